This is an optimization exercise on Yosys and OpenROAD, whose aim is small area, a short achievable clock period and few clock cycles per item, not a production implementation. Only simulation tests tie the RTL to the original design; equivalence was not proved. The runs stand in the order in which they began. Some may have run side by side, so a run need not build on the results above it, and the first need not be the original design. Not every run is shown, and edits may drop behaviour that the tests do not exercise.

$ cat flow/constraint.sdc
create_clock -name core_clock -period 8.0 [get_ports {clk}]
set_input_delay 1.6000 -clock core_clock [delete_from_list [all_inputs] [get_ports {clk}]]
set_output_delay 1.6000 -clock core_clock [all_outputs]
set_load 0.01 [all_outputs]
$ cat flow/config.mk
export PLATFORM = sky130hd
export DESIGN_NAME = net_4_8_12_16_16_1_10
export DESIGN_NICKNAME = net_4_8_12_16_16_1_10
export VERILOG_FILES = /design/flow/design.v
export SDC_FILE = /design/flow/constraint.sdc
export NUM_CORES = 4
export LEC_CHECK = 0
export CAP_MARGIN = 20
export CORE_MARGIN = 2
export CORE_UTILIZATION = 40
export SLEW_MARGIN = 20
$ cat flow/design.v
module net_4_8_12_16_16_1_10(clk, reset, input_valid, input_ready, input_data, output_valid, output_ready, output_data);
   localparam N = 4;
   localparam M1 = 8;
   localparam M2 = 12;
   localparam M3 = 16;
   localparam T = 16;
   localparam R = 1;
   localparam B = 10;
   input                    clk, reset, input_valid, output_ready;
   input  signed [T-1:0]    input_data;
   output                   output_valid, input_ready;
   output signed [T-1:0]    output_data;
   logic                    output_valid_l1;
   logic  signed [T-1:0]    output_data_l1;
   logic                    input_ready_l2, output_valid_l2, output_ready_l2;
   logic  signed [T-1:0]    output_data_l2;
   logic                    input_ready_l3;
   l1_fc_8_4_16_1_2 l1(.clk(clk), .reset(reset), .input_valid(input_valid), .input_ready(input_ready), .input_data(input_data),
                       .output_valid(output_valid_l1), .output_ready(input_ready_l2), .output_data(output_data_l1));
   l2_fc_12_8_16_1_4 l2(.clk(clk), .reset(reset), .input_valid(output_valid_l1), .input_ready(input_ready_l2), .input_data(output_data_l1),
                       .output_valid(output_valid_l2), .output_ready(input_ready_l3), .output_data(output_data_l2));
   l3_fc_16_12_16_1_4 l3(.clk(clk), .reset(reset), .input_valid(output_valid_l2), .input_ready(input_ready_l3), .input_data(output_data_l2),
                      .output_valid(output_valid), .output_ready(output_ready), .output_data(output_data));
endmodule
module l1_fc_8_4_16_1_2(clk, reset, input_valid, input_ready, input_data, output_valid, output_ready, output_data);
    localparam              WIDTH = 16;
    localparam              W_M = 8;
    localparam              W_N = 4;
    localparam              P = 2;
    localparam              R = 1;
    localparam              LOGSIZE_X = $clog2(W_N);
    localparam              LOGSIZE_W = $clog2(W_M/P * W_N);
    localparam              NUM_OUTPUT = $clog2(P);
    input                           clk, reset, input_valid, output_ready;
    input  signed [WIDTH-1:0]       input_data;
    output signed [WIDTH-1:0]       output_data;
    output                          output_valid, input_ready;
    logic                           clk, reset, wr_en_x, clear_acc, en_acc;
    logic [LOGSIZE_X-1:0]           addr_x;
    logic [LOGSIZE_W-1:0]           addr_w;
    logic [NUM_OUTPUT:0]            out_addr;
    logic [1:0]                     delay_ctrl;
    l1_fc_8_4_16_1_2_datapath #(WIDTH, W_M, W_N, P, R) dp( 
                            .in_data(input_data), .clk(clk), .reset(reset), .clear_acc(clear_acc), .en_acc(en_acc), 
                            .addr_x(addr_x), .wr_en_x(wr_en_x), .addr_w(addr_w),
                            .out_addr(out_addr), .delay_ctrl(delay_ctrl),
                            .out_data(output_data));
    l1_fc_8_4_16_1_2_control #(WIDTH, W_M, W_N, P) ctrl(
                            .clk(clk), .reset(reset), .in_valid(input_valid), .out_ready(output_ready),
                            .addr_x(addr_x), .wr_en_x(wr_en_x), .addr_w(addr_w),
                            .clear_acc(clear_acc), .en_acc(en_acc), .in_ready(input_ready),
                            .out_valid(output_valid), .out_addr(out_addr),
                            .delay_ctrl(delay_ctrl));
endmodule
module l1_fc_8_4_16_1_2_datapath(in_data, clk, reset, 
                addr_x, wr_en_x, addr_w,
                clear_acc, en_acc, out_data, out_addr, delay_ctrl);
    parameter                           WIDTH = 20, W_M = 5, W_N = 4, P = 1, R = 1;
    localparam                          X_SIZE = W_N;
    localparam                          LOGSIZE_X=$clog2(W_N);
    localparam                          LOGSIZE_W=$clog2(W_M/P * W_N);
    localparam                          NUM_PER_ROM = W_M/P * W_N;
    localparam                          NUM_OUTPUT = $clog2(P);
    input                               clk, reset, clear_acc, en_acc;
    input signed    [WIDTH-1:0]         in_data;
    input                               wr_en_x;
    input           [LOGSIZE_X-1:0]     addr_x;
    input           [LOGSIZE_W-1:0]     addr_w;
    input           [NUM_OUTPUT:0]      out_addr;
    input           [1:0]               delay_ctrl;
    output signed   [WIDTH-1:0]         out_data;
    logic                               acc_clr;
    logic signed    [WIDTH-1:0]         w_in0;
    logic signed    [WIDTH-1:0]         w_in1;
    logic signed    [WIDTH-1:0]         x_in;
    logic signed    [WIDTH-1:0]         mac_out0;
    logic signed    [WIDTH-1:0]         mac_out1;
    logic                               mac_out_valid0;
    logic                               mac_out_valid1;
    logic signed    [P:0][WIDTH-1:0]     out_v;
    logic signed    [WIDTH-1:0]          out;
    memory #(WIDTH, X_SIZE) l1_fc_8_4_16_1_2_vector(.clk(clk), .data_in(in_data), .addr(addr_x), .wr_en(wr_en_x), .data_out(x_in));
    l1_fc_8_4_16_1_2_W_rom0 l1_fc_8_4_16_1_2_w0(.clk(clk), .addr(addr_w), .z(w_in0));
    l1_fc_8_4_16_1_2_W_rom1 l1_fc_8_4_16_1_2_w1(.clk(clk), .addr(addr_w), .z(w_in1));
    mac #(WIDTH) l1_fc_8_4_16_1_2_mc0(.clk(clk), .reset(acc_clr), .a(w_in0), .b(x_in), .valid_in(en_acc), .f(mac_out0), .valid_out(mac_out_valid0));
    mac #(WIDTH) l1_fc_8_4_16_1_2_mc1(.clk(clk), .reset(acc_clr), .a(w_in1), .b(x_in), .valid_in(en_acc), .f(mac_out1), .valid_out(mac_out_valid1));
    always_comb begin
        acc_clr = reset || clear_acc;
    end
    always_ff @(posedge clk) begin
        if(delay_ctrl == 2)begin
            if (R==0)begin
                out_v[0] <= mac_out0;
                out_v[1] <= mac_out1;
            end
            else begin
                if (mac_out0 > 0)
                    out_v[0] <= mac_out0;
                else
                    out_v[0] <= 0;
                if (mac_out1 > 0)
                    out_v[1] <= mac_out1;
                else
                    out_v[1] <= 0;
            end
        end
        else
            out_v <= out_v;
        end
        always_comb begin
            case(out_addr)
                0: out = out_v[0];
                1: out = out_v[1];
                default: out = 0;
            endcase
        end
        assign out_data = out;
endmodule
module l1_fc_8_4_16_1_2_control(clk, reset, in_valid, out_ready,
               addr_x, wr_en_x, addr_w, 
               clear_acc, en_acc, in_ready, out_valid, out_addr, delay_ctrl);
    parameter                     WIDTH = 20, W_M = 5, W_N = 4, P = 1;
    localparam                    X_SIZE = W_N;
    localparam                    LOGSIZE_X=$clog2(W_N);
    localparam                    LOGSIZE_W=$clog2(W_M/P * W_N);
    localparam                    NUM_ACC=W_N;
    localparam                    LOG_NUM_ACC = $clog2(W_N);
    localparam                    NUM_OUTPUT = W_M;
    localparam                    LOG_NUM_OUTPUT = $clog2(W_M);
    localparam                    NUM_ITER = P;
    localparam                    LOG_NUM_ITER = $clog2(P);
    input                                   clk, reset, in_valid, out_ready;
    output                                  wr_en_x;
    output                                  clear_acc;
    output logic                            en_acc;
    output logic [LOGSIZE_X-1:0]            addr_x;
    output logic [LOGSIZE_W-1:0]            addr_w;
    output                                  in_ready, out_valid;
    output       [LOG_NUM_ITER:0]           out_addr;
    output logic [1:0]                      delay_ctrl;
    logic        [2:0]                      state, next_state;
    logic        [LOG_NUM_ACC:0]            acc_count;
    logic        [LOG_NUM_OUTPUT:0]         output_count;
    logic        [LOGSIZE_W+1:0]            addr_count_w; 
    logic        [LOGSIZE_X+1:0]            addr_count_x;
    logic                                   last_valid;
    logic        [LOG_NUM_ITER+1:0]         iter_count;
    always_ff @(posedge clk) begin
        if(reset)
            state <= 0;
        else
            state <= next_state;
    end
    always_comb begin
        next_state = state;
        if(state == 0) begin
            if(in_valid == 1)begin
                next_state = 2;
            end 
            else
                next_state = 0;
        end
        else if(state == 2) begin
            if (addr_count_x < X_SIZE)
                next_state = 2;
            else if (delay_ctrl == 2 && output_count < W_M)
                next_state = 2;
            else
                next_state = 3;
        end
        else if (state == 3) begin
            if(last_valid == 0) 
                next_state = 3;
            else if (output_count < W_M-P)
                next_state = 4;
            else
                next_state = 0;
        end
        else if (state == 4) begin
            if(delay_ctrl == 2 && iter_count < P)
               next_state = 4;
            else
               next_state = 3;
        end
    end
    assign clear_acc = ((state == 2 && output_count >= W_M) ||(state == 4 && iter_count >= P) || reset == 1)? 1 : 0;
    assign in_ready = (state == 2 && addr_count_x < X_SIZE)? 1 : 0; 
    assign wr_en_x = (state == 2) && (in_valid == 1) && (addr_count_x < X_SIZE)? 1 : 0;
    assign out_valid = ( last_valid == 1 && (((state == 2 || state == 0) && output_count < W_M) || (state == 4 && iter_count < P)))? 1 : 0;
    assign out_addr = iter_count;
    always_ff @(posedge clk)begin
        if(state == 0) begin
            addr_x <= 0;
            addr_count_x <= 0;
        end 
        else if (state == 2 && addr_count_x >= X_SIZE && output_count >= W_M)begin
                addr_x <= 0;
                addr_count_x <= 0;
        end
        else if (state == 2 && delay_ctrl < 2 && addr_count_x >= X_SIZE)begin
                addr_x <= 0;
                addr_count_x <= 0;
        end
        else if (state == 4 && iter_count >= P)begin
                addr_x <= 0;
                addr_count_x <= 0;
        end
        else if ((state == 2 && in_valid == 1 && addr_count_x < X_SIZE)|| (state == 3 && acc_count < NUM_ACC)) begin
            addr_x <= addr_x + 1;
            addr_count_x <= addr_count_x + 1;
        end else begin
            addr_x <= addr_x;
            addr_count_x <= addr_count_x;
        end
    end
    always_ff @(posedge clk)begin
        if(state == 0 || state == 2) begin
            addr_w <= 0;
            addr_count_w <= 0;
        end 
        else if (state == 3 && acc_count < NUM_ACC) begin
            addr_w <= addr_w + 1;
            addr_count_w <= addr_count_w + 1;
        end
        else begin
            addr_w <= addr_w;
            addr_count_w <= addr_count_w;
        end
    end
    always_ff @(posedge clk)begin
        if(state == 0 | state == 4)
            acc_count <= 0;
        else if(state == 3 && acc_count < NUM_ACC)
            acc_count <= acc_count + 1;
        else
            acc_count <= acc_count;
    end
    always_ff @(posedge clk)begin
        if(reset == 1 || (state == 2 && addr_count_x >= X_SIZE && output_count >= W_M))
            output_count <= 0;
        else if(out_ready == 1 && out_valid == 1 && (((state == 2 || state == 0) && output_count < W_M) || (state == 4 && iter_count < P)))
            output_count <= output_count + 1;
        else
            output_count <= output_count;
    end
    always_ff @(posedge clk) begin
        if(state == 3 && acc_count < NUM_ACC )
            en_acc <= 1;
        else
            en_acc <= 0;
    end
    always_ff @(posedge clk)begin
       if(reset == 1 | state == 3)
         iter_count <= 0;
       else if ((state == 4 || state == 2 || state == 0) && out_ready == 1 && out_valid == 1 && iter_count < P)
         iter_count <= iter_count + 1;
       else
         iter_count <= iter_count;
    end
    always_ff @(posedge clk) begin
        if(reset == 1 || en_acc == 1 || ((state == 4 || state ==3) && iter_count >= P))
            delay_ctrl <= 0;
        else if (state == 3 && delay_ctrl < 2)
            delay_ctrl <= delay_ctrl + 1;
        else
            delay_ctrl <= delay_ctrl;
    end
    always_ff @(posedge clk) begin
        if(delay_ctrl == 2 && (((state == 4||state == 3) && iter_count < P) || ((state == 2 || state == 0) && output_count < W_M))) 
            last_valid <= 1;
        else
            last_valid <= 0;
    end
endmodule
module l1_fc_8_4_16_1_2_W_rom0(clk, addr, z);
   input clk;
   input [3:0] addr;
   output logic signed [15:0] z;
   always_ff @(posedge clk) begin
      case(addr)
        0: z <= 16'd7;
        1: z <= 16'd1;
        2: z <= -16'd4;
        3: z <= -16'd5;
        4: z <= 16'd0;
        5: z <= -16'd3;
        6: z <= 16'd2;
        7: z <= 16'd2;
        8: z <= -16'd1;
        9: z <= 16'd1;
        10: z <= -16'd7;
        11: z <= 16'd5;
        12: z <= 16'd7;
        13: z <= -16'd4;
        14: z <= 16'd2;
        15: z <= 16'd3;
      endcase
   end
endmodule
module l1_fc_8_4_16_1_2_W_rom1(clk, addr, z);
   input clk;
   input [3:0] addr;
   output logic signed [15:0] z;
   always_ff @(posedge clk) begin
      case(addr)
        0: z <= 16'd1;
        1: z <= 16'd7;
        2: z <= 16'd2;
        3: z <= -16'd1;
        4: z <= -16'd6;
        5: z <= 16'd6;
        6: z <= -16'd6;
        7: z <= -16'd2;
        8: z <= -16'd1;
        9: z <= -16'd2;
        10: z <= 16'd0;
        11: z <= -16'd4;
        12: z <= -16'd2;
        13: z <= -16'd4;
        14: z <= 16'd7;
        15: z <= -16'd3;
      endcase
   end
endmodule
module l2_fc_12_8_16_1_4(clk, reset, input_valid, input_ready, input_data, output_valid, output_ready, output_data);
    localparam              WIDTH = 16;
    localparam              W_M = 12;
    localparam              W_N = 8;
    localparam              P = 4;
    localparam              R = 1;
    localparam              LOGSIZE_X = $clog2(W_N);
    localparam              LOGSIZE_W = $clog2(W_M/P * W_N);
    localparam              NUM_OUTPUT = $clog2(P);
    input                           clk, reset, input_valid, output_ready;
    input  signed [WIDTH-1:0]       input_data;
    output signed [WIDTH-1:0]       output_data;
    output                          output_valid, input_ready;
    logic                           clk, reset, wr_en_x, clear_acc, en_acc;
    logic [LOGSIZE_X-1:0]           addr_x;
    logic [LOGSIZE_W-1:0]           addr_w;
    logic [NUM_OUTPUT:0]            out_addr;
    logic [1:0]                     delay_ctrl;
    l2_fc_12_8_16_1_4_datapath #(WIDTH, W_M, W_N, P, R) dp( 
                            .in_data(input_data), .clk(clk), .reset(reset), .clear_acc(clear_acc), .en_acc(en_acc), 
                            .addr_x(addr_x), .wr_en_x(wr_en_x), .addr_w(addr_w),
                            .out_addr(out_addr), .delay_ctrl(delay_ctrl),
                            .out_data(output_data));
    l2_fc_12_8_16_1_4_control #(WIDTH, W_M, W_N, P) ctrl(
                            .clk(clk), .reset(reset), .in_valid(input_valid), .out_ready(output_ready),
                            .addr_x(addr_x), .wr_en_x(wr_en_x), .addr_w(addr_w),
                            .clear_acc(clear_acc), .en_acc(en_acc), .in_ready(input_ready),
                            .out_valid(output_valid), .out_addr(out_addr),
                            .delay_ctrl(delay_ctrl));
endmodule
module l2_fc_12_8_16_1_4_datapath(in_data, clk, reset, 
                addr_x, wr_en_x, addr_w,
                clear_acc, en_acc, out_data, out_addr, delay_ctrl);
    parameter                           WIDTH = 20, W_M = 5, W_N = 4, P = 1, R = 1;
    localparam                          X_SIZE = W_N;
    localparam                          LOGSIZE_X=$clog2(W_N);
    localparam                          LOGSIZE_W=$clog2(W_M/P * W_N);
    localparam                          NUM_PER_ROM = W_M/P * W_N;
    localparam                          NUM_OUTPUT = $clog2(P);
    input                               clk, reset, clear_acc, en_acc;
    input signed    [WIDTH-1:0]         in_data;
    input                               wr_en_x;
    input           [LOGSIZE_X-1:0]     addr_x;
    input           [LOGSIZE_W-1:0]     addr_w;
    input           [NUM_OUTPUT:0]      out_addr;
    input           [1:0]               delay_ctrl;
    output signed   [WIDTH-1:0]         out_data;
    logic                               acc_clr;
    logic signed    [WIDTH-1:0]         w_in0;
    logic signed    [WIDTH-1:0]         w_in1;
    logic signed    [WIDTH-1:0]         w_in2;
    logic signed    [WIDTH-1:0]         w_in3;
    logic signed    [WIDTH-1:0]         x_in;
    logic signed    [WIDTH-1:0]         mac_out0;
    logic signed    [WIDTH-1:0]         mac_out1;
    logic signed    [WIDTH-1:0]         mac_out2;
    logic signed    [WIDTH-1:0]         mac_out3;
    logic                               mac_out_valid0;
    logic                               mac_out_valid1;
    logic                               mac_out_valid2;
    logic                               mac_out_valid3;
    logic signed    [P:0][WIDTH-1:0]     out_v;
    logic signed    [WIDTH-1:0]          out;
    memory #(WIDTH, X_SIZE) l2_fc_12_8_16_1_4_vector(.clk(clk), .data_in(in_data), .addr(addr_x), .wr_en(wr_en_x), .data_out(x_in));
    l2_fc_12_8_16_1_4_W_rom0 l2_fc_12_8_16_1_4_w0(.clk(clk), .addr(addr_w), .z(w_in0));
    l2_fc_12_8_16_1_4_W_rom1 l2_fc_12_8_16_1_4_w1(.clk(clk), .addr(addr_w), .z(w_in1));
    l2_fc_12_8_16_1_4_W_rom2 l2_fc_12_8_16_1_4_w2(.clk(clk), .addr(addr_w), .z(w_in2));
    l2_fc_12_8_16_1_4_W_rom3 l2_fc_12_8_16_1_4_w3(.clk(clk), .addr(addr_w), .z(w_in3));
    mac #(WIDTH) l2_fc_12_8_16_1_4_mc0(.clk(clk), .reset(acc_clr), .a(w_in0), .b(x_in), .valid_in(en_acc), .f(mac_out0), .valid_out(mac_out_valid0));
    mac #(WIDTH) l2_fc_12_8_16_1_4_mc1(.clk(clk), .reset(acc_clr), .a(w_in1), .b(x_in), .valid_in(en_acc), .f(mac_out1), .valid_out(mac_out_valid1));
    mac #(WIDTH) l2_fc_12_8_16_1_4_mc2(.clk(clk), .reset(acc_clr), .a(w_in2), .b(x_in), .valid_in(en_acc), .f(mac_out2), .valid_out(mac_out_valid2));
    mac #(WIDTH) l2_fc_12_8_16_1_4_mc3(.clk(clk), .reset(acc_clr), .a(w_in3), .b(x_in), .valid_in(en_acc), .f(mac_out3), .valid_out(mac_out_valid3));
    always_comb begin
        acc_clr = reset || clear_acc;
    end
    always_ff @(posedge clk) begin
        if(delay_ctrl == 2)begin
            if (R==0)begin
                out_v[0] <= mac_out0;
                out_v[1] <= mac_out1;
                out_v[2] <= mac_out2;
                out_v[3] <= mac_out3;
            end
            else begin
                if (mac_out0 > 0)
                    out_v[0] <= mac_out0;
                else
                    out_v[0] <= 0;
                if (mac_out1 > 0)
                    out_v[1] <= mac_out1;
                else
                    out_v[1] <= 0;
                if (mac_out2 > 0)
                    out_v[2] <= mac_out2;
                else
                    out_v[2] <= 0;
                if (mac_out3 > 0)
                    out_v[3] <= mac_out3;
                else
                    out_v[3] <= 0;
            end
        end
        else
            out_v <= out_v;
        end
        always_comb begin
            case(out_addr)
                0: out = out_v[0];
                1: out = out_v[1];
                2: out = out_v[2];
                3: out = out_v[3];
                default: out = 0;
            endcase
        end
        assign out_data = out;
endmodule
module l2_fc_12_8_16_1_4_control(clk, reset, in_valid, out_ready,
               addr_x, wr_en_x, addr_w, 
               clear_acc, en_acc, in_ready, out_valid, out_addr, delay_ctrl);
    parameter                     WIDTH = 20, W_M = 5, W_N = 4, P = 1;
    localparam                    X_SIZE = W_N;
    localparam                    LOGSIZE_X=$clog2(W_N);
    localparam                    LOGSIZE_W=$clog2(W_M/P * W_N);
    localparam                    NUM_ACC=W_N;
    localparam                    LOG_NUM_ACC = $clog2(W_N);
    localparam                    NUM_OUTPUT = W_M;
    localparam                    LOG_NUM_OUTPUT = $clog2(W_M);
    localparam                    NUM_ITER = P;
    localparam                    LOG_NUM_ITER = $clog2(P);
    input                                   clk, reset, in_valid, out_ready;
    output                                  wr_en_x;
    output                                  clear_acc;
    output logic                            en_acc;
    output logic [LOGSIZE_X-1:0]            addr_x;
    output logic [LOGSIZE_W-1:0]            addr_w;
    output                                  in_ready, out_valid;
    output       [LOG_NUM_ITER:0]           out_addr;
    output logic [1:0]                      delay_ctrl;
    logic        [2:0]                      state, next_state;
    logic        [LOG_NUM_ACC:0]            acc_count;
    logic        [LOG_NUM_OUTPUT:0]         output_count;
    logic        [LOGSIZE_W+1:0]            addr_count_w; 
    logic        [LOGSIZE_X+1:0]            addr_count_x;
    logic                                   last_valid;
    logic        [LOG_NUM_ITER+1:0]         iter_count;
    always_ff @(posedge clk) begin
        if(reset)
            state <= 0;
        else
            state <= next_state;
    end
    always_comb begin
        next_state = state;
        if(state == 0) begin
            if(in_valid == 1)begin
                next_state = 2;
            end 
            else
                next_state = 0;
        end
        else if(state == 2) begin
            if (addr_count_x < X_SIZE)
                next_state = 2;
            else if (delay_ctrl == 2 && output_count < W_M)
                next_state = 2;
            else
                next_state = 3;
        end
        else if (state == 3) begin
            if(last_valid == 0) 
                next_state = 3;
            else if (output_count < W_M-P)
                next_state = 4;
            else
                next_state = 0;
        end
        else if (state == 4) begin
            if(delay_ctrl == 2 && iter_count < P)
               next_state = 4;
            else
               next_state = 3;
        end
    end
    assign clear_acc = ((state == 2 && output_count >= W_M) ||(state == 4 && iter_count >= P) || reset == 1)? 1 : 0;
    assign in_ready = (state == 2 && addr_count_x < X_SIZE)? 1 : 0; 
    assign wr_en_x = (state == 2) && (in_valid == 1) && (addr_count_x < X_SIZE)? 1 : 0;
    assign out_valid = ( last_valid == 1 && (((state == 2 || state == 0) && output_count < W_M) || (state == 4 && iter_count < P)))? 1 : 0;
    assign out_addr = iter_count;
    always_ff @(posedge clk)begin
        if(state == 0) begin
            addr_x <= 0;
            addr_count_x <= 0;
        end 
        else if (state == 2 && addr_count_x >= X_SIZE && output_count >= W_M)begin
                addr_x <= 0;
                addr_count_x <= 0;
        end
        else if (state == 2 && delay_ctrl < 2 && addr_count_x >= X_SIZE)begin
                addr_x <= 0;
                addr_count_x <= 0;
        end
        else if (state == 4 && iter_count >= P)begin
                addr_x <= 0;
                addr_count_x <= 0;
        end
        else if ((state == 2 && in_valid == 1 && addr_count_x < X_SIZE)|| (state == 3 && acc_count < NUM_ACC)) begin
            addr_x <= addr_x + 1;
            addr_count_x <= addr_count_x + 1;
        end else begin
            addr_x <= addr_x;
            addr_count_x <= addr_count_x;
        end
    end
    always_ff @(posedge clk)begin
        if(state == 0 || state == 2) begin
            addr_w <= 0;
            addr_count_w <= 0;
        end 
        else if (state == 3 && acc_count < NUM_ACC) begin
            addr_w <= addr_w + 1;
            addr_count_w <= addr_count_w + 1;
        end
        else begin
            addr_w <= addr_w;
            addr_count_w <= addr_count_w;
        end
    end
    always_ff @(posedge clk)begin
        if(state == 0 | state == 4)
            acc_count <= 0;
        else if(state == 3 && acc_count < NUM_ACC)
            acc_count <= acc_count + 1;
        else
            acc_count <= acc_count;
    end
    always_ff @(posedge clk)begin
        if(reset == 1 || (state == 2 && addr_count_x >= X_SIZE && output_count >= W_M))
            output_count <= 0;
        else if(out_ready == 1 && out_valid == 1 && (((state == 2 || state == 0) && output_count < W_M) || (state == 4 && iter_count < P)))
            output_count <= output_count + 1;
        else
            output_count <= output_count;
    end
    always_ff @(posedge clk) begin
        if(state == 3 && acc_count < NUM_ACC )
            en_acc <= 1;
        else
            en_acc <= 0;
    end
    always_ff @(posedge clk)begin
       if(reset == 1 | state == 3)
         iter_count <= 0;
       else if ((state == 4 || state == 2 || state == 0) && out_ready == 1 && out_valid == 1 && iter_count < P)
         iter_count <= iter_count + 1;
       else
         iter_count <= iter_count;
    end
    always_ff @(posedge clk) begin
        if(reset == 1 || en_acc == 1 || ((state == 4 || state ==3) && iter_count >= P))
            delay_ctrl <= 0;
        else if (state == 3 && delay_ctrl < 2)
            delay_ctrl <= delay_ctrl + 1;
        else
            delay_ctrl <= delay_ctrl;
    end
    always_ff @(posedge clk) begin
        if(delay_ctrl == 2 && (((state == 4||state == 3) && iter_count < P) || ((state == 2 || state == 0) && output_count < W_M))) 
            last_valid <= 1;
        else
            last_valid <= 0;
    end
endmodule
module l2_fc_12_8_16_1_4_W_rom0(clk, addr, z);
   input clk;
   input [4:0] addr;
   output logic signed [15:0] z;
   always_ff @(posedge clk) begin
      case(addr)
        0: z <= 16'd5;
        1: z <= -16'd5;
        2: z <= 16'd0;
        3: z <= -16'd1;
        4: z <= -16'd5;
        5: z <= -16'd6;
        6: z <= 16'd6;
        7: z <= 16'd3;
        8: z <= -16'd3;
        9: z <= 16'd4;
        10: z <= 16'd6;
        11: z <= 16'd0;
        12: z <= 16'd6;
        13: z <= 16'd5;
        14: z <= -16'd4;
        15: z <= -16'd2;
        16: z <= 16'd7;
        17: z <= 16'd2;
        18: z <= -16'd2;
        19: z <= 16'd6;
        20: z <= -16'd1;
        21: z <= 16'd2;
        22: z <= -16'd4;
        23: z <= 16'd5;
      endcase
   end
endmodule
module l2_fc_12_8_16_1_4_W_rom1(clk, addr, z);
   input clk;
   input [4:0] addr;
   output logic signed [15:0] z;
   always_ff @(posedge clk) begin
      case(addr)
        0: z <= 16'd0;
        1: z <= 16'd1;
        2: z <= -16'd3;
        3: z <= 16'd2;
        4: z <= -16'd1;
        5: z <= -16'd1;
        6: z <= -16'd7;
        7: z <= 16'd6;
        8: z <= -16'd2;
        9: z <= 16'd1;
        10: z <= -16'd7;
        11: z <= 16'd5;
        12: z <= -16'd7;
        13: z <= -16'd6;
        14: z <= 16'd3;
        15: z <= -16'd7;
        16: z <= -16'd4;
        17: z <= -16'd3;
        18: z <= 16'd2;
        19: z <= -16'd3;
        20: z <= -16'd1;
        21: z <= -16'd2;
        22: z <= -16'd2;
        23: z <= 16'd3;
      endcase
   end
endmodule
module l2_fc_12_8_16_1_4_W_rom2(clk, addr, z);
   input clk;
   input [4:0] addr;
   output logic signed [15:0] z;
   always_ff @(posedge clk) begin
      case(addr)
        0: z <= -16'd8;
        1: z <= -16'd6;
        2: z <= 16'd3;
        3: z <= -16'd1;
        4: z <= 16'd0;
        5: z <= -16'd5;
        6: z <= 16'd3;
        7: z <= -16'd1;
        8: z <= -16'd4;
        9: z <= -16'd1;
        10: z <= 16'd1;
        11: z <= 16'd4;
        12: z <= 16'd2;
        13: z <= -16'd4;
        14: z <= -16'd4;
        15: z <= -16'd6;
        16: z <= 16'd5;
        17: z <= 16'd7;
        18: z <= 16'd0;
        19: z <= -16'd1;
        20: z <= -16'd4;
        21: z <= 16'd4;
        22: z <= 16'd1;
        23: z <= 16'd6;
      endcase
   end
endmodule
module l2_fc_12_8_16_1_4_W_rom3(clk, addr, z);
   input clk;
   input [4:0] addr;
   output logic signed [15:0] z;
   always_ff @(posedge clk) begin
      case(addr)
        0: z <= -16'd1;
        1: z <= -16'd2;
        2: z <= -16'd6;
        3: z <= 16'd6;
        4: z <= 16'd2;
        5: z <= -16'd6;
        6: z <= -16'd5;
        7: z <= -16'd1;
        8: z <= 16'd2;
        9: z <= -16'd2;
        10: z <= -16'd8;
        11: z <= -16'd4;
        12: z <= 16'd0;
        13: z <= -16'd5;
        14: z <= 16'd4;
        15: z <= 16'd6;
        16: z <= -16'd6;
        17: z <= 16'd1;
        18: z <= -16'd5;
        19: z <= 16'd3;
        20: z <= 16'd5;
        21: z <= 16'd7;
        22: z <= 16'd1;
        23: z <= 16'd4;
      endcase
   end
endmodule
module l3_fc_16_12_16_1_4(clk, reset, input_valid, input_ready, input_data, output_valid, output_ready, output_data);
    localparam              WIDTH = 16;
    localparam              W_M = 16;
    localparam              W_N = 12;
    localparam              P = 4;
    localparam              R = 1;
    localparam              LOGSIZE_X = $clog2(W_N);
    localparam              LOGSIZE_W = $clog2(W_M/P * W_N);
    localparam              NUM_OUTPUT = $clog2(P);
    input                           clk, reset, input_valid, output_ready;
    input  signed [WIDTH-1:0]       input_data;
    output signed [WIDTH-1:0]       output_data;
    output                          output_valid, input_ready;
    logic                           clk, reset, wr_en_x, clear_acc, en_acc;
    logic [LOGSIZE_X-1:0]           addr_x;
    logic [LOGSIZE_W-1:0]           addr_w;
    logic [NUM_OUTPUT:0]            out_addr;
    logic [1:0]                     delay_ctrl;
    l3_fc_16_12_16_1_4_datapath #(WIDTH, W_M, W_N, P, R) dp( 
                            .in_data(input_data), .clk(clk), .reset(reset), .clear_acc(clear_acc), .en_acc(en_acc), 
                            .addr_x(addr_x), .wr_en_x(wr_en_x), .addr_w(addr_w),
                            .out_addr(out_addr), .delay_ctrl(delay_ctrl),
                            .out_data(output_data));
    l3_fc_16_12_16_1_4_control #(WIDTH, W_M, W_N, P) ctrl(
                            .clk(clk), .reset(reset), .in_valid(input_valid), .out_ready(output_ready),
                            .addr_x(addr_x), .wr_en_x(wr_en_x), .addr_w(addr_w),
                            .clear_acc(clear_acc), .en_acc(en_acc), .in_ready(input_ready),
                            .out_valid(output_valid), .out_addr(out_addr),
                            .delay_ctrl(delay_ctrl));
endmodule
module l3_fc_16_12_16_1_4_datapath(in_data, clk, reset, 
                addr_x, wr_en_x, addr_w,
                clear_acc, en_acc, out_data, out_addr, delay_ctrl);
    parameter                           WIDTH = 20, W_M = 5, W_N = 4, P = 1, R = 1;
    localparam                          X_SIZE = W_N;
    localparam                          LOGSIZE_X=$clog2(W_N);
    localparam                          LOGSIZE_W=$clog2(W_M/P * W_N);
    localparam                          NUM_PER_ROM = W_M/P * W_N;
    localparam                          NUM_OUTPUT = $clog2(P);
    input                               clk, reset, clear_acc, en_acc;
    input signed    [WIDTH-1:0]         in_data;
    input                               wr_en_x;
    input           [LOGSIZE_X-1:0]     addr_x;
    input           [LOGSIZE_W-1:0]     addr_w;
    input           [NUM_OUTPUT:0]      out_addr;
    input           [1:0]               delay_ctrl;
    output signed   [WIDTH-1:0]         out_data;
    logic                               acc_clr;
    logic signed    [WIDTH-1:0]         w_in0;
    logic signed    [WIDTH-1:0]         w_in1;
    logic signed    [WIDTH-1:0]         w_in2;
    logic signed    [WIDTH-1:0]         w_in3;
    logic signed    [WIDTH-1:0]         x_in;
    logic signed    [WIDTH-1:0]         mac_out0;
    logic signed    [WIDTH-1:0]         mac_out1;
    logic signed    [WIDTH-1:0]         mac_out2;
    logic signed    [WIDTH-1:0]         mac_out3;
    logic                               mac_out_valid0;
    logic                               mac_out_valid1;
    logic                               mac_out_valid2;
    logic                               mac_out_valid3;
    logic signed    [P:0][WIDTH-1:0]     out_v;
    logic signed    [WIDTH-1:0]          out;
    memory #(WIDTH, X_SIZE) l3_fc_16_12_16_1_4_vector(.clk(clk), .data_in(in_data), .addr(addr_x), .wr_en(wr_en_x), .data_out(x_in));
    l3_fc_16_12_16_1_4_W_rom0 l3_fc_16_12_16_1_4_w0(.clk(clk), .addr(addr_w), .z(w_in0));
    l3_fc_16_12_16_1_4_W_rom1 l3_fc_16_12_16_1_4_w1(.clk(clk), .addr(addr_w), .z(w_in1));
    l3_fc_16_12_16_1_4_W_rom2 l3_fc_16_12_16_1_4_w2(.clk(clk), .addr(addr_w), .z(w_in2));
    l3_fc_16_12_16_1_4_W_rom3 l3_fc_16_12_16_1_4_w3(.clk(clk), .addr(addr_w), .z(w_in3));
    mac #(WIDTH) l3_fc_16_12_16_1_4_mc0(.clk(clk), .reset(acc_clr), .a(w_in0), .b(x_in), .valid_in(en_acc), .f(mac_out0), .valid_out(mac_out_valid0));
    mac #(WIDTH) l3_fc_16_12_16_1_4_mc1(.clk(clk), .reset(acc_clr), .a(w_in1), .b(x_in), .valid_in(en_acc), .f(mac_out1), .valid_out(mac_out_valid1));
    mac #(WIDTH) l3_fc_16_12_16_1_4_mc2(.clk(clk), .reset(acc_clr), .a(w_in2), .b(x_in), .valid_in(en_acc), .f(mac_out2), .valid_out(mac_out_valid2));
    mac #(WIDTH) l3_fc_16_12_16_1_4_mc3(.clk(clk), .reset(acc_clr), .a(w_in3), .b(x_in), .valid_in(en_acc), .f(mac_out3), .valid_out(mac_out_valid3));
    always_comb begin
        acc_clr = reset || clear_acc;
    end
    always_ff @(posedge clk) begin
        if(delay_ctrl == 2)begin
            if (R==0)begin
                out_v[0] <= mac_out0;
                out_v[1] <= mac_out1;
                out_v[2] <= mac_out2;
                out_v[3] <= mac_out3;
            end
            else begin
                if (mac_out0 > 0)
                    out_v[0] <= mac_out0;
                else
                    out_v[0] <= 0;
                if (mac_out1 > 0)
                    out_v[1] <= mac_out1;
                else
                    out_v[1] <= 0;
                if (mac_out2 > 0)
                    out_v[2] <= mac_out2;
                else
                    out_v[2] <= 0;
                if (mac_out3 > 0)
                    out_v[3] <= mac_out3;
                else
                    out_v[3] <= 0;
            end
        end
        else
            out_v <= out_v;
        end
        always_comb begin
            case(out_addr)
                0: out = out_v[0];
                1: out = out_v[1];
                2: out = out_v[2];
                3: out = out_v[3];
                default: out = 0;
            endcase
        end
        assign out_data = out;
endmodule
module l3_fc_16_12_16_1_4_control(clk, reset, in_valid, out_ready,
               addr_x, wr_en_x, addr_w, 
               clear_acc, en_acc, in_ready, out_valid, out_addr, delay_ctrl);
    parameter                     WIDTH = 20, W_M = 5, W_N = 4, P = 1;
    localparam                    X_SIZE = W_N;
    localparam                    LOGSIZE_X=$clog2(W_N);
    localparam                    LOGSIZE_W=$clog2(W_M/P * W_N);
    localparam                    NUM_ACC=W_N;
    localparam                    LOG_NUM_ACC = $clog2(W_N);
    localparam                    NUM_OUTPUT = W_M;
    localparam                    LOG_NUM_OUTPUT = $clog2(W_M);
    localparam                    NUM_ITER = P;
    localparam                    LOG_NUM_ITER = $clog2(P);
    input                                   clk, reset, in_valid, out_ready;
    output                                  wr_en_x;
    output                                  clear_acc;
    output logic                            en_acc;
    output logic [LOGSIZE_X-1:0]            addr_x;
    output logic [LOGSIZE_W-1:0]            addr_w;
    output                                  in_ready, out_valid;
    output       [LOG_NUM_ITER:0]           out_addr;
    output logic [1:0]                      delay_ctrl;
    logic        [2:0]                      state, next_state;
    logic        [LOG_NUM_ACC:0]            acc_count;
    logic        [LOG_NUM_OUTPUT:0]         output_count;
    logic        [LOGSIZE_W+1:0]            addr_count_w; 
    logic        [LOGSIZE_X+1:0]            addr_count_x;
    logic                                   last_valid;
    logic        [LOG_NUM_ITER+1:0]         iter_count;
    always_ff @(posedge clk) begin
        if(reset)
            state <= 0;
        else
            state <= next_state;
    end
    always_comb begin
        next_state = state;
        if(state == 0) begin
            if(in_valid == 1)begin
                next_state = 2;
            end 
            else
                next_state = 0;
        end
        else if(state == 2) begin
            if (addr_count_x < X_SIZE)
                next_state = 2;
            else if (delay_ctrl == 2 && output_count < W_M)
                next_state = 2;
            else
                next_state = 3;
        end
        else if (state == 3) begin
            if(last_valid == 0) 
                next_state = 3;
            else if (output_count < W_M-P)
                next_state = 4;
            else
                next_state = 0;
        end
        else if (state == 4) begin
            if(delay_ctrl == 2 && iter_count < P)
               next_state = 4;
            else
               next_state = 3;
        end
    end
    assign clear_acc = ((state == 2 && output_count >= W_M) ||(state == 4 && iter_count >= P) || reset == 1)? 1 : 0;
    assign in_ready = (state == 2 && addr_count_x < X_SIZE)? 1 : 0; 
    assign wr_en_x = (state == 2) && (in_valid == 1) && (addr_count_x < X_SIZE)? 1 : 0;
    assign out_valid = ( last_valid == 1 && (((state == 2 || state == 0) && output_count < W_M) || (state == 4 && iter_count < P)))? 1 : 0;
    assign out_addr = iter_count;
    always_ff @(posedge clk)begin
        if(state == 0) begin
            addr_x <= 0;
            addr_count_x <= 0;
        end 
        else if (state == 2 && addr_count_x >= X_SIZE && output_count >= W_M)begin
                addr_x <= 0;
                addr_count_x <= 0;
        end
        else if (state == 2 && delay_ctrl < 2 && addr_count_x >= X_SIZE)begin
                addr_x <= 0;
                addr_count_x <= 0;
        end
        else if (state == 4 && iter_count >= P)begin
                addr_x <= 0;
                addr_count_x <= 0;
        end
        else if ((state == 2 && in_valid == 1 && addr_count_x < X_SIZE)|| (state == 3 && acc_count < NUM_ACC)) begin
            addr_x <= addr_x + 1;
            addr_count_x <= addr_count_x + 1;
        end else begin
            addr_x <= addr_x;
            addr_count_x <= addr_count_x;
        end
    end
    always_ff @(posedge clk)begin
        if(state == 0 || state == 2) begin
            addr_w <= 0;
            addr_count_w <= 0;
        end 
        else if (state == 3 && acc_count < NUM_ACC) begin
            addr_w <= addr_w + 1;
            addr_count_w <= addr_count_w + 1;
        end
        else begin
            addr_w <= addr_w;
            addr_count_w <= addr_count_w;
        end
    end
    always_ff @(posedge clk)begin
        if(state == 0 | state == 4)
            acc_count <= 0;
        else if(state == 3 && acc_count < NUM_ACC)
            acc_count <= acc_count + 1;
        else
            acc_count <= acc_count;
    end
    always_ff @(posedge clk)begin
        if(reset == 1 || (state == 2 && addr_count_x >= X_SIZE && output_count >= W_M))
            output_count <= 0;
        else if(out_ready == 1 && out_valid == 1 && (((state == 2 || state == 0) && output_count < W_M) || (state == 4 && iter_count < P)))
            output_count <= output_count + 1;
        else
            output_count <= output_count;
    end
    always_ff @(posedge clk) begin
        if(state == 3 && acc_count < NUM_ACC )
            en_acc <= 1;
        else
            en_acc <= 0;
    end
    always_ff @(posedge clk)begin
       if(reset == 1 | state == 3)
         iter_count <= 0;
       else if ((state == 4 || state == 2 || state == 0) && out_ready == 1 && out_valid == 1 && iter_count < P)
         iter_count <= iter_count + 1;
       else
         iter_count <= iter_count;
    end
    always_ff @(posedge clk) begin
        if(reset == 1 || en_acc == 1 || ((state == 4 || state ==3) && iter_count >= P))
            delay_ctrl <= 0;
        else if (state == 3 && delay_ctrl < 2)
            delay_ctrl <= delay_ctrl + 1;
        else
            delay_ctrl <= delay_ctrl;
    end
    always_ff @(posedge clk) begin
        if(delay_ctrl == 2 && (((state == 4||state == 3) && iter_count < P) || ((state == 2 || state == 0) && output_count < W_M))) 
            last_valid <= 1;
        else
            last_valid <= 0;
    end
endmodule
module l3_fc_16_12_16_1_4_W_rom0(clk, addr, z);
   input clk;
   input [5:0] addr;
   output logic signed [15:0] z;
   always_ff @(posedge clk) begin
      case(addr)
        0: z <= 16'd1;
        1: z <= 16'd7;
        2: z <= 16'd2;
        3: z <= -16'd7;
        4: z <= 16'd2;
        5: z <= 16'd7;
        6: z <= 16'd6;
        7: z <= 16'd6;
        8: z <= -16'd4;
        9: z <= 16'd1;
        10: z <= -16'd5;
        11: z <= 16'd4;
        12: z <= -16'd7;
        13: z <= 16'd6;
        14: z <= 16'd4;
        15: z <= 16'd4;
        16: z <= 16'd3;
        17: z <= -16'd1;
        18: z <= 16'd2;
        19: z <= -16'd7;
        20: z <= -16'd2;
        21: z <= -16'd5;
        22: z <= -16'd3;
        23: z <= -16'd5;
        24: z <= -16'd1;
        25: z <= 16'd5;
        26: z <= 16'd6;
        27: z <= -16'd8;
        28: z <= 16'd1;
        29: z <= -16'd3;
        30: z <= 16'd1;
        31: z <= -16'd7;
        32: z <= -16'd2;
        33: z <= -16'd8;
        34: z <= -16'd8;
        35: z <= 16'd1;
        36: z <= -16'd8;
        37: z <= 16'd5;
        38: z <= -16'd1;
        39: z <= -16'd1;
        40: z <= -16'd3;
        41: z <= -16'd2;
        42: z <= 16'd4;
        43: z <= 16'd5;
        44: z <= 16'd7;
        45: z <= -16'd3;
        46: z <= 16'd4;
        47: z <= 16'd6;
      endcase
   end
endmodule
module l3_fc_16_12_16_1_4_W_rom1(clk, addr, z);
   input clk;
   input [5:0] addr;
   output logic signed [15:0] z;
   always_ff @(posedge clk) begin
      case(addr)
        0: z <= 16'd7;
        1: z <= 16'd1;
        2: z <= -16'd1;
        3: z <= 16'd4;
        4: z <= 16'd1;
        5: z <= 16'd7;
        6: z <= -16'd5;
        7: z <= 16'd5;
        8: z <= 16'd3;
        9: z <= 16'd5;
        10: z <= 16'd3;
        11: z <= 16'd6;
        12: z <= -16'd3;
        13: z <= -16'd3;
        14: z <= 16'd2;
        15: z <= -16'd1;
        16: z <= 16'd7;
        17: z <= -16'd6;
        18: z <= -16'd6;
        19: z <= 16'd1;
        20: z <= 16'd1;
        21: z <= 16'd4;
        22: z <= -16'd1;
        23: z <= 16'd0;
        24: z <= -16'd7;
        25: z <= 16'd5;
        26: z <= 16'd4;
        27: z <= -16'd7;
        28: z <= -16'd1;
        29: z <= 16'd4;
        30: z <= 16'd3;
        31: z <= 16'd0;
        32: z <= -16'd1;
        33: z <= -16'd1;
        34: z <= 16'd7;
        35: z <= -16'd3;
        36: z <= 16'd0;
        37: z <= -16'd8;
        38: z <= -16'd4;
        39: z <= 16'd0;
        40: z <= -16'd6;
        41: z <= 16'd2;
        42: z <= -16'd7;
        43: z <= 16'd2;
        44: z <= 16'd2;
        45: z <= 16'd3;
        46: z <= 16'd1;
        47: z <= 16'd1;
      endcase
   end
endmodule
module l3_fc_16_12_16_1_4_W_rom2(clk, addr, z);
   input clk;
   input [5:0] addr;
   output logic signed [15:0] z;
   always_ff @(posedge clk) begin
      case(addr)
        0: z <= -16'd2;
        1: z <= 16'd6;
        2: z <= 16'd1;
        3: z <= -16'd5;
        4: z <= 16'd5;
        5: z <= -16'd6;
        6: z <= -16'd8;
        7: z <= -16'd1;
        8: z <= -16'd7;
        9: z <= 16'd2;
        10: z <= 16'd0;
        11: z <= 16'd3;
        12: z <= 16'd0;
        13: z <= -16'd7;
        14: z <= -16'd1;
        15: z <= 16'd6;
        16: z <= -16'd6;
        17: z <= -16'd7;
        18: z <= 16'd5;
        19: z <= -16'd5;
        20: z <= 16'd7;
        21: z <= 16'd1;
        22: z <= -16'd8;
        23: z <= 16'd2;
        24: z <= 16'd0;
        25: z <= 16'd1;
        26: z <= 16'd0;
        27: z <= 16'd6;
        28: z <= 16'd6;
        29: z <= -16'd5;
        30: z <= -16'd4;
        31: z <= -16'd2;
        32: z <= -16'd8;
        33: z <= -16'd6;
        34: z <= -16'd2;
        35: z <= 16'd1;
        36: z <= -16'd2;
        37: z <= -16'd8;
        38: z <= 16'd2;
        39: z <= 16'd6;
        40: z <= -16'd4;
        41: z <= 16'd4;
        42: z <= 16'd5;
        43: z <= -16'd3;
        44: z <= 16'd2;
        45: z <= -16'd4;
        46: z <= 16'd4;
        47: z <= 16'd7;
      endcase
   end
endmodule
module l3_fc_16_12_16_1_4_W_rom3(clk, addr, z);
   input clk;
   input [5:0] addr;
   output logic signed [15:0] z;
   always_ff @(posedge clk) begin
      case(addr)
        0: z <= 16'd1;
        1: z <= -16'd2;
        2: z <= 16'd1;
        3: z <= 16'd6;
        4: z <= 16'd7;
        5: z <= 16'd4;
        6: z <= 16'd2;
        7: z <= 16'd6;
        8: z <= -16'd2;
        9: z <= -16'd7;
        10: z <= 16'd2;
        11: z <= 16'd7;
        12: z <= -16'd7;
        13: z <= 16'd2;
        14: z <= 16'd4;
        15: z <= -16'd1;
        16: z <= 16'd6;
        17: z <= -16'd7;
        18: z <= 16'd2;
        19: z <= -16'd5;
        20: z <= -16'd2;
        21: z <= -16'd3;
        22: z <= 16'd2;
        23: z <= -16'd3;
        24: z <= 16'd0;
        25: z <= 16'd7;
        26: z <= 16'd2;
        27: z <= 16'd6;
        28: z <= 16'd7;
        29: z <= 16'd2;
        30: z <= -16'd1;
        31: z <= -16'd7;
        32: z <= 16'd0;
        33: z <= -16'd4;
        34: z <= -16'd6;
        35: z <= 16'd7;
        36: z <= 16'd2;
        37: z <= 16'd1;
        38: z <= 16'd4;
        39: z <= 16'd1;
        40: z <= 16'd6;
        41: z <= 16'd0;
        42: z <= -16'd1;
        43: z <= -16'd2;
        44: z <= 16'd0;
        45: z <= 16'd3;
        46: z <= 16'd6;
        47: z <= 16'd3;
      endcase
   end
endmodule
module memory(clk, data_in, data_out, addr, wr_en);
    parameter                   WIDTH=16, SIZE=64;
    localparam                  LOGSIZE=$clog2(SIZE);
    input [WIDTH-1:0]           data_in;
    output logic [WIDTH-1:0]    data_out;
    input [LOGSIZE-1:0]         addr;
    input                       clk, wr_en;
    logic [SIZE-1:0][WIDTH-1:0] mem;
    always_ff @(posedge clk) begin
        data_out <= mem[addr];
        if (wr_en)
            mem[addr] <= data_in;
    end
endmodule
module mac(clk, reset, a, b, valid_in, f, valid_out);
    parameter                           WIDTH = 16;
    localparam                          MAX = 32767;
    localparam                          MIN = -32768;
    input                               clk, reset, valid_in;
    input signed [WIDTH - 1:0]          a, b;
    output logic signed [WIDTH - 1:0]   f;
    output                              valid_out;
    logic signed [WIDTH - 1:0]          a_r, b_r;
    logic signed [WIDTH*2 - 1:0]        product;
    logic signed [WIDTH-1:0]            acc;
    logic [2:0]                         shift_delay;
    logic signed [WIDTH-1:0]            product_sat;
    always_ff @(posedge clk) begin
          if(reset)
            shift_delay <= 0;
          else
            shift_delay <= {shift_delay[2:0], valid_in};
    end
    assign valid_out = shift_delay[2];
    always_comb begin
        if(shift_delay[1]==1)
            acc = f + product_sat;
        else
            acc = 0;
    end
    always_comb begin
        product = a_r*b_r;
    end
    always_ff @(posedge clk) begin
        if (product > MAX)
            product_sat <= MAX;
        else if (product < MIN)
            product_sat <= MIN;
        else
            product_sat <= product[WIDTH-1:0];
    end
    always_ff @(posedge clk)begin
        if(reset) begin
            a_r <= 0;
            b_r <= 0;
        end
        else if(valid_in)begin
            a_r <= a;
            b_r <= b;
        end
        else begin
            a_r <= a_r;
            b_r <= b_r;
        end
    end
    always_ff @ (posedge clk) begin
        if(reset)
            f <= 0;
		else if(shift_delay[1]==1)begin
		      if(f[WIDTH-1]==0 & product_sat[WIDTH-1]==0 & acc[WIDTH-1]==1)    
	              f <= MAX;
		      else if (f[WIDTH-1]==1 & product_sat[WIDTH-1]==1 & acc[WIDTH-1]==0)  
			      f <= MIN;
		      else
		   	      f <= acc;
        end
        else
            f <= f;
    end
endmodule
$ cat flow/run.sh
#!/bin/bash
# synth_recipe.tcl (not shown) runs the flow's synth.tcl, then flattens the netlist and writes it again
# the make line also repeats each setting of config.mk as NAME=value (left out here)
make -C /OpenROAD-flow-scripts/flow DESIGN_CONFIG=/design/flow/config.mk WORK_HOME=/design/flow/orfs CLKGATE_MAP_FILE= SYNTH_SCRIPT=/design/flow/synth_recipe.tcl finish
==> results of run 1 <==
cell usage after synthesis, types with 57 or more instances:
master    instances  area [µm²]
a21oi_1         568        2840
fa_1           1080       21600
o21bai_1         85         638
xor2_1          138        1210
nor3_1          108         541
clkbuf_1        382        1430
a22oi_1          57         428
nand2b_1         84         526
xnor2_1         219        1920
edfxtp_1        576       17300
nand3_1         101         505
dfxtp_1         567       11400
nor2_1          662        2480
ha_1            898       11200
and2_1          430        2690
mux4_2           96        2160
nor2b_1         162        1010
a21o_1          180        1350
inv_1          1906        7150
o21ai_0         563        2820
a22o_1          153        1340
mux2i_1         135        1350
nand2_1         810        3040
final timing paths:
kind | endpoint | slack, ns | cells past startpoint
worst max-delay path | l3.dp.l3_fc_16_12_16_1_4_mc2.product_sat[5]$_SDFF_PN1_ | 0.43 | 22
worst min-delay path | l1.dp.l1_fc_8_4_16_1_2_mc0.shift_delay[1]$_SDFF_PP0_ | 0.42 | 1
worst max register to register | l3.dp.l3_fc_16_12_16_1_4_mc2.product_sat[5]$_SDFF_PN1_ | 0.43 | 22
worst min register to register | l1.dp.l1_fc_8_4_16_1_2_mc0.shift_delay[1]$_SDFF_PP0_ | 0.42 | 1
metrics by stage:
step / util / hold slack, ns / std cells
after global placement: 0.419 / 0.410 / 14000
final: 0.438 / 0.416 / 14200
after CTS: 0.437 / 0.421 / 14200
after global routing: 0.438 / 0.448 / 14200
after detailed placement: 0.419 / 0.416 / 14000
after floorplan: - / 0.406 / 10800
critical path, cell delays in order (launching register included):
cell      delay [ns]
dfxtp_1         0.41
nand2_1         0.16
fa_1            0.63
fa_1            0.62
inv_1           0.18
fa_1            0.65
inv_1           0.12
fa_1            0.61
fa_1            0.48
fa_1            0.51
inv_1           0.04
ha_1            0.33
and4_1          0.19
and2_1          0.19
a31o_2          0.25
a21oi_1         0.17
a21boi_0        0.43
mux2i_1         0.23
nand4_1         0.10
or4b_1          0.57
o31ai_4         0.29
buf_12          0.18
a31o_2          0.16
cell type report:
cell class              instances  area share
multi-input cells            7329       0.588
flip-flops and latches       1143       0.255
diodes                          2   0.0000445
repair buffers                203      0.0151
clock buffers                 182      0.0324
inverters                    1909      0.0639
clock inverters                66     0.00818
well taps                    3384      0.0377
repair_timing:
item                                    CTS  global route
endpoints found under the setup margin    0            88
gates resized for setup                   0            13
hold endpoints to repair                  0             0
buffers inserted                          0            14
registers in the layout, summed over array words and instances (netlist names), 32 cells and up:
name                                 flops
l1.dp.l1_fc_8_4_16_1_2_vector.mem       64
l3.dp.l3_fc_16_12_16_1_4_vector.mem    192
l1.dp.out_v                             32
l3.dp.out_v                             64
l2.dp.out_v                             64
l2.dp.l2_fc_12_8_16_1_4_vector.mem     128
kinds of logic (layout without fill, tap and decap cells):
kind of cell,Yosys count,in the layout,share of synthesized area
compound gates,2122,2122,0.132
xor+xnor,357,357,0.0302
fa+ha+maj,1978,1978,0.318
buf+inv,2334,2360,0.0851
flops,1143,1143,0.277
mux,243,243,0.0353
other cells,1,12,0.0000363
simple gates,2619,2619,0.122
layer usage:
metal  track usage  part of all wire
met2         0.334              0.50
met1         0.241              0.44
met5             0                 0
met4        0.0550             0.028
met3        0.0214             0.036
layout by cell type (no fill, tap or decap), drive strengths merged, types with 31 or more instances in the layout:
cell,count
nand4,41
inv,1910
or3,31
nor2,662
clkbuf,182
fa,1080
clkinv,43
o22ai,44
and2,431
a21o,182
o211ai,31
dfxtp,567
nand2,810
o21ai,581
a31oi,40
xnor2,219
mux4,96
a21oi,571
nor3,108
ha,898
o21a,55
xor2,138
edfxtp,576
a22oi,57
a22o,153
nand2b,84
nand3,102
clkdlybuf4s50,36
o21bai,85
nor4,52
nor2b,162
buf,167
and3,36
mux2i,135
o31ai,39
a211oi,43
==> results.sh, run 1 <==
export IMPL_placed_area_um2=108000
export IMPL_maxSlewHeadroom=0.235
export IMPL_rr_startpoint="l3.dp.l3_fc_16_12_16_1_4_mc2.a_r[14]$_SDFFE_PP0P_"
export IMPL_grt_pass1_wl_um=407000
export IMPL_tightest_slew_ns=1.15
export IMPL_skew_ns=0.0467
export IMPL_fin_area_um2=112000
export IMPL_wl_per_cell_um=17.3
export IMPL_pre_cts_slack_ns=0.257
export IMPL_status="timing/DRC/antenna clean"
export IMPL_worstHoldStart="l1.dp.l1_fc_8_4_16_1_2_mc0.shift_delay[0]$_SDFF_PP0_"
export IMPL_netlist_instances=10800
export IMPL_synth_flop_cell="edfxtp_1"
export IMPL_clock_sinks=1143
export IMPL_finalMaxSlewViolations=0
export IMPL_worstSetupPathType="flop to flop"
export IMPL_multi_input_area_um2=66100
export IMPL_yosysWarnings=20
export IMPL_die_area_um2=263000
export IMPL_critical_path_arrival_ns=8.29
export IMPL_rsz0062_at_grt="no"
export IMPL_worst_slack_ns=0.430
export IMPL_rows=186
export IMPL_tritoncts="built"
export IMPL_async_reset_ff_frac=0
export IMPL_hold_viol_final=0
export IMPL_syn_to_final_growth_pct=8.77
export IMPL_final_nets=12700
export IMPL_grt_max_degree=83
export IMPL_die_x_um=512
export IMPL_fin_tns_setup_ns=0
export IMPL_crit_fanout=15
export IMPL_crit_path_end_kind="flop"
export IMPL_ys_types=105
export IMPL_drt_pass1_iterations=5
export IMPL_startpoint="l3.dp.l3_fc_16_12_16_1_4_mc2.a_r[14]$_SDFFE_PP0P_"
export IMPL_grt_pass1_vias=76800
export IMPL_dp_hpwl_um=191000
export IMPL_dr_total_vias=73600
export IMPL_regArea_um2=28700
export IMPL_cts_buffers=133
export IMPL_wl_um=246000
export IMPL_initial_core_util=0.402
export IMPL_critPathLaunchType="flop"
export IMPL_port_buffers=37
export IMPL_yosysSeqAreaShare=0.277
export IMPL_via_per_inst=5.18
export IMPL_clk_path_buf_depth=3
export IMPL_core_area_um2=257000
export IMPL_cts_root_buf="clkbuf_16"
export IMPL_track_usage=0.189
export IMPL_fmax_ghz=0.132
export IMPL_io_pins=38
export IMPL_overflow=0
export IMPL_worstPathRequired_ns=8.72
export IMPL_fillerInstances=24600
export IMPL_cts_hold_buf=0
export IMPL_syn_area_um2=103000
export IMPL_drive_gt1_frac=0.0570
export IMPL_final_antenna_net_count=0
export IMPL_path_clk_slew_ns=0.06
export IMPL_antenna_found_initial=1
export IMPL_hp_class="flop to flop"
export IMPL_drt_iter0_drc=4441
export IMPL_synth_edf_count=576
export IMPL_die_h_um=512
export IMPL_globalplace_congestion=0.887
export IMPL_insertion_delay_ns=0.81
export IMPL_setup_viol=0
export IMPL_synth_seq_cells=1143
export IMPL_min_period_over_period=0.946
export IMPL_synth_avg_cell_area_um2=9.57
export IMPL_drc=0
export IMPL_min_period_ns=7.57
export IMPL_drv_cap=0
export IMPL_h_tree_depth=4
Testbench counts, summed over its fixed seeds: cycles 120,576, items 960.
Power of run 1 is not shown: the default activity estimate is doubtful for this run.
==> inputs of run 2 (changes only) <==
==> flow/design.v (replaced) <==
module net_4_8_12_16_16_1_10(clk, reset, input_valid, input_ready, input_data, output_valid, output_ready, output_data);
    input                    clk, reset, input_valid, output_ready;
    input  signed [15:0]     input_data;
    output                   output_valid, input_ready;
    output signed [15:0]     output_data;
    function automatic logic signed [15:0] mac(input logic signed [15:0] f, input logic signed [3:0] w, input logic signed [16:0] x);
        logic signed [20:0] pr;
        logic signed [15:0] ps;
        logic signed [16:0] s;
        pr = w * x;
        if (pr > 21'sd32767) ps = 16'sd32767;
        else if (pr < -21'sd32768) ps = -16'sd32768;
        else ps = pr[15:0];
        s = f + ps;
        if (s > 17'sd32767) mac = 16'sd32767;
        else if (s < -17'sd32768) mac = -16'sd32768;
        else mac = s[15:0];
    endfunction
    logic [3:0]  ph;           
    logic [2:0]  fvs;          
    logic [2:0]  wcnt;         
    logic        in_v;         
    logic signed [15:0] in_r;
    logic        v0, v1;       
    logic [14:0] o0, o1;       
    wire         en = ~v1;
    wire         wr = in_v && (wcnt < 3'd4) && (!fvs[0] || ph >= {1'b0, wcnt} + 4'd8);
    wire         launch = en && (ph == 4'd15);
    assign input_ready = ~in_v;
    always_ff @(posedge clk) begin
        if (reset) begin
            ph <= 4'd6;
            fvs <= 3'd0;
            wcnt <= 3'd0;
            in_v <= 1'b0;
        end else begin
            if (en) ph <= ph + 4'd1;
            if (launch) fvs <= {fvs[1:0], wcnt == 3'd4};
            if (launch && wcnt == 3'd4) wcnt <= 3'd0;
            else if (wr) wcnt <= wcnt + 3'd1;
            if (in_v) in_v <= ~wr;
            else in_v <= input_valid;
        end
    end
    always_ff @(posedge clk)
        if (!in_v) in_r <= input_data;
    logic signed [15:0] x1_0;
    logic signed [3:0] w1_0;
    logic signed [15:0] f1_0;
    logic signed [15:0] x1_1;
    logic signed [3:0] w1_1;
    logic signed [15:0] f1_1;
    logic signed [15:0] x1_2;
    logic signed [3:0] w1_2;
    logic signed [15:0] f1_2;
    logic signed [15:0] x1_3;
    logic signed [3:0] w1_3;
    logic signed [15:0] f1_3;
    logic [14:0] x2_0;
    logic signed [3:0] w2_0;
    logic signed [15:0] f2_0;
    logic [14:0] x2_1;
    logic signed [3:0] w2_1;
    logic signed [15:0] f2_1;
    logic [14:0] x2_2;
    logic signed [3:0] w2_2;
    logic signed [15:0] f2_2;
    logic [14:0] x2_3;
    logic signed [3:0] w2_3;
    logic signed [15:0] f2_3;
    logic [14:0] x2_4;
    logic signed [3:0] w2_4;
    logic signed [15:0] f2_4;
    logic [14:0] x2_5;
    logic signed [3:0] w2_5;
    logic signed [15:0] f2_5;
    logic [14:0] x2_6;
    logic signed [3:0] w2_6;
    logic signed [15:0] f2_6;
    logic [14:0] x2_7;
    logic signed [3:0] w2_7;
    logic signed [15:0] f2_7;
    logic [14:0] x3_0;
    logic signed [3:0] w3_0;
    logic signed [15:0] f3_0;
    logic [14:0] x3_1;
    logic signed [3:0] w3_1;
    logic signed [15:0] f3_1;
    logic [14:0] x3_2;
    logic signed [3:0] w3_2;
    logic signed [15:0] f3_2;
    logic [14:0] x3_3;
    logic signed [3:0] w3_3;
    logic signed [15:0] f3_3;
    logic [14:0] x3_4;
    logic signed [3:0] w3_4;
    logic signed [15:0] f3_4;
    logic [14:0] x3_5;
    logic signed [3:0] w3_5;
    logic signed [15:0] f3_5;
    logic [14:0] x3_6;
    logic signed [3:0] w3_6;
    logic signed [15:0] f3_6;
    logic [14:0] x3_7;
    logic signed [3:0] w3_7;
    logic signed [15:0] f3_7;
    logic [14:0] x3_8;
    logic signed [3:0] w3_8;
    logic signed [15:0] f3_8;
    logic [14:0] x3_9;
    logic signed [3:0] w3_9;
    logic signed [15:0] f3_9;
    logic [14:0] x3_10;
    logic signed [3:0] w3_10;
    logic signed [15:0] f3_10;
    logic [14:0] x3_11;
    logic signed [3:0] w3_11;
    always_comb begin
        case (ph)
            4'd0: w1_0 = 4'sd7;
            4'd1: w1_0 = 4'sd1;
            4'd2: w1_0 = 4'sd0;
            4'd3: w1_0 = -4'sd6;
            4'd4: w1_0 = -4'sd1;
            4'd5: w1_0 = -4'sd1;
            4'd6: w1_0 = 4'sd7;
            4'd7: w1_0 = -4'sd2;
            4'd8: w1_0 = 4'sd0;
            4'd9: w1_0 = 4'sd0;
            4'd10: w1_0 = 4'sd0;
            4'd11: w1_0 = 4'sd0;
            4'd12: w1_0 = 4'sd0;
            4'd13: w1_0 = 4'sd0;
            4'd14: w1_0 = 4'sd0;
            4'd15: w1_0 = 4'sd0;
            default: w1_0 = 4'sd0;
        endcase
    end
    always_comb begin
        case (ph)
            4'd0: w1_1 = 4'sd0;
            4'd1: w1_1 = 4'sd1;
            4'd2: w1_1 = 4'sd7;
            4'd3: w1_1 = -4'sd3;
            4'd4: w1_1 = 4'sd6;
            4'd5: w1_1 = 4'sd1;
            4'd6: w1_1 = -4'sd2;
            4'd7: w1_1 = -4'sd4;
            4'd8: w1_1 = -4'sd4;
            4'd9: w1_1 = 4'sd0;
            4'd10: w1_1 = 4'sd0;
            4'd11: w1_1 = 4'sd0;
            4'd12: w1_1 = 4'sd0;
            4'd13: w1_1 = 4'sd0;
            4'd14: w1_1 = 4'sd0;
            4'd15: w1_1 = 4'sd0;
            default: w1_1 = 4'sd0;
        endcase
    end
    always_comb begin
        case (ph)
            4'd0: w1_2 = 4'sd0;
            4'd1: w1_2 = 4'sd0;
            4'd2: w1_2 = -4'sd4;
            4'd3: w1_2 = 4'sd2;
            4'd4: w1_2 = 4'sd2;
            4'd5: w1_2 = -4'sd6;
            4'd6: w1_2 = -4'sd7;
            4'd7: w1_2 = 4'sd0;
            4'd8: w1_2 = 4'sd2;
            4'd9: w1_2 = 4'sd7;
            4'd10: w1_2 = 4'sd0;
            4'd11: w1_2 = 4'sd0;
            4'd12: w1_2 = 4'sd0;
            4'd13: w1_2 = 4'sd0;
            4'd14: w1_2 = 4'sd0;
            4'd15: w1_2 = 4'sd0;
            default: w1_2 = 4'sd0;
        endcase
    end
    always_comb begin
        case (ph)
            4'd0: w1_3 = 4'sd0;
            4'd1: w1_3 = 4'sd0;
            4'd2: w1_3 = 4'sd0;
            4'd3: w1_3 = -4'sd5;
            4'd4: w1_3 = -4'sd1;
            4'd5: w1_3 = 4'sd2;
            4'd6: w1_3 = -4'sd2;
            4'd7: w1_3 = 4'sd5;
            4'd8: w1_3 = -4'sd4;
            4'd9: w1_3 = 4'sd3;
            4'd10: w1_3 = -4'sd3;
            4'd11: w1_3 = 4'sd0;
            4'd12: w1_3 = 4'sd0;
            4'd13: w1_3 = 4'sd0;
            4'd14: w1_3 = 4'sd0;
            4'd15: w1_3 = 4'sd0;
            default: w1_3 = 4'sd0;
        endcase
    end
    always_comb begin
        case (ph)
            4'd0: w2_0 = -4'sd6;
            4'd1: w2_0 = 4'sd0;
            4'd2: w2_0 = 4'sd0;
            4'd3: w2_0 = 4'sd0;
            4'd4: w2_0 = 4'sd0;
            4'd5: w2_0 = 4'sd5;
            4'd6: w2_0 = 4'sd0;
            4'd7: w2_0 = -4'sd8;
            4'd8: w2_0 = -4'sd1;
            4'd9: w2_0 = -4'sd3;
            4'd10: w2_0 = -4'sd2;
            4'd11: w2_0 = -4'sd4;
            4'd12: w2_0 = 4'sd2;
            4'd13: w2_0 = 4'sd7;
            4'd14: w2_0 = -4'sd4;
            4'd15: w2_0 = 4'sd5;
            default: w2_0 = 4'sd0;
        endcase
    end
    always_comb begin
        case (ph)
            4'd0: w2_1 = 4'sd7;
            4'd1: w2_1 = 4'sd1;
            4'd2: w2_1 = 4'sd0;
            4'd3: w2_1 = 4'sd0;
            4'd4: w2_1 = 4'sd0;
            4'd5: w2_1 = 4'sd0;
            4'd6: w2_1 = -4'sd5;
            4'd7: w2_1 = 4'sd1;
            4'd8: w2_1 = -4'sd6;
            4'd9: w2_1 = -4'sd2;
            4'd10: w2_1 = 4'sd4;
            4'd11: w2_1 = 4'sd1;
            4'd12: w2_1 = -4'sd1;
            4'd13: w2_1 = -4'sd2;
            4'd14: w2_1 = 4'sd2;
            4'd15: w2_1 = -4'sd3;
            default: w2_1 = 4'sd0;
        endcase
    end
    always_comb begin
        case (ph)
            4'd0: w2_2 = 4'sd2;
            4'd1: w2_2 = 4'sd0;
            4'd2: w2_2 = -4'sd5;
            4'd3: w2_2 = 4'sd0;
            4'd4: w2_2 = 4'sd0;
            4'd5: w2_2 = 4'sd0;
            4'd6: w2_2 = 4'sd0;
            4'd7: w2_2 = 4'sd0;
            4'd8: w2_2 = -4'sd3;
            4'd9: w2_2 = 4'sd3;
            4'd10: w2_2 = -4'sd6;
            4'd11: w2_2 = 4'sd6;
            4'd12: w2_2 = -4'sd7;
            4'd13: w2_2 = 4'sd1;
            4'd14: w2_2 = -4'sd8;
            4'd15: w2_2 = -4'sd2;
            default: w2_2 = 4'sd0;
        endcase
    end
    always_comb begin
        case (ph)
            4'd0: w2_3 = 4'sd6;
            4'd1: w2_3 = -4'sd3;
            4'd2: w2_3 = -4'sd1;
            4'd3: w2_3 = 4'sd3;
            4'd4: w2_3 = 4'sd0;
            4'd5: w2_3 = 4'sd0;
            4'd6: w2_3 = 4'sd0;
            4'd7: w2_3 = 4'sd0;
            4'd8: w2_3 = -4'sd1;
            4'd9: w2_3 = 4'sd2;
            4'd10: w2_3 = -4'sd1;
            4'd11: w2_3 = 4'sd6;
            4'd12: w2_3 = 4'sd0;
            4'd13: w2_3 = 4'sd5;
            4'd14: w2_3 = 4'sd4;
            4'd15: w2_3 = -4'sd4;
            default: w2_3 = 4'sd0;
        endcase
    end
    always_comb begin
        case (ph)
            4'd0: w2_4 = 4'sd0;
            4'd1: w2_4 = -4'sd1;
            4'd2: w2_4 = -4'sd1;
            4'd3: w2_4 = -4'sd4;
            4'd4: w2_4 = 4'sd5;
            4'd5: w2_4 = 4'sd0;
            4'd6: w2_4 = 4'sd0;
            4'd7: w2_4 = 4'sd0;
            4'd8: w2_4 = 4'sd0;
            4'd9: w2_4 = -4'sd5;
            4'd10: w2_4 = -4'sd1;
            4'd11: w2_4 = 4'sd0;
            4'd12: w2_4 = 4'sd2;
            4'd13: w2_4 = 4'sd6;
            4'd14: w2_4 = -4'sd7;
            4'd15: w2_4 = 4'sd2;
            default: w2_4 = 4'sd0;
        endcase
    end
    always_comb begin
        case (ph)
            4'd0: w2_5 = -4'sd4;
            4'd1: w2_5 = -4'sd5;
            4'd2: w2_5 = 4'sd2;
            4'd3: w2_5 = -4'sd2;
            4'd4: w2_5 = 4'sd4;
            4'd5: w2_5 = 4'sd7;
            4'd6: w2_5 = 4'sd0;
            4'd7: w2_5 = 4'sd0;
            4'd8: w2_5 = 4'sd0;
            4'd9: w2_5 = 4'sd0;
            4'd10: w2_5 = -4'sd6;
            4'd11: w2_5 = -4'sd1;
            4'd12: w2_5 = -4'sd5;
            4'd13: w2_5 = -4'sd6;
            4'd14: w2_5 = 4'sd5;
            4'd15: w2_5 = -4'sd6;
            default: w2_5 = 4'sd0;
        endcase
    end
    always_comb begin
        case (ph)
            4'd0: w2_6 = 4'sd3;
            4'd1: w2_6 = -4'sd4;
            4'd2: w2_6 = 4'sd4;
            4'd3: w2_6 = -4'sd4;
            4'd4: w2_6 = -4'sd2;
            4'd5: w2_6 = 4'sd1;
            4'd6: w2_6 = 4'sd1;
            4'd7: w2_6 = 4'sd0;
            4'd8: w2_6 = 4'sd0;
            4'd9: w2_6 = 4'sd0;
            4'd10: w2_6 = 4'sd0;
            4'd11: w2_6 = 4'sd6;
            4'd12: w2_6 = -4'sd7;
            4'd13: w2_6 = 4'sd3;
            4'd14: w2_6 = -4'sd5;
            4'd15: w2_6 = -4'sd4;
            default: w2_6 = 4'sd0;
        endcase
    end
    always_comb begin
        case (ph)
            4'd0: w2_7 = -4'sd2;
            4'd1: w2_7 = -4'sd7;
            4'd2: w2_7 = -4'sd6;
            4'd3: w2_7 = 4'sd6;
            4'd4: w2_7 = 4'sd5;
            4'd5: w2_7 = 4'sd3;
            4'd6: w2_7 = 4'sd6;
            4'd7: w2_7 = 4'sd4;
            4'd8: w2_7 = 4'sd0;
            4'd9: w2_7 = 4'sd0;
            4'd10: w2_7 = 4'sd0;
            4'd11: w2_7 = 4'sd0;
            4'd12: w2_7 = 4'sd3;
            4'd13: w2_7 = 4'sd6;
            4'd14: w2_7 = -4'sd1;
            4'd15: w2_7 = -4'sd1;
            default: w2_7 = 4'sd0;
        endcase
    end
    always_comb begin
        case (ph)
            4'd0: w3_0 = -4'sd2;
            4'd1: w3_0 = 4'sd1;
            4'd2: w3_0 = -4'sd7;
            4'd3: w3_0 = -4'sd3;
            4'd4: w3_0 = 4'sd0;
            4'd5: w3_0 = -4'sd7;
            4'd6: w3_0 = -4'sd1;
            4'd7: w3_0 = -4'sd7;
            4'd8: w3_0 = 4'sd0;
            4'd9: w3_0 = 4'sd0;
            4'd10: w3_0 = -4'sd8;
            4'd11: w3_0 = 4'sd0;
            4'd12: w3_0 = -4'sd2;
            4'd13: w3_0 = 4'sd2;
            4'd14: w3_0 = 4'sd1;
            4'd15: w3_0 = 4'sd7;
            default: w3_0 = 4'sd0;
        endcase
    end
    always_comb begin
        case (ph)
            4'd0: w3_1 = 4'sd1;
            4'd1: w3_1 = 4'sd6;
            4'd2: w3_1 = -4'sd2;
            4'd3: w3_1 = 4'sd6;
            4'd4: w3_1 = -4'sd3;
            4'd5: w3_1 = -4'sd7;
            4'd6: w3_1 = 4'sd2;
            4'd7: w3_1 = 4'sd5;
            4'd8: w3_1 = 4'sd5;
            4'd9: w3_1 = 4'sd1;
            4'd10: w3_1 = 4'sd7;
            4'd11: w3_1 = 4'sd5;
            4'd12: w3_1 = -4'sd8;
            4'd13: w3_1 = -4'sd8;
            4'd14: w3_1 = 4'sd1;
            4'd15: w3_1 = 4'sd7;
            default: w3_1 = 4'sd0;
        endcase
    end
    always_comb begin
        case (ph)
            4'd0: w3_2 = 4'sd2;
            4'd1: w3_2 = -4'sd1;
            4'd2: w3_2 = 4'sd1;
            4'd3: w3_2 = 4'sd1;
            4'd4: w3_2 = 4'sd4;
            4'd5: w3_2 = 4'sd2;
            4'd6: w3_2 = -4'sd1;
            4'd7: w3_2 = 4'sd4;
            4'd8: w3_2 = 4'sd6;
            4'd9: w3_2 = 4'sd4;
            4'd10: w3_2 = 4'sd0;
            4'd11: w3_2 = 4'sd2;
            4'd12: w3_2 = -4'sd1;
            4'd13: w3_2 = -4'sd4;
            4'd14: w3_2 = 4'sd2;
            4'd15: w3_2 = 4'sd4;
            default: w3_2 = 4'sd0;
        endcase
    end
    always_comb begin
        case (ph)
            4'd0: w3_3 = 4'sd1;
            4'd1: w3_3 = -4'sd7;
            4'd2: w3_3 = 4'sd4;
            4'd3: w3_3 = -4'sd5;
            4'd4: w3_3 = 4'sd6;
            4'd5: w3_3 = 4'sd4;
            4'd6: w3_3 = -4'sd1;
            4'd7: w3_3 = 4'sd6;
            4'd8: w3_3 = -4'sd1;
            4'd9: w3_3 = -4'sd8;
            4'd10: w3_3 = -4'sd7;
            4'd11: w3_3 = 4'sd6;
            4'd12: w3_3 = 4'sd6;
            4'd13: w3_3 = -4'sd1;
            4'd14: w3_3 = 4'sd0;
            4'd15: w3_3 = 4'sd6;
            default: w3_3 = 4'sd0;
        endcase
    end
    always_comb begin
        case (ph)
            4'd0: w3_4 = -4'sd4;
            4'd1: w3_4 = 4'sd6;
            4'd2: w3_4 = 4'sd2;
            4'd3: w3_4 = 4'sd1;
            4'd4: w3_4 = 4'sd5;
            4'd5: w3_4 = 4'sd7;
            4'd6: w3_4 = 4'sd3;
            4'd7: w3_4 = 4'sd7;
            4'd8: w3_4 = -4'sd6;
            4'd9: w3_4 = 4'sd6;
            4'd10: w3_4 = 4'sd1;
            4'd11: w3_4 = -4'sd1;
            4'd12: w3_4 = 4'sd6;
            4'd13: w3_4 = 4'sd7;
            4'd14: w3_4 = -4'sd3;
            4'd15: w3_4 = -4'sd6;
            default: w3_4 = 4'sd0;
        endcase
    end
    always_comb begin
        case (ph)
            4'd0: w3_5 = 4'sd2;
            4'd1: w3_5 = 4'sd4;
            4'd2: w3_5 = 4'sd0;
            4'd3: w3_5 = 4'sd7;
            4'd4: w3_5 = 4'sd7;
            4'd5: w3_5 = -4'sd6;
            4'd6: w3_5 = 4'sd4;
            4'd7: w3_5 = -4'sd1;
            4'd8: w3_5 = -4'sd6;
            4'd9: w3_5 = -4'sd7;
            4'd10: w3_5 = -4'sd7;
            4'd11: w3_5 = -4'sd3;
            4'd12: w3_5 = 4'sd4;
            4'd13: w3_5 = -4'sd5;
            4'd14: w3_5 = 4'sd2;
            4'd15: w3_5 = -4'sd2;
            default: w3_5 = 4'sd0;
        endcase
    end
    always_comb begin
        case (ph)
            4'd0: w3_6 = 4'sd4;
            4'd1: w3_6 = -4'sd7;
            4'd2: w3_6 = 4'sd5;
            4'd3: w3_6 = -4'sd1;
            4'd4: w3_6 = 4'sd6;
            4'd5: w3_6 = -4'sd5;
            4'd6: w3_6 = -4'sd8;
            4'd7: w3_6 = 4'sd2;
            4'd8: w3_6 = 4'sd2;
            4'd9: w3_6 = -4'sd6;
            4'd10: w3_6 = 4'sd5;
            4'd11: w3_6 = 4'sd2;
            4'd12: w3_6 = 4'sd1;
            4'd13: w3_6 = 4'sd3;
            4'd14: w3_6 = -4'sd4;
            4'd15: w3_6 = -4'sd1;
            default: w3_6 = 4'sd0;
        endcase
    end
    always_comb begin
        case (ph)
            4'd0: w3_7 = -4'sd7;
            4'd1: w3_7 = 4'sd5;
            4'd2: w3_7 = 4'sd2;
            4'd3: w3_7 = -4'sd3;
            4'd4: w3_7 = -4'sd2;
            4'd5: w3_7 = 4'sd6;
            4'd6: w3_7 = 4'sd5;
            4'd7: w3_7 = -4'sd1;
            4'd8: w3_7 = 4'sd6;
            4'd9: w3_7 = -4'sd7;
            4'd10: w3_7 = 4'sd1;
            4'd11: w3_7 = -4'sd5;
            4'd12: w3_7 = -4'sd5;
            4'd13: w3_7 = -4'sd7;
            4'd14: w3_7 = 4'sd0;
            4'd15: w3_7 = -4'sd2;
            default: w3_7 = 4'sd0;
        endcase
    end
    always_comb begin
        case (ph)
            4'd0: w3_8 = -4'sd8;
            4'd1: w3_8 = 4'sd0;
            4'd2: w3_8 = 4'sd7;
            4'd3: w3_8 = 4'sd2;
            4'd4: w3_8 = 4'sd2;
            4'd5: w3_8 = 4'sd0;
            4'd6: w3_8 = -4'sd4;
            4'd7: w3_8 = 4'sd3;
            4'd8: w3_8 = -4'sd7;
            4'd9: w3_8 = -4'sd2;
            4'd10: w3_8 = -4'sd2;
            4'd11: w3_8 = 4'sd1;
            4'd12: w3_8 = 4'sd7;
            4'd13: w3_8 = -4'sd2;
            4'd14: w3_8 = -4'sd2;
            4'd15: w3_8 = -4'sd1;
            default: w3_8 = 4'sd0;
        endcase
    end
    always_comb begin
        case (ph)
            4'd0: w3_9 = -4'sd1;
            4'd1: w3_9 = -4'sd6;
            4'd2: w3_9 = -4'sd4;
            4'd3: w3_9 = -4'sd3;
            4'd4: w3_9 = 4'sd3;
            4'd5: w3_9 = -4'sd4;
            4'd6: w3_9 = 4'sd3;
            4'd7: w3_9 = 4'sd1;
            4'd8: w3_9 = 4'sd5;
            4'd9: w3_9 = 4'sd2;
            4'd10: w3_9 = -4'sd7;
            4'd11: w3_9 = -4'sd5;
            4'd12: w3_9 = 4'sd4;
            4'd13: w3_9 = 4'sd1;
            4'd14: w3_9 = -4'sd3;
            4'd15: w3_9 = -4'sd8;
            default: w3_9 = 4'sd0;
        endcase
    end
    always_comb begin
        case (ph)
            4'd0: w3_10 = -4'sd8;
            4'd1: w3_10 = 4'sd7;
            4'd2: w3_10 = -4'sd2;
            4'd3: w3_10 = -4'sd6;
            4'd4: w3_10 = 4'sd4;
            4'd5: w3_10 = 4'sd1;
            4'd6: w3_10 = 4'sd4;
            4'd7: w3_10 = 4'sd6;
            4'd8: w3_10 = -4'sd5;
            4'd9: w3_10 = 4'sd3;
            4'd10: w3_10 = 4'sd0;
            4'd11: w3_10 = 4'sd2;
            4'd12: w3_10 = -4'sd3;
            4'd13: w3_10 = -4'sd1;
            4'd14: w3_10 = -4'sd8;
            4'd15: w3_10 = 4'sd2;
            default: w3_10 = 4'sd0;
        endcase
    end
    always_comb begin
        case (ph)
            4'd0: w3_11 = -4'sd3;
            4'd1: w3_11 = 4'sd1;
            4'd2: w3_11 = -4'sd3;
            4'd3: w3_11 = 4'sd1;
            4'd4: w3_11 = 4'sd7;
            4'd5: w3_11 = 4'sd6;
            4'd6: w3_11 = 4'sd1;
            4'd7: w3_11 = 4'sd7;
            4'd8: w3_11 = 4'sd3;
            4'd9: w3_11 = 4'sd4;
            4'd10: w3_11 = 4'sd6;
            4'd11: w3_11 = 4'sd3;
            4'd12: w3_11 = 4'sd7;
            4'd13: w3_11 = -4'sd5;
            4'd14: w3_11 = 4'sd0;
            4'd15: w3_11 = 4'sd2;
            default: w3_11 = 4'sd0;
        endcase
    end
    always_ff @(posedge clk) if (wr && wcnt == 3'd0) x1_0 <= in_r;
    always_ff @(posedge clk) if (wr && wcnt == 3'd1) x1_1 <= in_r;
    always_ff @(posedge clk) if (wr && wcnt == 3'd2) x1_2 <= in_r;
    always_ff @(posedge clk) if (wr && wcnt == 3'd3) x1_3 <= in_r;
    always_ff @(posedge clk) if (en && ph == 4'd4) x2_0 <= f1_3[15] ? 15'd0 : f1_3[14:0];
    always_ff @(posedge clk) if (en && ph == 4'd5) x2_1 <= f1_3[15] ? 15'd0 : f1_3[14:0];
    always_ff @(posedge clk) if (en && ph == 4'd6) x2_2 <= f1_3[15] ? 15'd0 : f1_3[14:0];
    always_ff @(posedge clk) if (en && ph == 4'd7) x2_3 <= f1_3[15] ? 15'd0 : f1_3[14:0];
    always_ff @(posedge clk) if (en && ph == 4'd8) x2_4 <= f1_3[15] ? 15'd0 : f1_3[14:0];
    always_ff @(posedge clk) if (en && ph == 4'd9) x2_5 <= f1_3[15] ? 15'd0 : f1_3[14:0];
    always_ff @(posedge clk) if (en && ph == 4'd10) x2_6 <= f1_3[15] ? 15'd0 : f1_3[14:0];
    always_ff @(posedge clk) if (en && ph == 4'd11) x2_7 <= f1_3[15] ? 15'd0 : f1_3[14:0];
    always_ff @(posedge clk) if (en && ph == 4'd13) x3_0 <= f2_7[15] ? 15'd0 : f2_7[14:0];
    always_ff @(posedge clk) if (en && ph == 4'd14) x3_1 <= f2_7[15] ? 15'd0 : f2_7[14:0];
    always_ff @(posedge clk) if (en && ph == 4'd15) x3_2 <= f2_7[15] ? 15'd0 : f2_7[14:0];
    always_ff @(posedge clk) if (en && ph == 4'd0) x3_3 <= f2_7[15] ? 15'd0 : f2_7[14:0];
    always_ff @(posedge clk) if (en && ph == 4'd1) x3_4 <= f2_7[15] ? 15'd0 : f2_7[14:0];
    always_ff @(posedge clk) if (en && ph == 4'd2) x3_5 <= f2_7[15] ? 15'd0 : f2_7[14:0];
    always_ff @(posedge clk) if (en && ph == 4'd3) x3_6 <= f2_7[15] ? 15'd0 : f2_7[14:0];
    always_ff @(posedge clk) if (en && ph == 4'd4) x3_7 <= f2_7[15] ? 15'd0 : f2_7[14:0];
    always_ff @(posedge clk) if (en && ph == 4'd5) x3_8 <= f2_7[15] ? 15'd0 : f2_7[14:0];
    always_ff @(posedge clk) if (en && ph == 4'd6) x3_9 <= f2_7[15] ? 15'd0 : f2_7[14:0];
    always_ff @(posedge clk) if (en && ph == 4'd7) x3_10 <= f2_7[15] ? 15'd0 : f2_7[14:0];
    always_ff @(posedge clk) if (en && ph == 4'd8) x3_11 <= f2_7[15] ? 15'd0 : f2_7[14:0];
    always_ff @(posedge clk) if (en) f1_0 <= mac(16'sd0, w1_0, {x1_0[15], x1_0});
    always_ff @(posedge clk) if (en) f1_1 <= mac(f1_0, w1_1, {x1_1[15], x1_1});
    always_ff @(posedge clk) if (en) f1_2 <= mac(f1_1, w1_2, {x1_2[15], x1_2});
    always_ff @(posedge clk) if (en) f1_3 <= mac(f1_2, w1_3, {x1_3[15], x1_3});
    always_ff @(posedge clk) if (en) f2_0 <= mac(16'sd0, w2_0, {2'b00, x2_0});
    always_ff @(posedge clk) if (en) f2_1 <= mac(f2_0, w2_1, {2'b00, x2_1});
    always_ff @(posedge clk) if (en) f2_2 <= mac(f2_1, w2_2, {2'b00, x2_2});
    always_ff @(posedge clk) if (en) f2_3 <= mac(f2_2, w2_3, {2'b00, x2_3});
    always_ff @(posedge clk) if (en) f2_4 <= mac(f2_3, w2_4, {2'b00, x2_4});
    always_ff @(posedge clk) if (en) f2_5 <= mac(f2_4, w2_5, {2'b00, x2_5});
    always_ff @(posedge clk) if (en) f2_6 <= mac(f2_5, w2_6, {2'b00, x2_6});
    always_ff @(posedge clk) if (en) f2_7 <= mac(f2_6, w2_7, {2'b00, x2_7});
    always_ff @(posedge clk) if (en) f3_0 <= mac(16'sd0, w3_0, {2'b00, x3_0});
    always_ff @(posedge clk) if (en) f3_1 <= mac(f3_0, w3_1, {2'b00, x3_1});
    always_ff @(posedge clk) if (en) f3_2 <= mac(f3_1, w3_2, {2'b00, x3_2});
    always_ff @(posedge clk) if (en) f3_3 <= mac(f3_2, w3_3, {2'b00, x3_3});
    always_ff @(posedge clk) if (en) f3_4 <= mac(f3_3, w3_4, {2'b00, x3_4});
    always_ff @(posedge clk) if (en) f3_5 <= mac(f3_4, w3_5, {2'b00, x3_5});
    always_ff @(posedge clk) if (en) f3_6 <= mac(f3_5, w3_6, {2'b00, x3_6});
    always_ff @(posedge clk) if (en) f3_7 <= mac(f3_6, w3_7, {2'b00, x3_7});
    always_ff @(posedge clk) if (en) f3_8 <= mac(f3_7, w3_8, {2'b00, x3_8});
    always_ff @(posedge clk) if (en) f3_9 <= mac(f3_8, w3_9, {2'b00, x3_9});
    always_ff @(posedge clk) if (en) f3_10 <= mac(f3_9, w3_10, {2'b00, x3_10});
    wire signed [15:0] y = mac(f3_10, w3_11, {2'b00, x3_11});
    wire [14:0] yr = y[15] ? 15'd0 : y[14:0];
    wire push = en && (ph >= 4'd9 ? fvs[1] : fvs[2]);
    wire pop = v0 && output_ready;
    always_ff @(posedge clk) begin
        if (reset) begin
            v0 <= 1'b0;
            v1 <= 1'b0;
        end else begin
            if (!v0) v0 <= push;
            else if (!v1) begin
                if (pop && !push) v0 <= 1'b0;
                if (!pop && push) v1 <= 1'b1;
            end else if (pop) v1 <= 1'b0;
        end
    end
    always_ff @(posedge clk) begin
        if (!v0 || (!v1 && pop)) begin
            if (push) o0 <= yr;
        end else if (v1 && pop) o0 <= o1;
        if (v0 && !v1 && !pop && push) o1 <= yr;
    end
    assign output_valid = v0;
    assign output_data = {1'b0, o0};
endmodule
==> run 2 against run 1 <==
Against the previous run: global-route usage grew 0.97 points; final area shrank 6.8%; routed wire length shrank 2.7%; maximum frequency shrank 1.5%; highest routed layer is now met5.
==> results.sh, run 2 <==
export IMPL_io_pins=38
export IMPL_tritoncts="built"
export IMPL_gr_usage_met2=0.345
export IMPL_min_period_ns=7.68
export IMPL_min_period_over_period=0.960
export IMPL_drc=0
export IMPL_synth_area_leaders="edfxtp_1 (25%), ha_1 (17%), fa_1 (15%)"
export IMPL_synthXorXnorAreaFrac=0.0572
export IMPL_final_util=0.446
export IMPL_worst_slack_ns=0.316
export IMPL_grt_pass1_vias=70100
export IMPL_post_synth_top_area_cell="edfxtp_1"
export IMPL_final_nets=11700
export IMPL_grt_busiest_layer="met2"
export IMPL_r2r_end="f2_4[0]$_SDFFCE_PN1N_"
export IMPL_overflow=0
export IMPL_tightest_slew_ns=1.21
export IMPL_hp_class="flop to flop"
export IMPL_rows=178
export IMPL_worstSetupPathType="flop to flop"
export IMPL_muxShareOfSynthArea=0.00122
export IMPL_initial_core_util=0.402
export IMPL_netlist_instances=9544
export IMPL_layout_commonest_cell="ha_1"
export IMPL_synth_top_family_by_area="adder cells"
export IMPL_hold_slack_ns=0.464
export IMPL_crit_fanout=8
export IMPL_reg2reg_depth=30
export IMPL_track_usage=0.198
export IMPL_h_tree_depth=3
export IMPL_synth_avg_cell_area_um2=9.88
export IMPL_maxSlewHeadroom=0.189
export IMPL_drt_pass1_iterations=6
export IMPL_crit_path_end_kind="flop"
export IMPL_core_area_um2=235000
export IMPL_die_area_um2=240000
export IMPL_async_reset_ff_frac=0
export IMPL_syn_area_um2=94300
export IMPL_critPathLaunchType="flop"
export IMPL_fmax_ghz=0.130
export IMPL_grt_pass1_wl_um=381000
export IMPL_ys_types=104
export IMPL_globalRouteMet3Util=0.0221
export IMPL_die_x_um=490
export IMPL_worstHoldStart="fvs[1]$_SDFFE_PP0P_"
export IMPL_setup_viol=0
export IMPL_syn_to_final_growth_pct=11.1
export IMPL_port_buffers=36
export IMPL_synth_flop_cell="edfxtp_1"
export IMPL_synth_compound_area_share=0.154
export IMPL_drive_gt1_frac=0.0792
export IMPL_globalRouteMet1Util=0.259
export IMPL_synth_most_common_cell="ha_1"
export IMPL_final_antenna_net_count=0
export IMPL_status="timing/DRC/antenna clean"
export IMPL_startpoint="x2_4[0]$_DFFE_PP_"
export IMPL_worstSetupEndpoint="f2_4[0]$_SDFFCE_PN1N_"
export IMPL_synth_seq_cells=887
export IMPL_clock_sinks=887
export IMPL_final_cell_mix="ha_1 (1284), and2_1 (848), edfxtp_1 (778)"
export IMPL_worstPathRequired_ns=8.47
export IMPL_synth_commonest_cells="ha_1 (1285), and2_1 (850), edfxtp_1 (778), fa_1 (693), inv_1 (692)"
export IMPL_via_per_inst=5.35
export IMPL_rr_startpoint="x2_4[0]$_DFFE_PP_"
export IMPL_synth_fa_ha_area_frac=0.323
export IMPL_yosysTopAreaCellShare=0.248
export IMPL_grt_max_degree=119
export IMPL_wl_per_cell_um=18.5
export IMPL_antenna_found_initial=13
export IMPL_critical_path_arrival_ns=8.16
export IMPL_cts_buffers=103
export IMPL_skew_ns=0.0461
export IMPL_cts_hold_buf=0
export IMPL_path_clk_slew_ns=0.07
export IMPL_hold_viol_final=0
export IMPL_dp_hpwl_um=188000
export IMPL_die_h_um=490
export IMPL_yosysWarnings=1
export IMPL_fillerInstances=22300
export IMPL_synth_simple_area_share=0.155
export IMPL_clk_path_buf_depth=3
export IMPL_dr_total_vias=69300
export IMPL_drv_cap=0
export IMPL_critPathMaxStageDelay_ns=0.55
export IMPL_globalplace_congestion=0.902
export IMPL_synth_edf_count=778
export IMPL_drt_iter0_drc=4360
export IMPL_ff2ff_setup_slack_ns=0.32
export IMPL_cpMaxStageDelayCell="fa_1"
export IMPL_yosysSeqAreaShare=0.271
export IMPL_cts_root_buf="clkbuf_16"
export IMPL_wl_um=240000
export IMPL_insertion_delay_ns=0.79
export IMPL_finalMaxSlewViolations=0
export IMPL_pre_cts_slack_ns=-0.227
==> run 2: cell count changes after synthesis, moves of 128 or more <==
cell and change:
mux2i_1 -128, fa_1 -387, xnor2_1 +164, ha_1 +387, a22o_1 -149, inv_1 -1214, and2_1 +420, clkbuf_1 -164
nor2b_1 +169, dfxtp_1 -458, nand2_1 -249, edfxtp_1 +202, nor2_1 -246, a21o_1 +193
==> run 2: metrics by stage <==
step,cell area [µm²],std cells,TNS [ns]
5_1_grt,105000,12900,-0.860
3_3_place_gp,99400,12700,-2.63
6_report,105000,13000,0
2_1_floorplan,94300,9544,0
4_1_cts,103000,12900,0
3_5_place_dp,99400,12700,-4.23
==> run 2: worst min path at each step <==
stage | end | slack (ns) | depth (start not counted)
finish | fvs[2]$_SDFFE_PP0P_ | 0.46 | 2
global route | fvs[2]$_SDFFE_PP0P_ | 0.48 | 2
CTS | fvs[2]$_SDFFE_PP0P_ | 0.47 | 2
detailed placement | fvs[2]$_SDFFE_PP0P_ | 0.46 | 2
global placement | fvs[2]$_SDFFE_PP0P_ | 0.46 | 2
floorplan | fvs[2]$_SDFFE_PP0P_ | 0.44 | 2
==> run 2: layer usage <==
| layer | vias up | wire length (µm) |
|---|---|---|
| met3 | 352 | 8890 |
| met5 | - | 41 |
| met2 | 1286 | 117000 |
| met1 | 33800 | 107000 |
| met4 | 6 | 7420 |
| li1 | 33800 | - |
==> run 2: cells by family (layout without fill, tap and decap cells) <==
family          count (synthesis)  after routing
compound gates               2312           2312
xor+xnor                      614            615
fa+ha+maj                    2030           2030
buf+inv                       944           1194
flops                         887            887
mux                            11             11
other cells                     1              7
simple gates                 2745           2748
==> run 2: worst max-delay path: cells and delay by family, from the launching register on <==
| kind | cells | cell delay [ns] |
|---|---|---|
| XOR/XNOR | 1 | 0.12 |
| flip-flops | 1 | 0.38 |
| adder cells (fa/ha/maj) | 7 | 2.75 |
| AO/OA/AOI/OAI | 14 | 2.81 |
| buffers and inverters | 3 | 0.41 |
| AND/OR/NAND/NOR | 5 | 0.92 |
==> run 2: what timing repair did <==
item	in CTS	in global routing
gates resized for setup	20	254
pin swaps	4	68
endpoints found under the setup margin	76	344
setup buffers	4	59
cloned	1	4
==> run 2: final cells by class <==
| type | count | area (µm²) | area share |
|---|---|---|---|
| Sequential cell | 887 | 25600 | 0.244 |
| Timing Repair Buffer | 305 | 2450 | 0.0234 |
| Clock buffer | 128 | 2860 | 0.0273 |
| Multi-Input combinational cell | 7717 | 66500 | 0.635 |
| Inverter | 693 | 2620 | 0.0250 |
| Clock inverter | 68 | 812 | 0.00775 |
| Tap cell | 3150 | 3940 | 0.0376 |
| Antenna cell | 6 | 15.0 | 0.000143 |
Testbench counts for the RTL of run 2, summed over its fixed seeds: cycles 15,640, items 960.
Power of run 2 is not shown: default switching activity piles up to over one toggle a cycle in this logic, so the estimate is an artifact.
==> inputs of run 3 (changes only) <==
==> flow/design.v (replaced) <==
module net_4_8_12_16_16_1_10(clk, reset, input_valid, input_ready, input_data, output_valid, output_ready, output_data);
    input                    clk, reset, input_valid, output_ready;
    input  signed [15:0]     input_data;
    output                   output_valid, input_ready;
    output signed [15:0]     output_data;
    logic [3:0]  ph;           
    logic [2:0]  fvs;          
    logic [2:0]  wcnt;         
    logic        in_v;         
    logic signed [15:0] in_r;
    logic        v0, v1;       
    logic [14:0] o0, o1;       
    wire         en = ~v1;
    wire         wr = in_v && (wcnt < 3'd4) && (!fvs[0] || ph >= {1'b0, wcnt} + 4'd8);
    wire         launch = en && (ph == 4'd15);
    assign input_ready = ~in_v;
    always_ff @(posedge clk) begin
        if (reset) begin
            ph <= 4'd6;
            fvs <= 3'd0;
            wcnt <= 3'd0;
            in_v <= 1'b0;
        end else begin
            if (en) ph <= ph + 4'd1;
            if (launch) fvs <= {fvs[1:0], wcnt == 3'd4};
            if (launch && wcnt == 3'd4) wcnt <= 3'd0;
            else if (wr) wcnt <= wcnt + 3'd1;
            if (in_v) in_v <= ~wr;
            else in_v <= input_valid;
        end
    end
    always_ff @(posedge clk)
        if (!in_v) in_r <= input_data;
    logic signed [15:0] x1_0;
    logic [5:0] c1_0;
    logic signed [15:0] f1_0, g1_0;
    logic signed [15:0] x1_1;
    logic [5:0] c1_1;
    logic signed [15:0] f1_1, g1_1;
    logic signed [15:0] x1_2;
    logic [5:0] c1_2;
    logic signed [15:0] f1_2, g1_2;
    logic signed [15:0] x1_3;
    logic [5:0] c1_3;
    logic signed [15:0] f1_3, g1_3;
    logic [14:0] x2_0;
    logic [5:0] c2_0;
    logic signed [15:0] f2_0, g2_0;
    logic [14:0] x2_1;
    logic [5:0] c2_1;
    logic signed [15:0] f2_1, g2_1;
    logic [14:0] x2_2;
    logic [5:0] c2_2;
    logic signed [15:0] f2_2, g2_2;
    logic [14:0] x2_3;
    logic [5:0] c2_3;
    logic signed [15:0] f2_3, g2_3;
    logic [14:0] x2_4;
    logic [5:0] c2_4;
    logic signed [15:0] f2_4, g2_4;
    logic [14:0] x2_5;
    logic [5:0] c2_5;
    logic signed [15:0] f2_5, g2_5;
    logic [14:0] x2_6;
    logic [5:0] c2_6;
    logic signed [15:0] f2_6, g2_6;
    logic [14:0] x2_7;
    logic [5:0] c2_7;
    logic signed [15:0] f2_7, g2_7;
    logic [14:0] x3_0;
    logic [5:0] c3_0;
    logic signed [15:0] f3_0, g3_0;
    logic [14:0] x3_1;
    logic [5:0] c3_1;
    logic signed [15:0] f3_1, g3_1;
    logic [14:0] x3_2;
    logic [5:0] c3_2;
    logic signed [15:0] f3_2, g3_2;
    logic [14:0] x3_3;
    logic [5:0] c3_3;
    logic signed [15:0] f3_3, g3_3;
    logic [14:0] x3_4;
    logic [5:0] c3_4;
    logic signed [15:0] f3_4, g3_4;
    logic [14:0] x3_5;
    logic [5:0] c3_5;
    logic signed [15:0] f3_5, g3_5;
    logic [14:0] x3_6;
    logic [5:0] c3_6;
    logic signed [15:0] f3_6, g3_6;
    logic [14:0] x3_7;
    logic [5:0] c3_7;
    logic signed [15:0] f3_7, g3_7;
    logic [14:0] x3_8;
    logic [5:0] c3_8;
    logic signed [15:0] f3_8, g3_8;
    logic [14:0] x3_9;
    logic [5:0] c3_9;
    logic signed [15:0] f3_9, g3_9;
    logic [14:0] x3_10;
    logic [5:0] c3_10;
    logic signed [15:0] f3_10, g3_10;
    logic [14:0] x3_11;
    logic [5:0] c3_11;
    logic signed [15:0] f3_11, g3_11;
    always_comb begin
        case (ph)
            4'd0: c1_0 = 6'b010101;
            4'd1: c1_0 = 6'b000001;
            4'd2: c1_0 = 6'b000000;
            4'd3: c1_0 = 6'b101110;
            4'd4: c1_0 = 6'b000101;
            4'd5: c1_0 = 6'b000101;
            4'd6: c1_0 = 6'b010101;
            4'd7: c1_0 = 6'b000110;
            4'd8: c1_0 = 6'b000000;
            4'd9: c1_0 = 6'b000000;
            4'd10: c1_0 = 6'b000000;
            4'd11: c1_0 = 6'b000000;
            4'd12: c1_0 = 6'b000000;
            4'd13: c1_0 = 6'b000000;
            4'd14: c1_0 = 6'b000000;
            4'd15: c1_0 = 6'b000000;
            default: c1_0 = 6'b000000;
        endcase
    end
    always_comb begin
        case (ph)
            4'd0: c1_1 = 6'b000000;
            4'd1: c1_1 = 6'b000001;
            4'd2: c1_1 = 6'b010101;
            4'd3: c1_1 = 6'b101001;
            4'd4: c1_1 = 6'b010110;
            4'd5: c1_1 = 6'b000001;
            4'd6: c1_1 = 6'b000110;
            4'd7: c1_1 = 6'b101000;
            4'd8: c1_1 = 6'b101000;
            4'd9: c1_1 = 6'b000000;
            4'd10: c1_1 = 6'b000000;
            4'd11: c1_1 = 6'b000000;
            4'd12: c1_1 = 6'b000000;
            4'd13: c1_1 = 6'b000000;
            4'd14: c1_1 = 6'b000000;
            4'd15: c1_1 = 6'b000000;
            default: c1_1 = 6'b000000;
        endcase
    end
    always_comb begin
        case (ph)
            4'd0: c1_2 = 6'b000000;
            4'd1: c1_2 = 6'b000000;
            4'd2: c1_2 = 6'b101000;
            4'd3: c1_2 = 6'b001110;
            4'd4: c1_2 = 6'b001110;
            4'd5: c1_2 = 6'b101110;
            4'd6: c1_2 = 6'b110001;
            4'd7: c1_2 = 6'b000000;
            4'd8: c1_2 = 6'b001110;
            4'd9: c1_2 = 6'b010101;
            4'd10: c1_2 = 6'b000000;
            4'd11: c1_2 = 6'b000000;
            4'd12: c1_2 = 6'b000000;
            4'd13: c1_2 = 6'b000000;
            4'd14: c1_2 = 6'b000000;
            4'd15: c1_2 = 6'b000000;
            default: c1_2 = 6'b000000;
        endcase
    end
    always_comb begin
        case (ph)
            4'd0: c1_3 = 6'b000000;
            4'd1: c1_3 = 6'b000000;
            4'd2: c1_3 = 6'b000000;
            4'd3: c1_3 = 6'b101101;
            4'd4: c1_3 = 6'b000101;
            4'd5: c1_3 = 6'b001110;
            4'd6: c1_3 = 6'b000110;
            4'd7: c1_3 = 6'b001001;
            4'd8: c1_3 = 6'b101000;
            4'd9: c1_3 = 6'b001101;
            4'd10: c1_3 = 6'b101001;
            4'd11: c1_3 = 6'b000000;
            4'd12: c1_3 = 6'b000000;
            4'd13: c1_3 = 6'b000000;
            4'd14: c1_3 = 6'b000000;
            4'd15: c1_3 = 6'b000000;
            default: c1_3 = 6'b000000;
        endcase
    end
    always_comb begin
        case (ph)
            4'd0: c2_0 = 6'b110110;
            4'd1: c2_0 = 6'b000000;
            4'd2: c2_0 = 6'b000000;
            4'd3: c2_0 = 6'b000000;
            4'd4: c2_0 = 6'b000000;
            4'd5: c2_0 = 6'b001001;
            4'd6: c2_0 = 6'b000000;
            4'd7: c2_0 = 6'b110000;
            4'd8: c2_0 = 6'b100001;
            4'd9: c2_0 = 6'b101101;
            4'd10: c2_0 = 6'b101110;
            4'd11: c2_0 = 6'b101000;
            4'd12: c2_0 = 6'b001110;
            4'd13: c2_0 = 6'b010101;
            4'd14: c2_0 = 6'b101000;
            4'd15: c2_0 = 6'b001001;
            default: c2_0 = 6'b000000;
        endcase
    end
    always_comb begin
        case (ph)
            4'd0: c2_1 = 6'b010101;
            4'd1: c2_1 = 6'b000001;
            4'd2: c2_1 = 6'b000000;
            4'd3: c2_1 = 6'b000000;
            4'd4: c2_1 = 6'b000000;
            4'd5: c2_1 = 6'b000000;
            4'd6: c2_1 = 6'b101001;
            4'd7: c2_1 = 6'b000001;
            4'd8: c2_1 = 6'b110110;
            4'd9: c2_1 = 6'b101110;
            4'd10: c2_1 = 6'b001000;
            4'd11: c2_1 = 6'b000001;
            4'd12: c2_1 = 6'b100001;
            4'd13: c2_1 = 6'b101110;
            4'd14: c2_1 = 6'b001110;
            4'd15: c2_1 = 6'b101101;
            default: c2_1 = 6'b000000;
        endcase
    end
    always_comb begin
        case (ph)
            4'd0: c2_2 = 6'b001110;
            4'd1: c2_2 = 6'b000000;
            4'd2: c2_2 = 6'b101001;
            4'd3: c2_2 = 6'b000000;
            4'd4: c2_2 = 6'b000000;
            4'd5: c2_2 = 6'b000000;
            4'd6: c2_2 = 6'b000000;
            4'd7: c2_2 = 6'b000000;
            4'd8: c2_2 = 6'b101101;
            4'd9: c2_2 = 6'b001101;
            4'd10: c2_2 = 6'b110110;
            4'd11: c2_2 = 6'b010110;
            4'd12: c2_2 = 6'b110101;
            4'd13: c2_2 = 6'b000001;
            4'd14: c2_2 = 6'b110000;
            4'd15: c2_2 = 6'b101110;
            default: c2_2 = 6'b000000;
        endcase
    end
    always_comb begin
        case (ph)
            4'd0: c2_3 = 6'b010110;
            4'd1: c2_3 = 6'b101101;
            4'd2: c2_3 = 6'b100001;
            4'd3: c2_3 = 6'b001101;
            4'd4: c2_3 = 6'b000000;
            4'd5: c2_3 = 6'b000000;
            4'd6: c2_3 = 6'b000000;
            4'd7: c2_3 = 6'b000000;
            4'd8: c2_3 = 6'b100001;
            4'd9: c2_3 = 6'b001110;
            4'd10: c2_3 = 6'b100001;
            4'd11: c2_3 = 6'b010110;
            4'd12: c2_3 = 6'b000000;
            4'd13: c2_3 = 6'b001001;
            4'd14: c2_3 = 6'b001000;
            4'd15: c2_3 = 6'b101000;
            default: c2_3 = 6'b000000;
        endcase
    end
    always_comb begin
        case (ph)
            4'd0: c2_4 = 6'b000000;
            4'd1: c2_4 = 6'b100001;
            4'd2: c2_4 = 6'b100001;
            4'd3: c2_4 = 6'b101000;
            4'd4: c2_4 = 6'b001001;
            4'd5: c2_4 = 6'b000000;
            4'd6: c2_4 = 6'b000000;
            4'd7: c2_4 = 6'b000000;
            4'd8: c2_4 = 6'b000000;
            4'd9: c2_4 = 6'b101001;
            4'd10: c2_4 = 6'b100001;
            4'd11: c2_4 = 6'b000000;
            4'd12: c2_4 = 6'b001110;
            4'd13: c2_4 = 6'b010110;
            4'd14: c2_4 = 6'b110101;
            4'd15: c2_4 = 6'b001110;
            default: c2_4 = 6'b000000;
        endcase
    end
    always_comb begin
        case (ph)
            4'd0: c2_5 = 6'b101000;
            4'd1: c2_5 = 6'b101001;
            4'd2: c2_5 = 6'b001110;
            4'd3: c2_5 = 6'b101110;
            4'd4: c2_5 = 6'b001000;
            4'd5: c2_5 = 6'b010101;
            4'd6: c2_5 = 6'b000000;
            4'd7: c2_5 = 6'b000000;
            4'd8: c2_5 = 6'b000000;
            4'd9: c2_5 = 6'b000000;
            4'd10: c2_5 = 6'b110110;
            4'd11: c2_5 = 6'b100001;
            4'd12: c2_5 = 6'b101001;
            4'd13: c2_5 = 6'b110110;
            4'd14: c2_5 = 6'b001001;
            4'd15: c2_5 = 6'b110110;
            default: c2_5 = 6'b000000;
        endcase
    end
    always_comb begin
        case (ph)
            4'd0: c2_6 = 6'b001101;
            4'd1: c2_6 = 6'b101000;
            4'd2: c2_6 = 6'b001000;
            4'd3: c2_6 = 6'b101000;
            4'd4: c2_6 = 6'b101110;
            4'd5: c2_6 = 6'b000001;
            4'd6: c2_6 = 6'b000001;
            4'd7: c2_6 = 6'b000000;
            4'd8: c2_6 = 6'b000000;
            4'd9: c2_6 = 6'b000000;
            4'd10: c2_6 = 6'b000000;
            4'd11: c2_6 = 6'b010110;
            4'd12: c2_6 = 6'b110101;
            4'd13: c2_6 = 6'b001101;
            4'd14: c2_6 = 6'b101001;
            4'd15: c2_6 = 6'b101000;
            default: c2_6 = 6'b000000;
        endcase
    end
    always_comb begin
        case (ph)
            4'd0: c2_7 = 6'b101110;
            4'd1: c2_7 = 6'b110101;
            4'd2: c2_7 = 6'b110110;
            4'd3: c2_7 = 6'b010110;
            4'd4: c2_7 = 6'b001001;
            4'd5: c2_7 = 6'b001101;
            4'd6: c2_7 = 6'b010110;
            4'd7: c2_7 = 6'b001000;
            4'd8: c2_7 = 6'b000000;
            4'd9: c2_7 = 6'b000000;
            4'd10: c2_7 = 6'b000000;
            4'd11: c2_7 = 6'b000000;
            4'd12: c2_7 = 6'b001101;
            4'd13: c2_7 = 6'b010110;
            4'd14: c2_7 = 6'b100001;
            4'd15: c2_7 = 6'b100001;
            default: c2_7 = 6'b000000;
        endcase
    end
    always_comb begin
        case (ph)
            4'd0: c3_0 = 6'b101110;
            4'd1: c3_0 = 6'b000001;
            4'd2: c3_0 = 6'b110101;
            4'd3: c3_0 = 6'b101101;
            4'd4: c3_0 = 6'b000000;
            4'd5: c3_0 = 6'b110101;
            4'd6: c3_0 = 6'b100001;
            4'd7: c3_0 = 6'b110101;
            4'd8: c3_0 = 6'b000000;
            4'd9: c3_0 = 6'b000000;
            4'd10: c3_0 = 6'b110000;
            4'd11: c3_0 = 6'b000000;
            4'd12: c3_0 = 6'b101110;
            4'd13: c3_0 = 6'b001110;
            4'd14: c3_0 = 6'b000001;
            4'd15: c3_0 = 6'b010101;
            default: c3_0 = 6'b000000;
        endcase
    end
    always_comb begin
        case (ph)
            4'd0: c3_1 = 6'b000001;
            4'd1: c3_1 = 6'b010110;
            4'd2: c3_1 = 6'b101110;
            4'd3: c3_1 = 6'b010110;
            4'd4: c3_1 = 6'b101101;
            4'd5: c3_1 = 6'b110101;
            4'd6: c3_1 = 6'b001110;
            4'd7: c3_1 = 6'b001001;
            4'd8: c3_1 = 6'b001001;
            4'd9: c3_1 = 6'b000001;
            4'd10: c3_1 = 6'b010101;
            4'd11: c3_1 = 6'b001001;
            4'd12: c3_1 = 6'b110000;
            4'd13: c3_1 = 6'b110000;
            4'd14: c3_1 = 6'b000001;
            4'd15: c3_1 = 6'b010101;
            default: c3_1 = 6'b000000;
        endcase
    end
    always_comb begin
        case (ph)
            4'd0: c3_2 = 6'b001110;
            4'd1: c3_2 = 6'b100001;
            4'd2: c3_2 = 6'b000001;
            4'd3: c3_2 = 6'b000001;
            4'd4: c3_2 = 6'b001000;
            4'd5: c3_2 = 6'b001110;
            4'd6: c3_2 = 6'b100001;
            4'd7: c3_2 = 6'b001000;
            4'd8: c3_2 = 6'b010110;
            4'd9: c3_2 = 6'b001000;
            4'd10: c3_2 = 6'b000000;
            4'd11: c3_2 = 6'b001110;
            4'd12: c3_2 = 6'b100001;
            4'd13: c3_2 = 6'b101000;
            4'd14: c3_2 = 6'b001110;
            4'd15: c3_2 = 6'b001000;
            default: c3_2 = 6'b000000;
        endcase
    end
    always_comb begin
        case (ph)
            4'd0: c3_3 = 6'b000001;
            4'd1: c3_3 = 6'b110101;
            4'd2: c3_3 = 6'b001000;
            4'd3: c3_3 = 6'b101001;
            4'd4: c3_3 = 6'b010110;
            4'd5: c3_3 = 6'b001000;
            4'd6: c3_3 = 6'b100001;
            4'd7: c3_3 = 6'b010110;
            4'd8: c3_3 = 6'b100001;
            4'd9: c3_3 = 6'b110000;
            4'd10: c3_3 = 6'b110101;
            4'd11: c3_3 = 6'b010110;
            4'd12: c3_3 = 6'b010110;
            4'd13: c3_3 = 6'b100001;
            4'd14: c3_3 = 6'b000000;
            4'd15: c3_3 = 6'b010110;
            default: c3_3 = 6'b000000;
        endcase
    end
    always_comb begin
        case (ph)
            4'd0: c3_4 = 6'b101000;
            4'd1: c3_4 = 6'b010110;
            4'd2: c3_4 = 6'b001110;
            4'd3: c3_4 = 6'b000001;
            4'd4: c3_4 = 6'b001001;
            4'd5: c3_4 = 6'b010101;
            4'd6: c3_4 = 6'b001101;
            4'd7: c3_4 = 6'b010101;
            4'd8: c3_4 = 6'b110110;
            4'd9: c3_4 = 6'b010110;
            4'd10: c3_4 = 6'b000001;
            4'd11: c3_4 = 6'b100001;
            4'd12: c3_4 = 6'b010110;
            4'd13: c3_4 = 6'b010101;
            4'd14: c3_4 = 6'b101101;
            4'd15: c3_4 = 6'b110110;
            default: c3_4 = 6'b000000;
        endcase
    end
    always_comb begin
        case (ph)
            4'd0: c3_5 = 6'b001110;
            4'd1: c3_5 = 6'b001000;
            4'd2: c3_5 = 6'b000000;
            4'd3: c3_5 = 6'b010101;
            4'd4: c3_5 = 6'b010101;
            4'd5: c3_5 = 6'b110110;
            4'd6: c3_5 = 6'b001000;
            4'd7: c3_5 = 6'b100001;
            4'd8: c3_5 = 6'b110110;
            4'd9: c3_5 = 6'b110101;
            4'd10: c3_5 = 6'b110101;
            4'd11: c3_5 = 6'b101101;
            4'd12: c3_5 = 6'b001000;
            4'd13: c3_5 = 6'b101001;
            4'd14: c3_5 = 6'b001110;
            4'd15: c3_5 = 6'b101110;
            default: c3_5 = 6'b000000;
        endcase
    end
    always_comb begin
        case (ph)
            4'd0: c3_6 = 6'b001000;
            4'd1: c3_6 = 6'b110101;
            4'd2: c3_6 = 6'b001001;
            4'd3: c3_6 = 6'b100001;
            4'd4: c3_6 = 6'b010110;
            4'd5: c3_6 = 6'b101001;
            4'd6: c3_6 = 6'b110000;
            4'd7: c3_6 = 6'b001110;
            4'd8: c3_6 = 6'b001110;
            4'd9: c3_6 = 6'b110110;
            4'd10: c3_6 = 6'b001001;
            4'd11: c3_6 = 6'b001110;
            4'd12: c3_6 = 6'b000001;
            4'd13: c3_6 = 6'b001101;
            4'd14: c3_6 = 6'b101000;
            4'd15: c3_6 = 6'b100001;
            default: c3_6 = 6'b000000;
        endcase
    end
    always_comb begin
        case (ph)
            4'd0: c3_7 = 6'b110101;
            4'd1: c3_7 = 6'b001001;
            4'd2: c3_7 = 6'b001110;
            4'd3: c3_7 = 6'b101101;
            4'd4: c3_7 = 6'b101110;
            4'd5: c3_7 = 6'b010110;
            4'd6: c3_7 = 6'b001001;
            4'd7: c3_7 = 6'b100001;
            4'd8: c3_7 = 6'b010110;
            4'd9: c3_7 = 6'b110101;
            4'd10: c3_7 = 6'b000001;
            4'd11: c3_7 = 6'b101001;
            4'd12: c3_7 = 6'b101001;
            4'd13: c3_7 = 6'b110101;
            4'd14: c3_7 = 6'b000000;
            4'd15: c3_7 = 6'b101110;
            default: c3_7 = 6'b000000;
        endcase
    end
    always_comb begin
        case (ph)
            4'd0: c3_8 = 6'b110000;
            4'd1: c3_8 = 6'b000000;
            4'd2: c3_8 = 6'b010101;
            4'd3: c3_8 = 6'b001110;
            4'd4: c3_8 = 6'b001110;
            4'd5: c3_8 = 6'b000000;
            4'd6: c3_8 = 6'b101000;
            4'd7: c3_8 = 6'b001101;
            4'd8: c3_8 = 6'b110101;
            4'd9: c3_8 = 6'b101110;
            4'd10: c3_8 = 6'b101110;
            4'd11: c3_8 = 6'b000001;
            4'd12: c3_8 = 6'b010101;
            4'd13: c3_8 = 6'b101110;
            4'd14: c3_8 = 6'b101110;
            4'd15: c3_8 = 6'b100001;
            default: c3_8 = 6'b000000;
        endcase
    end
    always_comb begin
        case (ph)
            4'd0: c3_9 = 6'b100001;
            4'd1: c3_9 = 6'b110110;
            4'd2: c3_9 = 6'b101000;
            4'd3: c3_9 = 6'b101101;
            4'd4: c3_9 = 6'b001101;
            4'd5: c3_9 = 6'b101000;
            4'd6: c3_9 = 6'b001101;
            4'd7: c3_9 = 6'b000001;
            4'd8: c3_9 = 6'b001001;
            4'd9: c3_9 = 6'b001110;
            4'd10: c3_9 = 6'b110101;
            4'd11: c3_9 = 6'b101001;
            4'd12: c3_9 = 6'b001000;
            4'd13: c3_9 = 6'b000001;
            4'd14: c3_9 = 6'b101101;
            4'd15: c3_9 = 6'b110000;
            default: c3_9 = 6'b000000;
        endcase
    end
    always_comb begin
        case (ph)
            4'd0: c3_10 = 6'b110000;
            4'd1: c3_10 = 6'b010101;
            4'd2: c3_10 = 6'b101110;
            4'd3: c3_10 = 6'b110110;
            4'd4: c3_10 = 6'b001000;
            4'd5: c3_10 = 6'b000001;
            4'd6: c3_10 = 6'b001000;
            4'd7: c3_10 = 6'b010110;
            4'd8: c3_10 = 6'b101001;
            4'd9: c3_10 = 6'b001101;
            4'd10: c3_10 = 6'b000000;
            4'd11: c3_10 = 6'b001110;
            4'd12: c3_10 = 6'b101101;
            4'd13: c3_10 = 6'b100001;
            4'd14: c3_10 = 6'b110000;
            4'd15: c3_10 = 6'b001110;
            default: c3_10 = 6'b000000;
        endcase
    end
    always_comb begin
        case (ph)
            4'd0: c3_11 = 6'b101101;
            4'd1: c3_11 = 6'b000001;
            4'd2: c3_11 = 6'b101101;
            4'd3: c3_11 = 6'b000001;
            4'd4: c3_11 = 6'b010101;
            4'd5: c3_11 = 6'b010110;
            4'd6: c3_11 = 6'b000001;
            4'd7: c3_11 = 6'b010101;
            4'd8: c3_11 = 6'b001101;
            4'd9: c3_11 = 6'b001000;
            4'd10: c3_11 = 6'b010110;
            4'd11: c3_11 = 6'b001101;
            4'd12: c3_11 = 6'b010101;
            4'd13: c3_11 = 6'b101001;
            4'd14: c3_11 = 6'b000000;
            4'd15: c3_11 = 6'b001110;
            default: c3_11 = 6'b000000;
        endcase
    end
    always_ff @(posedge clk) if (wr && wcnt == 3'd0) x1_0 <= in_r;
    always_ff @(posedge clk) if (wr && wcnt == 3'd1) x1_1 <= in_r;
    always_ff @(posedge clk) if (wr && wcnt == 3'd2) x1_2 <= in_r;
    always_ff @(posedge clk) if (wr && wcnt == 3'd3) x1_3 <= in_r;
    always_ff @(posedge clk) if (en && ph == 4'd4) x2_0 <= f1_3[15] ? 15'd0 : f1_3[14:0];
    always_ff @(posedge clk) if (en && ph == 4'd5) x2_1 <= f1_3[15] ? 15'd0 : f1_3[14:0];
    always_ff @(posedge clk) if (en && ph == 4'd6) x2_2 <= f1_3[15] ? 15'd0 : f1_3[14:0];
    always_ff @(posedge clk) if (en && ph == 4'd7) x2_3 <= f1_3[15] ? 15'd0 : f1_3[14:0];
    always_ff @(posedge clk) if (en && ph == 4'd8) x2_4 <= f1_3[15] ? 15'd0 : f1_3[14:0];
    always_ff @(posedge clk) if (en && ph == 4'd9) x2_5 <= f1_3[15] ? 15'd0 : f1_3[14:0];
    always_ff @(posedge clk) if (en && ph == 4'd10) x2_6 <= f1_3[15] ? 15'd0 : f1_3[14:0];
    always_ff @(posedge clk) if (en && ph == 4'd11) x2_7 <= f1_3[15] ? 15'd0 : f1_3[14:0];
    always_ff @(posedge clk) if (en && ph == 4'd13) x3_0 <= f2_7[15] ? 15'd0 : f2_7[14:0];
    always_ff @(posedge clk) if (en && ph == 4'd14) x3_1 <= f2_7[15] ? 15'd0 : f2_7[14:0];
    always_ff @(posedge clk) if (en && ph == 4'd15) x3_2 <= f2_7[15] ? 15'd0 : f2_7[14:0];
    always_ff @(posedge clk) if (en && ph == 4'd0) x3_3 <= f2_7[15] ? 15'd0 : f2_7[14:0];
    always_ff @(posedge clk) if (en && ph == 4'd1) x3_4 <= f2_7[15] ? 15'd0 : f2_7[14:0];
    always_ff @(posedge clk) if (en && ph == 4'd2) x3_5 <= f2_7[15] ? 15'd0 : f2_7[14:0];
    always_ff @(posedge clk) if (en && ph == 4'd3) x3_6 <= f2_7[15] ? 15'd0 : f2_7[14:0];
    always_ff @(posedge clk) if (en && ph == 4'd4) x3_7 <= f2_7[15] ? 15'd0 : f2_7[14:0];
    always_ff @(posedge clk) if (en && ph == 4'd5) x3_8 <= f2_7[15] ? 15'd0 : f2_7[14:0];
    always_ff @(posedge clk) if (en && ph == 4'd6) x3_9 <= f2_7[15] ? 15'd0 : f2_7[14:0];
    always_ff @(posedge clk) if (en && ph == 4'd7) x3_10 <= f2_7[15] ? 15'd0 : f2_7[14:0];
    always_ff @(posedge clk) if (en && ph == 4'd8) x3_11 <= f2_7[15] ? 15'd0 : f2_7[14:0];
    mac_s m1_0(.f(16'sd0), .x(x1_0), .c(c1_0), .g(g1_0));
    always_ff @(posedge clk) if (en) f1_0 <= g1_0;
    mac_s m1_1(.f(f1_0), .x(x1_1), .c(c1_1), .g(g1_1));
    always_ff @(posedge clk) if (en) f1_1 <= g1_1;
    mac_s m1_2(.f(f1_1), .x(x1_2), .c(c1_2), .g(g1_2));
    always_ff @(posedge clk) if (en) f1_2 <= g1_2;
    mac_s m1_3(.f(f1_2), .x(x1_3), .c(c1_3), .g(g1_3));
    always_ff @(posedge clk) if (en) f1_3 <= g1_3;
    mac_u m2_0(.f(16'sd0), .x(x2_0), .c(c2_0), .g(g2_0));
    always_ff @(posedge clk) if (en) f2_0 <= g2_0;
    mac_u m2_1(.f(f2_0), .x(x2_1), .c(c2_1), .g(g2_1));
    always_ff @(posedge clk) if (en) f2_1 <= g2_1;
    mac_u m2_2(.f(f2_1), .x(x2_2), .c(c2_2), .g(g2_2));
    always_ff @(posedge clk) if (en) f2_2 <= g2_2;
    mac_u m2_3(.f(f2_2), .x(x2_3), .c(c2_3), .g(g2_3));
    always_ff @(posedge clk) if (en) f2_3 <= g2_3;
    mac_u m2_4(.f(f2_3), .x(x2_4), .c(c2_4), .g(g2_4));
    always_ff @(posedge clk) if (en) f2_4 <= g2_4;
    mac_u m2_5(.f(f2_4), .x(x2_5), .c(c2_5), .g(g2_5));
    always_ff @(posedge clk) if (en) f2_5 <= g2_5;
    mac_u m2_6(.f(f2_5), .x(x2_6), .c(c2_6), .g(g2_6));
    always_ff @(posedge clk) if (en) f2_6 <= g2_6;
    mac_u m2_7(.f(f2_6), .x(x2_7), .c(c2_7), .g(g2_7));
    always_ff @(posedge clk) if (en) f2_7 <= g2_7;
    mac_u m3_0(.f(16'sd0), .x(x3_0), .c(c3_0), .g(g3_0));
    always_ff @(posedge clk) if (en) f3_0 <= g3_0;
    mac_u m3_1(.f(f3_0), .x(x3_1), .c(c3_1), .g(g3_1));
    always_ff @(posedge clk) if (en) f3_1 <= g3_1;
    mac_u m3_2(.f(f3_1), .x(x3_2), .c(c3_2), .g(g3_2));
    always_ff @(posedge clk) if (en) f3_2 <= g3_2;
    mac_u m3_3(.f(f3_2), .x(x3_3), .c(c3_3), .g(g3_3));
    always_ff @(posedge clk) if (en) f3_3 <= g3_3;
    mac_u m3_4(.f(f3_3), .x(x3_4), .c(c3_4), .g(g3_4));
    always_ff @(posedge clk) if (en) f3_4 <= g3_4;
    mac_u m3_5(.f(f3_4), .x(x3_5), .c(c3_5), .g(g3_5));
    always_ff @(posedge clk) if (en) f3_5 <= g3_5;
    mac_u m3_6(.f(f3_5), .x(x3_6), .c(c3_6), .g(g3_6));
    always_ff @(posedge clk) if (en) f3_6 <= g3_6;
    mac_u m3_7(.f(f3_6), .x(x3_7), .c(c3_7), .g(g3_7));
    always_ff @(posedge clk) if (en) f3_7 <= g3_7;
    mac_u m3_8(.f(f3_7), .x(x3_8), .c(c3_8), .g(g3_8));
    always_ff @(posedge clk) if (en) f3_8 <= g3_8;
    mac_u m3_9(.f(f3_8), .x(x3_9), .c(c3_9), .g(g3_9));
    always_ff @(posedge clk) if (en) f3_9 <= g3_9;
    mac_u m3_10(.f(f3_9), .x(x3_10), .c(c3_10), .g(g3_10));
    always_ff @(posedge clk) if (en) f3_10 <= g3_10;
    mac_u m3_11(.f(f3_10), .x(x3_11), .c(c3_11), .g(g3_11));
    wire [14:0] yr = g3_11[15] ? 15'd0 : g3_11[14:0];
    wire push = en && (ph >= 4'd9 ? fvs[1] : fvs[2]);
    wire pop = v0 && output_ready;
    always_ff @(posedge clk) begin
        if (reset) begin
            v0 <= 1'b0;
            v1 <= 1'b0;
        end else begin
            if (!v0) v0 <= push;
            else if (!v1) begin
                if (pop && !push) v0 <= 1'b0;
                if (!pop && push) v1 <= 1'b1;
            end else if (pop) v1 <= 1'b0;
        end
    end
    always_ff @(posedge clk) begin
        if (!v0 || (!v1 && pop)) begin
            if (push) o0 <= yr;
        end else if (v1 && pop) o0 <= o1;
        if (v0 && !v1 && !pop && push) o1 <= yr;
    end
    assign output_valid = v0;
    assign output_data = {1'b0, o0};
endmodule
module mac_u(f, x, c, g);
    input  signed [15:0] f;
    input         [14:0] x;
    input         [5:0]  c;
    output signed [15:0] g;
    wire         s = c[5];
    wire  [17:0] t1 = c[4] ? {x, 3'b000} : c[3] ? {1'b0, x, 2'b00} : 18'd0;
    wire  [17:0] t0 = c[1] ? {2'b00, x, 1'b0} : c[0] ? {3'b000, x} : 18'd0;
    wire  [17:0] m = t1 + (t0 ^ {18{c[2]}}) + {17'd0, c[2]};    
    wire         ovf = |m[17:15];
    wire  [15:0] a = ovf ? {s, {15{~s}}} : {s, m[14:0] ^ {15{s}}};
    wire  [16:0] sum = {f[15], f} + {a[15], a} + {16'd0, s & ~ovf};
    assign g = (sum[16] != sum[15]) ? {sum[16], {15{~sum[16]}}} : sum[15:0];
endmodule
module mac_s(f, x, c, g);
    input  signed [15:0] f;
    input  signed [15:0] x;
    input         [5:0]  c;
    output signed [15:0] g;
    wire  [17:0] xe = {{2{x[15]}}, x};
    wire  [17:0] s1 = c[4] ? {xe[16:0], 1'b0} : c[3] ? xe : 18'd0;
    wire  [17:0] s0 = c[1] ? {xe[16:0], 1'b0} : c[0] ? xe : 18'd0;
    wire  [19:0] pr = {s1 ^ {18{c[5]}}, 2'b00} + {{2{s0[17] ^ c[2]}}, s0 ^ {18{c[2]}}} + {17'd0, c[5], 1'b0, c[2]};
    wire  [15:0] ps = (pr[19:15] == 5'b00000 || pr[19:15] == 5'b11111) ? pr[15:0] : {pr[19], {15{~pr[19]}}};
    wire  [16:0] sum = {f[15], f} + {ps[15], ps};
    assign g = (sum[16] != sum[15]) ? {sum[16], {15{~sum[16]}}} : sum[15:0];
endmodule
==> run 3 against run 2 <==
Against the previous run: critical endpoint is now f1_1[4]$_DFFE_PN_; register-to-register slack better by 0.10 ns; synthesized area decreased by 13%; clock skew is 0.022 ns lower; still clean on timing, DRC and antenna; maximum frequency is 1.3% higher; highest routed layer unchanged; sequential share of layout area increased by 5.0 points; critical path type unchanged.
==> results.sh, run 3 <==
export IMPL_status="timing/DRC/antenna clean"
export IMPL_synth_avg_cell_area_um2=9.10
export IMPL_grt_pass1_vias=63300
export IMPL_worstSetupPathType="flop to flop"
export IMPL_tightest_slew_ns=1.14
export IMPL_path_clk_slew_ns=0.06
export IMPL_fillerInstances=19600
export IMPL_synth_commonest_cells="xnor2_1 (939), ha_1 (829), nand2_1 (789), edfxtp_1 (778), a21oi_1 (683)"
export IMPL_setup_viol=0
export IMPL_h_tree_depth=3
export IMPL_crit_path_end_kind="flop"
export IMPL_pre_cts_slack_ns=-0.0167
export IMPL_fin_area_um2=89800
export IMPL_final_util=0.441
export IMPL_die_x_um=456
export IMPL_finalMaxSlewViolations=0
export IMPL_track_usage=0.211
export IMPL_drt_pass1_iterations=7
export IMPL_netlist_instances=8995
export IMPL_synth_seq_cells=930
export IMPL_yosysWarnings=1
export IMPL_die_h_um=456
export IMPL_globalplace_congestion=0.958
export IMPL_cts_root_buf="clkbuf_16"
export IMPL_dr_total_vias=66400
export IMPL_drc=0
export IMPL_min_period_ns=7.58
export IMPL_final_cell_mix="xnor2_1 (936), ha_1 (829), nand2_1 (783)"
export IMPL_synth_most_common_cell="xnor2_1"
export IMPL_final_nets=9829
export IMPL_syn_to_final_growth_pct=9.74
export IMPL_ys_types=102
export IMPL_crit_fanout=15
export IMPL_synth_flop_cell="edfxtp_1"
export IMPL_hold_slack_ns=0.460
export IMPL_antenna_found_initial=28
export IMPL_cpMaxStageDelayCell="or3b_2"
export IMPL_placed_area_um2=85800
export IMPL_synth_area_leaders="edfxtp_1 (29%), ha_1 (13%), xnor2_1 (10%)"
export IMPL_via_per_inst=5.66
export IMPL_cts_hold_buf=0
export IMPL_ff2ff_setup_slack_ns=0.42
export IMPL_r2r_end="f1_1[4]$_DFFE_PN_"
export IMPL_worstHoldStart="fvs[2]$_SDFFE_PP0P_"
export IMPL_maxSlewHeadroom=0.234
export IMPL_worst_slack_ns=0.416
export IMPL_wl_um=227000
export IMPL_critPathLaunchType="flop"
export IMPL_drt_iter0_drc=5657
export IMPL_hold_viol_final=0
export IMPL_hp_class="flop to flop"
export IMPL_yosysTopAreaCellShare=0.285
export IMPL_rr_startpoint="m1_1.c[0]$_SDFF_PP0_"
export IMPL_skew_ns=0.0241
export IMPL_synth_edf_count=778
export IMPL_syn_area_um2=81900
export IMPL_cpMostUsedCell="a21o_1"
export IMPL_async_reset_ff_frac=0
export IMPL_clk_path_buf_depth=3
export IMPL_drive_gt1_frac=0.0704
export IMPL_whs_path_depth=2
export IMPL_insertion_delay_ns=0.77
export IMPL_fmax_ghz=0.132
export IMPL_dp_hpwl_um=173000
export IMPL_critPathMaxStageDelay_ns=0.50
export IMPL_io_pins=38
export IMPL_drv_cap=0
export IMPL_rows=166
export IMPL_core_area_um2=204000
export IMPL_grt_pass1_wl_um=355000
export IMPL_initial_core_util=0.401
export IMPL_final_antenna_net_count=0
export IMPL_min_period_over_period=0.948
export IMPL_reg2reg_depth=32
export IMPL_tritoncts="built"
export IMPL_critical_path_arrival_ns=8.08
export IMPL_yosysSeqAreaShare=0.323
export IMPL_post_synth_top_area_cell="edfxtp_1"
export IMPL_port_buffers=36
export IMPL_cts_buffers=103
export IMPL_worstPathRequired_ns=8.50
export IMPL_clock_sinks=930
export IMPL_layout_commonest_cell="xnor2_1"
export IMPL_die_area_um2=208000
export IMPL_wl_per_cell_um=19.4
export IMPL_holdPathEnd="fvs[2]$_SDFFE_PP0P_"
export IMPL_overflow=0
export IMPL_grt_max_degree=70
==> run 3: worst max-delay path by stage <==
stage / from / slack, ns / end / cells past startpoint
final: m1_1.c[0]$_SDFF_PP0_ / 0.42 / f1_1[4]$_DFFE_PN_ / 32
after global routing: m3_10.c[0]$_DFF_P_ / -0.06 / f3_10[8]$_DFFE_PN_ / 30
after CTS: m2_1.c[1]$_SDFF_PN0_ / 0.03 / f2_1[2]$_DFFE_PN_ / 30
after detailed placement: m2_1.c[1]$_SDFF_PN0_ / -0.02 / f2_1[10]$_DFFE_PN_ / 30
after global placement: m2_1.c[1]$_SDFF_PN0_ / 0.20 / f2_1[0]$_DFFE_PN_ / 30
after floorplan: m3_10.c[1]$_DFF_P_ / 0.06 / f3_10[10]$_DFFE_PN_ / 34
==> run 3: metal layers <==
metal  vias up  global-route usage  wire length (µm)
met1     31500               0.290            106000
met5         -                   0                69
met4        10              0.0670              7210
li1      32900                   -                 -
met2      1653               0.345            103000
met3       340              0.0263             11000
==> run 3: cell type report <==
cell class              count  area [µm²]  share of cell area
inverters                 247         931              0.0104
well taps                2688        3360              0.0374
flip-flops and latches    930       26400               0.294
clock inverters            65         701             0.00780
clock buffers             130        2900              0.0323
multi-input cells        7418       53600               0.596
diodes                     11        27.5            0.000306
repair buffers            241        1920              0.0213
==> run 3: worst max-delay path, delay by kind of cell, from the launching register on <==
| family | cells | cell delay [ns] |
|---|---|---|
| XOR/XNOR | 1 | 0.14 |
| adder cells (fa/ha/maj) | 4 | 1.29 |
| AND/OR/NAND/NOR | 5 | 1.08 |
| multiplexers | 2 | 0.51 |
| flip-flops | 1 | 0.36 |
| AO/OA/AOI/OAI | 19 | 3.73 |
| buffers and inverters | 1 | 0.18 |
==> run 3: through the flow <==
step / setup TNS, ns / instances
final: 0 / 11700
after global routing: -0.754 / 11700
after CTS: 0 / 11700
after detailed placement: -0.112 / 11500
after global placement: 0 / 11500
after floorplan: 0 / 8995
==> run 3: what timing repair did <==
| item | in CTS | in global routing |
|---|---|---|
| gates cloned | 0 | 1 |
| resized for setup | 2 | 108 |
| pin swaps | 0 | 6 |
| endpoints found under the setup margin | 19 | 313 |
| setup buffers | 0 | 4 |
| hold endpoints to repair | 0 | 0 |
==> run 3: cells by family after synthesis <==
group / after synthesis / synth area share
AOI/OAI and AO/OA: 2835 / 0.228
and+or+nand+nor: 2378 / 0.138
xor gates and xnor gates: 1256 / 0.135
DFF: 930 / 0.323
adders and majority gates: 869 / 0.136
buffers and inverters: 648 / 0.0301
muxes: 78 / 0.0101
other: 1 / 0.0000458
Testbench counts for the RTL of run 3, summed over its fixed seeds: cycles 15,640, items 960.
Power of run 3 is not shown: the default activity estimate is doubtful for this run.
==> inputs of run 4 (changes only) <==
==> flow/design.v (replaced) <==
module net_4_8_12_16_16_1_10(clk, reset, input_valid, input_ready, input_data, output_valid, output_ready, output_data);
    input                    clk, reset, input_valid, output_ready;
    input  signed [15:0]     input_data;
    output                   output_valid, input_ready;
    output signed [15:0]     output_data;
    logic [3:0]  ph;           
    logic [2:0]  fvs;          
    logic [2:0]  wcnt;         
    logic        in_v;         
    logic signed [15:0] in_r;
    logic        v0, v1;       
    logic [14:0] o0, o1;       
    wire         en = ~v1;
    wire         wr = in_v && (wcnt < 3'd4) && (!fvs[0] || ph >= {1'b0, wcnt} + 4'd8);
    wire         launch = en && (ph == 4'd15);
    assign input_ready = ~in_v;
    always_ff @(posedge clk) begin
        if (reset) begin
            ph <= 4'd6;
            fvs <= 3'd0;
            wcnt <= 3'd0;
            in_v <= 1'b0;
        end else begin
            if (en) ph <= ph + 4'd1;
            if (launch) fvs <= {fvs[1:0], wcnt == 3'd4};
            if (launch && wcnt == 3'd4) wcnt <= 3'd0;
            else if (wr) wcnt <= wcnt + 3'd1;
            if (in_v) in_v <= ~wr;
            else in_v <= input_valid;
        end
    end
    always_ff @(posedge clk)
        if (!in_v) in_r <= input_data;
    logic signed [15:0] x1_0;
    logic [5:0] c1_0;
    logic signed [15:0] f1_0, g1_0;
    logic signed [15:0] x1_1;
    logic [5:0] c1_1;
    logic signed [15:0] f1_1, g1_1;
    logic signed [15:0] x1_2;
    logic [5:0] c1_2;
    logic signed [15:0] f1_2, g1_2;
    logic signed [15:0] x1_3;
    logic [5:0] c1_3;
    logic signed [15:0] f1_3, g1_3;
    logic [14:0] x2_0;
    logic [5:0] c2_0;
    logic signed [15:0] f2_0, g2_0;
    logic [14:0] x2_1;
    logic [5:0] c2_1;
    logic signed [15:0] f2_1, g2_1;
    logic [14:0] x2_2;
    logic [5:0] c2_2;
    logic signed [15:0] f2_2, g2_2;
    logic [14:0] x2_3;
    logic [5:0] c2_3;
    logic signed [15:0] f2_3, g2_3;
    logic [14:0] x2_4;
    logic [5:0] c2_4;
    logic signed [15:0] f2_4, g2_4;
    logic [14:0] x2_5;
    logic [5:0] c2_5;
    logic signed [15:0] f2_5, g2_5;
    logic [14:0] x2_6;
    logic [5:0] c2_6;
    logic signed [15:0] f2_6, g2_6;
    logic [14:0] x2_7;
    logic [5:0] c2_7;
    logic signed [15:0] f2_7, g2_7;
    logic [14:0] x3_0;
    logic [5:0] c3_0;
    logic signed [15:0] f3_0, g3_0;
    logic [14:0] x3_1;
    logic [5:0] c3_1;
    logic signed [15:0] f3_1, g3_1;
    logic [14:0] x3_2;
    logic [5:0] c3_2;
    logic signed [15:0] f3_2, g3_2;
    logic [14:0] x3_3;
    logic [5:0] c3_3;
    logic signed [15:0] f3_3, g3_3;
    logic [14:0] x3_4;
    logic [5:0] c3_4;
    logic signed [15:0] f3_4, g3_4;
    logic [14:0] x3_5;
    logic [5:0] c3_5;
    logic signed [15:0] f3_5, g3_5;
    logic [14:0] x3_6;
    logic [5:0] c3_6;
    logic signed [15:0] f3_6, g3_6;
    logic [14:0] x3_7;
    logic [5:0] c3_7;
    logic signed [15:0] f3_7, g3_7;
    logic [14:0] x3_8;
    logic [5:0] c3_8;
    logic signed [15:0] f3_8, g3_8;
    logic [14:0] x3_9;
    logic [5:0] c3_9;
    logic signed [15:0] f3_9, g3_9;
    logic [14:0] x3_10;
    logic [5:0] c3_10;
    logic signed [15:0] f3_10, g3_10;
    logic [14:0] x3_11;
    logic [5:0] c3_11;
    logic signed [15:0] f3_11, g3_11;
    always_comb begin
        case (ph)
            4'd0: c1_0 = 6'b010101;
            4'd1: c1_0 = 6'b000001;
            4'd2: c1_0 = 6'b000000;
            4'd3: c1_0 = 6'b101110;
            4'd4: c1_0 = 6'b000101;
            4'd5: c1_0 = 6'b000101;
            4'd6: c1_0 = 6'b010101;
            4'd7: c1_0 = 6'b000110;
            4'd8: c1_0 = 6'b000000;
            4'd9: c1_0 = 6'b000000;
            4'd10: c1_0 = 6'b000000;
            4'd11: c1_0 = 6'b000000;
            4'd12: c1_0 = 6'b000000;
            4'd13: c1_0 = 6'b000000;
            4'd14: c1_0 = 6'b000000;
            4'd15: c1_0 = 6'b000000;
            default: c1_0 = 6'b000000;
        endcase
    end
    always_comb begin
        case (ph)
            4'd0: c1_1 = 6'b000000;
            4'd1: c1_1 = 6'b000001;
            4'd2: c1_1 = 6'b010101;
            4'd3: c1_1 = 6'b101001;
            4'd4: c1_1 = 6'b010110;
            4'd5: c1_1 = 6'b000001;
            4'd6: c1_1 = 6'b000110;
            4'd7: c1_1 = 6'b101000;
            4'd8: c1_1 = 6'b101000;
            4'd9: c1_1 = 6'b000000;
            4'd10: c1_1 = 6'b000000;
            4'd11: c1_1 = 6'b000000;
            4'd12: c1_1 = 6'b000000;
            4'd13: c1_1 = 6'b000000;
            4'd14: c1_1 = 6'b000000;
            4'd15: c1_1 = 6'b000000;
            default: c1_1 = 6'b000000;
        endcase
    end
    always_comb begin
        case (ph)
            4'd0: c1_2 = 6'b000000;
            4'd1: c1_2 = 6'b000000;
            4'd2: c1_2 = 6'b101000;
            4'd3: c1_2 = 6'b001110;
            4'd4: c1_2 = 6'b001110;
            4'd5: c1_2 = 6'b101110;
            4'd6: c1_2 = 6'b110001;
            4'd7: c1_2 = 6'b000000;
            4'd8: c1_2 = 6'b001110;
            4'd9: c1_2 = 6'b010101;
            4'd10: c1_2 = 6'b000000;
            4'd11: c1_2 = 6'b000000;
            4'd12: c1_2 = 6'b000000;
            4'd13: c1_2 = 6'b000000;
            4'd14: c1_2 = 6'b000000;
            4'd15: c1_2 = 6'b000000;
            default: c1_2 = 6'b000000;
        endcase
    end
    always_comb begin
        case (ph)
            4'd0: c1_3 = 6'b000000;
            4'd1: c1_3 = 6'b000000;
            4'd2: c1_3 = 6'b000000;
            4'd3: c1_3 = 6'b101101;
            4'd4: c1_3 = 6'b000101;
            4'd5: c1_3 = 6'b001110;
            4'd6: c1_3 = 6'b000110;
            4'd7: c1_3 = 6'b001001;
            4'd8: c1_3 = 6'b101000;
            4'd9: c1_3 = 6'b001101;
            4'd10: c1_3 = 6'b101001;
            4'd11: c1_3 = 6'b000000;
            4'd12: c1_3 = 6'b000000;
            4'd13: c1_3 = 6'b000000;
            4'd14: c1_3 = 6'b000000;
            4'd15: c1_3 = 6'b000000;
            default: c1_3 = 6'b000000;
        endcase
    end
    always_comb begin
        case (ph)
            4'd0: c2_0 = 6'b001001;
            4'd1: c2_0 = 6'b110110;
            4'd2: c2_0 = 6'b000000;
            4'd3: c2_0 = 6'b000000;
            4'd4: c2_0 = 6'b000000;
            4'd5: c2_0 = 6'b000000;
            4'd6: c2_0 = 6'b001001;
            4'd7: c2_0 = 6'b000000;
            4'd8: c2_0 = 6'b110000;
            4'd9: c2_0 = 6'b100001;
            4'd10: c2_0 = 6'b101101;
            4'd11: c2_0 = 6'b101110;
            4'd12: c2_0 = 6'b101000;
            4'd13: c2_0 = 6'b001110;
            4'd14: c2_0 = 6'b010101;
            4'd15: c2_0 = 6'b101000;
            default: c2_0 = 6'b000000;
        endcase
    end
    always_comb begin
        case (ph)
            4'd0: c2_1 = 6'b101101;
            4'd1: c2_1 = 6'b010101;
            4'd2: c2_1 = 6'b000001;
            4'd3: c2_1 = 6'b000000;
            4'd4: c2_1 = 6'b000000;
            4'd5: c2_1 = 6'b000000;
            4'd6: c2_1 = 6'b000000;
            4'd7: c2_1 = 6'b101001;
            4'd8: c2_1 = 6'b000001;
            4'd9: c2_1 = 6'b110110;
            4'd10: c2_1 = 6'b101110;
            4'd11: c2_1 = 6'b001000;
            4'd12: c2_1 = 6'b000001;
            4'd13: c2_1 = 6'b100001;
            4'd14: c2_1 = 6'b101110;
            4'd15: c2_1 = 6'b001110;
            default: c2_1 = 6'b000000;
        endcase
    end
    always_comb begin
        case (ph)
            4'd0: c2_2 = 6'b101110;
            4'd1: c2_2 = 6'b001110;
            4'd2: c2_2 = 6'b000000;
            4'd3: c2_2 = 6'b101001;
            4'd4: c2_2 = 6'b000000;
            4'd5: c2_2 = 6'b000000;
            4'd6: c2_2 = 6'b000000;
            4'd7: c2_2 = 6'b000000;
            4'd8: c2_2 = 6'b000000;
            4'd9: c2_2 = 6'b101101;
            4'd10: c2_2 = 6'b001101;
            4'd11: c2_2 = 6'b110110;
            4'd12: c2_2 = 6'b010110;
            4'd13: c2_2 = 6'b110101;
            4'd14: c2_2 = 6'b000001;
            4'd15: c2_2 = 6'b110000;
            default: c2_2 = 6'b000000;
        endcase
    end
    always_comb begin
        case (ph)
            4'd0: c2_3 = 6'b101000;
            4'd1: c2_3 = 6'b010110;
            4'd2: c2_3 = 6'b101101;
            4'd3: c2_3 = 6'b100001;
            4'd4: c2_3 = 6'b001101;
            4'd5: c2_3 = 6'b000000;
            4'd6: c2_3 = 6'b000000;
            4'd7: c2_3 = 6'b000000;
            4'd8: c2_3 = 6'b000000;
            4'd9: c2_3 = 6'b100001;
            4'd10: c2_3 = 6'b001110;
            4'd11: c2_3 = 6'b100001;
            4'd12: c2_3 = 6'b010110;
            4'd13: c2_3 = 6'b000000;
            4'd14: c2_3 = 6'b001001;
            4'd15: c2_3 = 6'b001000;
            default: c2_3 = 6'b000000;
        endcase
    end
    always_comb begin
        case (ph)
            4'd0: c2_4 = 6'b001110;
            4'd1: c2_4 = 6'b000000;
            4'd2: c2_4 = 6'b100001;
            4'd3: c2_4 = 6'b100001;
            4'd4: c2_4 = 6'b101000;
            4'd5: c2_4 = 6'b001001;
            4'd6: c2_4 = 6'b000000;
            4'd7: c2_4 = 6'b000000;
            4'd8: c2_4 = 6'b000000;
            4'd9: c2_4 = 6'b000000;
            4'd10: c2_4 = 6'b101001;
            4'd11: c2_4 = 6'b100001;
            4'd12: c2_4 = 6'b000000;
            4'd13: c2_4 = 6'b001110;
            4'd14: c2_4 = 6'b010110;
            4'd15: c2_4 = 6'b110101;
            default: c2_4 = 6'b000000;
        endcase
    end
    always_comb begin
        case (ph)
            4'd0: c2_5 = 6'b110110;
            4'd1: c2_5 = 6'b101000;
            4'd2: c2_5 = 6'b101001;
            4'd3: c2_5 = 6'b001110;
            4'd4: c2_5 = 6'b101110;
            4'd5: c2_5 = 6'b001000;
            4'd6: c2_5 = 6'b010101;
            4'd7: c2_5 = 6'b000000;
            4'd8: c2_5 = 6'b000000;
            4'd9: c2_5 = 6'b000000;
            4'd10: c2_5 = 6'b000000;
            4'd11: c2_5 = 6'b110110;
            4'd12: c2_5 = 6'b100001;
            4'd13: c2_5 = 6'b101001;
            4'd14: c2_5 = 6'b110110;
            4'd15: c2_5 = 6'b001001;
            default: c2_5 = 6'b000000;
        endcase
    end
    always_comb begin
        case (ph)
            4'd0: c2_6 = 6'b101000;
            4'd1: c2_6 = 6'b001101;
            4'd2: c2_6 = 6'b101000;
            4'd3: c2_6 = 6'b001000;
            4'd4: c2_6 = 6'b101000;
            4'd5: c2_6 = 6'b101110;
            4'd6: c2_6 = 6'b000001;
            4'd7: c2_6 = 6'b000001;
            4'd8: c2_6 = 6'b000000;
            4'd9: c2_6 = 6'b000000;
            4'd10: c2_6 = 6'b000000;
            4'd11: c2_6 = 6'b000000;
            4'd12: c2_6 = 6'b010110;
            4'd13: c2_6 = 6'b110101;
            4'd14: c2_6 = 6'b001101;
            4'd15: c2_6 = 6'b101001;
            default: c2_6 = 6'b000000;
        endcase
    end
    always_comb begin
        case (ph)
            4'd0: c2_7 = 6'b100001;
            4'd1: c2_7 = 6'b101110;
            4'd2: c2_7 = 6'b110101;
            4'd3: c2_7 = 6'b110110;
            4'd4: c2_7 = 6'b010110;
            4'd5: c2_7 = 6'b001001;
            4'd6: c2_7 = 6'b001101;
            4'd7: c2_7 = 6'b010110;
            4'd8: c2_7 = 6'b001000;
            4'd9: c2_7 = 6'b000000;
            4'd10: c2_7 = 6'b000000;
            4'd11: c2_7 = 6'b000000;
            4'd12: c2_7 = 6'b000000;
            4'd13: c2_7 = 6'b001101;
            4'd14: c2_7 = 6'b010110;
            4'd15: c2_7 = 6'b100001;
            default: c2_7 = 6'b000000;
        endcase
    end
    always_comb begin
        case (ph)
            4'd0: c3_0 = 6'b000001;
            4'd1: c3_0 = 6'b010101;
            4'd2: c3_0 = 6'b101110;
            4'd3: c3_0 = 6'b000001;
            4'd4: c3_0 = 6'b110101;
            4'd5: c3_0 = 6'b101101;
            4'd6: c3_0 = 6'b000000;
            4'd7: c3_0 = 6'b110101;
            4'd8: c3_0 = 6'b100001;
            4'd9: c3_0 = 6'b110101;
            4'd10: c3_0 = 6'b000000;
            4'd11: c3_0 = 6'b000000;
            4'd12: c3_0 = 6'b110000;
            4'd13: c3_0 = 6'b000000;
            4'd14: c3_0 = 6'b101110;
            4'd15: c3_0 = 6'b001110;
            default: c3_0 = 6'b000000;
        endcase
    end
    always_comb begin
        case (ph)
            4'd0: c3_1 = 6'b000001;
            4'd1: c3_1 = 6'b010101;
            4'd2: c3_1 = 6'b000001;
            4'd3: c3_1 = 6'b010110;
            4'd4: c3_1 = 6'b101110;
            4'd5: c3_1 = 6'b010110;
            4'd6: c3_1 = 6'b101101;
            4'd7: c3_1 = 6'b110101;
            4'd8: c3_1 = 6'b001110;
            4'd9: c3_1 = 6'b001001;
            4'd10: c3_1 = 6'b001001;
            4'd11: c3_1 = 6'b000001;
            4'd12: c3_1 = 6'b010101;
            4'd13: c3_1 = 6'b001001;
            4'd14: c3_1 = 6'b110000;
            4'd15: c3_1 = 6'b110000;
            default: c3_1 = 6'b000000;
        endcase
    end
    always_comb begin
        case (ph)
            4'd0: c3_2 = 6'b001110;
            4'd1: c3_2 = 6'b001000;
            4'd2: c3_2 = 6'b001110;
            4'd3: c3_2 = 6'b100001;
            4'd4: c3_2 = 6'b000001;
            4'd5: c3_2 = 6'b000001;
            4'd6: c3_2 = 6'b001000;
            4'd7: c3_2 = 6'b001110;
            4'd8: c3_2 = 6'b100001;
            4'd9: c3_2 = 6'b001000;
            4'd10: c3_2 = 6'b010110;
            4'd11: c3_2 = 6'b001000;
            4'd12: c3_2 = 6'b000000;
            4'd13: c3_2 = 6'b001110;
            4'd14: c3_2 = 6'b100001;
            4'd15: c3_2 = 6'b101000;
            default: c3_2 = 6'b000000;
        endcase
    end
    always_comb begin
        case (ph)
            4'd0: c3_3 = 6'b000000;
            4'd1: c3_3 = 6'b010110;
            4'd2: c3_3 = 6'b000001;
            4'd3: c3_3 = 6'b110101;
            4'd4: c3_3 = 6'b001000;
            4'd5: c3_3 = 6'b101001;
            4'd6: c3_3 = 6'b010110;
            4'd7: c3_3 = 6'b001000;
            4'd8: c3_3 = 6'b100001;
            4'd9: c3_3 = 6'b010110;
            4'd10: c3_3 = 6'b100001;
            4'd11: c3_3 = 6'b110000;
            4'd12: c3_3 = 6'b110101;
            4'd13: c3_3 = 6'b010110;
            4'd14: c3_3 = 6'b010110;
            4'd15: c3_3 = 6'b100001;
            default: c3_3 = 6'b000000;
        endcase
    end
    always_comb begin
        case (ph)
            4'd0: c3_4 = 6'b101101;
            4'd1: c3_4 = 6'b110110;
            4'd2: c3_4 = 6'b101000;
            4'd3: c3_4 = 6'b010110;
            4'd4: c3_4 = 6'b001110;
            4'd5: c3_4 = 6'b000001;
            4'd6: c3_4 = 6'b001001;
            4'd7: c3_4 = 6'b010101;
            4'd8: c3_4 = 6'b001101;
            4'd9: c3_4 = 6'b010101;
            4'd10: c3_4 = 6'b110110;
            4'd11: c3_4 = 6'b010110;
            4'd12: c3_4 = 6'b000001;
            4'd13: c3_4 = 6'b100001;
            4'd14: c3_4 = 6'b010110;
            4'd15: c3_4 = 6'b010101;
            default: c3_4 = 6'b000000;
        endcase
    end
    always_comb begin
        case (ph)
            4'd0: c3_5 = 6'b001110;
            4'd1: c3_5 = 6'b101110;
            4'd2: c3_5 = 6'b001110;
            4'd3: c3_5 = 6'b001000;
            4'd4: c3_5 = 6'b000000;
            4'd5: c3_5 = 6'b010101;
            4'd6: c3_5 = 6'b010101;
            4'd7: c3_5 = 6'b110110;
            4'd8: c3_5 = 6'b001000;
            4'd9: c3_5 = 6'b100001;
            4'd10: c3_5 = 6'b110110;
            4'd11: c3_5 = 6'b110101;
            4'd12: c3_5 = 6'b110101;
            4'd13: c3_5 = 6'b101101;
            4'd14: c3_5 = 6'b001000;
            4'd15: c3_5 = 6'b101001;
            default: c3_5 = 6'b000000;
        endcase
    end
    always_comb begin
        case (ph)
            4'd0: c3_6 = 6'b101000;
            4'd1: c3_6 = 6'b100001;
            4'd2: c3_6 = 6'b001000;
            4'd3: c3_6 = 6'b110101;
            4'd4: c3_6 = 6'b001001;
            4'd5: c3_6 = 6'b100001;
            4'd6: c3_6 = 6'b010110;
            4'd7: c3_6 = 6'b101001;
            4'd8: c3_6 = 6'b110000;
            4'd9: c3_6 = 6'b001110;
            4'd10: c3_6 = 6'b001110;
            4'd11: c3_6 = 6'b110110;
            4'd12: c3_6 = 6'b001001;
            4'd13: c3_6 = 6'b001110;
            4'd14: c3_6 = 6'b000001;
            4'd15: c3_6 = 6'b001101;
            default: c3_6 = 6'b000000;
        endcase
    end
    always_comb begin
        case (ph)
            4'd0: c3_7 = 6'b000000;
            4'd1: c3_7 = 6'b101110;
            4'd2: c3_7 = 6'b110101;
            4'd3: c3_7 = 6'b001001;
            4'd4: c3_7 = 6'b001110;
            4'd5: c3_7 = 6'b101101;
            4'd6: c3_7 = 6'b101110;
            4'd7: c3_7 = 6'b010110;
            4'd8: c3_7 = 6'b001001;
            4'd9: c3_7 = 6'b100001;
            4'd10: c3_7 = 6'b010110;
            4'd11: c3_7 = 6'b110101;
            4'd12: c3_7 = 6'b000001;
            4'd13: c3_7 = 6'b101001;
            4'd14: c3_7 = 6'b101001;
            4'd15: c3_7 = 6'b110101;
            default: c3_7 = 6'b000000;
        endcase
    end
    always_comb begin
        case (ph)
            4'd0: c3_8 = 6'b101110;
            4'd1: c3_8 = 6'b100001;
            4'd2: c3_8 = 6'b110000;
            4'd3: c3_8 = 6'b000000;
            4'd4: c3_8 = 6'b010101;
            4'd5: c3_8 = 6'b001110;
            4'd6: c3_8 = 6'b001110;
            4'd7: c3_8 = 6'b000000;
            4'd8: c3_8 = 6'b101000;
            4'd9: c3_8 = 6'b001101;
            4'd10: c3_8 = 6'b110101;
            4'd11: c3_8 = 6'b101110;
            4'd12: c3_8 = 6'b101110;
            4'd13: c3_8 = 6'b000001;
            4'd14: c3_8 = 6'b010101;
            4'd15: c3_8 = 6'b101110;
            default: c3_8 = 6'b000000;
        endcase
    end
    always_comb begin
        case (ph)
            4'd0: c3_9 = 6'b101101;
            4'd1: c3_9 = 6'b110000;
            4'd2: c3_9 = 6'b100001;
            4'd3: c3_9 = 6'b110110;
            4'd4: c3_9 = 6'b101000;
            4'd5: c3_9 = 6'b101101;
            4'd6: c3_9 = 6'b001101;
            4'd7: c3_9 = 6'b101000;
            4'd8: c3_9 = 6'b001101;
            4'd9: c3_9 = 6'b000001;
            4'd10: c3_9 = 6'b001001;
            4'd11: c3_9 = 6'b001110;
            4'd12: c3_9 = 6'b110101;
            4'd13: c3_9 = 6'b101001;
            4'd14: c3_9 = 6'b001000;
            4'd15: c3_9 = 6'b000001;
            default: c3_9 = 6'b000000;
        endcase
    end
    always_comb begin
        case (ph)
            4'd0: c3_10 = 6'b110000;
            4'd1: c3_10 = 6'b001110;
            4'd2: c3_10 = 6'b110000;
            4'd3: c3_10 = 6'b010101;
            4'd4: c3_10 = 6'b101110;
            4'd5: c3_10 = 6'b110110;
            4'd6: c3_10 = 6'b001000;
            4'd7: c3_10 = 6'b000001;
            4'd8: c3_10 = 6'b001000;
            4'd9: c3_10 = 6'b010110;
            4'd10: c3_10 = 6'b101001;
            4'd11: c3_10 = 6'b001101;
            4'd12: c3_10 = 6'b000000;
            4'd13: c3_10 = 6'b001110;
            4'd14: c3_10 = 6'b101101;
            4'd15: c3_10 = 6'b100001;
            default: c3_10 = 6'b000000;
        endcase
    end
    always_comb begin
        case (ph)
            4'd0: c3_11 = 6'b000000;
            4'd1: c3_11 = 6'b001110;
            4'd2: c3_11 = 6'b101101;
            4'd3: c3_11 = 6'b000001;
            4'd4: c3_11 = 6'b101101;
            4'd5: c3_11 = 6'b000001;
            4'd6: c3_11 = 6'b010101;
            4'd7: c3_11 = 6'b010110;
            4'd8: c3_11 = 6'b000001;
            4'd9: c3_11 = 6'b010101;
            4'd10: c3_11 = 6'b001101;
            4'd11: c3_11 = 6'b001000;
            4'd12: c3_11 = 6'b010110;
            4'd13: c3_11 = 6'b001101;
            4'd14: c3_11 = 6'b010101;
            4'd15: c3_11 = 6'b101001;
            default: c3_11 = 6'b000000;
        endcase
    end
    always_ff @(posedge clk) if (wr && wcnt == 3'd0) x1_0 <= in_r;
    always_ff @(posedge clk) if (wr && wcnt == 3'd1) x1_1 <= in_r;
    always_ff @(posedge clk) if (wr && wcnt == 3'd2) x1_2 <= in_r;
    always_ff @(posedge clk) if (wr && wcnt == 3'd3) x1_3 <= in_r;
    always_ff @(posedge clk) if (en && ph == 4'd5) x2_0 <= f1_3[15] ? 15'd0 : f1_3[14:0];
    always_ff @(posedge clk) if (en && ph == 4'd6) x2_1 <= f1_3[15] ? 15'd0 : f1_3[14:0];
    always_ff @(posedge clk) if (en && ph == 4'd7) x2_2 <= f1_3[15] ? 15'd0 : f1_3[14:0];
    always_ff @(posedge clk) if (en && ph == 4'd8) x2_3 <= f1_3[15] ? 15'd0 : f1_3[14:0];
    always_ff @(posedge clk) if (en && ph == 4'd9) x2_4 <= f1_3[15] ? 15'd0 : f1_3[14:0];
    always_ff @(posedge clk) if (en && ph == 4'd10) x2_5 <= f1_3[15] ? 15'd0 : f1_3[14:0];
    always_ff @(posedge clk) if (en && ph == 4'd11) x2_6 <= f1_3[15] ? 15'd0 : f1_3[14:0];
    always_ff @(posedge clk) if (en && ph == 4'd12) x2_7 <= f1_3[15] ? 15'd0 : f1_3[14:0];
    always_ff @(posedge clk) if (en && ph == 4'd15) x3_0 <= f2_7[15] ? 15'd0 : f2_7[14:0];
    always_ff @(posedge clk) if (en && ph == 4'd0) x3_1 <= f2_7[15] ? 15'd0 : f2_7[14:0];
    always_ff @(posedge clk) if (en && ph == 4'd1) x3_2 <= f2_7[15] ? 15'd0 : f2_7[14:0];
    always_ff @(posedge clk) if (en && ph == 4'd2) x3_3 <= f2_7[15] ? 15'd0 : f2_7[14:0];
    always_ff @(posedge clk) if (en && ph == 4'd3) x3_4 <= f2_7[15] ? 15'd0 : f2_7[14:0];
    always_ff @(posedge clk) if (en && ph == 4'd4) x3_5 <= f2_7[15] ? 15'd0 : f2_7[14:0];
    always_ff @(posedge clk) if (en && ph == 4'd5) x3_6 <= f2_7[15] ? 15'd0 : f2_7[14:0];
    always_ff @(posedge clk) if (en && ph == 4'd6) x3_7 <= f2_7[15] ? 15'd0 : f2_7[14:0];
    always_ff @(posedge clk) if (en && ph == 4'd7) x3_8 <= f2_7[15] ? 15'd0 : f2_7[14:0];
    always_ff @(posedge clk) if (en && ph == 4'd8) x3_9 <= f2_7[15] ? 15'd0 : f2_7[14:0];
    always_ff @(posedge clk) if (en && ph == 4'd9) x3_10 <= f2_7[15] ? 15'd0 : f2_7[14:0];
    always_ff @(posedge clk) if (en && ph == 4'd10) x3_11 <= f2_7[15] ? 15'd0 : f2_7[14:0];
    wire signed [15:0] pn1_0;
    logic signed [15:0] pr1_0;
    mul_s u1_0(.x(x1_0), .c(c1_0), .p(pn1_0));
    always_ff @(posedge clk) if (en) pr1_0 <= pn1_0;
    acc a1_0(.f(16'sd0), .a(pr1_0), .ci(1'b0), .g(g1_0));
    always_ff @(posedge clk) if (en) f1_0 <= g1_0;
    wire signed [15:0] pn1_1;
    logic signed [15:0] pr1_1;
    mul_s u1_1(.x(x1_1), .c(c1_1), .p(pn1_1));
    always_ff @(posedge clk) if (en) pr1_1 <= pn1_1;
    acc a1_1(.f(f1_0), .a(pr1_1), .ci(1'b0), .g(g1_1));
    always_ff @(posedge clk) if (en) f1_1 <= g1_1;
    wire signed [15:0] pn1_2;
    logic signed [15:0] pr1_2;
    mul_s u1_2(.x(x1_2), .c(c1_2), .p(pn1_2));
    always_ff @(posedge clk) if (en) pr1_2 <= pn1_2;
    acc a1_2(.f(f1_1), .a(pr1_2), .ci(1'b0), .g(g1_2));
    always_ff @(posedge clk) if (en) f1_2 <= g1_2;
    wire signed [15:0] pn1_3;
    logic signed [15:0] pr1_3;
    mul_s u1_3(.x(x1_3), .c(c1_3), .p(pn1_3));
    always_ff @(posedge clk) if (en) pr1_3 <= pn1_3;
    acc a1_3(.f(f1_2), .a(pr1_3), .ci(1'b0), .g(g1_3));
    always_ff @(posedge clk) if (en) f1_3 <= g1_3;
    wire [16:0] pn2_0;
    logic [16:0] pr2_0;
    mul_u u2_0(.x(x2_0), .c(c2_0), .p(pn2_0));
    always_ff @(posedge clk) if (en) pr2_0 <= pn2_0;
    acc a2_0(.f(16'sd0), .a(pr2_0[15:0]), .ci(pr2_0[16]), .g(g2_0));
    always_ff @(posedge clk) if (en) f2_0 <= g2_0;
    wire [16:0] pn2_1;
    logic [16:0] pr2_1;
    mul_u u2_1(.x(x2_1), .c(c2_1), .p(pn2_1));
    always_ff @(posedge clk) if (en) pr2_1 <= pn2_1;
    acc a2_1(.f(f2_0), .a(pr2_1[15:0]), .ci(pr2_1[16]), .g(g2_1));
    always_ff @(posedge clk) if (en) f2_1 <= g2_1;
    wire [16:0] pn2_2;
    logic [16:0] pr2_2;
    mul_u u2_2(.x(x2_2), .c(c2_2), .p(pn2_2));
    always_ff @(posedge clk) if (en) pr2_2 <= pn2_2;
    acc a2_2(.f(f2_1), .a(pr2_2[15:0]), .ci(pr2_2[16]), .g(g2_2));
    always_ff @(posedge clk) if (en) f2_2 <= g2_2;
    wire [16:0] pn2_3;
    logic [16:0] pr2_3;
    mul_u u2_3(.x(x2_3), .c(c2_3), .p(pn2_3));
    always_ff @(posedge clk) if (en) pr2_3 <= pn2_3;
    acc a2_3(.f(f2_2), .a(pr2_3[15:0]), .ci(pr2_3[16]), .g(g2_3));
    always_ff @(posedge clk) if (en) f2_3 <= g2_3;
    wire [16:0] pn2_4;
    logic [16:0] pr2_4;
    mul_u u2_4(.x(x2_4), .c(c2_4), .p(pn2_4));
    always_ff @(posedge clk) if (en) pr2_4 <= pn2_4;
    acc a2_4(.f(f2_3), .a(pr2_4[15:0]), .ci(pr2_4[16]), .g(g2_4));
    always_ff @(posedge clk) if (en) f2_4 <= g2_4;
    wire [16:0] pn2_5;
    logic [16:0] pr2_5;
    mul_u u2_5(.x(x2_5), .c(c2_5), .p(pn2_5));
    always_ff @(posedge clk) if (en) pr2_5 <= pn2_5;
    acc a2_5(.f(f2_4), .a(pr2_5[15:0]), .ci(pr2_5[16]), .g(g2_5));
    always_ff @(posedge clk) if (en) f2_5 <= g2_5;
    wire [16:0] pn2_6;
    logic [16:0] pr2_6;
    mul_u u2_6(.x(x2_6), .c(c2_6), .p(pn2_6));
    always_ff @(posedge clk) if (en) pr2_6 <= pn2_6;
    acc a2_6(.f(f2_5), .a(pr2_6[15:0]), .ci(pr2_6[16]), .g(g2_6));
    always_ff @(posedge clk) if (en) f2_6 <= g2_6;
    wire [16:0] pn2_7;
    logic [16:0] pr2_7;
    mul_u u2_7(.x(x2_7), .c(c2_7), .p(pn2_7));
    always_ff @(posedge clk) if (en) pr2_7 <= pn2_7;
    acc a2_7(.f(f2_6), .a(pr2_7[15:0]), .ci(pr2_7[16]), .g(g2_7));
    always_ff @(posedge clk) if (en) f2_7 <= g2_7;
    wire [16:0] pn3_0;
    logic [16:0] pr3_0;
    mul_u u3_0(.x(x3_0), .c(c3_0), .p(pn3_0));
    always_ff @(posedge clk) if (en) pr3_0 <= pn3_0;
    acc a3_0(.f(16'sd0), .a(pr3_0[15:0]), .ci(pr3_0[16]), .g(g3_0));
    always_ff @(posedge clk) if (en) f3_0 <= g3_0;
    wire [16:0] pn3_1;
    logic [16:0] pr3_1;
    mul_u u3_1(.x(x3_1), .c(c3_1), .p(pn3_1));
    always_ff @(posedge clk) if (en) pr3_1 <= pn3_1;
    acc a3_1(.f(f3_0), .a(pr3_1[15:0]), .ci(pr3_1[16]), .g(g3_1));
    always_ff @(posedge clk) if (en) f3_1 <= g3_1;
    wire [16:0] pn3_2;
    logic [16:0] pr3_2;
    mul_u u3_2(.x(x3_2), .c(c3_2), .p(pn3_2));
    always_ff @(posedge clk) if (en) pr3_2 <= pn3_2;
    acc a3_2(.f(f3_1), .a(pr3_2[15:0]), .ci(pr3_2[16]), .g(g3_2));
    always_ff @(posedge clk) if (en) f3_2 <= g3_2;
    wire [16:0] pn3_3;
    logic [16:0] pr3_3;
    mul_u u3_3(.x(x3_3), .c(c3_3), .p(pn3_3));
    always_ff @(posedge clk) if (en) pr3_3 <= pn3_3;
    acc a3_3(.f(f3_2), .a(pr3_3[15:0]), .ci(pr3_3[16]), .g(g3_3));
    always_ff @(posedge clk) if (en) f3_3 <= g3_3;
    wire [16:0] pn3_4;
    logic [16:0] pr3_4;
    mul_u u3_4(.x(x3_4), .c(c3_4), .p(pn3_4));
    always_ff @(posedge clk) if (en) pr3_4 <= pn3_4;
    acc a3_4(.f(f3_3), .a(pr3_4[15:0]), .ci(pr3_4[16]), .g(g3_4));
    always_ff @(posedge clk) if (en) f3_4 <= g3_4;
    wire [16:0] pn3_5;
    logic [16:0] pr3_5;
    mul_u u3_5(.x(x3_5), .c(c3_5), .p(pn3_5));
    always_ff @(posedge clk) if (en) pr3_5 <= pn3_5;
    acc a3_5(.f(f3_4), .a(pr3_5[15:0]), .ci(pr3_5[16]), .g(g3_5));
    always_ff @(posedge clk) if (en) f3_5 <= g3_5;
    wire [16:0] pn3_6;
    logic [16:0] pr3_6;
    mul_u u3_6(.x(x3_6), .c(c3_6), .p(pn3_6));
    always_ff @(posedge clk) if (en) pr3_6 <= pn3_6;
    acc a3_6(.f(f3_5), .a(pr3_6[15:0]), .ci(pr3_6[16]), .g(g3_6));
    always_ff @(posedge clk) if (en) f3_6 <= g3_6;
    wire [16:0] pn3_7;
    logic [16:0] pr3_7;
    mul_u u3_7(.x(x3_7), .c(c3_7), .p(pn3_7));
    always_ff @(posedge clk) if (en) pr3_7 <= pn3_7;
    acc a3_7(.f(f3_6), .a(pr3_7[15:0]), .ci(pr3_7[16]), .g(g3_7));
    always_ff @(posedge clk) if (en) f3_7 <= g3_7;
    wire [16:0] pn3_8;
    logic [16:0] pr3_8;
    mul_u u3_8(.x(x3_8), .c(c3_8), .p(pn3_8));
    always_ff @(posedge clk) if (en) pr3_8 <= pn3_8;
    acc a3_8(.f(f3_7), .a(pr3_8[15:0]), .ci(pr3_8[16]), .g(g3_8));
    always_ff @(posedge clk) if (en) f3_8 <= g3_8;
    wire [16:0] pn3_9;
    logic [16:0] pr3_9;
    mul_u u3_9(.x(x3_9), .c(c3_9), .p(pn3_9));
    always_ff @(posedge clk) if (en) pr3_9 <= pn3_9;
    acc a3_9(.f(f3_8), .a(pr3_9[15:0]), .ci(pr3_9[16]), .g(g3_9));
    always_ff @(posedge clk) if (en) f3_9 <= g3_9;
    wire [16:0] pn3_10;
    logic [16:0] pr3_10;
    mul_u u3_10(.x(x3_10), .c(c3_10), .p(pn3_10));
    always_ff @(posedge clk) if (en) pr3_10 <= pn3_10;
    acc a3_10(.f(f3_9), .a(pr3_10[15:0]), .ci(pr3_10[16]), .g(g3_10));
    always_ff @(posedge clk) if (en) f3_10 <= g3_10;
    wire [16:0] pn3_11;
    logic [16:0] pr3_11;
    mul_u u3_11(.x(x3_11), .c(c3_11), .p(pn3_11));
    always_ff @(posedge clk) if (en) pr3_11 <= pn3_11;
    acc a3_11(.f(f3_10), .a(pr3_11[15:0]), .ci(pr3_11[16]), .g(g3_11));
    wire [14:0] yr = g3_11[15] ? 15'd0 : g3_11[14:0];
    wire push = en && (ph >= 4'd12 ? fvs[1] : fvs[2]);
    wire pop = v0 && output_ready;
    always_ff @(posedge clk) begin
        if (reset) begin
            v0 <= 1'b0;
            v1 <= 1'b0;
        end else begin
            if (!v0) v0 <= push;
            else if (!v1) begin
                if (pop && !push) v0 <= 1'b0;
                if (!pop && push) v1 <= 1'b1;
            end else if (pop) v1 <= 1'b0;
        end
    end
    always_ff @(posedge clk) begin
        if (!v0 || (!v1 && pop)) begin
            if (push) o0 <= yr;
        end else if (v1 && pop) o0 <= o1;
        if (v0 && !v1 && !pop && push) o1 <= yr;
    end
    assign output_valid = v0;
    assign output_data = {1'b0, o0};
endmodule
module mul_u(x, c, p);
    input         [14:0] x;
    input         [5:0]  c;
    output        [16:0] p;
    wire         s = c[5];
    wire  [17:0] t1 = c[4] ? {x, 3'b000} : c[3] ? {1'b0, x, 2'b00} : 18'd0;
    wire  [17:0] t0 = c[1] ? {2'b00, x, 1'b0} : c[0] ? {3'b000, x} : 18'd0;
    wire  [17:0] m = t1 + (t0 ^ {18{c[2]}}) + {17'd0, c[2]};    
    wire         ovf = |m[17:15];
    assign p = ovf ? {1'b0, s, {15{~s}}} : {s, s, m[14:0] ^ {15{s}}};
endmodule
module mul_s(x, c, p);
    input  signed [15:0] x;
    input         [5:0]  c;
    output signed [15:0] p;
    wire  [17:0] xe = {{2{x[15]}}, x};
    wire  [17:0] s1 = c[4] ? {xe[16:0], 1'b0} : c[3] ? xe : 18'd0;
    wire  [17:0] s0 = c[1] ? {xe[16:0], 1'b0} : c[0] ? xe : 18'd0;
    wire  [19:0] pr = {s1 ^ {18{c[5]}}, 2'b00} + {{2{s0[17] ^ c[2]}}, s0 ^ {18{c[2]}}} + {17'd0, c[5], 1'b0, c[2]};
    assign p = (pr[19:15] == 5'b00000 || pr[19:15] == 5'b11111) ? pr[15:0] : {pr[19], {15{~pr[19]}}};
endmodule
module acc(f, a, ci, g);
    input  signed [15:0] f;
    input  signed [15:0] a;
    input                ci;
    output signed [15:0] g;
    wire  [16:0] sum = {f[15], f} + {a[15], a} + {16'd0, ci};
    assign g = (sum[16] != sum[15]) ? {sum[16], {15{~sum[16]}}} : sum[15:0];
endmodule
--- a/flow/config.mk
+++ b/flow/config.mk
@@ -8,4 +8,5 @@
 export CAP_MARGIN = 20
 export CORE_MARGIN = 2
 export CORE_UTILIZATION = 40
+export SETUP_SLACK_MARGIN = 5
 export SLEW_MARGIN = 20
==> run 4 against run 3 <==
Against the previous run: non-clock buffer count is 881 higher; worst setup slack better by 3.4 ns; cell count is 18% higher; clock skew is 0.014 ns higher; sequential share of layout area is 2.0 points higher; synthesized cell count is 7.1% higher; utilization is 8.5 points higher; via count is 17% higher; final area is 38% higher; synthesized area is 16% higher.
==> results.sh, run 4 <==
export IMPL_drt_iter0_drc=5660
export IMPL_yosysTopAreaCellShare=0.374
export IMPL_hold_viol_final=0
export IMPL_wl_um=280000
export IMPL_fillerInstances=20200
export IMPL_critical_path_arrival_ns=4.74
export IMPL_fmax_ghz=0.239
export IMPL_yosysSeqAreaShare=0.406
export IMPL_grt_pass1_wl_um=424000
export IMPL_track_usage=0.219
export IMPL_io_pins=38
export IMPL_grt_max_degree=86
export IMPL_cts_buffers=157
export IMPL_port_buffers=36
export IMPL_cpMaxStageDelayCell="a2111o_1"
export IMPL_post_synth_top_area_cell="edfxtp_1"
export IMPL_regArea_um2=38800
export IMPL_synth_avg_cell_area_um2=9.85
export IMPL_grt_pass1_vias=75700
export IMPL_fin_cells=13800
export IMPL_finalMaxSlewViolations=0
export IMPL_drv_cap=0
export IMPL_syn_area_um2=94900
export IMPL_worstSetupPathType="flop to flop"
export IMPL_synth_area_leaders="edfxtp_1 (37%), ha_1 (11%), xnor2_1 (8.7%)"
export IMPL_final_antenna_net_count=0
export IMPL_final_nets=11400
export IMPL_setup_viol=0
export IMPL_clk_path_buf_depth=3
export IMPL_cpMostUsedCell="nor2b_4"
export IMPL_min_period_over_period=0.524
export IMPL_critPathLaunchType="flop"
export IMPL_worstPathRequired_ns=8.55
export IMPL_min_period_ns=4.19
export IMPL_path_cells="nor2b_4, buf_6, a21boi_2, xnor2_1, ha_1, ha_4, a2111o_1, or3_1, a31o_1, a311o_1, a41oi_2, nor2b_4, xnor2_2, o41ai_4, buf_4, o21ai_0"
export IMPL_path_clk_slew_ns=0.06
export IMPL_die_h_um=491
export IMPL_insertion_delay_ns=0.83
export IMPL_drt_pass1_iterations=6
export IMPL_dr_total_vias=77900
export IMPL_h_tree_depth=4
export IMPL_netlist_instances=9635
export IMPL_tightest_slew_ns=1.29
export IMPL_die_x_um=491
export IMPL_synth_commonest_cells="edfxtp_1 (1182), xnor2_1 (942), ha_1 (825), nand2_1 (778), nor2_1 (732)"
export IMPL_core_area_um2=236000
export IMPL_tritoncts="built"
export IMPL_maxSlewHeadroom=0.141
export IMPL_clock_sinks=1333
export IMPL_wl_per_cell_um=20.2
export IMPL_synth_most_common_cell="edfxtp_1"
export IMPL_critPathMaxStageDelay_ns=0.38
export IMPL_overflow=0
export IMPL_synth_seq_cells=1333
export IMPL_globalplace_congestion=0.910
export IMPL_rows=178
export IMPL_cts_hold_buf=0
export IMPL_synth_edf_count=1182
export IMPL_cts_root_buf="clkbuf_16"
export IMPL_dp_cells=12500
export IMPL_via_per_inst=5.63
export IMPL_async_reset_ff_frac=0
export IMPL_crit_path_end_kind="flop"
export IMPL_layout_commonest_cell="edfxtp_1"
export IMPL_dp_hpwl_um=182000
export IMPL_skew_ns=0.0381
export IMPL_die_area_um2=241000
export IMPL_syn_to_final_growth_pct=30.5
export IMPL_synth_flop_cell="edfxtp_1"
export IMPL_final_cell_mix="edfxtp_1 (1182), xnor2_1 (847), buf_4 (825)"
export IMPL_drc=0
export IMPL_rsz0062_at_grt="yes"
export IMPL_yosysWarnings=1
export IMPL_antenna_found_initial=17
export IMPL_hp_class="flop to flop"
export IMPL_initial_core_util=0.403
export IMPL_crit_fanout=6
export IMPL_multi_input_area_um2=64000
export IMPL_status="timing/DRC/antenna clean"
export IMPL_ys_types=95
export IMPL_drive_gt1_frac=0.294
==> run 4: logic make-up after synthesis <==
kind of cell             Yosys count  synth area share
other                              1         0.0000395
XOR/XNOR                        1293             0.119
AO/OA/AOI/OAI                   2791             0.194
flip-flops                      1333             0.406
buffers and inverters            731            0.0294
AND/OR/NAND/NOR                 2554             0.127
adder cells (fa/ha/maj)          875             0.118
multiplexers                      57           0.00631
==> run 4: worst paths after layout <==
| kind | from | end | slack, ns | depth (start not counted) |
|---|---|---|---|---|
| setup reg to reg | u1_2.c[3]$_DFF_P_ | pr1_2[0]$_DFFE_PN_ | 3.81 | 16 |
| hold / removal | pr1_0[7]$_DFFE_PN_ | f1_0[7]$_DFFE_PN_ | 0.41 | 0 |
| setup / recovery | u1_2.c[3]$_DFF_P_ | pr1_2[0]$_DFFE_PN_ | 3.81 | 16 |
| hold reg to reg | pr1_0[7]$_DFFE_PN_ | f1_0[7]$_DFFE_PN_ | 0.41 | 0 |
==> run 4: timing repair <==
action / 4_1_cts / 5_1_grt
hold endpoints to repair: 0 / 0
cloned: 66 / 11
setup endpoints to repair: 1883 / 1336
setup buffers: 741 / 222
pin swaps: 799 / 578
gates resized for setup: 2127 / 760
==> run 4: final cells by class <==
class | count | area share
inverter | 335 | 0.0104
antenna | 2 | 0.0000404
timing repair buffer | 1122 | 0.0841
timing repair inverter | 3 | 0.000141
multi-input combinational | 7609 | 0.517
clock inverter | 100 | 0.00969
clock buffer | 189 | 0.0333
sequential | 1333 | 0.314
tap | 3150 | 0.0318
==> run 4: worst max-delay path: cells and delay by family, from the launching register on <==
family                   cells  cell delay, ns
adder cells (fa/ha/maj)      2            0.56
XOR/XNOR                     2            0.24
AO/OA/AOI/OAI                7            1.65
flip-flops                   1            0.34
AND/OR/NAND/NOR              3            0.78
buffers and inverters        2            0.34
==> run 4: through the flow <==
stage               worst slack (ns)  TNS [ns]   util  hold WS [ns]  instance area, µm²
global placement                2.34         0  0.418         0.402               98500
CTS                             3.92         0  0.503         0.411              119000
finish                          3.81         0  0.526         0.413              124000
detailed placement              2.33         0  0.418         0.405               98500
global route                    3.66         0  0.526         0.417              124000
floorplan                      -5.11  -5447.24      -         0.400               95100
==> run 4: metal layers <==
layer	up-vias	GRT usage	wire (µm)
li1	37300	-	-
met1	38000	0.287	121000
met2	2094	0.371	134000
met3	511	0.0267	13900
met4	2	0.0750	10400
met5	-	0	13
Testbench counts for the RTL of run 4, summed over its fixed seeds: cycles 15,664, items 960.
Power of run 4 is not shown: the default activity estimate is doubtful for this run.
==> inputs of run 5 (changes only) <==
--- a/flow/design.v
+++ b/flow/design.v
@@ -108,11 +108,11 @@
             4'd0: c1_0 = 6'b010101;
             4'd1: c1_0 = 6'b000001;
             4'd2: c1_0 = 6'b000000;
-            4'd3: c1_0 = 6'b101110;
-            4'd4: c1_0 = 6'b000101;
-            4'd5: c1_0 = 6'b000101;
+            4'd3: c1_0 = 6'b110110;
+            4'd4: c1_0 = 6'b100001;
+            4'd5: c1_0 = 6'b100001;
             4'd6: c1_0 = 6'b010101;
-            4'd7: c1_0 = 6'b000110;
+            4'd7: c1_0 = 6'b101110;
             4'd8: c1_0 = 6'b000000;
             4'd9: c1_0 = 6'b000000;
             4'd10: c1_0 = 6'b000000;
@@ -124,15 +124,16 @@
             default: c1_0 = 6'b000000;
         endcase
     end
+    wire c1_0_v = (c1_0 == 6'b110110 && ((~x1_0[15] & (x1_0[14] | (x1_0[13] | (x1_0[12] & (x1_0[11] | (x1_0[10] & (x1_0[9] | (x1_0[8] & (x1_0[7] | (x1_0[6] & (x1_0[5] | (x1_0[4] & (x1_0[3] | (x1_0[2] & x1_0[1])))))))))))))) || (x1_0[15] & (~x1_0[14] | (~x1_0[13] | (~x1_0[12] & (~x1_0[11] | (~x1_0[10] & (~x1_0[9] | (~x1_0[8] & (~x1_0[7] | (~x1_0[6] & (~x1_0[5] | (~x1_0[4] & (~x1_0[3] | (~x1_0[2] & (~x1_0[1] | ~x1_0[0]))))))))))))))))) || (c1_0 == 6'b101110 && ((~x1_0[15] & x1_0[14]) || (x1_0[15] & (~x1_0[14] | (~x1_0[13] & (~x1_0[12] & (~x1_0[11] & (~x1_0[10] & (~x1_0[9] & (~x1_0[8] & (~x1_0[7] & (~x1_0[6] & (~x1_0[5] & (~x1_0[4] & (~x1_0[3] & (~x1_0[2] & (~x1_0[1] & ~x1_0[0]))))))))))))))))) || (c1_0 == 6'b100001 && ((x1_0[15] & (~x1_0[14] & (~x1_0[13] & (~x1_0[12] & (~x1_0[11] & (~x1_0[10] & (~x1_0[9] & (~x1_0[8] & (~x1_0[7] & (~x1_0[6] & (~x1_0[5] & (~x1_0[4] & (~x1_0[3] & (~x1_0[2] & (~x1_0[1] & ~x1_0[0]))))))))))))))))) || (c1_0 == 6'b000001 && ((x1_0[15] & (~x1_0[14] & (~x1_0[13] & (~x1_0[12] & (~x1_0[11] & (~x1_0[10] & (~x1_0[9] & (~x1_0[8] & (~x1_0[7] & (~x1_0[6] & (~x1_0[5] & (~x1_0[4] & (~x1_0[3] & (~x1_0[2] & (~x1_0[1] & ~x1_0[0]))))))))))))))))) || (c1_0 == 6'b010101 && ((~x1_0[15] & (x1_0[14] | (x1_0[13] | (x1_0[12] & (x1_0[11] | (x1_0[10] | (x1_0[9] & (x1_0[8] | (x1_0[7] | (x1_0[6] & (x1_0[5] | (x1_0[4] | (x1_0[3] & (x1_0[2] | x1_0[1])))))))))))))) || (x1_0[15] & (~x1_0[14] | (~x1_0[13] | (~x1_0[12] & (~x1_0[11] | (~x1_0[10] | (~x1_0[9] & (~x1_0[8] | (~x1_0[7] | (~x1_0[6] & (~x1_0[5] | (~x1_0[4] | (~x1_0[3] & (~x1_0[2] | (~x1_0[1] | ~x1_0[0])))))))))))))))));
     always_comb begin
         case (ph)
             4'd0: c1_1 = 6'b000000;
             4'd1: c1_1 = 6'b000001;
             4'd2: c1_1 = 6'b010101;
-            4'd3: c1_1 = 6'b101001;
+            4'd3: c1_1 = 6'b101101;
             4'd4: c1_1 = 6'b010110;
             4'd5: c1_1 = 6'b000001;
-            4'd6: c1_1 = 6'b000110;
+            4'd6: c1_1 = 6'b101110;
             4'd7: c1_1 = 6'b101000;
             4'd8: c1_1 = 6'b101000;
             4'd9: c1_1 = 6'b000000;
@@ -145,6 +146,7 @@
             default: c1_1 = 6'b000000;
         endcase
     end
+    wire c1_1_v = (c1_1 == 6'b101000 && ((~x1_1[15] & (x1_1[14] | x1_1[13])) || (x1_1[15] & (~x1_1[14] | (~x1_1[13] | (~x1_1[12] & (~x1_1[11] & (~x1_1[10] & (~x1_1[9] & (~x1_1[8] & (~x1_1[7] & (~x1_1[6] & (~x1_1[5] & (~x1_1[4] & (~x1_1[3] & (~x1_1[2] & (~x1_1[1] & ~x1_1[0]))))))))))))))))) || (c1_1 == 6'b101101 && ((~x1_1[15] & (x1_1[14] | (x1_1[13] & (x1_1[12] | (x1_1[11] & (x1_1[10] | (x1_1[9] & (x1_1[8] | (x1_1[7] & (x1_1[6] | (x1_1[5] & (x1_1[4] | (x1_1[3] & (x1_1[2] | (x1_1[1] & x1_1[0]))))))))))))))) || (x1_1[15] & (~x1_1[14] | (~x1_1[13] & (~x1_1[12] | (~x1_1[11] & (~x1_1[10] | (~x1_1[9] & (~x1_1[8] | (~x1_1[7] & (~x1_1[6] | (~x1_1[5] & (~x1_1[4] | (~x1_1[3] & (~x1_1[2] | ~x1_1[1])))))))))))))))) || (c1_1 == 6'b101110 && ((~x1_1[15] & x1_1[14]) || (x1_1[15] & (~x1_1[14] | (~x1_1[13] & (~x1_1[12] & (~x1_1[11] & (~x1_1[10] & (~x1_1[9] & (~x1_1[8] & (~x1_1[7] & (~x1_1[6] & (~x1_1[5] & (~x1_1[4] & (~x1_1[3] & (~x1_1[2] & (~x1_1[1] & ~x1_1[0]))))))))))))))))) || (c1_1 == 6'b000001 && ((x1_1[15] & (~x1_1[14] & (~x1_1[13] & (~x1_1[12] & (~x1_1[11] & (~x1_1[10] & (~x1_1[9] & (~x1_1[8] & (~x1_1[7] & (~x1_1[6] & (~x1_1[5] & (~x1_1[4] & (~x1_1[3] & (~x1_1[2] & (~x1_1[1] & ~x1_1[0]))))))))))))))))) || (c1_1 == 6'b010110 && ((~x1_1[15] & (x1_1[14] | (x1_1[13] | (x1_1[12] & (x1_1[11] | (x1_1[10] & (x1_1[9] | (x1_1[8] & (x1_1[7] | (x1_1[6] & (x1_1[5] | (x1_1[4] & (x1_1[3] | (x1_1[2] & x1_1[1])))))))))))))) || (x1_1[15] & (~x1_1[14] | (~x1_1[13] | (~x1_1[12] & (~x1_1[11] | (~x1_1[10] & (~x1_1[9] | (~x1_1[8] & (~x1_1[7] | (~x1_1[6] & (~x1_1[5] | (~x1_1[4] & (~x1_1[3] | (~x1_1[2] & (~x1_1[1] | ~x1_1[0]))))))))))))))))) || (c1_1 == 6'b010101 && ((~x1_1[15] & (x1_1[14] | (x1_1[13] | (x1_1[12] & (x1_1[11] | (x1_1[10] | (x1_1[9] & (x1_1[8] | (x1_1[7] | (x1_1[6] & (x1_1[5] | (x1_1[4] | (x1_1[3] & (x1_1[2] | x1_1[1])))))))))))))) || (x1_1[15] & (~x1_1[14] | (~x1_1[13] | (~x1_1[12] & (~x1_1[11] | (~x1_1[10] | (~x1_1[9] & (~x1_1[8] | (~x1_1[7] | (~x1_1[6] & (~x1_1[5] | (~x1_1[4] | (~x1_1[3] & (~x1_1[2] | (~x1_1[1] | ~x1_1[0])))))))))))))))));
     always_comb begin
         case (ph)
             4'd0: c1_2 = 6'b000000;
@@ -152,8 +154,8 @@
             4'd2: c1_2 = 6'b101000;
             4'd3: c1_2 = 6'b001110;
             4'd4: c1_2 = 6'b001110;
-            4'd5: c1_2 = 6'b101110;
-            4'd6: c1_2 = 6'b110001;
+            4'd5: c1_2 = 6'b110110;
+            4'd6: c1_2 = 6'b110101;
             4'd7: c1_2 = 6'b000000;
             4'd8: c1_2 = 6'b001110;
             4'd9: c1_2 = 6'b010101;
@@ -166,19 +168,20 @@
             default: c1_2 = 6'b000000;
         endcase
     end
+    wire c1_2_v = (c1_2 == 6'b110101 && ((~x1_2[15] & (x1_2[14] | (x1_2[13] | (x1_2[12] & (x1_2[11] | (x1_2[10] | (x1_2[9] & (x1_2[8] | (x1_2[7] | (x1_2[6] & (x1_2[5] | (x1_2[4] | (x1_2[3] & (x1_2[2] | x1_2[1])))))))))))))) || (x1_2[15] & (~x1_2[14] | (~x1_2[13] | (~x1_2[12] & (~x1_2[11] | (~x1_2[10] | (~x1_2[9] & (~x1_2[8] | (~x1_2[7] | (~x1_2[6] & (~x1_2[5] | (~x1_2[4] | (~x1_2[3] & (~x1_2[2] | (~x1_2[1] | ~x1_2[0]))))))))))))))))) || (c1_2 == 6'b110110 && ((~x1_2[15] & (x1_2[14] | (x1_2[13] | (x1_2[12] & (x1_2[11] | (x1_2[10] & (x1_2[9] | (x1_2[8] & (x1_2[7] | (x1_2[6] & (x1_2[5] | (x1_2[4] & (x1_2[3] | (x1_2[2] & x1_2[1])))))))))))))) || (x1_2[15] & (~x1_2[14] | (~x1_2[13] | (~x1_2[12] & (~x1_2[11] | (~x1_2[10] & (~x1_2[9] | (~x1_2[8] & (~x1_2[7] | (~x1_2[6] & (~x1_2[5] | (~x1_2[4] & (~x1_2[3] | (~x1_2[2] & (~x1_2[1] | ~x1_2[0]))))))))))))))))) || (c1_2 == 6'b101000 && ((~x1_2[15] & (x1_2[14] | x1_2[13])) || (x1_2[15] & (~x1_2[14] | (~x1_2[13] | (~x1_2[12] & (~x1_2[11] & (~x1_2[10] & (~x1_2[9] & (~x1_2[8] & (~x1_2[7] & (~x1_2[6] & (~x1_2[5] & (~x1_2[4] & (~x1_2[3] & (~x1_2[2] & (~x1_2[1] & ~x1_2[0]))))))))))))))))) || (c1_2 == 6'b001110 && ((~x1_2[15] & x1_2[14]) || (x1_2[15] & (~x1_2[14] | (~x1_2[13] & (~x1_2[12] & (~x1_2[11] & (~x1_2[10] & (~x1_2[9] & (~x1_2[8] & (~x1_2[7] & (~x1_2[6] & (~x1_2[5] & (~x1_2[4] & (~x1_2[3] & (~x1_2[2] & (~x1_2[1] & ~x1_2[0]))))))))))))))))) || (c1_2 == 6'b010101 && ((~x1_2[15] & (x1_2[14] | (x1_2[13] | (x1_2[12] & (x1_2[11] | (x1_2[10] | (x1_2[9] & (x1_2[8] | (x1_2[7] | (x1_2[6] & (x1_2[5] | (x1_2[4] | (x1_2[3] & (x1_2[2] | x1_2[1])))))))))))))) || (x1_2[15] & (~x1_2[14] | (~x1_2[13] | (~x1_2[12] & (~x1_2[11] | (~x1_2[10] | (~x1_2[9] & (~x1_2[8] | (~x1_2[7] | (~x1_2[6] & (~x1_2[5] | (~x1_2[4] | (~x1_2[3] & (~x1_2[2] | (~x1_2[1] | ~x1_2[0])))))))))))))))));
     always_comb begin
         case (ph)
             4'd0: c1_3 = 6'b000000;
             4'd1: c1_3 = 6'b000000;
             4'd2: c1_3 = 6'b000000;
-            4'd3: c1_3 = 6'b101101;
-            4'd4: c1_3 = 6'b000101;
+            4'd3: c1_3 = 6'b101001;
+            4'd4: c1_3 = 6'b100001;
             4'd5: c1_3 = 6'b001110;
-            4'd6: c1_3 = 6'b000110;
+            4'd6: c1_3 = 6'b101110;
             4'd7: c1_3 = 6'b001001;
             4'd8: c1_3 = 6'b101000;
             4'd9: c1_3 = 6'b001101;
-            4'd10: c1_3 = 6'b101001;
+            4'd10: c1_3 = 6'b101101;
             4'd11: c1_3 = 6'b000000;
             4'd12: c1_3 = 6'b000000;
             4'd13: c1_3 = 6'b000000;
@@ -187,6 +190,7 @@
             default: c1_3 = 6'b000000;
         endcase
     end
+    wire c1_3_v = (c1_3 == 6'b101001 && ((~x1_3[15] & (x1_3[14] | (x1_3[13] | (x1_3[12] & (x1_3[11] & (x1_3[10] | (x1_3[9] | (x1_3[8] & (x1_3[7] & (x1_3[6] | (x1_3[5] | (x1_3[4] & (x1_3[3] & (x1_3[2] | x1_3[1])))))))))))))) || (x1_3[15] & (~x1_3[14] | (~x1_3[13] | (~x1_3[12] & (~x1_3[11] & (~x1_3[10] | (~x1_3[9] | (~x1_3[8] & (~x1_3[7] & (~x1_3[6] | (~x1_3[5] | (~x1_3[4] & (~x1_3[3] & (~x1_3[2] | (~x1_3[1] | ~x1_3[0]))))))))))))))))) || (c1_3 == 6'b101000 && ((~x1_3[15] & (x1_3[14] | x1_3[13])) || (x1_3[15] & (~x1_3[14] | (~x1_3[13] | (~x1_3[12] & (~x1_3[11] & (~x1_3[10] & (~x1_3[9] & (~x1_3[8] & (~x1_3[7] & (~x1_3[6] & (~x1_3[5] & (~x1_3[4] & (~x1_3[3] & (~x1_3[2] & (~x1_3[1] & ~x1_3[0]))))))))))))))))) || (c1_3 == 6'b101101 && ((~x1_3[15] & (x1_3[14] | (x1_3[13] & (x1_3[12] | (x1_3[11] & (x1_3[10] | (x1_3[9] & (x1_3[8] | (x1_3[7] & (x1_3[6] | (x1_3[5] & (x1_3[4] | (x1_3[3] & (x1_3[2] | (x1_3[1] & x1_3[0]))))))))))))))) || (x1_3[15] & (~x1_3[14] | (~x1_3[13] & (~x1_3[12] | (~x1_3[11] & (~x1_3[10] | (~x1_3[9] & (~x1_3[8] | (~x1_3[7] & (~x1_3[6] | (~x1_3[5] & (~x1_3[4] | (~x1_3[3] & (~x1_3[2] | ~x1_3[1])))))))))))))))) || (c1_3 == 6'b101110 && ((~x1_3[15] & x1_3[14]) || (x1_3[15] & (~x1_3[14] | (~x1_3[13] & (~x1_3[12] & (~x1_3[11] & (~x1_3[10] & (~x1_3[9] & (~x1_3[8] & (~x1_3[7] & (~x1_3[6] & (~x1_3[5] & (~x1_3[4] & (~x1_3[3] & (~x1_3[2] & (~x1_3[1] & ~x1_3[0]))))))))))))))))) || (c1_3 == 6'b100001 && ((x1_3[15] & (~x1_3[14] & (~x1_3[13] & (~x1_3[12] & (~x1_3[11] & (~x1_3[10] & (~x1_3[9] & (~x1_3[8] & (~x1_3[7] & (~x1_3[6] & (~x1_3[5] & (~x1_3[4] & (~x1_3[3] & (~x1_3[2] & (~x1_3[1] & ~x1_3[0]))))))))))))))))) || (c1_3 == 6'b001110 && ((~x1_3[15] & x1_3[14]) || (x1_3[15] & (~x1_3[14] | (~x1_3[13] & (~x1_3[12] & (~x1_3[11] & (~x1_3[10] & (~x1_3[9] & (~x1_3[8] & (~x1_3[7] & (~x1_3[6] & (~x1_3[5] & (~x1_3[4] & (~x1_3[3] & (~x1_3[2] & (~x1_3[1] & ~x1_3[0]))))))))))))))))) || (c1_3 == 6'b001101 && ((~x1_3[15] & (x1_3[14] | (x1_3[13] & (x1_3[12] | (x1_3[11] & (x1_3[10] | (x1_3[9] & (x1_3[8] | (x1_3[7] & (x1_3[6] | (x1_3[5] & (x1_3[4] | (x1_3[3] & (x1_3[2] | (x1_3[1] & x1_3[0]))))))))))))))) || (x1_3[15] & (~x1_3[14] | (~x1_3[13] & (~x1_3[12] | (~x1_3[11] & (~x1_3[10] | (~x1_3[9] & (~x1_3[8] | (~x1_3[7] & (~x1_3[6] | (~x1_3[5] & (~x1_3[4] | (~x1_3[3] & (~x1_3[2] | ~x1_3[1])))))))))))))))) || (c1_3 == 6'b001001 && ((~x1_3[15] & (x1_3[14] | (x1_3[13] | (x1_3[12] & (x1_3[11] & (x1_3[10] | (x1_3[9] | (x1_3[8] & (x1_3[7] & (x1_3[6] | (x1_3[5] | (x1_3[4] & (x1_3[3] & (x1_3[2] | x1_3[1])))))))))))))) || (x1_3[15] & (~x1_3[14] | (~x1_3[13] | (~x1_3[12] & (~x1_3[11] & (~x1_3[10] | (~x1_3[9] | (~x1_3[8] & (~x1_3[7] & (~x1_3[6] | (~x1_3[5] | (~x1_3[4] & (~x1_3[3] & (~x1_3[2] | (~x1_3[1] | ~x1_3[0])))))))))))))))));
     always_comb begin
         case (ph)
             4'd0: c2_0 = 6'b001001;
@@ -208,6 +212,7 @@
             default: c2_0 = 6'b000000;
         endcase
     end
+    wire c2_0_v = (c2_0 == 6'b110000 && ((x2_0[14] | (x2_0[13] | x2_0[12])))) || (c2_0 == 6'b110110 && ((x2_0[14] | (x2_0[13] | (x2_0[12] & (x2_0[11] | (x2_0[10] & (x2_0[9] | (x2_0[8] & (x2_0[7] | (x2_0[6] & (x2_0[5] | (x2_0[4] & (x2_0[3] | (x2_0[2] & x2_0[1]))))))))))))))) || (c2_0 == 6'b101000 && ((x2_0[14] | x2_0[13]))) || (c2_0 == 6'b101101 && ((x2_0[14] | (x2_0[13] & (x2_0[12] | (x2_0[11] & (x2_0[10] | (x2_0[9] & (x2_0[8] | (x2_0[7] & (x2_0[6] | (x2_0[5] & (x2_0[4] | (x2_0[3] & (x2_0[2] | (x2_0[1] & x2_0[0])))))))))))))))) || (c2_0 == 6'b101110 && (x2_0[14])) || (c2_0 == 6'b001110 && (x2_0[14])) || (c2_0 == 6'b001001 && ((x2_0[14] | (x2_0[13] | (x2_0[12] & (x2_0[11] & (x2_0[10] | (x2_0[9] | (x2_0[8] & (x2_0[7] & (x2_0[6] | (x2_0[5] | (x2_0[4] & (x2_0[3] & (x2_0[2] | x2_0[1]))))))))))))))) || (c2_0 == 6'b010101 && ((x2_0[14] | (x2_0[13] | (x2_0[12] & (x2_0[11] | (x2_0[10] | (x2_0[9] & (x2_0[8] | (x2_0[7] | (x2_0[6] & (x2_0[5] | (x2_0[4] | (x2_0[3] & (x2_0[2] | x2_0[1])))))))))))))));
     always_comb begin
         case (ph)
             4'd0: c2_1 = 6'b101101;
@@ -229,6 +234,7 @@
             default: c2_1 = 6'b000000;
         endcase
     end
+    wire c2_1_v = (c2_1 == 6'b110110 && ((x2_1[14] | (x2_1[13] | (x2_1[12] & (x2_1[11] | (x2_1[10] & (x2_1[9] | (x2_1[8] & (x2_1[7] | (x2_1[6] & (x2_1[5] | (x2_1[4] & (x2_1[3] | (x2_1[2] & x2_1[1]))))))))))))))) || (c2_1 == 6'b101001 && ((x2_1[14] | (x2_1[13] | (x2_1[12] & (x2_1[11] & (x2_1[10] | (x2_1[9] | (x2_1[8] & (x2_1[7] & (x2_1[6] | (x2_1[5] | (x2_1[4] & (x2_1[3] & (x2_1[2] | x2_1[1]))))))))))))))) || (c2_1 == 6'b101101 && ((x2_1[14] | (x2_1[13] & (x2_1[12] | (x2_1[11] & (x2_1[10] | (x2_1[9] & (x2_1[8] | (x2_1[7] & (x2_1[6] | (x2_1[5] & (x2_1[4] | (x2_1[3] & (x2_1[2] | (x2_1[1] & x2_1[0])))))))))))))))) || (c2_1 == 6'b101110 && (x2_1[14])) || (c2_1 == 6'b001110 && (x2_1[14])) || (c2_1 == 6'b001000 && ((x2_1[14] | x2_1[13]))) || (c2_1 == 6'b010101 && ((x2_1[14] | (x2_1[13] | (x2_1[12] & (x2_1[11] | (x2_1[10] | (x2_1[9] & (x2_1[8] | (x2_1[7] | (x2_1[6] & (x2_1[5] | (x2_1[4] | (x2_1[3] & (x2_1[2] | x2_1[1])))))))))))))));
     always_comb begin
         case (ph)
             4'd0: c2_2 = 6'b101110;
@@ -250,6 +256,7 @@
             default: c2_2 = 6'b000000;
         endcase
     end
+    wire c2_2_v = (c2_2 == 6'b110000 && ((x2_2[14] | (x2_2[13] | x2_2[12])))) || (c2_2 == 6'b110101 && ((x2_2[14] | (x2_2[13] | (x2_2[12] & (x2_2[11] | (x2_2[10] | (x2_2[9] & (x2_2[8] | (x2_2[7] | (x2_2[6] & (x2_2[5] | (x2_2[4] | (x2_2[3] & (x2_2[2] | x2_2[1]))))))))))))))) || (c2_2 == 6'b110110 && ((x2_2[14] | (x2_2[13] | (x2_2[12] & (x2_2[11] | (x2_2[10] & (x2_2[9] | (x2_2[8] & (x2_2[7] | (x2_2[6] & (x2_2[5] | (x2_2[4] & (x2_2[3] | (x2_2[2] & x2_2[1]))))))))))))))) || (c2_2 == 6'b101001 && ((x2_2[14] | (x2_2[13] | (x2_2[12] & (x2_2[11] & (x2_2[10] | (x2_2[9] | (x2_2[8] & (x2_2[7] & (x2_2[6] | (x2_2[5] | (x2_2[4] & (x2_2[3] & (x2_2[2] | x2_2[1]))))))))))))))) || (c2_2 == 6'b101101 && ((x2_2[14] | (x2_2[13] & (x2_2[12] | (x2_2[11] & (x2_2[10] | (x2_2[9] & (x2_2[8] | (x2_2[7] & (x2_2[6] | (x2_2[5] & (x2_2[4] | (x2_2[3] & (x2_2[2] | (x2_2[1] & x2_2[0])))))))))))))))) || (c2_2 == 6'b101110 && (x2_2[14])) || (c2_2 == 6'b001110 && (x2_2[14])) || (c2_2 == 6'b001101 && ((x2_2[14] | (x2_2[13] & (x2_2[12] | (x2_2[11] & (x2_2[10] | (x2_2[9] & (x2_2[8] | (x2_2[7] & (x2_2[6] | (x2_2[5] & (x2_2[4] | (x2_2[3] & (x2_2[2] | (x2_2[1] & x2_2[0])))))))))))))))) || (c2_2 == 6'b010110 && ((x2_2[14] | (x2_2[13] | (x2_2[12] & (x2_2[11] | (x2_2[10] & (x2_2[9] | (x2_2[8] & (x2_2[7] | (x2_2[6] & (x2_2[5] | (x2_2[4] & (x2_2[3] | (x2_2[2] & x2_2[1])))))))))))))));
     always_comb begin
         case (ph)
             4'd0: c2_3 = 6'b101000;
@@ -271,6 +278,7 @@
             default: c2_3 = 6'b000000;
         endcase
     end
+    wire c2_3_v = (c2_3 == 6'b101000 && ((x2_3[14] | x2_3[13]))) || (c2_3 == 6'b101101 && ((x2_3[14] | (x2_3[13] & (x2_3[12] | (x2_3[11] & (x2_3[10] | (x2_3[9] & (x2_3[8] | (x2_3[7] & (x2_3[6] | (x2_3[5] & (x2_3[4] | (x2_3[3] & (x2_3[2] | (x2_3[1] & x2_3[0])))))))))))))))) || (c2_3 == 6'b001110 && (x2_3[14])) || (c2_3 == 6'b001101 && ((x2_3[14] | (x2_3[13] & (x2_3[12] | (x2_3[11] & (x2_3[10] | (x2_3[9] & (x2_3[8] | (x2_3[7] & (x2_3[6] | (x2_3[5] & (x2_3[4] | (x2_3[3] & (x2_3[2] | (x2_3[1] & x2_3[0])))))))))))))))) || (c2_3 == 6'b001000 && ((x2_3[14] | x2_3[13]))) || (c2_3 == 6'b001001 && ((x2_3[14] | (x2_3[13] | (x2_3[12] & (x2_3[11] & (x2_3[10] | (x2_3[9] | (x2_3[8] & (x2_3[7] & (x2_3[6] | (x2_3[5] | (x2_3[4] & (x2_3[3] & (x2_3[2] | x2_3[1]))))))))))))))) || (c2_3 == 6'b010110 && ((x2_3[14] | (x2_3[13] | (x2_3[12] & (x2_3[11] | (x2_3[10] & (x2_3[9] | (x2_3[8] & (x2_3[7] | (x2_3[6] & (x2_3[5] | (x2_3[4] & (x2_3[3] | (x2_3[2] & x2_3[1])))))))))))))));
     always_comb begin
         case (ph)
             4'd0: c2_4 = 6'b001110;
@@ -292,6 +300,7 @@
             default: c2_4 = 6'b000000;
         endcase
     end
+    wire c2_4_v = (c2_4 == 6'b110101 && ((x2_4[14] | (x2_4[13] | (x2_4[12] & (x2_4[11] | (x2_4[10] | (x2_4[9] & (x2_4[8] | (x2_4[7] | (x2_4[6] & (x2_4[5] | (x2_4[4] | (x2_4[3] & (x2_4[2] | x2_4[1]))))))))))))))) || (c2_4 == 6'b101001 && ((x2_4[14] | (x2_4[13] | (x2_4[12] & (x2_4[11] & (x2_4[10] | (x2_4[9] | (x2_4[8] & (x2_4[7] & (x2_4[6] | (x2_4[5] | (x2_4[4] & (x2_4[3] & (x2_4[2] | x2_4[1]))))))))))))))) || (c2_4 == 6'b101000 && ((x2_4[14] | x2_4[13]))) || (c2_4 == 6'b001110 && (x2_4[14])) || (c2_4 == 6'b001001 && ((x2_4[14] | (x2_4[13] | (x2_4[12] & (x2_4[11] & (x2_4[10] | (x2_4[9] | (x2_4[8] & (x2_4[7] & (x2_4[6] | (x2_4[5] | (x2_4[4] & (x2_4[3] & (x2_4[2] | x2_4[1]))))))))))))))) || (c2_4 == 6'b010110 && ((x2_4[14] | (x2_4[13] | (x2_4[12] & (x2_4[11] | (x2_4[10] & (x2_4[9] | (x2_4[8] & (x2_4[7] | (x2_4[6] & (x2_4[5] | (x2_4[4] & (x2_4[3] | (x2_4[2] & x2_4[1])))))))))))))));
     always_comb begin
         case (ph)
             4'd0: c2_5 = 6'b110110;
@@ -313,6 +322,7 @@
             default: c2_5 = 6'b000000;
         endcase
     end
+    wire c2_5_v = (c2_5 == 6'b110110 && ((x2_5[14] | (x2_5[13] | (x2_5[12] & (x2_5[11] | (x2_5[10] & (x2_5[9] | (x2_5[8] & (x2_5[7] | (x2_5[6] & (x2_5[5] | (x2_5[4] & (x2_5[3] | (x2_5[2] & x2_5[1]))))))))))))))) || (c2_5 == 6'b101001 && ((x2_5[14] | (x2_5[13] | (x2_5[12] & (x2_5[11] & (x2_5[10] | (x2_5[9] | (x2_5[8] & (x2_5[7] & (x2_5[6] | (x2_5[5] | (x2_5[4] & (x2_5[3] & (x2_5[2] | x2_5[1]))))))))))))))) || (c2_5 == 6'b101000 && ((x2_5[14] | x2_5[13]))) || (c2_5 == 6'b101110 && (x2_5[14])) || (c2_5 == 6'b001110 && (x2_5[14])) || (c2_5 == 6'b001000 && ((x2_5[14] | x2_5[13]))) || (c2_5 == 6'b001001 && ((x2_5[14] | (x2_5[13] | (x2_5[12] & (x2_5[11] & (x2_5[10] | (x2_5[9] | (x2_5[8] & (x2_5[7] & (x2_5[6] | (x2_5[5] | (x2_5[4] & (x2_5[3] & (x2_5[2] | x2_5[1]))))))))))))))) || (c2_5 == 6'b010101 && ((x2_5[14] | (x2_5[13] | (x2_5[12] & (x2_5[11] | (x2_5[10] | (x2_5[9] & (x2_5[8] | (x2_5[7] | (x2_5[6] & (x2_5[5] | (x2_5[4] | (x2_5[3] & (x2_5[2] | x2_5[1])))))))))))))));
     always_comb begin
         case (ph)
             4'd0: c2_6 = 6'b101000;
@@ -334,6 +344,7 @@
             default: c2_6 = 6'b000000;
         endcase
     end
+    wire c2_6_v = (c2_6 == 6'b110101 && ((x2_6[14] | (x2_6[13] | (x2_6[12] & (x2_6[11] | (x2_6[10] | (x2_6[9] & (x2_6[8] | (x2_6[7] | (x2_6[6] & (x2_6[5] | (x2_6[4] | (x2_6[3] & (x2_6[2] | x2_6[1]))))))))))))))) || (c2_6 == 6'b101001 && ((x2_6[14] | (x2_6[13] | (x2_6[12] & (x2_6[11] & (x2_6[10] | (x2_6[9] | (x2_6[8] & (x2_6[7] & (x2_6[6] | (x2_6[5] | (x2_6[4] & (x2_6[3] & (x2_6[2] | x2_6[1]))))))))))))))) || (c2_6 == 6'b101000 && ((x2_6[14] | x2_6[13]))) || (c2_6 == 6'b101110 && (x2_6[14])) || (c2_6 == 6'b001101 && ((x2_6[14] | (x2_6[13] & (x2_6[12] | (x2_6[11] & (x2_6[10] | (x2_6[9] & (x2_6[8] | (x2_6[7] & (x2_6[6] | (x2_6[5] & (x2_6[4] | (x2_6[3] & (x2_6[2] | (x2_6[1] & x2_6[0])))))))))))))))) || (c2_6 == 6'b001000 && ((x2_6[14] | x2_6[13]))) || (c2_6 == 6'b010110 && ((x2_6[14] | (x2_6[13] | (x2_6[12] & (x2_6[11] | (x2_6[10] & (x2_6[9] | (x2_6[8] & (x2_6[7] | (x2_6[6] & (x2_6[5] | (x2_6[4] & (x2_6[3] | (x2_6[2] & x2_6[1])))))))))))))));
     always_comb begin
         case (ph)
             4'd0: c2_7 = 6'b100001;
@@ -355,6 +366,7 @@
             default: c2_7 = 6'b000000;
         endcase
     end
+    wire c2_7_v = (c2_7 == 6'b110101 && ((x2_7[14] | (x2_7[13] | (x2_7[12] & (x2_7[11] | (x2_7[10] | (x2_7[9] & (x2_7[8] | (x2_7[7] | (x2_7[6] & (x2_7[5] | (x2_7[4] | (x2_7[3] & (x2_7[2] | x2_7[1]))))))))))))))) || (c2_7 == 6'b110110 && ((x2_7[14] | (x2_7[13] | (x2_7[12] & (x2_7[11] | (x2_7[10] & (x2_7[9] | (x2_7[8] & (x2_7[7] | (x2_7[6] & (x2_7[5] | (x2_7[4] & (x2_7[3] | (x2_7[2] & x2_7[1]))))))))))))))) || (c2_7 == 6'b101110 && (x2_7[14])) || (c2_7 == 6'b001101 && ((x2_7[14] | (x2_7[13] & (x2_7[12] | (x2_7[11] & (x2_7[10] | (x2_7[9] & (x2_7[8] | (x2_7[7] & (x2_7[6] | (x2_7[5] & (x2_7[4] | (x2_7[3] & (x2_7[2] | (x2_7[1] & x2_7[0])))))))))))))))) || (c2_7 == 6'b001000 && ((x2_7[14] | x2_7[13]))) || (c2_7 == 6'b001001 && ((x2_7[14] | (x2_7[13] | (x2_7[12] & (x2_7[11] & (x2_7[10] | (x2_7[9] | (x2_7[8] & (x2_7[7] & (x2_7[6] | (x2_7[5] | (x2_7[4] & (x2_7[3] & (x2_7[2] | x2_7[1]))))))))))))))) || (c2_7 == 6'b010110 && ((x2_7[14] | (x2_7[13] | (x2_7[12] & (x2_7[11] | (x2_7[10] & (x2_7[9] | (x2_7[8] & (x2_7[7] | (x2_7[6] & (x2_7[5] | (x2_7[4] & (x2_7[3] | (x2_7[2] & x2_7[1])))))))))))))));
     always_comb begin
         case (ph)
             4'd0: c3_0 = 6'b000001;
@@ -376,6 +388,7 @@
             default: c3_0 = 6'b000000;
         endcase
     end
+    wire c3_0_v = (c3_0 == 6'b110000 && ((x3_0[14] | (x3_0[13] | x3_0[12])))) || (c3_0 == 6'b110101 && ((x3_0[14] | (x3_0[13] | (x3_0[12] & (x3_0[11] | (x3_0[10] | (x3_0[9] & (x3_0[8] | (x3_0[7] | (x3_0[6] & (x3_0[5] | (x3_0[4] | (x3_0[3] & (x3_0[2] | x3_0[1]))))))))))))))) || (c3_0 == 6'b101101 && ((x3_0[14] | (x3_0[13] & (x3_0[12] | (x3_0[11] & (x3_0[10] | (x3_0[9] & (x3_0[8] | (x3_0[7] & (x3_0[6] | (x3_0[5] & (x3_0[4] | (x3_0[3] & (x3_0[2] | (x3_0[1] & x3_0[0])))))))))))))))) || (c3_0 == 6'b101110 && (x3_0[14])) || (c3_0 == 6'b001110 && (x3_0[14])) || (c3_0 == 6'b010101 && ((x3_0[14] | (x3_0[13] | (x3_0[12] & (x3_0[11] | (x3_0[10] | (x3_0[9] & (x3_0[8] | (x3_0[7] | (x3_0[6] & (x3_0[5] | (x3_0[4] | (x3_0[3] & (x3_0[2] | x3_0[1])))))))))))))));
     always_comb begin
         case (ph)
             4'd0: c3_1 = 6'b000001;
@@ -397,6 +410,7 @@
             default: c3_1 = 6'b000000;
         endcase
     end
+    wire c3_1_v = (c3_1 == 6'b110000 && ((x3_1[14] | (x3_1[13] | x3_1[12])))) || (c3_1 == 6'b110101 && ((x3_1[14] | (x3_1[13] | (x3_1[12] & (x3_1[11] | (x3_1[10] | (x3_1[9] & (x3_1[8] | (x3_1[7] | (x3_1[6] & (x3_1[5] | (x3_1[4] | (x3_1[3] & (x3_1[2] | x3_1[1]))))))))))))))) || (c3_1 == 6'b101101 && ((x3_1[14] | (x3_1[13] & (x3_1[12] | (x3_1[11] & (x3_1[10] | (x3_1[9] & (x3_1[8] | (x3_1[7] & (x3_1[6] | (x3_1[5] & (x3_1[4] | (x3_1[3] & (x3_1[2] | (x3_1[1] & x3_1[0])))))))))))))))) || (c3_1 == 6'b101110 && (x3_1[14])) || (c3_1 == 6'b001110 && (x3_1[14])) || (c3_1 == 6'b001001 && ((x3_1[14] | (x3_1[13] | (x3_1[12] & (x3_1[11] & (x3_1[10] | (x3_1[9] | (x3_1[8] & (x3_1[7] & (x3_1[6] | (x3_1[5] | (x3_1[4] & (x3_1[3] & (x3_1[2] | x3_1[1]))))))))))))))) || (c3_1 == 6'b010110 && ((x3_1[14] | (x3_1[13] | (x3_1[12] & (x3_1[11] | (x3_1[10] & (x3_1[9] | (x3_1[8] & (x3_1[7] | (x3_1[6] & (x3_1[5] | (x3_1[4] & (x3_1[3] | (x3_1[2] & x3_1[1]))))))))))))))) || (c3_1 == 6'b010101 && ((x3_1[14] | (x3_1[13] | (x3_1[12] & (x3_1[11] | (x3_1[10] | (x3_1[9] & (x3_1[8] | (x3_1[7] | (x3_1[6] & (x3_1[5] | (x3_1[4] | (x3_1[3] & (x3_1[2] | x3_1[1])))))))))))))));
     always_comb begin
         case (ph)
             4'd0: c3_2 = 6'b001110;
@@ -418,6 +432,7 @@
             default: c3_2 = 6'b000000;
         endcase
     end
+    wire c3_2_v = (c3_2 == 6'b101000 && ((x3_2[14] | x3_2[13]))) || (c3_2 == 6'b001110 && (x3_2[14])) || (c3_2 == 6'b001000 && ((x3_2[14] | x3_2[13]))) || (c3_2 == 6'b010110 && ((x3_2[14] | (x3_2[13] | (x3_2[12] & (x3_2[11] | (x3_2[10] & (x3_2[9] | (x3_2[8] & (x3_2[7] | (x3_2[6] & (x3_2[5] | (x3_2[4] & (x3_2[3] | (x3_2[2] & x3_2[1])))))))))))))));
     always_comb begin
         case (ph)
             4'd0: c3_3 = 6'b000000;
@@ -439,6 +454,7 @@
             default: c3_3 = 6'b000000;
         endcase
     end
+    wire c3_3_v = (c3_3 == 6'b110000 && ((x3_3[14] | (x3_3[13] | x3_3[12])))) || (c3_3 == 6'b110101 && ((x3_3[14] | (x3_3[13] | (x3_3[12] & (x3_3[11] | (x3_3[10] | (x3_3[9] & (x3_3[8] | (x3_3[7] | (x3_3[6] & (x3_3[5] | (x3_3[4] | (x3_3[3] & (x3_3[2] | x3_3[1]))))))))))))))) || (c3_3 == 6'b101001 && ((x3_3[14] | (x3_3[13] | (x3_3[12] & (x3_3[11] & (x3_3[10] | (x3_3[9] | (x3_3[8] & (x3_3[7] & (x3_3[6] | (x3_3[5] | (x3_3[4] & (x3_3[3] & (x3_3[2] | x3_3[1]))))))))))))))) || (c3_3 == 6'b001000 && ((x3_3[14] | x3_3[13]))) || (c3_3 == 6'b010110 && ((x3_3[14] | (x3_3[13] | (x3_3[12] & (x3_3[11] | (x3_3[10] & (x3_3[9] | (x3_3[8] & (x3_3[7] | (x3_3[6] & (x3_3[5] | (x3_3[4] & (x3_3[3] | (x3_3[2] & x3_3[1])))))))))))))));
     always_comb begin
         case (ph)
             4'd0: c3_4 = 6'b101101;
@@ -460,6 +476,7 @@
             default: c3_4 = 6'b000000;
         endcase
     end
+    wire c3_4_v = (c3_4 == 6'b110110 && ((x3_4[14] | (x3_4[13] | (x3_4[12] & (x3_4[11] | (x3_4[10] & (x3_4[9] | (x3_4[8] & (x3_4[7] | (x3_4[6] & (x3_4[5] | (x3_4[4] & (x3_4[3] | (x3_4[2] & x3_4[1]))))))))))))))) || (c3_4 == 6'b101000 && ((x3_4[14] | x3_4[13]))) || (c3_4 == 6'b101101 && ((x3_4[14] | (x3_4[13] & (x3_4[12] | (x3_4[11] & (x3_4[10] | (x3_4[9] & (x3_4[8] | (x3_4[7] & (x3_4[6] | (x3_4[5] & (x3_4[4] | (x3_4[3] & (x3_4[2] | (x3_4[1] & x3_4[0])))))))))))))))) || (c3_4 == 6'b001110 && (x3_4[14])) || (c3_4 == 6'b001101 && ((x3_4[14] | (x3_4[13] & (x3_4[12] | (x3_4[11] & (x3_4[10] | (x3_4[9] & (x3_4[8] | (x3_4[7] & (x3_4[6] | (x3_4[5] & (x3_4[4] | (x3_4[3] & (x3_4[2] | (x3_4[1] & x3_4[0])))))))))))))))) || (c3_4 == 6'b001001 && ((x3_4[14] | (x3_4[13] | (x3_4[12] & (x3_4[11] & (x3_4[10] | (x3_4[9] | (x3_4[8] & (x3_4[7] & (x3_4[6] | (x3_4[5] | (x3_4[4] & (x3_4[3] & (x3_4[2] | x3_4[1]))))))))))))))) || (c3_4 == 6'b010110 && ((x3_4[14] | (x3_4[13] | (x3_4[12] & (x3_4[11] | (x3_4[10] & (x3_4[9] | (x3_4[8] & (x3_4[7] | (x3_4[6] & (x3_4[5] | (x3_4[4] & (x3_4[3] | (x3_4[2] & x3_4[1]))))))))))))))) || (c3_4 == 6'b010101 && ((x3_4[14] | (x3_4[13] | (x3_4[12] & (x3_4[11] | (x3_4[10] | (x3_4[9] & (x3_4[8] | (x3_4[7] | (x3_4[6] & (x3_4[5] | (x3_4[4] | (x3_4[3] & (x3_4[2] | x3_4[1])))))))))))))));
     always_comb begin
         case (ph)
             4'd0: c3_5 = 6'b001110;
@@ -481,6 +498,7 @@
             default: c3_5 = 6'b000000;
         endcase
     end
+    wire c3_5_v = (c3_5 == 6'b110101 && ((x3_5[14] | (x3_5[13] | (x3_5[12] & (x3_5[11] | (x3_5[10] | (x3_5[9] & (x3_5[8] | (x3_5[7] | (x3_5[6] & (x3_5[5] | (x3_5[4] | (x3_5[3] & (x3_5[2] | x3_5[1]))))))))))))))) || (c3_5 == 6'b110110 && ((x3_5[14] | (x3_5[13] | (x3_5[12] & (x3_5[11] | (x3_5[10] & (x3_5[9] | (x3_5[8] & (x3_5[7] | (x3_5[6] & (x3_5[5] | (x3_5[4] & (x3_5[3] | (x3_5[2] & x3_5[1]))))))))))))))) || (c3_5 == 6'b101001 && ((x3_5[14] | (x3_5[13] | (x3_5[12] & (x3_5[11] & (x3_5[10] | (x3_5[9] | (x3_5[8] & (x3_5[7] & (x3_5[6] | (x3_5[5] | (x3_5[4] & (x3_5[3] & (x3_5[2] | x3_5[1]))))))))))))))) || (c3_5 == 6'b101101 && ((x3_5[14] | (x3_5[13] & (x3_5[12] | (x3_5[11] & (x3_5[10] | (x3_5[9] & (x3_5[8] | (x3_5[7] & (x3_5[6] | (x3_5[5] & (x3_5[4] | (x3_5[3] & (x3_5[2] | (x3_5[1] & x3_5[0])))))))))))))))) || (c3_5 == 6'b101110 && (x3_5[14])) || (c3_5 == 6'b001110 && (x3_5[14])) || (c3_5 == 6'b001000 && ((x3_5[14] | x3_5[13]))) || (c3_5 == 6'b010101 && ((x3_5[14] | (x3_5[13] | (x3_5[12] & (x3_5[11] | (x3_5[10] | (x3_5[9] & (x3_5[8] | (x3_5[7] | (x3_5[6] & (x3_5[5] | (x3_5[4] | (x3_5[3] & (x3_5[2] | x3_5[1])))))))))))))));
     always_comb begin
         case (ph)
             4'd0: c3_6 = 6'b101000;
@@ -502,6 +520,7 @@
             default: c3_6 = 6'b000000;
         endcase
     end
+    wire c3_6_v = (c3_6 == 6'b110000 && ((x3_6[14] | (x3_6[13] | x3_6[12])))) || (c3_6 == 6'b110101 && ((x3_6[14] | (x3_6[13] | (x3_6[12] & (x3_6[11] | (x3_6[10] | (x3_6[9] & (x3_6[8] | (x3_6[7] | (x3_6[6] & (x3_6[5] | (x3_6[4] | (x3_6[3] & (x3_6[2] | x3_6[1]))))))))))))))) || (c3_6 == 6'b110110 && ((x3_6[14] | (x3_6[13] | (x3_6[12] & (x3_6[11] | (x3_6[10] & (x3_6[9] | (x3_6[8] & (x3_6[7] | (x3_6[6] & (x3_6[5] | (x3_6[4] & (x3_6[3] | (x3_6[2] & x3_6[1]))))))))))))))) || (c3_6 == 6'b101001 && ((x3_6[14] | (x3_6[13] | (x3_6[12] & (x3_6[11] & (x3_6[10] | (x3_6[9] | (x3_6[8] & (x3_6[7] & (x3_6[6] | (x3_6[5] | (x3_6[4] & (x3_6[3] & (x3_6[2] | x3_6[1]))))))))))))))) || (c3_6 == 6'b101000 && ((x3_6[14] | x3_6[13]))) || (c3_6 == 6'b001110 && (x3_6[14])) || (c3_6 == 6'b001101 && ((x3_6[14] | (x3_6[13] & (x3_6[12] | (x3_6[11] & (x3_6[10] | (x3_6[9] & (x3_6[8] | (x3_6[7] & (x3_6[6] | (x3_6[5] & (x3_6[4] | (x3_6[3] & (x3_6[2] | (x3_6[1] & x3_6[0])))))))))))))))) || (c3_6 == 6'b001000 && ((x3_6[14] | x3_6[13]))) || (c3_6 == 6'b001001 && ((x3_6[14] | (x3_6[13] | (x3_6[12] & (x3_6[11] & (x3_6[10] | (x3_6[9] | (x3_6[8] & (x3_6[7] & (x3_6[6] | (x3_6[5] | (x3_6[4] & (x3_6[3] & (x3_6[2] | x3_6[1]))))))))))))))) || (c3_6 == 6'b010110 && ((x3_6[14] | (x3_6[13] | (x3_6[12] & (x3_6[11] | (x3_6[10] & (x3_6[9] | (x3_6[8] & (x3_6[7] | (x3_6[6] & (x3_6[5] | (x3_6[4] & (x3_6[3] | (x3_6[2] & x3_6[1])))))))))))))));
     always_comb begin
         case (ph)
             4'd0: c3_7 = 6'b000000;
@@ -523,6 +542,7 @@
             default: c3_7 = 6'b000000;
         endcase
     end
+    wire c3_7_v = (c3_7 == 6'b110101 && ((x3_7[14] | (x3_7[13] | (x3_7[12] & (x3_7[11] | (x3_7[10] | (x3_7[9] & (x3_7[8] | (x3_7[7] | (x3_7[6] & (x3_7[5] | (x3_7[4] | (x3_7[3] & (x3_7[2] | x3_7[1]))))))))))))))) || (c3_7 == 6'b101001 && ((x3_7[14] | (x3_7[13] | (x3_7[12] & (x3_7[11] & (x3_7[10] | (x3_7[9] | (x3_7[8] & (x3_7[7] & (x3_7[6] | (x3_7[5] | (x3_7[4] & (x3_7[3] & (x3_7[2] | x3_7[1]))))))))))))))) || (c3_7 == 6'b101101 && ((x3_7[14] | (x3_7[13] & (x3_7[12] | (x3_7[11] & (x3_7[10] | (x3_7[9] & (x3_7[8] | (x3_7[7] & (x3_7[6] | (x3_7[5] & (x3_7[4] | (x3_7[3] & (x3_7[2] | (x3_7[1] & x3_7[0])))))))))))))))) || (c3_7 == 6'b101110 && (x3_7[14])) || (c3_7 == 6'b001110 && (x3_7[14])) || (c3_7 == 6'b001001 && ((x3_7[14] | (x3_7[13] | (x3_7[12] & (x3_7[11] & (x3_7[10] | (x3_7[9] | (x3_7[8] & (x3_7[7] & (x3_7[6] | (x3_7[5] | (x3_7[4] & (x3_7[3] & (x3_7[2] | x3_7[1]))))))))))))))) || (c3_7 == 6'b010110 && ((x3_7[14] | (x3_7[13] | (x3_7[12] & (x3_7[11] | (x3_7[10] & (x3_7[9] | (x3_7[8] & (x3_7[7] | (x3_7[6] & (x3_7[5] | (x3_7[4] & (x3_7[3] | (x3_7[2] & x3_7[1])))))))))))))));
     always_comb begin
         case (ph)
             4'd0: c3_8 = 6'b101110;
@@ -544,6 +564,7 @@
             default: c3_8 = 6'b000000;
         endcase
     end
+    wire c3_8_v = (c3_8 == 6'b110000 && ((x3_8[14] | (x3_8[13] | x3_8[12])))) || (c3_8 == 6'b110101 && ((x3_8[14] | (x3_8[13] | (x3_8[12] & (x3_8[11] | (x3_8[10] | (x3_8[9] & (x3_8[8] | (x3_8[7] | (x3_8[6] & (x3_8[5] | (x3_8[4] | (x3_8[3] & (x3_8[2] | x3_8[1]))))))))))))))) || (c3_8 == 6'b101000 && ((x3_8[14] | x3_8[13]))) || (c3_8 == 6'b101110 && (x3_8[14])) || (c3_8 == 6'b001110 && (x3_8[14])) || (c3_8 == 6'b001101 && ((x3_8[14] | (x3_8[13] & (x3_8[12] | (x3_8[11] & (x3_8[10] | (x3_8[9] & (x3_8[8] | (x3_8[7] & (x3_8[6] | (x3_8[5] & (x3_8[4] | (x3_8[3] & (x3_8[2] | (x3_8[1] & x3_8[0])))))))))))))))) || (c3_8 == 6'b010101 && ((x3_8[14] | (x3_8[13] | (x3_8[12] & (x3_8[11] | (x3_8[10] | (x3_8[9] & (x3_8[8] | (x3_8[7] | (x3_8[6] & (x3_8[5] | (x3_8[4] | (x3_8[3] & (x3_8[2] | x3_8[1])))))))))))))));
     always_comb begin
         case (ph)
             4'd0: c3_9 = 6'b101101;
@@ -565,6 +586,7 @@
             default: c3_9 = 6'b000000;
         endcase
     end
+    wire c3_9_v = (c3_9 == 6'b110000 && ((x3_9[14] | (x3_9[13] | x3_9[12])))) || (c3_9 == 6'b110101 && ((x3_9[14] | (x3_9[13] | (x3_9[12] & (x3_9[11] | (x3_9[10] | (x3_9[9] & (x3_9[8] | (x3_9[7] | (x3_9[6] & (x3_9[5] | (x3_9[4] | (x3_9[3] & (x3_9[2] | x3_9[1]))))))))))))))) || (c3_9 == 6'b110110 && ((x3_9[14] | (x3_9[13] | (x3_9[12] & (x3_9[11] | (x3_9[10] & (x3_9[9] | (x3_9[8] & (x3_9[7] | (x3_9[6] & (x3_9[5] | (x3_9[4] & (x3_9[3] | (x3_9[2] & x3_9[1]))))))))))))))) || (c3_9 == 6'b101001 && ((x3_9[14] | (x3_9[13] | (x3_9[12] & (x3_9[11] & (x3_9[10] | (x3_9[9] | (x3_9[8] & (x3_9[7] & (x3_9[6] | (x3_9[5] | (x3_9[4] & (x3_9[3] & (x3_9[2] | x3_9[1]))))))))))))))) || (c3_9 == 6'b101000 && ((x3_9[14] | x3_9[13]))) || (c3_9 == 6'b101101 && ((x3_9[14] | (x3_9[13] & (x3_9[12] | (x3_9[11] & (x3_9[10] | (x3_9[9] & (x3_9[8] | (x3_9[7] & (x3_9[6] | (x3_9[5] & (x3_9[4] | (x3_9[3] & (x3_9[2] | (x3_9[1] & x3_9[0])))))))))))))))) || (c3_9 == 6'b001110 && (x3_9[14])) || (c3_9 == 6'b001101 && ((x3_9[14] | (x3_9[13] & (x3_9[12] | (x3_9[11] & (x3_9[10] | (x3_9[9] & (x3_9[8] | (x3_9[7] & (x3_9[6] | (x3_9[5] & (x3_9[4] | (x3_9[3] & (x3_9[2] | (x3_9[1] & x3_9[0])))))))))))))))) || (c3_9 == 6'b001000 && ((x3_9[14] | x3_9[13]))) || (c3_9 == 6'b001001 && ((x3_9[14] | (x3_9[13] | (x3_9[12] & (x3_9[11] & (x3_9[10] | (x3_9[9] | (x3_9[8] & (x3_9[7] & (x3_9[6] | (x3_9[5] | (x3_9[4] & (x3_9[3] & (x3_9[2] | x3_9[1])))))))))))))));
     always_comb begin
         case (ph)
             4'd0: c3_10 = 6'b110000;
@@ -586,6 +608,7 @@
             default: c3_10 = 6'b000000;
         endcase
     end
+    wire c3_10_v = (c3_10 == 6'b110000 && ((x3_10[14] | (x3_10[13] | x3_10[12])))) || (c3_10 == 6'b110110 && ((x3_10[14] | (x3_10[13] | (x3_10[12] & (x3_10[11] | (x3_10[10] & (x3_10[9] | (x3_10[8] & (x3_10[7] | (x3_10[6] & (x3_10[5] | (x3_10[4] & (x3_10[3] | (x3_10[2] & x3_10[1]))))))))))))))) || (c3_10 == 6'b101001 && ((x3_10[14] | (x3_10[13] | (x3_10[12] & (x3_10[11] & (x3_10[10] | (x3_10[9] | (x3_10[8] & (x3_10[7] & (x3_10[6] | (x3_10[5] | (x3_10[4] & (x3_10[3] & (x3_10[2] | x3_10[1]))))))))))))))) || (c3_10 == 6'b101101 && ((x3_10[14] | (x3_10[13] & (x3_10[12] | (x3_10[11] & (x3_10[10] | (x3_10[9] & (x3_10[8] | (x3_10[7] & (x3_10[6] | (x3_10[5] & (x3_10[4] | (x3_10[3] & (x3_10[2] | (x3_10[1] & x3_10[0])))))))))))))))) || (c3_10 == 6'b101110 && (x3_10[14])) || (c3_10 == 6'b001110 && (x3_10[14])) || (c3_10 == 6'b001101 && ((x3_10[14] | (x3_10[13] & (x3_10[12] | (x3_10[11] & (x3_10[10] | (x3_10[9] & (x3_10[8] | (x3_10[7] & (x3_10[6] | (x3_10[5] & (x3_10[4] | (x3_10[3] & (x3_10[2] | (x3_10[1] & x3_10[0])))))))))))))))) || (c3_10 == 6'b001000 && ((x3_10[14] | x3_10[13]))) || (c3_10 == 6'b010110 && ((x3_10[14] | (x3_10[13] | (x3_10[12] & (x3_10[11] | (x3_10[10] & (x3_10[9] | (x3_10[8] & (x3_10[7] | (x3_10[6] & (x3_10[5] | (x3_10[4] & (x3_10[3] | (x3_10[2] & x3_10[1]))))))))))))))) || (c3_10 == 6'b010101 && ((x3_10[14] | (x3_10[13] | (x3_10[12] & (x3_10[11] | (x3_10[10] | (x3_10[9] & (x3_10[8] | (x3_10[7] | (x3_10[6] & (x3_10[5] | (x3_10[4] | (x3_10[3] & (x3_10[2] | x3_10[1])))))))))))))));
     always_comb begin
         case (ph)
             4'd0: c3_11 = 6'b000000;
@@ -607,6 +630,7 @@
             default: c3_11 = 6'b000000;
         endcase
     end
+    wire c3_11_v = (c3_11 == 6'b101001 && ((x3_11[14] | (x3_11[13] | (x3_11[12] & (x3_11[11] & (x3_11[10] | (x3_11[9] | (x3_11[8] & (x3_11[7] & (x3_11[6] | (x3_11[5] | (x3_11[4] & (x3_11[3] & (x3_11[2] | x3_11[1]))))))))))))))) || (c3_11 == 6'b101101 && ((x3_11[14] | (x3_11[13] & (x3_11[12] | (x3_11[11] & (x3_11[10] | (x3_11[9] & (x3_11[8] | (x3_11[7] & (x3_11[6] | (x3_11[5] & (x3_11[4] | (x3_11[3] & (x3_11[2] | (x3_11[1] & x3_11[0])))))))))))))))) || (c3_11 == 6'b001110 && (x3_11[14])) || (c3_11 == 6'b001101 && ((x3_11[14] | (x3_11[13] & (x3_11[12] | (x3_11[11] & (x3_11[10] | (x3_11[9] & (x3_11[8] | (x3_11[7] & (x3_11[6] | (x3_11[5] & (x3_11[4] | (x3_11[3] & (x3_11[2] | (x3_11[1] & x3_11[0])))))))))))))))) || (c3_11 == 6'b001000 && ((x3_11[14] | x3_11[13]))) || (c3_11 == 6'b010110 && ((x3_11[14] | (x3_11[13] | (x3_11[12] & (x3_11[11] | (x3_11[10] & (x3_11[9] | (x3_11[8] & (x3_11[7] | (x3_11[6] & (x3_11[5] | (x3_11[4] & (x3_11[3] | (x3_11[2] & x3_11[1]))))))))))))))) || (c3_11 == 6'b010101 && ((x3_11[14] | (x3_11[13] | (x3_11[12] & (x3_11[11] | (x3_11[10] | (x3_11[9] & (x3_11[8] | (x3_11[7] | (x3_11[6] & (x3_11[5] | (x3_11[4] | (x3_11[3] & (x3_11[2] | x3_11[1])))))))))))))));
     always_ff @(posedge clk) if (wr && wcnt == 3'd0) x1_0 <= in_r;
     always_ff @(posedge clk) if (wr && wcnt == 3'd1) x1_1 <= in_r;
     always_ff @(posedge clk) if (wr && wcnt == 3'd2) x1_2 <= in_r;
@@ -631,147 +655,147 @@
     always_ff @(posedge clk) if (en && ph == 4'd8) x3_9 <= f2_7[15] ? 15'd0 : f2_7[14:0];
     always_ff @(posedge clk) if (en && ph == 4'd9) x3_10 <= f2_7[15] ? 15'd0 : f2_7[14:0];
     always_ff @(posedge clk) if (en && ph == 4'd10) x3_11 <= f2_7[15] ? 15'd0 : f2_7[14:0];
-    wire signed [15:0] pn1_0;
-    logic signed [15:0] pr1_0;
-    mul_s u1_0(.x(x1_0), .c(c1_0), .p(pn1_0));
+    wire [16:0] pn1_0;
+    logic [16:0] pr1_0;
+    mulp u1_0(.xe({{2{x1_0[15]}}, x1_0}), .c(c1_0), .ovf(c1_0_v), .ps(c1_0[5] ^ x1_0[15]), .p(pn1_0));
     always_ff @(posedge clk) if (en) pr1_0 <= pn1_0;
-    acc a1_0(.f(16'sd0), .a(pr1_0), .ci(1'b0), .g(g1_0));
+    acc a1_0(.f(16'sd0), .a(pr1_0[15:0]), .ci(pr1_0[16]), .g(g1_0));
     always_ff @(posedge clk) if (en) f1_0 <= g1_0;
-    wire signed [15:0] pn1_1;
-    logic signed [15:0] pr1_1;
-    mul_s u1_1(.x(x1_1), .c(c1_1), .p(pn1_1));
+    wire [16:0] pn1_1;
+    logic [16:0] pr1_1;
+    mulp u1_1(.xe({{2{x1_1[15]}}, x1_1}), .c(c1_1), .ovf(c1_1_v), .ps(c1_1[5] ^ x1_1[15]), .p(pn1_1));
     always_ff @(posedge clk) if (en) pr1_1 <= pn1_1;
-    acc a1_1(.f(f1_0), .a(pr1_1), .ci(1'b0), .g(g1_1));
+    acc a1_1(.f(f1_0), .a(pr1_1[15:0]), .ci(pr1_1[16]), .g(g1_1));
     always_ff @(posedge clk) if (en) f1_1 <= g1_1;
-    wire signed [15:0] pn1_2;
-    logic signed [15:0] pr1_2;
-    mul_s u1_2(.x(x1_2), .c(c1_2), .p(pn1_2));
+    wire [16:0] pn1_2;
+    logic [16:0] pr1_2;
+    mulp u1_2(.xe({{2{x1_2[15]}}, x1_2}), .c(c1_2), .ovf(c1_2_v), .ps(c1_2[5] ^ x1_2[15]), .p(pn1_2));
     always_ff @(posedge clk) if (en) pr1_2 <= pn1_2;
-    acc a1_2(.f(f1_1), .a(pr1_2), .ci(1'b0), .g(g1_2));
+    acc a1_2(.f(f1_1), .a(pr1_2[15:0]), .ci(pr1_2[16]), .g(g1_2));
     always_ff @(posedge clk) if (en) f1_2 <= g1_2;
-    wire signed [15:0] pn1_3;
-    logic signed [15:0] pr1_3;
-    mul_s u1_3(.x(x1_3), .c(c1_3), .p(pn1_3));
+    wire [16:0] pn1_3;
+    logic [16:0] pr1_3;
+    mulp u1_3(.xe({{2{x1_3[15]}}, x1_3}), .c(c1_3), .ovf(c1_3_v), .ps(c1_3[5] ^ x1_3[15]), .p(pn1_3));
     always_ff @(posedge clk) if (en) pr1_3 <= pn1_3;
-    acc a1_3(.f(f1_2), .a(pr1_3), .ci(1'b0), .g(g1_3));
+    acc a1_3(.f(f1_2), .a(pr1_3[15:0]), .ci(pr1_3[16]), .g(g1_3));
     always_ff @(posedge clk) if (en) f1_3 <= g1_3;
     wire [16:0] pn2_0;
     logic [16:0] pr2_0;
-    mul_u u2_0(.x(x2_0), .c(c2_0), .p(pn2_0));
+    mulp u2_0(.xe({3'b000, x2_0}), .c(c2_0), .ovf(c2_0_v), .ps(c2_0[5]), .p(pn2_0));
     always_ff @(posedge clk) if (en) pr2_0 <= pn2_0;
     acc a2_0(.f(16'sd0), .a(pr2_0[15:0]), .ci(pr2_0[16]), .g(g2_0));
     always_ff @(posedge clk) if (en) f2_0 <= g2_0;
     wire [16:0] pn2_1;
     logic [16:0] pr2_1;
-    mul_u u2_1(.x(x2_1), .c(c2_1), .p(pn2_1));
+    mulp u2_1(.xe({3'b000, x2_1}), .c(c2_1), .ovf(c2_1_v), .ps(c2_1[5]), .p(pn2_1));
     always_ff @(posedge clk) if (en) pr2_1 <= pn2_1;
     acc a2_1(.f(f2_0), .a(pr2_1[15:0]), .ci(pr2_1[16]), .g(g2_1));
     always_ff @(posedge clk) if (en) f2_1 <= g2_1;
     wire [16:0] pn2_2;
     logic [16:0] pr2_2;
-    mul_u u2_2(.x(x2_2), .c(c2_2), .p(pn2_2));
+    mulp u2_2(.xe({3'b000, x2_2}), .c(c2_2), .ovf(c2_2_v), .ps(c2_2[5]), .p(pn2_2));
     always_ff @(posedge clk) if (en) pr2_2 <= pn2_2;
     acc a2_2(.f(f2_1), .a(pr2_2[15:0]), .ci(pr2_2[16]), .g(g2_2));
     always_ff @(posedge clk) if (en) f2_2 <= g2_2;
     wire [16:0] pn2_3;
     logic [16:0] pr2_3;
-    mul_u u2_3(.x(x2_3), .c(c2_3), .p(pn2_3));
+    mulp u2_3(.xe({3'b000, x2_3}), .c(c2_3), .ovf(c2_3_v), .ps(c2_3[5]), .p(pn2_3));
     always_ff @(posedge clk) if (en) pr2_3 <= pn2_3;
     acc a2_3(.f(f2_2), .a(pr2_3[15:0]), .ci(pr2_3[16]), .g(g2_3));
     always_ff @(posedge clk) if (en) f2_3 <= g2_3;
     wire [16:0] pn2_4;
     logic [16:0] pr2_4;
-    mul_u u2_4(.x(x2_4), .c(c2_4), .p(pn2_4));
+    mulp u2_4(.xe({3'b000, x2_4}), .c(c2_4), .ovf(c2_4_v), .ps(c2_4[5]), .p(pn2_4));
     always_ff @(posedge clk) if (en) pr2_4 <= pn2_4;
     acc a2_4(.f(f2_3), .a(pr2_4[15:0]), .ci(pr2_4[16]), .g(g2_4));
     always_ff @(posedge clk) if (en) f2_4 <= g2_4;
     wire [16:0] pn2_5;
     logic [16:0] pr2_5;
-    mul_u u2_5(.x(x2_5), .c(c2_5), .p(pn2_5));
+    mulp u2_5(.xe({3'b000, x2_5}), .c(c2_5), .ovf(c2_5_v), .ps(c2_5[5]), .p(pn2_5));
     always_ff @(posedge clk) if (en) pr2_5 <= pn2_5;
     acc a2_5(.f(f2_4), .a(pr2_5[15:0]), .ci(pr2_5[16]), .g(g2_5));
     always_ff @(posedge clk) if (en) f2_5 <= g2_5;
     wire [16:0] pn2_6;
     logic [16:0] pr2_6;
-    mul_u u2_6(.x(x2_6), .c(c2_6), .p(pn2_6));
+    mulp u2_6(.xe({3'b000, x2_6}), .c(c2_6), .ovf(c2_6_v), .ps(c2_6[5]), .p(pn2_6));
     always_ff @(posedge clk) if (en) pr2_6 <= pn2_6;
     acc a2_6(.f(f2_5), .a(pr2_6[15:0]), .ci(pr2_6[16]), .g(g2_6));
     always_ff @(posedge clk) if (en) f2_6 <= g2_6;
     wire [16:0] pn2_7;
     logic [16:0] pr2_7;
-    mul_u u2_7(.x(x2_7), .c(c2_7), .p(pn2_7));
+    mulp u2_7(.xe({3'b000, x2_7}), .c(c2_7), .ovf(c2_7_v), .ps(c2_7[5]), .p(pn2_7));
     always_ff @(posedge clk) if (en) pr2_7 <= pn2_7;
     acc a2_7(.f(f2_6), .a(pr2_7[15:0]), .ci(pr2_7[16]), .g(g2_7));
     always_ff @(posedge clk) if (en) f2_7 <= g2_7;
     wire [16:0] pn3_0;
     logic [16:0] pr3_0;
-    mul_u u3_0(.x(x3_0), .c(c3_0), .p(pn3_0));
+    mulp u3_0(.xe({3'b000, x3_0}), .c(c3_0), .ovf(c3_0_v), .ps(c3_0[5]), .p(pn3_0));
     always_ff @(posedge clk) if (en) pr3_0 <= pn3_0;
     acc a3_0(.f(16'sd0), .a(pr3_0[15:0]), .ci(pr3_0[16]), .g(g3_0));
     always_ff @(posedge clk) if (en) f3_0 <= g3_0;
     wire [16:0] pn3_1;
     logic [16:0] pr3_1;
-    mul_u u3_1(.x(x3_1), .c(c3_1), .p(pn3_1));
+    mulp u3_1(.xe({3'b000, x3_1}), .c(c3_1), .ovf(c3_1_v), .ps(c3_1[5]), .p(pn3_1));
     always_ff @(posedge clk) if (en) pr3_1 <= pn3_1;
     acc a3_1(.f(f3_0), .a(pr3_1[15:0]), .ci(pr3_1[16]), .g(g3_1));
     always_ff @(posedge clk) if (en) f3_1 <= g3_1;
     wire [16:0] pn3_2;
     logic [16:0] pr3_2;
-    mul_u u3_2(.x(x3_2), .c(c3_2), .p(pn3_2));
+    mulp u3_2(.xe({3'b000, x3_2}), .c(c3_2), .ovf(c3_2_v), .ps(c3_2[5]), .p(pn3_2));
     always_ff @(posedge clk) if (en) pr3_2 <= pn3_2;
     acc a3_2(.f(f3_1), .a(pr3_2[15:0]), .ci(pr3_2[16]), .g(g3_2));
     always_ff @(posedge clk) if (en) f3_2 <= g3_2;
     wire [16:0] pn3_3;
     logic [16:0] pr3_3;
-    mul_u u3_3(.x(x3_3), .c(c3_3), .p(pn3_3));
+    mulp u3_3(.xe({3'b000, x3_3}), .c(c3_3), .ovf(c3_3_v), .ps(c3_3[5]), .p(pn3_3));
     always_ff @(posedge clk) if (en) pr3_3 <= pn3_3;
     acc a3_3(.f(f3_2), .a(pr3_3[15:0]), .ci(pr3_3[16]), .g(g3_3));
     always_ff @(posedge clk) if (en) f3_3 <= g3_3;
     wire [16:0] pn3_4;
     logic [16:0] pr3_4;
-    mul_u u3_4(.x(x3_4), .c(c3_4), .p(pn3_4));
+    mulp u3_4(.xe({3'b000, x3_4}), .c(c3_4), .ovf(c3_4_v), .ps(c3_4[5]), .p(pn3_4));
     always_ff @(posedge clk) if (en) pr3_4 <= pn3_4;
     acc a3_4(.f(f3_3), .a(pr3_4[15:0]), .ci(pr3_4[16]), .g(g3_4));
     always_ff @(posedge clk) if (en) f3_4 <= g3_4;
     wire [16:0] pn3_5;
     logic [16:0] pr3_5;
-    mul_u u3_5(.x(x3_5), .c(c3_5), .p(pn3_5));
+    mulp u3_5(.xe({3'b000, x3_5}), .c(c3_5), .ovf(c3_5_v), .ps(c3_5[5]), .p(pn3_5));
     always_ff @(posedge clk) if (en) pr3_5 <= pn3_5;
     acc a3_5(.f(f3_4), .a(pr3_5[15:0]), .ci(pr3_5[16]), .g(g3_5));
     always_ff @(posedge clk) if (en) f3_5 <= g3_5;
     wire [16:0] pn3_6;
     logic [16:0] pr3_6;
-    mul_u u3_6(.x(x3_6), .c(c3_6), .p(pn3_6));
+    mulp u3_6(.xe({3'b000, x3_6}), .c(c3_6), .ovf(c3_6_v), .ps(c3_6[5]), .p(pn3_6));
     always_ff @(posedge clk) if (en) pr3_6 <= pn3_6;
     acc a3_6(.f(f3_5), .a(pr3_6[15:0]), .ci(pr3_6[16]), .g(g3_6));
     always_ff @(posedge clk) if (en) f3_6 <= g3_6;
     wire [16:0] pn3_7;
     logic [16:0] pr3_7;
-    mul_u u3_7(.x(x3_7), .c(c3_7), .p(pn3_7));
+    mulp u3_7(.xe({3'b000, x3_7}), .c(c3_7), .ovf(c3_7_v), .ps(c3_7[5]), .p(pn3_7));
     always_ff @(posedge clk) if (en) pr3_7 <= pn3_7;
     acc a3_7(.f(f3_6), .a(pr3_7[15:0]), .ci(pr3_7[16]), .g(g3_7));
     always_ff @(posedge clk) if (en) f3_7 <= g3_7;
     wire [16:0] pn3_8;
     logic [16:0] pr3_8;
-    mul_u u3_8(.x(x3_8), .c(c3_8), .p(pn3_8));
+    mulp u3_8(.xe({3'b000, x3_8}), .c(c3_8), .ovf(c3_8_v), .ps(c3_8[5]), .p(pn3_8));
     always_ff @(posedge clk) if (en) pr3_8 <= pn3_8;
     acc a3_8(.f(f3_7), .a(pr3_8[15:0]), .ci(pr3_8[16]), .g(g3_8));
     always_ff @(posedge clk) if (en) f3_8 <= g3_8;
     wire [16:0] pn3_9;
     logic [16:0] pr3_9;
-    mul_u u3_9(.x(x3_9), .c(c3_9), .p(pn3_9));
+    mulp u3_9(.xe({3'b000, x3_9}), .c(c3_9), .ovf(c3_9_v), .ps(c3_9[5]), .p(pn3_9));
     always_ff @(posedge clk) if (en) pr3_9 <= pn3_9;
     acc a3_9(.f(f3_8), .a(pr3_9[15:0]), .ci(pr3_9[16]), .g(g3_9));
     always_ff @(posedge clk) if (en) f3_9 <= g3_9;
     wire [16:0] pn3_10;
     logic [16:0] pr3_10;
-    mul_u u3_10(.x(x3_10), .c(c3_10), .p(pn3_10));
+    mulp u3_10(.xe({3'b000, x3_10}), .c(c3_10), .ovf(c3_10_v), .ps(c3_10[5]), .p(pn3_10));
     always_ff @(posedge clk) if (en) pr3_10 <= pn3_10;
     acc a3_10(.f(f3_9), .a(pr3_10[15:0]), .ci(pr3_10[16]), .g(g3_10));
     always_ff @(posedge clk) if (en) f3_10 <= g3_10;
     wire [16:0] pn3_11;
     logic [16:0] pr3_11;
-    mul_u u3_11(.x(x3_11), .c(c3_11), .p(pn3_11));
+    mulp u3_11(.xe({3'b000, x3_11}), .c(c3_11), .ovf(c3_11_v), .ps(c3_11[5]), .p(pn3_11));
     always_ff @(posedge clk) if (en) pr3_11 <= pn3_11;
     acc a3_11(.f(f3_10), .a(pr3_11[15:0]), .ci(pr3_11[16]), .g(g3_11));
     wire [14:0] yr = g3_11[15] ? 15'd0 : g3_11[14:0];
@@ -798,32 +822,205 @@
     assign output_valid = v0;
     assign output_data = {1'b0, o0};
 endmodule
-module mul_u(x, c, p);
-    input         [14:0] x;
+module mulp(xe, c, ovf, ps, p);
+    input         [17:0] xe;      
     input         [5:0]  c;
+    input                ovf;
+    input                ps;
     output        [16:0] p;
-    wire         s = c[5];
-    wire  [17:0] t1 = c[4] ? {x, 3'b000} : c[3] ? {1'b0, x, 2'b00} : 18'd0;
-    wire  [17:0] t0 = c[1] ? {2'b00, x, 1'b0} : c[0] ? {3'b000, x} : 18'd0;
-    wire  [17:0] m = t1 + (t0 ^ {18{c[2]}}) + {17'd0, c[2]};    
-    wire         ovf = |m[17:15];
-    assign p = ovf ? {1'b0, s, {15{~s}}} : {s, s, m[14:0] ^ {15{s}}};
-endmodule
-module mul_s(x, c, p);
-    input  signed [15:0] x;
-    input         [5:0]  c;
-    output signed [15:0] p;
-    wire  [17:0] xe = {{2{x[15]}}, x};
-    wire  [17:0] s1 = c[4] ? {xe[16:0], 1'b0} : c[3] ? xe : 18'd0;
-    wire  [17:0] s0 = c[1] ? {xe[16:0], 1'b0} : c[0] ? xe : 18'd0;
-    wire  [19:0] pr = {s1 ^ {18{c[5]}}, 2'b00} + {{2{s0[17] ^ c[2]}}, s0 ^ {18{c[2]}}} + {17'd0, c[5], 1'b0, c[2]};
-    assign p = (pr[19:15] == 5'b00000 || pr[19:15] == 5'b11111) ? pr[15:0] : {pr[19], {15{~pr[19]}}};
+    wire        s = c[5];
+    wire        n0 = c[5] ^ c[2];
+    wire [15:0] t1 = c[4] ? {xe[12:0], 3'b000} : c[3] ? {xe[13:0], 2'b00} : 16'd0;
+    wire [15:0] t0 = c[1] ? {xe[14:0], 1'b0} : c[0] ? xe[15:0] : 16'd0;
+    wire [15:0] m;
+    padd16 ad(.a(t1 ^ {16{s}}), .b(t0 ^ {16{n0}}), .ci(s), .s(m));
+    assign p = ovf ? {1'b0, ps, {15{~ps}}} : {n0, m};
 endmodule
 module acc(f, a, ci, g);
     input  signed [15:0] f;
     input  signed [15:0] a;
     input                ci;
     output signed [15:0] g;
-    wire  [16:0] sum = {f[15], f} + {a[15], a} + {16'd0, ci};
-    assign g = (sum[16] != sum[15]) ? {sum[16], {15{~sum[16]}}} : sum[15:0];
+    wire   [15:0] sum;
+    wire   [1:0]  cy;
+    padd16c ad(.a(f), .b(a), .ci(ci), .s(sum), .c(cy));
+    assign g = (cy[1] ^ cy[0]) ? {f[15], {15{~f[15]}}} : sum;
+endmodule
+module padd16(a, b, ci, s);
+    input  [15:0] a, b;
+    input            ci;
+    output [15:0] s;
+    wire   [15:0] p = a ^ b;
+    wire   [15:0] g0 = a & b;
+    wire gc0 = g0[0] | (p[0] & ci);
+    wire g_1 = g0[1] | (p[1] & gc0);
+    wire p_1 = p[1] & p[0];
+    wire g_2 = g0[3] | (p[3] & g0[2]);
+    wire p_2 = p[3] & p[2];
+    wire g_3 = g0[5] | (p[5] & g0[4]);
+    wire p_3 = p[5] & p[4];
+    wire g_4 = g0[7] | (p[7] & g0[6]);
+    wire p_4 = p[7] & p[6];
+    wire g_5 = g0[9] | (p[9] & g0[8]);
+    wire p_5 = p[9] & p[8];
+    wire g_6 = g0[11] | (p[11] & g0[10]);
+    wire p_6 = p[11] & p[10];
+    wire g_7 = g0[13] | (p[13] & g0[12]);
+    wire p_7 = p[13] & p[12];
+    wire g_8 = g0[15] | (p[15] & g0[14]);
+    wire p_8 = p[15] & p[14];
+    wire g_9 = g0[2] | (p[2] & g_1);
+    wire p_9 = p[2] & p_1;
+    wire g_10 = g_2 | (p_2 & g_1);
+    wire p_10 = p_2 & p_1;
+    wire g_11 = g0[6] | (p[6] & g_3);
+    wire p_11 = p[6] & p_3;
+    wire g_12 = g_4 | (p_4 & g_3);
+    wire p_12 = p_4 & p_3;
+    wire g_13 = g0[10] | (p[10] & g_5);
+    wire p_13 = p[10] & p_5;
+    wire g_14 = g_6 | (p_6 & g_5);
+    wire p_14 = p_6 & p_5;
+    wire g_15 = g0[14] | (p[14] & g_7);
+    wire p_15 = p[14] & p_7;
+    wire g_16 = g_8 | (p_8 & g_7);
+    wire p_16 = p_8 & p_7;
+    wire g_17 = g0[4] | (p[4] & g_10);
+    wire p_17 = p[4] & p_10;
+    wire g_18 = g_3 | (p_3 & g_10);
+    wire p_18 = p_3 & p_10;
+    wire g_19 = g_11 | (p_11 & g_10);
+    wire p_19 = p_11 & p_10;
+    wire g_20 = g_12 | (p_12 & g_10);
+    wire p_20 = p_12 & p_10;
+    wire g_21 = g0[12] | (p[12] & g_14);
+    wire p_21 = p[12] & p_14;
+    wire g_22 = g_7 | (p_7 & g_14);
+    wire p_22 = p_7 & p_14;
+    wire g_23 = g_15 | (p_15 & g_14);
+    wire p_23 = p_15 & p_14;
+    wire g_24 = g_16 | (p_16 & g_14);
+    wire p_24 = p_16 & p_14;
+    wire g_25 = g0[8] | (p[8] & g_20);
+    wire p_25 = p[8] & p_20;
+    wire g_26 = g_5 | (p_5 & g_20);
+    wire p_26 = p_5 & p_20;
+    wire g_27 = g_13 | (p_13 & g_20);
+    wire p_27 = p_13 & p_20;
+    wire g_28 = g_14 | (p_14 & g_20);
+    wire p_28 = p_14 & p_20;
+    wire g_29 = g_21 | (p_21 & g_20);
+    wire p_29 = p_21 & p_20;
+    wire g_30 = g_22 | (p_22 & g_20);
+    wire p_30 = p_22 & p_20;
+    wire g_31 = g_23 | (p_23 & g_20);
+    wire p_31 = p_23 & p_20;
+    wire g_32 = g_24 | (p_24 & g_20);
+    wire p_32 = p_24 & p_20;
+    assign s[0] = p[0] ^ ci;
+    assign s[1] = p[1] ^ gc0;
+    assign s[2] = p[2] ^ g_1;
+    assign s[3] = p[3] ^ g_9;
+    assign s[4] = p[4] ^ g_10;
+    assign s[5] = p[5] ^ g_17;
+    assign s[6] = p[6] ^ g_18;
+    assign s[7] = p[7] ^ g_19;
+    assign s[8] = p[8] ^ g_20;
+    assign s[9] = p[9] ^ g_25;
+    assign s[10] = p[10] ^ g_26;
+    assign s[11] = p[11] ^ g_27;
+    assign s[12] = p[12] ^ g_28;
+    assign s[13] = p[13] ^ g_29;
+    assign s[14] = p[14] ^ g_30;
+    assign s[15] = p[15] ^ g_31;
+endmodule
+module padd16c(a, b, ci, s, c);
+    input  [15:0] a, b;
+    input            ci;
+    output [15:0] s;
+    output [1:0]     c;
+    wire   [15:0] p = a ^ b;
+    wire   [15:0] g0 = a & b;
+    wire gc0 = g0[0] | (p[0] & ci);
+    wire g_1 = g0[1] | (p[1] & gc0);
+    wire p_1 = p[1] & p[0];
+    wire g_2 = g0[3] | (p[3] & g0[2]);
+    wire p_2 = p[3] & p[2];
+    wire g_3 = g0[5] | (p[5] & g0[4]);
+    wire p_3 = p[5] & p[4];
+    wire g_4 = g0[7] | (p[7] & g0[6]);
+    wire p_4 = p[7] & p[6];
+    wire g_5 = g0[9] | (p[9] & g0[8]);
+    wire p_5 = p[9] & p[8];
+    wire g_6 = g0[11] | (p[11] & g0[10]);
+    wire p_6 = p[11] & p[10];
+    wire g_7 = g0[13] | (p[13] & g0[12]);
+    wire p_7 = p[13] & p[12];
+    wire g_8 = g0[15] | (p[15] & g0[14]);
+    wire p_8 = p[15] & p[14];
+    wire g_9 = g0[2] | (p[2] & g_1);
+    wire p_9 = p[2] & p_1;
+    wire g_10 = g_2 | (p_2 & g_1);
+    wire p_10 = p_2 & p_1;
+    wire g_11 = g0[6] | (p[6] & g_3);
+    wire p_11 = p[6] & p_3;
+    wire g_12 = g_4 | (p_4 & g_3);
+    wire p_12 = p_4 & p_3;
+    wire g_13 = g0[10] | (p[10] & g_5);
+    wire p_13 = p[10] & p_5;
+    wire g_14 = g_6 | (p_6 & g_5);
+    wire p_14 = p_6 & p_5;
+    wire g_15 = g0[14] | (p[14] & g_7);
+    wire p_15 = p[14] & p_7;
+    wire g_16 = g_8 | (p_8 & g_7);
+    wire p_16 = p_8 & p_7;
+    wire g_17 = g0[4] | (p[4] & g_10);
+    wire p_17 = p[4] & p_10;
+    wire g_18 = g_3 | (p_3 & g_10);
+    wire p_18 = p_3 & p_10;
+    wire g_19 = g_11 | (p_11 & g_10);
+    wire p_19 = p_11 & p_10;
+    wire g_20 = g_12 | (p_12 & g_10);
+    wire p_20 = p_12 & p_10;
+    wire g_21 = g0[12] | (p[12] & g_14);
+    wire p_21 = p[12] & p_14;
+    wire g_22 = g_7 | (p_7 & g_14);
+    wire p_22 = p_7 & p_14;
+    wire g_23 = g_15 | (p_15 & g_14);
+    wire p_23 = p_15 & p_14;
+    wire g_24 = g_16 | (p_16 & g_14);
+    wire p_24 = p_16 & p_14;
+    wire g_25 = g0[8] | (p[8] & g_20);
+    wire p_25 = p[8] & p_20;
+    wire g_26 = g_5 | (p_5 & g_20);
+    wire p_26 = p_5 & p_20;
+    wire g_27 = g_13 | (p_13 & g_20);
+    wire p_27 = p_13 & p_20;
+    wire g_28 = g_14 | (p_14 & g_20);
+    wire p_28 = p_14 & p_20;
+    wire g_29 = g_21 | (p_21 & g_20);
+    wire p_29 = p_21 & p_20;
+    wire g_30 = g_22 | (p_22 & g_20);
+    wire p_30 = p_22 & p_20;
+    wire g_31 = g_23 | (p_23 & g_20);
+    wire p_31 = p_23 & p_20;
+    wire g_32 = g_24 | (p_24 & g_20);
+    wire p_32 = p_24 & p_20;
+    assign s[0] = p[0] ^ ci;
+    assign s[1] = p[1] ^ gc0;
+    assign s[2] = p[2] ^ g_1;
+    assign s[3] = p[3] ^ g_9;
+    assign s[4] = p[4] ^ g_10;
+    assign s[5] = p[5] ^ g_17;
+    assign s[6] = p[6] ^ g_18;
+    assign s[7] = p[7] ^ g_19;
+    assign s[8] = p[8] ^ g_20;
+    assign s[9] = p[9] ^ g_25;
+    assign s[10] = p[10] ^ g_26;
+    assign s[11] = p[11] ^ g_27;
+    assign s[12] = p[12] ^ g_28;
+    assign s[13] = p[13] ^ g_29;
+    assign s[14] = p[14] ^ g_30;
+    assign s[15] = p[15] ^ g_31;
+    assign c = {g_32, g_31};
 endmodule
==> run 5 against run 4 <==
Against the previous run: maximum frequency up 22%; synthesized area down 1.1%; register-to-register slack gained 0.76 ns.
==> results.sh, run 5 <==
export IMPL_status="timing/DRC/antenna clean"
export IMPL_min_period_over_period=0.428
export IMPL_syn_area_um2=93900
export IMPL_ys_types=112
export IMPL_die_area_um2=239000
export IMPL_yosysTopAreaCellShare=0.379
export IMPL_crit_path_end_kind="flop"
export IMPL_cts_buffers=161
export IMPL_reg2reg_depth=15
export IMPL_maxSlewHeadroom=0.260
export IMPL_wl_per_cell_um=21.4
export IMPL_worstHoldStart="fvs[0]$_SDFFE_PP0P_"
export IMPL_synth_edf_count=1186
export IMPL_drive_gt1_frac=0.289
export IMPL_final_cell_mix="edfxtp_1 (1186), buf_4 (837), xnor2_1 (739)"
export IMPL_globalplace_congestion=0.896
export IMPL_synth_seq_cells=1339
export IMPL_holdPathEnd="fvs[1]$_SDFFE_PP0P_"
export IMPL_whs_path_depth=2
export IMPL_drv_cap=0
export IMPL_hold_viol_final=0
export IMPL_synth_flop_cell="edfxtp_1"
export IMPL_setup_viol=0
export IMPL_insertion_delay_ns=0.83
export IMPL_yosysWarnings=1
export IMPL_die_x_um=488
export IMPL_clock_sinks=1339
export IMPL_io_pins=38
export IMPL_grt_max_degree=165
export IMPL_wl_um=280000
export IMPL_post_synth_top_area_cell="edfxtp_1"
export IMPL_fin_tns_setup_ns=0
export IMPL_skew_ns=0.0313
export IMPL_layout_commonest_cell="edfxtp_1"
export IMPL_overflow=0
export IMPL_final_nets=10600
export IMPL_clk_path_buf_depth=3
export IMPL_synth_commonest_cells="edfxtp_1 (1186), xnor2_1 (860), ha_1 (651), a22oi_1 (612), nand2_1 (503)"
export IMPL_synth_most_common_cell="edfxtp_1"
export IMPL_path_clk_slew_ns=0.06
export IMPL_cts_root_buf="clkbuf_16"
export IMPL_hold_slack_ns=0.482
export IMPL_synth_avg_cell_area_um2=10.5
export IMPL_critical_path_arrival_ns=3.96
export IMPL_fillerInstances=19900
export IMPL_die_h_um=488
export IMPL_grt_pass1_wl_um=419000
export IMPL_yosysSeqAreaShare=0.412
export IMPL_dr_total_vias=74700
export IMPL_h_tree_depth=4
export IMPL_rows=177
export IMPL_via_per_inst=5.71
export IMPL_min_period_ns=3.43
export IMPL_tightest_slew_ns=1.11
export IMPL_finalMaxSlewViolations=0
export IMPL_netlist_instances=8979
export IMPL_final_antenna_net_count=0
export IMPL_tritoncts="built"
export IMPL_critPathLaunchType="flop"
export IMPL_initial_core_util=0.403
export IMPL_async_reset_ff_frac=0
export IMPL_drt_iter0_drc=6607
export IMPL_port_buffers=36
export IMPL_drc=0
export IMPL_fmax_ghz=0.292
export IMPL_rsz0062_at_grt="yes"
export IMPL_startpoint="f3_1[0]$_DFFE_PN_"
export IMPL_drt_pass1_iterations=6
export IMPL_syn_to_final_growth_pct=29.0
export IMPL_track_usage=0.223
export IMPL_worstSetupPathType="flop to flop"
export IMPL_worstPathRequired_ns=8.53
export IMPL_hp_class="flop to flop"
export IMPL_r2r_end="f3_2[11]$_DFFE_PN_"
export IMPL_synth_area_leaders="edfxtp_1 (38%), ha_1 (8.7%), xnor2_1 (8.0%)"
export IMPL_ff2ff_setup_slack_ns=4.57
export IMPL_dp_hpwl_um=178000
export IMPL_antenna_found_initial=25
export IMPL_grt_pass1_vias=72700
export IMPL_crit_fanout=5
export IMPL_cts_hold_buf=0
export IMPL_rr_startpoint="f3_1[0]$_DFFE_PN_"
export IMPL_core_area_um2=233000
[run 5: changes by cell type after synthesis, sizes merged, moves of 139 or more]
cell	previous run	this run
a21oi	644	446
a22o	223	14
a22oi	256	612
clkbuf	318	457
ha	825	651
mux2i	34	227
nand2	778	503
nor2	732	414
[run 5: layout make-up]
class / instances / area [µm²] / share of cell area
inverters: 324 / 1280 / 0.0106
multi-input cells: 6740 / 59000 / 0.487
diodes: 6 / 15.0 / 0.000124
clock buffers: 194 / 4370 / 0.0361
repair buffers: 1243 / 12200 / 0.101
clock inverters: 107 / 1170 / 0.00970
repair inverters: 1 / 16.3 / 0.000134
flip-flops and latches: 1339 / 39100 / 0.323
well taps: 3132 / 3920 / 0.0324
[run 5: kinds of logic (layout without fill, tap and decap cells)]
kind of cell | count (synthesis) | in the layout | share of synthesized area
adders and majority gates | 810 | 810 | 0.120
xor gates and xnor gates | 1215 | 1215 | 0.114
buffers and inverters | 913 | 1869 | 0.0379
DFF | 1339 | 1339 | 0.412
AOI/OAI and AO/OA | 2668 | 2676 | 0.195
and+or+nand+nor | 1779 | 1784 | 0.0930
other | 1 | 7 | 0.0000400
muxes | 254 | 254 | 0.0280
[run 5: timing repair]
item	in CTS	in global routing
endpoints found under the hold margin	0	0
cloned	46	12
pin swaps	605	459
gates resized for setup	1459	710
setup buffers	773	246
endpoints found under the setup margin	918	783
[run 5: worst max-delay path by stage]
stage                                    end
after floorplan              c3_5[2]$_DFF_P_
after global placement       c3_7[3]$_DFF_P_
after detailed placement    c3_11[1]$_DFF_P_
after CTS                 f3_2[15]$_DFFE_PN_
after global routing      f3_2[11]$_DFFE_PN_
final                     f3_2[11]$_DFFE_PN_
[run 5: routing by layer]
| metal | track usage | routed length, µm |
|---|---|---|
| met3 | 0.0330 | 17000 |
| met2 | 0.372 | 134000 |
| met4 | 0.0977 | 12900 |
| met5 | 0 | 26 |
| met1 | 0.288 | 116000 |
[run 5: worst max-delay path: stages, from the launching register on]
cell and delay [ns]:
edfxtp_1 0.42, inv_2 0.08, fa_2 0.18, inv_2 0.04
fa_2 0.36, a211oi_4 0.26, o21ai_2 0.10, a31o_1 0.27
a41o_1 0.24, o41ai_4 0.29, buf_4 0.19, o21a_1 0.15
a211oi_4 0.10, clkbuf_16 0.18, buf_6 0.12, mux2i_2 0.14
[run 5: stage by stage]
step / util / instance area, µm² / cells / worst slack (ns)
detailed placement: 0.418 / 97300 / 11700 / 2.37
floorplan: - / 94200 / 8979 / 4.33
finish: 0.520 / 121000 / 13100 / 4.57
CTS: 0.496 / 116000 / 12800 / 4.43
global route: 0.520 / 121000 / 13100 / 4.37
global placement: 0.417 / 97200 / 11700 / 2.49
Testbench counts for the RTL of run 5, summed over its fixed seeds: cycles 15,664, items 960.
Power of run 5 is not shown: the default activity estimate is doubtful for this run.
==> inputs of run 6 (changes only) <==
--- a/flow/config.mk
+++ b/flow/config.mk
@@ -8,5 +8,5 @@
 export CAP_MARGIN = 20
 export CORE_MARGIN = 2
 export CORE_UTILIZATION = 40
-export SETUP_SLACK_MARGIN = 5
+export SETUP_SLACK_MARGIN = 4.0
 export SLEW_MARGIN = 20
==> run 6 against run 5 <==
Against the previous run: register-to-register slack worse by 0.47 ns; worst hold slack worse by 0.016 ns; non-clock buffer count down 985; sequential share of layout area up 5.0 points; via count down 8.5%; largest cell class unchanged; routed wire length down 12%; synthesized cell count unchanged; still clean; critical endpoint is now pr2_3[13]$_DFFE_PN_.
==> results.sh, run 6 <==
export IMPL_globalRouteMet1Util=0.279
export IMPL_fin_tns_setup_ns=0
export IMPL_maxSlewHeadroom=0.248
export IMPL_skew_ns=0.0309
export IMPL_multi_input_area_um2=52300
export IMPL_grt_max_degree=202
export IMPL_layout_commonest_cell="edfxtp_1"
export IMPL_globalplace_congestion=0.906
export IMPL_min_period_ns=3.89
export IMPL_min_period_over_period=0.487
export IMPL_fillerInstances=21800
export IMPL_netlist_instances=8979
export IMPL_post_synth_top_area_cell="edfxtp_1"
export IMPL_clock_sinks=1339
export IMPL_rsz0062_at_grt="yes"
export IMPL_worstHoldStart="fvs[1]$_SDFFE_PP0P_"
export IMPL_tightest_slew_ns=1.13
export IMPL_startpoint="c2_3[3]$_DFF_P_"
export IMPL_die_x_um=488
export IMPL_status="timing/DRC/antenna clean"
export IMPL_critical_path_arrival_ns=4.42
export IMPL_tritoncts="built"
export IMPL_r2r_end="pr2_3[13]$_DFFE_PN_"
export IMPL_wl_per_cell_um=20.5
export IMPL_synth_avg_cell_area_um2=10.5
export IMPL_h_tree_depth=4
export IMPL_worstSetupPathType="flop to flop"
export IMPL_gr_usage_met2=0.333
export IMPL_critPathLaunchType="flop"
export IMPL_antenna_found_initial=18
export IMPL_hold_slack_ns=0.467
export IMPL_synth_seq_cells=1339
export IMPL_syn_area_um2=93900
export IMPL_grt_pass1_vias=65900
export IMPL_wl_um=247000
export IMPL_yosysTopAreaCellShare=0.379
export IMPL_hp_class="flop to flop"
export IMPL_dr_total_vias=68300
export IMPL_cts_hold_buf=0
export IMPL_drv_cap=0
export IMPL_yosysWarnings=1
export IMPL_synth_edf_count=1186
export IMPL_setup_viol=0
export IMPL_syn_to_final_growth_pct=10.6
export IMPL_cts_root_buf="clkbuf_16"
export IMPL_port_buffers=36
export IMPL_synth_area_leaders="edfxtp_1 (38%), ha_1 (8.7%), xnor2_1 (8.0%)"
export IMPL_drt_pass1_iterations=6
export IMPL_via_per_inst=5.66
export IMPL_die_h_um=488
export IMPL_ys_types=112
export IMPL_worstPathRequired_ns=8.53
export IMPL_insertion_delay_ns=0.82
export IMPL_rows=177
export IMPL_core_area_um2=233000
export IMPL_synth_most_common_cell="edfxtp_1"
export IMPL_grt_busiest_layer="met2"
export IMPL_async_reset_ff_frac=0
export IMPL_yosysSeqAreaShare=0.412
export IMPL_rr_startpoint="c2_3[3]$_DFF_P_"
export IMPL_hold_viol_final=0
export IMPL_synth_commonest_cells="edfxtp_1 (1186), xnor2_1 (860), ha_1 (651), a22oi_1 (612), nand2_1 (503)"
export IMPL_finalMaxSlewViolations=0
export IMPL_die_area_um2=239000
export IMPL_path_clk_slew_ns=0.06
export IMPL_ff2ff_setup_slack_ns=4.11
export IMPL_grt_pass1_wl_um=381000
export IMPL_regArea_um2=38800
export IMPL_holdPathEnd="fvs[2]$_SDFFE_PP0P_"
export IMPL_drt_iter0_drc=5879
export IMPL_initial_core_util=0.403
export IMPL_crit_path_end_kind="flop"
export IMPL_drc=0
export IMPL_whs_path_depth=2
export IMPL_final_cell_mix="edfxtp_1 (1186), xnor2_1 (849), ha_1 (649)"
export IMPL_io_pins=38
export IMPL_overflow=0
export IMPL_final_nets=9630
export IMPL_clk_path_buf_depth=3
export IMPL_globalRouteMet3Util=0.0233
export IMPL_reg2reg_depth=13
export IMPL_drive_gt1_frac=0.0818
export IMPL_dp_hpwl_um=180000
export IMPL_track_usage=0.202
export IMPL_cts_buffers=154
export IMPL_final_antenna_net_count=0
export IMPL_fmax_ghz=0.257
export IMPL_crit_fanout=17
export IMPL_synth_flop_cell="edfxtp_1"
==> run 6: cell counts after synthesis <==
No cell type changed its count.
==> run 6: metrics by stage <==
stage / instances / worst slack (ns) / util / area (µm²)
floorplan: 8979 / 3.91 / - / 93900
global placement: 11700 / 2.69 / 0.417 / 97100
detailed placement: 11700 / 2.58 / 0.417 / 97200
CTS: 12000 / 3.90 / 0.441 / 103000
global route: 12100 / 3.97 / 0.446 / 104000
finish: 12100 / 4.11 / 0.446 / 104000
==> run 6: kinds of logic after synthesis <==
group                      count (synthesis)  synth area share
muxes                                    254            0.0280
adders and majority gates                810             0.120
DFF                                     1339             0.412
xor gates and xnor gates                1215             0.114
and+or+nand+nor                         1779            0.0930
AOI/OAI and AO/OA                       2668             0.195
buffers and inverters                    913            0.0379
other                                      1         0.0000400
==> run 6: area by class of cell <==
type | instances | share of cell area
Timing Repair Buffer | 258 | 0.0226
Timing Repair inverter | 2 | 0.000157
Sequential cell | 1339 | 0.373
Inverter | 324 | 0.0121
Clock buffer | 198 | 0.0407
Antenna cell | 4 | 0.0000964
Clock inverter | 88 | 0.00964
Multi-Input combinational cell | 6727 | 0.504
Tap cell | 3132 | 0.0377
==> run 6: worst max-delay path by stage <==
| stage | end | slack (ns) | cells past startpoint |
|---|---|---|---|
| floorplan | pr1_1[14]$_DFFE_PN_ | 3.91 | 15 |
| global placement | c3_11[1]$_DFF_P_ | 2.69 | 9 |
| detailed placement | c3_11[1]$_DFF_P_ | 2.58 | 9 |
| CTS | pr2_7[15]$_DFFE_PN_ | 3.90 | 11 |
| global route | pr2_7[15]$_DFFE_PN_ | 3.97 | 12 |
| finish | pr2_3[13]$_DFFE_PN_ | 4.11 | 13 |
==> run 6: timing repair <==
action,CTS,global route
pin swaps,4,8
setup endpoints to repair,203,220
gates cloned,0,2
resized for setup,62,94
buffers inserted,16,55
==> run 6: per-layer routing <==
| layer | routed length, µm | part of all wire | vias up |
|---|---|---|---|
| li1 | - | - | 32900 |
| met5 | 27 | 0.00011 | - |
| met2 | 115000 | 0.46 | 1885 |
| met3 | 13300 | 0.054 | 348 |
| met4 | 7310 | 0.030 | 4 |
| met1 | 112000 | 0.45 | 33300 |
==> run 6: worst max-delay path, stage by stage, from the launching register on <==
cell,delay (ns)
dfxtp_1,0.49
nor2b_1,0.19
buf_4,0.23
nand2_1,0.16
xnor2_1,0.16
ha_1,0.29
a21o_1,0.17
a21o_1,0.22
a2111o_1,0.46
a21o_1,0.21
o41a_1,0.40
a21oi_1,0.21
xor2_1,0.30
o21ai_1,0.12
Power of run 6 is not shown: the default activity estimate is doubtful for this run.
==> inputs of run 7 (changes only) <==
--- a/flow/config.mk
+++ b/flow/config.mk
@@ -8,5 +8,5 @@
 export CAP_MARGIN = 20
 export CORE_MARGIN = 2
 export CORE_UTILIZATION = 40
-export SETUP_SLACK_MARGIN = 4.0
+export SETUP_SLACK_MARGIN = 4.5
 export SLEW_MARGIN = 20
==> run 7 against run 6 <==
Against the previous run: final area grew 4.9%; non-clock buffer count grew 310; worst hold slack gained 0.0096 ns; cell count grew 2.7%; utilization grew 2.2 points; routed wire length grew 3.7%; critical endpoint is now c3_9[0]$_DFF_P_.
==> results.sh, run 7 <==
export IMPL_drive_gt1_frac=0.149
export IMPL_skew_ns=0.0386
export IMPL_synth_flop_cell="edfxtp_1"
export IMPL_grt_pass1_vias=67500
export IMPL_finalMaxSlewViolations=0
export IMPL_drv_cap=0
export IMPL_cts_root_buf="clkbuf_16"
export IMPL_synth_avg_cell_area_um2=10.5
export IMPL_h_tree_depth=4
export IMPL_synth_commonest_cells="edfxtp_1 (1186), xnor2_1 (860), ha_1 (651), a22oi_1 (612), nand2_1 (503)"
export IMPL_hp_class="flop to flop"
export IMPL_yosysSeqAreaShare=0.412
export IMPL_synth_seq_cells=1339
export IMPL_worstHoldStart="fvs[1]$_SDFFE_PP0P_"
export IMPL_die_h_um=488
export IMPL_dp_hpwl_um=177000
export IMPL_hold_slack_ns=0.476
export IMPL_yosysWarnings=1
export IMPL_clock_sinks=1339
export IMPL_rows=177
export IMPL_layout_commonest_cell="edfxtp_1"
export IMPL_ys_types=112
export IMPL_holdPathEnd="fvs[2]$_SDFFE_PP0P_"
export IMPL_grt_max_degree=105
export IMPL_synth_most_common_cell="edfxtp_1"
export IMPL_via_per_inst=5.66
export IMPL_fin_tns_setup_ns=0
export IMPL_wl_per_cell_um=20.7
export IMPL_port_buffers=36
export IMPL_track_usage=0.206
export IMPL_crit_path_end_kind="flop"
export IMPL_tritoncts="built"
export IMPL_syn_area_um2=93900
export IMPL_rr_startpoint="c2_3[3]$_DFF_P_"
export IMPL_globalplace_congestion=0.896
export IMPL_async_reset_ff_frac=0
export IMPL_crit_fanout=50
export IMPL_yosysTopAreaCellShare=0.379
export IMPL_overflow=0
export IMPL_netlist_instances=8979
export IMPL_die_area_um2=239000
export IMPL_final_antenna_net_count=0
export IMPL_r2r_end="pr2_3[15]$_DFFE_PN_"
export IMPL_final_cell_mix="edfxtp_1 (1186), xnor2_1 (826), ha_1 (636)"
export IMPL_fmax_ghz=0.280
export IMPL_reg2reg_depth=13
export IMPL_syn_to_final_growth_pct=16.0
export IMPL_maxSlewHeadroom=0.258
export IMPL_grt_pass1_wl_um=388000
export IMPL_insertion_delay_ns=0.83
export IMPL_cts_buffers=156
export IMPL_hold_viol_final=0
export IMPL_path_clk_slew_ns=0.06
export IMPL_synth_area_leaders="edfxtp_1 (38%), ha_1 (8.7%), xnor2_1 (8.0%)"
export IMPL_worstPathRequired_ns=8.57
export IMPL_final_nets=9947
export IMPL_min_period_ns=3.57
export IMPL_critPathLaunchType="primary input"
export IMPL_tightest_slew_ns=1.11
export IMPL_setup_viol=0
export IMPL_core_area_um2=233000
export IMPL_antenna_found_initial=17
export IMPL_io_pins=38
export IMPL_whs_path_depth=2
export IMPL_synth_edf_count=1186
export IMPL_die_x_um=488
export IMPL_post_synth_top_area_cell="edfxtp_1"
export IMPL_clk_path_buf_depth=3
export IMPL_dr_total_vias=70200
export IMPL_startpoint="reset"
export IMPL_critical_path_arrival_ns=4.14
export IMPL_ff2ff_setup_slack_ns=4.46
export IMPL_status="timing/DRC/antenna clean"
export IMPL_drt_pass1_iterations=6
export IMPL_rsz0062_at_grt="yes"
export IMPL_drt_iter0_drc=6125
export IMPL_wl_um=256000
export IMPL_drc=0
export IMPL_worstSetupPathType="primary input to flop"
export IMPL_initial_core_util=0.403
export IMPL_min_period_over_period=0.446
[run 7: cell counts after synthesis]
No cell type changed its count.
[run 7: cell type report]
class / count / area (µm²)
clock buffer: 184 / 4090
tap: 3132 / 3920
inverter: 324 / 1260
fill: 21200 / 124000
clock inverter: 108 / 1300
timing repair inverter: 2 / 27.5
sequential: 1339 / 39000
multi-input combinational: 6732 / 53900
timing repair buffer: 568 / 5420
antenna: 4 / 10.0
[run 7: cell families after synthesis]
family                   after synthesis  share of synthesized area
AND/OR/NAND/NOR                     1779                     0.0930
XOR/XNOR                            1215                      0.114
multiplexers                         254                     0.0280
flip-flops                          1339                      0.412
AO/OA/AOI/OAI                       2668                      0.195
buffers and inverters                913                     0.0379
adder cells (fa/ha/maj)              810                      0.120
other                                  1                  0.0000400
[run 7: worst max path at each step]
stage / to / slack [ns] / depth (start not counted)
after floorplan: pr3_5[9]$_DFFE_PN_ / 4.24 / 12
after global placement: c3_11[1]$_DFF_P_ / 3.23 / 10
after detailed placement: c3_11[1]$_DFF_P_ / 3.14 / 10
after CTS: f1_1[8]$_DFFE_PN_ / 4.41 / 14
after global routing: pr2_2[15]$_DFFE_PN_ / 4.38 / 13
final: c3_9[0]$_DFF_P_ / 4.43 / 8
[run 7: critical path: stages]
cell and delay [ns]:
buf_2 0.17, buf_8 0.33, inv_1 0.10, nand2_1 0.07, buf_4 0.31, ha_1 0.68
or3_1 0.46, nand3_1 0.37
[run 7: metal layers]
layer | part of all wire | up-vias | global-route usage
met2 | 0.47 | 2098 | 0.338
met3 | 0.060 | 440 | 0.0267
met1 | 0.44 | 34100 | 0.279
li1 | - | 33500 | -
met4 | 0.036 | 2 | 0.0684
met5 | 0.000027 | - | 0
[run 7: through the flow]
step / worst slack [ns] / util / instance area, µm² / cells
floorplan: 4.24 / - / 94100 / 8979
global placement: 3.23 / 0.417 / 97100 / 11700
detailed placement: 3.14 / 0.417 / 97200 / 11700
CTS: 4.41 / 0.453 / 106000 / 12200
global route: 4.38 / 0.467 / 109000 / 12400
finish: 4.43 / 0.467 / 109000 / 12400
[run 7: repair_timing]
item | in CTS | in global routing
setup buffers | 173 | 207
cloned | 9 | 16
pin swaps | 70 | 146
resized for setup | 368 | 310
hold buffers | 0 | 0
endpoints found under the setup margin | 814 | 473
Power of run 7 is not shown: the default activity estimate is doubtful for this run.
==> inputs of run 8 (changes only) <==
--- a/flow/config.mk
+++ b/flow/config.mk
@@ -7,6 +7,7 @@
 export LEC_CHECK = 0
 export CAP_MARGIN = 20
 export CORE_MARGIN = 2
-export CORE_UTILIZATION = 40
+export CORE_UTILIZATION = 65
+export PLACE_DENSITY = 0.75
 export SETUP_SLACK_MARGIN = 4.5
 export SLEW_MARGIN = 20
==> run 8 against run 7 <==
Against the previous run: worst hold slack improved by 0.019 ns; clock-buffer cell count fell by 5; still clean on timing, DRC and antenna; maximum frequency barely moved; highest routed layer unchanged; first-iteration DRC count rose by 20%; sequential share of layout area rose by 0.53 points; cell count fell by 9.8%; synthesized cell count did not move; routed wire length fell by 1.7%; die area fell by 38%; synthesized area did not move; critical path type is now flop to flop; flip-flop and latch count did not move.
==> results.sh, run 8 <==
export IMPL_tightest_slew_ns=1.09
export IMPL_dp_hpwl_um=169000
export IMPL_dr_total_vias=71900
export IMPL_synth_avg_cell_area_um2=10.5
export IMPL_port_buffers=36
export IMPL_grt_pass1_wl_um=380000
export IMPL_final_nets=9965
export IMPL_synth_edf_count=1186
export IMPL_hp_class="flop to flop"
export IMPL_ff2ff_setup_slack_ns=4.43
export IMPL_synth_seq_cells=1339
export IMPL_io_pins=38
export IMPL_synth_most_common_cell="edfxtp_1"
export IMPL_critPathLaunchType="flop"
export IMPL_grt_max_degree=145
export IMPL_worstSetupPathType="flop to flop"
export IMPL_core_area_um2=143000
export IMPL_syn_area_um2=93900
export IMPL_synth_commonest_cells="edfxtp_1 (1186), xnor2_1 (860), ha_1 (651), a22oi_1 (612), nand2_1 (503)"
export IMPL_critical_path_arrival_ns=4.10
export IMPL_min_period_over_period=0.446
export IMPL_track_usage=0.327
export IMPL_crit_path_end_kind="flop"
export IMPL_cts_buffers=149
export IMPL_netlist_instances=8979
export IMPL_min_period_ns=3.57
export IMPL_worstPathRequired_ns=8.53
export IMPL_ys_types=112
export IMPL_worst_slack_ns=4.43
export IMPL_path_clk_slew_ns=0.06
export IMPL_rows=139
export IMPL_yosysWarnings=1
export IMPL_insertion_delay_ns=0.81
export IMPL_crit_fanout=6
export IMPL_syn_to_final_growth_pct=14.2
export IMPL_final_util=0.747
export IMPL_fin_cells=11200
export IMPL_drt_pass1_iterations=8
export IMPL_fmax_ghz=0.280
export IMPL_overflow=0
export IMPL_dp_cells=10500
export IMPL_drv_cap=0
export IMPL_status="timing/DRC/antenna clean"
export IMPL_clock_sinks=1339
export IMPL_final_antenna_net_count=0
export IMPL_wl_um=252000
export IMPL_maxSlewHeadroom=0.270
export IMPL_yosysSeqAreaShare=0.412
export IMPL_rsz0062_at_grt="yes"
export IMPL_setup_viol=0
export IMPL_hold_viol_final=0
export IMPL_die_h_um=384
export IMPL_fillerInstances=9655
export IMPL_via_per_inst=6.43
export IMPL_yosysTopAreaCellShare=0.379
export IMPL_drive_gt1_frac=0.150
export IMPL_globalplace_congestion=0.917
export IMPL_skew_ns=0.0235
export IMPL_clk_path_buf_depth=3
export IMPL_finalMaxSlewViolations=0
export IMPL_die_area_um2=147000
export IMPL_whs_path_depth=2
export IMPL_initial_core_util=0.654
export IMPL_async_reset_ff_frac=0
export IMPL_die_x_um=384
export IMPL_cts_root_buf="clkbuf_16"
export IMPL_synth_area_leaders="edfxtp_1 (38%), ha_1 (8.7%), xnor2_1 (8.0%)"
export IMPL_post_synth_top_area_cell="edfxtp_1"
export IMPL_pre_cts_slack_ns=3.42
export IMPL_final_cell_mix="edfxtp_1 (1186), xnor2_1 (839), ha_1 (640)"
export IMPL_fin_tns_setup_ns=0
export IMPL_wl_per_cell_um=22.5
export IMPL_drc=0
export IMPL_grt_pass1_vias=67500
export IMPL_layout_commonest_cell="edfxtp_1"
export IMPL_synth_flop_cell="edfxtp_1"
export IMPL_reg2reg_depth=13
export IMPL_tritoncts="built"
export IMPL_h_tree_depth=4
export IMPL_drt_iter0_drc=7380
export IMPL_antenna_found_initial=15
## run 8: cell count changes in the layout (fill, tap and decap cells not counted), moves of 9 or more
cell	change
mux2i_1	+9
dfxtp_1	+9
a21oi_1	-14
nor2b_1	-11
a21oi_2	+11
mux2i_2	-9
buf_4	+14
clkbuf_16	-11
xnor2_1	+13
## run 8: what timing repair did
item	in CTS	in global routing
buffers inserted	158	239
hold buffers	0	0
setup endpoints to repair	628	457
cloned	10	18
resized for setup	340	323
endpoints found under the hold margin	0	0
pin swaps	56	168
## run 8: cell families after synthesis
| kind of cell | count (synthesis) | synth area share |
|---|---|---|
| simple gates | 1779 | 0.0930 |
| compound gates | 2668 | 0.195 |
| fa+ha+maj | 810 | 0.120 |
| mux | 254 | 0.0280 |
| buf+inv | 913 | 0.0379 |
| other cells | 1 | 0.0000400 |
| flops | 1339 | 0.412 |
| xor+xnor | 1215 | 0.114 |
## run 8: layout make-up
type                    count  area (µm²)  share of cell area
diodes                      7        17.5            0.000163
clock buffers             179        3950              0.0369
clock inverters           100        1220              0.0114
inverters                 324        1250              0.0117
multi-input cells        6730       53800               0.502
flip-flops and latches   1339       39000               0.363
well taps                1903        2380              0.0222
repair buffers            594        5620              0.0524
repair inverters            3        40.0            0.000373
## run 8: worst max-delay path, stage by stage (launching register included)
cell	delay [ns]
edfxtp_1	0.38
inv_2	0.08
fa_2	0.19
inv_2	0.04
fa_2	0.40
a211o_1	0.36
a2111oi_4	0.44
o21ai_2	0.13
a2111oi_4	0.44
o31ai_4	0.13
mux2i_4	0.24
buf_6	0.16
nor2b_4	0.24
a21oi_2	0.07
## run 8: path summary, 6_finish.rpt
kind,start,endpoint
worst max-delay path,f3_9[0]$_DFFE_PN_,f3_10[3]$_DFFE_PN_
worst max register to register,f3_9[0]$_DFFE_PN_,f3_10[3]$_DFFE_PN_
worst min-delay path,fvs[0]$_SDFFE_PP0P_,fvs[1]$_SDFFE_PP0P_
worst min register to register,fvs[0]$_SDFFE_PP0P_,fvs[1]$_SDFFE_PP0P_
## run 8: routing by layer
layer / GRT usage / up-vias / part of all wire
met4: 0.113 / 2 / 0.039
met1: 0.459 / 35100 / 0.42
li1: - / 33600 / -
met2: 0.515 / 2803 / 0.46
met3: 0.0564 / 487 / 0.082
met5: 0 / - / 0.000052
## run 8: metrics by stage
step                      hold WS [ns]  instance area, µm²
after CTS                        0.482              104000
after detailed placement         0.474               95700
after global placement           0.461               95600
final                            0.495              107000
after floorplan                  0.438               94100
after global routing             0.515              107000
Power of run 8 is not shown: the default activity estimate is doubtful for this run.
==> inputs of run 9 (changes only) <==
--- a/flow/design.v
+++ b/flow/design.v
@@ -33,76 +33,100 @@
         if (!in_v) in_r <= input_data;
     logic signed [15:0] x1_0;
     logic [5:0] c1_0;
-    logic signed [15:0] f1_0, g1_0;
+    logic signed [15:0] f1_0, g1_0;   
+    logic fo1_0, go1_0;   
     logic signed [15:0] x1_1;
     logic [5:0] c1_1;
-    logic signed [15:0] f1_1, g1_1;
+    logic signed [15:0] f1_1, g1_1;   
+    logic fo1_1, go1_1;   
     logic signed [15:0] x1_2;
     logic [5:0] c1_2;
-    logic signed [15:0] f1_2, g1_2;
+    logic signed [15:0] f1_2, g1_2;   
+    logic fo1_2, go1_2;   
     logic signed [15:0] x1_3;
     logic [5:0] c1_3;
-    logic signed [15:0] f1_3, g1_3;
+    logic signed [15:0] f1_3, g1_3;   
+    logic fo1_3, go1_3;   
     logic [14:0] x2_0;
     logic [5:0] c2_0;
-    logic signed [15:0] f2_0, g2_0;
+    logic signed [15:0] f2_0, g2_0;   
+    logic fo2_0, go2_0;   
     logic [14:0] x2_1;
     logic [5:0] c2_1;
-    logic signed [15:0] f2_1, g2_1;
+    logic signed [15:0] f2_1, g2_1;   
+    logic fo2_1, go2_1;   
     logic [14:0] x2_2;
     logic [5:0] c2_2;
-    logic signed [15:0] f2_2, g2_2;
+    logic signed [15:0] f2_2, g2_2;   
+    logic fo2_2, go2_2;   
     logic [14:0] x2_3;
     logic [5:0] c2_3;
-    logic signed [15:0] f2_3, g2_3;
+    logic signed [15:0] f2_3, g2_3;   
+    logic fo2_3, go2_3;   
     logic [14:0] x2_4;
     logic [5:0] c2_4;
-    logic signed [15:0] f2_4, g2_4;
+    logic signed [15:0] f2_4, g2_4;   
+    logic fo2_4, go2_4;   
     logic [14:0] x2_5;
     logic [5:0] c2_5;
-    logic signed [15:0] f2_5, g2_5;
+    logic signed [15:0] f2_5, g2_5;   
+    logic fo2_5, go2_5;   
     logic [14:0] x2_6;
     logic [5:0] c2_6;
-    logic signed [15:0] f2_6, g2_6;
+    logic signed [15:0] f2_6, g2_6;   
+    logic fo2_6, go2_6;   
     logic [14:0] x2_7;
     logic [5:0] c2_7;
-    logic signed [15:0] f2_7, g2_7;
+    logic signed [15:0] f2_7, g2_7;   
+    logic fo2_7, go2_7;   
     logic [14:0] x3_0;
     logic [5:0] c3_0;
-    logic signed [15:0] f3_0, g3_0;
+    logic signed [15:0] f3_0, g3_0;   
+    logic fo3_0, go3_0;   
     logic [14:0] x3_1;
     logic [5:0] c3_1;
-    logic signed [15:0] f3_1, g3_1;
+    logic signed [15:0] f3_1, g3_1;   
+    logic fo3_1, go3_1;   
     logic [14:0] x3_2;
     logic [5:0] c3_2;
-    logic signed [15:0] f3_2, g3_2;
+    logic signed [15:0] f3_2, g3_2;   
+    logic fo3_2, go3_2;   
     logic [14:0] x3_3;
     logic [5:0] c3_3;
-    logic signed [15:0] f3_3, g3_3;
+    logic signed [15:0] f3_3, g3_3;   
+    logic fo3_3, go3_3;   
     logic [14:0] x3_4;
     logic [5:0] c3_4;
-    logic signed [15:0] f3_4, g3_4;
+    logic signed [15:0] f3_4, g3_4;   
+    logic fo3_4, go3_4;   
     logic [14:0] x3_5;
     logic [5:0] c3_5;
-    logic signed [15:0] f3_5, g3_5;
+    logic signed [15:0] f3_5, g3_5;   
+    logic fo3_5, go3_5;   
     logic [14:0] x3_6;
     logic [5:0] c3_6;
-    logic signed [15:0] f3_6, g3_6;
+    logic signed [15:0] f3_6, g3_6;   
+    logic fo3_6, go3_6;   
     logic [14:0] x3_7;
     logic [5:0] c3_7;
-    logic signed [15:0] f3_7, g3_7;
+    logic signed [15:0] f3_7, g3_7;   
+    logic fo3_7, go3_7;   
     logic [14:0] x3_8;
     logic [5:0] c3_8;
-    logic signed [15:0] f3_8, g3_8;
+    logic signed [15:0] f3_8, g3_8;   
+    logic fo3_8, go3_8;   
     logic [14:0] x3_9;
     logic [5:0] c3_9;
-    logic signed [15:0] f3_9, g3_9;
+    logic signed [15:0] f3_9, g3_9;   
+    logic fo3_9, go3_9;   
     logic [14:0] x3_10;
     logic [5:0] c3_10;
-    logic signed [15:0] f3_10, g3_10;
+    logic signed [15:0] f3_10, g3_10;   
+    logic fo3_10, go3_10;   
     logic [14:0] x3_11;
     logic [5:0] c3_11;
-    logic signed [15:0] f3_11, g3_11;
+    logic signed [15:0] f3_11, g3_11;   
+    logic fo3_11, go3_11;   
     always_comb begin
         case (ph)
             4'd0: c1_0 = 6'b010101;
@@ -635,171 +659,172 @@
     always_ff @(posedge clk) if (wr && wcnt == 3'd1) x1_1 <= in_r;
     always_ff @(posedge clk) if (wr && wcnt == 3'd2) x1_2 <= in_r;
     always_ff @(posedge clk) if (wr && wcnt == 3'd3) x1_3 <= in_r;
-    always_ff @(posedge clk) if (en && ph == 4'd5) x2_0 <= f1_3[15] ? 15'd0 : f1_3[14:0];
-    always_ff @(posedge clk) if (en && ph == 4'd6) x2_1 <= f1_3[15] ? 15'd0 : f1_3[14:0];
-    always_ff @(posedge clk) if (en && ph == 4'd7) x2_2 <= f1_3[15] ? 15'd0 : f1_3[14:0];
-    always_ff @(posedge clk) if (en && ph == 4'd8) x2_3 <= f1_3[15] ? 15'd0 : f1_3[14:0];
-    always_ff @(posedge clk) if (en && ph == 4'd9) x2_4 <= f1_3[15] ? 15'd0 : f1_3[14:0];
-    always_ff @(posedge clk) if (en && ph == 4'd10) x2_5 <= f1_3[15] ? 15'd0 : f1_3[14:0];
-    always_ff @(posedge clk) if (en && ph == 4'd11) x2_6 <= f1_3[15] ? 15'd0 : f1_3[14:0];
-    always_ff @(posedge clk) if (en && ph == 4'd12) x2_7 <= f1_3[15] ? 15'd0 : f1_3[14:0];
-    always_ff @(posedge clk) if (en && ph == 4'd15) x3_0 <= f2_7[15] ? 15'd0 : f2_7[14:0];
-    always_ff @(posedge clk) if (en && ph == 4'd0) x3_1 <= f2_7[15] ? 15'd0 : f2_7[14:0];
-    always_ff @(posedge clk) if (en && ph == 4'd1) x3_2 <= f2_7[15] ? 15'd0 : f2_7[14:0];
-    always_ff @(posedge clk) if (en && ph == 4'd2) x3_3 <= f2_7[15] ? 15'd0 : f2_7[14:0];
-    always_ff @(posedge clk) if (en && ph == 4'd3) x3_4 <= f2_7[15] ? 15'd0 : f2_7[14:0];
-    always_ff @(posedge clk) if (en && ph == 4'd4) x3_5 <= f2_7[15] ? 15'd0 : f2_7[14:0];
-    always_ff @(posedge clk) if (en && ph == 4'd5) x3_6 <= f2_7[15] ? 15'd0 : f2_7[14:0];
-    always_ff @(posedge clk) if (en && ph == 4'd6) x3_7 <= f2_7[15] ? 15'd0 : f2_7[14:0];
-    always_ff @(posedge clk) if (en && ph == 4'd7) x3_8 <= f2_7[15] ? 15'd0 : f2_7[14:0];
-    always_ff @(posedge clk) if (en && ph == 4'd8) x3_9 <= f2_7[15] ? 15'd0 : f2_7[14:0];
-    always_ff @(posedge clk) if (en && ph == 4'd9) x3_10 <= f2_7[15] ? 15'd0 : f2_7[14:0];
-    always_ff @(posedge clk) if (en && ph == 4'd10) x3_11 <= f2_7[15] ? 15'd0 : f2_7[14:0];
+    always_ff @(posedge clk) if (en && ph == 4'd5) x2_0 <= f1_3[15] ? {15{fo1_3}} : (f1_3[14:0] & {15{~fo1_3}});
+    always_ff @(posedge clk) if (en && ph == 4'd6) x2_1 <= f1_3[15] ? {15{fo1_3}} : (f1_3[14:0] & {15{~fo1_3}});
+    always_ff @(posedge clk) if (en && ph == 4'd7) x2_2 <= f1_3[15] ? {15{fo1_3}} : (f1_3[14:0] & {15{~fo1_3}});
+    always_ff @(posedge clk) if (en && ph == 4'd8) x2_3 <= f1_3[15] ? {15{fo1_3}} : (f1_3[14:0] & {15{~fo1_3}});
+    always_ff @(posedge clk) if (en && ph == 4'd9) x2_4 <= f1_3[15] ? {15{fo1_3}} : (f1_3[14:0] & {15{~fo1_3}});
+    always_ff @(posedge clk) if (en && ph == 4'd10) x2_5 <= f1_3[15] ? {15{fo1_3}} : (f1_3[14:0] & {15{~fo1_3}});
+    always_ff @(posedge clk) if (en && ph == 4'd11) x2_6 <= f1_3[15] ? {15{fo1_3}} : (f1_3[14:0] & {15{~fo1_3}});
+    always_ff @(posedge clk) if (en && ph == 4'd12) x2_7 <= f1_3[15] ? {15{fo1_3}} : (f1_3[14:0] & {15{~fo1_3}});
+    always_ff @(posedge clk) if (en && ph == 4'd15) x3_0 <= f2_7[15] ? {15{fo2_7}} : (f2_7[14:0] & {15{~fo2_7}});
+    always_ff @(posedge clk) if (en && ph == 4'd0) x3_1 <= f2_7[15] ? {15{fo2_7}} : (f2_7[14:0] & {15{~fo2_7}});
+    always_ff @(posedge clk) if (en && ph == 4'd1) x3_2 <= f2_7[15] ? {15{fo2_7}} : (f2_7[14:0] & {15{~fo2_7}});
+    always_ff @(posedge clk) if (en && ph == 4'd2) x3_3 <= f2_7[15] ? {15{fo2_7}} : (f2_7[14:0] & {15{~fo2_7}});
+    always_ff @(posedge clk) if (en && ph == 4'd3) x3_4 <= f2_7[15] ? {15{fo2_7}} : (f2_7[14:0] & {15{~fo2_7}});
+    always_ff @(posedge clk) if (en && ph == 4'd4) x3_5 <= f2_7[15] ? {15{fo2_7}} : (f2_7[14:0] & {15{~fo2_7}});
+    always_ff @(posedge clk) if (en && ph == 4'd5) x3_6 <= f2_7[15] ? {15{fo2_7}} : (f2_7[14:0] & {15{~fo2_7}});
+    always_ff @(posedge clk) if (en && ph == 4'd6) x3_7 <= f2_7[15] ? {15{fo2_7}} : (f2_7[14:0] & {15{~fo2_7}});
+    always_ff @(posedge clk) if (en && ph == 4'd7) x3_8 <= f2_7[15] ? {15{fo2_7}} : (f2_7[14:0] & {15{~fo2_7}});
+    always_ff @(posedge clk) if (en && ph == 4'd8) x3_9 <= f2_7[15] ? {15{fo2_7}} : (f2_7[14:0] & {15{~fo2_7}});
+    always_ff @(posedge clk) if (en && ph == 4'd9) x3_10 <= f2_7[15] ? {15{fo2_7}} : (f2_7[14:0] & {15{~fo2_7}});
+    always_ff @(posedge clk) if (en && ph == 4'd10) x3_11 <= f2_7[15] ? {15{fo2_7}} : (f2_7[14:0] & {15{~fo2_7}});
     wire [16:0] pn1_0;
     logic [16:0] pr1_0;
     mulp u1_0(.xe({{2{x1_0[15]}}, x1_0}), .c(c1_0), .ovf(c1_0_v), .ps(c1_0[5] ^ x1_0[15]), .p(pn1_0));
     always_ff @(posedge clk) if (en) pr1_0 <= pn1_0;
-    acc a1_0(.f(16'sd0), .a(pr1_0[15:0]), .ci(pr1_0[16]), .g(g1_0));
-    always_ff @(posedge clk) if (en) f1_0 <= g1_0;
+    acc a1_0(.f(16'sd0), .fo(1'b0), .a(pr1_0[15:0]), .ci(pr1_0[16]), .g(g1_0), .go(go1_0));
+    always_ff @(posedge clk) if (en) begin f1_0 <= g1_0; fo1_0 <= go1_0; end
     wire [16:0] pn1_1;
     logic [16:0] pr1_1;
     mulp u1_1(.xe({{2{x1_1[15]}}, x1_1}), .c(c1_1), .ovf(c1_1_v), .ps(c1_1[5] ^ x1_1[15]), .p(pn1_1));
     always_ff @(posedge clk) if (en) pr1_1 <= pn1_1;
-    acc a1_1(.f(f1_0), .a(pr1_1[15:0]), .ci(pr1_1[16]), .g(g1_1));
-    always_ff @(posedge clk) if (en) f1_1 <= g1_1;
+    acc a1_1(.f(f1_0), .fo(fo1_0), .a(pr1_1[15:0]), .ci(pr1_1[16]), .g(g1_1), .go(go1_1));
+    always_ff @(posedge clk) if (en) begin f1_1 <= g1_1; fo1_1 <= go1_1; end
     wire [16:0] pn1_2;
     logic [16:0] pr1_2;
     mulp u1_2(.xe({{2{x1_2[15]}}, x1_2}), .c(c1_2), .ovf(c1_2_v), .ps(c1_2[5] ^ x1_2[15]), .p(pn1_2));
     always_ff @(posedge clk) if (en) pr1_2 <= pn1_2;
-    acc a1_2(.f(f1_1), .a(pr1_2[15:0]), .ci(pr1_2[16]), .g(g1_2));
-    always_ff @(posedge clk) if (en) f1_2 <= g1_2;
+    acc a1_2(.f(f1_1), .fo(fo1_1), .a(pr1_2[15:0]), .ci(pr1_2[16]), .g(g1_2), .go(go1_2));
+    always_ff @(posedge clk) if (en) begin f1_2 <= g1_2; fo1_2 <= go1_2; end
     wire [16:0] pn1_3;
     logic [16:0] pr1_3;
     mulp u1_3(.xe({{2{x1_3[15]}}, x1_3}), .c(c1_3), .ovf(c1_3_v), .ps(c1_3[5] ^ x1_3[15]), .p(pn1_3));
     always_ff @(posedge clk) if (en) pr1_3 <= pn1_3;
-    acc a1_3(.f(f1_2), .a(pr1_3[15:0]), .ci(pr1_3[16]), .g(g1_3));
-    always_ff @(posedge clk) if (en) f1_3 <= g1_3;
+    acc a1_3(.f(f1_2), .fo(fo1_2), .a(pr1_3[15:0]), .ci(pr1_3[16]), .g(g1_3), .go(go1_3));
+    always_ff @(posedge clk) if (en) begin f1_3 <= g1_3; fo1_3 <= go1_3; end
     wire [16:0] pn2_0;
     logic [16:0] pr2_0;
     mulp u2_0(.xe({3'b000, x2_0}), .c(c2_0), .ovf(c2_0_v), .ps(c2_0[5]), .p(pn2_0));
     always_ff @(posedge clk) if (en) pr2_0 <= pn2_0;
-    acc a2_0(.f(16'sd0), .a(pr2_0[15:0]), .ci(pr2_0[16]), .g(g2_0));
-    always_ff @(posedge clk) if (en) f2_0 <= g2_0;
+    acc a2_0(.f(16'sd0), .fo(1'b0), .a(pr2_0[15:0]), .ci(pr2_0[16]), .g(g2_0), .go(go2_0));
+    always_ff @(posedge clk) if (en) begin f2_0 <= g2_0; fo2_0 <= go2_0; end
     wire [16:0] pn2_1;
     logic [16:0] pr2_1;
     mulp u2_1(.xe({3'b000, x2_1}), .c(c2_1), .ovf(c2_1_v), .ps(c2_1[5]), .p(pn2_1));
     always_ff @(posedge clk) if (en) pr2_1 <= pn2_1;
-    acc a2_1(.f(f2_0), .a(pr2_1[15:0]), .ci(pr2_1[16]), .g(g2_1));
-    always_ff @(posedge clk) if (en) f2_1 <= g2_1;
+    acc a2_1(.f(f2_0), .fo(fo2_0), .a(pr2_1[15:0]), .ci(pr2_1[16]), .g(g2_1), .go(go2_1));
+    always_ff @(posedge clk) if (en) begin f2_1 <= g2_1; fo2_1 <= go2_1; end
     wire [16:0] pn2_2;
     logic [16:0] pr2_2;
     mulp u2_2(.xe({3'b000, x2_2}), .c(c2_2), .ovf(c2_2_v), .ps(c2_2[5]), .p(pn2_2));
     always_ff @(posedge clk) if (en) pr2_2 <= pn2_2;
-    acc a2_2(.f(f2_1), .a(pr2_2[15:0]), .ci(pr2_2[16]), .g(g2_2));
-    always_ff @(posedge clk) if (en) f2_2 <= g2_2;
+    acc a2_2(.f(f2_1), .fo(fo2_1), .a(pr2_2[15:0]), .ci(pr2_2[16]), .g(g2_2), .go(go2_2));
+    always_ff @(posedge clk) if (en) begin f2_2 <= g2_2; fo2_2 <= go2_2; end
     wire [16:0] pn2_3;
     logic [16:0] pr2_3;
     mulp u2_3(.xe({3'b000, x2_3}), .c(c2_3), .ovf(c2_3_v), .ps(c2_3[5]), .p(pn2_3));
     always_ff @(posedge clk) if (en) pr2_3 <= pn2_3;
-    acc a2_3(.f(f2_2), .a(pr2_3[15:0]), .ci(pr2_3[16]), .g(g2_3));
-    always_ff @(posedge clk) if (en) f2_3 <= g2_3;
+    acc a2_3(.f(f2_2), .fo(fo2_2), .a(pr2_3[15:0]), .ci(pr2_3[16]), .g(g2_3), .go(go2_3));
+    always_ff @(posedge clk) if (en) begin f2_3 <= g2_3; fo2_3 <= go2_3; end
     wire [16:0] pn2_4;
     logic [16:0] pr2_4;
     mulp u2_4(.xe({3'b000, x2_4}), .c(c2_4), .ovf(c2_4_v), .ps(c2_4[5]), .p(pn2_4));
     always_ff @(posedge clk) if (en) pr2_4 <= pn2_4;
-    acc a2_4(.f(f2_3), .a(pr2_4[15:0]), .ci(pr2_4[16]), .g(g2_4));
-    always_ff @(posedge clk) if (en) f2_4 <= g2_4;
+    acc a2_4(.f(f2_3), .fo(fo2_3), .a(pr2_4[15:0]), .ci(pr2_4[16]), .g(g2_4), .go(go2_4));
+    always_ff @(posedge clk) if (en) begin f2_4 <= g2_4; fo2_4 <= go2_4; end
     wire [16:0] pn2_5;
     logic [16:0] pr2_5;
     mulp u2_5(.xe({3'b000, x2_5}), .c(c2_5), .ovf(c2_5_v), .ps(c2_5[5]), .p(pn2_5));
     always_ff @(posedge clk) if (en) pr2_5 <= pn2_5;
-    acc a2_5(.f(f2_4), .a(pr2_5[15:0]), .ci(pr2_5[16]), .g(g2_5));
-    always_ff @(posedge clk) if (en) f2_5 <= g2_5;
+    acc a2_5(.f(f2_4), .fo(fo2_4), .a(pr2_5[15:0]), .ci(pr2_5[16]), .g(g2_5), .go(go2_5));
+    always_ff @(posedge clk) if (en) begin f2_5 <= g2_5; fo2_5 <= go2_5; end
     wire [16:0] pn2_6;
     logic [16:0] pr2_6;
     mulp u2_6(.xe({3'b000, x2_6}), .c(c2_6), .ovf(c2_6_v), .ps(c2_6[5]), .p(pn2_6));
     always_ff @(posedge clk) if (en) pr2_6 <= pn2_6;
-    acc a2_6(.f(f2_5), .a(pr2_6[15:0]), .ci(pr2_6[16]), .g(g2_6));
-    always_ff @(posedge clk) if (en) f2_6 <= g2_6;
+    acc a2_6(.f(f2_5), .fo(fo2_5), .a(pr2_6[15:0]), .ci(pr2_6[16]), .g(g2_6), .go(go2_6));
+    always_ff @(posedge clk) if (en) begin f2_6 <= g2_6; fo2_6 <= go2_6; end
     wire [16:0] pn2_7;
     logic [16:0] pr2_7;
     mulp u2_7(.xe({3'b000, x2_7}), .c(c2_7), .ovf(c2_7_v), .ps(c2_7[5]), .p(pn2_7));
     always_ff @(posedge clk) if (en) pr2_7 <= pn2_7;
-    acc a2_7(.f(f2_6), .a(pr2_7[15:0]), .ci(pr2_7[16]), .g(g2_7));
-    always_ff @(posedge clk) if (en) f2_7 <= g2_7;
+    acc a2_7(.f(f2_6), .fo(fo2_6), .a(pr2_7[15:0]), .ci(pr2_7[16]), .g(g2_7), .go(go2_7));
+    always_ff @(posedge clk) if (en) begin f2_7 <= g2_7; fo2_7 <= go2_7; end
     wire [16:0] pn3_0;
     logic [16:0] pr3_0;
     mulp u3_0(.xe({3'b000, x3_0}), .c(c3_0), .ovf(c3_0_v), .ps(c3_0[5]), .p(pn3_0));
     always_ff @(posedge clk) if (en) pr3_0 <= pn3_0;
-    acc a3_0(.f(16'sd0), .a(pr3_0[15:0]), .ci(pr3_0[16]), .g(g3_0));
-    always_ff @(posedge clk) if (en) f3_0 <= g3_0;
+    acc a3_0(.f(16'sd0), .fo(1'b0), .a(pr3_0[15:0]), .ci(pr3_0[16]), .g(g3_0), .go(go3_0));
+    always_ff @(posedge clk) if (en) begin f3_0 <= g3_0; fo3_0 <= go3_0; end
     wire [16:0] pn3_1;
     logic [16:0] pr3_1;
     mulp u3_1(.xe({3'b000, x3_1}), .c(c3_1), .ovf(c3_1_v), .ps(c3_1[5]), .p(pn3_1));
     always_ff @(posedge clk) if (en) pr3_1 <= pn3_1;
-    acc a3_1(.f(f3_0), .a(pr3_1[15:0]), .ci(pr3_1[16]), .g(g3_1));
-    always_ff @(posedge clk) if (en) f3_1 <= g3_1;
+    acc a3_1(.f(f3_0), .fo(fo3_0), .a(pr3_1[15:0]), .ci(pr3_1[16]), .g(g3_1), .go(go3_1));
+    always_ff @(posedge clk) if (en) begin f3_1 <= g3_1; fo3_1 <= go3_1; end
     wire [16:0] pn3_2;
     logic [16:0] pr3_2;
     mulp u3_2(.xe({3'b000, x3_2}), .c(c3_2), .ovf(c3_2_v), .ps(c3_2[5]), .p(pn3_2));
     always_ff @(posedge clk) if (en) pr3_2 <= pn3_2;
-    acc a3_2(.f(f3_1), .a(pr3_2[15:0]), .ci(pr3_2[16]), .g(g3_2));
-    always_ff @(posedge clk) if (en) f3_2 <= g3_2;
+    acc a3_2(.f(f3_1), .fo(fo3_1), .a(pr3_2[15:0]), .ci(pr3_2[16]), .g(g3_2), .go(go3_2));
+    always_ff @(posedge clk) if (en) begin f3_2 <= g3_2; fo3_2 <= go3_2; end
     wire [16:0] pn3_3;
     logic [16:0] pr3_3;
     mulp u3_3(.xe({3'b000, x3_3}), .c(c3_3), .ovf(c3_3_v), .ps(c3_3[5]), .p(pn3_3));
     always_ff @(posedge clk) if (en) pr3_3 <= pn3_3;
-    acc a3_3(.f(f3_2), .a(pr3_3[15:0]), .ci(pr3_3[16]), .g(g3_3));
-    always_ff @(posedge clk) if (en) f3_3 <= g3_3;
+    acc a3_3(.f(f3_2), .fo(fo3_2), .a(pr3_3[15:0]), .ci(pr3_3[16]), .g(g3_3), .go(go3_3));
+    always_ff @(posedge clk) if (en) begin f3_3 <= g3_3; fo3_3 <= go3_3; end
     wire [16:0] pn3_4;
     logic [16:0] pr3_4;
     mulp u3_4(.xe({3'b000, x3_4}), .c(c3_4), .ovf(c3_4_v), .ps(c3_4[5]), .p(pn3_4));
     always_ff @(posedge clk) if (en) pr3_4 <= pn3_4;
-    acc a3_4(.f(f3_3), .a(pr3_4[15:0]), .ci(pr3_4[16]), .g(g3_4));
-    always_ff @(posedge clk) if (en) f3_4 <= g3_4;
+    acc a3_4(.f(f3_3), .fo(fo3_3), .a(pr3_4[15:0]), .ci(pr3_4[16]), .g(g3_4), .go(go3_4));
+    always_ff @(posedge clk) if (en) begin f3_4 <= g3_4; fo3_4 <= go3_4; end
     wire [16:0] pn3_5;
     logic [16:0] pr3_5;
     mulp u3_5(.xe({3'b000, x3_5}), .c(c3_5), .ovf(c3_5_v), .ps(c3_5[5]), .p(pn3_5));
     always_ff @(posedge clk) if (en) pr3_5 <= pn3_5;
-    acc a3_5(.f(f3_4), .a(pr3_5[15:0]), .ci(pr3_5[16]), .g(g3_5));
-    always_ff @(posedge clk) if (en) f3_5 <= g3_5;
+    acc a3_5(.f(f3_4), .fo(fo3_4), .a(pr3_5[15:0]), .ci(pr3_5[16]), .g(g3_5), .go(go3_5));
+    always_ff @(posedge clk) if (en) begin f3_5 <= g3_5; fo3_5 <= go3_5; end
     wire [16:0] pn3_6;
     logic [16:0] pr3_6;
     mulp u3_6(.xe({3'b000, x3_6}), .c(c3_6), .ovf(c3_6_v), .ps(c3_6[5]), .p(pn3_6));
     always_ff @(posedge clk) if (en) pr3_6 <= pn3_6;
-    acc a3_6(.f(f3_5), .a(pr3_6[15:0]), .ci(pr3_6[16]), .g(g3_6));
-    always_ff @(posedge clk) if (en) f3_6 <= g3_6;
+    acc a3_6(.f(f3_5), .fo(fo3_5), .a(pr3_6[15:0]), .ci(pr3_6[16]), .g(g3_6), .go(go3_6));
+    always_ff @(posedge clk) if (en) begin f3_6 <= g3_6; fo3_6 <= go3_6; end
     wire [16:0] pn3_7;
     logic [16:0] pr3_7;
     mulp u3_7(.xe({3'b000, x3_7}), .c(c3_7), .ovf(c3_7_v), .ps(c3_7[5]), .p(pn3_7));
     always_ff @(posedge clk) if (en) pr3_7 <= pn3_7;
-    acc a3_7(.f(f3_6), .a(pr3_7[15:0]), .ci(pr3_7[16]), .g(g3_7));
-    always_ff @(posedge clk) if (en) f3_7 <= g3_7;
+    acc a3_7(.f(f3_6), .fo(fo3_6), .a(pr3_7[15:0]), .ci(pr3_7[16]), .g(g3_7), .go(go3_7));
+    always_ff @(posedge clk) if (en) begin f3_7 <= g3_7; fo3_7 <= go3_7; end
     wire [16:0] pn3_8;
     logic [16:0] pr3_8;
     mulp u3_8(.xe({3'b000, x3_8}), .c(c3_8), .ovf(c3_8_v), .ps(c3_8[5]), .p(pn3_8));
     always_ff @(posedge clk) if (en) pr3_8 <= pn3_8;
-    acc a3_8(.f(f3_7), .a(pr3_8[15:0]), .ci(pr3_8[16]), .g(g3_8));
-    always_ff @(posedge clk) if (en) f3_8 <= g3_8;
+    acc a3_8(.f(f3_7), .fo(fo3_7), .a(pr3_8[15:0]), .ci(pr3_8[16]), .g(g3_8), .go(go3_8));
+    always_ff @(posedge clk) if (en) begin f3_8 <= g3_8; fo3_8 <= go3_8; end
     wire [16:0] pn3_9;
     logic [16:0] pr3_9;
     mulp u3_9(.xe({3'b000, x3_9}), .c(c3_9), .ovf(c3_9_v), .ps(c3_9[5]), .p(pn3_9));
     always_ff @(posedge clk) if (en) pr3_9 <= pn3_9;
-    acc a3_9(.f(f3_8), .a(pr3_9[15:0]), .ci(pr3_9[16]), .g(g3_9));
-    always_ff @(posedge clk) if (en) f3_9 <= g3_9;
+    acc a3_9(.f(f3_8), .fo(fo3_8), .a(pr3_9[15:0]), .ci(pr3_9[16]), .g(g3_9), .go(go3_9));
+    always_ff @(posedge clk) if (en) begin f3_9 <= g3_9; fo3_9 <= go3_9; end
     wire [16:0] pn3_10;
     logic [16:0] pr3_10;
     mulp u3_10(.xe({3'b000, x3_10}), .c(c3_10), .ovf(c3_10_v), .ps(c3_10[5]), .p(pn3_10));
     always_ff @(posedge clk) if (en) pr3_10 <= pn3_10;
-    acc a3_10(.f(f3_9), .a(pr3_10[15:0]), .ci(pr3_10[16]), .g(g3_10));
-    always_ff @(posedge clk) if (en) f3_10 <= g3_10;
+    acc a3_10(.f(f3_9), .fo(fo3_9), .a(pr3_10[15:0]), .ci(pr3_10[16]), .g(g3_10), .go(go3_10));
+    always_ff @(posedge clk) if (en) begin f3_10 <= g3_10; fo3_10 <= go3_10; end
     wire [16:0] pn3_11;
     logic [16:0] pr3_11;
     mulp u3_11(.xe({3'b000, x3_11}), .c(c3_11), .ovf(c3_11_v), .ps(c3_11[5]), .p(pn3_11));
     always_ff @(posedge clk) if (en) pr3_11 <= pn3_11;
-    acc a3_11(.f(f3_10), .a(pr3_11[15:0]), .ci(pr3_11[16]), .g(g3_11));
-    wire [14:0] yr = g3_11[15] ? 15'd0 : g3_11[14:0];
-    wire push = en && (ph >= 4'd12 ? fvs[1] : fvs[2]);
+    acc a3_11(.f(f3_10), .fo(fo3_10), .a(pr3_11[15:0]), .ci(pr3_11[16]), .g(g3_11), .go(go3_11));
+    always_ff @(posedge clk) if (en) begin f3_11 <= g3_11; fo3_11 <= go3_11; end
+    wire [14:0] yr = f3_11[15] ? {15{fo3_11}} : (f3_11[14:0] & {15{~fo3_11}});
+    wire push = en && (ph >= 4'd13 ? fvs[1] : fvs[2]);
     wire pop = v0 && output_ready;
     always_ff @(posedge clk) begin
         if (reset) begin
@@ -836,15 +861,19 @@
     padd16 ad(.a(t1 ^ {16{s}}), .b(t0 ^ {16{n0}}), .ci(s), .s(m));
     assign p = ovf ? {1'b0, ps, {15{~ps}}} : {n0, m};
 endmodule
-module acc(f, a, ci, g);
-    input  signed [15:0] f;
+module acc(f, fo, a, ci, g, go);
+    input  signed [15:0] f;       
+    input                fo;      
     input  signed [15:0] a;
     input                ci;
-    output signed [15:0] g;
+    output signed [15:0] g;       
+    output               go;
+    wire   [15:0] fc = fo ? {~f[15], {15{f[15]}}} : f;
     wire   [15:0] sum;
     wire   [1:0]  cy;
-    padd16c ad(.a(f), .b(a), .ci(ci), .s(sum), .c(cy));
-    assign g = (cy[1] ^ cy[0]) ? {f[15], {15{~f[15]}}} : sum;
+    padd16c ad(.a(fc), .b(a), .ci(ci), .s(sum), .c(cy));
+    assign g = sum;
+    assign go = cy[1] ^ cy[0];
 endmodule
 module padd16(a, b, ci, s);
     input  [15:0] a, b;
==> run 9 against run 8 <==
Against the previous run: register-to-register slack improved by 0.06 ns; utilization decreased by 1.7 points; still clean on timing, DRC and antenna; non-clock buffer count decreased by 155; critical endpoint is now f3_5[14]$_DFFE_PN_; die area about the same; final area decreased by 2.3%.
==> results.sh, run 9 <==
export IMPL_path_cells="mux2i_2, fa_2, inv_2, fa_2, a21o_1, a21o_4, a2111oi_4, o311ai_2, a31oi_2, buf_4, buf_6, buf_6, buf_6, nand2b_4, a21oi_2"
export IMPL_fillerInstances=9926
export IMPL_yosysWarnings=1
export IMPL_tightest_slew_ns=1.19
export IMPL_finalMaxSlewViolations=0
export IMPL_crit_fanout=3
export IMPL_worstSetupPathType="flop to flop"
export IMPL_worst_path_buf_inv=5
export IMPL_critPathMaxStageDelay_ns=0.42
export IMPL_synth_flop_cell="edfxtp_1"
export IMPL_tritoncts="built"
export IMPL_skew_ns=0.0298
export IMPL_final_util=0.730
export IMPL_clock_sinks=1379
export IMPL_fmax_ghz=0.285
export IMPL_port_buffers=36
export IMPL_yosysTopAreaCellShare=0.393
export IMPL_maxSlewHeadroom=0.205
export IMPL_core_area_um2=143000
export IMPL_hp_class="flop to flop"
export IMPL_setup_viol=0
export IMPL_cts_buffers=150
export IMPL_synth_avg_cell_area_um2=10.2
export IMPL_grt_max_degree=185
export IMPL_synth_seq_cells=1379
export IMPL_yosysSeqAreaShare=0.425
export IMPL_status="timing/DRC/antenna clean"
export IMPL_wl_um=237000
export IMPL_die_h_um=384
export IMPL_synth_most_common_cell="edfxtp_1"
export IMPL_die_area_um2=147000
export IMPL_insertion_delay_ns=0.79
export IMPL_via_per_inst=6.30
export IMPL_drv_cap=0
export IMPL_startpoint="fo3_4$_DFFE_PN_"
export IMPL_grt_pass1_vias=67300
export IMPL_drt_pass1_iterations=9
export IMPL_drive_gt1_frac=0.122
export IMPL_worstSetupEndpoint="f3_5[14]$_DFFE_PN_"
export IMPL_reg2reg_depth=15
export IMPL_synth_commonest_cells="edfxtp_1 (1226), xnor2_1 (886), o21ai_0 (759), ha_1 (652), a22oi_1 (610)"
export IMPL_hold_slack_ns=0.496
export IMPL_hold_viol_final=0
export IMPL_final_antenna_net_count=0
export IMPL_rows=139
export IMPL_globalplace_congestion=0.955
export IMPL_grt_pass1_wl_um=365000
export IMPL_final_nets=9976
export IMPL_die_x_um=384
export IMPL_ys_types=88
export IMPL_min_period_ns=3.51
export IMPL_path_delay_family="compound AO/OA/AOI/OAI gates"
export IMPL_synth_edf_count=1226
export IMPL_initial_core_util=0.654
export IMPL_dp_hpwl_um=165000
export IMPL_rsz0062_at_grt="yes"
export IMPL_syn_area_um2=93800
export IMPL_h_tree_depth=4
export IMPL_fin_tns_setup_ns=0
export IMPL_ff2ff_setup_slack_ns=4.49
export IMPL_drc=0
export IMPL_cpMostUsedCell="buf_6"
export IMPL_min_period_over_period=0.439
export IMPL_critical_path_arrival_ns=4.03
export IMPL_syn_to_final_growth_pct=11.7
export IMPL_cts_root_buf="clkbuf_16"
export IMPL_io_pins=38
export IMPL_cts_hold_buf=0
export IMPL_final_cell_mix="edfxtp_1 (1226), xnor2_1 (870), o21ai_0 (683)"
export IMPL_drt_iter0_drc=6887
export IMPL_cpMaxStageDelayCell="edfxtp_1"
export IMPL_rr_startpoint="fo3_4$_DFFE_PN_"
export IMPL_wl_per_cell_um=21.2
export IMPL_dr_total_vias=70500
export IMPL_r2r_end="f3_5[14]$_DFFE_PN_"
export IMPL_post_synth_top_area_cell="edfxtp_1"
export IMPL_crit_path_end_kind="flop"
export IMPL_worstPathRequired_ns=8.52
export IMPL_antenna_found_initial=11
export IMPL_netlist_instances=9168
export IMPL_worstSetupPathDepth=15
export IMPL_async_reset_ff_frac=0
export IMPL_critPathLaunchType="flop"
export IMPL_synth_area_leaders="edfxtp_1 (39%), ha_1 (8.7%), xnor2_1 (8.3%)"
export IMPL_track_usage=0.312
export IMPL_path_clk_slew_ns=0.06
export IMPL_clk_path_buf_depth=3
export IMPL_layout_commonest_cell="edfxtp_1"
export IMPL_overflow=0
## run 9: worst min-delay path by stage
stage / start / to / slack [ns] / cells past startpoint
final: fvs[0]$_SDFFE_PP0P_ / fvs[0]$_SDFFE_PP0P_ / 0.50 / 2
after global routing: fvs[0]$_SDFFE_PP0P_ / fvs[0]$_SDFFE_PP0P_ / 0.53 / 2
after CTS: fvs[0]$_SDFFE_PP0P_ / fvs[0]$_SDFFE_PP0P_ / 0.50 / 2
after detailed placement: fvs[0]$_SDFFE_PP0P_ / fvs[0]$_SDFFE_PP0P_ / 0.49 / 2
after global placement: fvs[2]$_SDFFE_PP0P_ / fvs[2]$_SDFFE_PP0P_ / 0.48 / 2
after floorplan: in_r[0]$_DFFE_PN_ / x1_0[0]$_DFFE_PP_ / 0.46 / 0
## run 9: stage by stage
stage          cell area [µm²]  instances  setup WS [ns]
4_1_cts                 102000      11100           4.49
3_3_place_gp             95400      10600           2.92
3_5_place_dp             95400      10600           2.85
6_report                105000      11200           4.49
2_1_floorplan            93800       9168          -6.77
5_1_grt                 105000      11200           4.36
## run 9: area by class of cell
cell class	instances	area [µm²]	share of cell area
Antenna cell	3	7.51	0.0000716
Clock buffer	179	3950	0.0377
Clock inverter	101	972	0.00928
Inverter	528	2000	0.0191
Multi-Input combinational cell	6652	51400	0.490
Sequential cell	1379	40100	0.383
Tap cell	1903	2380	0.0227
Timing Repair Buffer	439	4040	0.0386
Timing Repair inverter	1	7.51	0.0000716
## run 9: kinds of logic after synthesis
kind of cell | share of synthesized area
AOI/OAI and AO/OA | 0.190
and+or+nand+nor | 0.0909
DFF | 0.425
xor gates and xnor gates | 0.118
buffers and inverters | 0.0460
adders and majority gates | 0.120
muxes | 0.00958
other | 0.0000400
## run 9: worst min-delay path, cell delays in order, from the launching register on
cell	delay [ns]
dfxtp_1	0.31
o21ai_0	0.07
a21oi_1	0.06
## run 9: layer usage
layer | vias to the layer above | wire (µm) | share of wire | GRT usage
met3 | 574 | 16600 | 0.070 | 0.0467
met5 | - | 57 | 0.00024 | 0
li1 | 33300 | - | - | -
met2 | 2644 | 115000 | 0.48 | 0.525
met4 | 8 | 10200 | 0.043 | 0.128
met1 | 34000 | 95800 | 0.40 | 0.403
## run 9: what timing repair did
item | CTS | global route
buffers inserted | 145 | 115
setup endpoints to repair | 475 | 403
gates resized for setup | 312 | 332
hold endpoints to repair | 0 | 0
gates cloned | 3 | 8
pin swaps | 37 | 113
Testbench counts for the RTL of run 9, summed over its fixed seeds: cycles 15,672, items 960.
Power of run 9 is not shown: the default activity estimate is doubtful for this run.
==> inputs of run 10 (changes only) <==
--- a/flow/design.v
+++ b/flow/design.v
@@ -14,14 +14,18 @@
     wire         wr = in_v && (wcnt < 3'd4) && (!fvs[0] || ph >= {1'b0, wcnt} + 4'd8);
     wire         launch = en && (ph == 4'd15);
     assign input_ready = ~in_v;
+    logic        rst_q;
+    always_ff @(posedge clk) begin
+        rst_q <= reset;
+        if (rst_q) ph <= 4'd7;
+        else if (en) ph <= ph + 4'd1;
+    end
     always_ff @(posedge clk) begin
         if (reset) begin
-            ph <= 4'd6;
             fvs <= 3'd0;
             wcnt <= 3'd0;
             in_v <= 1'b0;
         end else begin
-            if (en) ph <= ph + 4'd1;
             if (launch) fvs <= {fvs[1:0], wcnt == 3'd4};
             if (launch && wcnt == 3'd4) wcnt <= 3'd0;
             else if (wr) wcnt <= wcnt + 3'd1;
@@ -855,8 +859,8 @@
     output        [16:0] p;
     wire        s = c[5];
     wire        n0 = c[5] ^ c[2];
-    wire [15:0] t1 = c[4] ? {xe[12:0], 3'b000} : c[3] ? {xe[13:0], 2'b00} : 16'd0;
-    wire [15:0] t0 = c[1] ? {xe[14:0], 1'b0} : c[0] ? xe[15:0] : 16'd0;
+    wire [15:0] t1 = ({16{c[4]}} & {xe[12:0], 3'b000}) | ({16{c[3]}} & {xe[13:0], 2'b00});    
+    wire [15:0] t0 = ({16{c[1]}} & {xe[14:0], 1'b0}) | ({16{c[0]}} & xe[15:0]);            
     wire [15:0] m;
     padd16 ad(.a(t1 ^ {16{s}}), .b(t0 ^ {16{n0}}), .ci(s), .s(m));
     assign p = ovf ? {1'b0, ps, {15{~ps}}} : {n0, m};
==> run 10 against run 9 <==
Against the previous run: still clean on timing, DRC and antenna; critical path depth decreased by 13; highest routed layer unchanged; clock skew increased by 0.015 ns; die area increased by 0.34%; synthesized cell count increased by 0.46%; final area fell by 0.20%; via count decreased by 0.37%; worst hold slack worse by 0.031 ns; synthesized area up 0.34%; first-iteration DRC count fell by 5.1%; routed wire length increased by 0.31%.
==> results.sh, run 10 <==
export IMPL_fin_cells=11100
export IMPL_status="timing/DRC/antenna clean"
export IMPL_min_period_over_period=0.432
export IMPL_post_synth_top_area_cell="edfxtp_1"
export IMPL_rows=139
export IMPL_syn_to_final_growth_pct=11.1
export IMPL_path_clk_slew_ns=0.06
export IMPL_critPathLaunchType="flop"
export IMPL_insertion_delay_ns=0.81
export IMPL_synth_most_common_cell="edfxtp_1"
export IMPL_globalplace_congestion=0.941
export IMPL_track_usage=0.313
export IMPL_yosysTopAreaCellShare=0.391
export IMPL_cts_root_buf="clkbuf_16"
export IMPL_worstSetupPathType="flop to output pin"
export IMPL_synth_avg_cell_area_um2=10.2
export IMPL_skew_ns=0.0452
export IMPL_tritoncts="built"
export IMPL_final_antenna_net_count=0
export IMPL_crit_path_end_kind="output pin"
export IMPL_ys_types=92
export IMPL_die_h_um=385
export IMPL_drc=0
export IMPL_hold_viol_final=0
export IMPL_port_buffers=36
export IMPL_syn_area_um2=94100
export IMPL_final_nets=9936
export IMPL_wl_um=238000
export IMPL_antenna_found_initial=4
export IMPL_fmax_ghz=0.289
export IMPL_async_reset_ff_frac=0
export IMPL_synth_seq_cells=1380
export IMPL_worstPathRequired_ns=6.40
export IMPL_clock_sinks=1380
export IMPL_wl_per_cell_um=21.4
export IMPL_crit_fanout=3
export IMPL_critPathMaxStageDelay_ns=0.49
export IMPL_drt_iter0_drc=6538
export IMPL_drt_pass1_iterations=8
export IMPL_core_area_um2=144000
export IMPL_worst_slack_ns=4.54
export IMPL_grt_pass1_vias=67400
export IMPL_yosysSeqAreaShare=0.424
export IMPL_rsz0062_at_grt="yes"
export IMPL_die_area_um2=148000
export IMPL_pre_cts_slack_ns=3.40
export IMPL_via_per_inst=6.30
export IMPL_drv_cap=0
export IMPL_final_cell_mix="edfxtp_1 (1226), xnor2_1 (970), ha_1 (641)"
export IMPL_dp_hpwl_um=166000
export IMPL_overflow=0
export IMPL_dr_total_vias=70200
export IMPL_tightest_slew_ns=1.25
export IMPL_cts_hold_buf=0
export IMPL_netlist_instances=9210
export IMPL_dp_cells=10600
export IMPL_setup_viol=0
export IMPL_synth_edf_count=1226
export IMPL_critical_path_arrival_ns=1.86
export IMPL_die_x_um=385
export IMPL_maxSlewHeadroom=0.169
export IMPL_clk_path_buf_depth=3
export IMPL_min_period_ns=3.46
export IMPL_yosysWarnings=1
export IMPL_grt_max_degree=185
export IMPL_drive_gt1_frac=0.116
export IMPL_io_pins=38
export IMPL_path_cells="clkinvlp_4, clkdlybuf4s50_1"
export IMPL_synth_commonest_cells="edfxtp_1 (1226), xnor2_1 (984), o21ai_0 (702), ha_1 (653), a22oi_1 (618)"
export IMPL_layout_commonest_cell="edfxtp_1"
export IMPL_h_tree_depth=4
export IMPL_grt_pass1_wl_um=366000
export IMPL_finalMaxSlewViolations=0
export IMPL_path_delay_family="buffers and inverters"
export IMPL_worst_path_buf_inv=2
export IMPL_initial_core_util=0.655
export IMPL_cpMaxStageDelayCell="clkdlybuf4s50_1"
export IMPL_synth_area_leaders="edfxtp_1 (39%), xnor2_1 (9.2%), ha_1 (8.7%)"
export IMPL_cts_buffers=151
export IMPL_hp_class="flop to flop"
export IMPL_synth_flop_cell="edfxtp_1"
[run 10: changes by cell type after synthesis, moves of 17 or more]
| cell | previous run | this run |
|---|---|---|
| xnor2_1 | 886 | 984 |
| xor2_1 | 381 | 286 |
| o21ai_0 | 759 | 702 |
| nor2b_1 | 124 | 78 |
| clkbuf_1 | 506 | 528 |
| a21oi_1 | 387 | 407 |
| nand3b_1 | 20 | 40 |
| nor2_1 | 482 | 502 |
| nand3_1 | 119 | 136 |
[run 10: worst paths after layout]
check,startpoint,endpoint,slack (ns),cells after the start
worst max-delay path,in_v$_SDFF_PP0_,input_ready,4.54,2
worst min-delay path,fvs[2]$_SDFFE_PP0P_,fvs[2]$_SDFFE_PP0P_,0.47,2
worst max register to register,c3_4[4]$_DFF_P_,pr3_4[9]$_DFFE_PN_,4.57,11
worst min register to register,fvs[2]$_SDFFE_PP0P_,fvs[2]$_SDFFE_PP0P_,0.47,2
[run 10: logic make-up after synthesis]
| family | after synthesis | share of synthesized area |
|---|---|---|
| AOI/OAI and AO/OA | 2681 | 0.188 |
| xor gates and xnor gates | 1271 | 0.118 |
| adders and majority gates | 807 | 0.119 |
| buffers and inverters | 1148 | 0.0464 |
| DFF | 1380 | 0.424 |
| muxes | 93 | 0.0103 |
| other | 1 | 0.0000398 |
| and+or+nand+nor | 1829 | 0.0932 |
[run 10: worst min-delay path, stage by stage (launching register included)]
cell     delay (ns)
dfxtp_1        0.31
nand2_1        0.05
a21oi_1        0.06
[run 10: layout make-up]
type / count / area [µm²]
diodes: 4 / 10.0
clock buffers: 192 / 4090
well taps: 1903 / 2380
clock inverters: 90 / 1000
repair inverters: 1 / 5.00
repair buffers: 377 / 3580
flip-flops and latches: 1380 / 40100
multi-input cells: 6682 / 51500
fillers: 10200 / 39100
inverters: 517 / 1960
[run 10: per-stage QoR]
| step | area (µm²) | TNS [ns] | hold slack (ns) | util |
|---|---|---|---|---|
| final | 105000 | 0 | 0.465 | 0.728 |
| after global placement | 95500 | 0 | 0.442 | 0.665 |
| after global routing | 105000 | 0 | 0.489 | 0.728 |
| after detailed placement | 95500 | 0 | 0.455 | 0.665 |
| after CTS | 102000 | 0 | 0.465 | 0.711 |
| after floorplan | 94600 | -4880.21 | 0.427 | - |
[run 10: timing repair]
action                     4_1_cts  5_1_grt
resized for setup              258      292
cloned                           2       10
setup endpoints to repair      363      305
pin swaps                       33       87
setup buffers                   91      145
hold endpoints to repair         0        0
[run 10: metal layers]
layer  vias to the layer above  part of all wire  global-route usage
met4                         2             0.049               0.147
li1                      33300                 -                   -
met1                     33800              0.40               0.398
met2                      2554              0.48               0.528
met5                         -          0.000055                   0
met3                       608             0.063              0.0447
Testbench counts for the RTL of run 10, summed over its fixed seeds: cycles 15,672, items 960.
Power of run 10 is not shown: the default activity estimate is doubtful for this run.
--- run 11: outline of the changes from run 10 ---
flow/design.v: 1059 -> 960 lines; modules unchanged: 4
  net_4_8_12_16_16_1_10: edited, 853 -> 754 lines, shown in part
==> module net_4_8_12_16_16_1_10, changes in run 11, first 52 of 1259 lines <==
@@ -4,14 +4,14 @@
     output                   output_valid, input_ready;
     output signed [15:0]     output_data;
     logic [3:0]  ph;           
-    logic [2:0]  fvs;          
+    logic [3:0]  fvs;          
     logic [2:0]  wcnt;         
     logic        in_v;         
     logic signed [15:0] in_r;
     logic        v0, v1;       
     logic [14:0] o0, o1;       
     wire         en = ~v1;
-    wire         wr = in_v && (wcnt < 3'd4) && (!fvs[0] || ph >= {1'b0, wcnt} + 4'd8);
+    wire         wr = in_v && (wcnt < 3'd4) && (!fvs[0] || ph >= {1'b0, wcnt} + 4'd5);
     wire         launch = en && (ph == 4'd15);
     assign input_ready = ~in_v;
     logic        rst_q;
@@ -22,11 +22,11 @@
     end
     always_ff @(posedge clk) begin
         if (reset) begin
-            fvs <= 3'd0;
+            fvs <= 4'd0;
             wcnt <= 3'd0;
             in_v <= 1'b0;
         end else begin
-            if (launch) fvs <= {fvs[1:0], wcnt == 3'd4};
+            if (launch) fvs <= {fvs[2:0], wcnt == 3'd4};
             if (launch && wcnt == 3'd4) wcnt <= 3'd0;
             else if (wr) wcnt <= wcnt + 3'd1;
             if (in_v) in_v <= ~wr;
@@ -36,558 +36,466 @@
     always_ff @(posedge clk)
         if (!in_v) in_r <= input_data;
     logic signed [15:0] x1_0;
-    logic [5:0] c1_0;
-    logic signed [15:0] f1_0, g1_0;   
-    logic fo1_0, go1_0;   
     logic signed [15:0] x1_1;
-    logic [5:0] c1_1;
-    logic signed [15:0] f1_1, g1_1;   
-    logic fo1_1, go1_1;   
     logic signed [15:0] x1_2;
-    logic [5:0] c1_2;
-    logic signed [15:0] f1_2, g1_2;   
-    logic fo1_2, go1_2;   
     logic signed [15:0] x1_3;
-    logic [5:0] c1_3;
-    logic signed [15:0] f1_3, g1_3;   
-    logic fo1_3, go1_3;   
-    logic [14:0] x2_0;
-    logic [5:0] c2_0;
--- a/flow/config.mk
+++ b/flow/config.mk
@@ -7,7 +7,6 @@
 export LEC_CHECK = 0
 export CAP_MARGIN = 20
 export CORE_MARGIN = 2
-export CORE_UTILIZATION = 65
-export PLACE_DENSITY = 0.75
+export CORE_UTILIZATION = 40
 export SETUP_SLACK_MARGIN = 4.5
 export SLEW_MARGIN = 20
==> run 11 against run 10 <==
Against the previous run: via count down 9.0%; flip-flop and latch count down 28; global-route usage down 10 points; critical path type is now flop to flop.
==> results.sh, run 11 <==
export IMPL_status="timing/DRC/antenna clean"
export IMPL_fin_cells=11200
export IMPL_skew_ns=0.0352
export IMPL_layout_commonest_cell="edfxtp_1"
export IMPL_maxSlewHeadroom=0.212
export IMPL_final_antenna_net_count=0
export IMPL_synthXorXnorAreaFrac=0.105
export IMPL_wl_per_cell_um=21.8
export IMPL_hp_class="flop to flop"
export IMPL_cts_buffers=152
export IMPL_synth_most_common_cell="edfxtp_1"
export IMPL_yosysTopAreaCellShare=0.415
export IMPL_h_tree_depth=4
export IMPL_min_period_over_period=0.441
export IMPL_syn_area_um2=88100
export IMPL_synth_avg_cell_area_um2=10.6
export IMPL_synth_edf_count=1218
export IMPL_path_clk_slew_ns=0.06
export IMPL_finalMaxSlewViolations=0
export IMPL_drive_gt1_frac=0.134
export IMPL_async_reset_ff_frac=0
export IMPL_tritoncts="built"
export IMPL_dr_total_vias=63900
export IMPL_min_period_ns=3.52
export IMPL_grt_max_degree=171
export IMPL_synth_top_family_by_area="compound AO/OA/AOI/OAI gates"
export IMPL_cpMaxStageDelayCell="edfxtp_1"
export IMPL_insertion_delay_ns=0.82
export IMPL_wl_um=245000
export IMPL_via_per_inst=5.68
export IMPL_r2r_end="fo3_9$_DFFE_PN_"
export IMPL_rsz0062_at_grt="yes"
export IMPL_muxShareOfSynthArea=0.0237
export IMPL_drt_iter0_drc=5658
export IMPL_yosysSeqAreaShare=0.445
export IMPL_clk_path_buf_depth=3
export IMPL_globalplace_congestion=0.930
export IMPL_crit_path_end_kind="flop"
export IMPL_grt_pass1_wl_um=368000
export IMPL_dp_hpwl_um=173000
export IMPL_holdPathEnd="fvs[3]$_SDFFE_PP0P_"
export IMPL_ff2ff_setup_slack_ns=4.48
export IMPL_worstPathRequired_ns=8.56
export IMPL_netlist_instances=8323
export IMPL_ys_types=94
export IMPL_overflow=0
export IMPL_grt_pass1_vias=60700
export IMPL_reg2reg_depth=12
export IMPL_synth_flop_cell="edfxtp_1"
export IMPL_rows=172
export IMPL_fmax_ghz=0.284
export IMPL_synth_commonest_cells="edfxtp_1 (1218), xnor2_1 (802), o21ai_0 (569), ha_1 (546), a22oi_1 (543)"
export IMPL_clock_sinks=1352
export IMPL_synth_seq_cells=1352
export IMPL_dp_cells=10700
export IMPL_setup_viol=0
export IMPL_startpoint="fo3_8$_DFFE_PN_"
export IMPL_critical_path_arrival_ns=4.08
export IMPL_final_nets=8934
export IMPL_synth_area_leaders="edfxtp_1 (41%), xnor2_1 (8.0%), ha_1 (7.8%)"
export IMPL_cts_root_buf="clkbuf_16"
export IMPL_synth_compound_area_share=0.183
export IMPL_worstSetupPathType="flop to flop"
export IMPL_initial_core_util=0.402
export IMPL_hold_viol_final=0
export IMPL_rr_startpoint="fo3_8$_DFFE_PN_"
export IMPL_final_cell_mix="edfxtp_1 (1218), xnor2_1 (780), a22oi_1 (537), ha_1 (537), o21ai_0 (529)"
export IMPL_die_area_um2=224000
export IMPL_syn_to_final_growth_pct=12.8
export IMPL_port_buffers=36
export IMPL_critPathMaxStageDelay_ns=0.45
export IMPL_synth_simple_area_share=0.0909
export IMPL_worstHoldStart="fvs[3]$_SDFFE_PP0P_"
export IMPL_die_x_um=473
export IMPL_tightest_slew_ns=1.18
export IMPL_path_cells="mux2i_2, fa_2, inv_2, fa_2, a21o_1, a21o_1, a2111oi_4, nor3_2, o31a_1, o41a_1, a221oi_2, o32ai_2"
export IMPL_drt_pass1_iterations=6
export IMPL_track_usage=0.211
export IMPL_synth_fa_ha_area_frac=0.107
export IMPL_yosysWarnings=1
export IMPL_core_area_um2=219000
export IMPL_drc=0
export IMPL_post_synth_top_area_cell="edfxtp_1"
export IMPL_io_pins=38
export IMPL_crit_fanout=3
export IMPL_whs_path_depth=2
export IMPL_drv_cap=0
export IMPL_die_h_um=473
export IMPL_critPathLaunchType="flop"
export IMPL_antenna_found_initial=22
==> run 11: repair_timing <==
item	in CTS	in global routing
gates cloned	3	8
pin swaps	96	121
endpoints found under the setup margin	319	272
buffers inserted	115	110
hold endpoints to repair	0	0
resized for setup	273	228
hold buffers	0	0
==> run 11: worst max path at each step <==
stage	cells after the start	to	slack, ns
2_1_floorplan	8	cb_7[2]$_DFF_P_	-3.60
3_3_place_gp	12	pr3_10[9]$_DFFE_PN_	3.10
3_5_place_dp	12	pr3_10[9]$_DFFE_PN_	3.13
4_1_cts	12	fo3_6$_DFFE_PN_	4.37
5_1_grt	19	fb_4[15]$_DFFE_PN_	4.31
6_report	12	fo3_9$_DFFE_PN_	4.48
==> run 11: final cells by class <==
class | count | area, µm²
Sequential cell | 1352 | 39500
Inverter | 425 | 1600
Antenna cell | 10 | 25.0
Fill cell | 20000 | 120000
Multi-Input combinational cell | 5951 | 46500
Clock buffer | 188 | 4020
Timing Repair Buffer | 356 | 3280
Clock inverter | 93 | 998
Tap cell | 2871 | 3590
==> run 11: logic make-up after synthesis <==
| logic type | Yosys count |
|---|---|
| other cells | 1 |
| flops | 1352 |
| mux | 190 |
| buf+inv | 1020 |
| xor+xnor | 1057 |
| simple gates | 1613 |
| compound gates | 2412 |
| fa+ha+maj | 678 |
==> run 11: worst max-delay path: cells and delay by family, from the launching register on <==
family	cells	cell delay, ns
AND/OR/NAND/NOR	1	0.08
flip-flops	1	0.45
multiplexers	1	0.23
buffers and inverters	1	0.04
adder cells (fa/ha/maj)	2	0.60
AO/OA/AOI/OAI	7	1.87
==> run 11: routing by layer <==
metal / up-vias / routed length (µm) / track usage
li1: 30400 / - / -
met1: 31200 / 106000 / 0.278
met2: 1915 / 117000 / 0.354
met3: 406 / 12700 / 0.0291
met4: 4 / 9010 / 0.0755
met5: - / 30 / 0
==> run 11: metrics by stage <==
step	TNS (ns)	cell area, µm²	utilization	hold slack, ns	setup slack [ns]
floorplan	-2537.88	88200	-	0.432	-3.60
global placement	0	90600	0.413	0.436	3.10
detailed placement	0	90600	0.413	0.451	3.13
CTS	0	97500	0.444	0.472	4.37
global route	0	99400	0.453	0.493	4.31
finish	0	99400	0.453	0.474	4.48
Testbench counts for the RTL of run 11, summed over its fixed seeds: cycles 15,792, items 960.
Power of run 11 is not shown: the default activity estimate is doubtful for this run.
==> inputs of run 12 (changes only) <==
--- a/flow/config.mk
+++ b/flow/config.mk
@@ -8,5 +8,5 @@
 export CAP_MARGIN = 20
 export CORE_MARGIN = 2
 export CORE_UTILIZATION = 40
-export SETUP_SLACK_MARGIN = 4.5
+export SETUP_SLACK_MARGIN = 4.8
 export SLEW_MARGIN = 20
==> run 12 against run 11 <==
Against the previous run: clock skew decreased by 0.0037 ns; register-to-register slack about the same; synthesized cell count stayed put; highest routed layer unchanged; final area increased by 4.6%; worst setup slack better by 0.0085 ns; sequential share of layout area is 1.6 points lower; maximum frequency increased by 0.24%; flip-flop and latch count unchanged; first-iteration DRC count is 5.4% higher; global-route usage rose by 0.46 points; die area stayed put; worst hold slack barely moved.
==> results.sh, run 12 <==
export IMPL_status="timing/DRC/antenna clean"
export IMPL_cts_hold_buf=0
export IMPL_synth_flop_cell="edfxtp_1"
export IMPL_worstSetupPathType="flop to flop"
export IMPL_track_usage=0.216
export IMPL_synth_seq_cells=1352
export IMPL_worstPathRequired_ns=8.56
export IMPL_dr_total_vias=65700
export IMPL_tritoncts="built"
export IMPL_layout_commonest_cell="edfxtp_1"
export IMPL_dp_cells=10700
export IMPL_grt_pass1_wl_um=376000
export IMPL_critical_path_arrival_ns=4.08
export IMPL_grt_pass1_vias=62100
export IMPL_synth_area_leaders="edfxtp_1 (41%), xnor2_1 (8.0%), ha_1 (7.8%)"
export IMPL_skew_ns=0.0315
export IMPL_met3_wirelength_um=14500
export IMPL_via_per_inst=5.69
export IMPL_overflow=0
export IMPL_ff2ff_setup_slack_ns=4.48
export IMPL_grt_max_degree=171
export IMPL_worstHoldStart="fvs[3]$_SDFFE_PP0P_"
export IMPL_rsz0062_at_grt="yes"
export IMPL_fin_cells=11500
export IMPL_ys_types=94
export IMPL_h_tree_depth=4
export IMPL_rows=172
export IMPL_synth_most_common_cell="edfxtp_1"
export IMPL_synth_edf_count=1218
export IMPL_async_reset_ff_frac=0
export IMPL_die_h_um=473
export IMPL_cts_root_buf="clkbuf_16"
export IMPL_dp_hpwl_um=173000
export IMPL_multi_input_area_um2=48400
export IMPL_path_clk_slew_ns=0.06
export IMPL_post_synth_top_area_cell="edfxtp_1"
export IMPL_cts_buffers=152
export IMPL_yosysSeqAreaShare=0.445
export IMPL_setup_viol=0
export IMPL_syn_to_final_growth_pct=18.0
export IMPL_fillerInstances=19500
export IMPL_drv_cap=0
export IMPL_rr_startpoint="fo3_8$_DFFE_PN_"
export IMPL_min_period_over_period=0.439
export IMPL_maxSlewHeadroom=0.127
export IMPL_drt_pass1_iterations=6
export IMPL_yosysWarnings=1
export IMPL_clock_sinks=1352
export IMPL_antenna_found_initial=20
export IMPL_wl_um=253000
export IMPL_netlist_instances=8323
export IMPL_min_period_ns=3.52
export IMPL_regArea_um2=39600
export IMPL_hp_class="flop to flop"
export IMPL_fmax_ghz=0.284
export IMPL_port_buffers=36
export IMPL_drc=0
export IMPL_final_nets=9224
export IMPL_drive_gt1_frac=0.203
export IMPL_yosysTopAreaCellShare=0.415
export IMPL_core_area_um2=219000
export IMPL_syn_area_um2=88100
export IMPL_top_layer="met5"
export IMPL_drt_iter0_drc=5963
export IMPL_initial_core_util=0.402
export IMPL_die_area_um2=224000
export IMPL_synth_avg_cell_area_um2=10.6
export IMPL_crit_path_end_kind="flop"
export IMPL_met1_length_um=107000
export IMPL_insertion_delay_ns=0.82
export IMPL_finalMaxSlewViolations=0
export IMPL_wl_met2_um=122000
export IMPL_final_cell_mix="edfxtp_1 (1218), xnor2_1 (723), ha_1 (515)"
export IMPL_die_x_um=473
export IMPL_final_antenna_net_count=0
export IMPL_tightest_slew_ns=1.31
export IMPL_clk_path_buf_depth=3
export IMPL_globalplace_congestion=0.930
export IMPL_startpoint="fo3_8$_DFFE_PN_"
export IMPL_crit_fanout=3
export IMPL_io_pins=38
export IMPL_synth_commonest_cells="edfxtp_1 (1218), xnor2_1 (802), o21ai_0 (569), ha_1 (546), a22oi_1 (543)"
export IMPL_wl_per_cell_um=21.9
export IMPL_hold_viol_final=0
export IMPL_critPathLaunchType="flop"
run 12: cell types whose count changed in the layout (fill, tap and decap cells not counted), sizes merged:
cell           delta
buf             +285
clkdlybuf4s50    -15
dlygate4sd2      +13
bufbuf            +8
clkbuf            -2
diode             -2
clkdlybuf4s15     +1
run 12: layout make-up:
cell class | instances | area share
inverter | 425 | 0.0154
timing repair buffer | 646 | 0.0564
multi-input combinational | 5951 | 0.465
antenna | 8 | 0.000192
tap | 2871 | 0.0345
sequential | 1352 | 0.380
clock buffer | 188 | 0.0386
clock inverter | 93 | 0.00960
run 12: stage by stage:
stage	setup slack, ns	hold WS (ns)	TNS [ns]	instance area (µm²)	utilization
6_report	4.48	0.474	0	104000	0.474
5_1_grt	4.34	0.494	0	104000	0.474
4_1_cts	4.37	0.472	0	100000	0.457
3_5_place_dp	3.13	0.451	0	90600	0.413
3_3_place_gp	3.10	0.436	0	90600	0.413
2_1_floorplan	-3.60	0.432	-2537.88	88200	-
run 12: metal layers:
metal	global-route usage	up-vias
met5	0	-
met4	0.0810	2
met3	0.0305	454
met2	0.362	2096
met1	0.282	32100
li1	-	31000
run 12: path summary, 6_finish.rpt:
path / endpoint / cells after the start
setup / recovery: fo3_9$_DFFE_PN_ / 12
hold / removal: fvs[3]$_SDFFE_PP0P_ / 2
setup reg to reg: fo3_9$_DFFE_PN_ / 12
hold reg to reg: fvs[3]$_SDFFE_PP0P_ / 2
run 12: critical path, stage by stage (launching register included):
cell and delay (ns):
edfxtp_1 0.44, mux2i_2 0.23, fa_2 0.23, inv_2 0.04, fa_2 0.37, a21o_1 0.16, a21o_1 0.19, a2111oi_4 0.41
nor3_2 0.09, o31a_1 0.28, o41a_1 0.37, a221oi_2 0.33, o32ai_2 0.11
run 12: what timing repair did:
item                                    4_1_cts  5_1_grt
gates resized for setup                     632      437
pin swaps                                   229      280
cloned                                       11        5
setup buffers                               291      219
endpoints found under the setup margin      592      476
endpoints found under the hold margin         0        0
run 12: cells by family (layout without fill, tap and decap cells):
family / count (synthesis) / after routing / synth area share
AO/OA/AOI/OAI: 2412 / 2412 / 0.183
XOR/XNOR: 1057 / 1057 / 0.105
multiplexers: 190 / 190 / 0.0237
buffers and inverters: 1020 / 1352 / 0.0441
flip-flops: 1352 / 1352 / 0.445
other: 1 / 9 / 0.0000425
adder cells (fa/ha/maj): 678 / 678 / 0.107
AND/OR/NAND/NOR: 1613 / 1613 / 0.0909
Power of run 12 is not shown: the default activity estimate is doubtful for this run.
==> inputs of run 13 (changes only) <==
--- a/flow/config.mk
+++ b/flow/config.mk
@@ -7,6 +7,7 @@
 export LEC_CHECK = 0
 export CAP_MARGIN = 20
 export CORE_MARGIN = 2
-export CORE_UTILIZATION = 40
-export SETUP_SLACK_MARGIN = 4.8
+export CORE_UTILIZATION = 65
+export PLACE_DENSITY = 0.75
+export SETUP_SLACK_MARGIN = 4.5
 export SLEW_MARGIN = 20
==> run 13 against run 12 <==
Against the previous run: global-route usage increased by 11 points; cell count decreased by 12%; non-clock buffer count decreased by 273; critical path depth unchanged; die area decreased by 38%; synthesized cell count unchanged; flip-flop and latch count unchanged; largest cell class unchanged.
==> results.sh, run 13 <==
export IMPL_yosysWarnings=1
export IMPL_die_x_um=372
export IMPL_status="timing/DRC/antenna clean"
export IMPL_grt_pass1_vias=61400
export IMPL_hold_viol_final=0
export IMPL_synth_area_leaders="edfxtp_1 (41%), xnor2_1 (8.0%), ha_1 (7.8%)"
export IMPL_grt_max_degree=176
export IMPL_dp_hpwl_um=163000
export IMPL_tightest_slew_ns=1.23
export IMPL_critPathLaunchType="flop"
export IMPL_synth_simple_area_share=0.0909
export IMPL_setup_viol=0
export IMPL_synth_seq_cells=1352
export IMPL_syn_to_final_growth_pct=11.5
export IMPL_min_period_over_period=0.445
export IMPL_critical_path_arrival_ns=4.10
export IMPL_skew_ns=0.0260
export IMPL_final_util=0.728
export IMPL_rsz0062_at_grt="yes"
export IMPL_syn_area_um2=88100
export IMPL_die_h_um=372
export IMPL_synth_top_family_by_area="compound AO/OA/AOI/OAI gates"
export IMPL_antenna_found_initial=18
export IMPL_crit_fanout=4
export IMPL_netlist_instances=8323
export IMPL_synth_flop_cell="edfxtp_1"
export IMPL_rows=135
export IMPL_synthXorXnorAreaFrac=0.105
export IMPL_fillerInstances=9266
export IMPL_io_pins=38
export IMPL_fmax_ghz=0.281
export IMPL_drc=0
export IMPL_yosysTopAreaCellShare=0.415
export IMPL_min_period_ns=3.56
export IMPL_via_per_inst=6.42
export IMPL_drt_pass1_iterations=8
export IMPL_die_area_um2=139000
export IMPL_globalplace_congestion=0.938
export IMPL_drt_iter0_drc=6475
export IMPL_worstPathRequired_ns=8.54
export IMPL_track_usage=0.330
export IMPL_core_area_um2=135000
export IMPL_wl_per_cell_um=23.3
export IMPL_finalMaxSlewViolations=0
export IMPL_synth_avg_cell_area_um2=10.6
export IMPL_maxSlewHeadroom=0.178
export IMPL_synth_edf_count=1218
export IMPL_insertion_delay_ns=0.80
export IMPL_overflow=0
export IMPL_synth_most_common_cell="edfxtp_1"
export IMPL_final_cell_mix="edfxtp_1 (1218), xnor2_1 (776), ha_1 (536)"
export IMPL_final_nets=8943
export IMPL_tritoncts="built"
export IMPL_cts_root_buf="clkbuf_16"
export IMPL_clock_sinks=1352
export IMPL_wl_um=236000
export IMPL_cts_hold_buf=0
export IMPL_path_clk_slew_ns=0.06
export IMPL_yosysSeqAreaShare=0.445
export IMPL_port_buffers=36
export IMPL_post_synth_top_area_cell="edfxtp_1"
export IMPL_synth_compound_area_share=0.183
export IMPL_cts_buffers=144
export IMPL_dr_total_vias=65200
export IMPL_grt_pass1_wl_um=352000
export IMPL_clk_path_buf_depth=3
export IMPL_drv_cap=0
export IMPL_h_tree_depth=4
export IMPL_synth_commonest_cells="edfxtp_1 (1218), xnor2_1 (802), o21ai_0 (569), ha_1 (546), a22oi_1 (543)"
export IMPL_ys_types=94
export IMPL_worstSetupPathType="flop to flop"
export IMPL_fin_cells=10200
export IMPL_initial_core_util=0.653
export IMPL_final_antenna_net_count=0
export IMPL_hp_class="flop to flop"
export IMPL_dp_cells=9631
export IMPL_async_reset_ff_frac=0
export IMPL_synth_fa_ha_area_frac=0.107
export IMPL_fin_tns_setup_ns=0
export IMPL_muxShareOfSynthArea=0.0237
export IMPL_layout_commonest_cell="edfxtp_1"
export IMPL_drive_gt1_frac=0.140
export IMPL_crit_path_end_kind="flop"
run 13: cell counts after synthesis:
Identical to the previous run, type by type.
run 13: area by class of cell:
class | count | area (µm²) | share of cell area
antenna | 8 | 20.0 | 0.000204
clock buffer | 177 | 3840 | 0.0391
clock inverter | 93 | 1080 | 0.0110
inverter | 425 | 1610 | 0.0164
multi-input combinational | 5951 | 46600 | 0.475
sequential | 1352 | 39400 | 0.401
tap | 1781 | 2230 | 0.0227
timing repair buffer | 373 | 3400 | 0.0346
run 13: worst max-delay path, cell delays in order, from the launching register on:
cell	delay, ns
edfxtp_1	0.46
mux2i_2	0.23
fa_2	0.24
inv_2	0.04
fa_2	0.36
a21o_1	0.17
a21o_1	0.20
a2111oi_4	0.35
nor3_2	0.10
o31a_1	0.30
o41a_1	0.41
a221oi_2	0.31
o32ai_1	0.13
run 13: worst paths after layout:
check                                         start                  end  slack, ns  depth (start not counted)
worst max-delay path                fo3_8$_DFFE_PN_      fo3_9$_DFFE_PN_       4.44                         12
worst min-delay path            fvs[1]$_SDFFE_PP0P_  fvs[2]$_SDFFE_PP0P_       0.46                          2
worst max register to register      fo3_8$_DFFE_PN_      fo3_9$_DFFE_PN_       4.44                         12
worst min register to register  fvs[1]$_SDFFE_PP0P_  fvs[2]$_SDFFE_PP0P_       0.46                          2
run 13: repair_timing:
action                     CTS  global route
setup endpoints to repair  299           273
pin swaps                   97           136
buffers inserted           123           117
hold endpoints to repair     0             0
gates cloned                 3             8
resized for setup          278           269
run 13: logic make-up (layout without fill, tap and decap cells):
| logic type | Yosys count | in the layout |
|---|---|---|
| AO/OA/AOI/OAI | 2412 | 2412 |
| other | 1 | 9 |
| adder cells (fa/ha/maj) | 678 | 678 |
| buffers and inverters | 1020 | 1068 |
| multiplexers | 190 | 190 |
| AND/OR/NAND/NOR | 1613 | 1613 |
| XOR/XNOR | 1057 | 1057 |
| flip-flops | 1352 | 1352 |
run 13: per-stage QoR:
stage	area (µm²)	worst slack, ns	hold WS [ns]
after floorplan	88200	-3.60	0.432
after global placement	89200	3.67	0.438
after detailed placement	89200	3.61	0.445
after CTS	96100	4.39	0.453
after global routing	98300	4.23	0.492
final	98300	4.44	0.456
run 13: metal layers:
layer	global-route usage	up-vias	part of all wire
met5	0	-	0.000097
met4	0.169	4	0.055
met3	0.0542	615	0.077
met2	0.532	2735	0.47
met1	0.432	31500	0.40
li1	-	30400	-
Power of run 13 is left out: the tool's default activity adds up to more than one toggle a clock period on the data nets, which glitch-free logic cannot reach.
==> inputs of run 14 (changes only) <==
--- a/flow/config.mk
+++ b/flow/config.mk
@@ -7,7 +7,6 @@
 export LEC_CHECK = 0
 export CAP_MARGIN = 20
 export CORE_MARGIN = 2
-export CORE_UTILIZATION = 65
-export PLACE_DENSITY = 0.75
-export SETUP_SLACK_MARGIN = 4.5
+export CORE_UTILIZATION = 40
+export SETUP_SLACK_MARGIN = 4.3
 export SLEW_MARGIN = 20
==> run 14 against run 13 <==
Against the previous run: highest routed layer unchanged; global-route usage fell by 12 points; still clean; via count fell by 2.9%; utilization fell by 28 points.
==> results.sh, run 14 <==
export IMPL_wl_per_cell_um=21.7
export IMPL_post_synth_top_area_cell="edfxtp_1"
export IMPL_dr_total_vias=63400
export IMPL_cts_root_buf="clkbuf_16"
export IMPL_synth_seq_cells=1352
export IMPL_h_tree_depth=4
export IMPL_grt_pass1_wl_um=365000
export IMPL_tightest_slew_ns=1.25
export IMPL_worstSetupPathType="flop to flop"
export IMPL_synth_compound_area_share=0.183
export IMPL_drive_gt1_frac=0.111
export IMPL_initial_core_util=0.402
export IMPL_clock_sinks=1352
export IMPL_globalplace_congestion=0.930
export IMPL_status="timing/DRC/antenna clean"
export IMPL_setup_viol=0
export IMPL_min_period_ns=3.63
export IMPL_die_h_um=473
export IMPL_drv_cap=0
export IMPL_skew_ns=0.0343
export IMPL_syn_to_final_growth_pct=11.1
export IMPL_drt_iter0_drc=5711
export IMPL_core_area_um2=219000
export IMPL_io_pins=38
export IMPL_synth_simple_area_share=0.0909
export IMPL_ys_types=94
export IMPL_maxSlewHeadroom=0.166
export IMPL_worst_path_buf_inv=1
export IMPL_finalMaxSlewViolations=0
export IMPL_die_x_um=473
export IMPL_yosysWarnings=1
export IMPL_insertion_delay_ns=0.82
export IMPL_tritoncts="built"
export IMPL_synth_avg_cell_area_um2=10.6
export IMPL_synth_top_family_by_area="compound AO/OA/AOI/OAI gates"
export IMPL_antenna_found_initial=22
export IMPL_yosysTopAreaCellShare=0.415
export IMPL_layout_commonest_cell="edfxtp_1"
export IMPL_crit_fanout=4
export IMPL_fillerInstances=20100
export IMPL_synth_most_common_cell="edfxtp_1"
export IMPL_hold_slack_ns=0.474
export IMPL_critPathLaunchType="flop"
export IMPL_cpMaxStageDelayCell="edfxtp_1"
export IMPL_drc=0
export IMPL_track_usage=0.209
export IMPL_muxShareOfSynthArea=0.0237
export IMPL_grt_pass1_vias=60200
export IMPL_die_area_um2=224000
export IMPL_synth_flop_cell="edfxtp_1"
export IMPL_synth_fa_ha_area_frac=0.107
export IMPL_synthXorXnorAreaFrac=0.105
export IMPL_synth_edf_count=1218
export IMPL_cts_hold_buf=0
export IMPL_final_cell_mix="edfxtp_1 (1218), xnor2_1 (797), a22oi_1 (542)"
export IMPL_grt_max_degree=171
export IMPL_async_reset_ff_frac=0
export IMPL_via_per_inst=5.68
export IMPL_min_period_over_period=0.454
export IMPL_critical_path_arrival_ns=4.18
export IMPL_crit_path_end_kind="flop"
export IMPL_hold_viol_final=0
export IMPL_path_cells="mux2i_2, fa_1, inv_1, fa_1, a21o_1, a21o_1, a2111o_1, a311oi_4, o21ai_2, nor4_1, nor3_1, mux2_2"
export IMPL_drt_pass1_iterations=7
export IMPL_synth_commonest_cells="edfxtp_1 (1218), xnor2_1 (802), o21ai_0 (569), ha_1 (546), a22oi_1 (543)"
export IMPL_rsz0062_at_grt="yes"
export IMPL_clk_path_buf_depth=3
export IMPL_path_clk_slew_ns=0.06
export IMPL_worstPathRequired_ns=8.55
export IMPL_yosysSeqAreaShare=0.445
export IMPL_syn_area_um2=88100
export IMPL_final_antenna_net_count=0
export IMPL_fmax_ghz=0.275
export IMPL_overflow=0
export IMPL_synth_area_leaders="edfxtp_1 (41%), xnor2_1 (8.0%), ha_1 (7.8%)"
export IMPL_critPathMaxStageDelay_ns=0.45
export IMPL_wl_um=243000
export IMPL_hp_class="flop to flop"
export IMPL_port_buffers=36
export IMPL_final_nets=8847
export IMPL_rows=172
export IMPL_cts_buffers=152
export IMPL_path_delay_family="compound AO/OA/AOI/OAI gates"
export IMPL_dp_hpwl_um=173000
export IMPL_netlist_instances=8323
run 14: cell counts after synthesis:
No cell type changed its count.
run 14: metrics by stage:
step	worst slack (ns)	TNS [ns]	cells	instance area, µm²	utilization
2_1_floorplan	-3.60	-2537.88	8323	88200	-
4_1_cts	4.28	0	11000	96300	0.439
3_5_place_dp	3.13	0	10700	90600	0.413
6_report	4.37	0	11200	98000	0.447
5_1_grt	4.15	0	11200	98000	0.447
3_3_place_gp	3.10	0	10700	90600	0.413
run 14: kinds of logic after synthesis:
| kind of cell | count (synthesis) |
|---|---|
| AND/OR/NAND/NOR | 1613 |
| buffers and inverters | 1020 |
| XOR/XNOR | 1057 |
| AO/OA/AOI/OAI | 2412 |
| adder cells (fa/ha/maj) | 678 |
| flip-flops | 1352 |
| other | 1 |
| multiplexers | 190 |
run 14: cell type report:
class / count / area, µm² / share of cell area
Clock inverter: 93 / 998 / 0.0102
Timing Repair Buffer: 269 / 2390 / 0.0244
Inverter: 425 / 1610 / 0.0164
Tap cell: 2871 / 3590 / 0.0367
Multi-Input combinational cell: 5951 / 46000 / 0.469
Antenna cell: 5 / 12.5 / 0.000128
Clock buffer: 188 / 4020 / 0.0410
Sequential cell: 1352 / 39400 / 0.402
run 14: per-layer routing:
| metal | vias up | global-route usage | part of all wire |
|---|---|---|---|
| met5 | - | 0 | 0.000054 |
| li1 | 30200 | - | - |
| met1 | 30900 | 0.276 | 0.43 |
| met2 | 1828 | 0.349 | 0.48 |
| met4 | 2 | 0.0761 | 0.038 |
| met3 | 385 | 0.0283 | 0.053 |
run 14: worst paths after layout:
kind | from | endpoint | slack (ns) | cells after the start
worst min register to register | fvs[3]$_SDFFE_PP0P_ | fvs[3]$_SDFFE_PP0P_ | 0.47 | 2
worst max-delay path | fob_6$_DFFE_PN_ | fob_7$_DFFE_PN_ | 4.37 | 12
worst max register to register | fob_6$_DFFE_PN_ | fob_7$_DFFE_PN_ | 4.37 | 12
worst min-delay path | fvs[3]$_SDFFE_PP0P_ | fvs[3]$_SDFFE_PP0P_ | 0.47 | 2
run 14: worst register-to-register path, cell delays in order, from the launching register on:
cell and delay (ns):
edfxtp_1 0.45, mux2i_2 0.30, fa_1 0.21, inv_1 0.05
fa_1 0.43, a21o_1 0.18, a21o_1 0.23, a2111o_1 0.45
a311oi_4 0.36, o21ai_2 0.13, nor4_1 0.18, nor3_1 0.12
mux2_2 0.29
run 14: timing repair:
action                                  in CTS  in global routing
pin swaps                                    8                 71
buffers inserted                            43                101
gates resized for setup                    120                197
endpoints found under the setup margin     165                229
gates cloned                                 0                  5
hold endpoints to repair                     0                  0
Power of run 14 is not shown: the default activity estimate is doubtful for this run.
==> inputs of run 15 (changes only) <==
--- a/flow/config.mk
+++ b/flow/config.mk
@@ -8,5 +8,7 @@
 export CAP_MARGIN = 20
 export CORE_MARGIN = 2
 export CORE_UTILIZATION = 40
-export SETUP_SLACK_MARGIN = 4.3
+export CTS_CLUSTER_DIAMETER = 100
+export CTS_CLUSTER_SIZE = 22
+export SETUP_SLACK_MARGIN = 4.5
 export SLEW_MARGIN = 20
==> run 15 against run 14 <==
Against the previous run: utilization down 0.48 points; synthesized area unchanged; final area down 1.1%; critical path type unchanged; maximum frequency up 3.0%; still clean on timing, DRC and antenna; critical path depth unchanged; sequential share of layout area up 0.52 points; worst setup slack better by 0.11 ns; worst hold slack worse by 0.0073 ns; non-clock buffer count up 102.
==> results.sh, run 15 <==
export IMPL_status="timing/DRC/antenna clean"
export IMPL_setup_viol=0
export IMPL_synth_avg_cell_area_um2=10.6
export IMPL_synthXorXnorAreaFrac=0.105
export IMPL_synth_area_leaders="edfxtp_1 (41%), xnor2_1 (8.0%), ha_1 (7.8%)"
export IMPL_synth_top_family_by_area="compound AO/OA/AOI/OAI gates"
export IMPL_min_period_ns=3.52
export IMPL_tightest_slew_ns=1.27
export IMPL_path_clk_slew_ns=0.09
export IMPL_crit_path_end_kind="flop"
export IMPL_reg2reg_depth=12
export IMPL_core_area_um2=219000
export IMPL_async_reset_ff_frac=0
export IMPL_fmax_ghz=0.284
export IMPL_ys_types=94
export IMPL_worstSetupPathType="flop to flop"
export IMPL_wl_um=243000
export IMPL_via_per_inst=5.69
export IMPL_final_cell_mix="edfxtp_1 (1218), xnor2_1 (781), ha_1 (537)"
export IMPL_drt_iter0_drc=5829
export IMPL_min_period_over_period=0.441
export IMPL_critical_path_arrival_ns=4.01
export IMPL_final_antenna_net_count=0
export IMPL_layout_commonest_cell="edfxtp_1"
export IMPL_drive_gt1_frac=0.123
export IMPL_syn_area_um2=88100
export IMPL_drc=0
export IMPL_grt_max_degree=171
export IMPL_hold_slack_ns=0.467
export IMPL_dp_hpwl_um=173000
export IMPL_critPathLaunchType="flop"
export IMPL_synth_compound_area_share=0.183
export IMPL_wl_per_cell_um=21.9
export IMPL_insertion_delay_ns=0.74
export IMPL_yosysTopAreaCellShare=0.415
export IMPL_grt_pass1_vias=59900
export IMPL_clk_path_buf_depth=3
export IMPL_finalMaxSlewViolations=0
export IMPL_synth_flop_cell="edfxtp_1"
export IMPL_dr_total_vias=63200
export IMPL_h_tree_depth=3
export IMPL_skew_ns=0.0458
export IMPL_worstHoldStart="fvs[3]$_SDFFE_PP0P_"
export IMPL_final_util=0.442
export IMPL_netlist_instances=8323
export IMPL_track_usage=0.209
export IMPL_yosysSeqAreaShare=0.445
export IMPL_drt_pass1_iterations=7
export IMPL_whs_path_depth=2
export IMPL_tritoncts="built"
export IMPL_worstPathRequired_ns=8.48
export IMPL_synth_fa_ha_area_frac=0.107
export IMPL_rr_startpoint="fo3_8$_DFFE_PN_"
export IMPL_ff2ff_setup_slack_ns=4.48
export IMPL_synth_edf_count=1218
export IMPL_cts_hold_buf=0
export IMPL_grt_pass1_wl_um=366000
export IMPL_syn_to_final_growth_pct=9.94
export IMPL_synth_simple_area_share=0.0909
export IMPL_final_nets=8874
export IMPL_synth_seq_cells=1352
export IMPL_globalplace_congestion=0.930
export IMPL_port_buffers=36
export IMPL_r2r_end="fo3_9$_DFFE_PN_"
export IMPL_die_h_um=473
export IMPL_hp_class="flop to flop"
export IMPL_clock_sinks=1352
export IMPL_synth_commonest_cells="edfxtp_1 (1218), xnor2_1 (802), o21ai_0 (569), ha_1 (546), a22oi_1 (543)"
export IMPL_initial_core_util=0.402
export IMPL_rows=172
export IMPL_maxSlewHeadroom=0.155
export IMPL_post_synth_top_area_cell="edfxtp_1"
export IMPL_crit_fanout=3
export IMPL_yosysWarnings=1
export IMPL_hold_viol_final=0
export IMPL_die_area_um2=224000
export IMPL_holdPathEnd="fvs[3]$_SDFFE_PP0P_"
export IMPL_io_pins=38
export IMPL_drv_cap=0
export IMPL_cts_root_buf="clkbuf_16"
export IMPL_antenna_found_initial=22
export IMPL_fin_tns_setup_ns=0
export IMPL_die_x_um=473
export IMPL_cts_buffers=77
export IMPL_synth_most_common_cell="edfxtp_1"
export IMPL_muxShareOfSynthArea=0.0237
export IMPL_rsz0062_at_grt="yes"
export IMPL_overflow=0
[run 15: cell counts after synthesis]
No cell type changed its count.
[run 15: critical path, cell delays in order, from the launching register on]
cell and delay, ns:
edfxtp_1 0.46, mux2i_2 0.23, fa_2 0.23, inv_2 0.04, fa_2 0.37, a21o_1 0.16
a21o_1 0.19, a2111oi_4 0.43, nor3_2 0.08, o31a_1 0.27, o41a_1 0.37, a221oi_2 0.33
o32ai_2 0.11
[run 15: layer usage]
| layer | wire, µm | track usage | part of all wire | vias up |
|---|---|---|---|---|
| met5 | 46 | 0 | 0.00019 | - |
| met4 | 9730 | 0.0691 | 0.040 | 8 |
| met3 | 13000 | 0.0256 | 0.053 | 351 |
| met2 | 116000 | 0.354 | 0.48 | 1774 |
| met1 | 105000 | 0.277 | 0.43 | 30900 |
| li1 | - | - | - | 30200 |
[run 15: logic make-up after synthesis]
family                   Yosys count
XOR/XNOR                        1057
buffers and inverters           1020
flip-flops                      1352
AO/OA/AOI/OAI                   2412
AND/OR/NAND/NOR                 1613
multiplexers                     190
other                              1
adder cells (fa/ha/maj)          678
[run 15: worst max path at each step]
stage	startpoint	endpoint	depth (start not counted)
2_1_floorplan	v1$_SDFFE_PP0P_	cb_7[2]$_DFF_P_	8
3_3_place_gp	c3_10[5]$_DFF_P_	pr3_10[9]$_DFFE_PN_	12
3_5_place_dp	c3_10[5]$_DFF_P_	pr3_10[9]$_DFFE_PN_	12
4_1_cts	fo3_5$_DFFE_PN_	fo3_6$_DFFE_PN_	12
5_1_grt	fo3_8$_DFFE_PN_	fo3_9$_DFFE_PN_	12
6_report	fo3_8$_DFFE_PN_	fo3_9$_DFFE_PN_	12
[run 15: final cells by class]
cell class | instances | area, µm²
fill | 20100 | 122000
multi-input combinational | 5951 | 46400
sequential | 1352 | 39500
tap | 2871 | 3590
timing repair buffer | 371 | 3410
clock buffer | 110 | 2080
inverter | 425 | 1600
clock inverter | 23 | 304
antenna | 6 | 15.0
[run 15: timing repair]
action,CTS,global route
endpoints found under the setup margin,318,274
pin swaps,96,119
resized for setup,277,230
buffers inserted,116,125
gates cloned,4,6
[run 15: per-stage QoR]
| step | std cells | cell area [µm²] | setup WS (ns) |
|---|---|---|---|
| 2_1_floorplan | 8323 | 88200 | -3.60 |
| 3_3_place_gp | 10700 | 90600 | 3.10 |
| 3_5_place_dp | 10700 | 90600 | 3.13 |
| 4_1_cts | 11000 | 94900 | 4.32 |
| 5_1_grt | 11100 | 96900 | 4.32 |
| 6_report | 11100 | 96900 | 4.48 |
Power of run 15 is not shown: the default activity estimate is doubtful for this run.
==> run 16: too many edits to list; what changed since run 15 <==
flow/design.v: 960 -> 563 lines; modules unchanged: 4
  net_4_8_12_16_16_1_10: edited, 754 -> 357 lines, shown in part
==> module net_4_8_12_16_16_1_10, changes in run 16, first 36 of 476 lines <==
@@ -20,6 +20,9 @@
         if (rst_q) ph <= 4'd7;
         else if (en) ph <= ph + 4'd1;
     end
+    logic [15:0] oh;
+    wire  [15:0] oh_n = rst_q ? 16'd128 : en ? {oh[14:0], oh[15]} : oh;
+    always_ff @(posedge clk) oh <= oh_n;
     always_ff @(posedge clk) begin
         if (reset) begin
             fvs <= 4'd0;
@@ -127,445 +130,45 @@
     logic [5:0] c3_11;
     logic signed [15:0] f3_11, g3_11;   
     logic fo3_11, go3_11;   
-    always_comb begin
-        case (ph)
-            4'd0: cb_0 = 6'b110110;
-            4'd1: cb_0 = 6'b010101;
-            4'd2: cb_0 = 6'b000001;
-            4'd3: cb_0 = 6'b000000;
-            4'd4: cb_0 = 6'b110110;
-            4'd5: cb_0 = 6'b001001;
-            4'd6: cb_0 = 6'b000000;
-            4'd7: cb_0 = 6'b110000;
-            4'd8: cb_0 = 6'b100001;
-            4'd9: cb_0 = 6'b101101;
-            4'd10: cb_0 = 6'b101110;
-            4'd11: cb_0 = 6'b101000;
-            4'd12: cb_0 = 6'b001110;
-            4'd13: cb_0 = 6'b010101;
-            4'd14: cb_0 = 6'b101000;
-            4'd15: cb_0 = 6'b001001;
-            default: cb_0 = 6'b000000;
-        endcase
-    end
+    always_ff @(posedge clk) cb_0 <= {(oh_n[0] | oh_n[4] | oh_n[7] | oh_n[8] | oh_n[9] | oh_n[10] | oh_n[11] | oh_n[14]), (oh_n[0] | oh_n[1] | oh_n[4] | oh_n[7] | oh_n[13]), (oh_n[5] | oh_n[9] | oh_n[10] | oh_n[11] | oh_n[12] | oh_n[14] | oh_n[15]), (oh_n[0] | oh_n[1] | oh_n[4] | oh_n[9] | oh_n[10] | oh_n[12] | oh_n[13]), (oh_n[0] | oh_n[4] | oh_n[10] | oh_n[12]), (oh_n[1] | oh_n[2] | oh_n[5] | oh_n[8] | oh_n[9] | oh_n[13] | oh_n[15])};
--- a/flow/config.mk
+++ b/flow/config.mk
@@ -8,7 +8,5 @@
 export CAP_MARGIN = 20
 export CORE_MARGIN = 2
 export CORE_UTILIZATION = 40
-export CTS_CLUSTER_DIAMETER = 100
-export CTS_CLUSTER_SIZE = 22
 export SETUP_SLACK_MARGIN = 4.5
 export SLEW_MARGIN = 20
==> run 16 against run 15 <==
Against the previous run: cell count rose by 0.37%; die area fell by 0.30%; synthesized area fell by 0.30%; critical path type unchanged; largest cell class unchanged.
==> results.sh, run 16 <==
export IMPL_synth_seq_cells=1367
export IMPL_pre_cts_slack_ns=3.37
export IMPL_fin_area_um2=98100
export IMPL_critPathMaxStageDelay_ns=0.38
export IMPL_drc=0
export IMPL_cpMaxStageDelayCell="dfxtp_4"
export IMPL_status="timing/DRC/antenna clean"
export IMPL_r2r_end="fob_4$_DFFE_PN_"
export IMPL_placed_area_um2=90300
export IMPL_port_buffers=36
export IMPL_path_delay_family="compound AO/OA/AOI/OAI gates"
export IMPL_wl_per_cell_um=21.6
export IMPL_grt_pass1_wl_um=363000
export IMPL_clk_path_buf_depth=3
export IMPL_fmax_ghz=0.287
export IMPL_rsz0062_at_grt="yes"
export IMPL_hold_viol_final=0
export IMPL_dp_hpwl_um=172000
export IMPL_drt_pass1_iterations=6
export IMPL_multi_input_area_um2=45600
export IMPL_layout_commonest_cell="edfxtp_1"
export IMPL_synth_area_leaders="edfxtp_1 (42%), xnor2_1 (8.2%), ha_1 (7.6%)"
export IMPL_ys_types=103
export IMPL_crit_path_end_kind="flop"
export IMPL_whs_path_depth=2
export IMPL_async_reset_ff_frac=0
export IMPL_drv_cap=0
export IMPL_worstHoldStart="fvs[3]$_SDFFE_PP0P_"
export IMPL_die_h_um=473
export IMPL_synth_most_common_cell="edfxtp_1"
export IMPL_finalMaxSlewViolations=0
export IMPL_synth_commonest_cells="edfxtp_1 (1218), xnor2_1 (824), o21ai_0 (592), a22oi_1 (540), ha_1 (537)"
export IMPL_cts_root_buf="clkbuf_16"
export IMPL_yosysWarnings=1
export IMPL_netlist_instances=8301
export IMPL_hp_class="flop to flop"
export IMPL_worstPathRequired_ns=8.56
export IMPL_insertion_delay_ns=0.81
export IMPL_track_usage=0.208
export IMPL_min_period_ns=3.48
export IMPL_grt_pass1_vias=60500
export IMPL_globalplace_congestion=0.926
export IMPL_worst_path_buf_inv=2
export IMPL_die_area_um2=223000
export IMPL_setup_viol=0
export IMPL_reg2reg_depth=16
export IMPL_critPathLaunchType="flop"
export IMPL_worst_slack_ns=4.52
export IMPL_tritoncts="built"
export IMPL_holdPathEnd="fvs[3]$_SDFFE_PP0P_"
export IMPL_clock_sinks=1367
export IMPL_path_cells="inv_4, ha_4, o21ai_1, o21ai_4, a21oi_2, fa_2, inv_2, fa_2, nor2b_4, o2111ai_2, nand3_2, a311oi_2, o21ai_1, a21o_1, a21oi_2, mux2_4"
export IMPL_fillerInstances=20200
export IMPL_worstSetupPathType="flop to flop"
export IMPL_h_tree_depth=4
export IMPL_syn_to_final_growth_pct=11.7
export IMPL_initial_core_util=0.401
export IMPL_rows=172
export IMPL_drive_gt1_frac=0.120
export IMPL_io_pins=38
export IMPL_final_antenna_net_count=0
export IMPL_final_cell_mix="edfxtp_1 (1218), xnor2_1 (818), a22oi_1 (539)"
export IMPL_yosysTopAreaCellShare=0.416
export IMPL_core_area_um2=219000
export IMPL_wl_um=241000
export IMPL_min_period_over_period=0.435
export IMPL_cts_hold_buf=0
export IMPL_critical_path_arrival_ns=4.04
export IMPL_post_synth_top_area_cell="edfxtp_1"
export IMPL_final_util=0.448
export IMPL_antenna_found_initial=25
export IMPL_synth_edf_count=1218
export IMPL_via_per_inst=5.68
export IMPL_synth_avg_cell_area_um2=10.6
export IMPL_yosysSeqAreaShare=0.450
export IMPL_syn_area_um2=87900
export IMPL_final_nets=8823
export IMPL_path_clk_slew_ns=0.07
export IMPL_synth_flop_cell="edfxtp_1"
export IMPL_cts_buffers=151
export IMPL_tightest_slew_ns=1.18
export IMPL_die_x_um=473
export IMPL_crit_fanout=8
export IMPL_rr_startpoint="ph[1]$_SDFFE_PP1N_"
export IMPL_dr_total_vias=63300
export IMPL_startpoint="ph[1]$_SDFFE_PP1N_"
export IMPL_drt_iter0_drc=5827
export IMPL_ff2ff_setup_slack_ns=4.52
export IMPL_maxSlewHeadroom=0.216
export IMPL_overflow=0
export IMPL_grt_max_degree=173
export IMPL_skew_ns=0.0254
export IMPL_regArea_um2=39700
==> run 16: cell types whose count changed in the layout (fill, tap and decap cells not counted), sizes merged, moves of 50 or more <==
cell and change:
clkinv +50, clkbuf +73, nand3 +63, buf -102
a21oi -77, nand2 +63
==> run 16: through the flow <==
step / hold slack (ns) / instances / TNS (ns)
after floorplan: 0.432 / 8301 / -2427.95
after global placement: 0.438 / 10700 / 0
after detailed placement: 0.446 / 10700 / 0
after CTS: 0.454 / 11100 / 0
after global routing: 0.479 / 11100 / 0
final: 0.453 / 11200 / 0
==> run 16: worst register-to-register path, delay by kind of cell, from the launching register on <==
family                     cells  cell delay [ns]
AOI/OAI and AO/OA              8             1.49
adders and majority gates      3             0.74
DFF                            1             0.38
muxes                          1             0.31
and+or+nand+nor                2             0.17
buffers and inverters          2             0.15
==> run 16: area by class of cell <==
class	instances	share of cell area
Clock buffer	185	0.0416
Clock inverter	98	0.0110
Timing Repair Buffer	264	0.0251
Multi-Input combinational cell	5915	0.464
Inverter	437	0.0168
Sequential cell	1367	0.404
Tap cell	2871	0.0366
Antenna cell	13	0.000331
==> run 16: kinds of logic (layout without fill, tap and decap cells) <==
family                   count (synthesis)  count (layout)  synth area share
AO/OA/AOI/OAI                         2246            2246             0.170
AND/OR/NAND/NOR                       1723            1723            0.0958
flip-flops                            1367            1367             0.450
XOR/XNOR                              1065            1065             0.107
buffers and inverters                 1019             984            0.0445
adder cells (fa/ha/maj)                668             668             0.106
multiplexers                           212             212            0.0263
other                                    1              14         0.0000427
==> run 16: timing repair <==
item / 4_1_cts / 5_1_grt
resized for setup: 133 / 274
pin swaps: 33 / 78
buffers inserted: 81 / 79
gates cloned: 1 / 5
endpoints found under the setup margin: 409 / 274
==> run 16: worst max path at each step <==
stage	to	cells past startpoint
floorplan	f3_0[0]$_DFFE_PN_	4
global route	fo3_10$_DFFE_PN_	12
detailed placement	pr3_7[15]$_DFFE_PN_	11
global placement	pr3_7[15]$_DFFE_PN_	11
finish	fob_4$_DFFE_PN_	16
CTS	pr3_7[15]$_DFFE_PN_	11
==> run 16: metal layers <==
| layer | part of all wire | GRT usage | vias to the layer above |
|---|---|---|---|
| met3 | 0.058 | 0.0296 | 389 |
| met4 | 0.038 | 0.0787 | 8 |
| met2 | 0.47 | 0.342 | 2070 |
| met1 | 0.43 | 0.279 | 30800 |
| li1 | - | - | 30000 |
| met5 | 0.00022 | 0 | - |
Testbench counts for the RTL of run 16, summed over its fixed seeds: cycles 15,792, items 960.
Power of run 16 is not shown: the default activity estimate is doubtful for this run.
==> inputs of run 17 (changes only) <==
--- a/flow/config.mk
+++ b/flow/config.mk
@@ -8,5 +8,7 @@
 export CAP_MARGIN = 20
 export CORE_MARGIN = 2
 export CORE_UTILIZATION = 40
+export CTS_CLUSTER_DIAMETER = 100
+export CTS_CLUSTER_SIZE = 22
 export SETUP_SLACK_MARGIN = 4.5
 export SLEW_MARGIN = 20
==> run 17 against run 16 <==
Against the previous run: critical path depth fell by 3; worst hold slack better by 0.0063 ns; die area unchanged; clock-buffer cell count shrank 72; sequential share of layout area rose by 1.2 points; register-to-register slack worse by 0.07 ns.
==> results.sh, run 17 <==
export IMPL_cts_buffers=78
export IMPL_die_area_um2=223000
export IMPL_critPathLaunchType="flop"
export IMPL_grt_max_degree=173
export IMPL_dp_cells=10700
export IMPL_met1_length_um=104000
export IMPL_drt_iter0_drc=5775
export IMPL_fin_area_um2=95400
export IMPL_skew_ns=0.0565
export IMPL_cts_root_buf="clkbuf_16"
export IMPL_reg2reg_depth=13
export IMPL_globalplace_congestion=0.926
export IMPL_drv_cap=0
export IMPL_synth_area_leaders="edfxtp_1 (42%), xnor2_1 (8.2%), ha_1 (7.6%)"
export IMPL_ff2ff_setup_slack_ns=4.45
export IMPL_die_x_um=473
export IMPL_layout_commonest_cell="edfxtp_1"
export IMPL_wl_um=239000
export IMPL_finalMaxSlewViolations=0
export IMPL_synth_edf_count=1218
export IMPL_synth_commonest_cells="edfxtp_1 (1218), xnor2_1 (824), o21ai_0 (592), a22oi_1 (540), ha_1 (537)"
export IMPL_hp_class="flop to flop"
export IMPL_regArea_um2=39700
export IMPL_yosysTopAreaCellShare=0.416
export IMPL_drive_gt1_frac=0.103
export IMPL_fin_tns_setup_ns=0
export IMPL_crit_fanout=7
export IMPL_initial_core_util=0.401
export IMPL_insertion_delay_ns=0.75
export IMPL_worstSetupPathType="flop to flop"
export IMPL_grt_pass1_vias=59700
export IMPL_placed_area_um2=90300
export IMPL_maxSlewHeadroom=0.224
export IMPL_min_period_over_period=0.443
export IMPL_hold_viol_final=0
export IMPL_status="timing/DRC/antenna clean"
export IMPL_fin_cells=11000
export IMPL_r2r_end="fo3_3$_DFFE_PN_"
export IMPL_synth_seq_cells=1367
export IMPL_clk_path_buf_depth=3
export IMPL_syn_area_um2=87900
export IMPL_grt_pass1_wl_um=361000
export IMPL_drc=0
export IMPL_dp_hpwl_um=172000
export IMPL_antenna_found_initial=30
export IMPL_wl_per_cell_um=21.8
export IMPL_core_area_um2=219000
export IMPL_yosysWarnings=1
export IMPL_synth_flop_cell="edfxtp_1"
export IMPL_cts_hold_buf=0
export IMPL_final_antenna_net_count=0
export IMPL_die_h_um=473
export IMPL_overflow=0
export IMPL_rows=172
export IMPL_synth_most_common_cell="edfxtp_1"
export IMPL_top_layer="met5"
export IMPL_rr_startpoint="fo3_2$_DFFE_PN_"
export IMPL_pre_cts_slack_ns=3.37
export IMPL_port_buffers=36
export IMPL_wl_met2_um=113000
export IMPL_fillerInstances=20500
export IMPL_async_reset_ff_frac=0
export IMPL_dr_total_vias=62600
export IMPL_whs_path_depth=2
export IMPL_multi_input_area_um2=45600
export IMPL_holdPathEnd="fvs[3]$_SDFFE_PP0P_"
export IMPL_io_pins=38
export IMPL_crit_path_end_kind="flop"
export IMPL_h_tree_depth=3
export IMPL_path_clk_slew_ns=0.10
export IMPL_worst_slack_ns=4.45
export IMPL_final_nets=8745
export IMPL_post_synth_top_area_cell="edfxtp_1"
export IMPL_final_cell_mix="edfxtp_1 (1218), xnor2_1 (819), a22oi_1 (539)"
export IMPL_tritoncts="built"
export IMPL_rsz0062_at_grt="yes"
export IMPL_track_usage=0.207
export IMPL_critical_path_arrival_ns=4.04
export IMPL_netlist_instances=8301
export IMPL_via_per_inst=5.70
export IMPL_setup_viol=0
export IMPL_fmax_ghz=0.282
export IMPL_tightest_slew_ns=1.16
export IMPL_clock_sinks=1367
export IMPL_ys_types=103
export IMPL_min_period_ns=3.55
export IMPL_met3_wirelength_um=12800
export IMPL_syn_to_final_growth_pct=8.59
export IMPL_synth_avg_cell_area_um2=10.6
export IMPL_worstHoldStart="fvs[3]$_SDFFE_PP0P_"
export IMPL_yosysSeqAreaShare=0.450
export IMPL_drt_pass1_iterations=6
export IMPL_worstPathRequired_ns=8.49
==> run 17: cell counts after synthesis <==
No cell type changed its count.
==> run 17: layout make-up <==
type	count	area share
inverter	437	0.0173
tap	2871	0.0376
sequential	1367	0.416
antenna	6	0.000157
clock buffer	113	0.0221
clock inverter	23	0.00336
timing repair buffer	258	0.0259
multi-input combinational	5916	0.478
==> run 17: per-stage QoR <==
step / hold WS, ns / util
detailed placement: 0.446 / 0.412
CTS: 0.461 / 0.429
finish: 0.459 / 0.436
global placement: 0.438 / 0.412
floorplan: 0.432 / -
global route: 0.486 / 0.436
==> run 17: how the worst max path moves through the flow <==
stage,start,depth (start not counted),endpoint,slack (ns)
4_1_cts,c3_7[1]$_DFF_P_,11,pr3_7[15]$_DFFE_PN_,4.43
3_3_place_gp,c3_7[5]$_DFF_P_,11,pr3_7[15]$_DFFE_PN_,3.28
2_1_floorplan,v1$_SDFFE_PP0P_,4,f3_0[0]$_DFFE_PN_,-3.42
3_5_place_dp,c3_7[5]$_DFF_P_,11,pr3_7[15]$_DFFE_PN_,3.37
6_report,fo3_2$_DFFE_PN_,13,fo3_3$_DFFE_PN_,4.45
5_1_grt,fo3_3$_DFFE_PN_,12,fo3_4$_DFFE_PN_,4.34
==> run 17: repair_timing <==
action,in CTS,in global routing
endpoints found under the setup margin,439,361
resized for setup,143,277
cloned,2,5
setup buffers,82,72
pin swaps,29,89
==> run 17: logic make-up (layout without fill, tap and decap cells) <==
group | Yosys count | count (layout) | share of synthesized area
fa+ha+maj | 668 | 668 | 0.106
simple gates | 1723 | 1724 | 0.0958
mux | 212 | 212 | 0.0263
flops | 1367 | 1367 | 0.450
compound gates | 2246 | 2246 | 0.170
xor+xnor | 1065 | 1065 | 0.107
buf+inv | 1019 | 831 | 0.0445
other cells | 1 | 7 | 0.0000427
==> run 17: critical path: stages (launching register included) <==
cell      delay, ns
edfxtp_1       0.48
buf_4          0.19
buf_4          0.15
o21ai_1        0.39
ha_1           0.36
a211oi_4       0.25
o21ai_2        0.11
a311oi_2       0.36
buf_4          0.17
o21ai_2        0.05
nand2_1        0.12
o21ai_1        0.11
nor2_1         0.19
mux2_2         0.35
==> run 17: metal layers <==
layer / vias to the layer above / global-route usage
met1: 30600 / 0.278
li1: 29800 / -
met5: - / 0
met2: 1847 / 0.340
met4: 8 / 0.0766
met3: 362 / 0.0270
Power of run 17 is not shown: the default activity estimate is doubtful for this run.

[port drivers added, routing unchanged]
The flow's constraints put no driver on any port. The routed layouts listed below were extracted and timed again, unchanged, in two steps.
Step 1 (the two cells are an assumption about what drives the block):
set clk [get_ports {clk}]
set_driving_cell -lib_cell sky130_fd_sc_hd__clkbuf_16 $clk
set_driving_cell -lib_cell sky130_fd_sc_hd__buf_2 [delete_from_list [all_inputs] $clk]
Step 2 times the ports against the registers' clock, not the clock port: input delays grow and output delays shrink by t, the midpoint of the rising clock arrivals with the driver on.
Slacks: ideal ports / drivers / drivers and shift; pairs: ideal ports / drivers.
| run | shift t [ns] | slack for setup (ns) | latest minus earliest clock arrival (ns) |
|---|---|---|---|
| run 1 | 0.888 | 0.430 / 0.430 / 0.430 | 0.048 / 0.048 |
| run 2 | 0.849 | 0.316 / 0.316 / 0.316 | 0.067 / 0.067 |
| run 3 | 0.843 | 0.416 / 0.416 / 0.416 | 0.035 / 0.035 |
| run 4 | 0.907 | 3.812 / 3.811 / 3.811 | 0.038 / 0.039 |
| run 5 | 0.913 | 4.575 / 4.575 / 4.058 | 0.033 / 0.033 |
| run 6 | 0.903 | 4.107 / 4.107 / 3.355 | 0.036 / 0.036 |
| run 7 | 0.909 | 4.429 / 4.464 / 3.597 | 0.040 / 0.041 |
| run 8 | 0.881 | 4.429 / 4.429 / 3.639 | 0.028 / 0.028 |
| run 9 | 0.862 | 4.486 / 4.464 / 3.724 | 0.031 / 0.032 |
| run 10 | 0.871 | 4.541 / 4.457 / 4.569 | 0.047 / 0.046 |
| run 11 | 0.893 | 4.476 / 4.476 / 4.476 | 0.043 / 0.044 |
| run 12 | 0.896 | 4.484 / 4.484 / 4.475 | 0.042 / 0.042 |
| run 13 | 0.879 | 4.437 / 4.437 / 4.437 | 0.030 / 0.029 |
| run 14 | 0.897 | 4.370 / 4.366 / 4.370 | 0.043 / 0.043 |
| run 15 | 0.821 | 4.476 / 4.476 / 4.431 | 0.063 / 0.063 |
| run 16 | 0.887 | 4.519 / 4.473 / 4.391 | 0.027 / 0.027 |
| run 17 | 0.821 | 4.454 / 4.454 / 4.404 | 0.068 / 0.068 |
After both steps every run listed still meets setup and hold. For run 7, which loses most, drivers alone change the setup slack by +0.035 ns; drivers and shift together by -0.832 ns.
